Source: an optimization exercise on an open RTL-to-GDS flow (aim: small area, a short achievable clock period and few clock cycles per item). Production flows keep margins and buffers that such runs may drop.
Only simulation tests tie the RTL to the original design; equivalence was not proved.
Order is by start time. A run may have started before the one above it ended, and the first run may already hold edits.
Not every run is shown, and edits may drop behaviour that the tests do not exercise.
Power is estimated from default activity; no workload was simulated.

`flow/run.sh`:
```
#!/bin/bash
# synth_recipe.tcl (not shown) runs the flow's synth.tcl, then flattens the netlist and writes it again
# the make line also repeats each setting of config.mk as NAME=value (left out here)
make -C /OpenROAD-flow-scripts/flow DESIGN_CONFIG=/design/flow/config.mk WORK_HOME=/design/flow/orfs CLKGATE_MAP_FILE= SYNTH_SCRIPT=/design/flow/synth_recipe.tcl finish
```
`flow/config.mk`:
```
export PLATFORM = sky130hd
export DESIGN_NAME = ysyx_22040228divunit
export DESIGN_NICKNAME = ysyx_22040228divunit
export VERILOG_FILES = /design/flow/design.v
export SDC_FILE = /design/flow/constraint.sdc
export NUM_CORES = 4
export LEC_CHECK = 0
export CAP_MARGIN = 20
export CORE_MARGIN = 2
export CORE_UTILIZATION = 40
export PLACE_DENSITY = 0.6
export SLEW_MARGIN = 20
```
`flow/constraint.sdc`:
```
create_clock -name core_clock -period 5.5 [get_ports {clk}]
set_input_delay 1.1000 -clock core_clock [delete_from_list [all_inputs] [get_ports {clk}]]
set_output_delay 1.1000 -clock core_clock [all_outputs]
set_load 0.01 [all_outputs]
```
`flow/design.v`:
```
module ysyx_22040228divider (
    input        wire                                       clk               ,
    input        wire                                       rst               ,
    input        wire    [63:0]                             diviser           ,
    input        wire    [63:0]                             dividend          ,
    input        wire    [7 :0]                             inst_opcode       ,
    input        wire                                       div_ready         ,
    output       wire    [63:0]                             div_rem_data      ,
    output       wire                                       div_finish                               
);
reg     [6:0]    counter ;
reg              sign    ;
reg              sign_y  ;
reg     [63:0]   dividend_t;
reg     [63:0]   divider_t ;
reg     [127: 0] temp_a   ;
reg     [64:0]   temp_b   ;
reg              finish   ;
wire             sigin_inst ;
reg     [63:0]   shang_temp ;
reg              div_zero   ;
wire    [64:0]   temp_diff  ;
assign temp_diff = temp_a[127:63] - temp_b ;
assign sigin_inst = (inst_opcode == 8'b10000110) || (inst_opcode == 8'b01010001) || (inst_opcode == 8'b11000001) || (inst_opcode == 8'b00010011);
always @(posedge clk ) begin
    if(rst == 1'b1) begin
        counter <= 7'b0     ;
        dividend_t <= 64'h0 ;
        divider_t  <= 64'h0 ;
        temp_a     <= 128'h0 ;
        temp_b     <= 65'h0  ;
        finish     <= 1'b0   ;
        sign       <= 1'b0   ;
        sign_y     <= 1'b0   ;
    end
    else begin
        case (counter)
            0 : begin
                if(div_ready) begin
                    counter <= counter + 1 ;
                    finish  <= 1'b0        ;
                    div_zero <= (diviser == 64'h0000000000000000) ;
                    if((sigin_inst) && (dividend[63]) && (diviser[63])) begin
                        dividend_t <= ~dividend + 1 ;
                        divider_t  <= ~diviser + 1  ;
                        sign       <= 1'b0          ;
                        sign_y     <= 1'b1          ;
                    end 
                    else if((sigin_inst) && dividend[63]) begin
                        dividend_t <= ~dividend + 1 ;
                        divider_t  <= diviser       ;
                        sign       <= 1'b1           ;
                        sign_y     <= 1'b1           ;
                    end 
                    else if((sigin_inst) && diviser[63]) begin
                        divider_t   <= ~diviser + 1    ;
                        dividend_t  <= dividend        ;
                        sign        <= 1'b1            ;
                        sign_y      <= 1'b0            ;
                    end
                    else begin
                        divider_t  <= diviser  ;
                        dividend_t <= dividend ;
                        sign       <= 1'b0     ; 
                        sign_y     <= 1'b0     ;
                    end 
                end
            end
            1 : begin
                temp_a <= {64'b0, dividend_t};
                temp_b <= {1'b0, divider_t} ;
                counter <= counter + 1 ;
            end  
            66 : begin
                finish <= 1'b1 ;
                counter <= counter + 1 ;
            end 
            67 : begin
                 counter <= 7'h0 ;
                 finish <= 1'b0  ;
            end 
            default:  begin
                counter <= counter + 1 ;
                if(temp_a[127:63] >= temp_b) begin 
                    temp_a <= {temp_diff[63:0], temp_a[62:0], 1'b0} ;
                    shang_temp <= {shang_temp[62:0], 1'b1};
                end 
                else begin 
                    temp_a <= {temp_a[126:0], 1'b0 };
                    shang_temp <= {shang_temp[62:0], 1'b0};
                end 
            end 
        endcase
    end 
end
reg [63:0] yushu ;
reg [63:0] shang ;
always @(*) begin
    if(rst == 1'b1) begin
        yushu = 64'h0000000000000000 ;
        shang = 64'h0000000000000000 ;
    end 
    else if(finish) begin
        if((sign) && (!sign_y)) begin
            yushu = temp_a[127:64]      ;
            shang = ~shang_temp     + 1 ;
        end 
        else if((sign) && (sign_y)) begin
            yushu = ~temp_a[127:64] + 1 ;
            shang = ~shang_temp     + 1 ;
        end 
        else if((!sign) && (sign_y)) begin
            yushu = ~temp_a[127:64] + 1 ;
            shang = shang_temp          ;
        end 
        else begin
            yushu = temp_a[127:64] ;
            shang = shang_temp     ;
        end 
    end
    else begin
        yushu = temp_a[127:64] ;
        shang = shang_temp     ;
    end 
end
assign div_finish = finish ;
assign div_rem_data = ((inst_opcode == 8'b10000110) || (inst_opcode == 8'b00011010) || (inst_opcode == 8'b00100101) || (inst_opcode == 8'b01010001)) ? (div_zero ? 64'hffffffffffffffff : shang) :
                      ((inst_opcode == 8'b11000001) || (inst_opcode == 8'b10000101) || (inst_opcode == 8'b01000011) || (inst_opcode == 8'b00010011)) ? yushu :
                      64'h0000000000000000 ;
endmodule
module ysyx_22040228divunit (
    input        wire                                       clk               ,
    input        wire                                       rst               ,
    input        wire    [63:0]                             op1_i             ,
    input        wire    [63:0]                             op2_i             ,
    input        wire    [7 :0]                             inst_opcode_i     ,
    input        wire                                       div_ready         ,
    output       wire    [63:0]                             div_rem_data      ,
    output       wire                                       div_finish
);
wire  [63:0]  op1_divdata ;
wire  [63:0]  op2_divdata ;
assign op1_divdata = (inst_opcode_i == 8'b10000110     ) ? op1_i         :
                     (inst_opcode_i == 8'b00011010    ) ? op1_i         :
                     (inst_opcode_i == 8'b00100101   ) ? {32'b0, op1_i[31:0]}   :
                     (inst_opcode_i == 8'b01010001    ) ? (op1_i[31] ? {32'hffffffff, op1_i[31:0]} : {32'b0, op1_i[31:0]})   :
                     (inst_opcode_i == 8'b11000001     ) ? op1_i         :
                     (inst_opcode_i == 8'b10000101    ) ? op1_i         :
                     (inst_opcode_i == 8'b01000011   ) ? {32'b0, op1_i[31:0]}   :
                     (inst_opcode_i == 8'b00010011    ) ? (op1_i[31] ? {32'hffffffff, op1_i[31:0]} : {32'b0, op1_i[31:0]})   :
                                                64'h0000000000000000 ;
assign op2_divdata = (inst_opcode_i == 8'b10000110     ) ? op2_i         :
                     (inst_opcode_i == 8'b00011010    ) ? op2_i         :
                     (inst_opcode_i == 8'b00100101   ) ? {32'b0, op2_i[31:0]}   :
                     (inst_opcode_i == 8'b01010001    ) ? (op2_i[31] ? {32'hffffffff, op2_i[31:0]} : {32'b0, op2_i[31:0]})   :
                     (inst_opcode_i == 8'b11000001     ) ? op2_i         :
                     (inst_opcode_i == 8'b10000101    ) ? op2_i         :
                     (inst_opcode_i == 8'b01000011   ) ? {32'b0, op2_i[31:0]}   :
                     (inst_opcode_i == 8'b00010011    ) ? (op2_i[31] ? {32'hffffffff, op2_i[31:0]} : {32'b0, op2_i[31:0]})   :
                                                64'h0000000000000000 ;
wire  [63:0]  divrem_data ;
ysyx_22040228divider divider2 (
    .clk              (clk            ) ,
    .rst              (rst            ) ,
    .diviser          (op2_divdata    ) ,
    .dividend         (op1_divdata    ) ,
    .inst_opcode      (inst_opcode_i  ) ,
    .div_ready        (div_ready      ) ,
    .div_rem_data     (divrem_data    ) ,
    .div_finish       (div_finish     )
);
wire          word_inst = (inst_opcode_i == 8'b01010001) || (inst_opcode_i == 8'b00100101) ||
                          (inst_opcode_i == 8'b00010011) || (inst_opcode_i == 8'b01000011) ;
assign div_rem_data = word_inst ? {{32{divrem_data[31]}}, divrem_data[31:0]} : divrem_data ;
endmodule
```
==> key figures, run 1 <==
Run status
  – Outcome: no timing/DRC/antenna violations

Timing
  – RSZ-0062 raised after global routing: yes
  – Slew Limit Fails: 0
  – Hold Vio Cnt, Final: 0
  – Max Freq: 0.189 GHz
  – Setup Viol. Count Final: 0
  – Fin crit share: 0.963
  – Relative slew margins: 0.285
  – Setup Skew: 0.0148 ns
  – Tightest Pin Transition: 1.07 ns
  – Min Clock Period, post-route: 5.29 ns

Setup path
  – Worst EP arrival: 4.19 ns
  – R2r startpoint: divider2.temp_a[70]$_SDFFE_PP0N_
  – CP Capture Type: output pin
  – CP startpoint kind: input pin
  – Reg-to-reg endpoint: divider2.temp_a[84]$_SDFFE_PP0N_
  – Crit path kind: input pin to output pin
  – Max Fanout on Critical Path: 9
  – Reg2Reg Setup Slack: 1.33 ns
  – Reg2Reg Depth: 11
  – Required time of the critical path: 4.40 ns

Synthesis
  – Most frequent cells after synthesis: nand2_1, nor2_1, a21oi_1
  – Main area contributors after synthesis: dfxtp_1, nand2_1, edfxtp_1
  – Sequential cell area fraction in the yosys report: 0.326
  – Yosys Warn Count: 1
  – Most used DFF post-synth: dfxtp_1
  – Synth unique cells: 99
  – Area leader, netlist: dfxtp_1
  – Fraction of registers with async set/reset: 0
  – Syn Inst Count: 3506
  – Syn Std Cell Area: 0.0262 mm^2
  – Syn Area/Cell: 7.48 um^2
  – Synth Net Count: 3718
  – Yosys reg bits: 395
  – Most common cell in the netlist: nand2_1
  – Yosys top cell area share: 0.252
  – Post-synth EDFFs: 65

Power and ir drop
  – Register share of total power: 0.214
  – Power Total: 0.0195 W
  – Clock share of power: 0.168
  – P_sw: 0.00925 W
  – Internal power: 0.0103 W
  – Part of the power in combinational logic: 0.618
  – Sw frac: 0.474
  – Max IR drop VDD: 0.00129 V
  – PwrDens: 631 mW/mm^2
  – Static leakage power: 11.1 nW

GRT
  – GRT overflow: 0
  – Initial antenna violation count: 0
  – Largest net degree at the start of global routing: 197
  – Vias in the first global route: 23020
  – GRT Total Usage: 0.239
  – First-pass GRT wire length: 132000 um

Min path
  – Hold Path Sink: divider2.divider_t[46]$_SDFFE_PP0P_
  – Hold path depth: 2
  – Worst min path class: flip-flop to flip-flop
  – Startpoint of the worst hold path: divider2.divider_t[46]$_SDFFE_PP0P_

Placement
  – Placed insts: 4380
  – Port bufs: 203
  – Routability Congestion: 0.950
  – Detail Placement HPWL: 61000 um
  – Dpl cell area: 0.0290 mm^2

Detailed routing
  – Metal2 WL: 34700 um
  – Metal-1 WL: 41300 um
  – DRC: 0
  – DR iter-0 viols: 2081
  – DR vias: 25245
  – Detailed Route WL: 83100 um
  – DR WL/cell: 18.6 um
  – Top Metal Used: met4
  – Vias per cell: 5.64
  – WL met3: 5710 um
  – DRT Pass-1 Iters: 5
  – ANT nets after route: 0

Clock network
  – Clock Latency Late Sink: 0.59 ns
  – Clock Path Buffers: 3
  – H-tree levels: 2
  – CTS Buf Count: 45
  – Hold_buf cts: 0
  – CTS tree: done
  – Root Buffer Master: clkbuf_16
  – Clock Pin Slew Worst Setup and Hold Paths: 0.06 ns
  – Clock sink count: 395

Final layout
  – Layout net count: 3798
  – Post-layout instance area: 0.0309 mm^2
  – Ant. Diodes: 0
  – Share of post-route cells with drive strength above 1: 0.0665
  – Layout filler cell count: 6495
  – Area grow syn2layout: 17.8%
  – Layout Cells excl Fill: 4478

Floorplan
  – Rows: 93
  – Die Ht: 260 um
  – Full die area: 0.0676 mm^2
  – Placeable Area: 0.0646 mm^2
  – Starting Density: 0.406
  – Number of I/O pins: 204
  – Horiz. Die Dim: 260 um

Job
  – Max Cap Violations: 0
==> how the worst max path moves through the flow <==
stage                                      start                             endpoint  slack (ns)  cells past startpoint
2_1_floorplan                   inst_opcode_i[2]  divider2.divider_t[54]$_SDFFE_PP0P_        0.72                     18
3_3_place_gp                    inst_opcode_i[4]                     div_rem_data[58]        0.14                     11
3_5_place_dp                    inst_opcode_i[4]                     div_rem_data[54]        0.09                     11
4_1_cts        divider2.shang_temp[23]$_DFFE_PP_                     div_rem_data[60]        0.02                     10
5_1_grt        divider2.shang_temp[23]$_DFFE_PP_                     div_rem_data[62]      -0.009                     11
6_report                        inst_opcode_i[4]                     div_rem_data[50]        0.21                     10
==> logic make-up after synthesis <==
logic type | share of synthesized area
DFF | 0.326
buffers and inverters | 0.0522
AOI/OAI and AO/OA | 0.263
xor gates and xnor gates | 0.0858
and+or+nand+nor | 0.224
adders and majority gates | 0.0351
muxes | 0.0132
==> cells in the final DEF, fill, tap and decap left out, drive strengths merged, types with 30 or more instances in the layout <==
master,Yosys,routed
dfxtp,330,330
xor2,126,126
a21oi,348,348
or3,58,58
clkdlybuf4s50,0,202
xnor2,131,131
nand4,35,35
clkbuf,222,60
nor2,366,367
mux2i,32,32
a311oi,73,73
o31ai,45,45
ha,72,72
nand3,47,47
a21o,45,45
edfxtp,65,65
nand2,534,534
buf,27,79
inv,110,113
nor3,96,96
o21ai,290,290
a211oi,30,30
a31oi,40,40
nor4,37,37
a22oi,45,45
==> flip-flops by register name (all words and copies together), names as in the netlist <==
name,flops
divider2.divider_t,64
divider2.sign_y,1
divider2.dividend_t,64
divider2.counter,7
divider2.sign,1
divider2.div_zero,1
divider2.finish,1
divider2.temp_b,64
divider2.temp_a,128
divider2.shang_temp,64
==> power groups by stage <==
| stage | Sequential, W | Clock [W] | Combinational [W] |
|---|---|---|---|
| after floorplan | 0.00400 | 0 | 0.00876 |
| after global placement | 0.00419 | 0 | 0.0117 |
| after detailed placement | 0.00419 | 0 | 0.0117 |
| after CTS | 0.00414 | 0.00335 | 0.0118 |
| after global routing | 0.00425 | 0.00346 | 0.0132 |
| final | 0.00417 | 0.00328 | 0.0120 |
==> stage by stage <==
step                setup TNS, ns  hold slack [ns]  worst slack [ns]   util
floorplan                       0            0.423             0.720      -
global placement                0            0.438             0.143  0.449
detailed placement              0            0.442            0.0927  0.449
CTS                             0            0.447            0.0157  0.475
global route              -0.0129            0.466          -0.00852  0.478
finish                          0            0.449             0.205  0.478
==> area by class of cell <==
cell class              count  area (um^2)  share of cell area
multi-input cells        2752        16500               0.536
flip-flops and latches    395         8560               0.277
repair buffers            281         2660              0.0861
clock buffers              60         1330              0.0430
well taps                 855         1070              0.0346
inverters                 111          417              0.0135
clock inverters            24          314              0.0102
==> repair_timing <==
item,4_1_cts,5_1_grt
pin swaps,1,9
buffers inserted,1,12
setup endpoints to repair,32,32
cloned,0,1
gates resized for setup,6,21
==> worst max-delay path: stages <==
cell,delay (ns)
clkdlybuf4s50_1,0.65
nor3b_1,0.12
a31o_2,0.23
nand3_1,0.33
and2_1,0.39
buf_4,0.23
clkinv_1,0.21
a21oi_2,0.32
a21oi_1,0.12
clkdlybuf4s50_1,0.49
==> layer usage <==
metal | vias to the layer above | track usage
met3 | 74 | 0.0438
met5 | - | 0
li1 | 12701 | -
met4 | 0 | 0.0500
met1 | 11698 | 0.362
met2 | 772 | 0.349
Testbench counts, summed over its fixed seeds: cycles 217,600, items 3,200.
==> run 2: changes to the inputs <==
==> flow/design.v (replaced) <==
module ysyx_22040228divider (
    input        wire                                       clk               ,
    input        wire                                       rst               ,
    input        wire    [63:0]                             diviser           ,
    input        wire    [63:0]                             dividend          ,
    input        wire    [7 :0]                             inst_opcode       ,
    input        wire                                       div_ready         ,
    output       wire    [63:0]                             div_rem_data      ,
    output       wire                                       div_finish
);
localparam [2:0] S_IDLE = 3'd0,
                 S_CHK  = 3'd1,
                 S_RUN  = 3'd2,
                 S_FIX  = 3'd3,
                 S_DONE = 3'd4;
reg     [2:0]    st       ;
reg              finish   ;
reg     [63:0]   R        ;    
reg     [71:0]   D        ;    
reg     [63:0]   Q        ;    
reg     [6:0]    t        ;    
reg              aln      ;    
reg              wrd      ;    
reg              rem      ;    
reg              aneg     ;    
reg              bneg     ;    
reg              nfin     ;    
wire op_div   = (inst_opcode == 8'b10000110  );
wire op_divu  = (inst_opcode == 8'b00011010 );
wire op_divw  = (inst_opcode == 8'b01010001 );
wire op_divuw = (inst_opcode == 8'b00100101);
wire op_rem   = (inst_opcode == 8'b11000001  );
wire op_remu  = (inst_opcode == 8'b10000101 );
wire op_remw  = (inst_opcode == 8'b00010011 );
wire op_remuw = (inst_opcode == 8'b01000011);
wire i_sgn  = op_div | op_divw | op_rem | op_remw ;
wire i_wrd  = op_divw | op_divuw | op_remw | op_remuw ;
wire i_rem  = op_rem | op_remu | op_remw | op_remuw ;
wire i_aneg = i_sgn & (i_wrd ? dividend[31] : dividend[63]) ;
wire i_bneg = i_sgn & (i_wrd ? diviser[31]  : diviser[63] ) ;
wire [63:0] a_mag = {(i_wrd ? 32'b0 : (dividend[63:32] ^ {32{i_aneg}})), dividend[31:0] ^ {32{i_aneg}}} ;
wire [63:0] b_mag = {(i_wrd ? 32'b0 : (diviser[63:32]  ^ {32{i_bneg}})), diviser[31:0]  ^ {32{i_bneg}}} ;
reg [63:0] H ;
integer k ;
always @(*) begin
    H[63] = R[63] ;
    for (k = 62; k >= 0; k = k - 1)
        H[k] = H[k+1] | R[k] ;
end
wire d_hi  = |D[71:64] ;
wire len_ge = d_hi | (|(D[63:0] & ~{1'b0, H[63:1]})) ;    
wire len_gt = d_hi | (|(D[63:0] & ~H)) ;                  
wire len_g2 = (|D[71:65]) | (|(D[64:1] & ~H)) ;           
wire d_zero = ~(|D) & ~bneg ;                             
wire        force1 = (st == S_FIX) | ((st == S_CHK) & aneg) ;    
wire [63:0] sub_b  = force1 ? 64'b0 : ~D[63:0] ;
wire        sub_ci = force1 | ~bneg ;
wire [64:0] sub    = {1'b0, R} + {1'b0, sub_b} + {64'b0, sub_ci} ;
wire        ge     = sub[64] & ~d_hi ;
wire quick  = d_zero | (aneg ? len_g2 : len_gt) ;
wire run    = (st == S_RUN) | ((st == S_CHK) & ~quick & ~aneg) ;
wire shift8 = run & aln & H[0] & ~len_ge ;                  
wire skip2  = run & ~shift8 & (t != 7'd0) & len_g2 ;        
wire step1  = run & ~shift8 & ~skip2 ;
wire last   = (skip2 & (t == 7'd1)) | (step1 & (t == 7'd0)) ;
wire [63:0] r_step = ge ? sub[63:0] : R ;
wire [63:0] q_next = skip2 ? {Q[61:0], 2'b00} : {Q[62:0], ge} ;
wire [63:0] r_last = (rem ? (skip2 ? R : r_step) : q_next) ^ {64{nfin}} ;
always @(posedge clk) begin
    if (rst == 1'b1) begin
        st     <= S_IDLE ;
        finish <= 1'b0 ;
    end
    else begin
        case (st)
            S_IDLE : begin
                finish <= 1'b0 ;
                if (div_ready) begin
                    st   <= S_CHK ;
                    R    <= a_mag ;
                    D    <= {8'b0, b_mag} ;
                    Q    <= 64'b0 ;
                    t    <= 7'd0 ;
                    aln  <= 1'b1 ;
                    wrd  <= i_wrd ;
                    rem  <= i_rem ;
                    aneg <= i_aneg ;
                    bneg <= i_bneg ;
                    nfin <= i_rem ? i_aneg : (i_aneg ^ i_bneg) ;
                end
            end
            S_FIX : begin
                R      <= sub[63:0] ;
                st     <= S_DONE ;
                finish <= 1'b1 ;
            end
            S_DONE : begin
                st     <= S_IDLE ;
                finish <= 1'b0 ;
            end
            default : begin    
                if ((st == S_CHK) & quick) begin
                    R      <= rem ? dividend : {64{d_zero}} ;
                    st     <= S_DONE ;
                    finish <= 1'b1 ;
                end
                else begin
                    if ((st == S_CHK) & aneg) begin
                        R  <= sub[63:0] ;                   
                        st <= S_RUN ;
                        if (~len_gt) begin                  
                            D <= {D[63:0], {8{bneg}}} ;
                            t <= t + 7'd8 ;
                        end
                    end
                    if (shift8) begin
                        D  <= {D[63:0], {8{bneg}}} ;
                        t  <= t + 7'd8 ;
                        st <= S_RUN ;
                    end
                    if (step1 | skip2) begin
                        aln <= 1'b0 ;
                        Q   <= q_next ;
                        D   <= skip2 ? {2'b0, D[71:2]} : {1'b0, D[71:1]} ;
                        t   <= t - (skip2 ? 7'd2 : 7'd1) ;
                        R   <= last ? r_last : (skip2 ? R : r_step) ;
                        st  <= last ? (nfin ? S_FIX : S_DONE) : S_RUN ;
                        finish <= last & ~nfin ;
                    end
                end
            end
        endcase
    end
end
assign div_finish   = finish ;
assign div_rem_data = wrd ? {{32{R[31]}}, R[31:0]} : R ;
endmodule
module ysyx_22040228divunit (
    input        wire                                       clk               ,
    input        wire                                       rst               ,
    input        wire    [63:0]                             op1_i             ,
    input        wire    [63:0]                             op2_i             ,
    input        wire    [7 :0]                             inst_opcode_i     ,
    input        wire                                       div_ready         ,
    output       wire    [63:0]                             div_rem_data      ,
    output       wire                                       div_finish
);
ysyx_22040228divider divider2 (
    .clk              (clk            ) ,
    .rst              (rst            ) ,
    .dividend         (op1_i          ) ,
    .diviser          (op2_i          ) ,
    .inst_opcode      (inst_opcode_i  ) ,
    .div_ready        (div_ready      ) ,
    .div_rem_data     (div_rem_data   ) ,
    .div_finish       (div_finish     )
);
endmodule
==> run 2 against run 1 <==
  * Still clean
  * Core utilization rose by 0.26 points
  * Clock-buffer cell count decreased by 31
  * Worst setup slack worse by 0.045 ns
  * Non-clock buffer count increased by 67
  * Die area decreased by 13%
  * First-iteration DRC count up 67%
  * Maximum frequency is 0.84% lower
  * Global-route usage is 9.1 points higher
  * Critical endpoint is now divider2.R[43]$_DFFE_PP_
==> key figures, run 2 <==
Run status
  – Outcome: no timing/DRC/antenna violations

Final layout
  – Most frequent cells in the layout: nor2_1, nand2_1, a21oi_1
  – Share of post-route cells with drive strength above 1: 0.0922 (+0.0257)
  – Ant. Diodes: 0 (unchanged)
  – Most flop-heavy register: divider2.D
  – Final Core Density: 0.481 (+0.00256)
  – Post-layout instance area: 0.0271 mm^2 (-12%)
  – Layout net count: 3201 (-16%)
  – Commonest non-fill, non-tap cell in the layout: nor2_1
  – Max FFs per register: 72 (-44%)
  – Area grow syn2layout: 19.1%
  – Biggest registers after layout: divider2.D (72), divider2.R (64), divider2.Q (63)

Floorplan
  – Rows: 87 (-6.5%)
  – Number of I/O pins: 204 (unchanged)
  – Horiz. Die Dim: 242 um (-6.8%)
  – Full die area: 0.0587 mm^2 (-13%)
  – Placeable Area: 0.0563 mm^2 (-13%)
  – Die Ht: 242 um (-6.8%)
  – Starting Density: 0.404 (-0.00232)

Timing
  – PnR worst setup slack: 0.160 ns (-0.0450 ns)
  – Relative slew margins: 0.237 (-0.0476)
  – TNS Setup: 0 ns (unchanged)
  – Hold Vio Cnt, Final: 0 (unchanged)
  – Setup Viol. Count Final: 0 (unchanged)
  – Min Clock Period, post-route: 5.34 ns (+0.0450 ns)
  – Max Freq: 0.187 GHz (-0.84%)
  – Fin crit share: 0.971 (+0.00817)
  – Tightest Pin Transition: 1.14 ns (+0.0672 ns)
  – RSZ-0062 raised after global routing: no
  – Slew Limit Fails: 0 (unchanged)
  – Setup Skew: 0.0430 ns (+0.0282 ns)

Detailed routing
  – Detailed Route WL: 102000 um (+23%)
  – DRT Pass-1 Iters: 6 (+1)
  – DR iter-0 viols: 3484 (+67%)
  – DR vias: 24382 (-3.4%)
  – ANT nets after route: 0 (unchanged)
  – Vias per cell: 6.47 (+15%)
  – DR WL/cell: 27.0 um (+46%)
  – DRC: 0 (unchanged)

Synthesis
  – Yosys top cell area share: 0.280 (+0.0283)
  – Fraction of registers with async set/reset: 0 (unchanged)
  – Area leader, netlist: edfxtp_1
  – Syn Inst Count: 2838 (-19%)
  – Syn Std Cell Area: 0.0227 mm^2 (-13%)
  – Most frequent cells after synthesis: nor2_1, nand2_1, a21oi_1
  – Yosys reg bits: 216 (-45%)
  – Yosys Warn Count: 1 (unchanged)
  – Synth unique cells: 91 (-8.1%)
  – Post-synth EDFFs: 212 (+230%)
  – Sequential cell area fraction in the yosys report: 0.284 (-0.0427)
  – Most used DFF post-synth: edfxtp_1
  – Synth Net Count: 3047 (-18%)
  – Most common cell in the netlist: nor2_1
  – Syn Area/Cell: 8.01 um^2 (+7.0%)
  – Main area contributors after synthesis: edfxtp_1, mux2i_1, a21oi_1

Setup path
  – Worst setup path start: divider2.aneg$_DFFE_PP_
  – Required time of the critical path: 5.87 ns (+1.47 ns)
  – Delay-heaviest family, CP: compound AO/OA/AOI/OAI gates
  – Crit path buf inv count: 1 (-3)
  – Max Fanout on Critical Path: 17 (+8)
  – R2r startpoint: divider2.aneg$_DFFE_PP_
  – Slowest Stage Delay on Critical Path: 0.52 ns (-0.13 ns)
  – CP startpoint kind: flip-flop
  – Crit-path cells: nor2_1 -> nor2_4 -> buf_4 -> nor2_1 -> ha_1 -> a21o_1 -> a31o_2 -> or4_1 -> a21oi_1 -> or2_2 -> o31a_1 -> o21ai_1 -> a211oi_1 -> xnor2_1 -> mux2i_1 -> o221ai_1 -> or3_1 -> o311a_1
  – Slowest-stage cell, CP: or4_1
  – Worst EP arrival: 5.71 ns (+1.52 ns)
  – Crit path kind: flip-flop to flip-flop
  – Cell mode on critical path: nor2_1
  – CP Capture Type: flip-flop

Clock network
  – Clock sink count: 216 (-45%)
  – Clock Pin Slew Worst Setup and Hold Paths: 0.07 ns (about the same)
  – CTS Buf Count: 28 (-38%)
  – Root Buffer Master: clkbuf_16
  – Hold_buf cts: 0 (unchanged)
  – Clock Latency Late Sink: 0.62 ns (+0.03 ns)
  – Clock Path Buffers: 3 (unchanged)
  – H-tree levels: 1 (-1)
  – CTS tree: done

GRT
  – GRT Total Usage: 0.331 (+0.0913)
  – Initial antenna violation count: 0 (unchanged)
  – GRT overflow: 0 (unchanged)
  – Largest net degree at the start of global routing: 90 (-54%)
  – Vias in the first global route: 22542 (-2.1%)
  – First-pass GRT wire length: 148000 um (+13%)

Min path
  – Startpoint of the worst hold path: divider2.finish$_SDFFE_PP0P_
  – Worst min path class: flip-flop to flip-flop

Placement
  – Routability Congestion: 0.982 (+3.3%)
  – Port bufs: 203 (unchanged)
  – Detail Placement HPWL: 77100 um (+26%)
  – Dpl cell area: 0.0260 mm^2 (-10%)
  – Place WS: 0.0778 ns (-0.0149 ns)

Job
  – Max Cap Violations: 0 (unchanged)
run 2: repair_timing:
action | 4_1_cts | 5_1_grt
setup endpoints to repair | 0 | 55
buffers inserted | 0 | 7
hold endpoints to repair | 0 | 0
resized for setup | 0 | 5
run 2: per-stage QoR:
step | hold slack (ns) | instances
final | 0.624 | 3770
after global routing | 0.616 | 3770
after CTS | 0.608 | 3762
after detailed placement | 0.595 | 3710
after global placement | 0.568 | 3710
after floorplan | 0.517 | 2838
run 2: path summary, 6_finish.rpt:
path / end / slack, ns / cells past startpoint
max reg2reg: divider2.R[43]$_DFFE_PP_ / 0.16 / 18
min reg2reg: divider2.finish$_SDFFE_PP0P_ / 0.62 / 2
max: divider2.R[43]$_DFFE_PP_ / 0.16 / 18
min: divider2.finish$_SDFFE_PP0P_ / 0.62 / 2
run 2: kinds of logic after synthesis:
group                    after synthesis  share of synthesized area
AO/OA/AOI/OAI                        905                      0.265
adder cells (fa/ha/maj)               70                     0.0395
flip-flops                           216                      0.284
buffers and inverters                346                     0.0661
AND/OR/NAND/NOR                      914                      0.185
XOR/XNOR                             193                     0.0744
multiplexers                         194                     0.0861
run 2: routing by layer:
| layer | vias up | global-route usage | wire length (um) |
|---|---|---|---|
| met5 | - | 0 | 0 |
| met4 | 0 | 0.119 | 4050 |
| met3 | 201 | 0.0599 | 11500 |
| met2 | 1637 | 0.471 | 41700 |
| met1 | 11698 | 0.493 | 44700 |
| li1 | 10846 | - | - |
run 2: final cells by class:
cell class	instances	area [um^2]
timing repair buffer	348	3280
tap	756	946
fill	5551	29200
clock buffer	29	704
multi-input combinational	2277	14900
sequential	216	6450
clock inverter	23	280
inverter	121	457
run 2: worst register-to-register path: stages, from the launching register on:
cell and delay, ns:
edfxtp_1 0.43, nor2_1 0.24, nor2_4 0.09, buf_4 0.19, nor2_1 0.12, ha_1 0.33, a21o_1 0.21, a31o_2 0.26
or4_1 0.52, a21oi_1 0.42, or2_2 0.29, o31a_1 0.24, o21ai_1 0.17, a211oi_1 0.30, xnor2_1 0.27, mux2i_1 0.35
o221ai_1 0.18, or3_1 0.39, o311a_1 0.13
Testbench counts for the RTL of run 2, summed over its fixed seeds: cycles 39,535, items 3,200.
Power of run 2 is not shown: the default activity estimate is doubtful for this run.
==> run 3: changes to the inputs <==
--- a/flow/config.mk
+++ b/flow/config.mk
@@ -9,4 +9,5 @@
 export CORE_MARGIN = 2
 export CORE_UTILIZATION = 40
 export PLACE_DENSITY = 0.6
+export SETUP_SLACK_MARGIN = 2.8
 export SLEW_MARGIN = 20
==> run 3 against run 2 <==
  * Still clean
  * Wire length rose by 31%
  * Die area did not move
  * Clock-buffer cell count rose by 4
  * Critical path depth rose by 2
  * Final area rose by 39%
  * Sequential share of layout area fell by 6.6 points
  * Non-clock buffer count rose by 510
  * Synthesized cell count did not move
  * Sequential cell count did not move
  * Final cell count rose by 14%
  * Highest routed layer is now met5
==> key figures, run 3 <==
Setup path
  – Required time of the critical path: 5.87 ns (about the same)
  – Crit-path cells: nand2b_4 -> nor2_4 -> buf_12 -> buf_12 -> nor2_1 -> ha_1 -> a21o_1 -> a41oi_2 -> nand3_1 -> o211ai_1 -> nand3_2 -> and3_4 -> o2111ai_4 -> a21oi_2 -> buf_4 -> o211ai_1 -> o211ai_1 -> mux2_2 -> o21ai_1 -> a221o_1
  – Cell mode on critical path: o211ai_1
  – Delay-heaviest family, CP: compound AO/OA/AOI/OAI gates
  – Max Fanout on Critical Path: 7 (-10)
  – Crit path buf inv count: 3 (+2)
  – Crit path kind: flip-flop to flip-flop
  – Slowest-stage cell, CP: o211ai_1
  – CP Capture Type: flip-flop
  – Slowest Stage Delay on Critical Path: 0.47 ns (-0.05 ns)
  – CP startpoint kind: flip-flop
  – Worst EP arrival: 5.21 ns (-0.50 ns)

Floorplan
  – Full die area: 0.0587 mm^2 (unchanged)
  – Rows: 87 (unchanged)
  – Starting Density: 0.404 (unchanged)
  – Number of I/O pins: 204 (unchanged)
  – Horiz. Die Dim: 242 um (unchanged)
  – Placeable Area: 0.0563 mm^2 (unchanged)
  – Die Ht: 242 um (unchanged)

Clock network
  – Hold_buf cts: 0 (unchanged)
  – Clock Pin Slew Worst Setup and Hold Paths: 0.07 ns (about the same)
  – H-tree levels: 1 (unchanged)
  – Clock sink count: 216 (unchanged)
  – Clock Latency Late Sink: 0.63 ns (about the same)
  – Clock Path Buffers: 3 (unchanged)
  – Root Buffer Master: clkbuf_16
  – CTS tree: done
  – CTS Buf Count: 29 (+3.6%)

Final layout
  – Area taken by multi-input logic gates: 0.0187 mm^2 (+25%)
  – Most frequent cells in the layout: buf_4, nor2_1, a21oi_1
  – Area grow syn2layout: 65.1%
  – Layout filler cell count: 4292 (-23%)
  – Max FFs per register: 72 (unchanged)
  – Commonest non-fill, non-tap cell in the layout: buf_4
  – Share of post-route cells with drive strength above 1: 0.375 (+0.283)
  – Reg area: 0.00646 mm^2 (+0.16%)
  – Biggest registers after layout: divider2.D (72), divider2.R (64), divider2.Q (63)
  – Most flop-heavy register: divider2.D
  – Layout net count: 3717 (+16%)

Synthesis
  – Most used DFF post-synth: edfxtp_1
  – Yosys Warn Count: 1 (unchanged)
  – Area leader, netlist: edfxtp_1
  – Syn Inst Count: 2838 (unchanged)
  – Sequential cell area fraction in the yosys report: 0.284 (unchanged)
  – Post-synth EDFFs: 212 (unchanged)
  – Yosys top cell area share: 0.280 (unchanged)
  – Syn Area/Cell: 8.01 um^2 (unchanged)
  – Synth unique cells: 91 (unchanged)
  – Main area contributors after synthesis: edfxtp_1, mux2i_1, a21oi_1
  – Most common cell in the netlist: nor2_1
  – Yosys reg bits: 216 (unchanged)
  – Fraction of registers with async set/reset: 0 (unchanged)
  – Most frequent cells after synthesis: nor2_1, nand2_1, a21oi_1
  – Syn Std Cell Area: 0.0227 mm^2 (unchanged)
  – Synth Net Count: 3047 (unchanged)

GRT
  – Met3 Use GR: 0.121 (+0.0615)
  – GRT overflow: 0 (unchanged)
  – GR peak layer: met2
  – First-pass GRT wire length: 185000 um (+25%)
  – Largest net degree at the start of global routing: 66 (-27%)
  – Met2 Use GR: 0.618 (+0.147)
  – Vias in the first global route: 27039 (+20%)
  – Met1 usage: 0.556 (+0.0636)
  – Initial antenna violation count: 3 (+3)
  – GRT Total Usage: 0.421 (+0.0900)

Detailed routing
  – DR WL/cell: 31.2 um (+15%)
  – DR iter-0 viols: 5053 (+45%)
  – Detailed Route WL: 134000 um (+31%)
  – DRC: 0 (unchanged)
  – DR vias: 28827 (+18%)
  – DRT Pass-1 Iters: 8 (+2)
  – ANT nets after route: 0 (unchanged)
  – Vias per cell: 6.72 (+3.9%)

Timing
  – Max Freq: 0.207 GHz (+10%)
  – Tightest Pin Transition: 1.26 ns (+0.118 ns)
  – Slew Limit Fails: 0 (unchanged)
  – RSZ-0062 raised after global routing: yes
  – Hold Vio Cnt, Final: 0 (unchanged)
  – Setup Viol. Count Final: 0 (unchanged)
  – Fin crit share: 0.880 (-0.0911)
  – TNS Setup: 0 ns (unchanged)
  – Min Clock Period, post-route: 4.84 ns (-0.501 ns)
  – Relative slew margins: 0.158 (-0.0790)
  – Setup Skew: 0.0269 ns (-0.0161 ns)

Job
  – Max Cap Violations: 0 (unchanged)

Run status
  – Outcome: no timing/DRC/antenna violations

Min path
  – Worst min path class: flip-flop to flip-flop

Placement
  – Port bufs: 203 (unchanged)
  – Routability Congestion: 0.993 (+1.2%)
  – Detail Placement HPWL: 78300 um (+1.6%)
[run 3: what timing repair did]
item / CTS / global route
gates resized for setup: 993 / 321
pin swaps: 189 / 129
buffers inserted: 359 / 93
gates cloned: 70 / 2
endpoints found under the setup margin: 490 / 463
[run 3: logic make-up (layout without fill, tap and decap cells)]
kind of cell / after synthesis / in the layout / share of synthesized area
other: 0 / 2 / 0
buffers and inverters: 346 / 1032 / 0.0661
flip-flops: 216 / 216 / 0.284
multiplexers: 194 / 194 / 0.0861
AND/OR/NAND/NOR: 914 / 918 / 0.185
adder cells (fa/ha/maj): 70 / 70 / 0.0395
AO/OA/AOI/OAI: 905 / 907 / 0.265
XOR/XNOR: 193 / 193 / 0.0744
[run 3: routing by layer]
metal	vias up	part of all wire
li1	11916	-
met1	13723	0.38
met2	2529	0.41
met3	657	0.14
met4	2	0.080
met5	-	0.00012
[run 3: tightest hold or removal path: cells and delay by family (launching register included)]
family / cells / cell delay (ns)
simple gates: 1 / 0.10
flops: 1 / 0.37
compound gates: 1 / 0.07
[run 3: final timing paths]
check	cells after the start	start	slack (ns)	end
worst min register to register	2	divider2.finish$_SDFFE_PP0P_	0.59	divider2.finish$_SDFFE_PP0P_
worst max-delay path	20	divider2.st[2]$_SDFFE_PP0P_	0.66	divider2.R[1]$_DFFE_PP_
worst max register to register	20	divider2.st[2]$_SDFFE_PP0P_	0.66	divider2.R[1]$_DFFE_PP_
worst min-delay path	2	divider2.finish$_SDFFE_PP0P_	0.59	divider2.finish$_SDFFE_PP0P_
[run 3: final cells by class]
type                       instances  share of cell area
multi-input combinational       2282               0.499
clock buffer                      33              0.0197
timing repair buffer             858               0.264
antenna                            2            0.000133
clock inverter                    20             0.00714
sequential                       216               0.172
tap                              756              0.0252
inverter                         121              0.0132
[run 3: metrics by stage]
| step | hold slack (ns) | cell area (um^2) | std cells | setup WS [ns] | utilization |
|---|---|---|---|---|---|
| final | 0.588 | 37500 | 4288 | 0.662 | 0.666 |
| after CTS | 0.574 | 35300 | 4190 | 0.892 | 0.627 |
| after global routing | 0.599 | 37500 | 4288 | 0.661 | 0.666 |
| after floorplan | 0.517 | 22900 | 2838 | -0.309 | - |
| after detailed placement | 0.582 | 26000 | 3708 | 0.254 | 0.463 |
| after global placement | 0.587 | 26000 | 3708 | 0.223 | 0.463 |
Power of run 3 is not shown: the default activity estimate is doubtful for this run.
==> run 4: changes to the inputs <==
--- a/flow/design.v
+++ b/flow/design.v
@@ -41,11 +41,16 @@
 wire [63:0] a_mag = {(i_wrd ? 32'b0 : (dividend[63:32] ^ {32{i_aneg}})), dividend[31:0] ^ {32{i_aneg}}} ;
 wire [63:0] b_mag = {(i_wrd ? 32'b0 : (diviser[63:32]  ^ {32{i_bneg}})), diviser[31:0]  ^ {32{i_bneg}}} ;
 reg [63:0] H ;
-integer k ;
+reg [63:0] hl ;
+integer k, l ;
 always @(*) begin
-    H[63] = R[63] ;
-    for (k = 62; k >= 0; k = k - 1)
-        H[k] = H[k+1] | R[k] ;
+    H = R ;
+    for (l = 0; l < 6; l = l + 1) begin
+        hl = H ;
+        for (k = 0; k < 64; k = k + 1)
+            if (((k >> l) & 1) == 0)
+                H[k] = hl[k] | hl[(k | (1 << l)) & ~((1 << l) - 1)] ;
+    end
 end
 wire d_hi  = |D[71:64] ;
 wire len_ge = d_hi | (|(D[63:0] & ~{1'b0, H[63:1]})) ;    
@@ -55,7 +60,8 @@
 wire        force1 = (st == S_FIX) | ((st == S_CHK) & aneg) ;    
 wire [63:0] sub_b  = force1 ? 64'b0 : ~D[63:0] ;
 wire        sub_ci = force1 | ~bneg ;
-wire [64:0] sub    = {1'b0, R} + {1'b0, sub_b} + {64'b0, sub_ci} ;
+wire [65:0] sum    = {1'b0, R, 1'b1} + {1'b0, sub_b, sub_ci} ;    
+wire [64:0] sub    = sum[65:1] ;
 wire        ge     = sub[64] & ~d_hi ;
 wire quick  = d_zero | (aneg ? len_g2 : len_gt) ;
 wire run    = (st == S_RUN) | ((st == S_CHK) & ~quick & ~aneg) ;
@@ -66,6 +72,45 @@
 wire [63:0] r_step = ge ? sub[63:0] : R ;
 wire [63:0] q_next = skip2 ? {Q[61:0], 2'b00} : {Q[62:0], ge} ;
 wire [63:0] r_last = (rem ? (skip2 ? R : r_step) : q_next) ^ {64{nfin}} ;
+wire idle   = (st == S_IDLE) ;
+wire chk_q  = (st == S_CHK) & quick ;
+wire chk_n  = (st == S_CHK) & ~quick & aneg ;              
+wire grow   = shift8 | (chk_n & ~len_gt) ;                 
+wire iter   = step1 | skip2 ;
+always @(posedge clk) begin
+    if (idle | (chk_n & len_gt))
+        D <= {8'b0, b_mag} ;
+    else if (grow)
+        D <= {D[63:0], {8{bneg}}} ;
+    else if (skip2)
+        D <= {2'b0, D[71:2]} ;
+    else
+        D <= {1'b0, D[71:1]} ;
+    Q <= iter ? q_next : 64'b0 ;
+    if (idle)
+        t <= 7'd0 ;
+    else if (grow)
+        t <= t + 7'd8 ;
+    else if (iter)
+        t <= t - (skip2 ? 7'd2 : 7'd1) ;
+    if (idle) begin
+        R    <= a_mag ;
+        aln  <= 1'b1 ;
+        wrd  <= i_wrd ;
+        rem  <= i_rem ;
+        aneg <= i_aneg ;
+        bneg <= i_bneg ;
+        nfin <= i_rem ? i_aneg : (i_aneg ^ i_bneg) ;
+    end
+    else if (chk_q)
+        R <= rem ? dividend : {64{d_zero}} ;
+    else if (chk_n | (st == S_FIX))
+        R <= sub[63:0] ;
+    else if (iter) begin
+        R   <= last ? r_last : (skip2 ? R : r_step) ;
+        aln <= 1'b0 ;
+    end
+end
 always @(posedge clk) begin
     if (rst == 1'b1) begin
         st     <= S_IDLE ;
@@ -75,22 +120,10 @@
         case (st)
             S_IDLE : begin
                 finish <= 1'b0 ;
-                if (div_ready) begin
-                    st   <= S_CHK ;
-                    R    <= a_mag ;
-                    D    <= {8'b0, b_mag} ;
-                    Q    <= 64'b0 ;
-                    t    <= 7'd0 ;
-                    aln  <= 1'b1 ;
-                    wrd  <= i_wrd ;
-                    rem  <= i_rem ;
-                    aneg <= i_aneg ;
-                    bneg <= i_bneg ;
-                    nfin <= i_rem ? i_aneg : (i_aneg ^ i_bneg) ;
-                end
+                if (div_ready)
+                    st <= S_CHK ;
             end
             S_FIX : begin
-                R      <= sub[63:0] ;
                 st     <= S_DONE ;
                 finish <= 1'b1 ;
             end
@@ -99,35 +132,16 @@
                 finish <= 1'b0 ;
             end
             default : begin    
-                if ((st == S_CHK) & quick) begin
-                    R      <= rem ? dividend : {64{d_zero}} ;
+                if (chk_q) begin
                     st     <= S_DONE ;
                     finish <= 1'b1 ;
                 end
-                else begin
-                    if ((st == S_CHK) & aneg) begin
-                        R  <= sub[63:0] ;                   
-                        st <= S_RUN ;
-                        if (~len_gt) begin                  
-                            D <= {D[63:0], {8{bneg}}} ;
-                            t <= t + 7'd8 ;
-                        end
-                    end
-                    if (shift8) begin
-                        D  <= {D[63:0], {8{bneg}}} ;
-                        t  <= t + 7'd8 ;
-                        st <= S_RUN ;
-                    end
-                    if (step1 | skip2) begin
-                        aln <= 1'b0 ;
-                        Q   <= q_next ;
-                        D   <= skip2 ? {2'b0, D[71:2]} : {1'b0, D[71:1]} ;
-                        t   <= t - (skip2 ? 7'd2 : 7'd1) ;
-                        R   <= last ? r_last : (skip2 ? R : r_step) ;
-                        st  <= last ? (nfin ? S_FIX : S_DONE) : S_RUN ;
-                        finish <= last & ~nfin ;
-                    end
+                else if (iter & last) begin
+                    st     <= nfin ? S_FIX : S_DONE ;
+                    finish <= ~nfin ;
                 end
+                else
+                    st <= S_RUN ;
             end
         endcase
     end
--- a/flow/config.mk
+++ b/flow/config.mk
@@ -9,5 +9,4 @@
 export CORE_MARGIN = 2
 export CORE_UTILIZATION = 40
 export PLACE_DENSITY = 0.6
-export SETUP_SLACK_MARGIN = 2.8
 export SLEW_MARGIN = 20
==> run 4 against run 3 <==
  * Clock-buffer cell count is 4 higher
  * Area after synthesis is 6.1% lower
  * Wire length is 26% lower
  * Global-route usage is 7.9 points lower
  * Critical path type unchanged
  * Via count is 16% lower
  * Register-to-register slack worse by 0.71 ns
  * Clock skew is 0.027 ns higher
  * Sequential cell count stayed put
  * Worst hold slack worse by 0.13 ns
  * Synthesized cell count is 4.8% higher
  * Worst setup slack worse by 0.71 ns
  * The layout now fails its checks (negative setup slack)
  * Die area is 6.0% lower
==> key figures, run 4 <==
Run status
  – Outcome: complete, but fails checks
  – Fail Reasons: negative setup slack

Synthesis
  – Area leader, netlist: dfxtp_1
  – Most used DFF post-synth: dfxtp_1
  – Syn Area/Cell: 7.17 um^2 (-10%)
  – Fraction of registers with async set/reset: 0 (unchanged)
  – Post-synth EDFFs: 69 (-67%)
  – Yosys Warn Count: 1 (unchanged)
  – Yosys reg bits: 216 (unchanged)
  – Synth Net Count: 3183 (+4.5%)
  – Most common cell in the netlist: nand2_1
  – Most frequent cells after synthesis: nand2_1, a21oi_1, nor2_1
  – Sequential cell area fraction in the yosys report: 0.235 (-0.0486)
  – Yosys top cell area share: 0.138 (-0.142)
  – Syn Inst Count: 2974 (+4.8%)
  – Main area contributors after synthesis: dfxtp_1, edfxtp_1, a21oi_1
  – Synth unique cells: 93 (+2.2%)
  – Syn Std Cell Area: 0.0213 mm^2 (-6.1%)

Timing
  – Slew Limit Fails: 0 (unchanged)
  – Setup Viol. Count Final: 1 (+1)
  – Fin crit share: 1.01 (+0.129)
  – Tightest Pin Transition: 1.03 ns (-0.233 ns)
  – Relative slew margins: 0.315 (+0.157)
  – Max Freq: 0.180 GHz (-13%)
  – RSZ-0062 raised after global routing: yes
  – Min Clock Period, post-route: 5.55 ns (+0.709 ns)
  – Hold Vio Cnt, Final: 0 (unchanged)
  – PnR worst setup slack: -0.0472 ns (-0.709 ns)
  – Setup Skew: 0.0542 ns (+0.0273 ns)

Final layout
  – Layout net count: 3311 (-11%)
  – Biggest registers after layout: divider2.D (72), divider2.R (64), divider2.Q (63)
  – Commonest non-fill, non-tap cell in the layout: nand2_1
  – Max FFs per register: 72 (unchanged)
  – Layout filler cell count: 5305 (+24%)
  – Share of post-route cells with drive strength above 1: 0.0906 (-0.285)
  – Most frequent cells in the layout: nand2_1, a21oi_1, nor2_1
  – Area grow syn2layout: 19.4%
  – Layout Cells excl Fill: 3811 (-11%)
  – Ant. Diodes: 0 (-2)
  – Most flop-heavy register: divider2.D

GRT
  – Initial antenna violation count: 3 (unchanged)
  – Vias in the first global route: 22438 (-17%)
  – GRT Total Usage: 0.342 (-0.0787)
  – First-pass GRT wire length: 146000 um (-21%)
  – GRT overflow: 0 (unchanged)
  – Largest net degree at the start of global routing: 136 (+110%)

Detailed routing
  – DRT Pass-1 Iters: 8 (unchanged)
  – Vias per cell: 6.32 (-6.0%)
  – ANT nets after route: 0 (unchanged)
  – DRC: 0 (unchanged)
  – DR iter-0 viols: 3013 (-40%)
  – Detailed Route WL: 99300 um (-26%)
  – DR vias: 24075 (-16%)
  – DR WL/cell: 26.0 um (-16%)

Setup path
  – Crit path kind: flip-flop to flip-flop
  – Crit path buf inv count: 5 (+2)
  – Cell mode on critical path: buf_4
  – Worst EP arrival: 5.98 ns (+0.77 ns)
  – Delay-heaviest family, CP: simple AND/OR/NAND/NOR gates
  – Required time of the critical path: 5.94 ns (+0.07 ns)
  – CP Capture Type: flip-flop
  – Slowest-stage cell, CP: edfxtp_1
  – Crit-path cells: nor4_1 -> nand4_1 -> buf_4 -> nor2_1 -> a211o_1 -> or3_1 -> or3b_4 -> a2111oi_4 -> buf_4 -> buf_4 -> nand2_2 -> nor3_2 -> buf_4 -> mux2_2 -> a211oi_1 -> o32ai_1 -> buf_4
  – Max Fanout on Critical Path: 14 (+7)
  – CP startpoint kind: flip-flop
  – Slowest Stage Delay on Critical Path: 0.69 ns (+0.22 ns)

Placement
  – Place WS: -0.124 ns (-0.378 ns)
  – Port bufs: 203 (unchanged)
  – Routability Congestion: 1.00 (+1.0%)
  – Placed insts: 3758 (+1.3%)
  – Detail Placement HPWL: 76300 um (-2.6%)

Clock network
  – Clock Path Buffers: 3 (unchanged)
  – CTS Buf Count: 28 (-3.4%)
  – H-tree levels: 1 (unchanged)
  – Clock Pin Slew Worst Setup and Hold Paths: 0.07 ns (about the same)
  – Root Buffer Master: clkbuf_16
  – Clock Latency Late Sink: 0.61 ns (-0.02 ns)
  – Clock sink count: 216 (unchanged)
  – CTS tree: done

Floorplan
  – Starting Density: 0.405 (+0.00128)
  – Rows: 84 (-3.4%)
  – Full die area: 0.0552 mm^2 (-6.0%)
  – Horiz. Die Dim: 235 um (-3.1%)
  – Placeable Area: 0.0527 mm^2 (-6.4%)
  – Number of I/O pins: 204 (unchanged)
  – Die Ht: 235 um (-3.1%)

Job
  – Max Cap Violations: 0 (unchanged)

Min path
  – Worst min path class: flip-flop to flip-flop
[run 4: worst register-to-register path, cell delays in order, from the launching register on]
cell       delay (ns)
edfxtp_1         0.69
nor4_1           0.15
nand4_1          0.25
buf_4            0.20
nor2_1           0.08
a211o_1          0.30
or3_1            0.48
or3b_4           0.48
a2111oi_4        0.61
buf_4            0.27
buf_4            0.25
nand2_2          0.13
nor3_2           0.28
buf_4            0.29
mux2_2           0.24
a211oi_1         0.05
o32ai_1          0.42
buf_4            0.20
[run 4: cell families (layout without fill, tap and decap cells)]
group	Yosys count	after routing	share of synthesized area
AND/OR/NAND/NOR	1016	1016	0.219
AO/OA/AOI/OAI	998	998	0.296
buffers and inverters	368	517	0.0742
flip-flops	216	216	0.235
XOR/XNOR	176	176	0.0723
multiplexers	130	130	0.0619
adder cells (fa/ha/maj)	70	70	0.0418
[run 4: through the flow]
| step | cell area [um^2] | setup TNS [ns] | util | hold WS [ns] |
|---|---|---|---|---|
| 6_report | 25500 | -0.0472 | 0.484 | 0.457 |
| 5_1_grt | 25500 | -0.0539 | 0.484 | 0.479 |
| 4_1_cts | 25400 | 0 | 0.483 | 0.460 |
| 3_5_place_dp | 24500 | -0.194 | 0.464 | 0.452 |
| 3_3_place_gp | 24500 | -0.0903 | 0.464 | 0.452 |
| 2_1_floorplan | 21300 | 0 | - | 0.432 |
[run 4: what timing repair did]
action	4_1_cts	5_1_grt
pin swaps	0	3
buffers inserted	0	2
hold buffers	0	0
endpoints found under the setup margin	6	80
gates resized for setup	3	5
cloned	0	0
[run 4: final timing paths]
kind	start	to	slack, ns	cells after the start
max	divider2.R[49]$_DFFE_PP_	divider2.R[37]$_DFFE_PP_	-0.05	17
max reg2reg	divider2.R[49]$_DFFE_PP_	divider2.R[37]$_DFFE_PP_	-0.05	17
min	divider2.Q[32]$_SDFF_PN0_	divider2.Q[34]$_SDFF_PN0_	0.46	2
min reg2reg	divider2.Q[32]$_SDFF_PN0_	divider2.Q[34]$_SDFF_PN0_	0.46	2
[run 4: layer usage]
layer | global-route usage | up-vias | share of wire
met1 | 0.504 | 11491 | 0.45
met4 | 0.113 | 2 | 0.036
met5 | 0 | - | 0.000040
met3 | 0.0766 | 189 | 0.11
li1 | - | 11031 | -
met2 | 0.486 | 1362 | 0.41
[run 4: cell type report]
type	instances	area, um^2	share of cell area
multi-input cells	2390	14900	0.583
inverters	92	345	0.0136
repair buffers	374	3450	0.136
clock inverters	14	130	0.00511
well taps	688	861	0.0338
flip-flops and latches	216	5010	0.197
clock buffers	37	807	0.0317
Testbench counts for the RTL of run 4, summed over its fixed seeds: cycles 39,535, items 3,200.
Power of run 4 is not shown: the default activity estimate is doubtful for this run.
==> run 5: changes to the inputs <==
--- a/flow/design.v
+++ b/flow/design.v
@@ -60,8 +60,25 @@
 wire        force1 = (st == S_FIX) | ((st == S_CHK) & aneg) ;    
 wire [63:0] sub_b  = force1 ? 64'b0 : ~D[63:0] ;
 wire        sub_ci = force1 | ~bneg ;
-wire [65:0] sum    = {1'b0, R, 1'b1} + {1'b0, sub_b, sub_ci} ;    
-wire [64:0] sub    = sum[65:1] ;
+reg [63:0] ag, ap, AG, AP, agl, apl ;
+integer m, n ;
+always @(*) begin
+    ag = R & sub_b ;
+    ap = R ^ sub_b ;
+    AG = ag ;
+    AP = ap ;
+    for (n = 0; n < 6; n = n + 1) begin
+        agl = AG ;
+        apl = AP ;
+        for (m = 0; m < 64; m = m + 1)
+            if (((m >> n) & 1) == 1) begin
+                AG[m] = agl[m] | (apl[m] & agl[((m >> n) << n) - 1]) ;
+                AP[m] = apl[m] & apl[((m >> n) << n) - 1] ;
+            end
+    end
+end
+wire [64:0] cy  = {AG | (AP & {64{sub_ci}}), sub_ci} ;    
+wire [64:0] sub = {cy[64], ap ^ cy[63:0]} ;
 wire        ge     = sub[64] & ~d_hi ;
 wire quick  = d_zero | (aneg ? len_g2 : len_gt) ;
 wire run    = (st == S_RUN) | ((st == S_CHK) & ~quick & ~aneg) ;
@@ -69,14 +86,16 @@
 wire skip2  = run & ~shift8 & (t != 7'd0) & len_g2 ;        
 wire step1  = run & ~shift8 & ~skip2 ;
 wire last   = (skip2 & (t == 7'd1)) | (step1 & (t == 7'd0)) ;
-wire [63:0] r_step = ge ? sub[63:0] : R ;
-wire [63:0] q_next = skip2 ? {Q[61:0], 2'b00} : {Q[62:0], ge} ;
-wire [63:0] r_last = (rem ? (skip2 ? R : r_step) : q_next) ^ {64{nfin}} ;
 wire idle   = (st == S_IDLE) ;
 wire chk_q  = (st == S_CHK) & quick ;
 wire chk_n  = (st == S_CHK) & ~quick & aneg ;              
 wire grow   = shift8 | (chk_n & ~len_gt) ;                 
 wire iter   = step1 | skip2 ;
+wire [63:0] q_next = (skip2 | chk_q) ? {Q[61:0], 2'b00} : {Q[62:0], ge} ;
+wire        fin     = chk_q | (iter & last) ;               
+wire        nf      = chk_q ? (rem ? aneg : d_zero) : nfin ;
+wire        use_sub = chk_n | (st == S_FIX) | (ge & iter & ~(last & ~rem)) ;
+wire [63:0] r_oth   = idle ? a_mag : (fin ? ((rem ? R : q_next) ^ {64{nf}}) : R) ;
 always @(posedge clk) begin
     if (idle | (chk_n & len_gt))
         D <= {8'b0, b_mag} ;
@@ -94,7 +113,6 @@
     else if (iter)
         t <= t - (skip2 ? 7'd2 : 7'd1) ;
     if (idle) begin
-        R    <= a_mag ;
         aln  <= 1'b1 ;
         wrd  <= i_wrd ;
         rem  <= i_rem ;
@@ -102,14 +120,9 @@
         bneg <= i_bneg ;
         nfin <= i_rem ? i_aneg : (i_aneg ^ i_bneg) ;
     end
-    else if (chk_q)
-        R <= rem ? dividend : {64{d_zero}} ;
-    else if (chk_n | (st == S_FIX))
-        R <= sub[63:0] ;
-    else if (iter) begin
-        R   <= last ? r_last : (skip2 ? R : r_step) ;
+    else if (iter)
         aln <= 1'b0 ;
-    end
+    R <= use_sub ? (sub[63:0] ^ {64{fin & rem & nf}}) : r_oth ;
 end
 always @(posedge clk) begin
     if (rst == 1'b1) begin
--- a/flow/config.mk
+++ b/flow/config.mk
@@ -9,4 +9,5 @@
 export CORE_MARGIN = 2
 export CORE_UTILIZATION = 40
 export PLACE_DENSITY = 0.6
+export SETUP_SLACK_MARGIN = 1.5
 export SLEW_MARGIN = 20
==> run 5 against run 4 <==
  * The run now finishes clean
  * Core utilization rose by 7.8 points
  * Maximum frequency is 30% higher
  * Worst hold slack improved by 0.011 ns
  * Critical path depth grew 4
  * Register-to-register slack gained 1.3 ns
  * Final area fell by 1.9%
  * Via count decreased by 20%
  * Synthesized cell count decreased by 23%
  * Die area decreased by 15%
  * Largest cell class unchanged
  * Area after synthesis down 15%
  * First-iteration DRC count fell by 20%
  * Highest routed layer unchanged
  * Clock-buffer cell count increased by 2
==> key figures, run 5 <==
Synthesis
  – Synth Net Count: 2497 (-22%)
  – Yosys top cell area share: 0.162 (+0.0244)
  – Main area contributors after synthesis: dfxtp_1, edfxtp_1, xnor2_1
  – Area leader, netlist: dfxtp_1
  – Yosys reg bits: 216 (unchanged)
  – Sequential cell area fraction in the yosys report: 0.277 (+0.0417)
  – Fraction of registers with async set/reset: 0 (unchanged)
  – Syn Area/Cell: 7.92 um^2 (+10%)
  – Post-synth EDFFs: 69 (unchanged)
  – Most frequent cells after synthesis: nor2_1, nand2_1, xnor2_1
  – Most used DFF post-synth: dfxtp_1
  – Yosys Warn Count: 1 (unchanged)
  – Synth unique cells: 81 (-13%)
  – Syn Inst Count: 2288 (-23%)
  – Most common cell in the netlist: nor2_1
  – Syn Std Cell Area: 0.0181 mm^2 (-15%)

Timing
  – RSZ-0062 raised after global routing: yes
  – Slew Limit Fails: 0 (unchanged)
  – TNS Setup: 0 ns (+0.0472 ns)
  – Setup Skew: 0.0392 ns (-0.0150 ns)
  – Min Clock Period, post-route: 4.26 ns (-1.29 ns)
  – Hold Vio Cnt, Final: 0 (unchanged)
  – Setup Viol. Count Final: 0 (-1)
  – PnR worst setup slack: 1.24 ns (+1.29 ns)
  – Max Freq: 0.235 GHz (+30%)
  – Tightest Pin Transition: 0.917 ns (-0.109 ns)
  – Fin crit share: 0.774 (-0.234)
  – Relative slew margins: 0.373 (+0.0583)

Floorplan
  – Full die area: 0.0470 mm^2 (-15%)
  – Horiz. Die Dim: 217 um (-7.7%)
  – Rows: 77 (-8.3%)
  – Placeable Area: 0.0445 mm^2 (-15%)
  – Number of I/O pins: 204 (unchanged)
  – Die Ht: 217 um (-7.7%)
  – Starting Density: 0.407 (+0.00202)

Setup path
  – Crit-path cells: nor2_4 -> nor2_4 -> buf_6 -> buf_12 -> nor2_4 -> ha_4 -> and4_1 -> nand4_1 -> buf_4 -> nor3_4 -> nor2_2 -> o31a_1 -> a31oi_4 -> a41oi_4 -> buf_6 -> o32a_1 -> buf_6 -> nand2_8 -> buf_12 -> mux2i_1 -> a221oi_1
  – Max Fanout on Critical Path: 8 (-6)
  – CP startpoint kind: flip-flop
  – Required time of the critical path: 5.88 ns (-0.06 ns)
  – Slowest-stage cell, CP: edfxtp_1
  – CP Capture Type: flip-flop
  – Slowest Stage Delay on Critical Path: 0.41 ns (-0.28 ns)
  – Crit path kind: flip-flop to flip-flop
  – Worst EP arrival: 4.64 ns (-1.34 ns)

Clock network
  – Root Buffer Master: clkbuf_16
  – Clock Latency Late Sink: 0.58 ns (-0.03 ns)
  – CTS tree: done
  – Clock Pin Slew Worst Setup and Hold Paths: 0.07 ns (about the same)
  – Clock sink count: 216 (unchanged)
  – Hold_buf cts: 0 (unchanged)
  – Clock Path Buffers: 3 (unchanged)
  – H-tree levels: 1 (unchanged)
  – CTS Buf Count: 27 (-3.6%)

Detailed routing
  – DR vias: 19189 (-20%)
  – DRT Pass-1 Iters: 6 (-2)
  – DR iter-0 viols: 2420 (-20%)
  – DR WL/cell: 24.5 um (-5.9%)
  – DRC: 0 (unchanged)
  – Vias per cell: 6.06 (-4.1%)
  – Detailed Route WL: 77600 um (-22%)
  – ANT nets after route: 0 (unchanged)

Final layout
  – Most frequent cells in the layout: clkdlybuf4s50_1, nor2_1, nand2_1
  – Layout net count: 2765 (-16%)
  – Area grow syn2layout: 37.9%
  – Post-layout instance area: 0.0250 mm^2 (-1.9%)
  – Share of post-route cells with drive strength above 1: 0.200 (+0.109)
  – Final Core Density: 0.561 (+0.0777)
  – Most flop-heavy register: divider2.D
  – Commonest non-fill, non-tap cell in the layout: clkdlybuf4s50_1
  – Ant. Diodes: 0 (unchanged)
  – Biggest registers after layout: divider2.D (72), divider2.R (64), divider2.Q (63)
  – Max FFs per register: 72 (unchanged)

GRT
  – GRT Total Usage: 0.313 (-0.0291)
  – Largest net degree at the start of global routing: 101 (-26%)
  – Initial antenna violation count: 1 (-2)
  – Vias in the first global route: 17968 (-20%)
  – GRT overflow: 0 (unchanged)
  – First-pass GRT wire length: 113000 um (-22%)

Placement
  – Place WS: 0.269 ns (+0.393 ns)
  – Port bufs: 203 (unchanged)
  – Routability Congestion: 0.957 (-4.6%)
  – Detail Placement HPWL: 53100 um (-30%)
  – Dpl cell area: 0.0208 mm^2 (-15%)

Job
  – Max Cap Violations: 0 (unchanged)

Min path
  – Worst min path class: flip-flop to flip-flop

Run status
  – Outcome: no timing/DRC/antenna violations
-- run 5: final timing paths --
check / cells past startpoint / slack [ns] / from / to
hold reg to reg: 2 / 0.47 / divider2.aln$_SDFFE_PP1P_ / divider2.aln$_SDFFE_PP1P_
setup reg to reg: 21 / 1.24 / divider2.aneg$_DFFE_PP_ / divider2.R[14]$_DFFE_PP_
setup / recovery: 21 / 1.24 / divider2.aneg$_DFFE_PP_ / divider2.R[14]$_DFFE_PP_
hold / removal: 2 / 0.47 / divider2.aln$_SDFFE_PP1P_ / divider2.aln$_SDFFE_PP1P_
-- run 5: area by class of cell --
| class | count | area, um^2 |
|---|---|---|
| clock inverters | 11 | 80.1 |
| multi-input cells | 1775 | 13400 |
| fillers | 3993 | 19500 |
| repair buffers | 439 | 4560 |
| clock buffers | 39 | 801 |
| well taps | 592 | 741 |
| inverters | 97 | 377 |
| flip-flops and latches | 216 | 5020 |
-- run 5: logic make-up (layout without fill, tap and decap cells) --
kind of cell | count (synthesis) | in the layout | synth area share
AOI/OAI and AO/OA | 673 | 675 | 0.241
xor gates and xnor gates | 257 | 257 | 0.127
adders and majority gates | 70 | 70 | 0.0492
buffers and inverters | 303 | 586 | 0.0723
DFF | 216 | 216 | 0.277
muxes | 125 | 125 | 0.0695
and+or+nand+nor | 644 | 648 | 0.164
-- run 5: what timing repair did --
action	4_1_cts	5_1_grt
pin swaps	61	45
gates resized for setup	193	134
setup buffers	120	30
cloned	18	6
setup endpoints to repair	275	203
endpoints found under the hold margin	0	0
-- run 5: per-stage QoR --
stage | cells | hold WS, ns
after floorplan | 2288 | 0.431
after global placement | 2945 | 0.443
after detailed placement | 2945 | 0.453
after CTS | 3133 | 0.462
after global routing | 3169 | 0.502
final | 3169 | 0.468
-- run 5: critical path: cells and delay by family, from the launching register on --
family,cells,cell delay [ns]
AOI/OAI and AO/OA,5,1.20
adders and majority gates,1,0.28
and+or+nand+nor,8,1.09
muxes,1,0.08
DFF,1,0.41
buffers and inverters,6,0.99
-- run 5: per-layer routing --
metal  track usage  vias to the layer above  part of all wire
li1              -                     8795                 -
met1         0.465                     9214              0.45
met2         0.458                     1026              0.42
met3        0.0528                      152             0.092
met4        0.0975                        2             0.035
met5             0                        -           0.00017
Testbench counts for the RTL of run 5, summed over its fixed seeds: cycles 39,535, items 3,200.
Power of run 5 is not shown: the default activity estimate is doubtful for this run.
==> run 6: changes to the inputs <==
--- a/flow/design.v
+++ b/flow/design.v
@@ -9,16 +9,19 @@
     output       wire                                       div_finish
 );
 localparam [2:0] S_IDLE = 3'd0,
-                 S_CHK  = 3'd1,
-                 S_RUN  = 3'd2,
-                 S_FIX  = 3'd3,
-                 S_DONE = 3'd4;
+                 S_PREP = 3'd1,
+                 S_CHK  = 3'd2,
+                 S_RUN  = 3'd3,
+                 S_FIX1 = 3'd4,
+                 S_FIX2 = 3'd5,
+                 S_DONE = 3'd6;
 reg     [2:0]    st       ;
 reg              finish   ;
 reg     [63:0]   R        ;    
 reg     [71:0]   D        ;    
 reg     [63:0]   Q        ;    
 reg     [6:0]    t        ;    
+reg              ci       ;    
 reg              aln      ;    
 reg              wrd      ;    
 reg              rem      ;    
@@ -26,7 +29,6 @@
 reg              bneg     ;    
 reg              nfin     ;    
 wire op_div   = (inst_opcode == 8'b10000110  );
-wire op_divu  = (inst_opcode == 8'b00011010 );
 wire op_divw  = (inst_opcode == 8'b01010001 );
 wire op_divuw = (inst_opcode == 8'b00100101);
 wire op_rem   = (inst_opcode == 8'b11000001  );
@@ -52,54 +54,52 @@
                 H[k] = hl[k] | hl[(k | (1 << l)) & ~((1 << l) - 1)] ;
     end
 end
-wire d_hi  = |D[71:64] ;
+wire d_hi   = |D[71:64] ;
 wire len_ge = d_hi | (|(D[63:0] & ~{1'b0, H[63:1]})) ;    
 wire len_gt = d_hi | (|(D[63:0] & ~H)) ;                  
 wire len_g2 = (|D[71:65]) | (|(D[64:1] & ~H)) ;           
 wire d_zero = ~(|D) & ~bneg ;                             
-wire        force1 = (st == S_FIX) | ((st == S_CHK) & aneg) ;    
-wire [63:0] sub_b  = force1 ? 64'b0 : ~D[63:0] ;
-wire        sub_ci = force1 | ~bneg ;
-reg [63:0] ag, ap, AG, AP, agl, apl ;
+wire [63:0] sub_b = ~D[63:0] ;
+reg  [63:0] ag, ap, cg, cp, cgl, cpl ;
 integer m, n ;
 always @(*) begin
     ag = R & sub_b ;
     ap = R ^ sub_b ;
-    AG = ag ;
-    AP = ap ;
+    cg = ag ;
+    cp = ap ;
     for (n = 0; n < 6; n = n + 1) begin
-        agl = AG ;
-        apl = AP ;
+        cgl = cg ;
+        cpl = cp ;
         for (m = 0; m < 64; m = m + 1)
             if (((m >> n) & 1) == 1) begin
-                AG[m] = agl[m] | (apl[m] & agl[((m >> n) << n) - 1]) ;
-                AP[m] = apl[m] & apl[((m >> n) << n) - 1] ;
+                cg[m] = cgl[m] | (cpl[m] & cgl[((m >> n) << n) - 1]) ;
+                cp[m] = cpl[m] & cpl[((m >> n) << n) - 1] ;
             end
     end
 end
-wire [64:0] cy  = {AG | (AP & {64{sub_ci}}), sub_ci} ;    
+wire [64:0] cy  = {cg | (cp & {64{ci}}), ci} ;    
 wire [64:0] sub = {cy[64], ap ^ cy[63:0]} ;
-wire        ge     = sub[64] & ~d_hi ;
-wire quick  = d_zero | (aneg ? len_g2 : len_gt) ;
-wire run    = (st == S_RUN) | ((st == S_CHK) & ~quick & ~aneg) ;
+wire        ge  = sub[64] & ~d_hi ;
+wire idle   = (st == S_IDLE) ;
+wire prep   = (st == S_PREP) ;
+wire quick  = d_zero | len_gt ;                             
+wire chk_q  = (st == S_CHK) & quick ;
+wire run    = (st == S_RUN) | ((st == S_CHK) & ~quick) ;
 wire shift8 = run & aln & H[0] & ~len_ge ;                  
 wire skip2  = run & ~shift8 & (t != 7'd0) & len_g2 ;        
 wire step1  = run & ~shift8 & ~skip2 ;
+wire iter   = step1 | skip2 ;
 wire last   = (skip2 & (t == 7'd1)) | (step1 & (t == 7'd0)) ;
-wire idle   = (st == S_IDLE) ;
-wire chk_q  = (st == S_CHK) & quick ;
-wire chk_n  = (st == S_CHK) & ~quick & aneg ;              
-wire grow   = shift8 | (chk_n & ~len_gt) ;                 
-wire iter   = step1 | skip2 ;
+wire fin    = chk_q | (iter & last) ;                       
+wire nf     = chk_q ? (rem ? aneg : d_zero) : nfin ;        
+wire tofix  = chk_q ? (rem & aneg) : nfin ;                 
 wire [63:0] q_next = (skip2 | chk_q) ? {Q[61:0], 2'b00} : {Q[62:0], ge} ;
-wire        fin     = chk_q | (iter & last) ;               
-wire        nf      = chk_q ? (rem ? aneg : d_zero) : nfin ;
-wire        use_sub = chk_n | (st == S_FIX) | (ge & iter & ~(last & ~rem)) ;
+wire        use_sub = prep | (st == S_FIX2) | (ge & step1 & ~(last & ~rem)) ;
 wire [63:0] r_oth   = idle ? a_mag : (fin ? ((rem ? R : q_next) ^ {64{nf}}) : R) ;
 always @(posedge clk) begin
-    if (idle | (chk_n & len_gt))
-        D <= {8'b0, b_mag} ;
-    else if (grow)
+    if (idle | prep | (st == S_FIX1))
+        D <= {8'b0, b_mag | {64{(idle & i_aneg) | (st == S_FIX1)}}} ;
+    else if (shift8)
         D <= {D[63:0], {8{bneg}}} ;
     else if (skip2)
         D <= {2'b0, D[71:2]} ;
@@ -108,10 +108,16 @@
     Q <= iter ? q_next : 64'b0 ;
     if (idle)
         t <= 7'd0 ;
-    else if (grow)
+    else if (shift8)
         t <= t + 7'd8 ;
     else if (iter)
         t <= t - (skip2 ? 7'd2 : 7'd1) ;
+    if (idle)
+        ci <= i_aneg | ~i_bneg ;
+    else if (prep)
+        ci <= ~bneg ;
+    else if (st == S_FIX1)
+        ci <= 1'b1 ;
     if (idle) begin
         aln  <= 1'b1 ;
         wrd  <= i_wrd ;
@@ -134,9 +140,13 @@
             S_IDLE : begin
                 finish <= 1'b0 ;
                 if (div_ready)
-                    st <= S_CHK ;
+                    st <= i_aneg ? S_PREP : S_CHK ;
             end
-            S_FIX : begin
+            S_PREP :
+                st <= S_CHK ;
+            S_FIX1 :
+                st <= S_FIX2 ;
+            S_FIX2 : begin
                 st     <= S_DONE ;
                 finish <= 1'b1 ;
             end
@@ -145,13 +155,9 @@
                 finish <= 1'b0 ;
             end
             default : begin    
-                if (chk_q) begin
-                    st     <= S_DONE ;
-                    finish <= 1'b1 ;
-                end
-                else if (iter & last) begin
-                    st     <= nfin ? S_FIX : S_DONE ;
-                    finish <= ~nfin ;
+                if (fin) begin
+                    st     <= tofix ? S_FIX1 : S_DONE ;
+                    finish <= ~tofix ;
                 end
                 else
                     st <= S_RUN ;
==> run 6 against run 5 <==
  * Still clean
  * Critical path depth down 4
  * Core utilization is 4.6 points lower
  * Clock-buffer cell count fell by 2
  * Final cell count grew 3.0%
  * Critical endpoint is now divider2.t[5]$_SDFFE_PP0P_
  * Final area down 4.0%
  * Global-route usage is 1.7 points lower
  * Die area up 3.9%
==> key figures, run 6 <==
Synthesis
  – Post-synth EDFFs: 70 (+1.4%)
  – Main area contributors after synthesis: dfxtp_1, edfxtp_1, xnor2_1
  – Most used DFF post-synth: dfxtp_1
  – Fraction of registers with async set/reset: 0 (unchanged)
  – Area leader, netlist: dfxtp_1
  – Yosys Warn Count: 1 (unchanged)
  – Most frequent cells after synthesis: nor2_1, o21ai_0, nand2_1
  – Sequential cell area fraction in the yosys report: 0.268 (-0.00901)
  – Most common cell in the netlist: nor2_1
  – Syn Std Cell Area: 0.0188 mm^2 (+4.0%)
  – Syn Inst Count: 2441 (+6.7%)
  – Synth Net Count: 2652 (+6.2%)
  – Syn Area/Cell: 7.72 um^2 (-2.5%)
  – Yosys top cell area share: 0.156 (-0.00622)
  – Synth unique cells: 87 (+7.4%)
  – Yosys reg bits: 217 (+0.46%)

GRT
  – Initial antenna violation count: 0 (-1)
  – Vias in the first global route: 18023 (+0.31%)
  – Largest net degree at the start of global routing: 97 (-4.0%)
  – GRT Total Usage: 0.296 (-0.0168)
  – First-pass GRT wire length: 113000 um (-0.29%)
  – GRT overflow: 0 (unchanged)

Clock network
  – Clock sink count: 217 (+0.46%)
  – Clock Path Buffers: 3 (unchanged)
  – CTS tree: done
  – CTS Buf Count: 27 (unchanged)
  – Hold_buf cts: 0 (unchanged)
  – H-tree levels: 1 (unchanged)
  – Root Buffer Master: clkbuf_16
  – Clock Pin Slew Worst Setup and Hold Paths: 0.06 ns (about the same)
  – Clock Latency Late Sink: 0.58 ns (about the same)

Floorplan
  – Horiz. Die Dim: 221 um (+1.9%)
  – Placeable Area: 0.0466 mm^2 (+4.6%)
  – Starting Density: 0.405 (-0.00238)
  – Full die area: 0.0488 mm^2 (+3.9%)
  – Rows: 79 (+2.6%)
  – Number of I/O pins: 204 (unchanged)
  – Die Ht: 221 um (+1.9%)

Min path
  – Worst min path class: flip-flop to flip-flop
  – Hold Path Sink: divider2.aln$_SDFFE_PP1N_
  – Startpoint of the worst hold path: divider2.aln$_SDFFE_PP1N_
  – Hold path depth: 2 (unchanged)

Setup path
  – Max Fanout on Critical Path: 4 (-4)
  – Crit-path cells: nor4_4 -> nand4_1 -> buf_6 -> buf_4 -> nor4_2 -> a2111oi_2 -> o2111ai_2 -> o31ai_4 -> buf_6 -> nor4_4 -> inv_2 -> buf_4 -> ha_1 -> a211oi_2 -> o21ai_1 -> or3_1 -> a21oi_1
  – Slowest-stage cell, CP: edfxtp_1
  – Reg2Reg Depth: 17 (-19%)
  – Crit path kind: flip-flop to flip-flop
  – Reg-to-reg endpoint: divider2.t[5]$_SDFFE_PP0P_
  – Worst EP arrival: 4.55 ns (-0.09 ns)
  – R2r startpoint: divider2.R[40]$_DFFE_PP_
  – Delay-heaviest family, CP: simple AND/OR/NAND/NOR gates
  – Slowest Stage Delay on Critical Path: 0.55 ns (+0.14 ns)
  – CP Capture Type: flip-flop
  – CP startpoint kind: flip-flop
  – Crit path buf inv count: 5 (-1)
  – Reg2Reg Setup Slack: 1.43 ns (+0.19 ns)
  – Required time of the critical path: 5.98 ns (+0.10 ns)

Detailed routing
  – DRC: 0 (unchanged)
  – DR vias: 19125 (-0.33%)
  – DRT Pass-1 Iters: 6 (unchanged)
  – Detailed Route WL: 76500 um (-1.5%)
  – DR WL/cell: 23.4 um (-4.3%)
  – ANT nets after route: 0 (unchanged)
  – DR iter-0 viols: 2549 (+5.3%)
  – Vias per cell: 5.86 (-3.2%)

Final layout
  – Biggest registers after layout: divider2.D (72), divider2.R (64), divider2.Q (63)
  – Area taken by multi-input logic gates: 0.0133 mm^2 (-0.77%)
  – Post-layout instance area: 0.0240 mm^2 (-4.0%)
  – Layout filler cell count: 4467 (+12%)
  – Ant. Diodes: 0 (unchanged)
  – Layout net count: 2846 (+2.9%)
  – Reg area: 0.00505 mm^2 (+0.47%)
  – Most frequent cells in the layout: nor2_1, o21ai_0, nand2_1
  – Area grow syn2layout: 27.4%
  – Commonest non-fill, non-tap cell in the layout: nor2_1
  – Most flop-heavy register: divider2.D
  – Max FFs per register: 72 (unchanged)
  – Share of post-route cells with drive strength above 1: 0.124 (-0.0756)
  – Layout Cells excl Fill: 3263 (+3.0%)

Timing
  – RSZ-0062 raised after global routing: yes
  – TNS Setup: 0 ns (unchanged)
  – Min Clock Period, post-route: 4.07 ns (-0.189 ns)
  – Slew Limit Fails: 0 (unchanged)
  – Max Freq: 0.246 GHz (+4.6%)
  – Hold Vio Cnt, Final: 0 (unchanged)
  – Fin crit share: 0.740 (-0.0344)
  – Setup Skew: 0.0307 ns (-0.00848 ns)
  – Setup Viol. Count Final: 0 (unchanged)
  – Tightest Pin Transition: 1.03 ns (+0.111 ns)
  – Relative slew margins: 0.315 (-0.0583)

Placement
  – Placed insts: 3127 (+6.2%)
  – Routability Congestion: 1.03 (+8.0%)
  – Dpl cell area: 0.0215 mm^2 (+3.3%)
  – Port bufs: 203 (unchanged)
  – Detail Placement HPWL: 56300 um (+6.0%)

Job
  – Max Cap Violations: 0 (unchanged)

Run status
  – Outcome: no timing/DRC/antenna violations
-- run 6: cell count changes after synthesis, moves of 21 or more --
cell	before	now
clkbuf_1	137	103
o31ai_1	40	17
nor2_1	213	255
nand2b_1	14	35
a31oi_1	16	52
nand3_1	55	27
a21oi_1	153	187
a211oi_1	46	25
o21ai_0	157	249
inv_1	95	132
o211ai_1	98	19
and3_1	3	33
-- run 6: how the worst max path moves through the flow --
stage / cells past startpoint / to / startpoint / slack [ns]
after floorplan: 17 / divider2.t[6]$_SDFFE_PP0P_ / divider2.R[39]$_DFFE_PP_ / 1.50
after global placement: 12 / divider2.R[47]$_DFFE_PP_ / divider2.R[40]$_DFFE_PP_ / 0.78
after detailed placement: 14 / divider2.t[6]$_SDFFE_PP0P_ / divider2.R[40]$_DFFE_PP_ / 0.79
after CTS: 15 / divider2.t[6]$_SDFFE_PP0P_ / divider2.D[69]$_SDFF_PN0_ / 1.43
after global routing: 18 / divider2.t[6]$_SDFFE_PP0P_ / divider2.R[40]$_DFFE_PP_ / 1.30
final: 17 / divider2.t[5]$_SDFFE_PP0P_ / divider2.R[40]$_DFFE_PP_ / 1.43
-- run 6: layout make-up --
| class | count | area share |
|---|---|---|
| inverter | 134 | 0.0210 |
| tap | 607 | 0.0317 |
| multi-input combinational | 1912 | 0.554 |
| clock inverter | 13 | 0.00501 |
| clock buffer | 37 | 0.0327 |
| sequential | 217 | 0.210 |
| timing repair buffer | 343 | 0.145 |
-- run 6: worst min-delay path, delay by kind of cell, from the launching register on --
kind,cells,cell delay [ns]
DFF,1,0.35
and+or+nand+nor,2,0.11
-- run 6: per-stage QoR --
step	setup WS, ns	utilization	hold slack, ns
2_1_floorplan	1.50	-	0.423
5_1_grt	1.30	0.515	0.511
4_1_cts	1.43	0.500	0.489
6_report	1.43	0.515	0.503
3_3_place_gp	0.780	0.461	0.476
3_5_place_dp	0.794	0.461	0.479
-- run 6: timing repair --
item | in CTS | in global routing
resized for setup | 54 | 118
pin swaps | 23 | 25
buffers inserted | 57 | 20
endpoints found under the setup margin | 275 | 190
cloned | 6 | 3
-- run 6: cells by family after synthesis --
logic type,Yosys count,synth area share
compound gates,718,0.232
buf+inv,314,0.0735
simple gates,722,0.181
xor+xnor,256,0.121
other cells,1,0.000199
fa+ha+maj,72,0.0486
mux,141,0.0762
flops,217,0.268
-- run 6: layer usage --
metal | part of all wire | global-route usage | up-vias
li1 | - | - | 9023
met1 | 0.47 | 0.452 | 9117
met4 | 0.028 | 0.0773 | 0
met3 | 0.089 | 0.0457 | 104
met2 | 0.42 | 0.428 | 881
met5 | 0 | 0 | -
Testbench counts for the RTL of run 6, summed over its fixed seeds: cycles 41,001, items 3,200.
Power of run 6 is not shown: the default activity estimate is doubtful for this run.
==> run 7: changes to the inputs <==
--- a/flow/design.v
+++ b/flow/design.v
@@ -56,7 +56,6 @@
 end
 wire d_hi   = |D[71:64] ;
 wire len_ge = d_hi | (|(D[63:0] & ~{1'b0, H[63:1]})) ;    
-wire len_gt = d_hi | (|(D[63:0] & ~H)) ;                  
 wire len_g2 = (|D[71:65]) | (|(D[64:1] & ~H)) ;           
 wire d_zero = ~(|D) & ~bneg ;                             
 wire [63:0] sub_b = ~D[63:0] ;
@@ -82,7 +81,7 @@
 wire        ge  = sub[64] & ~d_hi ;
 wire idle   = (st == S_IDLE) ;
 wire prep   = (st == S_PREP) ;
-wire quick  = d_zero | len_gt ;                             
+wire quick  = d_zero ;
 wire chk_q  = (st == S_CHK) & quick ;
 wire run    = (st == S_RUN) | ((st == S_CHK) & ~quick) ;
 wire shift8 = run & aln & H[0] & ~len_ge ;                  
@@ -91,14 +90,16 @@
 wire iter   = step1 | skip2 ;
 wire last   = (skip2 & (t == 7'd1)) | (step1 & (t == 7'd0)) ;
 wire fin    = chk_q | (iter & last) ;                       
-wire nf     = chk_q ? (rem ? aneg : d_zero) : nfin ;        
-wire tofix  = chk_q ? (rem & aneg) : nfin ;                 
-wire [63:0] q_next = (skip2 | chk_q) ? {Q[61:0], 2'b00} : {Q[62:0], ge} ;
+wire q_zero = ~(|Q[62:0]) & ~ge ;                          
+wire tofix  = chk_q ? (rem ? aneg : 1'b1) : (nfin & (rem | ~q_zero)) ;    
+wire [63:0] q_next = (skip2 | chk_q) ? {Q[61:0], 1'b0, chk_q & d_zero} : {Q[62:0], ge} ;
 wire        use_sub = prep | (st == S_FIX2) | (ge & step1 & ~(last & ~rem)) ;
-wire [63:0] r_oth   = idle ? a_mag : (fin ? ((rem ? R : q_next) ^ {64{nf}}) : R) ;
+wire [63:0] r_oth   = idle ? a_mag : ((st == S_FIX1) ? 64'b0 : ((fin & ~rem) ? q_next : R)) ;
 always @(posedge clk) begin
-    if (idle | prep | (st == S_FIX1))
-        D <= {8'b0, b_mag | {64{(idle & i_aneg) | (st == S_FIX1)}}} ;
+    if (idle | prep)
+        D <= {8'b0, b_mag | {64{idle & i_aneg}}} ;
+    else if (st == S_FIX1)
+        D <= {8'b0, R} ;
     else if (shift8)
         D <= {D[63:0], {8{bneg}}} ;
     else if (skip2)
@@ -128,7 +129,7 @@
     end
     else if (iter)
         aln <= 1'b0 ;
-    R <= use_sub ? (sub[63:0] ^ {64{fin & rem & nf}}) : r_oth ;
+    R <= use_sub ? sub[63:0] : r_oth ;
 end
 always @(posedge clk) begin
     if (rst == 1'b1) begin
==> run 7 against run 6 <==
  * First-iteration DRC count fell by 12%
  * Via count decreased by 14%
  * Critical path depth shrank 2
  * Register-to-register slack got worse by 0.21 ns
  * Die area down 14%
  * Global-route usage up 0.26 points
  * Clock-buffer cell count increased by 3
  * Non-clock buffer count unchanged
  * Synthesized cell count shrank 21%
  * Wire length down 14%
  * Area after synthesis down 14%
==> key figures, run 7 <==
Floorplan
  – Rows: 73 (-7.6%)
  – Horiz. Die Dim: 205 um (-7.2%)
  – Starting Density: 0.406 (+0.00159)
  – Die Ht: 205 um (-7.2%)
  – Number of I/O pins: 204 (unchanged)
  – Full die area: 0.0421 mm^2 (-14%)
  – Placeable Area: 0.0398 mm^2 (-14%)

Final layout
  – Share of post-route cells with drive strength above 1: 0.171 (+0.0468)
  – Max FFs per register: 72 (unchanged)
  – Commonest non-fill, non-tap cell in the layout: clkdlybuf4s50_1
  – Area taken by multi-input logic gates: 0.0112 mm^2 (-15%)
  – Post-layout instance area: 0.0217 mm^2 (-9.5%)
  – Layout net count: 2377 (-16%)
  – Reg area: 0.00506 mm^2 (+0.30%)
  – Most flop-heavy register: divider2.D
  – Ant. Diodes: 0 (unchanged)
  – Most frequent cells in the layout: clkdlybuf4s50_1, o21ai_0, nand2_1
  – Biggest registers after layout: divider2.D (72), divider2.R (64), divider2.Q (63)
  – Area grow syn2layout: 34.3%
  – Layout filler cell count: 3610 (-19%)

Detailed routing
  – ANT nets after route: 0 (unchanged)
  – DRC: 0 (unchanged)
  – DR vias: 16499 (-14%)
  – Vias per cell: 6.08 (+3.8%)
  – DRT Pass-1 Iters: 6 (unchanged)
  – DR iter-0 viols: 2250 (-12%)
  – DR WL/cell: 24.2 um (+3.3%)
  – Detailed Route WL: 65600 um (-14%)

Setup path
  – Required time of the critical path: 5.79 ns (-0.19 ns)
  – CP Capture Type: flip-flop
  – Max Fanout on Critical Path: 10 (+6)
  – Crit path buf inv count: 5 (unchanged)
  – CP startpoint kind: flip-flop
  – Delay-heaviest family, CP: simple AND/OR/NAND/NOR gates
  – Slowest-stage cell, CP: or4b_4
  – Worst EP arrival: 4.56 ns (about the same)
  – Worst setup path start: divider2.R[18]$_DFFE_PP_
  – Crit-path cells: buf_4 -> nor3_2 -> nand4_1 -> or4b_4 -> a31o_2 -> a31oi_4 -> nor4_4 -> buf_6 -> o31ai_4 -> buf_4 -> clkbuf_16 -> clkbuf_16 -> mux2i_4 -> o22ai_2 -> mux2_1
  – Crit path kind: flip-flop to flip-flop
  – Slowest Stage Delay on Critical Path: 0.58 ns (+0.03 ns)
  – R2r startpoint: divider2.R[18]$_DFFE_PP_

Min path
  – Worst min path class: flip-flop to flip-flop
  – Startpoint of the worst hold path: divider2.aln$_SDFFE_PP1N_

Placement
  – Port bufs: 203 (unchanged)
  – Detail Placement HPWL: 46400 um (-18%)
  – Routability Congestion: 0.941 (-8.9%)
  – Dpl cell area: 0.0185 mm^2 (-14%)

Timing
  – RSZ-0062 raised after global routing: yes
  – Tightest Pin Transition: 0.974 ns (-0.0539 ns)
  – Relative slew margins: 0.348 (+0.0336)
  – Setup Skew: 0.0258 ns (-0.00496 ns)
  – TNS Setup: 0 ns (unchanged)
  – Slew Limit Fails: 0 (unchanged)
  – Max Freq: 0.234 GHz (-4.8%)
  – Fin crit share: 0.777 (+0.0374)
  – Min Clock Period, post-route: 4.28 ns (+0.206 ns)
  – Setup Viol. Count Final: 0 (unchanged)
  – Hold Vio Cnt, Final: 0 (unchanged)

GRT
  – Initial antenna violation count: 0 (unchanged)
  – GRT overflow: 0 (unchanged)
  – Largest net degree at the start of global routing: 125 (+29%)
  – Vias in the first global route: 15615 (-13%)
  – First-pass GRT wire length: 96100 um (-15%)
  – GRT Total Usage: 0.299 (+0.00261)

Synthesis
  – Synth unique cells: 86 (-1.1%)
  – Syn Std Cell Area: 0.0162 mm^2 (-14%)
  – Sequential cell area fraction in the yosys report: 0.312 (+0.0441)
  – Main area contributors after synthesis: dfxtp_1, edfxtp_1, xnor2_1
  – Most common cell in the netlist: o21ai_0
  – Syn Inst Count: 1933 (-21%)
  – Post-synth EDFFs: 70 (unchanged)
  – Yosys top cell area share: 0.182 (+0.0257)
  – Fraction of registers with async set/reset: 0 (unchanged)
  – Syn Area/Cell: 8.37 um^2 (+8.4%)
  – Yosys reg bits: 217 (unchanged)
  – Area leader, netlist: dfxtp_1
  – Yosys Warn Count: 1 (unchanged)
  – Most frequent cells after synthesis: o21ai_0, nand2_1, dfxtp_1, xnor2_1, a21oi_1
  – Synth Net Count: 2143 (-19%)
  – Most used DFF post-synth: dfxtp_1

Clock network
  – CTS tree: done
  – CTS Buf Count: 26 (-3.7%)
  – Clock Pin Slew Worst Setup and Hold Paths: 0.06 ns (about the same)
  – H-tree levels: 1 (unchanged)
  – Hold_buf cts: 0 (unchanged)
  – Clock sink count: 217 (unchanged)
  – Root Buffer Master: clkbuf_16
  – Clock Path Buffers: 3 (unchanged)
  – Clock Latency Late Sink: 0.56 ns (-0.02 ns)

Job
  – Max Cap Violations: 0 (unchanged)

Run status
  – Outcome: no timing/DRC/antenna violations
-- run 7: worst min-delay path, stage by stage (launching register included) --
cell,delay [ns]
dfxtp_1,0.34
nand2_1,0.06
nand2_1,0.04
-- run 7: cell families after synthesis --
group / after synthesis / share of synthesized area
buffers and inverters: 263 / 0.0756
multiplexers: 130 / 0.0845
adder cells (fa/ha/maj): 71 / 0.0558
XOR/XNOR: 184 / 0.0996
AND/OR/NAND/NOR: 488 / 0.147
AO/OA/AOI/OAI: 579 / 0.225
other: 1 / 0.000232
flip-flops: 217 / 0.312
-- run 7: worst paths after layout --
check	endpoint	cells after the start	slack (ns)
min	divider2.aln$_SDFFE_PP1N_	2	0.49
max reg2reg	divider2.R[22]$_DFFE_PP_	15	1.22
min reg2reg	divider2.aln$_SDFFE_PP1N_	2	0.49
max	divider2.R[22]$_DFFE_PP_	15	1.22
-- run 7: routing by layer --
layer / wire length (um) / GRT usage
met1: 28800 / 0.434
met2: 29100 / 0.466
met3: 5940 / 0.0412
met4: 1840 / 0.0712
met5: 0 / 0
-- run 7: timing repair --
item | in CTS | in global routing
gates cloned | 4 | 6
pin swaps | 23 | 16
resized for setup | 132 | 116
buffers inserted | 66 | 35
hold endpoints to repair | 0 | 0
endpoints found under the setup margin | 271 | 205
-- run 7: cell type report --
class	instances	area share
Multi-Input combinational cell	1453	0.517
Clock buffer	40	0.0357
Timing Repair inverter	1	0.000173
Clock inverter	8	0.00334
Tap cell	525	0.0302
Timing Repair Buffer	343	0.158
Sequential cell	217	0.233
Inverter	125	0.0218
-- run 7: per-stage QoR --
stage | utilization | worst slack, ns | instances | hold slack, ns
final | 0.545 | 1.22 | 2712 | 0.485
after global routing | 0.545 | 1.18 | 2712 | 0.516
after CTS | 0.520 | 1.38 | 2671 | 0.477
after detailed placement | 0.465 | 0.632 | 2553 | 0.466
after global placement | 0.465 | 0.776 | 2553 | 0.471
after floorplan | - | 1.43 | 1933 | 0.432
Testbench counts for the RTL of run 7, summed over its fixed seeds: cycles 40,989, items 3,200.
Power of run 7 is not shown: the default activity estimate is doubtful for this run.
==> run 8: changes to the inputs <==
--- a/flow/config.mk
+++ b/flow/config.mk
@@ -9,5 +9,5 @@
 export CORE_MARGIN = 2
 export CORE_UTILIZATION = 40
 export PLACE_DENSITY = 0.6
-export SETUP_SLACK_MARGIN = 1.5
+export SETUP_SLACK_MARGIN = 0.8
 export SLEW_MARGIN = 20
==> run 8 against run 7 <==
  * Highest routed layer unchanged
  * Maximum frequency decreased by 8.5%
  * Die area unchanged
  * Clock skew decreased by 0.015 ns
  * Synthesized cell count unchanged
  * Worst hold slack improved by 0.014 ns
  * Global-route usage decreased by 2.3 points
  * Still clean on timing, DRC and antenna
  * Via count decreased by 5.2%
  * Area after synthesis unchanged
  * Sequential share of layout area increased by 2.4 points
==> key figures, run 8 <==
Run status
  – Outcome: no timing/DRC/antenna violations

Clock network
  – Root Buffer Master: clkbuf_16
  – Clock Latency Late Sink: 0.55 ns (about the same)
  – Hold_buf cts: 0 (unchanged)
  – CTS Buf Count: 27 (+3.8%)
  – CTS tree: done
  – Clock Pin Slew Worst Setup and Hold Paths: 0.06 ns (about the same)
  – H-tree levels: 1 (unchanged)
  – Clock Path Buffers: 3 (unchanged)
  – Clock sink count: 217 (unchanged)

Timing
  – Fin crit share: 0.849 (+0.0720)
  – Max Freq: 0.214 GHz (-8.5%)
  – Setup Viol. Count Final: 0 (unchanged)
  – Relative slew margins: 0.371 (+0.0227)
  – TNS Setup: 0 ns (unchanged)
  – RSZ-0062 raised after global routing: yes
  – Hold Vio Cnt, Final: 0 (unchanged)
  – Setup Skew: 0.0110 ns (-0.0147 ns)
  – Slew Limit Fails: 0 (unchanged)
  – Min Clock Period, post-route: 4.67 ns (+0.396 ns)
  – Final hold slack: 0.500 ns (+0.0142 ns)
  – Tightest Pin Transition: 0.944 ns (-0.0305 ns)

Detailed routing
  – DRC: 0 (unchanged)
  – DRT Pass-1 Iters: 6 (unchanged)
  – Detailed Route WL: 60100 um (-8.4%)
  – DR vias: 15647 (-5.2%)
  – Vias per cell: 5.96 (-2.0%)
  – DR WL/cell: 22.9 um (-5.4%)
  – DR iter-0 viols: 1562 (-31%)
  – ANT nets after route: 0 (unchanged)

Floorplan
  – Die Ht: 205 um (unchanged)
  – Number of I/O pins: 204 (unchanged)
  – Placeable Area: 0.0398 mm^2 (unchanged)
  – Starting Density: 0.406 (unchanged)
  – Horiz. Die Dim: 205 um (unchanged)
  – Rows: 73 (unchanged)
  – Full die area: 0.0421 mm^2 (unchanged)

Synthesis
  – Main area contributors after synthesis: dfxtp_1, edfxtp_1, xnor2_1
  – Fraction of registers with async set/reset: 0 (unchanged)
  – Most frequent cells after synthesis: o21ai_0, nand2_1, dfxtp_1, xnor2_1, a21oi_1
  – Yosys Warn Count: 1 (unchanged)
  – Most used DFF post-synth: dfxtp_1
  – Synth Net Count: 2143 (unchanged)
  – Yosys top cell area share: 0.182 (unchanged)
  – Synth unique cells: 86 (unchanged)
  – Post-synth EDFFs: 70 (unchanged)
  – Sequential cell area fraction in the yosys report: 0.312 (unchanged)
  – Syn Std Cell Area: 0.0162 mm^2 (unchanged)
  – Area leader, netlist: dfxtp_1
  – Yosys reg bits: 217 (unchanged)
  – Syn Inst Count: 1933 (unchanged)
  – Most common cell in the netlist: o21ai_0
  – Syn Area/Cell: 8.37 um^2 (unchanged)

Placement
  – Routability Congestion: 0.916 (-2.6%)
  – Port bufs: 203 (unchanged)
  – Dpl cell area: 0.0186 mm^2 (+0.20%)
  – Detail Placement HPWL: 45300 um (-2.4%)

Final layout
  – Layout filler cell count: 3894 (+7.9%)
  – Most frequent cells in the layout: clkdlybuf4s50_1, o21ai_0, nand2_1
  – Post-layout instance area: 0.0196 mm^2 (-9.7%)
  – Layout net count: 2288 (-3.7%)
  – Most flop-heavy register: divider2.D
  – Area grow syn2layout: 21.3%
  – Final Core Density: 0.493 (-0.0528)
  – Commonest non-fill, non-tap cell in the layout: clkdlybuf4s50_1
  – Max FFs per register: 72 (unchanged)
  – Biggest registers after layout: divider2.D (72), divider2.R (64), divider2.Q (63)
  – Share of post-route cells with drive strength above 1: 0.0653 (-0.106)

Power and ir drop
  – P_sw: 0.00634 W
  – Part of the power in combinational logic: 0.601
  – Max IR drop VDD: 0.000426 V
  – Register share of total power: 0.261
  – PwrDens: 666 mW/mm^2
  – Clock share of power: 0.138
  – Internal power: 0.00672 W
  – Sw frac: 0.486
  – Power Total: 0.0131 W
  – Static leakage power: 7.46 nW

Setup path
  – Slowest Stage Delay on Critical Path: 0.55 ns (-0.03 ns)
  – Max Fanout on Critical Path: 16 (+6)
  – R2r startpoint: divider2.R[59]$_DFFE_PP_
  – Crit path buf inv count: 3 (-2)
  – CP startpoint kind: flip-flop
  – Crit-path cells: or4_4 -> nor4b_4 -> buf_4 -> nand4_2 -> or3_4 -> a31oi_2 -> nor4_4 -> buf_4 -> o31ai_4 -> clkbuf_16 -> mux2i_1 -> a2bb2oi_1 -> mux2i_1
  – Required time of the critical path: 5.77 ns (-0.02 ns)
  – CP Capture Type: flip-flop
  – Worst setup path start: divider2.R[59]$_DFFE_PP_
  – Crit path kind: flip-flop to flip-flop
  – Delay-heaviest family, CP: simple AND/OR/NAND/NOR gates
  – Slowest-stage cell, CP: or4_4
  – Worst EP arrival: 4.94 ns (+0.38 ns)

GRT
  – GRT Total Usage: 0.276 (-0.0228)
  – Vias in the first global route: 14693 (-5.9%)
  – GRT overflow: 0 (unchanged)
  – First-pass GRT wire length: 89100 um (-7.3%)
  – Largest net degree at the start of global routing: 125 (unchanged)
  – Initial antenna violation count: 3 (+3)

Min path
  – Startpoint of the worst hold path: divider2.D[71]$_SDFF_PP0_
  – Worst min path class: flip-flop to flip-flop

Job
  – Max Cap Violations: 0 (unchanged)
[run 8: cell counts after synthesis]
Identical to the previous run, type by type.
[run 8: per-layer routing]
metal / global-route usage / up-vias / wire length, um
met1: 0.407 / 7481 / 27200
met2: 0.409 / 763 / 25700
met5: 0 / - / 0
met4: 0.0825 / 0 / 1880
li1: - / 7295 / -
met3: 0.0457 / 108 / 5340
[run 8: through the flow]
step | setup WS [ns] | cells
4_1_cts | 0.867 | 2611
3_5_place_dp | 0.772 | 2561
5_1_grt | 0.698 | 2624
2_1_floorplan | 0.891 | 1933
3_3_place_gp | 0.801 | 2561
6_report | 0.828 | 2625
[run 8: final timing paths]
check / end / slack, ns / cells past startpoint
max: divider2.R[23]$_DFFE_PP_ / 0.83 / 13
min: divider2.D[69]$_SDFF_PP0_ / 0.50 / 2
max reg2reg: divider2.R[23]$_DFFE_PP_ / 0.83 / 13
min reg2reg: divider2.D[69]$_SDFF_PP0_ / 0.50 / 2
[run 8: timing repair]
| action | 4_1_cts | 5_1_grt |
|---|---|---|
| buffers inserted | 0 | 11 |
| resized for setup | 1 | 15 |
| cloned | 0 | 2 |
| setup endpoints to repair | 36 | 89 |
| pin swaps | 0 | 3 |
[run 8: cells by family (layout without fill, tap and decap cells)]
family / Yosys count / in the layout / share of synthesized area
compound gates: 579 / 579 / 0.225
xor+xnor: 184 / 184 / 0.0996
fa+ha+maj: 71 / 71 / 0.0558
buf+inv: 263 / 429 / 0.0756
flops: 217 / 217 / 0.312
mux: 130 / 130 / 0.0845
other cells: 1 / 2 / 0.000232
simple gates: 488 / 488 / 0.147
[run 8: power by group through the flow]
stage | logic, W | registers [W] | clock network (W)
2_1_floorplan | 0.00543 | 0.00294 | 0
3_3_place_gp | 0.00755 | 0.00337 | 0
3_5_place_dp | 0.00759 | 0.00337 | 0
4_1_cts | 0.00766 | 0.00335 | 0.00182
5_1_grt | 0.00856 | 0.00346 | 0.00186
6_report | 0.00785 | 0.00341 | 0.00180
[run 8: area by class of cell]
| type | count | area [um^2] | area share |
|---|---|---|---|
| multi-input cells | 1453 | 10100 | 0.513 |
| flip-flops and latches | 217 | 5040 | 0.257 |
| repair buffers | 254 | 2500 | 0.127 |
| clock buffers | 34 | 743 | 0.0379 |
| well taps | 525 | 657 | 0.0335 |
| inverters | 125 | 472 | 0.0240 |
| clock inverters | 16 | 138 | 0.00702 |
| diodes | 1 | 2.50 | 0.000128 |
[run 8: tightest hold or removal path: cells and delay by family (launching register included)]
| family | cells | cell delay [ns] |
|---|---|---|
| AOI/OAI and AO/OA | 1 | 0.07 |
| and+or+nand+nor | 1 | 0.06 |
| DFF | 1 | 0.32 |
==> run 9: changes to the inputs <==
==> flow/flow/run.sh (new file) <==
#!/bin/bash
set -e
export BUFFER_PORTS_ARGS="-buffer_cell sky130_fd_sc_hd__buf_1"
cat standard.sh > standard_sh_copy.log
bash standard.sh > flow_standard.log 2>&1
==> flow/standard.sh (new file) <==
#!/bin/bash
# synth_recipe.tcl (not shown) runs the flow's synth.tcl, then flattens the netlist and writes it again
# the make line also repeats each setting of config.mk as NAME=value (left out here)
make -C /OpenROAD-flow-scripts/flow DESIGN_CONFIG=/design/flow/config.mk WORK_HOME=/design/flow/orfs CLKGATE_MAP_FILE= SYNTH_SCRIPT=/design/flow/synth_recipe.tcl "${@:-finish}"
--- a/flow/config.mk
+++ b/flow/config.mk
@@ -9,5 +9,5 @@
 export CORE_MARGIN = 2
 export CORE_UTILIZATION = 40
 export PLACE_DENSITY = 0.6
-export SETUP_SLACK_MARGIN = 0.8
+export SETUP_SLACK_MARGIN = 1.5
 export SLEW_MARGIN = 20
removed: flow/run.sh
==> run 9 against run 8 <==
  * Sequential share of layout area decreased by 1.9 points
  * Worst hold slack improved by 0.012 ns
  * Via count increased by 4.9%
  * Largest cell class unchanged
==> key figures, run 9 <==
Run status
  – Outcome: no timing/DRC/antenna violations

Placement
  – Place WS: 0.493 ns (-0.279 ns)
  – Routability Congestion: 0.945 (+3.1%)
  – Detail Placement HPWL: 45000 um (-0.64%)
  – Port bufs: 203 (unchanged)
  – Placed insts: 2550 (-0.43%)

Min path
  – Hold path depth: 2 (unchanged)
  – Worst min path class: flip-flop to flip-flop

GRT
  – GRT overflow: 0 (unchanged)
  – First-pass GRT wire length: 94400 um (+6.1%)
  – Initial antenna violation count: 1 (-2)
  – GRT Total Usage: 0.292 (+0.0165)
  – Vias in the first global route: 15374 (+4.6%)
  – Largest net degree at the start of global routing: 125 (unchanged)

Setup path
  – Reg2Reg Depth: 13 (unchanged)
  – Worst EP arrival: 4.57 ns (-0.37 ns)
  – Max Fanout on Critical Path: 8 (-8)
  – CP Capture Type: flip-flop
  – Crit path kind: flip-flop to flip-flop
  – Required time of the critical path: 5.81 ns (+0.04 ns)
  – CP startpoint kind: flip-flop

Final layout
  – Biggest registers after layout: divider2.D (72), divider2.R (64), divider2.Q (63)
  – Most flop-heavy register: divider2.D
  – Layout filler cell count: 3634 (-6.7%)
  – Share of post-route cells with drive strength above 1: 0.201 (+0.135)
  – Layout Cells excl Fill: 2733 (+4.1%)
  – Area grow syn2layout: 31.4%
  – Reg area: 0.00507 mm^2 (+0.50%)
  – Commonest non-fill, non-tap cell in the layout: buf_1
  – Area taken by multi-input logic gates: 0.0117 mm^2 (+17%)
  – Ant. Diodes: 0 (-1)
  – Max FFs per register: 72 (unchanged)
  – Most frequent cells in the layout: buf_1, o21ai_0, nand2_1
  – Layout net count: 2398 (+4.8%)

Detailed routing
  – DR WL/cell: 23.9 um (+4.6%)
  – DR vias: 16420 (+4.9%)
  – DR iter-0 viols: 1792 (+15%)
  – DRC: 0 (unchanged)
  – ANT nets after route: 0 (unchanged)
  – DRT Pass-1 Iters: 8 (+2)
  – Detailed Route WL: 65500 um (+8.9%)
  – Vias per cell: 6.01 (+0.79%)

Synthesis
  – Synth unique cells: 86 (unchanged)
  – Syn Std Cell Area: 0.0162 mm^2 (unchanged)
  – Post-synth EDFFs: 70 (unchanged)
  – Yosys reg bits: 217 (unchanged)
  – Area leader, netlist: dfxtp_1
  – Yosys Warn Count: 1 (unchanged)
  – Most common cell in the netlist: o21ai_0
  – Sequential cell area fraction in the yosys report: 0.312 (unchanged)
  – Main area contributors after synthesis: dfxtp_1, edfxtp_1, xnor2_1
  – Syn Area/Cell: 8.37 um^2 (unchanged)
  – Syn Inst Count: 1933 (unchanged)
  – Most used DFF post-synth: dfxtp_1
  – Fraction of registers with async set/reset: 0 (unchanged)
  – Most frequent cells after synthesis: o21ai_0, nand2_1, dfxtp_1, xnor2_1, a21oi_1
  – Yosys top cell area share: 0.182 (unchanged)
  – Synth Net Count: 2143 (unchanged)

Timing
  – Hold Vio Cnt, Final: 0 (unchanged)
  – Setup Viol. Count Final: 0 (unchanged)
  – PnR worst setup slack: 1.23 ns (+0.406 ns)
  – Fin crit share: 0.776 (-0.0739)
  – RSZ-0062 raised after global routing: yes
  – Min Clock Period, post-route: 4.27 ns (-0.406 ns)
  – Setup Skew: 0.0143 ns (+0.00332 ns)
  – TNS Setup: 0 ns (unchanged)
  – Tightest Pin Transition: 1.43 ns (+0.491 ns)
  – Max Freq: 0.234 GHz (+9.5%)
  – Relative slew margins: 0.0434 (-0.327)
  – Slew Limit Fails: 0 (unchanged)

Power and ir drop
  – Max IR drop VDD: 0.000336 V (-21%)
  – Static leakage power: 7.75 nW (+3.9%)
  – PwrDens: 687 mW/mm^2 (+3.2%)

Clock network
  – Root Buffer Master: clkbuf_16
  – Clock Pin Slew Worst Setup and Hold Paths: 0.06 ns (about the same)
  – Clock Path Buffers: 3 (unchanged)
  – Hold_buf cts: 0 (unchanged)
  – Clock Latency Late Sink: 0.56 ns (about the same)
  – CTS Buf Count: 26 (-3.7%)
  – CTS tree: done
  – Clock sink count: 217 (unchanged)
  – H-tree levels: 1 (unchanged)

Floorplan
  – Full die area: 0.0421 mm^2 (unchanged)
  – Die Ht: 205 um (unchanged)
  – Horiz. Die Dim: 205 um (unchanged)
  – Starting Density: 0.406 (unchanged)
  – Number of I/O pins: 204 (unchanged)
  – Placeable Area: 0.0398 mm^2 (unchanged)
  – Rows: 73 (unchanged)

Job
  – Max Cap Violations: 0 (unchanged)
## run 9: cell counts after synthesis
Identical to the previous run, type by type.
## run 9: metal layers
metal / part of all wire / track usage / up-vias / wire length, um
li1: - / - / 7528 / -
met1: 0.44 / 0.424 / 7973 / 28600
met2: 0.46 / 0.462 / 807 / 29900
met3: 0.079 / 0.0315 / 112 / 5150
met4: 0.028 / 0.0714 / 0 / 1830
met5: 0 / 0 / - / 0
## run 9: timing repair
item                       CTS  global route
setup buffers               51            71
setup endpoints to repair  241           166
gates resized for setup    150           208
pin swaps                    9            29
gates cloned                 7             6
## run 9: worst paths after layout
path | from | endpoint | slack (ns)
setup / recovery | divider2.R[57]$_DFFE_PP_ | divider2.R[57]$_DFFE_PP_ | 1.23
hold / removal | divider2.aln$_SDFFE_PP1N_ | divider2.aln$_SDFFE_PP1N_ | 0.51
setup reg to reg | divider2.R[57]$_DFFE_PP_ | divider2.R[57]$_DFFE_PP_ | 1.23
hold reg to reg | divider2.aln$_SDFFE_PP1N_ | divider2.aln$_SDFFE_PP1N_ | 0.51
## run 9: critical path: stages, from the launching register on
cell	delay (ns)
edfxtp_1	0.42
or4_4	0.55
nor4b_4	0.33
nand4_2	0.20
or3_4	0.42
a41oi_4	0.27
o31ai_4	0.14
o31ai_4	0.41
buf_6	0.22
buf_12	0.12
buf_16	0.16
mux2i_4	0.26
o22ai_1	0.14
mux2_4	0.36
## run 9: per-stage QoR
step | power [W] | util | hold slack (ns) | cell area [um^2]
5_1_grt | 0.0154 | 0.534 | 0.505 | 21300
2_1_floorplan | 0.00840 | - | 0.432 | 16200
3_5_place_dp | 0.0105 | 0.433 | 0.476 | 17200
6_report | 0.0146 | 0.534 | 0.512 | 21300
4_1_cts | 0.0132 | 0.488 | 0.485 | 19400
3_3_place_gp | 0.0104 | 0.433 | 0.475 | 17200
## run 9: area by class of cell
type / instances / area share
Tap cell: 525 / 0.0309
Sequential cell: 217 / 0.239
Timing Repair inverter: 1 / 0.000235
Clock inverter: 13 / 0.00571
Clock buffer: 35 / 0.0336
Multi-Input combinational cell: 1453 / 0.552
Inverter: 125 / 0.0223
Timing Repair Buffer: 364 / 0.116
## run 9: power by group
group | switching [W] | internal (W) | total (W)
clock network | 0.000734 | 0.00100 | 0.00174
registers | 0.00105 | 0.00241 | 0.00346
logic | 0.00532 | 0.00410 | 0.00942
## run 9: logic make-up after synthesis
group | count (synthesis) | share of synthesized area
buf+inv | 263 | 0.0756
other cells | 1 | 0.000232
simple gates | 488 | 0.147
mux | 130 | 0.0845
xor+xnor | 184 | 0.0996
flops | 217 | 0.312
fa+ha+maj | 71 | 0.0558
compound gates | 579 | 0.225
==> run 10: changes to the inputs <==
==> flow/run.sh (new file) <==
#!/bin/bash
# synth_recipe.tcl (not shown) runs the flow's synth.tcl, then flattens the netlist and writes it again
# the make line also repeats each setting of config.mk as NAME=value (left out here)
make -C /OpenROAD-flow-scripts/flow DESIGN_CONFIG=/design/flow/config.mk WORK_HOME=/design/flow/orfs CLKGATE_MAP_FILE= SYNTH_SCRIPT=/design/flow/synth_recipe.tcl finish
--- a/flow/config.mk
+++ b/flow/config.mk
@@ -11,3 +11,4 @@
 export PLACE_DENSITY = 0.6
 export SETUP_SLACK_MARGIN = 1.5
 export SLEW_MARGIN = 20
+export TNS_END_PERCENT = 5
removed: flow/flow/run.sh
removed: flow/standard.sh
==> run 10 against run 9 <==
  * Still clean on timing, DRC and antenna
  * Area after synthesis stayed put
  * Clock power is 5% higher
  * Wire length is 2.4% lower
  * Worst setup slack worse by 0.020 ns
  * Critical path type unchanged
  * Highest routed layer is now met5
==> key figures, run 10 <==
Detailed routing
  – DR vias: 16164 (-1.6%)
  – DRT Pass-1 Iters: 6 (-2)
  – ANT nets after route: 0 (unchanged)
  – Detailed Route WL: 63900 um (-2.4%)
  – DR WL/cell: 24.0 um (about the same)
  – DRC: 0 (unchanged)
  – DR iter-0 viols: 1819 (+1.5%)
  – Vias per cell: 6.07 (+0.99%)

Setup path
  – WP depth: 13 (unchanged)
  – Max Fanout on Critical Path: 8 (unchanged)
  – Slowest Stage Delay on Critical Path: 0.58 ns (+0.03 ns)
  – Crit-path cells: or4_4 -> nor4b_4 -> nand4_4 -> or3_4 -> a31oi_4 -> nor4_4 -> buf_6 -> o31ai_4 -> buf_6 -> buf_12 -> mux2i_1 -> a2bb2oi_1 -> mux2i_1
  – Required time of the critical path: 5.77 ns (-0.04 ns)
  – Crit path kind: flip-flop to flip-flop
  – CP Capture Type: flip-flop
  – Crit path buf inv count: 3 (unchanged)
  – Worst EP arrival: 4.55 ns (-0.02 ns)
  – Delay-heaviest family, CP: simple AND/OR/NAND/NOR gates
  – Reg2Reg Depth: 13 (unchanged)
  – Slowest-stage cell, CP: or4_4
  – CP startpoint kind: flip-flop

Timing
  – Hold Vio Cnt, Final: 0 (unchanged)
  – Min Clock Period, post-route: 4.29 ns (+0.0195 ns)
  – Setup Viol. Count Final: 0 (unchanged)
  – Setup Skew: 0.0117 ns (-0.00264 ns)
  – Relative slew margins: 0.257 (+0.214)
  – Fin crit share: 0.779 (+0.00355)
  – TNS Setup: 0 ns (unchanged)
  – RSZ-0062 raised after global routing: yes
  – Slew Limit Fails: 0 (unchanged)
  – Tightest Pin Transition: 1.11 ns (-0.320 ns)
  – Max Freq: 0.233 GHz (-0.46%)

GRT
  – Largest net degree at the start of global routing: 125 (unchanged)
  – Initial antenna violation count: 6 (+5)
  – GRT overflow: 0 (unchanged)
  – Vias in the first global route: 15292 (-0.53%)
  – GRT Total Usage: 0.291 (-0.00124)
  – First-pass GRT wire length: 93800 um (-0.72%)

Synthesis
  – Synth Area in Adders: 0.0558 (unchanged)
  – Synth Net Count: 2143 (unchanged)
  – Main area contributors after synthesis: dfxtp_1, edfxtp_1, xnor2_1
  – Most used DFF post-synth: dfxtp_1
  – Post-synthesis mux area share: 0.0845 (unchanged)
  – Yosys Warn Count: 1 (unchanged)
  – Syn Std Cell Area: 0.0162 mm^2 (unchanged)
  – Largest family of logic cells by synthesized area: compound AO/OA/AOI/OAI gates
  – Post-synth EDFFs: 70 (unchanged)
  – Yosys top cell area share: 0.182 (unchanged)
  – Post-Synth XOR/XNOR Area: 0.0996 (unchanged)
  – Most common cell in the netlist: o21ai_0
  – Area leader, netlist: dfxtp_1
  – Fraction of registers with async set/reset: 0 (unchanged)
  – Syn Area/Cell: 8.37 um^2 (unchanged)
  – Sequential cell area fraction in the yosys report: 0.312 (unchanged)
  – Compound-gate portion of the synthesized area: 0.225 (unchanged)
  – Most frequent cells after synthesis: o21ai_0, nand2_1, dfxtp_1, xnor2_1, a21oi_1
  – Synth unique cells: 86 (unchanged)
  – Synth Area in Simple Gates: 0.147 (unchanged)
  – Yosys reg bits: 217 (unchanged)
  – Syn Inst Count: 1933 (unchanged)

Floorplan
  – Full die area: 0.0421 mm^2 (unchanged)
  – Rows: 73 (unchanged)
  – Horiz. Die Dim: 205 um (unchanged)
  – Number of I/O pins: 204 (unchanged)
  – Die Ht: 205 um (unchanged)
  – Placeable Area: 0.0398 mm^2 (unchanged)
  – Starting Density: 0.406 (unchanged)

Power and ir drop
  – P_sw: 0.00680 W (-4.3%)
  – Internal power: 0.00735 W (-2.2%)
  – Max IR drop VDD: 0.000407 V (+21%)
  – Part of the power in combinational logic: 0.633 (-0.012)
  – Clock share of power: 0.129 (+0.010)
  – Register share of total power: 0.238 (about the same)
  – PwrDens: 675 mW/mm^2 (-1.8%)
  – Sw frac: 0.481 (-0.00542)
  – Static leakage power: 7.83 nW (+0.98%)

Final layout
  – Area grow syn2layout: 29.5%
  – Layout filler cell count: 3794 (+4.4%)
  – Area taken by multi-input logic gates: 0.0109 mm^2 (-7.5%)
  – Max FFs per register: 72 (unchanged)
  – Most flop-heavy register: divider2.D
  – Most frequent cells in the layout: clkdlybuf4s50_1, o21ai_0, nand2_1
  – Final Core Density: 0.526 (-0.00776)
  – Share of post-route cells with drive strength above 1: 0.133 (-0.0678)
  – Layout Cells excl Fill: 2664 (-2.5%)
  – Commonest non-fill, non-tap cell in the layout: clkdlybuf4s50_1
  – Biggest registers after layout: divider2.D (72), divider2.R (64), divider2.Q (63)
  – Layout net count: 2328 (-2.9%)
  – Reg area: 0.00505 mm^2 (-0.37%)

Clock network
  – H-tree levels: 1 (unchanged)
  – Clock Latency Late Sink: 0.56 ns (about the same)
  – Hold_buf cts: 0 (unchanged)
  – Root Buffer Master: clkbuf_16
  – CTS Buf Count: 26 (unchanged)
  – Clock Pin Slew Worst Setup and Hold Paths: 0.06 ns (about the same)
  – Clock sink count: 217 (unchanged)
  – CTS tree: done
  – Clock Path Buffers: 3 (unchanged)

Placement
  – Routability Congestion: 0.932 (-1.4%)
  – Port bufs: 203 (unchanged)
  – Detail Placement HPWL: 45500 um (+1.1%)
  – Placed insts: 2557 (+0.27%)

Min path
  – Hold path depth: 2 (unchanged)
  – Worst min path class: flip-flop to flip-flop

Run status
  – Outcome: no timing/DRC/antenna violations

Job
  – Max Cap Violations: 0 (unchanged)
-- run 10: logic make-up (layout without fill, tap and decap cells) --
group | count (synthesis) | count (layout)
AO/OA/AOI/OAI | 579 | 579
AND/OR/NAND/NOR | 488 | 488
buffers and inverters | 263 | 468
flip-flops | 217 | 217
XOR/XNOR | 184 | 184
multiplexers | 130 | 130
adder cells (fa/ha/maj) | 71 | 71
other | 1 | 2
-- run 10: metal layers --
layer	routed length (um)	global-route usage	part of all wire	up-vias
li1	-	-	-	7390
met1	28200	0.426	0.44	7793
met2	28100	0.450	0.44	862
met3	5570	0.0328	0.087	115
met4	1980	0.0809	0.031	4
met5	27	0	0.00042	-
-- run 10: power groups by stage --
stage	logic, W	clock network, W	registers (W)
CTS	0.00832	0.00183	0.00332
global route	0.00963	0.00188	0.00342
global placement	0.00752	0	0.00338
finish	0.00895	0.00182	0.00337
detailed placement	0.00758	0	0.00338
floorplan	0.00546	0	0.00294
-- run 10: through the flow --
step	hold slack, ns	area [um^2]	worst slack, ns	power [W]
after floorplan	0.432	16200	1.38	0.00840
after global placement	0.454	18500	0.637	0.0109
after detailed placement	0.465	18500	0.675	0.0110
after CTS	0.475	20300	1.31	0.0135
after global routing	0.513	20900	1.15	0.0149
final	0.479	20900	1.21	0.0141
-- run 10: timing repair --
item / 4_1_cts / 5_1_grt
buffers inserted: 36 / 14
cloned: 6 / 2
resized for setup: 101 / 80
endpoints found under the setup margin: 265 / 234
pin swaps: 14 / 12
-- run 10: worst paths after layout --
kind | startpoint | to | slack [ns]
setup / recovery | divider2.R[58]$_DFFE_PP_ | divider2.R[45]$_DFFE_PP_ | 1.21
hold / removal | divider2.aln$_SDFFE_PP1N_ | divider2.aln$_SDFFE_PP1N_ | 0.48
setup reg to reg | divider2.R[58]$_DFFE_PP_ | divider2.R[45]$_DFFE_PP_ | 1.21
hold reg to reg | divider2.aln$_SDFFE_PP1N_ | divider2.aln$_SDFFE_PP1N_ | 0.48
-- run 10: layout make-up --
class	count	area share
Sequential cell	217	0.241
Timing Repair Buffer	294	0.143
Clock inverter	6	0.00149
Clock buffer	42	0.0414
Inverter	125	0.0226
Timing Repair inverter	1	0.000179
Tap cell	525	0.0314
Antenna cell	1	0.000119
Multi-Input combinational cell	1453	0.519
-- run 10: worst reg2reg max path: stages (launching register included) --
cell and delay (ns):
edfxtp_1 0.43, or4_4 0.58, nor4b_4 0.40, nand4_4 0.16, or3_4 0.42, a31oi_4 0.22, nor4_4 0.09, buf_6 0.15
o31ai_4 0.28, buf_6 0.17, buf_12 0.16, mux2i_1 0.25, a2bb2oi_1 0.56, mux2i_1 0.14
==> run 11: changes to the inputs <==
--- a/flow/design.v
+++ b/flow/design.v
@@ -85,16 +85,17 @@
 wire chk_q  = (st == S_CHK) & quick ;
 wire run    = (st == S_RUN) | ((st == S_CHK) & ~quick) ;
 wire shift8 = run & aln & H[0] & ~len_ge ;                  
-wire skip2  = run & ~shift8 & (t != 7'd0) & len_g2 ;        
+wire skip2  = run & ~shift8 & (t[6:1] != 6'd0) & len_g2 ;  
 wire step1  = run & ~shift8 & ~skip2 ;
 wire iter   = step1 | skip2 ;
-wire last   = (skip2 & (t == 7'd1)) | (step1 & (t == 7'd0)) ;
+wire last   = step1 & (t == 7'd0) ;                         
 wire fin    = chk_q | (iter & last) ;                       
 wire q_zero = ~(|Q[62:0]) & ~ge ;                          
 wire tofix  = chk_q ? (rem ? aneg : 1'b1) : (nfin & (rem | ~q_zero)) ;    
+wire [63:0] q_last = {Q[62:0], ge & ~chk_q} | {63'b0, chk_q & d_zero} ;
 wire [63:0] q_next = (skip2 | chk_q) ? {Q[61:0], 1'b0, chk_q & d_zero} : {Q[62:0], ge} ;
 wire        use_sub = prep | (st == S_FIX2) | (ge & step1 & ~(last & ~rem)) ;
-wire [63:0] r_oth   = idle ? a_mag : ((st == S_FIX1) ? 64'b0 : ((fin & ~rem) ? q_next : R)) ;
+wire [63:0] r_oth   = idle ? a_mag : ((st == S_FIX1) ? 64'b0 : ((fin & ~rem) ? q_last : R)) ;
 always @(posedge clk) begin
     if (idle | prep)
         D <= {8'b0, b_mag | {64{idle & i_aneg}}} ;
--- a/flow/config.mk
+++ b/flow/config.mk
@@ -11,4 +11,3 @@
 export PLACE_DENSITY = 0.6
 export SETUP_SLACK_MARGIN = 1.5
 export SLEW_MARGIN = 20
-export TNS_END_PERCENT = 5
==> run 11 against run 10 <==
  * Still clean on timing, DRC and antenna
  * Final area down 4.8%
  * Global-route usage down 0.58 points
  * Clock power down 2%
  * Core utilization down 2.3 points
  * Via count down 0.43%
  * Clock-buffer cell count down 5
  * Sequential power about the same
  * Sequential cell count unchanged
  * Critical path depth up 1
  * Clock skew up 0.0099 ns
  * Non-clock buffer count down 19
  * Final cell count up 2.5%
==> key figures, run 11 <==
Synthesis
  – Yosys Warn Count: 1 (unchanged)
  – Post-synth EDFFs: 70 (unchanged)
  – Main area contributors after synthesis: dfxtp_1, edfxtp_1, xor2_1
  – Yosys reg bits: 217 (unchanged)
  – Most frequent cells after synthesis: nand2_1, nor2_1, a21oi_1
  – Syn Area/Cell: 7.94 um^2 (-5.2%)
  – Syn Inst Count: 2022 (+4.6%)
  – Fraction of registers with async set/reset: 0 (unchanged)
  – Sequential cell area fraction in the yosys report: 0.314 (+0.00248)
  – Area leader, netlist: dfxtp_1
  – Most used DFF post-synth: dfxtp_1
  – Synth Net Count: 2232 (+4.2%)
  – Yosys top cell area share: 0.183 (+0.00145)
  – Syn Std Cell Area: 0.0161 mm^2 (-0.79%)
  – Most common cell in the netlist: nand2_1
  – Synth unique cells: 80 (-7.0%)

Final layout
  – Commonest non-fill, non-tap cell in the layout: nand2_1
  – Post-layout instance area: 0.0199 mm^2 (-4.8%)
  – Layout filler cell count: 3836 (+1.1%)
  – Biggest registers after layout: divider2.D (72), divider2.R (64), divider2.Q (63)
  – Most frequent cells in the layout: nand2_1, clkdlybuf4s50_1, nor2_1
  – Most flop-heavy register: divider2.D
  – Max FFs per register: 72 (unchanged)
  – Layout net count: 2396 (+2.9%)
  – Share of post-route cells with drive strength above 1: 0.0938 (-0.0390)
  – Ant. Diodes: 0 (-1)
  – Area grow syn2layout: 24.2%

Clock network
  – Clock Pin Slew Worst Setup and Hold Paths: 0.06 ns (about the same)
  – Clock sink count: 217 (unchanged)
  – Hold_buf cts: 0 (unchanged)
  – H-tree levels: 1 (unchanged)
  – CTS Buf Count: 26 (unchanged)
  – Clock Latency Late Sink: 0.55 ns (about the same)
  – CTS tree: done
  – Clock Path Buffers: 3 (unchanged)
  – Root Buffer Master: clkbuf_16

Timing
  – Setup Viol. Count Final: 0 (unchanged)
  – Min Clock Period, post-route: 3.94 ns (-0.345 ns)
  – Slew Limit Fails: 0 (unchanged)
  – Hold Vio Cnt, Final: 0 (unchanged)
  – Setup Skew: 0.0216 ns (+0.00990 ns)
  – TNS Setup: 0 ns (unchanged)
  – PnR worst setup slack: 1.56 ns (+0.345 ns)
  – Relative slew margins: 0.226 (-0.0308)
  – Fin crit share: 0.716 (-0.0627)
  – RSZ-0062 raised after global routing: yes
  – Max Freq: 0.254 GHz (+8.7%)
  – Tightest Pin Transition: 1.16 ns (+0.0450 ns)
  – Final hold slack: 0.459 ns (-0.0197 ns)

Detailed routing
  – Detailed Route WL: 61600 um (-3.6%)
  – Vias per cell: 5.89 (-2.9%)
  – DRT Pass-1 Iters: 5 (-1)
  – DR WL/cell: 22.5 um (-5.9%)
  – DR iter-0 viols: 1730 (-4.9%)
  – DRC: 0 (unchanged)
  – ANT nets after route: 0 (unchanged)
  – DR vias: 16095 (-0.43%)

Floorplan
  – Starting Density: 0.405 (-0.00135)
  – Die Ht: 204 um (-0.39%)
  – Placeable Area: 0.0396 mm^2 (-0.46%)
  – Number of I/O pins: 204 (unchanged)
  – Full die area: 0.0417 mm^2 (-0.77%)
  – Horiz. Die Dim: 204 um (-0.39%)
  – Rows: 73 (unchanged)

Job
  – Max Cap Violations: 0 (unchanged)

Setup path
  – Slowest Stage Delay on Critical Path: 0.62 ns (+0.04 ns)
  – CP startpoint kind: flip-flop
  – CP Capture Type: flip-flop
  – Crit-path cells: nor4_1 -> nand4_1 -> nor3_1 -> a311oi_2 -> o31ai_4 -> or3_4 -> ha_1 -> inv_2 -> fa_2 -> nor4_4 -> and3b_1 -> o21ai_2 -> xor2_1 -> nor2_1
  – Required time of the critical path: 5.90 ns (+0.13 ns)
  – Max Fanout on Critical Path: 7 (-1)
  – Worst EP arrival: 4.34 ns (-0.21 ns)
  – Crit path kind: flip-flop to flip-flop
  – Slowest-stage cell, CP: nor4_1

Power and ir drop
  – Register share of total power: 0.258 (+0.020)
  – Max IR drop VDD: 0.000310 V (-24%)
  – Part of the power in combinational logic: 0.605 (-0.028)
  – Sw frac: 0.483 (+0.00297)
  – PwrDens: 652 mW/mm^2 (-3.4%)
  – P_sw: 0.00629 W (-7.5%)
  – Clock share of power: 0.137 (+0.008)
  – Static leakage power: 8.24 nW (+5.3%)
  – Internal power: 0.00672 W (-8.6%)

Run status
  – Outcome: no timing/DRC/antenna violations

Placement
  – Place WS: 0.819 ns (+0.144 ns)
  – Port bufs: 203 (unchanged)
  – Dpl cell area: 0.0184 mm^2 (-0.91%)
  – Routability Congestion: 0.990 (+6.2%)
  – Detail Placement HPWL: 44900 um (-1.3%)

GRT
  – GRT Total Usage: 0.285 (-0.00577)
  – First-pass GRT wire length: 92500 um (-1.4%)
  – GRT overflow: 0 (unchanged)
  – Largest net degree at the start of global routing: 88 (-30%)
  – Initial antenna violation count: 2 (-4)
  – Vias in the first global route: 15356 (+0.42%)

Min path
  – Worst min path class: flip-flop to flip-flop
==> run 11: cell count changes in the layout (fill, tap and decap cells not counted), sizes merged, moves of 13 or more <==
cell / previous run / this run
a2bb2oi: 18 / 2
xor2: 37 / 113
buf: 89 / 70
a21oi: 143 / 178
o21ai: 176 / 94
o221ai: 56 / 2
mux2: 53 / 6
o22ai: 50 / 65
xnor2: 147 / 72
a22oi: 3 / 61
nand2: 154 / 214
mux2i: 77 / 64
nor2: 137 / 192
a211oi: 8 / 61
==> run 11: path summary, 6_finish.rpt <==
| path | startpoint | to | depth (start not counted) | slack [ns] |
|---|---|---|---|---|
| worst min-delay path | divider2.aln$_SDFFE_PP1N_ | divider2.aln$_SDFFE_PP1N_ | 2 | 0.46 |
| worst min register to register | divider2.aln$_SDFFE_PP1N_ | divider2.aln$_SDFFE_PP1N_ | 2 | 0.46 |
| worst max register to register | divider2.D[21]$_DFF_P_ | divider2.t[6]$_SDFFE_PP0P_ | 14 | 1.56 |
| worst max-delay path | divider2.D[21]$_DFF_P_ | divider2.t[6]$_SDFFE_PP0P_ | 14 | 1.56 |
==> run 11: logic make-up after synthesis <==
| kind of cell | Yosys count | synth area share |
|---|---|---|
| AO/OA/AOI/OAI | 578 | 0.227 |
| other | 1 | 0.000234 |
| buffers and inverters | 274 | 0.0769 |
| XOR/XNOR | 185 | 0.101 |
| flip-flops | 217 | 0.314 |
| AND/OR/NAND/NOR | 626 | 0.180 |
| adder cells (fa/ha/maj) | 71 | 0.0563 |
| multiplexers | 70 | 0.0441 |
==> run 11: cell type report <==
class,count,area (um^2),share of cell area
clock buffers,37,774,0.0388
clock inverters,11,96.3,0.00483
inverters,134,503,0.0252
multi-input cells,1532,10200,0.509
flip-flops and latches,217,5050,0.254
well taps,525,657,0.0329
repair buffers,275,2700,0.135
==> run 11: per-layer routing <==
layer / global-route usage / vias up / share of wire
li1: - / 7546 / -
met1: 0.393 / 7721 / 0.43
met2: 0.463 / 728 / 0.46
met3: 0.0443 / 98 / 0.079
met4: 0.0782 / 2 / 0.028
met5: 0 / - / 0.00016
==> run 11: critical path: cells and delay by family, from the launching register on <==
family	cells	cell delay [ns]
buf+inv	1	0.05
fa+ha+maj	2	0.59
compound gates	3	0.58
flops	1	0.39
simple gates	7	2.03
xor+xnor	1	0.16
==> run 11: power by group through the flow <==
stage               sequential (W)  clock [W]  combinational, W
floorplan                  0.00292          0           0.00521
global placement           0.00332          0           0.00714
detailed placement         0.00334          0           0.00721
CTS                        0.00330    0.00179           0.00751
global route               0.00342    0.00186           0.00857
finish                     0.00336    0.00178           0.00787
==> run 11: through the flow <==
step	utilization	cells	total power, W
after floorplan	-	2022	0.00813
after global placement	0.463	2640	0.0105
after detailed placement	0.463	2640	0.0105
after CTS	0.493	2709	0.0126
after global routing	0.503	2731	0.0138
final	0.503	2731	0.0130
==> run 11: repair_timing <==
action,in CTS,in global routing
setup endpoints to repair,283,176
gates resized for setup,32,48
pin swaps,7,18
cloned,1,1
buffers inserted,20,21
Testbench counts for the RTL of run 11, summed over its fixed seeds: cycles 41,156, items 3,200.
==> run 12: changes to the inputs <==
--- a/flow/design.v
+++ b/flow/design.v
@@ -92,6 +92,9 @@
 wire fin    = chk_q | (iter & last) ;                       
 wire q_zero = ~(|Q[62:0]) & ~ge ;                          
 wire tofix  = chk_q ? (rem ? aneg : 1'b1) : (nfin & (rem | ~q_zero)) ;    
+wire [6:0] t_p8 = t + 7'd8 ;
+wire [6:0] t_m1 = t - 7'd1 ;
+wire [6:0] t_m2 = t - 7'd2 ;
 wire [63:0] q_last = {Q[62:0], ge & ~chk_q} | {63'b0, chk_q & d_zero} ;
 wire [63:0] q_next = (skip2 | chk_q) ? {Q[61:0], 1'b0, chk_q & d_zero} : {Q[62:0], ge} ;
 wire        use_sub = prep | (st == S_FIX2) | (ge & step1 & ~(last & ~rem)) ;
@@ -111,9 +114,11 @@
     if (idle)
         t <= 7'd0 ;
     else if (shift8)
-        t <= t + 7'd8 ;
-    else if (iter)
-        t <= t - (skip2 ? 7'd2 : 7'd1) ;
+        t <= t_p8 ;
+    else if (skip2)
+        t <= t_m2 ;
+    else if (step1)
+        t <= t_m1 ;
     if (idle)
         ci <= i_aneg | ~i_bneg ;
     else if (prep)
--- a/flow/config.mk
+++ b/flow/config.mk
@@ -11,3 +11,4 @@
 export PLACE_DENSITY = 0.6
 export SETUP_SLACK_MARGIN = 1.5
 export SLEW_MARGIN = 20
+export TNS_END_PERCENT = 5
==> run 12 against run 11 <==
  * Worst hold slack better by 0.024 ns
  * Worst setup slack worse by 0.0083 ns
  * Non-clock buffer count up 30
  * Still clean
==> key figures, run 12 <==
Floorplan
  – Horiz. Die Dim: 204 um (about the same)
  – Die Ht: 204 um (about the same)
  – Full die area: 0.0418 mm^2 (+0.13%)
  – Number of I/O pins: 204 (unchanged)
  – Rows: 73 (unchanged)
  – Starting Density: 0.405 (about the same)
  – Placeable Area: 0.0397 mm^2 (+0.23%)

Detailed routing
  – DRT Pass-1 Iters: 6 (+1)
  – DR vias: 16538 (+2.8%)
  – DRC: 0 (unchanged)
  – DR iter-0 viols: 1906 (+10%)
  – Vias per cell: 6.06 (+2.8%)
  – ANT nets after route: 0 (unchanged)
  – Detailed Route WL: 64200 um (+4.2%)
  – DR WL/cell: 23.5 um (+4.2%)

Setup path
  – CP startpoint kind: flip-flop
  – R2r startpoint: divider2.R[21]$_DFFE_PP_
  – Worst EP arrival: 4.25 ns (-0.09 ns)
  – Reg2Reg Depth: 15 (+1)
  – Max Fanout on Critical Path: 15 (+8)
  – Required time of the critical path: 5.80 ns (-0.10 ns)
  – CP Capture Type: flip-flop
  – Crit path kind: flip-flop to flip-flop
  – Reg-to-reg endpoint: divider2.R[43]$_DFFE_PP_
  – Reg2Reg Setup Slack: 1.55 ns (about the same)

Final layout
  – Layout filler cell count: 3724 (-2.9%)
  – Max FFs per register: 72 (unchanged)
  – Area taken by multi-input logic gates: 0.0104 mm^2 (+2.6%)
  – Ant. Diodes: 0 (unchanged)
  – Most flop-heavy register: divider2.D
  – Share of post-route cells with drive strength above 1: 0.141 (+0.0467)
  – Most frequent cells in the layout: nand2_1, clkdlybuf4s50_1, o21ai_0
  – Area grow syn2layout: 28.3%
  – Layout net count: 2395 (-0.042%)
  – Biggest registers after layout: divider2.D (72), divider2.R (64), divider2.Q (63)
  – Commonest non-fill, non-tap cell in the layout: nand2_1
  – Reg area: 0.00507 mm^2 (+0.27%)

Timing
  – Min Clock Period, post-route: 3.95 ns (+0.00828 ns)
  – Fin crit share: 0.718 (+0.00151)
  – Max Freq: 0.253 GHz (-0.21%)
  – Relative slew margins: 0.340 (+0.114)
  – Slew Limit Fails: 0 (unchanged)
  – Setup Viol. Count Final: 0 (unchanged)
  – PnR worst setup slack: 1.55 ns (-0.00828 ns)
  – Tightest Pin Transition: 0.988 ns (-0.172 ns)
  – RSZ-0062 raised after global routing: yes
  – TNS Setup: 0 ns (unchanged)
  – Hold Vio Cnt, Final: 0 (unchanged)
  – Setup Skew: 0.0154 ns (-0.00624 ns)

Min path
  – Hold path depth: 2 (unchanged)
  – Worst min path class: flip-flop to flip-flop
  – Startpoint of the worst hold path: divider2.Q[61]$_SDFF_PN0_
  – Hold Path Sink: divider2.Q[62]$_SDFF_PN0_

Synthesis
  – Yosys Warn Count: 1 (unchanged)
  – Synth Net Count: 2209 (-1.0%)
  – Most used DFF post-synth: dfxtp_1
  – Most frequent cells after synthesis: nand2_1, o21ai_0, dfxtp_1
  – Post-synth EDFFs: 70 (unchanged)
  – Synth unique cells: 82 (+2.5%)
  – Syn Area/Cell: 8.04 um^2 (+1.2%)
  – Yosys reg bits: 217 (unchanged)
  – Sequential cell area fraction in the yosys report: 0.314 (-0.000416)
  – Fraction of registers with async set/reset: 0 (unchanged)
  – Syn Std Cell Area: 0.0161 mm^2 (+0.13%)
  – Yosys top cell area share: 0.183 (-0.000243)
  – Syn Inst Count: 2000 (-1.1%)
  – Area leader, netlist: dfxtp_1
  – Most common cell in the netlist: nand2_1
  – Main area contributors after synthesis: dfxtp_1, edfxtp_1, xnor2_1

Clock network
  – Clock Pin Slew Worst Setup and Hold Paths: 0.07 ns (about the same)
  – CTS tree: done
  – CTS Buf Count: 26 (unchanged)
  – Clock Path Buffers: 3 (unchanged)
  – Clock Latency Late Sink: 0.55 ns (about the same)
  – Clock sink count: 217 (unchanged)
  – Root Buffer Master: clkbuf_16
  – H-tree levels: 1 (unchanged)

Placement
  – Detail Placement HPWL: 45700 um (+1.9%)
  – Routability Congestion: 0.933 (-5.7%)
  – Port bufs: 203 (unchanged)
  – Place WS: 0.518 ns (-0.301 ns)

Job
  – Max Cap Violations: 0 (unchanged)

GRT
  – Initial antenna violation count: 3 (+1)
  – Largest net degree at the start of global routing: 69 (-22%)
  – Vias in the first global route: 15144 (-1.4%)
  – GRT overflow: 0 (unchanged)
  – First-pass GRT wire length: 91900 um (-0.59%)
  – GRT Total Usage: 0.286 (+0.000614)

Run status
  – Outcome: no timing/DRC/antenna violations
## run 12: cell count changes after synthesis, moves of 48 or more
cell | previous run | this run
xor2_1 | 113 | 60
nor2_1 | 190 | 89
a211oi_1 | 61 | 4
o21ai_0 | 81 | 195
a221oi_1 | 6 | 110
xnor2_1 | 72 | 120
## run 12: timing repair
item                                    in CTS  in global routing
hold buffers                                 0                  0
setup buffers                               32                 24
gates cloned                                 3                  9
pin swaps                                    8                 17
endpoints found under the setup margin     271                253
gates resized for setup                     55                 86
## run 12: how the worst max path moves through the flow
stage	to	slack [ns]	startpoint	depth (start not counted)
after floorplan	divider2.R[0]$_DFFE_PP_	0.63	divider2.D[69]$_SDFF_PP0_	10
after global placement	divider2.R[27]$_DFFE_PP_	0.51	divider2.R[25]$_DFFE_PP_	13
after detailed placement	divider2.R[7]$_DFFE_PP_	0.52	divider2.R[25]$_DFFE_PP_	12
after CTS	divider2.R[20]$_DFFE_PP_	1.40	divider2.D[3]$_DFF_P_	16
after global routing	divider2.R[18]$_DFFE_PP_	1.43	divider2.D[9]$_DFF_P_	17
final	divider2.R[43]$_DFFE_PP_	1.55	divider2.R[21]$_DFFE_PP_	15
## run 12: cells by family (layout without fill, tap and decap cells)
| kind of cell | after synthesis | after routing | share of synthesized area |
|---|---|---|---|
| adder cells (fa/ha/maj) | 70 | 70 | 0.0550 |
| flip-flops | 217 | 217 | 0.314 |
| AND/OR/NAND/NOR | 570 | 574 | 0.171 |
| multiplexers | 20 | 20 | 0.0125 |
| buffers and inverters | 273 | 475 | 0.0800 |
| XOR/XNOR | 180 | 180 | 0.0981 |
| AO/OA/AOI/OAI | 669 | 669 | 0.269 |
| other | 1 | 1 | 0.000233 |
## run 12: through the flow
step | hold WS [ns] | instance area (um^2) | cells | utilization
after floorplan | 0.445 | 16100 | 2000 | -
after global placement | 0.463 | 18300 | 2615 | 0.462
after detailed placement | 0.469 | 18300 | 2615 | 0.462
after CTS | 0.480 | 19900 | 2698 | 0.500
after global routing | 0.510 | 20600 | 2731 | 0.519
final | 0.483 | 20600 | 2731 | 0.519
## run 12: area by class of cell
cell class / count / area share
multi-input cells: 1514 / 0.506
well taps: 525 / 0.0319
inverters: 122 / 0.0222
repair buffers: 305 / 0.150
flip-flops and latches: 217 / 0.246
clock inverters: 10 / 0.00655
clock buffers: 38 / 0.0383
## run 12: routing by layer
layer	share of wire	global-route usage	vias up	routed length, um
li1	-	-	7667	-
met1	0.44	0.405	7885	28100
met2	0.44	0.444	865	28400
met3	0.089	0.0475	119	5700
met4	0.031	0.0862	2	2010
met5	0.00019	0	-	12
## run 12: worst max-delay path, cell delays in order, from the launching register on
cell and delay [ns]:
edfxtp_1 0.52, buf_4 0.20, nor4_4 0.28, nand4_1 0.16, buf_6 0.18, a2111oi_4 0.24
nor2_2 0.12, o221ai_4 0.23, a211oi_4 0.12, or2_2 0.35, or3_4 0.37, o32ai_4 0.28
buf_12 0.18, buf_16 0.17, nor2_1 0.07, a31o_1 0.19
Testbench counts for the RTL of run 12, summed over its fixed seeds: cycles 41,156, items 3,200.
Power of run 12 is not shown: the default activity estimate is doubtful for this run.
==> run 13: changes to the inputs <==
--- a/flow/design.v
+++ b/flow/design.v
@@ -97,8 +97,10 @@
 wire [6:0] t_m2 = t - 7'd2 ;
 wire [63:0] q_last = {Q[62:0], ge & ~chk_q} | {63'b0, chk_q & d_zero} ;
 wire [63:0] q_next = (skip2 | chk_q) ? {Q[61:0], 1'b0, chk_q & d_zero} : {Q[62:0], ge} ;
-wire        use_sub = prep | (st == S_FIX2) | (ge & step1 & ~(last & ~rem)) ;
-wire [63:0] r_oth   = idle ? a_mag : ((st == S_FIX1) ? 64'b0 : ((fin & ~rem) ? q_last : R)) ;
+wire        fin_q   = fin & ~rem ;                          
+wire        sel_sub = prep | (st == S_FIX2) | (run & ~fin_q) ;
+wire        r_en    = idle | prep | (st == S_FIX1) | (st == S_FIX2) | fin_q | (ge & run & ~shift8) ;
+wire [63:0] r_d     = sel_sub ? sub[63:0] : (idle ? a_mag : (fin_q ? q_last : 64'b0)) ;
 always @(posedge clk) begin
     if (idle | prep)
         D <= {8'b0, b_mag | {64{idle & i_aneg}}} ;
@@ -135,7 +137,8 @@
     end
     else if (iter)
         aln <= 1'b0 ;
-    R <= use_sub ? sub[63:0] : r_oth ;
+    if (r_en)
+        R <= r_d ;
 end
 always @(posedge clk) begin
     if (rst == 1'b1) begin
==> run 13 against run 12 <==
  * Register-to-register slack barely moved
  * Core utilization shrank 2.9 points
  * Clock skew is 0.011 ns higher
==> key figures, run 13 <==
Synthesis
  – Synth Area in Simple Gates: 0.179 (+0.00763)
  – Syn Area/Cell: 8.02 um^2 (-0.19%)
  – Synth unique cells: 86 (+4.9%)
  – Largest family of logic cells by synthesized area: compound AO/OA/AOI/OAI gates
  – Syn Std Cell Area: 0.0164 mm^2 (+2.0%)
  – Main area contributors after synthesis: dfxtp_1, edfxtp_1, o21ai_0
  – Post-synth EDFFs: 70 (unchanged)
  – Most used DFF post-synth: dfxtp_1
  – Post-synthesis mux area share: 0.0441 (+0.0317)
  – Synth Net Count: 2253 (+2.0%)
  – Compound-gate portion of the synthesized area: 0.242 (-0.0270)
  – Post-Synth XOR/XNOR Area: 0.0967 (-0.00139)
  – Fraction of registers with async set/reset: 0 (unchanged)
  – Yosys top cell area share: 0.180 (-0.00359)
  – Sequential cell area fraction in the yosys report: 0.308 (-0.00616)
  – Syn Inst Count: 2044 (+2.2%)
  – Most frequent cells after synthesis: o21ai_0, nor2_1, dfxtp_1
  – Yosys reg bits: 217 (unchanged)
  – Synth Area in Adders: 0.0539 (-0.00108)
  – Area leader, netlist: dfxtp_1
  – Yosys Warn Count: 1 (unchanged)
  – Most common cell in the netlist: o21ai_0

Detailed routing
  – Metal2 WL: 28100 um (-1.2%)
  – DRT Pass-1 Iters: 8 (+2)
  – DR vias: 16532 (-0.036%)
  – Vias per cell: 6.05 (about the same)
  – DR iter-0 viols: 1957 (+2.7%)
  – Metal-1 WL: 29200 um (+4.0%)
  – Top Metal Used: met4
  – Detailed Route WL: 64800 um (+0.87%)
  – DR WL/cell: 23.7 um (+0.87%)
  – ANT nets after route: 0 (unchanged)
  – WL met3: 5520 um (-3.3%)
  – DRC: 0 (unchanged)

Timing
  – Fin crit share: 0.717 (-0.00107)
  – Relative slew margins: 0.347 (+0.00644)
  – RSZ-0062 raised after global routing: yes
  – Max Freq: 0.254 GHz (+0.15%)
  – Setup Viol. Count Final: 0 (unchanged)
  – TNS Setup: 0 ns (unchanged)
  – Setup Skew: 0.0264 ns (+0.0110 ns)
  – Tightest Pin Transition: 0.971 ns (-0.0162 ns)
  – Slew Limit Fails: 0 (unchanged)
  – Hold Vio Cnt, Final: 0 (unchanged)
  – Min Clock Period, post-route: 3.94 ns (-0.00587 ns)

Setup path
  – Worst EP arrival: 4.19 ns (-0.06 ns)
  – Required time of the critical path: 5.74 ns (-0.06 ns)
  – Slowest Stage Delay on Critical Path: 0.44 ns (-0.08 ns)
  – R2r startpoint: divider2.D[11]$_DFF_P_
  – Reg2Reg Depth: 15 (unchanged)
  – Reg-to-reg endpoint: divider2.R[36]$_DFFE_PP_
  – CP Capture Type: flip-flop
  – CP startpoint kind: flip-flop
  – Slowest-stage cell, CP: dfxtp_1
  – Max Fanout on Critical Path: 32 (+17)
  – Reg2Reg Setup Slack: 1.56 ns (about the same)
  – Crit path kind: flip-flop to flip-flop
  – Crit-path cells: inv_1 -> ha_1 -> nand4_1 -> nor2_4 -> o2111ai_4 -> a31oi_4 -> o211ai_1 -> buf_4 -> a2111oi_4 -> o31a_1 -> o21ai_1 -> a21o_1 -> o211ai_1 -> buf_4 -> buf_16

GRT
  – Vias in the first global route: 15693 (+3.6%)
  – GRT overflow: 0 (unchanged)
  – Largest net degree at the start of global routing: 99 (+43%)
  – Initial antenna violation count: 0 (-3)
  – GRT Total Usage: 0.297 (+0.0108)
  – First-pass GRT wire length: 96700 um (+5.2%)

Final layout
  – Biggest registers after layout: divider2.D (72), divider2.R (64), divider2.Q (63)
  – Layout net count: 2387 (-0.33%)
  – Commonest non-fill, non-tap cell in the layout: o21ai_0
  – Area taken by multi-input logic gates: 0.0104 mm^2 (-0.60%)
  – Max FFs per register: 72 (unchanged)
  – Ant. Diodes: 0 (unchanged)
  – Share of post-route cells with drive strength above 1: 0.0746 (-0.0659)
  – Area grow syn2layout: 21.6%
  – Layout Cells excl Fill: 2731 (unchanged)
  – Most frequent cells in the layout: o21ai_0, clkdlybuf4s50_1, nor2_1
  – Layout filler cell count: 3942 (+5.9%)
  – Most flop-heavy register: divider2.D
  – Reg area: 0.00505 mm^2 (-0.30%)

Clock network
  – Clock Path Buffers: 3 (unchanged)
  – CTS Buf Count: 27 (+3.8%)
  – Clock Pin Slew Worst Setup and Hold Paths: 0.06 ns (about the same)
  – Clock sink count: 217 (unchanged)
  – H-tree levels: 1 (unchanged)
  – Hold_buf cts: 0 (unchanged)
  – CTS tree: done
  – Clock Latency Late Sink: 0.58 ns (+0.03 ns)
  – Root Buffer Master: clkbuf_16

Floorplan
  – Full die area: 0.0426 mm^2 (+2.0%)
  – Die Ht: 206 um (+0.98%)
  – Horiz. Die Dim: 206 um (+0.98%)
  – Number of I/O pins: 204 (unchanged)
  – Rows: 74 (+1.4%)
  – Placeable Area: 0.0406 mm^2 (+2.3%)
  – Starting Density: 0.403 (-0.00119)

Min path
  – Startpoint of the worst hold path: divider2.aln$_SDFFE_PP1P_
  – Hold path depth: 2 (unchanged)
  – Worst min path class: flip-flop to flip-flop
  – Hold Path Sink: divider2.aln$_SDFFE_PP1P_

Placement
  – Placed insts: 2669 (+2.1%)
  – Routability Congestion: 0.964 (+3.3%)
  – Detail Placement HPWL: 47800 um (+4.6%)
  – Port bufs: 203 (unchanged)

Power and ir drop
  – Max IR drop VDD: 0.000332 V
  – Static leakage power: 7.48 nW
  – Power Total: 0.0134 W
  – PwrDens: 673 mW/mm^2

Job
  – Max Cap Violations: 0 (unchanged)

Run status
  – Outcome: no timing/DRC/antenna violations
[run 13: cell types whose count changed in the layout (fill, tap and decap cells not counted), moves of 33 or more]
cell      before  now
nand2_1      240  130
nor2_1        84  176
nand3_1       21   79
mux2i_1       19   70
a221oi_1      85   37
buf_4         77   41
o21ai_0      190  224
a21oi_2       36    3
[run 13: cells by family after synthesis]
| group | count (synthesis) |
|---|---|
| adder cells (fa/ha/maj) | 70 |
| other | 1 |
| AO/OA/AOI/OAI | 636 |
| AND/OR/NAND/NOR | 597 |
| flip-flops | 217 |
| buffers and inverters | 270 |
| XOR/XNOR | 181 |
| multiplexers | 72 |
[run 13: final cells by class]
| class | instances | area share |
|---|---|---|
| Clock inverter | 14 | 0.00465 |
| Clock buffer | 36 | 0.0372 |
| Tap cell | 532 | 0.0334 |
| Multi-Input combinational cell | 1557 | 0.520 |
| Sequential cell | 217 | 0.254 |
| Timing Repair Buffer | 255 | 0.129 |
| Inverter | 120 | 0.0226 |
[run 13: critical path: cells and delay by family (launching register included)]
family          cells  cell delay (ns)
buf+inv             4             0.78
simple gates        2             0.38
flops               1             0.44
compound gates      8             1.63
fa+ha+maj           1             0.36
[run 13: stage by stage]
stage                     worst slack, ns  hold WS (ns)  area [um^2]  utilization
after floorplan                    -0.568         0.431        16500            -
after global routing                 1.40         0.491        19900        0.490
after detailed placement            0.735         0.458        18800        0.462
after global placement              0.839         0.448        18800        0.462
after CTS                            1.44         0.466        19800        0.487
final                                1.56         0.468        19900        0.490
[run 13: timing repair]
item | CTS | global route
endpoints found under the setup margin | 170 | 207
pin swaps | 6 | 2
cloned | 1 | 1
resized for setup | 18 | 25
buffers inserted | 10 | 0
[run 13: worst max-delay path by stage]
stage	startpoint	end	slack, ns	cells after the start
after floorplan	divider2.R[0]$_DFFE_PP_	divider2.R[0]$_DFFE_PP_	-0.57	11
after global placement	inst_opcode_i[4]	divider2.D[60]$_DFF_P_	0.84	14
after detailed placement	inst_opcode_i[4]	divider2.D[54]$_DFF_P_	0.74	14
after CTS	divider2.D[9]$_DFF_P_	divider2.R[25]$_DFFE_PP_	1.44	11
after global routing	inst_opcode_i[4]	divider2.D[60]$_DFF_P_	1.40	12
final	divider2.D[11]$_DFF_P_	divider2.R[36]$_DFFE_PP_	1.56	15
[run 13: metal layers]
metal,up-vias,track usage
met1,7924,0.432
met5,-,0
met2,818,0.447
li1,7679,-
met4,0,0.0926
met3,111,0.0446
[run 13: where the power goes]
part           switching [W]  internal (W)
clock network       0.000747      0.000987
logic                0.00484       0.00335
registers            0.00105       0.00243
Testbench counts for the RTL of run 13, summed over its fixed seeds: cycles 41,156, items 3,200.
==> run 14: changes to the inputs <==
--- a/flow/config.mk
+++ b/flow/config.mk
@@ -9,6 +9,6 @@
 export CORE_MARGIN = 2
 export CORE_UTILIZATION = 40
 export PLACE_DENSITY = 0.6
-export SETUP_SLACK_MARGIN = 1.5
+export SETUP_SLACK_MARGIN = 2.0
 export SLEW_MARGIN = 20
 export TNS_END_PERCENT = 5
==> run 14 against run 13 <==
  * Via count up 5.0%
  * Highest routed layer unchanged
  * Area after synthesis unchanged
  * Worst hold slack better by 0.0045 ns
  * Clock power about the same
  * Core utilization up 3.8 points
  * Power up 8.8%
  * Still clean on timing, DRC and antenna
  * Die area unchanged
  * Wire length up 5.2%
  * Synthesized cell count unchanged
  * Sequential share of layout area down 1.6 points
  * Sequential cell count unchanged
  * Critical path type unchanged
  * Clock-buffer cell count unchanged
==> key figures, run 14 <==
Timing
  – Hold Vio Cnt, Final: 0 (unchanged)
  – Fin crit share: 0.689 (-0.0282)
  – RSZ-0062 raised after global routing: yes
  – Setup Skew: 0.0268 ns (+0.000421 ns)
  – Relative slew margins: 0.323 (-0.0230)
  – Setup Viol. Count Final: 0 (unchanged)
  – Tightest Pin Transition: 1.01 ns (+0.0342 ns)
  – Slew Limit Fails: 0 (unchanged)
  – TNS Setup: 0 ns (unchanged)
  – Min Clock Period, post-route: 3.79 ns (-0.155 ns)
  – Max Freq: 0.264 GHz (+4.1%)

Setup path
  – Required time of the critical path: 5.77 ns (+0.03 ns)
  – Crit path kind: flip-flop to flip-flop
  – Crit-path cells: inv_1 -> ha_1 -> nand2_1 -> o21ai_2 -> a22oi_2 -> a31oi_4 -> o211ai_1 -> buf_4 -> a2111oi_4 -> o31a_1 -> o21ai_1 -> a21o_1 -> o211ai_1 -> buf_4 -> buf_8 -> buf_16
  – Delay-heaviest family, CP: compound AO/OA/AOI/OAI gates
  – Slowest Stage Delay on Critical Path: 0.39 ns (-0.05 ns)
  – Worst EP arrival: 4.05 ns (-0.14 ns)
  – Slowest-stage cell, CP: a2111oi_4
  – CP Capture Type: flip-flop
  – CP startpoint kind: flip-flop
  – Max Fanout on Critical Path: 8 (-75%)
  – Crit path buf inv count: 5 (+1)

Synthesis
  – Syn Area/Cell: 8.02 um^2 (unchanged)
  – Yosys top cell area share: 0.180 (unchanged)
  – Yosys reg bits: 217 (unchanged)
  – Most used DFF post-synth: dfxtp_1
  – Area leader, netlist: dfxtp_1
  – Main area contributors after synthesis: dfxtp_1, edfxtp_1, o21ai_0
  – Synth unique cells: 86 (unchanged)
  – Fraction of registers with async set/reset: 0 (unchanged)
  – Yosys Warn Count: 1 (unchanged)
  – Syn Inst Count: 2044 (unchanged)
  – Synth Net Count: 2253 (unchanged)
  – Most frequent cells after synthesis: o21ai_0, nor2_1, dfxtp_1
  – Most common cell in the netlist: o21ai_0
  – Syn Std Cell Area: 0.0164 mm^2 (unchanged)
  – Sequential cell area fraction in the yosys report: 0.308 (unchanged)
  – Post-synth EDFFs: 70 (unchanged)

Floorplan
  – Number of I/O pins: 204 (unchanged)
  – Die Ht: 206 um (unchanged)
  – Placeable Area: 0.0406 mm^2 (unchanged)
  – Starting Density: 0.403 (unchanged)
  – Full die area: 0.0426 mm^2 (unchanged)
  – Horiz. Die Dim: 206 um (unchanged)
  – Rows: 74 (unchanged)

Clock network
  – Root Buffer Master: clkbuf_16
  – H-tree levels: 1 (unchanged)
  – Clock Latency Late Sink: 0.58 ns (about the same)
  – CTS tree: done
  – Clock Pin Slew Worst Setup and Hold Paths: 0.06 ns (about the same)
  – Clock sink count: 217 (unchanged)
  – CTS Buf Count: 27 (unchanged)
  – Clock Path Buffers: 3 (unchanged)

Power and ir drop
  – Clock share of power: 0.119 (-0.010)
  – Part of the power in combinational logic: 0.648 (+0.037)
  – Max IR drop VDD: 0.000333 V (+0.30%)
  – PwrDens: 679 mW/mm^2 (+0.88%)
  – P_sw: 0.00705 W (+6.3%)
  – Register share of total power: 0.233 (-0.026)
  – Sw frac: 0.484 (-0.0114)
  – Static leakage power: 8.13 nW (+8.8%)
  – Power Total: 0.0146 W (+8.8%)
  – Internal power: 0.00753 W (+11%)

Final layout
  – Layout Cells excl Fill: 2840 (+4.0%)
  – Ant. Diodes: 0 (unchanged)
  – Most flop-heavy register: divider2.D
  – Layout net count: 2496 (+4.6%)
  – Most frequent cells in the layout: o21ai_0, clkdlybuf4s50_1, nor2_1
  – Biggest registers after layout: divider2.D (72), divider2.R (64), divider2.Q (63)
  – Commonest non-fill, non-tap cell in the layout: o21ai_0
  – Layout filler cell count: 3773 (-4.3%)
  – Final Core Density: 0.529 (+0.0384)
  – Max FFs per register: 72 (unchanged)
  – Share of post-route cells with drive strength above 1: 0.160 (+0.0857)
  – Area grow syn2layout: 31.1%

GRT
  – GRT overflow: 0 (unchanged)
  – GRT Total Usage: 0.302 (+0.00578)
  – First-pass GRT wire length: 98600 um (+1.9%)
  – Initial antenna violation count: 0 (unchanged)
  – Largest net degree at the start of global routing: 66 (-33%)
  – Vias in the first global route: 15950 (+1.6%)

Detailed routing
  – Vias per cell: 6.11 (+0.96%)
  – DRT Pass-1 Iters: 8 (unchanged)
  – DR vias: 17357 (+5.0%)
  – Top Metal Used: met4
  – Detailed Route WL: 68100 um (+5.2%)
  – WL met3: 6550 um (+19%)
  – DRC: 0 (unchanged)
  – Metal2 WL: 30000 um (+6.8%)
  – Metal-1 WL: 29200 um (+0.26%)
  – DR WL/cell: 24.0 um (+1.2%)
  – DR iter-0 viols: 2008 (+2.6%)
  – ANT nets after route: 0 (unchanged)

Placement
  – Placed insts: 2669 (unchanged)
  – Detail Placement HPWL: 47800 um (unchanged)
  – Routability Congestion: 0.964 (unchanged)
  – Port bufs: 203 (unchanged)

Run status
  – Outcome: no timing/DRC/antenna violations

Job
  – Max Cap Violations: 0 (unchanged)

Min path
  – Worst min path class: flip-flop to flip-flop
-- run 14: per-stage QoR --
stage | instance area [um^2] | setup slack [ns] | hold slack [ns]
5_1_grt | 21500 | 1.65 | 0.491
2_1_floorplan | 16500 | -0.568 | 0.431
3_3_place_gp | 18800 | 0.839 | 0.448
4_1_cts | 20400 | 1.76 | 0.466
3_5_place_dp | 18800 | 0.735 | 0.458
6_report | 21500 | 1.71 | 0.473
-- run 14: repair_timing --
item	in CTS	in global routing
setup buffers	45	66
resized for setup	79	123
pin swaps	13	35
endpoints found under the setup margin	296	303
hold endpoints to repair	0	0
gates cloned	3	7
hold buffers	0	0
-- run 14: routing by layer --
metal	vias up	global-route usage
met5	-	0
met1	8395	0.436
li1	7902	-
met2	912	0.463
met3	148	0.0501
met4	0	0.0860
-- run 14: cell families (layout without fill, tap and decap cells) --
logic type                 Yosys count  in the layout  share of synthesized area
buffers and inverters              270            532                     0.0763
DFF                                217            217                      0.308
and+or+nand+nor                    597            597                      0.179
muxes                               72             72                     0.0441
xor gates and xnor gates           181            181                     0.0967
adders and majority gates           70             70                     0.0539
AOI/OAI and AO/OA                  636            638                      0.242
other                                1              1                   0.000229
-- run 14: final cells by class --
class / count / area [um^2] / area share
Inverter: 120 / 454 / 0.0211
Timing Repair Buffer: 362 / 3520 / 0.164
Sequential cell: 217 / 5110 / 0.238
Tap cell: 532 / 666 / 0.0310
Multi-Input combinational cell: 1559 / 10900 / 0.507
Clock buffer: 36 / 741 / 0.0345
Clock inverter: 14 / 92.6 / 0.00431
-- run 14: worst reg2reg max path: stages (launching register included) --
cell       delay [ns]
dfxtp_2          0.38
inv_1            0.09
ha_1             0.35
nand2_1          0.10
o21ai_2          0.21
a22oi_2          0.18
a31oi_4          0.31
o211ai_1         0.11
buf_4            0.18
a2111oi_4        0.39
o31a_1           0.19
o21ai_1          0.06
a21o_1           0.19
o211ai_1         0.20
buf_4            0.22
buf_8            0.16
buf_16           0.15
-- run 14: path summary, 6_finish.rpt --
check	startpoint	end	slack, ns	cells past startpoint
setup / recovery	divider2.D[6]$_DFF_P_	divider2.R[53]$_DFFE_PP_	1.71	16
hold / removal	divider2.t[1]$_SDFFE_PP0P_	divider2.t[1]$_SDFFE_PP0P_	0.47	2
setup reg to reg	divider2.D[6]$_DFF_P_	divider2.R[53]$_DFFE_PP_	1.71	16
hold reg to reg	divider2.t[1]$_SDFFE_PP0P_	divider2.t[1]$_SDFFE_PP0P_	0.47	2
-- run 14: power groups by stage --
stage	registers, W	logic, W	clock network (W)
2_1_floorplan	0.00300	0.00563	0
3_3_place_gp	0.00347	0.00771	0
3_5_place_dp	0.00346	0.00778	0
4_1_cts	0.00332	0.00844	0.00175
5_1_grt	0.00345	0.0102	0.00181
6_report	0.00340	0.00945	0.00173
==> run 15: changes to the inputs <==
--- a/flow/config.mk
+++ b/flow/config.mk
@@ -9,6 +9,6 @@
 export CORE_MARGIN = 2
 export CORE_UTILIZATION = 40
 export PLACE_DENSITY = 0.6
-export SETUP_SLACK_MARGIN = 2.0
+export SETUP_SLACK_MARGIN = 2.5
 export SLEW_MARGIN = 20
 export TNS_END_PERCENT = 5
==> run 15 against run 14 <==
  * Sequential cell count unchanged
  * Critical path type unchanged
  * Highest routed layer unchanged
  * Clock-buffer cell count unchanged
  * Critical path depth is 1 lower
  * Maximum frequency increased by 1.0%
  * Final cell count rose by 0.39%
  * Clock power barely moved
  * Worst hold slack lost 0.0077 ns
  * Power increased by 0.95%
  * Combinational power increased by 1%
  * Still clean on timing, DRC and antenna
  * Sequential power barely moved
==> key figures, run 15 <==
Setup path
  – Max Fanout on Critical Path: 28 (+20)
  – R2r startpoint: divider2.D[14]$_DFF_P_
  – Required time of the critical path: 5.76 ns (about the same)
  – Reg-to-reg endpoint: divider2.R[49]$_DFFE_PP_
  – Crit path kind: flip-flop to flip-flop
  – CP startpoint kind: flip-flop
  – Reg2Reg Setup Slack: 1.75 ns (+0.04 ns)
  – CP Capture Type: flip-flop
  – Worst EP arrival: 4.01 ns (-0.04 ns)
  – Reg2Reg Depth: 15 (-1)

Power and ir drop
  – Max IR drop VDD: 0.000342 V (+2.9%)
  – PwrDens: 680 mW/mm^2 (+0.20%)
  – Static leakage power: 8.24 nW (+1.3%)

Synthesis
  – Most frequent cells after synthesis: o21ai_0, nor2_1, dfxtp_1
  – Post-synth EDFFs: 70 (unchanged)
  – Area leader, netlist: dfxtp_1
  – Syn Std Cell Area: 0.0164 mm^2 (unchanged)
  – Main area contributors after synthesis: dfxtp_1, edfxtp_1, o21ai_0
  – Yosys Warn Count: 1 (unchanged)
  – Most used DFF post-synth: dfxtp_1
  – Yosys top cell area share: 0.180 (unchanged)
  – Syn Inst Count: 2044 (unchanged)
  – Yosys reg bits: 217 (unchanged)
  – Synth unique cells: 86 (unchanged)
  – Syn Area/Cell: 8.02 um^2 (unchanged)
  – Most common cell in the netlist: o21ai_0
  – Sequential cell area fraction in the yosys report: 0.308 (unchanged)
  – Fraction of registers with async set/reset: 0 (unchanged)
  – Synth Net Count: 2253 (unchanged)

Placement
  – Dpl cell area: 0.0188 mm^2 (unchanged)
  – Routability Congestion: 0.964 (unchanged)
  – Port bufs: 203 (unchanged)
  – Place WS: 0.735 ns (unchanged)
  – Detail Placement HPWL: 47800 um (unchanged)

Clock network
  – Clock sink count: 217 (unchanged)
  – Hold_buf cts: 0 (unchanged)
  – CTS Buf Count: 27 (unchanged)
  – Clock Latency Late Sink: 0.58 ns (about the same)
  – Root Buffer Master: clkbuf_16
  – CTS tree: done
  – Clock Pin Slew Worst Setup and Hold Paths: 0.06 ns (about the same)
  – Clock Path Buffers: 3 (unchanged)
  – H-tree levels: 1 (unchanged)

GRT
  – Vias in the first global route: 15950 (unchanged)
  – First-pass GRT wire length: 98600 um (unchanged)
  – GRT overflow: 0 (unchanged)
  – Initial antenna violation count: 0 (unchanged)
  – Largest net degree at the start of global routing: 66 (unchanged)
  – GRT Total Usage: 0.302 (unchanged)

Floorplan
  – Die Ht: 206 um (unchanged)
  – Starting Density: 0.403 (unchanged)
  – Number of I/O pins: 204 (unchanged)
  – Rows: 74 (unchanged)
  – Placeable Area: 0.0406 mm^2 (unchanged)
  – Full die area: 0.0426 mm^2 (unchanged)
  – Horiz. Die Dim: 206 um (unchanged)

Timing
  – Hold Vio Cnt, Final: 0 (unchanged)
  – Relative slew margins: 0.247 (-0.0763)
  – Max Freq: 0.267 GHz (+1.0%)
  – Final hold slack: 0.465 ns (-0.00770 ns)
  – RSZ-0062 raised after global routing: yes
  – Setup Skew: 0.0278 ns (+0.00101 ns)
  – Min Clock Period, post-route: 3.75 ns (-0.0388 ns)
  – Tightest Pin Transition: 1.12 ns (+0.113 ns)
  – Fin crit share: 0.682 (-0.00706)
  – Setup Viol. Count Final: 0 (unchanged)
  – PnR worst setup slack: 1.75 ns (+0.0388 ns)
  – Slew Limit Fails: 0 (unchanged)
  – TNS Setup: 0 ns (unchanged)

Min path
  – Hold path depth: 2 (unchanged)
  – Hold Path Sink: divider2.aln$_SDFFE_PP1P_
  – Startpoint of the worst hold path: divider2.aln$_SDFFE_PP1P_
  – Worst min path class: flip-flop to flip-flop

Final layout
  – Ant. Diodes: 0 (unchanged)
  – Commonest non-fill, non-tap cell in the layout: o21ai_0
  – Most flop-heavy register: divider2.D
  – Post-layout instance area: 0.0216 mm^2 (+0.75%)
  – Biggest registers after layout: divider2.D (72), divider2.R (64), divider2.Q (63)
  – Max FFs per register: 72 (unchanged)
  – Most frequent cells in the layout: o21ai_0, clkdlybuf4s50_1, nor2_1
  – Area grow syn2layout: 32.1%
  – Layout net count: 2507 (+0.44%)
  – Share of post-route cells with drive strength above 1: 0.166 (+0.00614)

Detailed routing
  – DRT Pass-1 Iters: 7 (-1)
  – DR WL/cell: 24.1 um (+0.41%)
  – DR vias: 17395 (+0.22%)
  – ANT nets after route: 0 (unchanged)
  – Detailed Route WL: 68700 um (+0.80%)
  – Vias per cell: 6.10 (-0.17%)
  – DRC: 0 (unchanged)
  – DR iter-0 viols: 2098 (+4.5%)

Run status
  – Outcome: no timing/DRC/antenna violations

Job
  – Max Cap Violations: 0 (unchanged)
[run 15: cell count changes in the layout (fill, tap and decap cells not counted), sizes merged]
cell           before  now
clkdlybuf4s15       1    0
buf               156  165
clkbuf             38   40
bufbuf              0    1
clkdlybuf4s50     198  197
dlymetal6s2s        5    6
[run 15: worst max path at each step]
stage	startpoint	depth (start not counted)	end	slack (ns)
finish	divider2.D[14]$_DFF_P_	15	divider2.R[49]$_DFFE_PP_	1.75
global route	divider2.R[25]$_DFFE_PP_	16	divider2.R[42]$_DFFE_PP_	1.66
CTS	divider2.D[8]$_DFF_P_	16	divider2.R[44]$_DFFE_PP_	1.76
detailed placement	inst_opcode_i[4]	14	divider2.D[54]$_DFF_P_	0.74
global placement	inst_opcode_i[4]	14	divider2.D[60]$_DFF_P_	0.84
floorplan	divider2.R[0]$_DFFE_PP_	11	divider2.R[0]$_DFFE_PP_	-0.57
[run 15: where the power goes]
group | switching [W] | internal (W)
clock network | 0.000745 | 0.000987
registers | 0.000934 | 0.00247
logic | 0.00542 | 0.00416
[run 15: layout make-up]
cell class / count / area, um^2
multi-input cells: 1559 / 10900
fillers: 3761 / 19000
clock buffers: 36 / 741
repair buffers: 373 / 3650
inverters: 120 / 454
flip-flops and latches: 217 / 5110
well taps: 532 / 666
clock inverters: 14 / 92.6
[run 15: stage by stage]
stage / power [W] / utilization / instances
floorplan: 0.00863 / - / 2044
finish: 0.0147 / 0.533 / 2851
global placement: 0.0112 / 0.462 / 2669
detailed placement: 0.0112 / 0.462 / 2669
global route: 0.0156 / 0.533 / 2851
CTS: 0.0135 / 0.501 / 2767
[run 15: worst max-delay path, cell delays in order (launching register included)]
cell and delay [ns]:
dfxtp_4 0.35, buf_4 0.14, nor4_1 0.45, nand4_1 0.25, nor4_2 0.54, a21oi_4 0.12
buf_6 0.21, o2111ai_2 0.15, or3_4 0.22, a41oi_4 0.14, nor2_4 0.18, inv_2 0.06
o211ai_1 0.09, buf_4 0.21, buf_12 0.13, buf_16 0.16
[run 15: cells by family after synthesis]
kind of cell,Yosys count,synth area share
xor gates and xnor gates,181,0.0967
and+or+nand+nor,597,0.179
adders and majority gates,70,0.0539
AOI/OAI and AO/OA,636,0.242
buffers and inverters,270,0.0763
DFF,217,0.308
muxes,72,0.0441
other,1,0.000229
[run 15: metal layers]
| metal | GRT usage | vias up | routed length (um) | share of wire |
|---|---|---|---|---|
| met4 | 0.0860 | 0 | 2400 | 0.035 |
| met1 | 0.436 | 8337 | 29600 | 0.43 |
| li1 | - | 7929 | - | - |
| met3 | 0.0501 | 148 | 6690 | 0.097 |
| met2 | 0.463 | 981 | 30000 | 0.44 |
| met5 | 0 | - | 0 | 0 |
[run 15: timing repair]
item                                    4_1_cts  5_1_grt
setup buffers                                45       76
gates cloned                                  3        8
pin swaps                                    13       44
endpoints found under the setup margin      310      310
gates resized for setup                      79      140
==> run 16: changes to the inputs <==
==> flow/flow/run.sh (new file) <==
#!/bin/bash
# The standard layout (standard.sh), with one change: the buffers that
# the flow puts on every input and output port are the smallest buffer cell
# (sky130_fd_sc_hd__buf_1) rather than the one the resizer picks. The full
# output of the flow goes to flow_standard.log in the folder this runs in.
set -e
export BUFFER_PORTS_ARGS="-buffer_cell sky130_fd_sc_hd__buf_1"
bash standard.sh > flow_standard.log 2>&1
==> flow/standard.sh (new file) <==
#!/bin/bash
# synth_recipe.tcl (not shown) runs the flow's synth.tcl, then flattens the netlist and writes it again
# the make line also repeats each setting of config.mk as NAME=value (left out here)
make -C /OpenROAD-flow-scripts/flow DESIGN_CONFIG=/design/flow/config.mk WORK_HOME=/design/flow/orfs CLKGATE_MAP_FILE= SYNTH_SCRIPT=/design/flow/synth_recipe.tcl "${@:-finish}"
--- a/flow/config.mk
+++ b/flow/config.mk
@@ -9,6 +9,6 @@
 export CORE_MARGIN = 2
 export CORE_UTILIZATION = 40
 export PLACE_DENSITY = 0.6
-export SETUP_SLACK_MARGIN = 2.5
+export SETUP_SLACK_MARGIN = 1.5
 export SLEW_MARGIN = 20
 export TNS_END_PERCENT = 5
removed: flow/run.sh
==> run 16 against run 15 <==
  * Final area is 14% lower
  * Clock skew is 0.017 ns lower
  * Sequential share of layout area grew 3.6 points
  * Critical path type unchanged
==> key figures, run 16 <==
Floorplan
  – Rows: 74 (unchanged)
  – Number of I/O pins: 204 (unchanged)
  – Die Ht: 206 um (unchanged)
  – Starting Density: 0.403 (unchanged)
  – Horiz. Die Dim: 206 um (unchanged)
  – Full die area: 0.0426 mm^2 (unchanged)
  – Placeable Area: 0.0406 mm^2 (unchanged)

Synthesis
  – Syn Std Cell Area: 0.0164 mm^2 (unchanged)
  – Yosys reg bits: 217 (unchanged)
  – Fraction of registers with async set/reset: 0 (unchanged)
  – Yosys top cell area share: 0.180 (unchanged)
  – Yosys Warn Count: 1 (unchanged)
  – Most frequent cells after synthesis: o21ai_0, nor2_1, dfxtp_1
  – Most used DFF post-synth: dfxtp_1
  – Most common cell in the netlist: o21ai_0
  – Synth unique cells: 86 (unchanged)
  – Post-synth EDFFs: 70 (unchanged)
  – Sequential cell area fraction in the yosys report: 0.308 (unchanged)
  – Main area contributors after synthesis: dfxtp_1, edfxtp_1, o21ai_0
  – Area leader, netlist: dfxtp_1
  – Synth Net Count: 2253 (unchanged)
  – Syn Area/Cell: 8.02 um^2 (unchanged)
  – Syn Inst Count: 2044 (unchanged)

Final layout
  – Share of post-route cells with drive strength above 1: 0.0703 (-0.0962)
  – Max FFs per register: 72 (unchanged)
  – Commonest non-fill, non-tap cell in the layout: o21ai_0
  – Layout Cells excl Fill: 2724 (-4.5%)
  – Most flop-heavy register: divider2.D
  – Post-layout instance area: 0.0185 mm^2 (-14%)
  – Area grow syn2layout: 13.2%
  – Biggest registers after layout: divider2.D (72), divider2.R (64), divider2.Q (63)
  – Most frequent cells in the layout: o21ai_0, buf_1, nor2_1
  – Final Core Density: 0.456 (-0.0763)
  – Layout net count: 2380 (-5.1%)

Min path
  – Hold path depth: 2 (unchanged)
  – Worst min path class: flip-flop to flip-flop

GRT
  – Initial antenna violation count: 2 (+2)
  – Largest net degree at the start of global routing: 66 (unchanged)
  – First-pass GRT wire length: 95600 um (-3.0%)
  – GRT overflow: 0 (unchanged)
  – GRT Total Usage: 0.293 (-0.00922)
  – Vias in the first global route: 15569 (-2.4%)

Timing
  – Fin crit share: 0.752 (+0.0700)
  – Relative slew margins: 0.347 (+0.100)
  – Slew Limit Fails: 0 (unchanged)
  – Setup Skew: 0.0103 ns (-0.0174 ns)
  – Min Clock Period, post-route: 4.13 ns (+0.385 ns)
  – Tightest Pin Transition: 0.979 ns (-0.140 ns)
  – Hold Vio Cnt, Final: 0 (unchanged)
  – RSZ-0062 raised after global routing: yes
  – Setup Viol. Count Final: 0 (unchanged)
  – Max Freq: 0.242 GHz (-9.3%)

Setup path
  – WP depth: 9 (-6)
  – CP startpoint kind: flip-flop
  – Crit path kind: flip-flop to flip-flop
  – Reg2Reg Depth: 9 (-6)
  – Crit path buf inv count: 0 (-6)
  – Max Fanout on Critical Path: 36 (+29%)
  – Worst EP arrival: 4.41 ns (+0.40 ns)
  – Slowest Stage Delay on Critical Path: 0.70 ns (+0.16 ns)
  – Required time of the critical path: 5.77 ns (about the same)
  – Crit-path cells: or4_1 -> or3_4 -> nand4b_1 -> a2111o_1 -> nor4_1 -> and3_4 -> nor2b_2 -> a21oi_1 -> a21oi_1
  – CP Capture Type: flip-flop
  – Slowest-stage cell, CP: a21oi_1
  – Delay-heaviest family, CP: simple AND/OR/NAND/NOR gates
  – Cell mode on critical path: a21oi_1

Clock network
  – CTS Buf Count: 27 (unchanged)
  – H-tree levels: 1 (unchanged)
  – Clock Pin Slew Worst Setup and Hold Paths: 0.06 ns (about the same)
  – Clock Latency Late Sink: 0.57 ns (about the same)
  – CTS tree: done
  – Clock Path Buffers: 3 (unchanged)
  – Clock sink count: 217 (unchanged)
  – Root Buffer Master: clkbuf_16
  – Hold_buf cts: 0 (unchanged)

Job
  – Max Cap Violations: 0 (unchanged)

Placement
  – Port bufs: 203 (unchanged)
  – Placed insts: 2663 (-0.22%)
  – Detail Placement HPWL: 47000 um (-1.7%)
  – Dpl cell area: 0.0175 mm^2 (-7.1%)
  – Routability Congestion: 0.974 (+1.0%)

Detailed routing
  – DR vias: 16582 (-4.7%)
  – DR iter-0 viols: 2401 (+14%)
  – DRT Pass-1 Iters: 6 (-1)
  – DRC: 0 (unchanged)
  – Vias per cell: 6.09 (-0.23%)
  – DR WL/cell: 23.4 um (-3.1%)
  – Detailed Route WL: 63600 um (-7.4%)
  – ANT nets after route: 0 (unchanged)

Run status
  – Outcome: no timing/DRC/antenna violations
[run 16: cell counts after synthesis]
No cell type changed its count.
[run 16: worst register-to-register path: cells and delay by family (launching register included)]
| family | cells | cell delay [ns] |
|---|---|---|
| and+or+nand+nor | 6 | 2.29 |
| AOI/OAI and AO/OA | 3 | 1.24 |
| DFF | 1 | 0.32 |
[run 16: cells by family after synthesis]
logic type	synth area share
simple gates	0.179
other cells	0.000229
compound gates	0.242
buf+inv	0.0763
xor+xnor	0.0967
mux	0.0441
flops	0.308
fa+ha+maj	0.0539
[run 16: layout make-up]
class,instances,area (um^2)
fillers,4036,22100
repair buffers,247,1170
diodes,1,2.50
flip-flops and latches,217,5050
inverters,120,450
clock inverters,5,52.6
well taps,532,666
multi-input cells,1558,10300
clock buffers,44,811
[run 16: what timing repair did]
| action | in CTS | in global routing |
|---|---|---|
| setup endpoints to repair | 149 | 193 |
| cloned | 3 | 0 |
| pin swaps | 3 | 2 |
| gates resized for setup | 9 | 23 |
| buffers inserted | 4 | 4 |
[run 16: metal layers]
| layer | GRT usage | wire length [um] |
|---|---|---|
| met3 | 0.0421 | 5860 |
| met2 | 0.443 | 27700 |
| met1 | 0.426 | 28000 |
| met5 | 0 | 12 |
| met4 | 0.0957 | 2050 |
[run 16: metrics by stage]
stage | hold WS [ns] | TNS, ns | setup slack, ns
2_1_floorplan | 0.431 | -36.38 | -0.568
3_3_place_gp | 0.447 | 0 | 0.931
3_5_place_dp | 0.462 | 0 | 0.810
4_1_cts | 0.471 | 0 | 1.43
5_1_grt | 0.495 | 0 | 1.36
6_report | 0.474 | 0 | 1.37
[run 16: path summary, 6_finish.rpt]
path / startpoint / to / slack (ns)
min reg2reg: divider2.t[1]$_SDFFE_PP0P_ / divider2.t[1]$_SDFFE_PP0P_ / 0.47
max: divider2.D[69]$_SDFF_PP0_ / divider2.R[59]$_DFFE_PP_ / 1.37
min: divider2.t[1]$_SDFFE_PP0P_ / divider2.t[1]$_SDFFE_PP0P_ / 0.47
max reg2reg: divider2.D[69]$_SDFF_PP0_ / divider2.R[59]$_DFFE_PP_ / 1.37
Power of run 16 is not shown: the default activity estimate is doubtful for this run.
==> run 17: changes to the inputs <==
==> flow/run.sh (new file) <==
#!/bin/bash
# synth_recipe.tcl (not shown) runs the flow's synth.tcl, then flattens the netlist and writes it again
# the make line also repeats each setting of config.mk as NAME=value (left out here)
make -C /OpenROAD-flow-scripts/flow DESIGN_CONFIG=/design/flow/config.mk WORK_HOME=/design/flow/orfs CLKGATE_MAP_FILE= SYNTH_SCRIPT=/design/flow/synth_recipe.tcl finish
--- a/flow/config.mk
+++ b/flow/config.mk
@@ -9,6 +9,6 @@
 export CORE_MARGIN = 2
 export CORE_UTILIZATION = 40
 export PLACE_DENSITY = 0.6
-export SETUP_SLACK_MARGIN = 1.5
+export SETUP_SLACK_MARGIN = 1.2
 export SLEW_MARGIN = 20
 export TNS_END_PERCENT = 5
removed: flow/flow/run.sh
removed: flow/standard.sh
==> run 17 against run 16 <==
  * Via count decreased by 0.43%
  * Sequential share of layout area decreased by 1.6 points
  * Still clean on timing, DRC and antenna
  * Final area up 6.3%
  * Clock skew increased by 0.011 ns
  * Core utilization up 2.9 points
  * Non-clock buffer count stayed put
  * Die area unchanged
  * Wire length increased by 1.1%
  * Global-route usage rose by 0.11 points
==> key figures, run 17 <==
Timing
  – Hold Vio Cnt, Final: 0 (unchanged)
  – Fin crit share: 0.775 (+0.0231)
  – Setup Skew: 0.0211 ns (+0.0107 ns)
  – Min Clock Period, post-route: 4.26 ns (+0.127 ns)
  – Tightest Pin Transition: 1.09 ns (+0.110 ns)
  – Relative slew margins: 0.267 (-0.0801)
  – RSZ-0062 raised after global routing: yes
  – Slew Limit Fails: 0 (unchanged)
  – PnR worst setup slack: 1.24 ns (-0.127 ns)
  – Setup Viol. Count Final: 0 (unchanged)
  – Max Freq: 0.235 GHz (-3.0%)

Min path
  – Startpoint of the worst hold path: divider2.aln$_SDFFE_PP1P_
  – Worst min path class: flip-flop to flip-flop

Synthesis
  – Most used DFF post-synth: dfxtp_1
  – Yosys Warn Count: 1 (unchanged)
  – Post-synth EDFFs: 70 (unchanged)
  – Main area contributors after synthesis: dfxtp_1, edfxtp_1, o21ai_0
  – Yosys top cell area share: 0.180 (unchanged)
  – Fraction of registers with async set/reset: 0 (unchanged)
  – Sequential cell area fraction in the yosys report: 0.308 (unchanged)
  – Synth unique cells: 86 (unchanged)
  – Most common cell in the netlist: o21ai_0
  – Synth Net Count: 2253 (unchanged)
  – Most frequent cells after synthesis: o21ai_0, nor2_1, dfxtp_1
  – Syn Std Cell Area: 0.0164 mm^2 (unchanged)
  – Area leader, netlist: dfxtp_1
  – Syn Inst Count: 2044 (unchanged)
  – Yosys reg bits: 217 (unchanged)
  – Syn Area/Cell: 8.02 um^2 (unchanged)

Final layout
  – Commonest non-fill, non-tap cell in the layout: o21ai_0
  – Most frequent cells in the layout: o21ai_0, clkdlybuf4s50_1, nor2_1
  – Area grow syn2layout: 20.2%
  – Ant. Diodes: 0 (-1)
  – Layout Cells excl Fill: 2723 (-0.037%)
  – Layout net count: 2379 (-0.042%)
  – Post-layout instance area: 0.0197 mm^2 (+6.3%)
  – Final Core Density: 0.485 (+0.0285)
  – Most flop-heavy register: divider2.D
  – Max FFs per register: 72 (unchanged)
  – Biggest registers after layout: divider2.D (72), divider2.R (64), divider2.Q (63)
  – Share of post-route cells with drive strength above 1: 0.0625 (-0.00776)

Setup path
  – Max Fanout on Critical Path: 32 (-11%)
  – CP Capture Type: flip-flop
  – Crit path buf inv count: 4 (+4)
  – Worst EP arrival: 4.51 ns (+0.10 ns)
  – Slowest-stage cell, CP: dfxtp_1
  – Crit path kind: flip-flop to flip-flop
  – Slowest Stage Delay on Critical Path: 0.47 ns (-0.23 ns)
  – R2r startpoint: divider2.D[7]$_DFF_P_
  – Required time of the critical path: 5.75 ns (-0.02 ns)
  – Crit-path cells: inv_1 -> ha_1 -> nand2_1 -> o21ai_0 -> a22oi_1 -> a31oi_4 -> o211ai_1 -> buf_4 -> a2111oi_2 -> o31a_1 -> o21ai_1 -> a21o_1 -> o211ai_1 -> buf_4 -> buf_12
  – Worst setup path start: divider2.D[7]$_DFF_P_
  – CP startpoint kind: flip-flop
  – Delay-heaviest family, CP: compound AO/OA/AOI/OAI gates

GRT
  – GRT overflow: 0 (unchanged)
  – Largest net degree at the start of global routing: 99 (+50%)
  – First-pass GRT wire length: 96100 um (+0.50%)
  – Initial antenna violation count: 0 (-2)
  – GRT Total Usage: 0.294 (+0.00109)
  – Vias in the first global route: 15590 (+0.13%)

Clock network
  – Hold_buf cts: 0 (unchanged)
  – H-tree levels: 1 (unchanged)
  – Clock sink count: 217 (unchanged)
  – Clock Latency Late Sink: 0.57 ns (about the same)
  – Clock Path Buffers: 3 (unchanged)
  – CTS tree: done
  – CTS Buf Count: 27 (unchanged)
  – Root Buffer Master: clkbuf_16
  – Clock Pin Slew Worst Setup and Hold Paths: 0.06 ns (about the same)

Floorplan
  – Full die area: 0.0426 mm^2 (unchanged)
  – Number of I/O pins: 204 (unchanged)
  – Rows: 74 (unchanged)
  – Horiz. Die Dim: 206 um (unchanged)
  – Die Ht: 206 um (unchanged)
  – Starting Density: 0.403 (unchanged)
  – Placeable Area: 0.0406 mm^2 (unchanged)

Detailed routing
  – DR WL/cell: 23.6 um (+1.1%)
  – DR vias: 16511 (-0.43%)
  – DRT Pass-1 Iters: 5 (-1)
  – Detailed Route WL: 64300 um (+1.1%)
  – Vias per cell: 6.06 (-0.39%)
  – DR iter-0 viols: 1884 (-22%)
  – DRC: 0 (unchanged)
  – ANT nets after route: 0 (unchanged)

Power and ir drop
  – PwrDens: 672 mW/mm^2
  – Max IR drop VDD: 0.000326 V
  – Static leakage power: 7.41 nW

Job
  – Max Cap Violations: 0 (unchanged)

Placement
  – Placed insts: 2669 (+0.23%)
  – Routability Congestion: 0.964 (-1.0%)
  – Port bufs: 203 (unchanged)
  – Detail Placement HPWL: 47800 um (+1.7%)
  – Dpl cell area: 0.0188 mm^2 (+7.7%)
  – Place WS: 0.735 ns (-0.0753 ns)

Run status
  – Outcome: no timing/DRC/antenna violations
[run 17: cell counts after synthesis]
No cell type changed its count.
[run 17: area by class of cell]
type	instances	area, um^2
clock inverters	14	92.6
multi-input cells	1557	10300
flip-flops and latches	217	5040
well taps	532	666
clock buffers	36	741
repair buffers	247	2450
fillers	3959	20900
inverters	120	450
[run 17: final timing paths]
kind / to / slack (ns) / cells past startpoint
hold reg to reg: divider2.aln$_SDFFE_PP1P_ / 0.47 / 2
setup reg to reg: divider2.R[24]$_DFFE_PP_ / 1.24 / 15
hold / removal: divider2.aln$_SDFFE_PP1P_ / 0.47 / 2
setup / recovery: divider2.R[24]$_DFFE_PP_ / 1.24 / 15
[run 17: power by group]
| part | total [W] | internal, W | leakage (nW) | switching [W] |
|---|---|---|---|---|
| registers | 0.00349 | 0.00243 | 1.94 | 0.00106 |
| clock network | 0.00173 | 0.000987 | 0.414 | 0.000747 |
| logic | 0.00803 | 0.00327 | 5.06 | 0.00476 |
[run 17: worst min-delay path, delay by kind of cell (launching register included)]
kind,cells,cell delay [ns]
and+or+nand+nor,2,0.10
DFF,1,0.32
[run 17: stage by stage]
step	TNS, ns	hold WS, ns	power, W
2_1_floorplan	-36.38	0.431	0.00863
3_3_place_gp	0	0.448	0.0112
3_5_place_dp	0	0.458	0.0112
4_1_cts	0	0.466	0.0130
5_1_grt	0	0.491	0.0141
6_report	0	0.466	0.0132
[run 17: logic make-up (layout without fill, tap and decap cells)]
logic type	Yosys count	after routing	share of synthesized area
AO/OA/AOI/OAI	636	636	0.242
AND/OR/NAND/NOR	597	597	0.179
buffers and inverters	270	417	0.0763
flip-flops	217	217	0.308
XOR/XNOR	181	181	0.0967
multiplexers	72	72	0.0441
adder cells (fa/ha/maj)	70	70	0.0539
other	1	1	0.000229
[run 17: repair_timing]
action,in CTS,in global routing
buffers inserted,0,3
gates cloned,0,1
gates resized for setup,1,9
setup endpoints to repair,64,139
pin swaps,0,2
[run 17: layer usage]
metal | wire length [um] | GRT usage | up-vias
li1 | - | - | 7678
met1 | 29000 | 0.433 | 7966
met2 | 28000 | 0.446 | 768
met3 | 5460 | 0.0391 | 99
met4 | 1790 | 0.0847 | 0
met5 | 0 | 0 | -
==> run 18: changes to the inputs <==
==> flow/flow/run.sh (new file) <==
#!/bin/bash
# The standard layout (standard.sh), with one change: the buffers that
# the flow puts on every input and output port are the smallest buffer cell
# (sky130_fd_sc_hd__buf_1) rather than the one the resizer picks. The full
# output of the flow goes to flow_standard.log in the folder this runs in.
set -e
export BUFFER_PORTS_ARGS="-buffer_cell sky130_fd_sc_hd__buf_1"
bash standard.sh > flow_standard.log 2>&1
==> flow/standard.sh (new file) <==
#!/bin/bash
# synth_recipe.tcl (not shown) runs the flow's synth.tcl, then flattens the netlist and writes it again
# the make line also repeats each setting of config.mk as NAME=value (left out here)
make -C /OpenROAD-flow-scripts/flow DESIGN_CONFIG=/design/flow/config.mk WORK_HOME=/design/flow/orfs CLKGATE_MAP_FILE= SYNTH_SCRIPT=/design/flow/synth_recipe.tcl "${@:-finish}"
--- a/flow/config.mk
+++ b/flow/config.mk
@@ -8,7 +8,8 @@
 export CAP_MARGIN = 20
 export CORE_MARGIN = 2
 export CORE_UTILIZATION = 40
+export CTS_BUF_LIST = sky130_fd_sc_hd__clkbuf_4 sky130_fd_sc_hd__clkbuf_8
 export PLACE_DENSITY = 0.6
-export SETUP_SLACK_MARGIN = 1.2
+export SETUP_SLACK_MARGIN = 1.5
 export SLEW_MARGIN = 20
 export TNS_END_PERCENT = 5
removed: flow/run.sh
==> run 18 against run 17 <==
  * Still clean
  * Clock-buffer cell count grew 27
  * Maximum frequency is 3.9% higher
  * Critical path depth down 4
  * Worst setup slack better by 0.16 ns
  * Register-to-register slack better by 0.16 ns
  * Final cell count is 1.2% higher
  * Core utilization down 2.8 points
  * Sequential cell count unchanged
  * First-iteration DRC count grew 21%
  * Via count up 1.3%
  * Worst hold slack improved by 0.010 ns
  * Global-route usage up 0.16 points
==> key figures, run 18 <==
Synthesis
  – Syn Inst Count: 2044 (unchanged)
  – Synth Net Count: 2253 (unchanged)
  – Synth unique cells: 86 (unchanged)
  – Most used DFF post-synth: dfxtp_1
  – Most frequent cells after synthesis: o21ai_0, nor2_1, dfxtp_1
  – Most common cell in the netlist: o21ai_0
  – Sequential cell area fraction in the yosys report: 0.308 (unchanged)
  – Yosys top cell area share: 0.180 (unchanged)
  – Fraction of registers with async set/reset: 0 (unchanged)
  – Area leader, netlist: dfxtp_1
  – Syn Std Cell Area: 0.0164 mm^2 (unchanged)
  – Yosys reg bits: 217 (unchanged)
  – Post-synth EDFFs: 70 (unchanged)
  – Syn Area/Cell: 8.02 um^2 (unchanged)
  – Yosys Warn Count: 1 (unchanged)
  – Main area contributors after synthesis: dfxtp_1, edfxtp_1, o21ai_0

Clock network
  – Clock Path Buffers: 3 (unchanged)
  – CTS Buf Count: 42 (+56%)
  – H-tree levels: 2 (+1)
  – CTS tree: done
  – Clock sink count: 217 (unchanged)
  – Clock Latency Late Sink: 0.61 ns (+0.04 ns)
  – Root Buffer Master: clkbuf_8
  – Clock Pin Slew Worst Setup and Hold Paths: 0.07 ns (about the same)

Placement
  – Place WS: 0.810 ns (+0.0753 ns)
  – Detail Placement HPWL: 47000 um (-1.7%)
  – Port bufs: 203 (unchanged)
  – Routability Congestion: 0.974 (+1.0%)
  – Placed insts: 2663 (-0.22%)
  – Dpl cell area: 0.0175 mm^2 (-7.1%)

Timing
  – Slew Limit Fails: 0 (unchanged)
  – Tightest Pin Transition: 0.989 ns (-0.100 ns)
  – Min Clock Period, post-route: 4.10 ns (-0.159 ns)
  – Relative slew margins: 0.341 (+0.0736)
  – Setup Viol. Count Final: 0 (unchanged)
  – Hold Vio Cnt, Final: 0 (unchanged)
  – Setup Skew: 0.0319 ns (+0.0109 ns)
  – Final hold slack: 0.476 ns (+0.0103 ns)
  – RSZ-0062 raised after global routing: yes
  – PnR worst setup slack: 1.40 ns (+0.159 ns)
  – Fin crit share: 0.746 (-0.0289)
  – Max Freq: 0.244 GHz (+3.9%)

Final layout
  – Layout net count: 2398 (+0.80%)
  – Reg area: 0.00505 mm^2 (+0.12%)
  – Share of post-route cells with drive strength above 1: 0.0860 (+0.0234)
  – Most flop-heavy register: divider2.D
  – Post-layout instance area: 0.0186 mm^2 (-5.7%)
  – Biggest registers after layout: divider2.D (72), divider2.R (64), divider2.Q (63)
  – Area grow syn2layout: 13.3%
  – Layout Cells excl Fill: 2755 (+1.2%)
  – Most frequent cells in the layout: o21ai_0, buf_1, nor2_1
  – Max FFs per register: 72 (unchanged)
  – Layout filler cell count: 4061 (+2.6%)
  – Area taken by multi-input logic gates: 0.0103 mm^2 (+0.78%)
  – Commonest non-fill, non-tap cell in the layout: o21ai_0

Detailed routing
  – Vias per cell: 6.07 (+0.13%)
  – DR vias: 16727 (+1.3%)
  – ANT nets after route: 0 (unchanged)
  – DRC: 0 (unchanged)
  – DR WL/cell: 23.3 um (-1.4%)
  – Detailed Route WL: 64100 um (-0.28%)
  – DR iter-0 viols: 2278 (+21%)
  – DRT Pass-1 Iters: 5 (unchanged)

Setup path
  – Max Fanout on Critical Path: 36 (+13%)
  – CP Capture Type: flip-flop
  – Reg2Reg Depth: 11 (-4)
  – R2r startpoint: divider2.D[69]$_SDFF_PP0_
  – CP startpoint kind: flip-flop
  – Reg-to-reg endpoint: divider2.R[62]$_DFFE_PP_
  – Worst setup path start: divider2.D[69]$_SDFF_PP0_
  – Worst EP arrival: 4.58 ns (+0.07 ns)
  – Required time of the critical path: 5.98 ns (+0.23 ns)
  – Reg2Reg Setup Slack: 1.40 ns (+0.16 ns)
  – Crit path kind: flip-flop to flip-flop

Floorplan
  – Number of I/O pins: 204 (unchanged)
  – Full die area: 0.0426 mm^2 (unchanged)
  – Horiz. Die Dim: 206 um (unchanged)
  – Rows: 74 (unchanged)
  – Placeable Area: 0.0406 mm^2 (unchanged)
  – Starting Density: 0.403 (unchanged)
  – Die Ht: 206 um (unchanged)

Run status
  – Outcome: no timing/DRC/antenna violations

GRT
  – Largest net degree at the start of global routing: 66 (-33%)
  – GRT overflow: 0 (unchanged)
  – GRT Total Usage: 0.296 (+0.00160)
  – Vias in the first global route: 15738 (+0.95%)
  – First-pass GRT wire length: 96100 um (about the same)
  – Initial antenna violation count: 2 (+2)

Job
  – Max Cap Violations: 0 (unchanged)

Min path
  – Hold path depth: 2 (unchanged)
  – Worst min path class: flip-flop to flip-flop
  – Hold Path Sink: divider2.t[1]$_SDFFE_PP0P_
  – Startpoint of the worst hold path: divider2.t[1]$_SDFFE_PP0P_
run 18: how the worst max path moves through the flow:
stage                     slack, ns                       end
after floorplan               -0.57   divider2.R[0]$_DFFE_PP_
after global routing           1.36  divider2.R[62]$_DFFE_PP_
after CTS                      1.45    divider2.D[42]$_DFF_P_
after detailed placement       0.81     divider2.D[3]$_DFF_P_
after global placement         0.93     divider2.D[7]$_DFF_P_
final                          1.40  divider2.R[62]$_DFFE_PP_
run 18: stage by stage:
stage	TNS, ns	util
global route	0	0.457
finish	0	0.457
detailed placement	0	0.429
global placement	0	0.429
floorplan	-36.38	-
CTS	0	0.453
run 18: cell families after synthesis:
family / synth area share
AO/OA/AOI/OAI: 0.242
AND/OR/NAND/NOR: 0.179
buffers and inverters: 0.0763
flip-flops: 0.308
XOR/XNOR: 0.0967
multiplexers: 0.0441
adder cells (fa/ha/maj): 0.0539
other: 0.000229
run 18: final cells by class:
cell class / count / share of cell area
timing repair buffer: 250 / 0.0647
multi-input combinational: 1558 / 0.557
clock buffer: 63 / 0.0413
clock inverter: 14 / 0.00505
tap: 532 / 0.0358
sequential: 217 / 0.272
antenna: 1 / 0.000135
inverter: 120 / 0.0242
run 18: metal layers:
metal | wire, um | global-route usage | vias to the layer above | share of wire
met4 | 2620 | 0.113 | 2 | 0.041
met1 | 28000 | 0.424 | 7962 | 0.44
met5 | 11 | 0 | - | 0.00017
li1 | - | - | 7689 | -
met2 | 27600 | 0.443 | 910 | 0.43
met3 | 5930 | 0.0481 | 164 | 0.092
run 18: critical path: stages (launching register included):
cell	delay (ns)
dfxtp_1	0.32
or4_1	0.60
or3_4	0.45
nand4b_1	0.20
a2111o_1	0.40
nor4_1	0.34
and3_4	0.58
nor2b_2	0.11
a21o_2	0.24
buf_4	0.24
nor3_2	0.34
a211o_1	0.15
run 18: what timing repair did:
item | 4_1_cts | 5_1_grt
pin swaps | 3 | 4
cloned | 2 | 1
buffers inserted | 3 | 8
hold buffers | 0 | 0
resized for setup | 8 | 26
endpoints found under the setup margin | 144 | 195
Power of run 18 is not shown: the default activity estimate is doubtful for this run.
==> run 19: changes to the inputs <==
--- a/flow/config.mk
+++ b/flow/config.mk
@@ -8,8 +8,7 @@
 export CAP_MARGIN = 20
 export CORE_MARGIN = 2
 export CORE_UTILIZATION = 40
-export CTS_BUF_LIST = sky130_fd_sc_hd__clkbuf_4 sky130_fd_sc_hd__clkbuf_8
 export PLACE_DENSITY = 0.6
-export SETUP_SLACK_MARGIN = 1.5
+export SETUP_SLACK_MARGIN = 1.7
 export SLEW_MARGIN = 20
 export TNS_END_PERCENT = 5
==> run 19 against run 18 <==
  * Still clean on timing, DRC and antenna
  * Register-to-register slack improved by 0.25 ns
  * Critical path depth grew 4
  * Final area rose by 2.0%
  * Die area unchanged
  * Critical path type unchanged
==> key figures, run 19 <==
Synthesis
  – Yosys reg bits: 217 (unchanged)
  – Synth Net Count: 2253 (unchanged)
  – Syn Area/Cell: 8.02 um^2 (unchanged)
  – Fraction of registers with async set/reset: 0 (unchanged)
  – Sequential cell area fraction in the yosys report: 0.308 (unchanged)
  – Synth unique cells: 86 (unchanged)
  – Most used DFF post-synth: dfxtp_1
  – Yosys top cell area share: 0.180 (unchanged)
  – Area leader, netlist: dfxtp_1
  – Syn Std Cell Area: 0.0164 mm^2 (unchanged)
  – Most frequent cells after synthesis: o21ai_0, nor2_1, dfxtp_1
  – Most common cell in the netlist: o21ai_0
  – Post-synth EDFFs: 70 (unchanged)
  – Yosys Warn Count: 1 (unchanged)
  – Syn Inst Count: 2044 (unchanged)
  – Main area contributors after synthesis: dfxtp_1, edfxtp_1, o21ai_0

Timing
  – Setup Viol. Count Final: 0 (unchanged)
  – Max Freq: 0.259 GHz (+6.4%)
  – Hold Vio Cnt, Final: 0 (unchanged)
  – Min Clock Period, post-route: 3.85 ns (-0.247 ns)
  – TNS Setup: 0 ns (unchanged)
  – RSZ-0062 raised after global routing: yes
  – Tightest Pin Transition: 0.997 ns (+0.00783 ns)
  – Relative slew margins: 0.335 (-0.00522)
  – Slew Limit Fails: 0 (unchanged)
  – Setup Skew: 0.0111 ns (-0.0208 ns)
  – Fin crit share: 0.701 (-0.0449)

GRT
  – Largest net degree at the start of global routing: 66 (unchanged)
  – Vias in the first global route: 15694 (-0.28%)
  – First-pass GRT wire length: 96500 um (+0.37%)
  – GRT Total Usage: 0.296 (+0.000408)
  – GRT overflow: 0 (unchanged)
  – Initial antenna violation count: 2 (unchanged)

Floorplan
  – Die Ht: 206 um (unchanged)
  – Full die area: 0.0426 mm^2 (unchanged)
  – Rows: 74 (unchanged)
  – Starting Density: 0.403 (unchanged)
  – Placeable Area: 0.0406 mm^2 (unchanged)
  – Horiz. Die Dim: 206 um (unchanged)
  – Number of I/O pins: 204 (unchanged)

Final layout
  – Share of post-route cells with drive strength above 1: 0.0950 (+0.00900)
  – Most frequent cells in the layout: o21ai_0, buf_1, nor2_1
  – Max FFs per register: 72 (unchanged)
  – Most flop-heavy register: divider2.D
  – Biggest registers after layout: divider2.D (72), divider2.R (64), divider2.Q (63)
  – Layout net count: 2411 (+0.54%)
  – Area grow syn2layout: 15.7%
  – Commonest non-fill, non-tap cell in the layout: o21ai_0

Setup path
  – Crit path kind: flip-flop to flip-flop
  – Max Fanout on Critical Path: 16 (-56%)
  – CP startpoint kind: flip-flop
  – Required time of the critical path: 5.77 ns (-0.21 ns)
  – CP Capture Type: flip-flop
  – R2r startpoint: divider2.D[30]$_DFF_P_
  – Worst setup path start: divider2.D[30]$_DFF_P_
  – Worst EP arrival: 4.12 ns (-0.46 ns)

Detailed routing
  – Detailed Route WL: 64400 um (+0.39%)
  – DRC: 0 (unchanged)
  – DR WL/cell: 23.4 um (+0.39%)
  – ANT nets after route: 0 (unchanged)
  – Vias per cell: 6.09 (+0.26%)
  – DRT Pass-1 Iters: 6 (+1)
  – DR iter-0 viols: 2337 (+2.6%)
  – DR vias: 16771 (+0.26%)

Clock network
  – CTS tree: done
  – Root Buffer Master: clkbuf_16
  – Hold_buf cts: 0 (unchanged)
  – Clock Path Buffers: 3 (unchanged)
  – H-tree levels: 1 (-1)
  – Clock Pin Slew Worst Setup and Hold Paths: 0.06 ns (about the same)
  – CTS Buf Count: 27 (-36%)
  – Clock Latency Late Sink: 0.57 ns (-0.04 ns)
  – Clock sink count: 217 (unchanged)

Run status
  – Outcome: no timing/DRC/antenna violations

Placement
  – Detail Placement HPWL: 47000 um (unchanged)
  – Routability Congestion: 0.974 (unchanged)
  – Port bufs: 203 (unchanged)

Min path
  – Worst min path class: flip-flop to flip-flop
  – Startpoint of the worst hold path: divider2.aln$_SDFFE_PP1P_

Job
  – Max Cap Violations: 0 (unchanged)
==> run 19: stage by stage <==
step	instances	instance area (um^2)	utilization	hold WS [ns]	setup WS, ns
floorplan	2044	16500	-	0.431	-0.568
global placement	2663	17500	0.429	0.447	0.931
detailed placement	2663	17500	0.429	0.462	0.810
CTS	2731	18600	0.458	0.471	1.59
global route	2755	19000	0.466	0.495	1.50
finish	2755	19000	0.466	0.476	1.65
==> run 19: kinds of logic after synthesis <==
logic type	synth area share
compound gates	0.242
simple gates	0.179
buf+inv	0.0763
flops	0.308
xor+xnor	0.0967
mux	0.0441
fa+ha+maj	0.0539
other cells	0.000229
==> run 19: cell type report <==
class	instances	area, um^2
Antenna cell	1	2.50
Clock buffer	44	811
Clock inverter	5	52.6
Fill cell	4021	21700
Inverter	120	450
Multi-Input combinational cell	1559	10500
Sequential cell	217	5080
Tap cell	532	666
Timing Repair Buffer	277	1420
==> run 19: path summary, 6_finish.rpt <==
path | endpoint | slack, ns | cells after the start
worst min-delay path | divider2.aln$_SDFFE_PP1P_ | 0.48 | 2
worst max-delay path | divider2.R[35]$_DFFE_PP_ | 1.65 | 15
worst max register to register | divider2.R[35]$_DFFE_PP_ | 1.65 | 15
worst min register to register | divider2.aln$_SDFFE_PP1P_ | 0.48 | 2
==> run 19: timing repair <==
item                                    CTS  global route
endpoints found under the setup margin  195           206
gates cloned                              4             0
pin swaps                                 7            12
gates resized for setup                  42            35
setup buffers                            15            23
==> run 19: worst max-delay path, cell delays in order, from the launching register on <==
cell,delay (ns)
dfxtp_1,0.42
inv_1,0.17
ha_1,0.38
nand4_1,0.15
nor2_2,0.17
nand3_1,0.17
a31oi_4,0.25
o211ai_1,0.13
buf_4,0.17
a2111oi_4,0.32
o31a_1,0.19
o21ai_1,0.07
a21o_1,0.19
o211ai_1,0.26
buf_4,0.19
bufbuf_16,0.30
==> run 19: routing by layer <==
layer	part of all wire	track usage	vias up	wire, um
li1	-	-	7721	-
met3	0.094	0.0486	157	6070
met4	0.038	0.101	2	2460
met5	0.00019	0	-	12
met1	0.43	0.426	7990	28000
met2	0.43	0.447	901	27900
Power of run 19 is not shown: the default activity estimate is doubtful for this run.
==> run 20: changes to the inputs <==
--- a/flow/config.mk
+++ b/flow/config.mk
@@ -8,7 +8,10 @@
 export CAP_MARGIN = 20
 export CORE_MARGIN = 2
 export CORE_UTILIZATION = 40
+export CTS_BUF_LIST = sky130_fd_sc_hd__clkbuf_8 sky130_fd_sc_hd__clkbuf_16
+export CTS_CLUSTER_DIAMETER = 80
+export CTS_CLUSTER_SIZE = 40
 export PLACE_DENSITY = 0.6
-export SETUP_SLACK_MARGIN = 1.7
+export SETUP_SLACK_MARGIN = 1.5
 export SLEW_MARGIN = 20
 export TNS_END_PERCENT = 5
==> run 20 against run 19 <==
  * Still clean on timing, DRC and antenna
  * Clock skew is 0.010 ns higher
  * Via count down 1.3%
  * Die area is the same
  * Area after synthesis unchanged
==> key figures, run 20 <==
Setup path
  – Reg2Reg Depth: 10 (-5)
  – Reg2Reg Setup Slack: 1.56 ns (-0.09 ns)
  – Max Fanout on Critical Path: 20 (+4)
  – Worst EP arrival: 4.31 ns (+0.19 ns)
  – CP Capture Type: flip-flop
  – Crit path kind: flip-flop to flip-flop
  – Required time of the critical path: 5.87 ns (+0.10 ns)
  – CP startpoint kind: flip-flop
  – Crit-path cells: or4_1 -> a211oi_1 -> o311ai_0 -> a21oi_1 -> o2111ai_1 -> o31a_2 -> nor3_2 -> a32oi_1 -> a2111oi_0 -> nor4_1
  – Slowest Stage Delay on Critical Path: 0.66 ns (+0.24 ns)
  – Slowest-stage cell, CP: a2111oi_0

Synthesis
  – Yosys top cell area share: 0.180 (unchanged)
  – Yosys Warn Count: 1 (unchanged)
  – Main area contributors after synthesis: dfxtp_1, edfxtp_1, o21ai_0
  – Yosys reg bits: 217 (unchanged)
  – Fraction of registers with async set/reset: 0 (unchanged)
  – Synth unique cells: 86 (unchanged)
  – Syn Area/Cell: 8.02 um^2 (unchanged)
  – Syn Std Cell Area: 0.0164 mm^2 (unchanged)
  – Synth Net Count: 2253 (unchanged)
  – Area leader, netlist: dfxtp_1
  – Post-synth EDFFs: 70 (unchanged)
  – Most frequent cells after synthesis: o21ai_0, nor2_1, dfxtp_1
  – Syn Inst Count: 2044 (unchanged)
  – Most used DFF post-synth: dfxtp_1
  – Sequential cell area fraction in the yosys report: 0.308 (unchanged)
  – Most common cell in the netlist: o21ai_0

Final layout
  – Share of post-route cells with drive strength above 1: 0.0842 (-0.0108)
  – Commonest non-fill, non-tap cell in the layout: o21ai_0
  – Most flop-heavy register: divider2.D
  – Layout Cells excl Fill: 2731 (-0.87%)
  – Biggest registers after layout: divider2.D (72), divider2.R (64), divider2.Q (63)
  – Max FFs per register: 72 (unchanged)
  – Layout filler cell count: 4071 (+1.2%)
  – Final Core Density: 0.455 (-0.0115)
  – Most frequent cells in the layout: o21ai_0, buf_1, nor2_1
  – Area grow syn2layout: 12.8%
  – Layout net count: 2397 (-0.58%)

Detailed routing
  – Vias per cell: 6.06 (-0.40%)
  – DR iter-0 viols: 2215 (-5.2%)
  – DRC: 0 (unchanged)
  – ANT nets after route: 0 (unchanged)
  – DR WL/cell: 23.3 um (-0.18%)
  – DRT Pass-1 Iters: 6 (unchanged)
  – Detailed Route WL: 63700 um (-1.0%)
  – DR vias: 16558 (-1.3%)

Job
  – Max Cap Violations: 0 (unchanged)

Timing
  – TNS Setup: 0 ns (unchanged)
  – Setup Viol. Count Final: 0 (unchanged)
  – Tightest Pin Transition: 0.992 ns (-0.00507 ns)
  – Fin crit share: 0.717 (+0.0163)
  – RSZ-0062 raised after global routing: yes
  – Min Clock Period, post-route: 3.94 ns (+0.0896 ns)
  – Setup Skew: 0.0215 ns (+0.0104 ns)
  – Final hold slack: 0.477 ns (+0.00118 ns)
  – Hold Vio Cnt, Final: 0 (unchanged)
  – Relative slew margins: 0.339 (+0.00338)
  – Slew Limit Fails: 0 (unchanged)
  – Max Freq: 0.254 GHz (-2.3%)

Min path
  – Worst min path class: flip-flop to flip-flop
  – Hold path depth: 2 (unchanged)

Placement
  – Detail Placement HPWL: 47000 um (unchanged)
  – Routability Congestion: 0.974 (unchanged)
  – Placed insts: 2663 (unchanged)
  – Port bufs: 203 (unchanged)

Floorplan
  – Number of I/O pins: 204 (unchanged)
  – Rows: 74 (unchanged)
  – Full die area: 0.0426 mm^2 (unchanged)
  – Horiz. Die Dim: 206 um (unchanged)
  – Starting Density: 0.403 (unchanged)
  – Placeable Area: 0.0406 mm^2 (unchanged)
  – Die Ht: 206 um (unchanged)

Clock network
  – Hold_buf cts: 0 (unchanged)
  – Root Buffer Master: clkbuf_16
  – Clock Path Buffers: 3 (unchanged)
  – Clock sink count: 217 (unchanged)
  – Clock Latency Late Sink: 0.52 ns (-0.05 ns)
  – Clock Pin Slew Worst Setup and Hold Paths: 0.08 ns (+0.02 ns)
  – H-tree levels: 1 (unchanged)
  – CTS tree: done
  – CTS Buf Count: 17 (-37%)

GRT
  – GRT Total Usage: 0.289 (-0.00746)
  – GRT overflow: 0 (unchanged)
  – First-pass GRT wire length: 94400 um (-2.1%)
  – Largest net degree at the start of global routing: 66 (unchanged)
  – Vias in the first global route: 15432 (-1.7%)
  – Initial antenna violation count: 2 (unchanged)

Run status
  – Outcome: no timing/DRC/antenna violations
## run 20: cell types whose count changed in the layout (fill, tap and decap cells not counted), sizes merged
cell and change:
clkbuf -26, inv +8, buf -4, bufbuf -1, bufinv -1
## run 20: final timing paths
check	start	endpoint
hold reg to reg	divider2.t[1]$_SDFFE_PP0P_	divider2.t[1]$_SDFFE_PP0P_
hold / removal	divider2.t[1]$_SDFFE_PP0P_	divider2.t[1]$_SDFFE_PP0P_
setup reg to reg	divider2.D[69]$_SDFF_PP0_	divider2.st[1]$_SDFFE_PP0P_
setup / recovery	divider2.D[69]$_SDFF_PP0_	divider2.st[1]$_SDFFE_PP0P_
## run 20: stage by stage
stage	setup slack (ns)	instance area, um^2
3_3_place_gp	0.931	17500
4_1_cts	1.41	18100
2_1_floorplan	-0.568	16500
6_report	1.56	18500
3_5_place_dp	0.810	17500
5_1_grt	1.44	18500
## run 20: cells by family after synthesis
logic type / after synthesis / share of synthesized area
multiplexers: 72 / 0.0441
buffers and inverters: 270 / 0.0763
AO/OA/AOI/OAI: 636 / 0.242
AND/OR/NAND/NOR: 597 / 0.179
other: 1 / 0.000229
XOR/XNOR: 181 / 0.0967
adder cells (fa/ha/maj): 70 / 0.0539
flip-flops: 217 / 0.308
## run 20: area by class of cell
type                            count  area [um^2]  area share
Antenna cell                        1         2.50    0.000135
Multi-Input combinational cell   1559        10400       0.562
Timing Repair Buffer              273         1380      0.0745
Inverter                          120          450      0.0244
Clock buffer                       17          425      0.0230
Sequential cell                   217         5060       0.274
Tap cell                          532          666      0.0360
Clock inverter                     12          113     0.00609
## run 20: timing repair
item,in CTS,in global routing
cloned,1,3
pin swaps,2,6
buffers inserted,2,32
resized for setup,8,46
setup endpoints to repair,153,195
## run 20: layer usage
layer | global-route usage | routed length (um)
met2 | 0.438 | 27600
met3 | 0.0416 | 5910
met1 | 0.419 | 27800
met5 | 0 | 11
met4 | 0.0939 | 2380
## run 20: critical path: cells and delay by family (launching register included)
kind / cells / cell delay, ns
AOI/OAI and AO/OA: 7 / 2.40
and+or+nand+nor: 3 / 1.06
DFF: 1 / 0.33
Power of run 20 is not shown: the default activity estimate is doubtful for this run.
==> run 21: changes to the inputs <==
--- a/flow/design.v
+++ b/flow/design.v
@@ -22,6 +22,7 @@
 reg     [63:0]   Q        ;    
 reg     [6:0]    t        ;    
 reg              ci       ;    
+reg              dh       ;    
 reg              aln      ;    
 reg              wrd      ;    
 reg              rem      ;    
@@ -54,10 +55,10 @@
                 H[k] = hl[k] | hl[(k | (1 << l)) & ~((1 << l) - 1)] ;
     end
 end
-wire d_hi   = |D[71:64] ;
+wire d_hi   = dh ;                                        
 wire len_ge = d_hi | (|(D[63:0] & ~{1'b0, H[63:1]})) ;    
 wire len_g2 = (|D[71:65]) | (|(D[64:1] & ~H)) ;           
-wire d_zero = ~(|D) & ~bneg ;                             
+wire d_zero = ~(|D[63:0]) & ~bneg ;                       
 wire [63:0] sub_b = ~D[63:0] ;
 reg  [63:0] ag, ap, cg, cp, cgl, cpl ;
 integer m, n ;
@@ -102,6 +103,14 @@
 wire        r_en    = idle | prep | (st == S_FIX1) | (st == S_FIX2) | fin_q | (ge & run & ~shift8) ;
 wire [63:0] r_d     = sel_sub ? sub[63:0] : (idle ? a_mag : (fin_q ? q_last : 64'b0)) ;
 always @(posedge clk) begin
+    if (idle | prep | (st == S_FIX1))
+        dh <= 1'b0 ;
+    else if (shift8)
+        dh <= |D[63:56] ;
+    else if (skip2)
+        dh <= |D[71:66] ;
+    else
+        dh <= |D[71:65] ;
     if (idle | prep)
         D <= {8'b0, b_mag | {64{idle & i_aneg}}} ;
     else if (st == S_FIX1)
--- a/flow/config.mk
+++ b/flow/config.mk
@@ -8,10 +8,8 @@
 export CAP_MARGIN = 20
 export CORE_MARGIN = 2
 export CORE_UTILIZATION = 40
-export CTS_BUF_LIST = sky130_fd_sc_hd__clkbuf_8 sky130_fd_sc_hd__clkbuf_16
-export CTS_CLUSTER_DIAMETER = 80
-export CTS_CLUSTER_SIZE = 40
+export CTS_BUF_LIST = sky130_fd_sc_hd__clkbuf_4 sky130_fd_sc_hd__clkbuf_8
 export PLACE_DENSITY = 0.6
-export SETUP_SLACK_MARGIN = 1.5
+export SETUP_SLACK_MARGIN = 1.7
 export SLEW_MARGIN = 20
 export TNS_END_PERCENT = 5
==> run 21 against run 20 <==
  * Still clean
  * Synthesized cell count decreased by 2.6%
  * Clock skew up 0.016 ns
  * Via count is 1.4% lower
  * First-iteration DRC count is 24% lower
  * Global-route usage decreased by 0.061 points
  * Critical path depth up 1
  * Worst setup slack improved by 0.082 ns
==> key figures, run 21 <==
Synthesis
  – Most frequent cells after synthesis: a21oi_1, nand2_1, o21ai_0
  – Syn Inst Count: 1991 (-2.6%)
  – Synth Net Count: 2200 (-2.4%)
  – Yosys top cell area share: 0.183 (+0.00375)
  – Sequential cell area fraction in the yosys report: 0.313 (+0.00555)
  – Most common cell in the netlist: a21oi_1
  – Area leader, netlist: dfxtp_1
  – Main area contributors after synthesis: dfxtp_1, edfxtp_1, a21oi_1
  – Fraction of registers with async set/reset: 0 (unchanged)
  – Most used DFF post-synth: dfxtp_1
  – Synth unique cells: 76 (-12%)
  – Syn Std Cell Area: 0.0162 mm^2 (-1.4%)
  – Syn Area/Cell: 8.12 um^2 (+1.2%)
  – Yosys reg bits: 218 (+0.46%)
  – Post-synth EDFFs: 70 (unchanged)
  – Yosys Warn Count: 1 (unchanged)

Detailed routing
  – DR WL/cell: 23.1 um (-1.0%)
  – DR vias: 16318 (-1.4%)
  – DRC: 0 (unchanged)
  – ANT nets after route: 0 (unchanged)
  – DR iter-0 viols: 1689 (-24%)
  – DRT Pass-1 Iters: 6 (unchanged)
  – Vias per cell: 5.98 (-1.3%)
  – Detailed Route WL: 63000 um (-1.1%)

Setup path
  – Slowest Stage Delay on Critical Path: 0.53 ns (-0.13 ns)
  – Slowest-stage cell, CP: edfxtp_1
  – Required time of the critical path: 5.77 ns (-0.10 ns)
  – Crit path buf inv count: 2 (+2)
  – Crit path kind: flip-flop to flip-flop
  – Max Fanout on Critical Path: 21 (+5.0%)
  – Delay-heaviest family, CP: simple AND/OR/NAND/NOR gates
  – CP startpoint kind: flip-flop
  – Reg-to-reg endpoint: divider2.R[55]$_DFFE_PP_
  – R2r startpoint: divider2.R[45]$_DFFE_PP_
  – Reg2Reg Depth: 11 (+1)
  – Worst EP arrival: 4.13 ns (-0.18 ns)
  – Cell mode on critical path: nor3_1
  – Reg2Reg Setup Slack: 1.64 ns (+0.08 ns)
  – CP Capture Type: flip-flop
  – Crit-path cells: nor3_1 -> nand4_1 -> or3_4 -> or3_1 -> o21ai_1 -> nor3_1 -> a2111o_1 -> and2_4 -> o221ai_4 -> buf_4 -> buf_12

Final layout
  – Biggest registers after layout: divider2.D (72), divider2.R (64), divider2.Q (63)
  – Layout net count: 2382 (-0.63%)
  – Max FFs per register: 72 (unchanged)
  – Area grow syn2layout: 16.5%
  – Ant. Diodes: 0 (-1)
  – Post-layout instance area: 0.0188 mm^2 (+1.9%)
  – Share of post-route cells with drive strength above 1: 0.103 (+0.0189)
  – Most frequent cells in the layout: a21oi_1, buf_1, nand2_1
  – Commonest non-fill, non-tap cell in the layout: a21oi_1
  – Most flop-heavy register: divider2.D

Floorplan
  – Number of I/O pins: 204 (unchanged)
  – Horiz. Die Dim: 205 um (-0.68%)
  – Starting Density: 0.406 (+0.00265)
  – Full die area: 0.0420 mm^2 (-1.4%)
  – Rows: 73 (-1.4%)
  – Die Ht: 205 um (-0.68%)
  – Placeable Area: 0.0398 mm^2 (-2.0%)

Timing
  – TNS Setup: 0 ns (unchanged)
  – Max Freq: 0.259 GHz (+2.1%)
  – Min Clock Period, post-route: 3.86 ns (-0.0825 ns)
  – Tightest Pin Transition: 0.996 ns (+0.00454 ns)
  – Hold Vio Cnt, Final: 0 (unchanged)
  – Relative slew margins: 0.336 (-0.00303)
  – Slew Limit Fails: 0 (unchanged)
  – Fin crit share: 0.702 (-0.0150)
  – Setup Viol. Count Final: 0 (unchanged)
  – RSZ-0062 raised after global routing: yes
  – Setup Skew: 0.0376 ns (+0.0161 ns)

Placement
  – Routability Congestion: 0.998 (+2.4%)
  – Port bufs: 203 (unchanged)
  – Dpl cell area: 0.0173 mm^2 (-1.0%)
  – Detail Placement HPWL: 46500 um (-1.1%)

Clock network
  – Root Buffer Master: clkbuf_8
  – H-tree levels: 2 (+1)
  – Clock Path Buffers: 3 (unchanged)
  – Clock Pin Slew Worst Setup and Hold Paths: 0.06 ns (-0.02 ns)
  – CTS Buf Count: 41 (+24)
  – Hold_buf cts: 0 (unchanged)
  – Clock sink count: 218 (+0.46%)
  – CTS tree: done
  – Clock Latency Late Sink: 0.59 ns (+0.07 ns)

Min path
  – Hold Path Sink: divider2.Q[62]$_SDFF_PN0_
  – Hold path depth: 2 (unchanged)
  – Worst min path class: flip-flop to flip-flop
  – Startpoint of the worst hold path: divider2.Q[61]$_SDFF_PN0_

Run status
  – Outcome: no timing/DRC/antenna violations

GRT
  – GRT Total Usage: 0.288 (-0.000606)
  – GRT overflow: 0 (unchanged)
  – Initial antenna violation count: 1 (-1)
  – Largest net degree at the start of global routing: 71 (+7.6%)
  – Vias in the first global route: 15017 (-2.7%)
  – First-pass GRT wire length: 92300 um (-2.3%)

Job
  – Max Cap Violations: 0 (unchanged)
[run 21: cell families after synthesis]
logic type                 Yosys count  share of synthesized area
xor gates and xnor gates           179                     0.0970
buffers and inverters              271                     0.0732
other                                1                   0.000232
adders and majority gates           70                     0.0546
muxes                               67                     0.0417
DFF                                218                      0.313
AOI/OAI and AO/OA                  658                      0.265
and+or+nand+nor                    527                      0.155
[run 21: worst max-delay path by stage]
stage / slack (ns) / startpoint / to / depth (start not counted)
floorplan: 1.49 / divider2.R[55]$_DFFE_PP_ / divider2.R[0]$_DFFE_PP_ / 9
global placement: 1.22 / divider2.D[5]$_DFF_P_ / divider2.R[55]$_DFFE_PP_ / 12
detailed placement: 1.10 / inst_opcode_i[6] / divider2.D[31]$_DFF_P_ / 12
CTS: 1.59 / divider2.D[5]$_DFF_P_ / divider2.R[21]$_DFFE_PP_ / 13
global route: 1.58 / divider2.R[62]$_DFFE_PP_ / divider2.R[6]$_DFFE_PP_ / 12
finish: 1.64 / divider2.R[45]$_DFFE_PP_ / divider2.R[55]$_DFFE_PP_ / 11
[run 21: per-stage QoR]
stage                     worst slack [ns]  std cells   util  hold slack, ns
after CTS                             1.59       2684  0.461           0.469
after global routing                  1.58       2728  0.473           0.490
final                                 1.64       2728  0.473           0.475
after floorplan                       1.49       1991      -           0.423
after global placement                1.22       2600  0.434           0.460
after detailed placement              1.10       2600  0.434           0.474
[run 21: worst register-to-register path, cell delays in order, from the launching register on]
cell      delay (ns)
edfxtp_1        0.53
nor3_1          0.33
nand4_1         0.23
or3_4           0.38
or3_1           0.40
o21ai_1         0.18
nor3_1          0.13
a2111o_1        0.53
and2_4          0.21
o221ai_4        0.23
buf_4           0.18
buf_12          0.18
[run 21: final cells by class]
cell class | instances | area, um^2
multi-input cells | 1504 | 10200
clock buffers | 67 | 822
clock inverters | 6 | 66.3
inverters | 125 | 469
repair buffers | 283 | 1520
flip-flops and latches | 218 | 5070
fillers | 4085 | 21000
well taps | 525 | 657
[run 21: per-layer routing]
layer / wire length (um) / part of all wire / global-route usage
met1: 29500 / 0.47 / 0.436
met2: 25800 / 0.41 / 0.411
met3: 5950 / 0.094 / 0.0570
met4: 1720 / 0.027 / 0.0784
met5: 0 / 0 / 0
[run 21: timing repair]
item                                   CTS  global route
setup endpoints to repair              296           287
buffers inserted                         8            42
gates resized for setup                 18            29
pin swaps                                3            13
endpoints found under the hold margin    0             0
cloned                                   3             2
Testbench counts for the RTL of run 21, summed over its fixed seeds: cycles 41,156, items 3,200.
Power of run 21 is not shown: the default activity estimate is doubtful for this run.
==> run 22: changes to the inputs <==
--- a/flow/design.v
+++ b/flow/design.v
@@ -22,7 +22,6 @@
 reg     [63:0]   Q        ;    
 reg     [6:0]    t        ;    
 reg              ci       ;    
-reg              dh       ;    
 reg              aln      ;    
 reg              wrd      ;    
 reg              rem      ;    
@@ -55,10 +54,10 @@
                 H[k] = hl[k] | hl[(k | (1 << l)) & ~((1 << l) - 1)] ;
     end
 end
-wire d_hi   = dh ;                                        
+wire d_hi   = |D[71:64] ;
 wire len_ge = d_hi | (|(D[63:0] & ~{1'b0, H[63:1]})) ;    
 wire len_g2 = (|D[71:65]) | (|(D[64:1] & ~H)) ;           
-wire d_zero = ~(|D[63:0]) & ~bneg ;                       
+wire d_zero = ~(|D) & ~bneg ;                             
 wire [63:0] sub_b = ~D[63:0] ;
 reg  [63:0] ag, ap, cg, cp, cgl, cpl ;
 integer m, n ;
@@ -103,14 +102,6 @@
 wire        r_en    = idle | prep | (st == S_FIX1) | (st == S_FIX2) | fin_q | (ge & run & ~shift8) ;
 wire [63:0] r_d     = sel_sub ? sub[63:0] : (idle ? a_mag : (fin_q ? q_last : 64'b0)) ;
 always @(posedge clk) begin
-    if (idle | prep | (st == S_FIX1))
-        dh <= 1'b0 ;
-    else if (shift8)
-        dh <= |D[63:56] ;
-    else if (skip2)
-        dh <= |D[71:66] ;
-    else
-        dh <= |D[71:65] ;
     if (idle | prep)
         D <= {8'b0, b_mag | {64{idle & i_aneg}}} ;
     else if (st == S_FIX1)
--- a/flow/config.mk
+++ b/flow/config.mk
@@ -8,7 +8,9 @@
 export CAP_MARGIN = 20
 export CORE_MARGIN = 2
 export CORE_UTILIZATION = 40
-export CTS_BUF_LIST = sky130_fd_sc_hd__clkbuf_4 sky130_fd_sc_hd__clkbuf_8
+export CTS_BUF_LIST = sky130_fd_sc_hd__clkbuf_8 sky130_fd_sc_hd__clkbuf_16
+export CTS_CLUSTER_DIAMETER = 80
+export CTS_CLUSTER_SIZE = 40
 export PLACE_DENSITY = 0.6
 export SETUP_SLACK_MARGIN = 1.7
 export SLEW_MARGIN = 20
==> run 22 against run 21 <==
  * Sequential cell count is 1 lower
  * Critical path type unchanged
  * Via count is 3.8% higher
  * Non-clock buffer count is 34 higher
  * Register-to-register slack better by 0.03 ns
==> key figures, run 22 <==
Min path
  – Worst min path class: flip-flop to flip-flop
  – Hold Path Sink: divider2.t[1]$_SDFFE_PP0P_
  – Hold path depth: 2 (unchanged)
  – Startpoint of the worst hold path: divider2.t[1]$_SDFFE_PP0P_

Final layout
  – Max FFs per register: 72 (unchanged)
  – Most flop-heavy register: divider2.D
  – Reg area: 0.00509 mm^2 (+0.30%)
  – Share of post-route cells with drive strength above 1: 0.117 (+0.0142)
  – Biggest registers after layout: divider2.D (72), divider2.R (64), divider2.Q (63)
  – Most frequent cells in the layout: o21ai_0, buf_1, nor2_1
  – Layout net count: 2442 (+2.5%)
  – Commonest non-fill, non-tap cell in the layout: o21ai_0
  – Area taken by multi-input logic gates: 0.0106 mm^2 (+3.7%)
  – Layout filler cell count: 4004 (-2.0%)
  – Area grow syn2layout: 16.7%

Floorplan
  – Starting Density: 0.403 (-0.00265)
  – Placeable Area: 0.0406 mm^2 (+2.1%)
  – Rows: 74 (+1.4%)
  – Horiz. Die Dim: 206 um (+0.68%)
  – Number of I/O pins: 204 (unchanged)
  – Full die area: 0.0426 mm^2 (+1.4%)
  – Die Ht: 206 um (+0.68%)

Detailed routing
  – Detailed Route WL: 65400 um (+3.9%)
  – Vias per cell: 6.10 (+2.0%)
  – DR vias: 16930 (+3.8%)
  – DR WL/cell: 23.6 um (+2.1%)
  – DRT Pass-1 Iters: 6 (unchanged)
  – DRC: 0 (unchanged)
  – ANT nets after route: 0 (unchanged)
  – DR iter-0 viols: 2497 (+48%)

Timing
  – Fin crit share: 0.696 (-0.00571)
  – Tightest Pin Transition: 0.976 ns (-0.0198 ns)
  – Slew Limit Fails: 0 (unchanged)
  – Setup Viol. Count Final: 0 (unchanged)
  – Setup Skew: 0.0234 ns (-0.0141 ns)
  – TNS Setup: 0 ns (unchanged)
  – Relative slew margins: 0.343 (+0.00721)
  – Hold Vio Cnt, Final: 0 (unchanged)
  – Max Freq: 0.261 GHz (+0.82%)
  – Min Clock Period, post-route: 3.83 ns (-0.0314 ns)
  – RSZ-0062 raised after global routing: yes

Run status
  – Outcome: no timing/DRC/antenna violations

Job
  – Max Cap Violations: 0 (unchanged)

Setup path
  – Crit path kind: flip-flop to flip-flop
  – Reg2Reg Depth: 12 (+1)
  – Reg-to-reg endpoint: divider2.R[54]$_DFFE_PP_
  – R2r startpoint: divider2.R[17]$_DFFE_PP_
  – Reg2Reg Setup Slack: 1.67 ns (+0.03 ns)
  – Worst EP arrival: 4.09 ns (-0.04 ns)
  – CP Capture Type: flip-flop
  – Max Fanout on Critical Path: 33 (+57%)
  – CP startpoint kind: flip-flop
  – Required time of the critical path: 5.76 ns (about the same)

Synthesis
  – Sequential cell area fraction in the yosys report: 0.308 (-0.00555)
  – Syn Area/Cell: 8.02 um^2 (-1.2%)
  – Fraction of registers with async set/reset: 0 (unchanged)
  – Yosys top cell area share: 0.180 (-0.00375)
  – Synth Net Count: 2253 (+2.4%)
  – Most frequent cells after synthesis: o21ai_0, nor2_1, dfxtp_1
  – Area leader, netlist: dfxtp_1
  – Syn Inst Count: 2044 (+2.7%)
  – Main area contributors after synthesis: dfxtp_1, edfxtp_1, o21ai_0
  – Post-synth EDFFs: 70 (unchanged)
  – Most common cell in the netlist: o21ai_0
  – Syn Std Cell Area: 0.0164 mm^2 (+1.4%)
  – Synth unique cells: 86 (+13%)
  – Most used DFF post-synth: dfxtp_1
  – Yosys reg bits: 217 (-0.46%)
  – Yosys Warn Count: 1 (unchanged)

Clock network
  – Clock Pin Slew Worst Setup and Hold Paths: 0.10 ns (+0.04 ns)
  – Hold_buf cts: 0 (unchanged)
  – CTS Buf Count: 17 (-59%)
  – Clock sink count: 217 (-0.46%)
  – Clock Path Buffers: 3 (unchanged)
  – Clock Latency Late Sink: 0.53 ns (-0.06 ns)
  – Root Buffer Master: clkbuf_16
  – CTS tree: done
  – H-tree levels: 1 (-1)

GRT
  – GRT overflow: 0 (unchanged)
  – First-pass GRT wire length: 96500 um (+4.6%)
  – GRT Total Usage: 0.296 (+0.00803)
  – Largest net degree at the start of global routing: 66 (-7.0%)
  – Initial antenna violation count: 2 (+1)
  – Vias in the first global route: 15673 (+4.4%)

Placement
  – Port bufs: 203 (unchanged)
  – Detail Placement HPWL: 47000 um (+1.1%)
  – Routability Congestion: 0.974 (-2.4%)
-- run 22: per-layer routing --
layer / wire length (um) / vias to the layer above / share of wire / track usage
li1: - / 7783 / - / -
met1: 28300 / 8096 / 0.43 / 0.424
met2: 28500 / 889 / 0.44 / 0.450
met3: 6010 / 160 / 0.092 / 0.0445
met4: 2530 / 2 / 0.039 / 0.106
met5: 11 / - / 0.00017 / 0
-- run 22: critical path, stage by stage, from the launching register on --
cell and delay, ns:
edfxtp_1 0.42, buf_4 0.18, or4_1 0.60, nor2_1 0.25, nand2_1 0.20, nor3_1 0.29
o31a_1 0.32, o31ai_4 0.15, a41oi_2 0.31, nor2_4 0.08, buf_4 0.26, a21oi_1 0.36
o21ai_1 0.11
-- run 22: kinds of logic after synthesis --
kind of cell               synth area share
AOI/OAI and AO/OA                     0.242
and+or+nand+nor                       0.179
buffers and inverters                0.0763
DFF                                   0.308
xor gates and xnor gates             0.0967
muxes                                0.0441
adders and majority gates            0.0539
other                              0.000229
-- run 22: final cells by class --
class | count | share of cell area
inverters | 120 | 0.0237
clock inverters | 12 | 0.00588
flip-flops and latches | 217 | 0.266
well taps | 532 | 0.0348
diodes | 1 | 0.000131
clock buffers | 17 | 0.0222
repair buffers | 317 | 0.0931
multi-input cells | 1560 | 0.554
-- run 22: through the flow --
| stage | cell area (um^2) | setup slack [ns] | util | hold slack [ns] | std cells |
|---|---|---|---|---|---|
| final | 19100 | 1.67 | 0.471 | 0.479 | 2776 |
| after global routing | 19100 | 1.55 | 0.471 | 0.499 | 2776 |
| after CTS | 18400 | 1.62 | 0.452 | 0.475 | 2719 |
| after detailed placement | 17500 | 0.810 | 0.429 | 0.462 | 2663 |
| after global placement | 17500 | 0.931 | 0.429 | 0.447 | 2663 |
| after floorplan | 16500 | -0.568 | - | 0.431 | 2044 |
-- run 22: worst max-delay path by stage --
| stage | start | endpoint | slack [ns] |
|---|---|---|---|
| final | divider2.R[17]$_DFFE_PP_ | divider2.R[54]$_DFFE_PP_ | 1.67 |
| after global routing | divider2.R[22]$_DFFE_PP_ | divider2.D[31]$_DFF_P_ | 1.55 |
| after CTS | inst_opcode_i[4] | divider2.R[2]$_DFFE_PP_ | 1.62 |
| after floorplan | divider2.R[0]$_DFFE_PP_ | divider2.R[0]$_DFFE_PP_ | -0.57 |
| after global placement | inst_opcode_i[4] | divider2.D[7]$_DFF_P_ | 0.93 |
| after detailed placement | inst_opcode_i[4] | divider2.D[3]$_DFF_P_ | 0.81 |
-- run 22: timing repair --
| item | in CTS | in global routing |
|---|---|---|
| setup buffers | 22 | 52 |
| setup endpoints to repair | 194 | 223 |
| cloned | 5 | 4 |
| pin swaps | 5 | 16 |
| gates resized for setup | 43 | 69 |
Testbench counts for the RTL of run 22, summed over its fixed seeds: cycles 41,156, items 3,200.
Power of run 22 is not shown: the default activity estimate is doubtful for this run.
==> run 23: changes to the inputs <==
--- a/flow/design.v
+++ b/flow/design.v
@@ -22,6 +22,7 @@
 reg     [63:0]   Q        ;    
 reg     [6:0]    t        ;    
 reg              ci       ;    
+reg              dh       ;    
 reg              aln      ;    
 reg              wrd      ;    
 reg              rem      ;    
@@ -54,10 +55,10 @@
                 H[k] = hl[k] | hl[(k | (1 << l)) & ~((1 << l) - 1)] ;
     end
 end
-wire d_hi   = |D[71:64] ;
+wire d_hi   = dh ;                                        
 wire len_ge = d_hi | (|(D[63:0] & ~{1'b0, H[63:1]})) ;    
 wire len_g2 = (|D[71:65]) | (|(D[64:1] & ~H)) ;           
-wire d_zero = ~(|D) & ~bneg ;                             
+wire d_zero = ~(|D[63:0]) & ~bneg ;                       
 wire [63:0] sub_b = ~D[63:0] ;
 reg  [63:0] ag, ap, cg, cp, cgl, cpl ;
 integer m, n ;
@@ -102,6 +103,14 @@
 wire        r_en    = idle | prep | (st == S_FIX1) | (st == S_FIX2) | fin_q | (ge & run & ~shift8) ;
 wire [63:0] r_d     = sel_sub ? sub[63:0] : (idle ? a_mag : (fin_q ? q_last : 64'b0)) ;
 always @(posedge clk) begin
+    if (idle | prep | (st == S_FIX1))
+        dh <= 1'b0 ;
+    else if (shift8)
+        dh <= |D[63:56] ;
+    else if (skip2)
+        dh <= |D[71:66] ;
+    else
+        dh <= |D[71:65] ;
     if (idle | prep)
         D <= {8'b0, b_mag | {64{idle & i_aneg}}} ;
     else if (st == S_FIX1)
--- a/flow/config.mk
+++ b/flow/config.mk
@@ -12,6 +12,6 @@
 export CTS_CLUSTER_DIAMETER = 80
 export CTS_CLUSTER_SIZE = 40
 export PLACE_DENSITY = 0.6
-export SETUP_SLACK_MARGIN = 1.7
+export SETUP_SLACK_MARGIN = 1.8
 export SLEW_MARGIN = 20
 export TNS_END_PERCENT = 5
==> run 23 against run 22 <==
  * Critical path depth shrank 1
  * Worst hold slack gained 0.017 ns
  * Critical path type unchanged
  * Area after synthesis shrank 1.4%
  * Sequential share of layout area grew 0.27 points
  * Sequential cell count grew 1
==> key figures, run 23 <==
Run status
  – Outcome: no timing/DRC/antenna violations

Clock network
  – H-tree levels: 1 (unchanged)
  – Root Buffer Master: clkbuf_16
  – CTS Buf Count: 15 (-2)
  – Clock Pin Slew Worst Setup and Hold Paths: 0.12 ns (+0.02 ns)
  – CTS tree: done
  – Clock sink count: 218 (+0.46%)
  – Clock Path Buffers: 3 (unchanged)
  – Clock Latency Late Sink: 0.55 ns (+0.02 ns)

Synthesis
  – Fraction of registers with async set/reset: 0 (unchanged)
  – Most used DFF post-synth: dfxtp_1
  – Sequential cell area fraction in the yosys report: 0.313 (+0.00555)
  – Most frequent cells after synthesis: a21oi_1, nand2_1, o21ai_0
  – Yosys reg bits: 218 (+0.46%)
  – Synth unique cells: 76 (-12%)
  – Synth Net Count: 2200 (-2.4%)
  – Most common cell in the netlist: a21oi_1
  – Yosys Warn Count: 1 (unchanged)
  – Post-synth EDFFs: 70 (unchanged)
  – Syn Std Cell Area: 0.0162 mm^2 (-1.4%)
  – Yosys top cell area share: 0.183 (+0.00375)
  – Syn Inst Count: 1991 (-2.6%)
  – Main area contributors after synthesis: dfxtp_1, edfxtp_1, a21oi_1
  – Syn Area/Cell: 8.12 um^2 (+1.2%)
  – Area leader, netlist: dfxtp_1

Setup path
  – Crit path kind: flip-flop to flip-flop
  – Worst setup path start: divider2.R[46]$_DFFE_PP_
  – Slowest-stage cell, CP: a2111o_1
  – R2r startpoint: divider2.R[46]$_DFFE_PP_
  – Crit path buf inv count: 2 (unchanged)
  – Slowest Stage Delay on Critical Path: 0.52 ns (-0.08 ns)
  – CP Capture Type: flip-flop
  – CP startpoint kind: flip-flop
  – Required time of the critical path: 5.77 ns (about the same)
  – Worst EP arrival: 4.08 ns (about the same)
  – Crit-path cells: nor3_1 -> nand4_1 -> or3_1 -> or3_1 -> o21ai_2 -> nor3_2 -> a2111o_1 -> and2_4 -> o221ai_4 -> buf_12 -> bufbuf_16
  – Cell mode on critical path: or3_1
  – Max Fanout on Critical Path: 21 (-36%)
  – Delay-heaviest family, CP: simple AND/OR/NAND/NOR gates

Detailed routing
  – DR iter-0 viols: 1732 (-31%)
  – DRC: 0 (unchanged)
  – ANT nets after route: 0 (unchanged)
  – DR vias: 16283 (-3.8%)
  – DR WL/cell: 23.5 um (-0.50%)
  – DRT Pass-1 Iters: 6 (unchanged)
  – Vias per cell: 6.02 (-1.3%)
  – Detailed Route WL: 63500 um (-3.0%)

GRT
  – GRT overflow: 0 (unchanged)
  – GRT Total Usage: 0.291 (-0.00579)
  – Largest net degree at the start of global routing: 71 (+7.6%)
  – Vias in the first global route: 15053 (-4.0%)
  – First-pass GRT wire length: 92900 um (-3.7%)
  – Initial antenna violation count: 0 (-2)

Placement
  – Routability Congestion: 0.998 (+2.4%)
  – Port bufs: 203 (unchanged)
  – Detail Placement HPWL: 46500 um (-1.1%)
  – Place WS: 1.10 ns (+0.290 ns)

Timing
  – Setup Skew: 0.0494 ns (+0.0260 ns)
  – Max Freq: 0.263 GHz (+0.64%)
  – PnR worst setup slack: 1.69 ns (+0.0243 ns)
  – RSZ-0062 raised after global routing: yes
  – Tightest Pin Transition: 0.915 ns (-0.0610 ns)
  – Hold Vio Cnt, Final: 0 (unchanged)
  – Slew Limit Fails: 0 (unchanged)
  – TNS Setup: 0 ns (unchanged)
  – Setup Viol. Count Final: 0 (unchanged)
  – Min Clock Period, post-route: 3.81 ns (-0.0243 ns)
  – Fin crit share: 0.692 (-0.00442)
  – Relative slew margins: 0.384 (+0.0411)

Final layout
  – Share of post-route cells with drive strength above 1: 0.103 (-0.0145)
  – Most flop-heavy register: divider2.D
  – Area grow syn2layout: 16.9%
  – Max FFs per register: 72 (unchanged)
  – Ant. Diodes: 0 (-1)
  – Layout net count: 2381 (-2.5%)
  – Biggest registers after layout: divider2.D (72), divider2.R (64), divider2.Q (63)
  – Commonest non-fill, non-tap cell in the layout: a21oi_1
  – Most frequent cells in the layout: a21oi_1, buf_1, nand2_1

Floorplan
  – Number of I/O pins: 204 (unchanged)
  – Horiz. Die Dim: 205 um (-0.68%)
  – Starting Density: 0.406 (+0.00265)
  – Placeable Area: 0.0398 mm^2 (-2.0%)
  – Die Ht: 205 um (-0.68%)
  – Rows: 73 (-1.4%)
  – Full die area: 0.0420 mm^2 (-1.4%)

Min path
  – Worst min path class: flip-flop to flip-flop
  – Startpoint of the worst hold path: divider2.Q[31]$_SDFF_PN0_

Job
  – Max Cap Violations: 0 (unchanged)
run 23: changes by cell type in the layout (fill, tap and decap cells not counted), sizes merged, moves of 25 or more:
cell | before | now
nand2 | 131 | 198
a21oi | 138 | 229
a221o | 10 | 45
a211o | 2 | 27
nand3 | 79 | 18
o21ai | 247 | 159
a221oi | 38 | 63
nor2 | 186 | 127
run 23: through the flow:
| stage | hold slack [ns] | std cells | utilization | instance area, um^2 |
|---|---|---|---|---|
| 5_1_grt | 0.516 | 2706 | 0.474 | 18900 |
| 3_3_place_gp | 0.460 | 2600 | 0.434 | 17300 |
| 3_5_place_dp | 0.474 | 2600 | 0.434 | 17300 |
| 6_report | 0.496 | 2706 | 0.474 | 18900 |
| 2_1_floorplan | 0.423 | 1991 | - | 16200 |
| 4_1_cts | 0.492 | 2679 | 0.465 | 18500 |
run 23: area by class of cell:
cell class              instances  area, um^2
clock inverters                11         210
clock buffers                  15         375
multi-input cells            1505       10300
inverters                     125         469
fillers                      4061       20900
repair buffers                307        1780
flip-flops and latches        218        5070
well taps                     525         657
run 23: timing repair:
action | CTS | global route
pin swaps | 13 | 10
hold endpoints to repair | 0 | 0
hold buffers | 0 | 0
gates cloned | 5 | 2
setup endpoints to repair | 300 | 286
gates resized for setup | 32 | 36
buffers inserted | 48 | 25
run 23: cell families (layout without fill, tap and decap cells):
group           Yosys count  after routing  share of synthesized area
compound gates          658            660                      0.265
xor+xnor                179            179                     0.0970
fa+ha+maj                70             70                     0.0546
buf+inv                 271            458                     0.0732
flops                   218            218                      0.313
mux                      67             67                     0.0417
other cells               1              1                   0.000232
simple gates            527            528                      0.155
run 23: final timing paths:
check / endpoint / cells after the start / slack (ns)
hold reg to reg: divider2.Q[32]$_SDFF_PN0_ / 2 / 0.50
hold / removal: divider2.Q[32]$_SDFF_PN0_ / 2 / 0.50
setup reg to reg: divider2.R[48]$_DFFE_PP_ / 11 / 1.69
setup / recovery: divider2.R[48]$_DFFE_PP_ / 11 / 1.69
run 23: per-layer routing:
layer,routed length (um),GRT usage
met4,1760,0.0858
met3,6960,0.0780
met5,0,0
met2,25700,0.406
met1,29000,0.431
run 23: worst min-delay path, cell delays in order, from the launching register on:
cell and delay [ns]:
dfxtp_1 0.36, nand2_1 0.07, a21oi_1 0.05
Testbench counts for the RTL of run 23, summed over its fixed seeds: cycles 41,156, items 3,200.
Power of run 23 is not shown: the default activity estimate is doubtful for this run.
==> run 24: changes to the inputs <==
--- a/flow/config.mk
+++ b/flow/config.mk
@@ -9,8 +9,8 @@
 export CORE_MARGIN = 2
 export CORE_UTILIZATION = 40
 export CTS_BUF_LIST = sky130_fd_sc_hd__clkbuf_8 sky130_fd_sc_hd__clkbuf_16
-export CTS_CLUSTER_DIAMETER = 80
-export CTS_CLUSTER_SIZE = 40
+export CTS_CLUSTER_DIAMETER = 60
+export CTS_CLUSTER_SIZE = 30
 export PLACE_DENSITY = 0.6
 export SETUP_SLACK_MARGIN = 1.8
 export SLEW_MARGIN = 20
==> run 24 against run 23 <==
  * Clock-buffer cell count grew 9
  * First-iteration DRC count grew 1.9%
  * Via count is essentially flat
  * Worst hold slack lost 0.014 ns
  * Final area grew 1.1%
==> key figures, run 24 <==
Detailed routing
  – DR WL/cell: 23.5 um (about the same)
  – Detailed Route WL: 63700 um (+0.43%)
  – DR iter-0 viols: 1765 (+1.9%)
  – DRT Pass-1 Iters: 5 (-1)
  – ANT nets after route: 0 (unchanged)
  – DRC: 0 (unchanged)
  – Vias per cell: 6.00 (-0.29%)
  – DR vias: 16289 (+0.037%)

Floorplan
  – Starting Density: 0.406 (unchanged)
  – Number of I/O pins: 204 (unchanged)
  – Horiz. Die Dim: 205 um (unchanged)
  – Rows: 73 (unchanged)
  – Die Ht: 205 um (unchanged)
  – Full die area: 0.0420 mm^2 (unchanged)
  – Placeable Area: 0.0398 mm^2 (unchanged)

GRT
  – Largest net degree at the start of global routing: 71 (unchanged)
  – GRT overflow: 0 (unchanged)
  – First-pass GRT wire length: 92100 um (-0.84%)
  – GRT Total Usage: 0.287 (-0.00402)
  – Initial antenna violation count: 1 (+1)
  – Vias in the first global route: 14907 (-0.97%)

Setup path
  – Max Fanout on Critical Path: 21 (unchanged)
  – Worst EP arrival: 3.98 ns (-0.10 ns)
  – CP startpoint kind: flip-flop
  – Required time of the critical path: 5.73 ns (-0.04 ns)
  – CP Capture Type: flip-flop
  – R2r startpoint: divider2.R[51]$_DFFE_PP_
  – Crit path kind: flip-flop to flip-flop
  – Worst setup path start: divider2.R[51]$_DFFE_PP_

Synthesis
  – Syn Std Cell Area: 0.0162 mm^2 (unchanged)
  – Synth Area in Simple Gates: 0.155 (unchanged)
  – Largest family of logic cells by synthesized area: compound AO/OA/AOI/OAI gates
  – Sequential cell area fraction in the yosys report: 0.313 (unchanged)
  – Synth Area in Adders: 0.0546 (unchanged)
  – Most common cell in the netlist: a21oi_1
  – Synth Net Count: 2200 (unchanged)
  – Most used DFF post-synth: dfxtp_1
  – Synth unique cells: 76 (unchanged)
  – Most frequent cells after synthesis: a21oi_1, nand2_1, o21ai_0
  – Area leader, netlist: dfxtp_1
  – Post-synth EDFFs: 70 (unchanged)
  – Yosys top cell area share: 0.183 (unchanged)
  – Yosys reg bits: 218 (unchanged)
  – Post-synthesis mux area share: 0.0417 (unchanged)
  – Syn Inst Count: 1991 (unchanged)
  – Yosys Warn Count: 1 (unchanged)
  – Post-Synth XOR/XNOR Area: 0.0970 (unchanged)
  – Syn Area/Cell: 8.12 um^2 (unchanged)
  – Compound-gate portion of the synthesized area: 0.265 (unchanged)
  – Main area contributors after synthesis: dfxtp_1, edfxtp_1, a21oi_1
  – Fraction of registers with async set/reset: 0 (unchanged)

Final layout
  – Max FFs per register: 72 (unchanged)
  – Most flop-heavy register: divider2.D
  – Layout net count: 2383 (+0.084%)
  – Area grow syn2layout: 18.1%
  – Most frequent cells in the layout: a21oi_1, buf_1, nand2_1
  – Post-layout instance area: 0.0191 mm^2 (+1.1%)
  – Share of post-route cells with drive strength above 1: 0.106 (+0.00323)
  – Ant. Diodes: 0 (unchanged)
  – Biggest registers after layout: divider2.D (72), divider2.R (64), divider2.Q (63)
  – Commonest non-fill, non-tap cell in the layout: a21oi_1

Clock network
  – Clock sink count: 218 (unchanged)
  – Clock Latency Late Sink: 0.54 ns (about the same)
  – H-tree levels: 1 (unchanged)
  – CTS tree: done
  – CTS Buf Count: 22 (+7)
  – Root Buffer Master: clkbuf_16
  – Hold_buf cts: 0 (unchanged)
  – Clock Path Buffers: 3 (unchanged)
  – Clock Pin Slew Worst Setup and Hold Paths: 0.08 ns (-0.04 ns)

Timing
  – Relative slew margins: 0.329 (-0.0551)
  – Fin crit share: 0.682 (-0.0103)
  – Setup Skew: 0.0175 ns (-0.0320 ns)
  – TNS Setup: 0 ns (unchanged)
  – Hold Vio Cnt, Final: 0 (unchanged)
  – RSZ-0062 raised after global routing: yes
  – Setup Viol. Count Final: 0 (unchanged)
  – Slew Limit Fails: 0 (unchanged)
  – Min Clock Period, post-route: 3.75 ns (-0.0568 ns)
  – Max Freq: 0.267 GHz (+1.5%)
  – Tightest Pin Transition: 1.01 ns (+0.0911 ns)

Placement
  – Dpl cell area: 0.0173 mm^2 (unchanged)
  – Detail Placement HPWL: 46500 um (unchanged)
  – Routability Congestion: 0.998 (unchanged)
  – Port bufs: 203 (unchanged)

Run status
  – Outcome: no timing/DRC/antenna violations

Job
  – Max Cap Violations: 0 (unchanged)

Min path
  – Worst min path class: flip-flop to flip-flop
  – Startpoint of the worst hold path: divider2.Q[61]$_SDFF_PN0_
-- run 24: final cells by class --
type	instances	area [um^2]
Fill cell	4025	20700
Multi-Input combinational cell	1505	10300
Sequential cell	218	5080
Timing Repair Buffer	302	1780
Tap cell	525	657
Clock buffer	24	601
Inverter	125	469
Clock inverter	16	190
-- run 24: final timing paths --
kind	to	slack, ns	depth (start not counted)
max	divider2.R[55]$_DFFE_PP_	1.75	11
min	divider2.Q[62]$_SDFF_PN0_	0.48	2
max reg2reg	divider2.R[55]$_DFFE_PP_	1.75	11
min reg2reg	divider2.Q[62]$_SDFF_PN0_	0.48	2
-- run 24: cells by family (layout without fill, tap and decap cells) --
group,Yosys count,count (layout)
flip-flops,218,218
AO/OA/AOI/OAI,658,660
adder cells (fa/ha/maj),70,70
other,1,1
buffers and inverters,271,467
AND/OR/NAND/NOR,527,528
multiplexers,67,67
XOR/XNOR,179,179
-- run 24: metal layers --
layer  global-route usage  wire (um)  vias to the layer above
met5                    0          0                        -
met4               0.0637       1490                        0
met2                0.412      26600                      809
met1                0.436      29300                     7792
met3               0.0557       6270                       93
li1                     -          -                     7595
-- run 24: what timing repair did --
item                                   in CTS  in global routing
gates cloned                                4                  6
resized for setup                          25                 51
setup endpoints to repair                 300                307
endpoints found under the hold margin       0                  0
buffers inserted                           14                 51
pin swaps                                   3                 17
-- run 24: per-stage QoR --
step	util	setup slack (ns)	std cells	hold WS [ns]
after floorplan	-	1.49	1991	0.423
after detailed placement	0.434	1.10	2600	0.474
after global routing	0.480	1.68	2715	0.501
after CTS	0.462	1.64	2658	0.486
final	0.480	1.75	2715	0.482
after global placement	0.434	1.22	2600	0.460
-- run 24: worst max-delay path: stages, from the launching register on --
cell and delay [ns]:
edfxtp_1 0.51, nor4_4 0.35, nand4_1 0.22, or3_4 0.38
or3_4 0.40, o21ai_2 0.16, nor3_2 0.10, a2111o_1 0.52
and2_4 0.21, o221ai_4 0.18, buf_4 0.18, buf_12 0.18
Power of run 24 is not shown: the default activity estimate is doubtful for this run.
==> run 25: changes to the inputs <==
--- a/flow/config.mk
+++ b/flow/config.mk
@@ -8,9 +8,7 @@
 export CAP_MARGIN = 20
 export CORE_MARGIN = 2
 export CORE_UTILIZATION = 40
-export CTS_BUF_LIST = sky130_fd_sc_hd__clkbuf_8 sky130_fd_sc_hd__clkbuf_16
-export CTS_CLUSTER_DIAMETER = 60
-export CTS_CLUSTER_SIZE = 30
+export CTS_BUF_LIST = sky130_fd_sc_hd__clkbuf_4 sky130_fd_sc_hd__clkbuf_8
 export PLACE_DENSITY = 0.6
 export SETUP_SLACK_MARGIN = 1.8
 export SLEW_MARGIN = 20
==> run 25 against run 24 <==
  * Worst hold slack got worse by 0.0059 ns
  * Area after synthesis stayed put
  * Maximum frequency decreased by 3.5%
  * Non-clock buffer count is 8 lower
  * Global-route usage grew 0.31 points
  * Final area is 0.62% lower
  * Sequential share of layout area increased by 0.11 points
  * Core utilization down 0.30 points
  * Critical path type unchanged
  * Critical endpoint is now divider2.R[26]$_DFFE_PP_
==> key figures, run 25 <==
Run status
  – Outcome: no timing/DRC/antenna violations

GRT
  – Vias in the first global route: 15083 (+1.2%)
  – First-pass GRT wire length: 92600 um (+0.53%)
  – GRT Total Usage: 0.290 (+0.00314)
  – Largest net degree at the start of global routing: 71 (unchanged)
  – Initial antenna violation count: 1 (unchanged)
  – GRT overflow: 0 (unchanged)

Synthesis
  – Fraction of registers with async set/reset: 0 (unchanged)
  – Yosys Warn Count: 1 (unchanged)
  – Main area contributors after synthesis: dfxtp_1, edfxtp_1, a21oi_1
  – Post-Synth XOR/XNOR Area: 0.0970 (unchanged)
  – Yosys reg bits: 218 (unchanged)
  – Syn Std Cell Area: 0.0162 mm^2 (unchanged)
  – Synth Area in Adders: 0.0546 (unchanged)
  – Syn Inst Count: 1991 (unchanged)
  – Largest family of logic cells by synthesized area: compound AO/OA/AOI/OAI gates
  – Compound-gate portion of the synthesized area: 0.265 (unchanged)
  – Syn Area/Cell: 8.12 um^2 (unchanged)
  – Area leader, netlist: dfxtp_1
  – Post-synthesis mux area share: 0.0417 (unchanged)
  – Synth Net Count: 2200 (unchanged)
  – Sequential cell area fraction in the yosys report: 0.313 (unchanged)
  – Yosys top cell area share: 0.183 (unchanged)
  – Post-synth EDFFs: 70 (unchanged)
  – Synth unique cells: 76 (unchanged)
  – Most used DFF post-synth: dfxtp_1
  – Most frequent cells after synthesis: a21oi_1, nand2_1, o21ai_0
  – Synth Area in Simple Gates: 0.155 (unchanged)
  – Most common cell in the netlist: a21oi_1

Clock network
  – CTS tree: done
  – CTS Buf Count: 41 (+86%)
  – H-tree levels: 2 (+1)
  – Clock Latency Late Sink: 0.59 ns (+0.05 ns)
  – Clock sink count: 218 (unchanged)
  – Clock Pin Slew Worst Setup and Hold Paths: 0.06 ns (-0.02 ns)
  – Root Buffer Master: clkbuf_8
  – Hold_buf cts: 0 (unchanged)
  – Clock Path Buffers: 3 (unchanged)

Detailed routing
  – DRC: 0 (unchanged)
  – DR iter-0 viols: 1857 (+5.2%)
  – Vias per cell: 5.96 (-0.58%)
  – ANT nets after route: 0 (unchanged)
  – DR vias: 16337 (+0.29%)
  – Detailed Route WL: 63500 um (-0.38%)
  – DR WL/cell: 23.2 um (-1.3%)
  – DRT Pass-1 Iters: 6 (+1)

Min path
  – Worst min path class: flip-flop to flip-flop
  – Startpoint of the worst hold path: divider2.Q[61]$_SDFF_PN0_

Setup path
  – Worst EP arrival: 4.30 ns (+0.32 ns)
  – Slowest Stage Delay on Critical Path: 0.54 ns (+0.02 ns)
  – CP Capture Type: flip-flop
  – R2r startpoint: divider2.R[45]$_DFFE_PP_
  – Worst setup path start: divider2.R[45]$_DFFE_PP_
  – Slowest-stage cell, CP: edfxtp_1
  – Max Fanout on Critical Path: 32 (+52%)
  – Required time of the critical path: 5.92 ns (+0.19 ns)
  – CP startpoint kind: flip-flop
  – Crit path kind: flip-flop to flip-flop
  – Crit-path cells: nor3_2 -> nand4_1 -> or3_4 -> or3_1 -> o21ai_1 -> nor3_1 -> a2111o_1 -> a211oi_4 -> buf_4 -> buf_8 -> a221o_1

Timing
  – Max Freq: 0.257 GHz (-3.5%)
  – Relative slew margins: 0.380 (+0.0513)
  – Tightest Pin Transition: 0.929 ns (-0.0770 ns)
  – Min Clock Period, post-route: 3.89 ns (+0.136 ns)
  – Hold Vio Cnt, Final: 0 (unchanged)
  – Slew Limit Fails: 0 (unchanged)
  – Setup Viol. Count Final: 0 (unchanged)
  – TNS Setup: 0 ns (unchanged)
  – Setup Skew: 0.0363 ns (+0.0189 ns)
  – Fin crit share: 0.706 (+0.0247)
  – RSZ-0062 raised after global routing: yes

Final layout
  – Most flop-heavy register: divider2.D
  – Biggest registers after layout: divider2.D (72), divider2.R (64), divider2.Q (63)
  – Area grow syn2layout: 17.4%
  – Layout net count: 2393 (+0.42%)
  – Share of post-route cells with drive strength above 1: 0.112 (+0.00608)
  – Ant. Diodes: 0 (unchanged)
  – Max FFs per register: 72 (unchanged)
  – Most frequent cells in the layout: a21oi_1, buf_1, nand2_1
  – Commonest non-fill, non-tap cell in the layout: a21oi_1

Placement
  – Routability Congestion: 0.998 (unchanged)
  – Port bufs: 203 (unchanged)
  – Detail Placement HPWL: 46500 um (unchanged)

Floorplan
  – Die Ht: 205 um (unchanged)
  – Starting Density: 0.406 (unchanged)
  – Rows: 73 (unchanged)
  – Number of I/O pins: 204 (unchanged)
  – Full die area: 0.0420 mm^2 (unchanged)
  – Horiz. Die Dim: 205 um (unchanged)
  – Placeable Area: 0.0398 mm^2 (unchanged)

Job
  – Max Cap Violations: 0 (unchanged)
==> run 25: path summary, 6_finish.rpt <==
kind	endpoint	slack (ns)	depth (start not counted)
worst max-delay path	divider2.R[26]$_DFFE_PP_	1.61	11
worst min-delay path	divider2.Q[62]$_SDFF_PN0_	0.48	2
worst max register to register	divider2.R[26]$_DFFE_PP_	1.61	11
worst min register to register	divider2.Q[62]$_SDFF_PN0_	0.48	2
==> run 25: layout make-up <==
| type | count | area [um^2] |
|---|---|---|
| multi-input cells | 1504 | 10300 |
| inverters | 125 | 469 |
| repair buffers | 294 | 1610 |
| clock buffers | 67 | 822 |
| flip-flops and latches | 218 | 5070 |
| well taps | 525 | 657 |
| fillers | 4079 | 20800 |
| clock inverters | 6 | 66.3 |
==> run 25: critical path, delay by kind of cell (launching register included) <==
| family | cells | cell delay, ns |
|---|---|---|
| AND/OR/NAND/NOR | 5 | 1.42 |
| AO/OA/AOI/OAI | 4 | 1.31 |
| flip-flops | 1 | 0.54 |
| buffers and inverters | 2 | 0.44 |
==> run 25: through the flow <==
step	utilization	worst slack, ns	hold slack (ns)	instance area (um^2)	instances
finish	0.477	1.61	0.476	19000	2739
global route	0.477	1.55	0.490	19000	2739
CTS	0.464	1.65	0.469	18500	2696
detailed placement	0.434	1.10	0.474	17300	2600
global placement	0.434	1.22	0.460	17300	2600
floorplan	-	1.49	0.423	16200	1991
==> run 25: layer usage <==
metal,GRT usage,vias to the layer above,part of all wire
met4,0.0773,0,0.025
li1,-,7628,-
met1,0.437,7807,0.46
met3,0.0579,102,0.10
met5,0,-,0
met2,0.414,800,0.41
==> run 25: repair_timing <==
item,in CTS,in global routing
setup endpoints to repair,300,303
setup buffers,20,41
gates resized for setup,25,36
gates cloned,3,2
pin swaps,3,9
==> run 25: logic make-up after synthesis <==
kind of cell / count (synthesis)
other: 1
AND/OR/NAND/NOR: 527
flip-flops: 218
buffers and inverters: 271
adder cells (fa/ha/maj): 70
multiplexers: 67
XOR/XNOR: 179
AO/OA/AOI/OAI: 658
Power of run 25 is not shown: the default activity estimate is doubtful for this run.
==> run 26: changes to the inputs <==
--- a/flow/config.mk
+++ b/flow/config.mk
@@ -8,8 +8,10 @@
 export CAP_MARGIN = 20
 export CORE_MARGIN = 2
 export CORE_UTILIZATION = 40
-export CTS_BUF_LIST = sky130_fd_sc_hd__clkbuf_4 sky130_fd_sc_hd__clkbuf_8
+export CTS_BUF_LIST = sky130_fd_sc_hd__clkbuf_8 sky130_fd_sc_hd__clkbuf_16
+export CTS_CLUSTER_DIAMETER = 60
+export CTS_CLUSTER_SIZE = 30
 export PLACE_DENSITY = 0.6
-export SETUP_SLACK_MARGIN = 1.8
+export SETUP_SLACK_MARGIN = 2.0
 export SLEW_MARGIN = 20
 export TNS_END_PERCENT = 5
==> run 26 against run 25 <==
  * Clock skew shrank 0.019 ns
  * Still clean on timing, DRC and antenna
  * First-iteration DRC count grew 0.75%
  * Wire length grew 2.8%
  * Clock-buffer cell count shrank 43
  * Maximum frequency grew 6.2%
  * Critical path type unchanged
==> key figures, run 26 <==
Run status
  – Outcome: no timing/DRC/antenna violations

Placement
  – Dpl cell area: 0.0173 mm^2 (unchanged)
  – Routability Congestion: 0.998 (unchanged)
  – Port bufs: 203 (unchanged)
  – Detail Placement HPWL: 46500 um (unchanged)

Final layout
  – Share of post-route cells with drive strength above 1: 0.132 (+0.0204)
  – Layout net count: 2421 (+1.2%)
  – Most flop-heavy register: divider2.D
  – Post-layout instance area: 0.0196 mm^2 (+3.1%)
  – Ant. Diodes: 0 (unchanged)
  – Area grow syn2layout: 21.1%
  – Commonest non-fill, non-tap cell in the layout: a21oi_1
  – Most frequent cells in the layout: a21oi_1, buf_1, nand2_1
  – Biggest registers after layout: divider2.D (72), divider2.R (64), divider2.Q (63)
  – Max FFs per register: 72 (unchanged)

Setup path
  – Slowest-stage cell, CP: o41a_1
  – Delay-heaviest family, CP: compound AO/OA/AOI/OAI gates
  – Crit path kind: flip-flop to flip-flop
  – Required time of the critical path: 5.88 ns (-0.04 ns)
  – Worst EP arrival: 4.04 ns (-0.26 ns)
  – Crit path buf inv count: 4 (+2)
  – CP Capture Type: flip-flop
  – Cell mode on critical path: buf_6
  – CP startpoint kind: flip-flop
  – Max Fanout on Critical Path: 8 (-75%)
  – Slowest Stage Delay on Critical Path: 0.45 ns (-0.09 ns)
  – Crit-path cells: nor2_1 -> nor4b_2 -> buf_4 -> o2111ai_1 -> a31oi_1 -> o41a_1 -> o31a_4 -> a2111o_1 -> buf_6 -> a211oi_4 -> buf_6 -> buf_12 -> a221oi_2 -> a21oi_1

Detailed routing
  – Detailed Route WL: 65300 um (+2.8%)
  – DR vias: 16515 (+1.1%)
  – DR WL/cell: 23.7 um (+2.3%)
  – ANT nets after route: 0 (unchanged)
  – DRC: 0 (unchanged)
  – DR iter-0 viols: 1871 (+0.75%)
  – Vias per cell: 6.00 (+0.58%)
  – DRT Pass-1 Iters: 6 (unchanged)

Min path
  – Worst min path class: flip-flop to flip-flop

Timing
  – Relative slew margins: 0.378 (-0.00221)
  – Min Clock Period, post-route: 3.66 ns (-0.226 ns)
  – Max Freq: 0.273 GHz (+6.2%)
  – Tightest Pin Transition: 0.931 ns (+0.00111 ns)
  – Hold Vio Cnt, Final: 0 (unchanged)
  – Setup Viol. Count Final: 0 (unchanged)
  – RSZ-0062 raised after global routing: yes
  – Slew Limit Fails: 0 (unchanged)
  – TNS Setup: 0 ns (unchanged)
  – Setup Skew: 0.0176 ns (-0.0187 ns)
  – Fin crit share: 0.665 (-0.0410)
  – Final hold slack: 0.479 ns (+0.00307 ns)

GRT
  – Initial antenna violation count: 1 (unchanged)
  – Vias in the first global route: 15212 (+0.86%)
  – GRT Total Usage: 0.295 (+0.00531)
  – GRT overflow: 0 (unchanged)
  – Largest net degree at the start of global routing: 71 (unchanged)
  – First-pass GRT wire length: 94600 um (+2.1%)

Synthesis
  – Most frequent cells after synthesis: a21oi_1, nand2_1, o21ai_0
  – Yosys top cell area share: 0.183 (unchanged)
  – Main area contributors after synthesis: dfxtp_1, edfxtp_1, a21oi_1
  – Yosys reg bits: 218 (unchanged)
  – Fraction of registers with async set/reset: 0 (unchanged)
  – Most common cell in the netlist: a21oi_1
  – Yosys Warn Count: 1 (unchanged)
  – Syn Std Cell Area: 0.0162 mm^2 (unchanged)
  – Area leader, netlist: dfxtp_1
  – Sequential cell area fraction in the yosys report: 0.313 (unchanged)
  – Syn Inst Count: 1991 (unchanged)
  – Synth Net Count: 2200 (unchanged)
  – Post-synth EDFFs: 70 (unchanged)
  – Most used DFF post-synth: dfxtp_1
  – Synth unique cells: 76 (unchanged)
  – Syn Area/Cell: 8.12 um^2 (unchanged)

Clock network
  – Clock Path Buffers: 3 (unchanged)
  – Clock Pin Slew Worst Setup and Hold Paths: 0.08 ns (+0.02 ns)
  – CTS Buf Count: 22 (-46%)
  – Clock sink count: 218 (unchanged)
  – Root Buffer Master: clkbuf_16
  – Hold_buf cts: 0 (unchanged)
  – CTS tree: done
  – H-tree levels: 1 (-1)
  – Clock Latency Late Sink: 0.54 ns (-0.05 ns)

Floorplan
  – Rows: 73 (unchanged)
  – Starting Density: 0.406 (unchanged)
  – Die Ht: 205 um (unchanged)
  – Placeable Area: 0.0398 mm^2 (unchanged)
  – Full die area: 0.0420 mm^2 (unchanged)
  – Horiz. Die Dim: 205 um (unchanged)
  – Number of I/O pins: 204 (unchanged)

Job
  – Max Cap Violations: 0 (unchanged)
run 26: cell counts after synthesis:
No cell type changed its count.
run 26: final timing paths:
kind	slack, ns	cells past startpoint	to	start
worst min register to register	0.48	2	divider2.Q[62]$_SDFF_PN0_	divider2.Q[61]$_SDFF_PN0_
worst max register to register	1.84	14	divider2.R[35]$_DFFE_PP_	divider2.R[31]$_DFFE_PP_
worst min-delay path	0.48	2	divider2.Q[62]$_SDFF_PN0_	divider2.Q[61]$_SDFF_PN0_
worst max-delay path	1.84	14	divider2.R[35]$_DFFE_PP_	divider2.R[31]$_DFFE_PP_
run 26: layout make-up:
cell class                 instances  area (um^2)
inverter                         125          469
timing repair buffer             340         2110
fill                            3977        20300
multi-input combinational       1505        10500
sequential                       218         5090
tap                              525          657
clock inverter                    16          190
clock buffer                      24          601
run 26: per-layer routing:
metal	share of wire	GRT usage
met3	0.11	0.0514
met2	0.42	0.428
met5	0	0
met1	0.45	0.449
met4	0.022	0.0681
run 26: what timing repair did:
action,in CTS,in global routing
setup buffers,66,37
setup endpoints to repair,306,303
pin swaps,25,17
gates resized for setup,71,50
gates cloned,7,3
run 26: cells by family after synthesis:
group / after synthesis / synth area share
and+or+nand+nor: 527 / 0.155
adders and majority gates: 70 / 0.0546
DFF: 218 / 0.313
muxes: 67 / 0.0417
xor gates and xnor gates: 179 / 0.0970
buffers and inverters: 271 / 0.0732
AOI/OAI and AO/OA: 658 / 0.265
other: 1 / 0.000232
run 26: through the flow:
| step | setup slack (ns) | util | instances |
|---|---|---|---|
| 3_5_place_dp | 1.10 | 0.434 | 2600 |
| 3_3_place_gp | 1.22 | 0.434 | 2600 |
| 6_report | 1.84 | 0.491 | 2753 |
| 2_1_floorplan | 1.49 | - | 1991 |
| 5_1_grt | 1.76 | 0.491 | 2753 |
| 4_1_cts | 1.90 | 0.478 | 2713 |
run 26: worst register-to-register path, cell delays in order, from the launching register on:
cell,delay (ns)
edfxtp_1,0.44
nor2_1,0.11
nor4b_2,0.17
buf_4,0.17
o2111ai_1,0.19
a31oi_1,0.16
o41a_1,0.45
o31a_4,0.40
a2111o_1,0.44
buf_6,0.14
a211oi_4,0.22
buf_6,0.19
buf_12,0.15
a221oi_2,0.10
a21oi_1,0.17
Power of run 26 is not shown: the default activity estimate is doubtful for this run.
==> run 27: changes to the inputs <==
--- a/flow/config.mk
+++ b/flow/config.mk
@@ -7,11 +7,11 @@
 export LEC_CHECK = 0
 export CAP_MARGIN = 20
 export CORE_MARGIN = 2
-export CORE_UTILIZATION = 40
+export CORE_UTILIZATION = 50
 export CTS_BUF_LIST = sky130_fd_sc_hd__clkbuf_8 sky130_fd_sc_hd__clkbuf_16
 export CTS_CLUSTER_DIAMETER = 60
 export CTS_CLUSTER_SIZE = 30
-export PLACE_DENSITY = 0.6
-export SETUP_SLACK_MARGIN = 2.0
+export PLACE_DENSITY = 0.7
+export SETUP_SLACK_MARGIN = 1.8
 export SLEW_MARGIN = 20
 export TNS_END_PERCENT = 5
==> run 27 against run 26 <==
  * Still clean on timing, DRC and antenna
  * Sequential cell count is the same
  * Die area down 20%
  * Maximum frequency down 4.5%
  * Critical endpoint is now divider2.R[30]$_DFFE_PP_
  * Largest cell class unchanged
  * Highest routed layer unchanged
==> key figures, run 27 <==
Final layout
  – Biggest registers after layout: divider2.D (72), divider2.R (64), divider2.Q (63)
  – Commonest non-fill, non-tap cell in the layout: a21oi_1
  – Final Core Density: 0.591 (+0.0994)
  – Reg area: 0.00509 mm^2 (about the same)
  – Layout Cells excl Fill: 2587 (-6.0%)
  – Most flop-heavy register: divider2.D
  – Layout filler cell count: 2943 (-26%)
  – Max FFs per register: 72 (unchanged)
  – Area taken by multi-input logic gates: 0.0103 mm^2 (-1.8%)
  – Share of post-route cells with drive strength above 1: 0.103 (-0.0294)
  – Most frequent cells in the layout: a21oi_1, buf_1, nand2_1
  – Area grow syn2layout: 15.9%
  – Layout net count: 2379 (-1.7%)

Synthesis
  – Synth Net Count: 2200 (unchanged)
  – Yosys Warn Count: 1 (unchanged)
  – Yosys top cell area share: 0.183 (unchanged)
  – Area leader, netlist: dfxtp_1
  – Syn Std Cell Area: 0.0162 mm^2 (unchanged)
  – Main area contributors after synthesis: dfxtp_1, edfxtp_1, a21oi_1
  – Sequential cell area fraction in the yosys report: 0.313 (unchanged)
  – Most used DFF post-synth: dfxtp_1
  – Syn Inst Count: 1991 (unchanged)
  – Most common cell in the netlist: a21oi_1
  – Most frequent cells after synthesis: a21oi_1, nand2_1, o21ai_0
  – Fraction of registers with async set/reset: 0 (unchanged)
  – Syn Area/Cell: 8.12 um^2 (unchanged)
  – Yosys reg bits: 218 (unchanged)
  – Synth unique cells: 76 (unchanged)
  – Post-synth EDFFs: 70 (unchanged)

GRT
  – GRT Total Usage: 0.339 (+0.0438)
  – GRT overflow: 0 (unchanged)
  – Initial antenna violation count: 1 (unchanged)
  – Largest net degree at the start of global routing: 71 (unchanged)
  – First-pass GRT wire length: 88000 um (-7.0%)
  – Vias in the first global route: 14795 (-2.7%)

Clock network
  – CTS tree: done
  – H-tree levels: 1 (unchanged)
  – Clock Pin Slew Worst Setup and Hold Paths: 0.08 ns (about the same)
  – CTS Buf Count: 21 (-4.5%)
  – Clock Path Buffers: 3 (unchanged)
  – Clock Latency Late Sink: 0.54 ns (about the same)
  – Root Buffer Master: clkbuf_16
  – Hold_buf cts: 0 (unchanged)
  – Clock sink count: 218 (unchanged)

Detailed routing
  – DR WL/cell: 23.1 um (-2.6%)
  – Vias per cell: 6.39 (+6.6%)
  – ANT nets after route: 0 (unchanged)
  – DRT Pass-1 Iters: 6 (unchanged)
  – Detailed Route WL: 59700 um (-8.5%)
  – DR iter-0 viols: 2448 (+31%)
  – DRC: 0 (unchanged)
  – DR vias: 16542 (+0.16%)

Timing
  – Hold Vio Cnt, Final: 0 (unchanged)
  – Fin crit share: 0.697 (+0.0317)
  – Setup Skew: 0.0233 ns (+0.00569 ns)
  – Relative slew margins: 0.267 (-0.111)
  – Tightest Pin Transition: 1.10 ns (+0.168 ns)
  – Min Clock Period, post-route: 3.83 ns (+0.174 ns)
  – TNS Setup: 0 ns (unchanged)
  – RSZ-0062 raised after global routing: yes
  – Setup Viol. Count Final: 0 (unchanged)
  – Max Freq: 0.261 GHz (-4.5%)
  – Final hold slack: 0.484 ns (+0.00533 ns)
  – Slew Limit Fails: 0 (unchanged)

Setup path
  – Max Fanout on Critical Path: 51 (+43)
  – CP startpoint kind: flip-flop
  – Worst EP arrival: 4.09 ns (+0.05 ns)
  – Worst setup path start: divider2.R[62]$_DFFE_PP_
  – Required time of the critical path: 5.76 ns (-0.12 ns)
  – CP Capture Type: flip-flop
  – R2r startpoint: divider2.R[62]$_DFFE_PP_
  – Crit path kind: flip-flop to flip-flop

Placement
  – Routability Congestion: 0.998 (about the same)
  – Placed insts: 2477 (-4.7%)
  – Detail Placement HPWL: 43700 um (-6.0%)
  – Port bufs: 203 (unchanged)

Floorplan
  – Full die area: 0.0338 mm^2 (-20%)
  – Starting Density: 0.510 (+0.104)
  – Number of I/O pins: 204 (unchanged)
  – Die Ht: 184 um (-10%)
  – Horiz. Die Dim: 184 um (-10%)
  – Placeable Area: 0.0317 mm^2 (-20%)
  – Rows: 65 (-11%)

Job
  – Max Cap Violations: 0 (unchanged)

Run status
  – Outcome: no timing/DRC/antenna violations

Min path
  – Startpoint of the worst hold path: divider2.Q[29]$_SDFF_PN0_
  – Worst min path class: flip-flop to flip-flop
==> run 27: area by class of cell <==
class	instances	area share
Multi-Input combinational cell	1504	0.548
Sequential cell	218	0.272
Timing Repair Buffer	300	0.0891
Clock buffer	21	0.0280
Tap cell	402	0.0268
Inverter	125	0.0250
Clock inverter	16	0.0116
Antenna cell	1	0.000134
==> run 27: cell families (layout without fill, tap and decap cells) <==
kind of cell,Yosys count,count (layout),share of synthesized area
other,1,2,0.000232
buffers and inverters,271,462,0.0732
XOR/XNOR,179,179,0.0970
multiplexers,67,67,0.0417
flip-flops,218,218,0.313
AND/OR/NAND/NOR,527,527,0.155
adder cells (fa/ha/maj),70,70,0.0546
AO/OA/AOI/OAI,658,660,0.265
==> run 27: worst max-delay path: stages, from the launching register on <==
cell and delay (ns):
edfxtp_1 0.50, inv_1 0.16, a21o_1 0.20, a211o_1 0.32, nor4_2 0.38, nand3_1 0.15
o31a_4 0.45, nor2_2 0.27, a31oi_4 0.27, buf_12 0.26, a221oi_1 0.45, a21oi_1 0.11
==> run 27: worst paths after layout <==
path	slack [ns]	endpoint	depth (start not counted)
worst max-delay path	1.67	divider2.R[30]$_DFFE_PP_	11
worst min-delay path	0.48	divider2.Q[30]$_SDFF_PN0_	2
worst max register to register	1.67	divider2.R[30]$_DFFE_PP_	11
worst min register to register	0.48	divider2.Q[30]$_SDFF_PN0_	2
==> run 27: timing repair <==
| action | CTS | global route |
|---|---|---|
| pin swaps | 5 | 17 |
| gates resized for setup | 24 | 49 |
| setup buffers | 7 | 57 |
| gates cloned | 3 | 4 |
| setup endpoints to repair | 298 | 251 |
==> run 27: layer usage <==
layer	GRT usage	vias up	share of wire
met4	0.0976	0	0.029
met2	0.483	1044	0.41
met1	0.514	7783	0.43
met5	0	-	0
li1	-	7608	-
met3	0.0642	107	0.12
==> run 27: through the flow <==
step           setup slack (ns)  instance area, um^2
2_1_floorplan              1.49                16200
3_3_place_gp               1.13                17100
3_5_place_dp               1.04                17100
4_1_cts                    1.58                18000
5_1_grt                    1.58                18700
6_report                   1.67                18700
Power of run 27 is not shown: the default activity estimate is doubtful for this run.
==> run 28: changes to the inputs <==
--- a/flow/config.mk
+++ b/flow/config.mk
@@ -7,11 +7,11 @@
 export LEC_CHECK = 0
 export CAP_MARGIN = 20
 export CORE_MARGIN = 2
-export CORE_UTILIZATION = 50
+export CORE_UTILIZATION = 40
 export CTS_BUF_LIST = sky130_fd_sc_hd__clkbuf_8 sky130_fd_sc_hd__clkbuf_16
 export CTS_CLUSTER_DIAMETER = 60
 export CTS_CLUSTER_SIZE = 30
-export PLACE_DENSITY = 0.7
-export SETUP_SLACK_MARGIN = 1.8
+export PLACE_DENSITY = 0.6
+export SETUP_SLACK_MARGIN = 1.9
 export SLEW_MARGIN = 20
 export TNS_END_PERCENT = 5
==> run 28 against run 27 <==
  * Via count down 0.72%
  * Sequential cell count unchanged
  * Clock skew about the same
  * Global-route usage down 4.6 points
  * First-iteration DRC count down 32%
  * Die area up 24%
  * Wire length up 7.6%
  * Still clean on timing, DRC and antenna
==> key figures, run 28 <==
Detailed routing
  – DR vias: 16423 (-0.72%)
  – Detailed Route WL: 64300 um (+7.6%)
  – DRC: 0 (unchanged)
  – DRT Pass-1 Iters: 5 (-1)
  – ANT nets after route: 0 (unchanged)
  – Vias per cell: 6.01 (-6.0%)
  – DR iter-0 viols: 1656 (-32%)
  – DR WL/cell: 23.5 um (+1.9%)

Final layout
  – Most frequent cells in the layout: a21oi_1, buf_1, nand2_1
  – Biggest registers after layout: divider2.D (72), divider2.R (64), divider2.Q (63)
  – Ant. Diodes: 0 (-1)
  – Commonest non-fill, non-tap cell in the layout: a21oi_1
  – Reg area: 0.00508 mm^2 (-0.20%)
  – Layout filler cell count: 4018 (+37%)
  – Layout net count: 2399 (+0.84%)
  – Area taken by multi-input logic gates: 0.0104 mm^2 (+1.0%)
  – Final Core Density: 0.484 (-0.107)
  – Area grow syn2layout: 19.3%
  – Most flop-heavy register: divider2.D
  – Share of post-route cells with drive strength above 1: 0.114 (+0.0108)
  – Max FFs per register: 72 (unchanged)

Min path
  – Worst min path class: flip-flop to flip-flop

Setup path
  – Slowest Stage Delay on Critical Path: 0.51 ns (about the same)
  – Worst EP arrival: 4.07 ns (-0.02 ns)
  – Crit path buf inv count: 1 (-1)
  – Required time of the critical path: 5.85 ns (+0.09 ns)
  – Crit-path cells: nor4_4 -> nand4_1 -> or3_4 -> or3_4 -> o21ai_4 -> nor3_4 -> a2111o_1 -> a211oi_4 -> bufbuf_16 -> a22oi_1 -> o21ai_0
  – CP Capture Type: flip-flop
  – Cell mode on critical path: or3_4
  – Slowest-stage cell, CP: a2111o_1
  – Max Fanout on Critical Path: 32 (-37%)
  – Delay-heaviest family, CP: simple AND/OR/NAND/NOR gates
  – CP startpoint kind: flip-flop
  – Crit path kind: flip-flop to flip-flop

Synthesis
  – Most frequent cells after synthesis: a21oi_1, nand2_1, o21ai_0
  – Most common cell in the netlist: a21oi_1
  – Fraction of registers with async set/reset: 0 (unchanged)
  – Yosys top cell area share: 0.183 (unchanged)
  – Main area contributors after synthesis: dfxtp_1, edfxtp_1, a21oi_1
  – Sequential cell area fraction in the yosys report: 0.313 (unchanged)
  – Syn Inst Count: 1991 (unchanged)
  – Most used DFF post-synth: dfxtp_1
  – Yosys reg bits: 218 (unchanged)
  – Synth unique cells: 76 (unchanged)
  – Yosys Warn Count: 1 (unchanged)
  – Syn Area/Cell: 8.12 um^2 (unchanged)
  – Syn Std Cell Area: 0.0162 mm^2 (unchanged)
  – Synth Net Count: 2200 (unchanged)
  – Post-synth EDFFs: 70 (unchanged)
  – Area leader, netlist: dfxtp_1

Floorplan
  – Placeable Area: 0.0398 mm^2 (+26%)
  – Starting Density: 0.406 (-0.104)
  – Horiz. Die Dim: 205 um (+12%)
  – Rows: 73 (+12%)
  – Full die area: 0.0420 mm^2 (+24%)
  – Die Ht: 205 um (+12%)
  – Number of I/O pins: 204 (unchanged)

Clock network
  – Root Buffer Master: clkbuf_16
  – Clock Latency Late Sink: 0.55 ns (about the same)
  – Hold_buf cts: 0 (unchanged)
  – H-tree levels: 1 (unchanged)
  – Clock sink count: 218 (unchanged)
  – Clock Pin Slew Worst Setup and Hold Paths: 0.08 ns (about the same)
  – CTS Buf Count: 22 (+4.8%)
  – Clock Path Buffers: 3 (unchanged)
  – CTS tree: done

GRT
  – GRT overflow: 0 (unchanged)
  – First-pass GRT wire length: 93800 um (+6.7%)
  – Largest net degree at the start of global routing: 71 (unchanged)
  – GRT Total Usage: 0.292 (-0.0464)
  – Vias in the first global route: 15182 (+2.6%)
  – Initial antenna violation count: 1 (unchanged)

Timing
  – TNS Setup: 0 ns (unchanged)
  – PnR worst setup slack: 1.79 ns (+0.123 ns)
  – Setup Viol. Count Final: 0 (unchanged)
  – Relative slew margins: 0.323 (+0.0559)
  – Hold Vio Cnt, Final: 0 (unchanged)
  – Min Clock Period, post-route: 3.71 ns (-0.123 ns)
  – Max Freq: 0.269 GHz (+3.3%)
  – Tightest Pin Transition: 1.02 ns (-0.0827 ns)
  – Setup Skew: 0.0231 ns (-0.000160 ns)
  – RSZ-0062 raised after global routing: yes
  – Slew Limit Fails: 0 (unchanged)
  – Fin crit share: 0.675 (-0.0223)

Placement
  – Place WS: 1.10 ns (+0.0598 ns)
  – Port bufs: 203 (unchanged)
  – Routability Congestion: 0.998 (about the same)
  – Detail Placement HPWL: 46500 um (+6.4%)

Job
  – Max Cap Violations: 0 (unchanged)

Run status
  – Outcome: no timing/DRC/antenna violations
-- run 28: cell counts after synthesis --
No cell type changed its count.
-- run 28: final cells by class --
type | instances | share of cell area
clock buffer | 24 | 0.0311
clock inverter | 16 | 0.00986
inverter | 125 | 0.0243
multi-input combinational | 1505 | 0.538
sequential | 218 | 0.263
tap | 525 | 0.0341
timing repair buffer | 318 | 0.0995
-- run 28: worst reg2reg max path: cells and delay by family (launching register included) --
family,cells,cell delay [ns]
DFF,1,0.49
buffers and inverters,1,0.40
and+or+nand+nor,5,1.38
AOI/OAI and AO/OA,5,1.25
-- run 28: kinds of logic (layout without fill, tap and decap cells) --
logic type	after synthesis	count (layout)	share of synthesized area
AND/OR/NAND/NOR	527	528	0.155
XOR/XNOR	179	179	0.0970
AO/OA/AOI/OAI	658	660	0.265
other	1	1	0.000232
buffers and inverters	271	483	0.0732
multiplexers	67	67	0.0417
flip-flops	218	218	0.313
adder cells (fa/ha/maj)	70	70	0.0546
-- run 28: worst paths after layout --
kind | slack, ns | depth (start not counted) | end | start
max | 1.79 | 11 | divider2.R[1]$_DFFE_PP_ | divider2.R[51]$_DFFE_PP_
min | 0.48 | 2 | divider2.Q[30]$_SDFF_PN0_ | divider2.Q[29]$_SDFF_PN0_
max reg2reg | 1.79 | 11 | divider2.R[1]$_DFFE_PP_ | divider2.R[51]$_DFFE_PP_
min reg2reg | 0.48 | 2 | divider2.Q[30]$_SDFF_PN0_ | divider2.Q[29]$_SDFF_PN0_
-- run 28: routing by layer --
layer / global-route usage / part of all wire / vias up
li1: - / - / 7639
met1: 0.440 / 0.46 / 7901
met2: 0.421 / 0.41 / 789
met3: 0.0628 / 0.10 / 94
met4: 0.0694 / 0.025 / 0
met5: 0 / 0 / -
-- run 28: metrics by stage --
step	instances	hold WS [ns]	instance area, um^2
global route	2731	0.501	19300
CTS	2701	0.486	18900
finish	2731	0.480	19300
global placement	2600	0.460	17300
detailed placement	2600	0.474	17300
floorplan	1991	0.423	16200
-- run 28: timing repair --
| action | in CTS | in global routing |
|---|---|---|
| gates cloned | 6 | 4 |
| pin swaps | 20 | 16 |
| resized for setup | 53 | 27 |
| setup buffers | 55 | 26 |
| setup endpoints to repair | 303 | 306 |
Power of run 28 is not shown: the default activity estimate is doubtful for this run.
==> run 29: changes to the inputs <==
--- a/flow/config.mk
+++ b/flow/config.mk
@@ -9,9 +9,9 @@
 export CORE_MARGIN = 2
 export CORE_UTILIZATION = 40
 export CTS_BUF_LIST = sky130_fd_sc_hd__clkbuf_8 sky130_fd_sc_hd__clkbuf_16
-export CTS_CLUSTER_DIAMETER = 60
-export CTS_CLUSTER_SIZE = 30
+export CTS_CLUSTER_DIAMETER = 50
+export CTS_CLUSTER_SIZE = 24
 export PLACE_DENSITY = 0.6
-export SETUP_SLACK_MARGIN = 1.9
+export SETUP_SLACK_MARGIN = 1.8
 export SLEW_MARGIN = 20
 export TNS_END_PERCENT = 5
==> run 29 against run 28 <==
  * Synthesized cell count unchanged
  * Via count barely moved
  * Maximum frequency is 3.0% lower
  * Final area decreased by 0.58%
  * Still clean
==> key figures, run 29 <==
Run status
  – Outcome: no timing/DRC/antenna violations

Timing
  – Setup Viol. Count Final: 0 (unchanged)
  – Slew Limit Fails: 0 (unchanged)
  – TNS Setup: 0 ns (unchanged)
  – Tightest Pin Transition: 0.951 ns (-0.0651 ns)
  – Hold Vio Cnt, Final: 0 (unchanged)
  – Min Clock Period, post-route: 3.83 ns (+0.115 ns)
  – Max Freq: 0.261 GHz (-3.0%)
  – Fin crit share: 0.696 (+0.0209)
  – Relative slew margins: 0.365 (+0.0419)
  – RSZ-0062 raised after global routing: yes
  – Setup Skew: 0.0327 ns (+0.00955 ns)

Synthesis
  – Post-synth EDFFs: 70 (unchanged)
  – Yosys reg bits: 218 (unchanged)
  – Most frequent cells after synthesis: a21oi_1, nand2_1, o21ai_0
  – Synth unique cells: 76 (unchanged)
  – Yosys Warn Count: 1 (unchanged)
  – Synth Net Count: 2200 (unchanged)
  – Fraction of registers with async set/reset: 0 (unchanged)
  – Most used DFF post-synth: dfxtp_1
  – Main area contributors after synthesis: dfxtp_1, edfxtp_1, a21oi_1
  – Syn Inst Count: 1991 (unchanged)
  – Syn Std Cell Area: 0.0162 mm^2 (unchanged)
  – Area leader, netlist: dfxtp_1
  – Yosys top cell area share: 0.183 (unchanged)
  – Most common cell in the netlist: a21oi_1
  – Sequential cell area fraction in the yosys report: 0.313 (unchanged)
  – Syn Area/Cell: 8.12 um^2 (unchanged)

Clock network
  – Clock Path Buffers: 3 (unchanged)
  – H-tree levels: 1 (unchanged)
  – CTS Buf Count: 30 (+36%)
  – Clock Latency Late Sink: 0.60 ns (+0.05 ns)
  – Root Buffer Master: clkbuf_16
  – Hold_buf cts: 0 (unchanged)
  – CTS tree: done
  – Clock Pin Slew Worst Setup and Hold Paths: 0.07 ns (about the same)
  – Clock sink count: 218 (unchanged)

Setup path
  – CP startpoint kind: flip-flop
  – Worst EP arrival: 4.31 ns (+0.24 ns)
  – CP Capture Type: flip-flop
  – Required time of the critical path: 5.98 ns (+0.13 ns)
  – Reg2Reg Depth: 11 (unchanged)
  – Crit path kind: flip-flop to flip-flop
  – Max Fanout on Critical Path: 43 (+34%)

Detailed routing
  – DRT Pass-1 Iters: 6 (+1)
  – DR iter-0 viols: 1752 (+5.8%)
  – ANT nets after route: 0 (unchanged)
  – DR vias: 16421 (-0.012%)
  – Vias per cell: 6.03 (+0.21%)
  – DRC: 0 (unchanged)
  – DR WL/cell: 23.3 um (-1.1%)
  – Detailed Route WL: 63400 um (-1.3%)

Final layout
  – Layout net count: 2385 (-0.58%)
  – Biggest registers after layout: divider2.D (72), divider2.R (64), divider2.Q (63)
  – Final Core Density: 0.481 (-0.00283)
  – Ant. Diodes: 0 (unchanged)
  – Share of post-route cells with drive strength above 1: 0.105 (-0.00924)
  – Area grow syn2layout: 18.6%
  – Max FFs per register: 72 (unchanged)
  – Commonest non-fill, non-tap cell in the layout: a21oi_1
  – Most flop-heavy register: divider2.D
  – Most frequent cells in the layout: a21oi_1, buf_1, nand2_1
  – Post-layout instance area: 0.0192 mm^2 (-0.58%)

GRT
  – Vias in the first global route: 15083 (-0.65%)
  – Initial antenna violation count: 2 (+1)
  – GRT Total Usage: 0.290 (-0.00228)
  – Largest net degree at the start of global routing: 71 (unchanged)
  – GRT overflow: 0 (unchanged)
  – First-pass GRT wire length: 93100 um (-0.77%)

Floorplan
  – Starting Density: 0.406 (unchanged)
  – Placeable Area: 0.0398 mm^2 (unchanged)
  – Die Ht: 205 um (unchanged)
  – Number of I/O pins: 204 (unchanged)
  – Horiz. Die Dim: 205 um (unchanged)
  – Rows: 73 (unchanged)
  – Full die area: 0.0420 mm^2 (unchanged)

Job
  – Max Cap Violations: 0 (unchanged)

Placement
  – Port bufs: 203 (unchanged)
  – Routability Congestion: 0.998 (unchanged)
  – Dpl cell area: 0.0173 mm^2 (unchanged)
  – Detail Placement HPWL: 46500 um (unchanged)

Min path
  – Hold path depth: 2 (unchanged)
  – Worst min path class: flip-flop to flip-flop
[run 29: cell counts after synthesis]
No cell type changed its count.
[run 29: timing repair]
action,in CTS,in global routing
gates resized for setup,25,33
endpoints found under the setup margin,300,300
pin swaps,4,14
gates cloned,4,1
setup buffers,21,43
[run 29: final timing paths]
path,start,endpoint,slack [ns]
hold reg to reg,divider2.Q[31]$_SDFF_PN0_,divider2.Q[32]$_SDFF_PN0_,0.47
hold / removal,divider2.Q[31]$_SDFF_PN0_,divider2.Q[32]$_SDFF_PN0_,0.47
setup / recovery,divider2.D[41]$_DFF_P_,divider2.t[6]$_SDFFE_PP0P_,1.67
setup reg to reg,divider2.D[41]$_DFF_P_,divider2.t[6]$_SDFFE_PP0P_,1.67
[run 29: worst max-delay path: stages (launching register included)]
cell      delay [ns]
dfxtp_1         0.36
inv_1           0.21
o21ai_0         0.14
a221o_1         0.37
a211oi_1        0.36
o21ai_1         0.14
or3_1           0.50
nor2_4          0.54
buf_4           0.51
nor2_1          0.12
a311oi_1        0.31
nor3_1          0.11
[run 29: area by class of cell]
cell class	instances	area [um^2]
multi-input combinational	1504	10300
clock buffer	32	778
sequential	218	5070
timing repair buffer	297	1660
clock inverter	24	246
tap	525	657
inverter	125	469
fill	4028	20700
[run 29: per-stage QoR]
stage          hold slack [ns]  setup slack, ns  cells
3_5_place_dp             0.474             1.10   2600
3_3_place_gp             0.460             1.22   2600
6_report                 0.474             1.67   2725
4_1_cts                  0.472             1.64   2681
2_1_floorplan            0.423             1.49   1991
5_1_grt                  0.502             1.60   2725
[run 29: cell families (layout without fill, tap and decap cells)]
logic type | after synthesis | in the layout | synth area share
AOI/OAI and AO/OA | 658 | 660 | 0.265
xor gates and xnor gates | 179 | 179 | 0.0970
adders and majority gates | 70 | 70 | 0.0546
buffers and inverters | 271 | 478 | 0.0732
DFF | 218 | 218 | 0.313
muxes | 67 | 67 | 0.0417
other | 1 | 1 | 0.000232
and+or+nand+nor | 527 | 527 | 0.155
[run 29: per-layer routing]
metal | wire length [um] | GRT usage | up-vias | part of all wire
met5 | 0 | 0 | - | 0
li1 | - | - | 7613 | -
met3 | 6730 | 0.0530 | 97 | 0.11
met1 | 28900 | 0.439 | 7880 | 0.46
met2 | 26300 | 0.422 | 831 | 0.42
met4 | 1460 | 0.0668 | 0 | 0.023
Power of run 29 is not shown: the default activity estimate is doubtful for this run.
==> run 30: changes to the inputs <==
==> flow/config.mk (replaced) <==
export PLATFORM = sky130hd
export DESIGN_NAME = ysyx_22040228divunit
export DESIGN_NICKNAME = ysyx_22040228divunit
export VERILOG_FILES = /design/flow/design.v
export SDC_FILE = /design/flow/constraint.sdc
export NUM_CORES = 4
export LEC_CHECK = 0
export CAP_MARGIN = 10
export CORE_MARGIN = 2
export CORE_UTILIZATION = 40
export CTS_BUF_LIST = sky130_fd_sc_hd__clkbuf_8 sky130_fd_sc_hd__clkbuf_16
export CTS_CLUSTER_DIAMETER = 60
export CTS_CLUSTER_SIZE = 30
export PLACE_DENSITY = 0.6
export SETUP_SLACK_MARGIN = 1.8
export SLEW_MARGIN = 10
export TNS_END_PERCENT = 5
==> run 30 against run 29 <==
  * Critical endpoint is now divider2.R[55]$_DFFE_PP_
  * Critical path type unchanged
  * Clock-buffer cell count fell by 8
  * Die area did not move
  * Still clean
  * Clock skew fell by 0.015 ns
==> key figures, run 30 <==
Run status
  – Outcome: no timing/DRC/antenna violations

Setup path
  – CP startpoint kind: flip-flop
  – Slowest Stage Delay on Critical Path: 0.52 ns (-0.02 ns)
  – Max Fanout on Critical Path: 21 (-51%)
  – Cell mode on critical path: or3_4
  – WP depth: 11 (unchanged)
  – Delay-heaviest family, CP: simple AND/OR/NAND/NOR gates
  – Reg2Reg Setup Slack: 1.75 ns (+0.08 ns)
  – Worst setup path start: divider2.R[51]$_DFFE_PP_
  – Crit path kind: flip-flop to flip-flop
  – R2r startpoint: divider2.R[51]$_DFFE_PP_
  – CP Capture Type: flip-flop
  – Reg2Reg Depth: 11 (unchanged)
  – Crit path buf inv count: 2 (unchanged)
  – Reg-to-reg endpoint: divider2.R[55]$_DFFE_PP_
  – Crit-path cells: nor4_4 -> nand4_1 -> or3_4 -> or3_4 -> o21ai_2 -> nor3_2 -> a2111o_1 -> and2_4 -> o221ai_4 -> buf_4 -> buf_12
  – Worst EP arrival: 3.98 ns (-0.33 ns)
  – Worst Setup EP: divider2.R[55]$_DFFE_PP_
  – Slowest-stage cell, CP: a2111o_1
  – Required time of the critical path: 5.73 ns (-0.25 ns)

Job
  – Max Cap Violations: 0 (unchanged)

Synthesis
  – Area leader, netlist: dfxtp_1
  – Most common cell in the netlist: a21oi_1
  – Syn Area/Cell: 8.12 um^2 (unchanged)
  – Syn Std Cell Area: 0.0162 mm^2 (unchanged)
  – Main area contributors after synthesis: dfxtp_1, edfxtp_1, a21oi_1
  – Yosys top cell area share: 0.183 (unchanged)
  – Sequential cell area fraction in the yosys report: 0.313 (unchanged)
  – Most frequent cells after synthesis: a21oi_1, nand2_1, o21ai_0
  – Synth unique cells: 76 (unchanged)
  – Most used DFF post-synth: dfxtp_1
  – Yosys Warn Count: 1 (unchanged)
  – Synth Net Count: 2200 (unchanged)
  – Post-synth EDFFs: 70 (unchanged)
  – Yosys reg bits: 218 (unchanged)
  – Fraction of registers with async set/reset: 0 (unchanged)
  – Syn Inst Count: 1991 (unchanged)

Timing
  – Setup Skew: 0.0175 ns (-0.0152 ns)
  – RSZ-0062 raised after global routing: yes
  – Hold Vio Cnt, Final: 0 (unchanged)
  – PnR worst setup slack: 1.75 ns (+0.0769 ns)
  – Tightest Pin Transition: 1.01 ns (+0.0558 ns)
  – TNS Setup: 0 ns (unchanged)
  – Fin crit share: 0.682 (-0.0140)
  – Relative slew margins: 0.329 (-0.0357)
  – Final hold slack: 0.482 ns (+0.00748 ns)
  – Slew Limit Fails: 0 (unchanged)
  – Max Freq: 0.267 GHz (+2.1%)
  – Setup Viol. Count Final: 0 (unchanged)
  – Min Clock Period, post-route: 3.75 ns (-0.0769 ns)

Floorplan
  – Number of I/O pins: 204 (unchanged)
  – Rows: 73 (unchanged)
  – Die Ht: 205 um (unchanged)
  – Full die area: 0.0420 mm^2 (unchanged)
  – Starting Density: 0.406 (unchanged)
  – Horiz. Die Dim: 205 um (unchanged)
  – Placeable Area: 0.0398 mm^2 (unchanged)

Detailed routing
  – DRC: 0 (unchanged)
  – DR vias: 16289 (-0.80%)
  – DRT Pass-1 Iters: 5 (-1)
  – DR WL/cell: 23.5 um (+0.85%)
  – Vias per cell: 6.00 (-0.44%)
  – ANT nets after route: 0 (unchanged)
  – Detailed Route WL: 63700 um (+0.48%)
  – DR iter-0 viols: 1765 (+0.74%)

Clock network
  – Clock sink count: 218 (unchanged)
  – H-tree levels: 1 (unchanged)
  – Root Buffer Master: clkbuf_16
  – Clock Pin Slew Worst Setup and Hold Paths: 0.08 ns (about the same)
  – CTS tree: done
  – CTS Buf Count: 22 (-27%)
  – Clock Latency Late Sink: 0.54 ns (-0.06 ns)
  – Clock Path Buffers: 3 (unchanged)

Placement
  – Place WS: 1.10 ns (unchanged)
  – Routability Congestion: 0.998 (unchanged)
  – Port bufs: 203 (unchanged)
  – Detail Placement HPWL: 46500 um (unchanged)
  – Placed insts: 2600 (unchanged)

Final layout
  – Share of post-route cells with drive strength above 1: 0.106 (+0.00139)
  – Biggest registers after layout: divider2.D (72), divider2.R (64), divider2.Q (63)
  – Layout net count: 2383 (-0.084%)
  – Area grow syn2layout: 18.1%
  – Layout Cells excl Fill: 2715 (-0.37%)
  – Most flop-heavy register: divider2.D
  – Most frequent cells in the layout: a21oi_1, buf_1, nand2_1
  – Max FFs per register: 72 (unchanged)
  – Commonest non-fill, non-tap cell in the layout: a21oi_1
  – Ant. Diodes: 0 (unchanged)

GRT
  – Initial antenna violation count: 1 (-1)
  – First-pass GRT wire length: 92100 um (-1.0%)
  – Largest net degree at the start of global routing: 71 (unchanged)
  – GRT Total Usage: 0.287 (-0.00359)
  – Vias in the first global route: 14907 (-1.2%)
  – GRT overflow: 0 (unchanged)

Min path
  – Worst min path class: flip-flop to flip-flop
  – Startpoint of the worst hold path: divider2.Q[61]$_SDFF_PN0_
==> run 30: cell counts after synthesis <==
No cell type changed its count.
==> run 30: cells by family after synthesis <==
logic type      count (synthesis)  synth area share
compound gates                658             0.265
xor+xnor                      179            0.0970
fa+ha+maj                      70            0.0546
buf+inv                       271            0.0732
flops                         218             0.313
mux                            67            0.0417
other cells                     1          0.000232
simple gates                  527             0.155
==> run 30: cell type report <==
class | count | area [um^2]
Clock buffer | 24 | 601
Clock inverter | 16 | 190
Fill cell | 4025 | 20700
Inverter | 125 | 469
Multi-Input combinational cell | 1505 | 10300
Sequential cell | 218 | 5080
Tap cell | 525 | 657
Timing Repair Buffer | 302 | 1780
==> run 30: worst min path at each step <==
stage | end | slack (ns) | cells after the start
2_1_floorplan | divider2.aln$_SDFFE_PP1P_ | 0.42 | 2
3_3_place_gp | divider2.Q[62]$_SDFF_PN0_ | 0.46 | 2
3_5_place_dp | divider2.Q[62]$_SDFF_PN0_ | 0.47 | 2
4_1_cts | divider2.Q[62]$_SDFF_PN0_ | 0.49 | 2
5_1_grt | divider2.Q[62]$_SDFF_PN0_ | 0.50 | 2
6_report | divider2.Q[62]$_SDFF_PN0_ | 0.48 | 2
==> run 30: metal layers <==
layer	up-vias	global-route usage	wire, um
met1	7792	0.436	29300
met4	0	0.0637	1490
li1	7595	-	-
met2	809	0.412	26600
met3	93	0.0557	6270
met5	-	0	0
==> run 30: worst min-delay path, cell delays in order, from the launching register on <==
cell     delay [ns]
dfxtp_1        0.33
nand2_1        0.06
a21oi_1        0.05
==> run 30: through the flow <==
step	util	area (um^2)
after CTS	0.462	18400
after global placement	0.434	17300
after global routing	0.480	19100
after floorplan	-	16200
final	0.480	19100
after detailed placement	0.434	17300
==> run 30: repair_timing <==
action	4_1_cts	5_1_grt
hold buffers	0	0
cloned	4	6
resized for setup	25	51
pin swaps	3	17
setup buffers	14	51
setup endpoints to repair	300	307
Power of run 30 is not shown: the default activity estimate is doubtful for this run.
==> run 31: changes to the inputs <==
--- a/flow/config.mk
+++ b/flow/config.mk
@@ -5,7 +5,7 @@
 export SDC_FILE = /design/flow/constraint.sdc
 export NUM_CORES = 4
 export LEC_CHECK = 0
-export CAP_MARGIN = 10
+export CAP_MARGIN = 20
 export CORE_MARGIN = 2
 export CORE_UTILIZATION = 40
 export CTS_BUF_LIST = sky130_fd_sc_hd__clkbuf_8 sky130_fd_sc_hd__clkbuf_16
@@ -13,5 +13,5 @@
 export CTS_CLUSTER_SIZE = 30
 export PLACE_DENSITY = 0.6
 export SETUP_SLACK_MARGIN = 1.8
-export SLEW_MARGIN = 10
-export TNS_END_PERCENT = 5
+export SLEW_MARGIN = 20
+export TNS_END_PERCENT = 100
==> run 31 against run 30 <==
  * Still clean on timing, DRC and antenna
  * Final area grew 2.0%
  * Register-to-register slack gained 0.04 ns
  * Die area is the same
  * Global-route usage grew 0.19 points
  * Critical endpoint is now divider2.R[23]$_DFFE_PP_
==> key figures, run 31 <==
Detailed routing
  – DR iter-0 viols: 1961 (+11%)
  – DR WL/cell: 23.4 um (-0.12%)
  – Vias per cell: 6.00 (about the same)
  – ANT nets after route: 0 (unchanged)
  – WL met3: 7060 um (+13%)
  – DRC: 0 (unchanged)
  – Metal2 WL: 26100 um (-1.8%)
  – Top Metal Used: met4
  – Detailed Route WL: 63900 um (+0.33%)
  – Metal-1 WL: 28500 um (-2.7%)
  – DR vias: 16357 (+0.42%)
  – DRT Pass-1 Iters: 6 (+1)

Timing
  – Setup Viol. Count Final: 0 (unchanged)
  – TNS Setup: 0 ns (unchanged)
  – RSZ-0062 raised after global routing: yes
  – Hold Vio Cnt, Final: 0 (unchanged)
  – Tightest Pin Transition: 0.913 ns (-0.0934 ns)
  – Final hold slack: 0.488 ns (+0.00622 ns)
  – Max Freq: 0.269 GHz (+0.98%)
  – Slew Limit Fails: 0 (unchanged)
  – Min Clock Period, post-route: 3.71 ns (-0.0362 ns)
  – Fin crit share: 0.675 (-0.00659)
  – Setup Skew: 0.0170 ns (-0.000494 ns)
  – Relative slew margins: 0.390 (+0.0608)

Clock network
  – Clock Pin Slew Worst Setup and Hold Paths: 0.08 ns (about the same)
  – Root Buffer Master: clkbuf_16
  – Clock Latency Late Sink: 0.55 ns (about the same)
  – Clock sink count: 218 (unchanged)
  – Clock Path Buffers: 3 (unchanged)
  – Hold_buf cts: 0 (unchanged)
  – H-tree levels: 1 (unchanged)
  – CTS Buf Count: 23 (+4.5%)
  – CTS tree: done

Final layout
  – Commonest non-fill, non-tap cell in the layout: a21oi_1
  – Max FFs per register: 72 (unchanged)
  – Final Core Density: 0.489 (+0.00949)
  – Layout filler cell count: 3994 (-0.77%)
  – Biggest registers after layout: divider2.D (72), divider2.R (64), divider2.Q (63)
  – Most frequent cells in the layout: a21oi_1, buf_1, nand2_1
  – Layout net count: 2395 (+0.50%)
  – Share of post-route cells with drive strength above 1: 0.122 (+0.0158)
  – Ant. Diodes: 0 (unchanged)
  – Most flop-heavy register: divider2.D
  – Area grow syn2layout: 20.5%

Job
  – Max Cap Violations: 0 (unchanged)

Placement
  – Routability Congestion: 0.993 (-0.51%)
  – Port bufs: 203 (unchanged)
  – Detail Placement HPWL: 46300 um (-0.47%)

Setup path
  – CP startpoint kind: flip-flop
  – R2r startpoint: divider2.R[49]$_DFFE_PP_
  – Slowest Stage Delay on Critical Path: 0.49 ns (-0.03 ns)
  – Max Fanout on Critical Path: 9 (-57%)
  – Reg-to-reg endpoint: divider2.R[23]$_DFFE_PP_
  – Reg2Reg Setup Slack: 1.79 ns (+0.04 ns)
  – Worst EP arrival: 4.01 ns (+0.03 ns)
  – Reg2Reg Depth: 14 (+3)
  – Slowest-stage cell, CP: edfxtp_1
  – Required time of the critical path: 5.80 ns (+0.07 ns)
  – CP Capture Type: flip-flop
  – Crit path kind: flip-flop to flip-flop
  – Worst setup path start: divider2.R[49]$_DFFE_PP_
  – Crit-path cells: buf_4 -> ha_1 -> a21oi_1 -> o21bai_1 -> a2111o_1 -> a31o_2 -> a21oi_2 -> o211a_4 -> nor3_4 -> o31ai_4 -> o221ai_4 -> buf_6 -> buf_12 -> buf_16
  – Worst Setup EP: divider2.R[23]$_DFFE_PP_

GRT
  – Largest net degree at the start of global routing: 71 (unchanged)
  – GRT Total Usage: 0.288 (+0.00189)
  – Vias in the first global route: 15174 (+1.8%)
  – Initial antenna violation count: 0 (-1)
  – GRT overflow: 0 (unchanged)
  – First-pass GRT wire length: 92500 um (+0.41%)

Synthesis
  – Post-synth EDFFs: 70 (unchanged)
  – Area leader, netlist: dfxtp_1
  – Sequential cell area fraction in the yosys report: 0.313 (unchanged)
  – Syn Area/Cell: 8.12 um^2 (unchanged)
  – Fraction of registers with async set/reset: 0 (unchanged)
  – Syn Std Cell Area: 0.0162 mm^2 (unchanged)
  – Most used DFF post-synth: dfxtp_1
  – Yosys reg bits: 218 (unchanged)
  – Main area contributors after synthesis: dfxtp_1, edfxtp_1, a21oi_1
  – Most common cell in the netlist: a21oi_1
  – Synth unique cells: 76 (unchanged)
  – Most frequent cells after synthesis: a21oi_1, nand2_1, o21ai_0
  – Yosys top cell area share: 0.183 (unchanged)
  – Yosys Warn Count: 1 (unchanged)
  – Synth Net Count: 2200 (unchanged)
  – Syn Inst Count: 1991 (unchanged)

Min path
  – Worst min path class: flip-flop to flip-flop

Floorplan
  – Rows: 73 (unchanged)
  – Starting Density: 0.406 (unchanged)
  – Full die area: 0.0420 mm^2 (unchanged)
  – Die Ht: 205 um (unchanged)
  – Placeable Area: 0.0398 mm^2 (unchanged)
  – Horiz. Die Dim: 205 um (unchanged)
  – Number of I/O pins: 204 (unchanged)

Run status
  – Outcome: no timing/DRC/antenna violations
run 31: how the worst min path moves through the flow:
stage	startpoint	cells after the start	endpoint	slack [ns]
after global routing	divider2.Q[20]$_SDFF_PN0_	2	divider2.Q[21]$_SDFF_PN0_	0.51
after global placement	divider2.Q[61]$_SDFF_PN0_	2	divider2.Q[62]$_SDFF_PN0_	0.47
after floorplan	divider2.aln$_SDFFE_PP1P_	2	divider2.aln$_SDFFE_PP1P_	0.42
final	divider2.Q[61]$_SDFF_PN0_	2	divider2.Q[62]$_SDFF_PN0_	0.49
after detailed placement	divider2.Q[61]$_SDFF_PN0_	2	divider2.Q[62]$_SDFF_PN0_	0.47
after CTS	divider2.Q[61]$_SDFF_PN0_	2	divider2.Q[62]$_SDFF_PN0_	0.49
run 31: critical path, delay by kind of cell, from the launching register on:
kind                     cells  cell delay, ns
flip-flops                   1            0.49
adder cells (fa/ha/maj)      1            0.33
AO/OA/AOI/OAI                8            1.95
buffers and inverters        4            0.61
AND/OR/NAND/NOR              1            0.06
run 31: area by class of cell:
| class | count | area [um^2] | share of cell area |
|---|---|---|---|
| tap | 525 | 657 | 0.0337 |
| clock inverter | 16 | 166 | 0.00855 |
| sequential | 218 | 5090 | 0.261 |
| timing repair buffer | 313 | 1940 | 0.0996 |
| clock buffer | 25 | 614 | 0.0315 |
| multi-input combinational | 1505 | 10500 | 0.541 |
| inverter | 125 | 469 | 0.0241 |
run 31: per-layer routing:
layer / GRT usage / vias to the layer above
li1: - / 7642
met2: 0.408 / 895
met4: 0.0897 / 0
met5: 0 / -
met1: 0.436 / 7707
met3: 0.0538 / 113
run 31: logic make-up (layout without fill, tap and decap cells):
family          after synthesis  count (layout)  share of synthesized area
other cells                   1               1                   0.000232
simple gates                527             527                      0.155
fa+ha+maj                    70              70                     0.0546
compound gates              658             661                      0.265
buf+inv                     271             479                     0.0732
mux                          67              67                     0.0417
flops                       218             218                      0.313
xor+xnor                    179             179                     0.0970
run 31: what timing repair did:
action / in CTS / in global routing
pin swaps: 11 / 27
resized for setup: 56 / 78
hold endpoints to repair: 0 / 0
gates cloned: 6 / 7
setup buffers: 45 / 32
endpoints found under the setup margin: 304 / 294
run 31: stage by stage:
stage | cell area, um^2 | setup WS (ns) | instances
2_1_floorplan | 16200 | 1.49 | 1991
3_5_place_dp | 17200 | 1.02 | 2596
5_1_grt | 19500 | 1.70 | 2727
6_report | 19500 | 1.79 | 2727
4_1_cts | 18700 | 1.80 | 2688
3_3_place_gp | 17200 | 1.09 | 2596
Power of run 31 is not shown: the default activity estimate is doubtful for this run.

==> port drivers added, routing unchanged <==
How much do the figures lean on ideal ports? The routed layouts below were timed once more, with nothing changed but the port constraints. Step 1, drivers: a clkbuf_16 drives clk and a buf_2 each remaining input, both assumed. Step 2, shift: input delay + t, output delay - t, t = (earliest + latest rising clock arrival at the registers) / 2. This alone moves slack from input paths to output paths. a / b / c = no drivers / after step 1 / after step 2; a / b = the first two.
| run | shift t [ns] | slack for setup (ns) | hold WS [ns] | worst register clock-pin slew, ns | pins driven straight from the clock port |
|---|---|---|---|---|---|
| run 1 | 0.641 | 0.205 / 0.145 / 0.181 | 0.449 / 0.449 / 0.449 | 0.06 / 0.06 | 1 |
| run 2 | 0.655 | 0.160 / 0.160 / 0.160 | 0.624 / 0.624 / 0.624 | 0.07 / 0.07 | 1 |
| run 3 | 0.675 | 0.662 / 0.662 / 0.662 | 0.588 / 0.588 / 0.588 | 0.07 / 0.07 | 1 |
| run 4 | 0.649 | -0.047 / -0.047 / -0.047 | 0.457 / 0.457 / 0.457 | 0.07 / 0.07 | 1 |
| run 5 | 0.619 | 1.241 / 1.241 / 1.167 | 0.468 / 0.468 / 0.468 | 0.07 / 0.07 | 1 |
| run 6 | 0.624 | 1.430 / 1.430 / 1.144 | 0.503 / 0.503 / 0.503 | 0.07 / 0.07 | 1 |
| run 7 | 0.599 | 1.224 / 1.224 / 1.116 | 0.485 / 0.485 / 0.485 | 0.07 / 0.07 | 1 |
| run 8 | 0.603 | 0.828 / 0.828 / 0.828 | 0.500 / 0.500 / 0.500 | 0.06 / 0.06 | 1 |
| run 9 | 0.605 | 1.234 / 1.234 / 1.234 | 0.512 / 0.512 / 0.512 | 0.06 / 0.06 | 1 |
| run 10 | 0.600 | 1.215 / 1.215 / 0.788 | 0.479 / 0.479 / 0.479 | 0.07 / 0.07 | 1 |
| run 11 | 0.597 | 1.560 / 1.560 / 1.023 | 0.459 / 0.459 / 0.459 | 0.07 / 0.07 | 1 |
| run 12 | 0.599 | 1.551 / 1.551 / 1.033 | 0.483 / 0.483 / 0.483 | 0.07 / 0.07 | 1 |
| run 13 | 0.617 | 1.557 / 1.557 / 0.997 | 0.468 / 0.468 / 0.468 | 0.07 / 0.07 | 1 |
| run 14 | 0.621 | 1.712 / 1.712 / 1.430 | 0.473 / 0.473 / 0.473 | 0.07 / 0.07 | 1 |
| run 15 | 0.619 | 1.751 / 1.751 / 1.473 | 0.465 / 0.465 / 0.465 | 0.07 / 0.07 | 1 |
| run 16 | 0.618 | 1.366 / 1.366 / 0.973 | 0.474 / 0.474 / 0.474 | 0.06 / 0.06 | 1 |
| run 17 | 0.619 | 1.239 / 1.239 / 0.697 | 0.466 / 0.466 / 0.466 | 0.07 / 0.07 | 1 |
| run 18 | 0.641 | 1.399 / 1.399 / 0.927 | 0.476 / 0.476 / 0.476 | 0.07 / 0.07 | 1 |
| run 19 | 0.615 | 1.646 / 1.646 / 1.146 | 0.476 / 0.476 / 0.476 | 0.06 / 0.06 | 1 |
| run 20 | 0.564 | 1.556 / 1.556 / 1.131 | 0.477 / 0.477 / 0.477 | 0.10 / 0.10 | 1 |
| run 21 | 0.621 | 1.638 / 1.638 / 1.330 | 0.475 / 0.475 / 0.475 | 0.06 / 0.06 | 1 |
| run 22 | 0.567 | 1.670 / 1.670 / 1.248 | 0.479 / 0.479 / 0.479 | 0.10 / 0.10 | 1 |
| run 23 | 0.578 | 1.694 / 1.694 / 1.496 | 0.496 / 0.496 / 0.496 | 0.12 / 0.12 | 1 |
| run 24 | 0.583 | 1.751 / 1.751 / 1.459 | 0.482 / 0.482 / 0.482 | 0.08 / 0.08 | 1 |
| run 25 | 0.619 | 1.615 / 1.615 / 1.358 | 0.476 / 0.476 / 0.476 | 0.06 / 0.06 | 1 |
| run 26 | 0.588 | 1.841 / 1.841 / 1.605 | 0.479 / 0.479 / 0.479 | 0.08 / 0.08 | 1 |
| run 27 | 0.579 | 1.666 / 1.666 / 1.270 | 0.484 / 0.484 / 0.484 | 0.09 / 0.09 | 1 |
| run 28 | 0.589 | 1.789 / 1.789 / 1.551 | 0.480 / 0.480 / 0.480 | 0.08 / 0.08 | 1 |
| run 29 | 0.637 | 1.674 / 1.674 / 1.355 | 0.474 / 0.474 / 0.474 | 0.07 / 0.07 | 1 |
| run 30 | 0.583 | 1.751 / 1.751 / 1.459 | 0.482 / 0.482 / 0.482 | 0.08 / 0.08 | 1 |
| run 31 | 0.587 | 1.787 / 1.787 / 1.461 | 0.488 / 0.488 / 0.488 | 0.08 / 0.08 | 1 |
The setup slack of run 13, which loses most, moves by 0.000 ns with the drivers and by -0.560 ns with both steps.
